This design comes from an exercise in tuning for small area and a short achievable clock period on the open sky130 flow, not from production work. At most, simulation tests tie the RTL to the original design; equivalence was not proved. The runs stand in the order in which they began. Some may have run side by side, so a run need not build on the results above it, and the first need not be the original design. Some runs may be left out. An edit can pass the tests and still lose a function that they never use. No functional check of the RTL was part of runs 2 to 4, 11, 12, 17, 18 and 21. Power is estimated from default activity; no workload was simulated.

==> design/flow/design.v <==
module decom(
	input clk,
	input rst_n,
	input [15:0] data_in,
	output reg[15:0] data_out_o,
	output reg[15:0] data_out_e
);
reg cnt;
reg [15:0] data_o_temp;
reg [15:0] data_e_temp;
always @(posedge clk or negedge rst_n) begin
	if(~rst_n)
		cnt <= 0;
	else
		cnt <= cnt + 1;
end
always @(posedge clk or negedge rst_n) begin
	if(!rst_n)
		data_o_temp <= 0;
	else if(cnt == 1'b0)
		data_o_temp <= data_in;
end
always @(posedge clk or negedge rst_n) begin
	if(!rst_n)
		data_e_temp <= 0;
	else if(cnt == 1'b1)
		data_e_temp <= data_in;
end
always@(posedge clk or negedge rst_n) begin
	if(!rst_n)
		data_out_e <= 0;
	else
		data_out_e <= data_e_temp;
end
always@(posedge clk or negedge rst_n) begin
	if(!rst_n)
		data_out_o <= 0;
	else
		data_out_o <= data_o_temp;
end
endmodule
module filter(
	input clk,
	input rst_n,
	input signed  [15:0] data_in,
	output signed [19:0] data_out
);
reg signed [15:0 ]  shift_reg[4];
parameter COF0 = 0  ;
parameter COF1 = 0  ;
parameter COF2 = 0  ;
parameter COF3 = 0  ;
wire signed [31:0] mul_temp0 = shift_reg[0] * COF0;
wire signed [31:0] mul_temp1 = shift_reg[1] * COF1;
wire signed [31:0] mul_temp2 = shift_reg[2] * COF2;
wire signed [31:0] mul_temp3 = shift_reg[3] * COF3;
assign data_out = mul_temp0[31:8] + mul_temp1[31:8] + mul_temp2[31:8] + mul_temp3[31:8];
genvar  i;
generate
	for(i = 0; i < 3 ; i = i + 1)begin:shift_reg_inst
		always @(posedge clk or negedge rst_n) begin
			if(!rst_n)
				shift_reg[i] <= 0;
			else
				shift_reg[i] <= shift_reg[i+1];
		end
	end
endgenerate
always @(posedge clk or negedge rst_n) begin
	if(!rst_n) begin
		shift_reg[3] <= 0;
		end
	else
		shift_reg[3] <= data_in;
end
endmodule
module wavlet(
	input clk,
	input rst_n,
	input [15:0] data_in,
	output signed [20:0] data_out_hd,
	output signed [20:0] data_out_ld
);
localparam HD_COF0 = -59;
localparam HD_COF1 = 183;
localparam HD_COF2 = -162;
localparam HD_COF3 = -7;
localparam HD_COF4 = 48;
localparam HD_COF5 = 8;
localparam HD_COF6 = -8;
localparam HD_COF7 = -3;
localparam LD_COF0 = -3;
localparam LD_COF1 = 8;
localparam LD_COF2 = 8;
localparam LD_COF3 = -48;
localparam LD_COF4 = -7;
localparam LD_COF5 = 162;
localparam LD_COF6 = 183;
localparam LD_COF7 = 59;
wire signed [19:0] hd_out_e;
wire signed [19:0] hd_out_o;
wire signed [19:0] ld_out_e;
wire signed [19:0] ld_out_o;
wire signed [15:0] data_out_o;
wire signed [15:0] data_out_e;
decom decom_inst (
        .clk         (clk         ) , 
        .rst_n       (rst_n       ) , 
        .data_in     (data_in     ) , 
        .data_out_o  (data_out_o  ) , 
        .data_out_e  (data_out_e  )); 
filter #(
        .COF0      (HD_COF0      ),
        .COF1      (HD_COF2      ),
        .COF2      (HD_COF4      ),
        .COF3      (HD_COF6      ))
       filter_inst0 (
        .clk       (clk       ) , 
        .rst_n     (rst_n     ) , 
        .data_in   (data_out_o) , 
        .data_out  (hd_out_o  )); 
filter #(
        .COF0      (LD_COF0      ),
        .COF1      (LD_COF2      ),
        .COF2      (LD_COF4      ),
        .COF3      (LD_COF6      ))
       filter_inst1 (
        .clk       (clk       ) , 
        .rst_n     (rst_n     ) , 
        .data_in   (data_out_o) , 
        .data_out  (ld_out_o  )); 
filter #(
        .COF0      (HD_COF1      ),
        .COF1      (HD_COF3      ),
        .COF2      (HD_COF5      ),
        .COF3      (HD_COF7      ))
       filter_inst2 (
        .clk       (clk       ) , 
        .rst_n     (rst_n     ) , 
        .data_in   (data_out_e) , 
        .data_out  (hd_out_e  )); 
filter #(
        .COF0      (LD_COF1      ),
        .COF1      (LD_COF3      ),
        .COF2      (LD_COF5      ),
        .COF3      (LD_COF7      ))
       filter_inst3 (
        .clk       (clk       ) , 
        .rst_n     (rst_n     ) , 
        .data_in   (data_out_e) , 
        .data_out  (ld_out_e  )); 
assign data_out_hd = hd_out_e + hd_out_o;
assign data_out_ld = ld_out_e + ld_out_o;
endmodule
==> design/flow/run.sh <==
#!/bin/bash
# synth_recipe.tcl (not shown) runs the flow's synth.tcl, then flattens the netlist and writes it again
# the make line also repeats each setting of config.mk as NAME=value (left out here)
make -C /OpenROAD-flow-scripts/flow DESIGN_CONFIG=/design/flow/config.mk WORK_HOME=/design/flow/orfs CLKGATE_MAP_FILE= SYNTH_SCRIPT=/design/flow/synth_recipe.tcl finish
==> design/flow/config.mk <==
export PLATFORM = sky130hd
export DESIGN_NAME = wavlet
export DESIGN_NICKNAME = wavlet
export VERILOG_FILES = /design/flow/design.v
export SDC_FILE = /design/flow/constraint.sdc
export NUM_CORES = 4
export LEC_CHECK = 0
export CAP_MARGIN = 20
export CORE_MARGIN = 2
export CORE_UTILIZATION = 40
export SLEW_MARGIN = 20
==> design/flow/constraint.sdc <==
create_clock -name core_clock -period 12.0 [get_ports {clk}]
set_input_delay 2.4000 -clock core_clock [delete_from_list [all_inputs] [get_ports {clk}]]
set_output_delay 2.4000 -clock core_clock [all_outputs]
set_load 0.01 [all_outputs]
==> impl_metrics.yaml, run 1 <==
status:
  status: "complete, no violations"
yosys:
  ys_async_sr_fraction: 1.000
  yosys_register_bits: 193
  muxShareOfSynthArea: 0.01267
  yosys.area_share.simple: 0.07792
  postSynthAreaPerCell_sq_um: 9.535
  synth_sequential_area_ratio: 0.1477
  syn_area_sq_um: 32690
  post_synth_xor_area_fraction: 0.07983
  synth_enable_flop_cells: 0
  ys_types: 69
  synth-adder-area-share: 0.4896
  synth-main-ff-cell: "sky130_fd_sc_hd__dfrtp_1"
  synth_top_family_by_area: "adder cells"
  number_of_warnings_issued_by_yosys: 9
  synth_nets: 4518
  fraction_of_the_mapped_netlist_area_in_compound_gates: 0.09855
  postSynthCellCount: 3429
timing:
  layout_setup_ws_ps: 552.8
  min_period_ps: 11450
  finalClockSkew_ps: 12.55
  max_freq_ghz: 0.08736
  worst_pin_slew_ps: 903.4
  final.period_utilization: 0.9539
  finalSetupViolations: 0
  max_slew_margin: 0.3978
  slew_violations: 0
  finalHoldViolCount: 0
  fin_setup_tns_ps: 0
clocking:
  clock_tree_from_tritoncts: "yes"
  cts_buffer_depth: 2
  clk_transition_reported_paths_ps: 90
  worst_skew_pair.late_latency_ps: 480
  htree_num_levels: 4
  cts_inserted_buffers: 17
  clock_tree.root_cell: "sky130_fd_sc_hd__clkbuf_16"
  cts_num_sinks: 193
cells_and_area:
  layout-area-overhead-vs-synth_pct: 8.921
  finalNetCount: 4610
  layout-drive-gt1-share: 0.04329
  utilization: 0.4414
  most_common_library_cell_in_the_layout_ignoring_fill_and_taps: "sky130_fd_sc_hd__inv_1"
  post-route-cell-area_sq_um: 35610
  layout.cells.most_common_list: "800 x sky130_fd_sc_hd__inv_1, 724 x sky130_fd_sc_hd__ha_1, 347 x sky130_fd_sc_hd__fa_1"
  diodes: 0
  num-fill-cells: 7851
detailed_routing:
  wl_mm: 71.54
  dr_total_vias: 22170
  postRouteAntennaNets: 0
  drt-pass1-iter-count: 5
  detailedRoute.firstIterationViolations: 1036
  post-route-drc-count: 0
  routed_via_density: 4.827
  wl_per_cell_um: 15.57
global_routing:
  grt_start_max_net_pins: 75
  grtUsageTotal: 0.1777
  antenna_found_initial: 0
  grt_first_pass_wirelength_mm: 119.5
  grt_pass1_vias: 23080
  gr-total-overflow: 0
floorplan:
  boundaryPins: 60
  floorplan.die_area_sq_um: 84040
  initial_core_util: 0.4052
  std_cell_rows: 104
  core_region_area_sq_um: 80680
  die_height_um: 289.9
  dieWidth_um: 289.9
place:
  dp.final_hpwl_mm: 62.23
  weighted_congestion_at_the_end_of_routability_driven_global_placement: 0.8449
  placedInstanceArea_sq_um: 34720
  io_buffers: 59
  dp_worst_setup_slack_ps: 316.8
critical_path:
  crit_top_cell: "sky130_fd_sc_hd__fa_1"
  critical_path.startpoint_type: "flop"
  cp_max_fo: 4
  nature_of_the_critical_path_endpoint: "output pin"
  timing.setup.critical_path_class: "reg2out"
  timing.critical_path.slowest_stage_cell: "sky130_fd_sc_hd__clkdlybuf4s50_1"
  slowest_delay_ps: 550
  cp.required_ps: 9600
  worst_ep_arrival_time_ps: 9050
hold_path:
  min_path_type: "reg2reg"
run:
  cap_viol_max_count: 0
[synthesized netlist by cell type, types with 4 or more instances]
cell type | count | area share
sky130_fd_sc_hd__inv_1 | 800 | 0.092
sky130_fd_sc_hd__ha_1 | 724 | 0.28
sky130_fd_sc_hd__fa_1 | 347 | 0.21
sky130_fd_sc_hd__xnor2_1 | 211 | 0.057
sky130_fd_sc_hd__dfrtp_1 | 193 | 0.15
sky130_fd_sc_hd__nor2_1 | 167 | 0.019
sky130_fd_sc_hd__a21oi_1 | 165 | 0.025
sky130_fd_sc_hd__nand2_1 | 84 | 0.0096
sky130_fd_sc_hd__xor2_1 | 76 | 0.020
sky130_fd_sc_hd__nor3_1 | 57 | 0.0087
sky130_fd_sc_hd__a21o_1 | 56 | 0.013
sky130_fd_sc_hd__nor2b_1 | 56 | 0.011
sky130_fd_sc_hd__o21ai_1 | 55 | 0.0084
sky130_fd_sc_hd__nand3_1 | 48 | 0.0073
sky130_fd_sc_hd__mux2_2 | 35 | 0.012
sky130_fd_sc_hd__o21a_1 | 34 | 0.0078
sky130_fd_sc_hd__o21ai_0 | 29 | 0.0044
sky130_fd_sc_hd__nand2b_1 | 28 | 0.0054
sky130_fd_sc_hd__o21bai_1 | 27 | 0.0062
sky130_fd_sc_hd__and3_1 | 25 | 0.0048
sky130_fd_sc_hd__a31oi_1 | 14 | 0.0027
sky130_fd_sc_hd__or3_1 | 14 | 0.0027
sky130_fd_sc_hd__a211oi_1 | 11 | 0.0025
sky130_fd_sc_hd__a21boi_1 | 11 | 0.0025
sky130_fd_sc_hd__nand4_1 | 10 | 0.0019
sky130_fd_sc_hd__clkbuf_1 | 9 | 0.0010
sky130_fd_sc_hd__o31ai_1 | 9 | 0.0021
sky130_fd_sc_hd__o41ai_1 | 9 | 0.0024
sky130_fd_sc_hd__or2_1 | 9 | 0.0017
sky130_fd_sc_hd__or2_2 | 9 | 0.0017
sky130_fd_sc_hd__a41o_1 | 8 | 0.0024
sky130_fd_sc_hd__o31a_1 | 8 | 0.0021
sky130_fd_sc_hd__a2111oi_0 | 7 | 0.0019
sky130_fd_sc_hd__a211o_1 | 7 | 0.0019
sky130_fd_sc_hd__and2_1 | 7 | 0.0013
sky130_fd_sc_hd__a41oi_1 | 5 | 0.0013
sky130_fd_sc_hd__nor4_1 | 5 | 0.00096
sky130_fd_sc_hd__o211ai_1 | 5 | 0.0011
sky130_fd_sc_hd__a311oi_1 | 4 | 0.0011
sky130_fd_sc_hd__a31o_1 | 4 | 0.0011
[metrics by stage]
step           instances  hold slack, ps
5_1_grt             4594           352.0
2_1_floorplan       3429           331.2
3_3_place_gp        4558           331.3
4_1_cts             4590           346.0
3_5_place_dp        4558           334.7
6_report            4594           343.9
[final cells by class]
type / instances / area, sq um / area share
sequential: 193 / 4837 / 0.1358
clock inverter: 15 / 207.7 / 0.005833
tap: 1060 / 1326 / 0.03724
clock buffer: 17 / 425.4 / 0.01195
timing repair buffer: 82 / 775.7 / 0.02178
inverter: 807 / 3032 / 0.08513
multi-input combinational: 2420 / 25010 / 0.7022
[final timing paths]
path / start / to / slack, ps / cells past startpoint
setup reg to reg: decom_inst.cnt / decom_inst.data_e_temp[12] / 10570 / 2
hold reg to reg: decom_inst.data_out_o[1] / filter_inst1.shift_reg[3][1] / 340 / 0
max in group asynchronous: rst_n / filter_inst1.shift_reg[3][3] / 8640 / 2
hold / removal: decom_inst.data_out_o[1] / filter_inst1.shift_reg[3][1] / 340 / 0
setup / recovery: filter_inst1.shift_reg[1][5] / data_out_hd[18] / 550 / 34
min in group asynchronous: rst_n / filter_inst2.shift_reg[3][15] / 1910 / 1
[timing repair]
item	4_1_cts	5_1_grt
gates resized for setup	11	43
hold buffers	0	0
pin swaps	1	10
setup buffers	0	4
endpoints found under the setup margin	5	14
[cells by family (layout without fill, tap and decap cells)]
| logic type | Yosys count | in the layout |
|---|---|---|
| buf+inv | 816 | 921 |
| compound gates | 495 | 495 |
| simple gates | 526 | 526 |
| xor+xnor | 291 | 291 |
| fa+ha+maj | 1071 | 1071 |
| mux | 37 | 37 |
| flops | 193 | 193 |
[per-layer routing]
metal  GRT usage  vias up  wire, um
li1            -    11310         -
met1      0.2678    10610     37900
met2      0.2795      218     31020
met3     0.01425       36      1775
met4     0.03379        0       847
met5           0        -         0
[critical path: cells and delay by family (launching register included)]
family                   cells  cell delay, ps
XOR/XNOR                     2             240
AND/OR/NAND/NOR              3             700
flip-flops                   1             410
AO/OA/AOI/OAI               14            2370
buffers and inverters        6             790
adder cells (fa/ha/maj)      9            4070
Power of run 1 is left out: the tool's default activity adds up to more than one toggle a clock period on the data nets, which glitch-free logic cannot reach.
==> run 2: changes to the inputs <==
==> design/flow/design.v (replaced) <==
module wavlet(
	input clk,
	input rst_n,
	input [15:0] data_in,
	output reg signed [20:0] data_out_hd,
	output reg signed [20:0] data_out_ld
);
reg [15:0] x1, x2, x3, x4, x5, x6;
reg ph;
always @(posedge clk or negedge rst_n) begin
	if (!rst_n) begin
		ph <= 1'b1;
		x1 <= 16'd0; x2 <= 16'd0; x3 <= 16'd0; x4 <= 16'd0; x5 <= 16'd0; x6 <= 16'd0;
	end else begin
		ph <= ~ph;
		x1 <= data_in; x2 <= x1; x3 <= x2; x4 <= x3; x5 <= x4; x6 <= x5;
	end
end
wire [15:0] o2 = ph ? x2 : x3;
wire [15:0] o3 = ph ? x4 : x3;
wire [15:0] o4 = ph ? x4 : x5;
wire [15:0] o5 = ph ? x6 : x5;
wire [15:0] e2 = ph ? x3 : x2;
wire [15:0] e3 = ph ? x3 : x4;
wire [15:0] e4 = ph ? x5 : x4;
wire [15:0] e5 = ph ? x5 : x6;
wire hd_o2_m8_c = ~|{o2[4], o2[3], o2[2], o2[1], o2[0]};
wire [10:0] hd_o3_p48_u = {3'b0, ~{o3[3], o3[2], o3[1], o3[0], 1'b0, 1'b0, 1'b0, 1'b0}} + {3'b0, {o3[1], o3[0], 1'b0, 1'b0, 1'b0, 1'b0, 1'b0, 1'b0}} + 11'd1;
wire [10:0] hd_o4_m162_u = {3'b0, ~{o4[6], o4[5], o4[4], o4[3], o4[2], o4[1], o4[0], 1'b0}} + {3'b0, ~{o4[2], o4[1], o4[0], 1'b0, 1'b0, 1'b0, 1'b0, 1'b0}} + {3'b0, ~{o4[0], 1'b0, 1'b0, 1'b0, 1'b0, 1'b0, 1'b0, 1'b0}} + 11'd3;
wire [10:0] hd_o5_m59_u = {3'b0, {o5[7], o5[6], o5[5], o5[4], o5[3], o5[2], o5[1], o5[0]}} + {3'b0, {o5[5], o5[4], o5[3], o5[2], o5[1], o5[0], 1'b0, 1'b0}} + {3'b0, ~{o5[1], o5[0], 1'b0, 1'b0, 1'b0, 1'b0, 1'b0, 1'b0}} + 11'd1;
wire [10:0] hd_e2_m3_u = {3'b0, {e2[7], e2[6], e2[5], e2[4], e2[3], e2[2], e2[1], e2[0]}} + {3'b0, ~{e2[5], e2[4], e2[3], e2[2], e2[1], e2[0], 1'b0, 1'b0}} + 11'd1;
wire [10:0] hd_e4_m7_u = {3'b0, {e4[7], e4[6], e4[5], e4[4], e4[3], e4[2], e4[1], e4[0]}} + {3'b0, ~{e4[4], e4[3], e4[2], e4[1], e4[0], 1'b0, 1'b0, 1'b0}} + 11'd1;
wire [10:0] hd_e5_p183_u = {3'b0, ~{e5[7], e5[6], e5[5], e5[4], e5[3], e5[2], e5[1], e5[0]}} + {3'b0, ~{e5[4], e5[3], e5[2], e5[1], e5[0], 1'b0, 1'b0, 1'b0}} + {3'b0, ~{e5[1], e5[0], 1'b0, 1'b0, 1'b0, 1'b0, 1'b0, 1'b0}} + 11'd3;
wire [20:0] hd_sum = {o2[15], ~o2[14], ~o2[13], ~o2[12], ~o2[11], ~o2[10], ~o2[9], ~o2[8], ~o2[7], ~o2[6], ~o2[5]}
    + {hd_o2_m8_c}
    + {o3[15], ~o3[14], ~o3[13], ~o3[12], ~o3[11], ~o3[10], ~o3[9], ~o3[8], ~o3[7], ~o3[6], ~o3[5], ~o3[4]}
    + {~o3[15], o3[14], o3[13], o3[12], o3[11], o3[10], o3[9], o3[8], o3[7], o3[6], o3[5], o3[4], o3[3], o3[2]}
    + {hd_o3_p48_u[10], hd_o3_p48_u[9], hd_o3_p48_u[8]}
    + {o4[15], ~o4[14], ~o4[13], ~o4[12], ~o4[11], ~o4[10], ~o4[9], ~o4[8], ~o4[7]}
    + {o4[15], ~o4[14], ~o4[13], ~o4[12], ~o4[11], ~o4[10], ~o4[9], ~o4[8], ~o4[7], ~o4[6], ~o4[5], ~o4[4], ~o4[3]}
    + {o4[15], ~o4[14], ~o4[13], ~o4[12], ~o4[11], ~o4[10], ~o4[9], ~o4[8], ~o4[7], ~o4[6], ~o4[5], ~o4[4], ~o4[3], ~o4[2], ~o4[1]}
    + {hd_o4_m162_u[10], hd_o4_m162_u[9], hd_o4_m162_u[8]}
    + {~o5[15], o5[14], o5[13], o5[12], o5[11], o5[10], o5[9], o5[8]}
    + {~o5[15], o5[14], o5[13], o5[12], o5[11], o5[10], o5[9], o5[8], o5[7], o5[6]}
    + {o5[15], ~o5[14], ~o5[13], ~o5[12], ~o5[11], ~o5[10], ~o5[9], ~o5[8], ~o5[7], ~o5[6], ~o5[5], ~o5[4], ~o5[3], ~o5[2]}
    + {hd_o5_m59_u[10], hd_o5_m59_u[9], hd_o5_m59_u[8]}
    + {~e2[15], e2[14], e2[13], e2[12], e2[11], e2[10], e2[9], e2[8]}
    + {e2[15], ~e2[14], ~e2[13], ~e2[12], ~e2[11], ~e2[10], ~e2[9], ~e2[8], ~e2[7], ~e2[6]}
    + {hd_e2_m3_u[10], hd_e2_m3_u[9], hd_e2_m3_u[8]}
    + {~e3[15], e3[14], e3[13], e3[12], e3[11], e3[10], e3[9], e3[8], e3[7], e3[6], e3[5]}
    + {~e4[15], e4[14], e4[13], e4[12], e4[11], e4[10], e4[9], e4[8]}
    + {e4[15], ~e4[14], ~e4[13], ~e4[12], ~e4[11], ~e4[10], ~e4[9], ~e4[8], ~e4[7], ~e4[6], ~e4[5]}
    + {hd_e4_m7_u[10], hd_e4_m7_u[9], hd_e4_m7_u[8]}
    + {e5[15], ~e5[14], ~e5[13], ~e5[12], ~e5[11], ~e5[10], ~e5[9], ~e5[8]}
    + {e5[15], ~e5[14], ~e5[13], ~e5[12], ~e5[11], ~e5[10], ~e5[9], ~e5[8], ~e5[7], ~e5[6], ~e5[5]}
    + {e5[15], ~e5[14], ~e5[13], ~e5[12], ~e5[11], ~e5[10], ~e5[9], ~e5[8], ~e5[7], ~e5[6], ~e5[5], ~e5[4], ~e5[3], ~e5[2]}
    + {~e5[15], e5[14], e5[13], e5[12], e5[11], e5[10], e5[9], e5[8], e5[7], e5[6], e5[5], e5[4], e5[3], e5[2], e5[1], e5[0]}
    + {hd_e5_p183_u[10], hd_e5_p183_u[9], hd_e5_p183_u[8]}
    + 21'd2011392;
wire [10:0] ld_o2_p183_u = {3'b0, ~{o2[7], o2[6], o2[5], o2[4], o2[3], o2[2], o2[1], o2[0]}} + {3'b0, ~{o2[4], o2[3], o2[2], o2[1], o2[0], 1'b0, 1'b0, 1'b0}} + {3'b0, ~{o2[1], o2[0], 1'b0, 1'b0, 1'b0, 1'b0, 1'b0, 1'b0}} + 11'd3;
wire [10:0] ld_o3_m7_u = {3'b0, {o3[7], o3[6], o3[5], o3[4], o3[3], o3[2], o3[1], o3[0]}} + {3'b0, ~{o3[4], o3[3], o3[2], o3[1], o3[0], 1'b0, 1'b0, 1'b0}} + 11'd1;
wire [10:0] ld_o5_m3_u = {3'b0, {o5[7], o5[6], o5[5], o5[4], o5[3], o5[2], o5[1], o5[0]}} + {3'b0, ~{o5[5], o5[4], o5[3], o5[2], o5[1], o5[0], 1'b0, 1'b0}} + 11'd1;
wire [10:0] ld_e2_p59_u = {3'b0, ~{e2[7], e2[6], e2[5], e2[4], e2[3], e2[2], e2[1], e2[0]}} + {3'b0, ~{e2[5], e2[4], e2[3], e2[2], e2[1], e2[0], 1'b0, 1'b0}} + {3'b0, {e2[1], e2[0], 1'b0, 1'b0, 1'b0, 1'b0, 1'b0, 1'b0}} + 11'd2;
wire [10:0] ld_e3_p162_u = {3'b0, {e3[6], e3[5], e3[4], e3[3], e3[2], e3[1], e3[0], 1'b0}} + {3'b0, {e3[2], e3[1], e3[0], 1'b0, 1'b0, 1'b0, 1'b0, 1'b0}} + {3'b0, {e3[0], 1'b0, 1'b0, 1'b0, 1'b0, 1'b0, 1'b0, 1'b0}};
wire [10:0] ld_e4_m48_u = {3'b0, {e4[3], e4[2], e4[1], e4[0], 1'b0, 1'b0, 1'b0, 1'b0}} + {3'b0, ~{e4[1], e4[0], 1'b0, 1'b0, 1'b0, 1'b0, 1'b0, 1'b0}} + 11'd1;
wire [20:0] ld_sum = {o2[15], ~o2[14], ~o2[13], ~o2[12], ~o2[11], ~o2[10], ~o2[9], ~o2[8]}
    + {o2[15], ~o2[14], ~o2[13], ~o2[12], ~o2[11], ~o2[10], ~o2[9], ~o2[8], ~o2[7], ~o2[6], ~o2[5]}
    + {o2[15], ~o2[14], ~o2[13], ~o2[12], ~o2[11], ~o2[10], ~o2[9], ~o2[8], ~o2[7], ~o2[6], ~o2[5], ~o2[4], ~o2[3], ~o2[2]}
    + {~o2[15], o2[14], o2[13], o2[12], o2[11], o2[10], o2[9], o2[8], o2[7], o2[6], o2[5], o2[4], o2[3], o2[2], o2[1], o2[0]}
    + {ld_o2_p183_u[10], ld_o2_p183_u[9], ld_o2_p183_u[8]}
    + {~o3[15], o3[14], o3[13], o3[12], o3[11], o3[10], o3[9], o3[8]}
    + {o3[15], ~o3[14], ~o3[13], ~o3[12], ~o3[11], ~o3[10], ~o3[9], ~o3[8], ~o3[7], ~o3[6], ~o3[5]}
    + {ld_o3_m7_u[10], ld_o3_m7_u[9], ld_o3_m7_u[8]}
    + {~o4[15], o4[14], o4[13], o4[12], o4[11], o4[10], o4[9], o4[8], o4[7], o4[6], o4[5]}
    + {~o5[15], o5[14], o5[13], o5[12], o5[11], o5[10], o5[9], o5[8]}
    + {o5[15], ~o5[14], ~o5[13], ~o5[12], ~o5[11], ~o5[10], ~o5[9], ~o5[8], ~o5[7], ~o5[6]}
    + {ld_o5_m3_u[10], ld_o5_m3_u[9], ld_o5_m3_u[8]}
    + {e2[15], ~e2[14], ~e2[13], ~e2[12], ~e2[11], ~e2[10], ~e2[9], ~e2[8]}
    + {e2[15], ~e2[14], ~e2[13], ~e2[12], ~e2[11], ~e2[10], ~e2[9], ~e2[8], ~e2[7], ~e2[6]}
    + {~e2[15], e2[14], e2[13], e2[12], e2[11], e2[10], e2[9], e2[8], e2[7], e2[6], e2[5], e2[4], e2[3], e2[2]}
    + {ld_e2_p59_u[10], ld_e2_p59_u[9], ld_e2_p59_u[8]}
    + {~e3[15], e3[14], e3[13], e3[12], e3[11], e3[10], e3[9], e3[8], e3[7]}
    + {~e3[15], e3[14], e3[13], e3[12], e3[11], e3[10], e3[9], e3[8], e3[7], e3[6], e3[5], e3[4], e3[3]}
    + {~e3[15], e3[14], e3[13], e3[12], e3[11], e3[10], e3[9], e3[8], e3[7], e3[6], e3[5], e3[4], e3[3], e3[2], e3[1]}
    + {ld_e3_p162_u[10], ld_e3_p162_u[9], ld_e3_p162_u[8]}
    + {~e4[15], e4[14], e4[13], e4[12], e4[11], e4[10], e4[9], e4[8], e4[7], e4[6], e4[5], e4[4]}
    + {e4[15], ~e4[14], ~e4[13], ~e4[12], ~e4[11], ~e4[10], ~e4[9], ~e4[8], ~e4[7], ~e4[6], ~e4[5], ~e4[4], ~e4[3], ~e4[2]}
    + {ld_e4_m48_u[10], ld_e4_m48_u[9], ld_e4_m48_u[8]}
    + {~e5[15], e5[14], e5[13], e5[12], e5[11], e5[10], e5[9], e5[8], e5[7], e5[6], e5[5]}
    + 21'd2011392;
always @(posedge clk or negedge rst_n) begin
	if (!rst_n) begin
		data_out_hd <= 21'd0;
		data_out_ld <= 21'd0;
	end else begin
		data_out_hd <= hd_sum;
		data_out_ld <= ld_sum;
	end
end
endmodule
==> impl_metrics.yaml, run 2 <==
detailed_routing:
  drt-pass1-iter-count: 5
  wl_mm: 44.55
  routed_via_density: 4.939
  postRouteAntennaNets: 0
  detailedRoute.firstIterationViolations: 778
  dr_total_vias: 11750
  post-route-drc-count: 0
  wl_per_cell_um: 18.73
floorplan:
  core_region_area_sq_um: 44410
  initial_core_util: 0.4071
  floorplan.die_area_sq_um: 46920
  boundaryPins: 60
  dieWidth_um: 216.6
  die_height_um: 216.6
  std_cell_rows: 77
place:
  weighted_congestion_at_the_end_of_routability_driven_global_placement: 0.9341
  place_inst: 2344
  dp.final_hpwl_mm: 38.10
  io_buffers: 59
timing:
  min_period_ps: 9575
  unrepaired_setup_endpoints_after_global_routing: "no"
  max_freq_ghz: 0.1044
  finalHoldViolCount: 0
  max_slew_margin: 0.2675
  slew_violations: 0
  fin_setup_tns_ps: 0
  finalSetupViolations: 0
  worst_pin_slew_ps: 1091
  finalClockSkew_ps: 14.28
  final.period_utilization: 0.7979
hold_path:
  min_delay_path_depth: 0
  hold-path-endpoint: "x2[3]"
  min_path_type: "reg2reg"
  min_from: "x1[3]"
critical_path:
  cp.required_ps: 12350
  worst_ep_arrival_time_ps: 9930
  r2r.worst_path.cells: 29
  end_of_the_worst_register_to_register_path: "data_out_hd[14]"
  crit_top_cell: "sky130_fd_sc_hd__fa_1"
  timing.setup.critical_path_class: "reg2reg"
  path_delay_family: "adder cells"
  r2r_slack_ps: 2420
  nature_of_the_critical_path_endpoint: "flop"
  crit-reg2reg-launch: "ph"
  cp_num_buf_inv: 7
  critical_path.startpoint_type: "flop"
  timing.critical_path.slowest_stage_cell: "sky130_fd_sc_hd__dfstp_4"
  cp_max_fo: 84
  slowest_delay_ps: 1100
yosys:
  most_area_hungry_cell_type_in_the_yosys_netlist: "sky130_fd_sc_hd__fa_1"
  synth.cells.most_frequent: "492 x sky130_fd_sc_hd__inv_1, 370 x sky130_fd_sc_hd__fa_1, 183 x sky130_fd_sc_hd__ha_1"
  number_of_warnings_issued_by_yosys: 1
  yosys_register_bits: 139
  postSynthCellCount: 1699
  synth_nets: 2270
  synth-main-ff-cell: "sky130_fd_sc_hd__dfrtp_1"
  ys_async_sr_fraction: 1.000
  synth.top_cell.area_share: 0.4097
  syn_area_sq_um: 18080
  synth_sequential_area_ratio: 0.1925
  synth_enable_flop_cells: 0
  yosys.cell_count.top_type: "sky130_fd_sc_hd__inv_1"
  synth_area_leaders: "sky130_fd_sc_hd__fa_1 41%, sky130_fd_sc_hd__dfrtp_1 19%, sky130_fd_sc_hd__ha_1 13%, sky130_fd_sc_hd__inv_1 10%, sky130_fd_sc_hd__nand2_1 2.4%"
  ys_types: 67
  postSynthAreaPerCell_sq_um: 10.64
cells_and_area:
  most_common_library_cell_in_the_layout_ignoring_fill_and_taps: "sky130_fd_sc_hd__inv_1"
  diodes: 0
  num-fill-cells: 4135
  area_occupied_by_multi_input_gates_sq_um: 12630
  layout.cells.most_common_list: "492 x sky130_fd_sc_hd__inv_1, 370 x sky130_fd_sc_hd__fa_1, 183 x sky130_fd_sc_hd__ha_1"
  finalNetCount: 2344
  layout-area-overhead-vs-synth_pct: 10.76
  post_layout_nonfiller_instances: 2378
  layout-drive-gt1-share: 0.04367
  sequential_cell_area_sq_um: 3483
clocking:
  cts_buffer_depth: 2
  cts_inserted_buffers: 17
  clock_tree_from_tritoncts: "yes"
  cts_num_sinks: 139
  post_cts_gate_resize_count: 0
  worst_skew_pair.late_latency_ps: 470
  htree_num_levels: 4
  cts_hold_buffers: 0
  post_cts.repair.setup_buffers: 0
  clock_tree.root_cell: "sky130_fd_sc_hd__clkbuf_16"
  clk_transition_reported_paths_ps: 70
global_routing:
  antenna_found_initial: 0
  gr-total-overflow: 0
  grt_start_max_net_pins: 92
  grtUsageTotal: 0.2093
  grt_pass1_vias: 13060
  grt_first_pass_wirelength_mm: 72.66
run:
  cap_viol_max_count: 0
status:
  status: "complete, no violations"
## run 2: changes by cell type after synthesis, moves of 48 or more
cell / change
sky130_fd_sc_hd__ha_1: -541
sky130_fd_sc_hd__inv_1: -308
sky130_fd_sc_hd__xnor2_1: -183
sky130_fd_sc_hd__nor2_1: -137
sky130_fd_sc_hd__a21oi_1: -83
sky130_fd_sc_hd__xor2_1: -64
sky130_fd_sc_hd__dfrtp_1: -55
sky130_fd_sc_hd__o21ai_1: -54
sky130_fd_sc_hd__nor3_1: -48
## run 2: per-stage QoR
stage / area [sq um] / worst slack, ps / utilization / hold WS [ps]
6_report: 20030 / 2425 / 0.4509 / 347.7
5_1_grt: 20030 / 1887 / 0.4509 / 358.2
4_1_cts: 20010 / 2441 / 0.4506 / 347.8
3_5_place_dp: 19440 / 2439 / 0.4378 / 334.7
3_3_place_gp: 19430 / 2699 / 0.4376 / 335.2
2_1_floorplan: 18080 / 3309 / - / 331.2
## run 2: cells by family (layout without fill, tap and decap cells)
logic type / after synthesis / count (layout) / synth area share
flip-flops: 139 / 139 / 0.1925
AND/OR/NAND/NOR: 219 / 219 / 0.05495
buffers and inverters: 519 / 606 / 0.1093
AO/OA/AOI/OAI: 217 / 217 / 0.08069
XOR/XNOR: 40 / 40 / 0.01938
multiplexers: 11 / 11 / 0.006367
adder cells (fa/ha/maj): 554 / 554 / 0.5369
## run 2: how the worst max path moves through the flow
stage          start               to  cells past startpoint
2_1_floorplan     ph  data_out_hd[14]                     33
3_3_place_gp      ph  data_out_hd[14]                     29
3_5_place_dp      ph  data_out_hd[14]                     29
4_1_cts           ph  data_out_hd[14]                     29
5_1_grt           ph  data_out_hd[20]                     29
6_report          ph  data_out_hd[14]                     29
## run 2: layer usage
metal  up-vias  track usage  wire, um
li1       5283            -         -
met1      6058       0.2657     18120
met2       315       0.3489     22290
met3        90      0.03860      2317
met4         0      0.09521      1826
met5         -            0         0
## run 2: area by class of cell
| type | count | area share |
|---|---|---|
| Multi-Input combinational cell | 1041 | 0.6306 |
| Sequential cell | 139 | 0.1739 |
| Inverter | 493 | 0.09241 |
| Timing Repair Buffer | 81 | 0.03774 |
| Tap cell | 592 | 0.03699 |
| Clock buffer | 18 | 0.02143 |
| Clock inverter | 14 | 0.006873 |
Power of run 2 is left out for the same reason.
==> run 3: changes to the inputs <==
==> design/flow/design.v (replaced) <==
module wavlet(
	input clk,
	input rst_n,
	input [15:0] data_in,
	output reg signed [20:0] data_out_hd,
	output reg signed [20:0] data_out_ld
);
reg [15:0] x1, x2, x3, x4;
reg ph;
reg hd_s2_0_0, hd_s2_0_1, hd_s2_1_0, hd_s2_1_1, hd_s2_2_0, hd_s2_2_1, hd_s2_3_0, hd_s2_3_1, hd_s2_4_0, hd_s2_4_1, hd_s2_5_0, hd_s2_5_1, hd_s2_6_0, hd_s2_6_1, hd_s2_7_0, hd_s2_7_1, hd_s2_8_0, hd_s2_9_0, hd_s2_10_0, hd_s2_11_0, hd_s2_11_1, hd_s2_12_0, hd_s2_12_1, hd_s2_13_0, hd_s2_13_1, hd_s2_14_0, hd_s2_15_0, hd_s2_16_0, hd_s1_0_0, hd_s1_0_1, hd_s1_1_0, hd_s1_2_0, hd_s1_2_1, hd_s1_3_0, hd_s1_3_1, hd_s1_4_0, hd_s1_4_1, hd_s1_5_0, hd_s1_5_1, hd_s1_6_0, hd_s1_6_1, hd_s1_7_0, hd_s1_7_1, hd_s1_8_0, hd_s1_8_1, hd_s1_9_0, hd_s1_10_0, hd_s1_10_1, hd_s1_11_0, hd_s1_11_1, hd_s1_12_0, hd_s1_12_1, hd_s1_13_0, hd_s1_14_0, hd_s1_15_0, hd_s1_15_1, hd_s1_16_0, ld_s2_0_0, ld_s2_0_1, ld_s2_1_0, ld_s2_1_1, ld_s2_2_0, ld_s2_2_1, ld_s2_3_0, ld_s2_3_1, ld_s2_4_0, ld_s2_4_1, ld_s2_5_0, ld_s2_5_1, ld_s2_6_0, ld_s2_6_1, ld_s2_7_0, ld_s2_7_1, ld_s2_8_0, ld_s2_9_0, ld_s2_10_0, ld_s2_10_1, ld_s2_11_0, ld_s2_12_0, ld_s2_13_0, ld_s2_13_1, ld_s1_0_0, ld_s1_1_0, ld_s1_2_0, ld_s1_2_1, ld_s1_3_0, ld_s1_3_1, ld_s1_4_0, ld_s1_4_1, ld_s1_5_0, ld_s1_5_1, ld_s1_6_0, ld_s1_6_1, ld_s1_7_0, ld_s1_7_1, ld_s1_8_0, ld_s1_8_1, ld_s1_9_0, ld_s1_10_0, ld_s1_10_1, ld_s1_11_0, ld_s1_11_1, ld_s1_12_0, ld_s1_12_1, ld_s1_13_0, ld_s1_14_0, ld_s1_15_0, ld_s1_15_1, ld_s1_16_0;
wire [15:0] o4_d2 = ph ? x2 : x3;
wire n1 = ~o4_d2[4] ^ ~o4_d2[0];
wire n2 = ~(~o4_d2[4] | ~o4_d2[0]);
wire n3 = o4_d2[5] ^ o4_d2[1] ^ n2;
wire n4 = (o4_d2[5] & o4_d2[1]) | (o4_d2[5] & n2) | (o4_d2[1] & n2);
wire n5 = ~o4_d2[6] ^ ~o4_d2[2];
wire n6 = ~(~o4_d2[6] | ~o4_d2[2]);
wire n7 = o4_d2[0] ^ n5 ^ n4;
wire n8 = (o4_d2[0] & n5) | (o4_d2[0] & n4) | (n5 & n4);
wire c9 = (~n7 & (~n3 & (~n1 & (~o4_d2[3] & (~o4_d2[2] & (~o4_d2[1] & ((~o4_d2[0] & 1'b1) | ((~o4_d2[0] | 1'b1) & 1'b0))))))));
wire [15:0] o5_d2 = ~ph ? x3 : x4;
wire n10 = o5_d2[6] ^ o5_d2[4];
wire n11 = ~(o5_d2[6] | o5_d2[4]);
wire n12 = o5_d2[7] ^ o5_d2[5] ^ ~o5_d2[1];
wire n13 = (o5_d2[7] & o5_d2[5]) | (o5_d2[7] & ~o5_d2[1]) | (o5_d2[5] & ~o5_d2[1]);
wire c14 = ((~n11 & n12) | ((~n11 | n12) & ((~o5_d2[0] & ~n10) | ((~o5_d2[0] | ~n10) & ((o5_d2[5] & o5_d2[3]) | ((o5_d2[5] | o5_d2[3]) & ((o5_d2[4] & o5_d2[2]) | ((o5_d2[4] | o5_d2[2]) & ((o5_d2[3] & o5_d2[1]) | ((o5_d2[3] | o5_d2[1]) & ((o5_d2[2] & o5_d2[0]) | ((o5_d2[2] | o5_d2[0]) & (o5_d2[1] & (o5_d2[0] & 1'b0))))))))))))));
wire [15:0] e4_d2 = ph ? x3 : x2;
wire n15 = e4_d2[3] ^ ~e4_d2[0];
wire n16 = ~(e4_d2[3] | ~e4_d2[0]);
wire n17 = ~e4_d2[4] ^ e4_d2[1] ^ n16;
wire n18 = (~e4_d2[4] & e4_d2[1]) | (~e4_d2[4] & n16) | (e4_d2[1] & n16);
wire n19 = ~e4_d2[5] ^ e4_d2[2] ^ n18;
wire n20 = (~e4_d2[5] & e4_d2[2]) | (~e4_d2[5] & n18) | (e4_d2[2] & n18);
wire n21 = ~e4_d2[6] ^ e4_d2[3] ^ n20;
wire n22 = (~e4_d2[6] & e4_d2[3]) | (~e4_d2[6] & n20) | (e4_d2[3] & n20);
wire n23 = ~e4_d2[7] ^ e4_d2[4] ^ n22;
wire n24 = (~e4_d2[7] & e4_d2[4]) | (~e4_d2[7] & n22) | (e4_d2[4] & n22);
wire c25 = (~n23 & (~n21 & (~n19 & (~n17 & (~n15 & (e4_d2[2] & (e4_d2[1] & (e4_d2[0] & 1'b0))))))));
wire [15:0] e5_d2 = ~ph ? x4 : x3;
wire n26 = ~e5_d2[3] ^ ~e5_d2[0];
wire n27 = ~(~e5_d2[3] | ~e5_d2[0]);
wire n28 = e5_d2[4] ^ e5_d2[1] ^ n27;
wire n29 = (e5_d2[4] & e5_d2[1]) | (e5_d2[4] & n27) | (e5_d2[1] & n27);
wire n30 = e5_d2[5] ^ e5_d2[2] ^ n29;
wire n31 = (e5_d2[5] & e5_d2[2]) | (e5_d2[5] & n29) | (e5_d2[2] & n29);
wire n32 = ~e5_d2[6] ^ ~e5_d2[3];
wire n33 = ~(~e5_d2[6] | ~e5_d2[3]);
wire n34 = e5_d2[0] ^ n32 ^ n31;
wire n35 = (e5_d2[0] & n32) | (e5_d2[0] & n31) | (n32 & n31);
wire n36 = e5_d2[7] ^ e5_d2[4] ^ e5_d2[1];
wire n37 = (e5_d2[7] & e5_d2[4]) | (e5_d2[7] & e5_d2[1]) | (e5_d2[4] & e5_d2[1]);
wire n38 = n33 ^ n36 ^ n35;
wire n39 = (n33 & n36) | (n33 & n35) | (n36 & n35);
wire c40 = (~n38 & (~n34 & (~n30 & (~n28 & (~n26 & (~e5_d2[2] & (~e5_d2[1] & ((~e5_d2[0] & 1'b1) | ((~e5_d2[0] | 1'b1) & 1'b0)))))))));
wire n41 = o4_d2[7] ^ o4_d2[3] ^ o4_d2[1];
wire n42 = (o4_d2[7] & o4_d2[3]) | (o4_d2[7] & o4_d2[1]) | (o4_d2[3] & o4_d2[1]);
wire n43 = o5_d2[8] ^ o5_d2[6] ^ e4_d2[8];
wire n44 = (o5_d2[8] & o5_d2[6]) | (o5_d2[8] & e4_d2[8]) | (o5_d2[6] & e4_d2[8]);
wire n45 = o5_d2[2] ^ e4_d2[5] ^ e5_d2[8];
wire n46 = (o5_d2[2] & e4_d2[5]) | (o5_d2[2] & e5_d2[8]) | (e4_d2[5] & e5_d2[8]);
wire n47 = e5_d2[5] ^ e5_d2[2] ^ n6;
wire n48 = (e5_d2[5] & e5_d2[2]) | (e5_d2[5] & n6) | (e5_d2[2] & n6);
wire n49 = e5_d2[0] ^ n13 ^ n43;
wire n50 = (e5_d2[0] & n13) | (e5_d2[0] & n43) | (n13 & n43);
wire n51 = n37 ^ n41 ^ n45;
wire n52 = (n37 & n41) | (n37 & n45) | (n41 & n45);
wire n53 = n47 ^ n51 ^ n8;
wire n54 = (n47 & n51) | (n47 & n8) | (n51 & n8);
wire n55 = n49 ^ c14 ^ ~n53;
wire n56 = (n49 & c14) | (n49 & ~n53) | (c14 & ~n53);
wire n57 = n24 ^ n39 ^ ~c9;
wire n58 = (n24 & n39) | (n24 & ~c9) | (n39 & ~c9);
wire n59 = n55 ^ c25 ^ c40;
wire n60 = (n55 & c25) | (n55 & c40) | (c25 & c40);
wire n61 = o4_d2[8] ^ o4_d2[4] ^ o4_d2[2];
wire n62 = (o4_d2[8] & o4_d2[4]) | (o4_d2[8] & o4_d2[2]) | (o4_d2[4] & o4_d2[2]);
wire n63 = o5_d2[9] ^ o5_d2[7] ^ e4_d2[9];
wire n64 = (o5_d2[9] & o5_d2[7]) | (o5_d2[9] & e4_d2[9]) | (o5_d2[7] & e4_d2[9]);
wire n65 = o5_d2[3] ^ e4_d2[6] ^ e5_d2[9];
wire n66 = (o5_d2[3] & e4_d2[6]) | (o5_d2[3] & e5_d2[9]) | (e4_d2[6] & e5_d2[9]);
wire n67 = e5_d2[6] ^ e5_d2[3] ^ ~e5_d2[1];
wire n68 = (e5_d2[6] & e5_d2[3]) | (e5_d2[6] & ~e5_d2[1]) | (e5_d2[3] & ~e5_d2[1]);
wire n69 = n42 ^ n46 ^ n61;
wire n70 = (n42 & n46) | (n42 & n61) | (n46 & n61);
wire n71 = n65 ^ n67 ^ n48;
wire n72 = (n65 & n67) | (n65 & n48) | (n67 & n48);
wire n73 = n44 ^ n63 ^ n50;
wire n74 = (n44 & n63) | (n44 & n50) | (n63 & n50);
wire n75 = n52 ^ n69 ^ n71;
wire n76 = (n52 & n69) | (n52 & n71) | (n69 & n71);
wire n77 = ~n73 ^ n54 ^ n75;
wire n78 = (~n73 & n54) | (~n73 & n75) | (n54 & n75);
wire n79 = ~n56 ^ n77 ^ n58;
wire n80 = (~n56 & n77) | (~n56 & n58) | (n77 & n58);
wire n81 = o4_d2[9] ^ o4_d2[5] ^ o4_d2[3];
wire n82 = (o4_d2[9] & o4_d2[5]) | (o4_d2[9] & o4_d2[3]) | (o4_d2[5] & o4_d2[3]);
wire n83 = o5_d2[10] ^ o5_d2[8] ^ e4_d2[10];
wire n84 = (o5_d2[10] & o5_d2[8]) | (o5_d2[10] & e4_d2[10]) | (o5_d2[8] & e4_d2[10]);
wire n85 = o5_d2[4] ^ e4_d2[7] ^ e5_d2[10];
wire n86 = (o5_d2[4] & e4_d2[7]) | (o5_d2[4] & e5_d2[10]) | (e4_d2[7] & e5_d2[10]);
wire n87 = e5_d2[7] ^ e5_d2[4] ^ ~e5_d2[2];
wire n88 = (e5_d2[7] & e5_d2[4]) | (e5_d2[7] & ~e5_d2[2]) | (e5_d2[4] & ~e5_d2[2]);
wire n89 = n62 ^ n66 ^ n68;
wire n90 = (n62 & n66) | (n62 & n68) | (n66 & n68);
wire n91 = n81 ^ n85 ^ n87;
wire n92 = (n81 & n85) | (n81 & n87) | (n85 & n87);
wire n93 = n70 ^ n89 ^ n91;
wire n94 = (n70 & n89) | (n70 & n91) | (n89 & n91);
wire n95 = n64 ^ n83 ^ n74;
wire n96 = (n64 & n83) | (n64 & n74) | (n83 & n74);
wire n97 = n72 ^ n93 ^ n76;
wire n98 = (n72 & n93) | (n72 & n76) | (n93 & n76);
wire n99 = ~n95 ^ n78 ^ n97;
wire n100 = (~n95 & n78) | (~n95 & n97) | (n78 & n97);
wire n101 = o4_d2[10] ^ o4_d2[6] ^ o4_d2[4];
wire n102 = (o4_d2[10] & o4_d2[6]) | (o4_d2[10] & o4_d2[4]) | (o4_d2[6] & o4_d2[4]);
wire n103 = o5_d2[11] ^ o5_d2[9] ^ e4_d2[11];
wire n104 = (o5_d2[11] & o5_d2[9]) | (o5_d2[11] & e4_d2[11]) | (o5_d2[9] & e4_d2[11]);
wire n105 = o5_d2[5] ^ e4_d2[8] ^ e5_d2[11];
wire n106 = (o5_d2[5] & e4_d2[8]) | (o5_d2[5] & e5_d2[11]) | (e4_d2[8] & e5_d2[11]);
wire n107 = e5_d2[8] ^ e5_d2[5] ^ ~e5_d2[3];
wire n108 = (e5_d2[8] & e5_d2[5]) | (e5_d2[8] & ~e5_d2[3]) | (e5_d2[5] & ~e5_d2[3]);
wire n109 = n82 ^ n86 ^ n88;
wire n110 = (n82 & n86) | (n82 & n88) | (n86 & n88);
wire n111 = n101 ^ n105 ^ n107;
wire n112 = (n101 & n105) | (n101 & n107) | (n105 & n107);
wire n113 = n90 ^ n92 ^ n109;
wire n114 = (n90 & n92) | (n90 & n109) | (n92 & n109);
wire n115 = n84 ^ n103 ^ ~n111;
wire n116 = (n84 & n103) | (n84 & ~n111) | (n103 & ~n111);
wire n117 = n94 ^ n113 ^ ~n115;
wire n118 = (n94 & n113) | (n94 & ~n115) | (n113 & ~n115);
wire n119 = ~n96 ^ n98 ^ n117;
wire n120 = (~n96 & n98) | (~n96 & n117) | (n98 & n117);
wire n121 = o4_d2[11] ^ o4_d2[7] ^ o4_d2[5];
wire n122 = (o4_d2[11] & o4_d2[7]) | (o4_d2[11] & o4_d2[5]) | (o4_d2[7] & o4_d2[5]);
wire n123 = o5_d2[12] ^ o5_d2[10] ^ e4_d2[12];
wire n124 = (o5_d2[12] & o5_d2[10]) | (o5_d2[12] & e4_d2[12]) | (o5_d2[10] & e4_d2[12]);
wire n125 = o5_d2[6] ^ e4_d2[9] ^ e5_d2[12];
wire n126 = (o5_d2[6] & e4_d2[9]) | (o5_d2[6] & e5_d2[12]) | (e4_d2[9] & e5_d2[12]);
wire n127 = e5_d2[9] ^ e5_d2[6] ^ ~e5_d2[4];
wire n128 = (e5_d2[9] & e5_d2[6]) | (e5_d2[9] & ~e5_d2[4]) | (e5_d2[6] & ~e5_d2[4]);
wire n129 = n102 ^ n106 ^ n108;
wire n130 = (n102 & n106) | (n102 & n108) | (n106 & n108);
wire n131 = n121 ^ n125 ^ n127;
wire n132 = (n121 & n125) | (n121 & n127) | (n125 & n127);
wire n133 = n110 ^ n112 ^ n129;
wire n134 = (n110 & n112) | (n110 & n129) | (n112 & n129);
wire n135 = n104 ^ n123 ^ ~n131;
wire n136 = (n104 & n123) | (n104 & ~n131) | (n123 & ~n131);
wire n137 = n114 ^ n133 ^ ~n116;
wire n138 = (n114 & n133) | (n114 & ~n116) | (n133 & ~n116);
wire n139 = ~n135 ^ n118 ^ n137;
wire n140 = (~n135 & n118) | (~n135 & n137) | (n118 & n137);
wire n141 = o4_d2[12] ^ o4_d2[8] ^ o4_d2[6];
wire n142 = (o4_d2[12] & o4_d2[8]) | (o4_d2[12] & o4_d2[6]) | (o4_d2[8] & o4_d2[6]);
wire n143 = o5_d2[13] ^ o5_d2[11] ^ e4_d2[13];
wire n144 = (o5_d2[13] & o5_d2[11]) | (o5_d2[13] & e4_d2[13]) | (o5_d2[11] & e4_d2[13]);
wire n145 = o5_d2[7] ^ e4_d2[10] ^ e5_d2[13];
wire n146 = (o5_d2[7] & e4_d2[10]) | (o5_d2[7] & e5_d2[13]) | (e4_d2[10] & e5_d2[13]);
wire n147 = e5_d2[10] ^ e5_d2[7] ^ ~e5_d2[5];
wire n148 = (e5_d2[10] & e5_d2[7]) | (e5_d2[10] & ~e5_d2[5]) | (e5_d2[7] & ~e5_d2[5]);
wire n149 = n122 ^ n126 ^ n128;
wire n150 = (n122 & n126) | (n122 & n128) | (n126 & n128);
wire n151 = n141 ^ n145 ^ n147;
wire n152 = (n141 & n145) | (n141 & n147) | (n145 & n147);
wire n153 = n130 ^ n132 ^ n149;
wire n154 = (n130 & n132) | (n130 & n149) | (n132 & n149);
wire n155 = n124 ^ n143 ^ ~n151;
wire n156 = (n124 & n143) | (n124 & ~n151) | (n143 & ~n151);
wire n157 = n134 ^ n153 ^ ~n136;
wire n158 = (n134 & n153) | (n134 & ~n136) | (n153 & ~n136);
wire n159 = ~n155 ^ n138 ^ n157;
wire n160 = (~n155 & n138) | (~n155 & n157) | (n138 & n157);
wire n161 = o4_d2[13] ^ o4_d2[9] ^ o4_d2[7];
wire n162 = (o4_d2[13] & o4_d2[9]) | (o4_d2[13] & o4_d2[7]) | (o4_d2[9] & o4_d2[7]);
wire n163 = o5_d2[14] ^ o5_d2[12] ^ e4_d2[14];
wire n164 = (o5_d2[14] & o5_d2[12]) | (o5_d2[14] & e4_d2[14]) | (o5_d2[12] & e4_d2[14]);
wire n165 = o5_d2[8] ^ e4_d2[11] ^ e5_d2[14];
wire n166 = (o5_d2[8] & e4_d2[11]) | (o5_d2[8] & e5_d2[14]) | (e4_d2[11] & e5_d2[14]);
wire n167 = e5_d2[11] ^ e5_d2[8] ^ ~e5_d2[6];
wire n168 = (e5_d2[11] & e5_d2[8]) | (e5_d2[11] & ~e5_d2[6]) | (e5_d2[8] & ~e5_d2[6]);
wire n169 = n142 ^ n146 ^ n148;
wire n170 = (n142 & n146) | (n142 & n148) | (n146 & n148);
wire n171 = n161 ^ n165 ^ n167;
wire n172 = (n161 & n165) | (n161 & n167) | (n165 & n167);
wire n173 = n150 ^ n152 ^ n169;
wire n174 = (n150 & n152) | (n150 & n169) | (n152 & n169);
wire n175 = n144 ^ n163 ^ ~n171;
wire n176 = (n144 & n163) | (n144 & ~n171) | (n163 & ~n171);
wire n177 = n154 ^ n173 ^ ~n156;
wire n178 = (n154 & n173) | (n154 & ~n156) | (n173 & ~n156);
wire n179 = ~n175 ^ n158 ^ n177;
wire n180 = (~n175 & n158) | (~n175 & n177) | (n158 & n177);
wire n181 = o4_d2[14] ^ o4_d2[10] ^ o4_d2[8];
wire n182 = (o4_d2[14] & o4_d2[10]) | (o4_d2[14] & o4_d2[8]) | (o4_d2[10] & o4_d2[8]);
wire n183 = o5_d2[15] ^ o5_d2[9] ^ e4_d2[15];
wire n184 = (o5_d2[15] & o5_d2[9]) | (o5_d2[15] & e4_d2[15]) | (o5_d2[9] & e4_d2[15]);
wire n185 = o5_d2[13] ^ e5_d2[15] ^ e5_d2[7];
wire n186 = (o5_d2[13] & e5_d2[15]) | (o5_d2[13] & e5_d2[7]) | (e5_d2[15] & e5_d2[7]);
wire n187 = e4_d2[12] ^ e5_d2[12] ^ e5_d2[9];
wire n188 = (e4_d2[12] & e5_d2[12]) | (e4_d2[12] & e5_d2[9]) | (e5_d2[12] & e5_d2[9]);
wire n189 = n162 ^ n166 ^ n168;
wire n190 = (n162 & n166) | (n162 & n168) | (n166 & n168);
wire n191 = n181 ^ n183 ^ n187;
wire n192 = (n181 & n183) | (n181 & n187) | (n183 & n187);
wire n193 = n170 ^ n172 ^ n189;
wire n194 = (n170 & n172) | (n170 & n189) | (n172 & n189);
wire n195 = n164 ^ n185 ^ ~n191;
wire n196 = (n164 & n185) | (n164 & ~n191) | (n185 & ~n191);
wire n197 = n174 ^ n193 ^ ~n176;
wire n198 = (n174 & n193) | (n174 & ~n176) | (n193 & ~n176);
wire n199 = ~n195 ^ n178 ^ n197;
wire n200 = (~n195 & n178) | (~n195 & n197) | (n178 & n197);
wire n201 = o4_d2[11] ^ o4_d2[9] ^ o5_d2[10];
wire n202 = (o4_d2[11] & o4_d2[9]) | (o4_d2[11] & o5_d2[10]) | (o4_d2[9] & o5_d2[10]);
wire n203 = o4_d2[15] ^ o5_d2[14] ^ e5_d2[8];
wire n204 = (o4_d2[15] & o5_d2[14]) | (o4_d2[15] & e5_d2[8]) | (o5_d2[14] & e5_d2[8]);
wire n205 = e4_d2[13] ^ e5_d2[13] ^ e5_d2[10];
wire n206 = (e4_d2[13] & e5_d2[13]) | (e4_d2[13] & e5_d2[10]) | (e5_d2[13] & e5_d2[10]);
wire n207 = n182 ^ n184 ^ n188;
wire n208 = (n182 & n184) | (n182 & n188) | (n184 & n188);
wire n209 = n186 ^ ~n201 ^ n203;
wire n210 = (n186 & ~n201) | (n186 & n203) | (~n201 & n203);
wire n211 = n205 ^ n190 ^ n192;
wire n212 = (n205 & n190) | (n205 & n192) | (n190 & n192);
wire n213 = n207 ^ n194 ^ n211;
wire n214 = (n207 & n194) | (n207 & n211) | (n194 & n211);
wire n215 = n209 ^ n196 ^ ~n213;
wire n216 = (n209 & n196) | (n209 & ~n213) | (n196 & ~n213);
wire n217 = n198 ^ ~n215 ^ n200;
wire n218 = (n198 & ~n215) | (n198 & n200) | (~n215 & n200);
wire n219 = o4_d2[12] ^ o4_d2[10] ^ o5_d2[15];
wire n220 = (o4_d2[12] & o4_d2[10]) | (o4_d2[12] & o5_d2[15]) | (o4_d2[10] & o5_d2[15]);
wire n221 = o5_d2[11] ^ e4_d2[14] ^ e5_d2[14];
wire n222 = (o5_d2[11] & e4_d2[14]) | (o5_d2[11] & e5_d2[14]) | (e4_d2[14] & e5_d2[14]);
wire n223 = e5_d2[11] ^ n202 ^ n206;
wire n224 = (e5_d2[11] & n202) | (e5_d2[11] & n206) | (n202 & n206);
wire n225 = e5_d2[9] ^ n204 ^ ~n219;
wire n226 = (e5_d2[9] & n204) | (e5_d2[9] & ~n219) | (n204 & ~n219);
wire n227 = n221 ^ n208 ^ n223;
wire n228 = (n221 & n208) | (n221 & n223) | (n208 & n223);
wire n229 = n210 ^ n225 ^ ~n212;
wire n230 = (n210 & n225) | (n210 & ~n212) | (n225 & ~n212);
wire n231 = n227 ^ n214 ^ ~n229;
wire n232 = (n227 & n214) | (n227 & ~n229) | (n214 & ~n229);
wire n233 = ~n216 ^ n231 ^ n218;
wire n234 = (~n216 & n231) | (~n216 & n218) | (n231 & n218);
wire n235 = o4_d2[13] ^ o4_d2[11] ^ o5_d2[12];
wire n236 = (o4_d2[13] & o4_d2[11]) | (o4_d2[13] & o5_d2[12]) | (o4_d2[11] & o5_d2[12]);
wire n237 = e4_d2[15] ^ e5_d2[15] ^ e5_d2[10];
wire n238 = (e4_d2[15] & e5_d2[15]) | (e4_d2[15] & e5_d2[10]) | (e5_d2[15] & e5_d2[10]);
wire n239 = e5_d2[12] ^ n220 ^ n222;
wire n240 = (e5_d2[12] & n220) | (e5_d2[12] & n222) | (n220 & n222);
wire n241 = n235 ^ n224 ^ n239;
wire n242 = (n235 & n224) | (n235 & n239) | (n224 & n239);
wire n243 = n237 ^ n226 ^ ~n228;
wire n244 = (n237 & n226) | (n237 & ~n228) | (n226 & ~n228);
wire n245 = ~n241 ^ n230 ^ n243;
wire n246 = (~n241 & n230) | (~n241 & n243) | (n230 & n243);
wire n247 = n232 ^ ~n245 ^ n234;
wire n248 = (n232 & ~n245) | (n232 & n234) | (~n245 & n234);
wire n249 = o4_d2[14] ^ o4_d2[12] ^ o5_d2[13];
wire n250 = (o4_d2[14] & o4_d2[12]) | (o4_d2[14] & o5_d2[13]) | (o4_d2[12] & o5_d2[13]);
wire n251 = e5_d2[13] ^ n236 ^ n249;
wire n252 = (e5_d2[13] & n236) | (e5_d2[13] & n249) | (n236 & n249);
wire n253 = e5_d2[11] ^ n238 ^ ~n240;
wire n254 = (e5_d2[11] & n238) | (e5_d2[11] & ~n240) | (n238 & ~n240);
wire n255 = n251 ^ n242 ^ ~n253;
wire n256 = (n251 & n242) | (n251 & ~n253) | (n242 & ~n253);
wire n257 = n244 ^ ~n255 ^ n246;
wire n258 = (n244 & ~n255) | (n244 & n246) | (~n255 & n246);
wire n259 = o4_d2[13] ^ o5_d2[14] ^ e5_d2[14];
wire n260 = (o4_d2[13] & o5_d2[14]) | (o4_d2[13] & e5_d2[14]) | (o5_d2[14] & e5_d2[14]);
wire n261 = o4_d2[15] ^ e5_d2[12] ^ ~n250;
wire n262 = (o4_d2[15] & e5_d2[12]) | (o4_d2[15] & ~n250) | (e5_d2[12] & ~n250);
wire n263 = n259 ^ n252 ^ ~n261;
wire n264 = (n259 & n252) | (n259 & ~n261) | (n252 & ~n261);
wire n265 = ~n254 ^ n263 ^ n256;
wire n266 = (~n254 & n263) | (~n254 & n256) | (n263 & n256);
wire n267 = o5_d2[15] ^ e5_d2[15] ^ e5_d2[13];
wire n268 = (o5_d2[15] & e5_d2[15]) | (o5_d2[15] & e5_d2[13]) | (e5_d2[15] & e5_d2[13]);
wire n269 = o4_d2[14] ^ n260 ^ ~n267;
wire n270 = (o4_d2[14] & n260) | (o4_d2[14] & ~n267) | (n260 & ~n267);
wire n271 = ~n262 ^ n269 ^ n264;
wire n272 = (~n262 & n269) | (~n262 & n264) | (n269 & n264);
wire n273 = o4_d2[15] ^ e5_d2[14] ^ n268;
wire n274 = (o4_d2[15] & e5_d2[14]) | (o4_d2[15] & n268) | (e5_d2[14] & n268);
wire n275 = ~n273 ^ n270 ^ n272;
wire n276 = (~n273 & n270) | (~n273 & n272) | (n270 & n272);
wire n277 = e5_d2[15] ^ ~n274 ^ n276;
wire n278 = (e5_d2[15] & ~n274) | (e5_d2[15] & n276) | (~n274 & n276);
wire [15:0] o2_d1 = ~ph ? x1 : x2;
wire c279 = (~o2_d1[4] & (~o2_d1[3] & (~o2_d1[2] & (~o2_d1[1] & ((~o2_d1[0] & 1'b1) | ((~o2_d1[0] | 1'b1) & 1'b0))))));
wire [15:0] o3_d1 = ph ? x2 : x3;
wire c280 = ((~o3_d1[3] & o3_d1[1]) | ((~o3_d1[3] | o3_d1[1]) & ((~o3_d1[2] & o3_d1[0]) | ((~o3_d1[2] | o3_d1[0]) & (~o3_d1[1] & ((~o3_d1[0] & 1'b1) | ((~o3_d1[0] | 1'b1) & 1'b0)))))));
wire [15:0] e2_d1 = ~ph ? x2 : x1;
wire n281 = e2_d1[2] ^ ~e2_d1[0];
wire n282 = ~(e2_d1[2] | ~e2_d1[0]);
wire n283 = ~e2_d1[3] ^ e2_d1[1] ^ n282;
wire n284 = (~e2_d1[3] & e2_d1[1]) | (~e2_d1[3] & n282) | (e2_d1[1] & n282);
wire n285 = ~e2_d1[4] ^ e2_d1[2] ^ n284;
wire n286 = (~e2_d1[4] & e2_d1[2]) | (~e2_d1[4] & n284) | (e2_d1[2] & n284);
wire n287 = ~e2_d1[5] ^ e2_d1[3] ^ n286;
wire n288 = (~e2_d1[5] & e2_d1[3]) | (~e2_d1[5] & n286) | (e2_d1[3] & n286);
wire n289 = ~e2_d1[6] ^ e2_d1[4] ^ n288;
wire n290 = (~e2_d1[6] & e2_d1[4]) | (~e2_d1[6] & n288) | (e2_d1[4] & n288);
wire n291 = ~e2_d1[7] ^ e2_d1[5] ^ n290;
wire n292 = (~e2_d1[7] & e2_d1[5]) | (~e2_d1[7] & n290) | (e2_d1[5] & n290);
wire c293 = (~n291 & (~n289 & (~n287 & (~n285 & (~n283 & (~n281 & (e2_d1[1] & (e2_d1[0] & 1'b0))))))));
wire [15:0] e3_d1 = ph ? x3 : x2;
wire n294 = hd_s2_0_0 ^ o2_d1[5] ^ o3_d1[4];
wire n295 = (hd_s2_0_0 & o2_d1[5]) | (hd_s2_0_0 & o3_d1[4]) | (o2_d1[5] & o3_d1[4]);
wire n296 = hd_s2_0_1 ^ o3_d1[2] ^ e2_d1[8];
wire n297 = (hd_s2_0_1 & o3_d1[2]) | (hd_s2_0_1 & e2_d1[8]) | (o3_d1[2] & e2_d1[8]);
wire n298 = e2_d1[6] ^ ~e3_d1[5] ^ n294;
wire n299 = (e2_d1[6] & ~e3_d1[5]) | (e2_d1[6] & n294) | (~e3_d1[5] & n294);
wire n300 = n296 ^ c279 ^ c280;
wire n301 = (n296 & c279) | (n296 & c280) | (c279 & c280);
wire n302 = n298 ^ ~n300 ^ n292;
wire n303 = (n298 & ~n300) | (n298 & n292) | (~n300 & n292);
wire n304 = hd_s2_1_0 ^ o3_d1[3] ^ e2_d1[9];
wire n305 = (hd_s2_1_0 & o3_d1[3]) | (hd_s2_1_0 & e2_d1[9]) | (o3_d1[3] & e2_d1[9]);
wire n306 = hd_s2_1_1 ^ o2_d1[6] ^ o3_d1[5];
wire n307 = (hd_s2_1_1 & o2_d1[6]) | (hd_s2_1_1 & o3_d1[5]) | (o2_d1[6] & o3_d1[5]);
wire n308 = e2_d1[7] ^ n295 ^ n306;
wire n309 = (e2_d1[7] & n295) | (e2_d1[7] & n306) | (n295 & n306);
wire n310 = e3_d1[6] ^ n297 ^ n304;
wire n311 = (e3_d1[6] & n297) | (e3_d1[6] & n304) | (n297 & n304);
wire n312 = n299 ^ n308 ^ ~n310;
wire n313 = (n299 & n308) | (n299 & ~n310) | (n308 & ~n310);
wire n314 = ~n301 ^ n312 ^ n303;
wire n315 = (~n301 & n312) | (~n301 & n303) | (n312 & n303);
wire n316 = hd_s2_2_0 ^ hd_s2_2_1 ^ o2_d1[7];
wire n317 = (hd_s2_2_0 & hd_s2_2_1) | (hd_s2_2_0 & o2_d1[7]) | (hd_s2_2_1 & o2_d1[7]);
wire n318 = o3_d1[4] ^ e2_d1[10] ^ e3_d1[7];
wire n319 = (o3_d1[4] & e2_d1[10]) | (o3_d1[4] & e3_d1[7]) | (e2_d1[10] & e3_d1[7]);
wire n320 = o3_d1[6] ^ e2_d1[8] ^ n307;
wire n321 = (o3_d1[6] & e2_d1[8]) | (o3_d1[6] & n307) | (e2_d1[8] & n307);
wire n322 = n305 ^ ~n316 ^ n318;
wire n323 = (n305 & ~n316) | (n305 & n318) | (~n316 & n318);
wire n324 = n309 ^ ~n311 ^ n320;
wire n325 = (n309 & ~n311) | (n309 & n320) | (~n311 & n320);
wire n326 = ~n322 ^ n313 ^ n324;
wire n327 = (~n322 & n313) | (~n322 & n324) | (n313 & n324);
wire n328 = hd_s2_3_0 ^ hd_s2_3_1 ^ o2_d1[8];
wire n329 = (hd_s2_3_0 & hd_s2_3_1) | (hd_s2_3_0 & o2_d1[8]) | (hd_s2_3_1 & o2_d1[8]);
wire n330 = o3_d1[5] ^ e2_d1[11] ^ e3_d1[8];
wire n331 = (o3_d1[5] & e2_d1[11]) | (o3_d1[5] & e3_d1[8]) | (e2_d1[11] & e3_d1[8]);
wire n332 = o3_d1[7] ^ e2_d1[9] ^ n317;
wire n333 = (o3_d1[7] & e2_d1[9]) | (o3_d1[7] & n317) | (e2_d1[9] & n317);
wire n334 = n319 ^ ~n328 ^ n330;
wire n335 = (n319 & ~n328) | (n319 & n330) | (~n328 & n330);
wire n336 = n321 ^ n332 ^ ~n323;
wire n337 = (n321 & n332) | (n321 & ~n323) | (n332 & ~n323);
wire n338 = ~n334 ^ n325 ^ n336;
wire n339 = (~n334 & n325) | (~n334 & n336) | (n325 & n336);
wire n340 = hd_s2_4_0 ^ hd_s2_4_1 ^ o2_d1[9];
wire n341 = (hd_s2_4_0 & hd_s2_4_1) | (hd_s2_4_0 & o2_d1[9]) | (hd_s2_4_1 & o2_d1[9]);
wire n342 = o3_d1[6] ^ e2_d1[12] ^ e3_d1[9];
wire n343 = (o3_d1[6] & e2_d1[12]) | (o3_d1[6] & e3_d1[9]) | (e2_d1[12] & e3_d1[9]);
wire n344 = o3_d1[8] ^ e2_d1[10] ^ n329;
wire n345 = (o3_d1[8] & e2_d1[10]) | (o3_d1[8] & n329) | (e2_d1[10] & n329);
wire n346 = n331 ^ ~n340 ^ n342;
wire n347 = (n331 & ~n340) | (n331 & n342) | (~n340 & n342);
wire n348 = n333 ^ n344 ^ ~n335;
wire n349 = (n333 & n344) | (n333 & ~n335) | (n344 & ~n335);
wire n350 = ~n346 ^ n337 ^ n348;
wire n351 = (~n346 & n337) | (~n346 & n348) | (n337 & n348);
wire n352 = hd_s2_5_0 ^ hd_s2_5_1 ^ o2_d1[10];
wire n353 = (hd_s2_5_0 & hd_s2_5_1) | (hd_s2_5_0 & o2_d1[10]) | (hd_s2_5_1 & o2_d1[10]);
wire n354 = o3_d1[7] ^ e2_d1[13] ^ e3_d1[10];
wire n355 = (o3_d1[7] & e2_d1[13]) | (o3_d1[7] & e3_d1[10]) | (e2_d1[13] & e3_d1[10]);
wire n356 = o3_d1[9] ^ e2_d1[11] ^ n341;
wire n357 = (o3_d1[9] & e2_d1[11]) | (o3_d1[9] & n341) | (e2_d1[11] & n341);
wire n358 = n343 ^ ~n352 ^ n354;
wire n359 = (n343 & ~n352) | (n343 & n354) | (~n352 & n354);
wire n360 = n345 ^ n356 ^ ~n347;
wire n361 = (n345 & n356) | (n345 & ~n347) | (n356 & ~n347);
wire n362 = ~n358 ^ n349 ^ n360;
wire n363 = (~n358 & n349) | (~n358 & n360) | (n349 & n360);
wire n364 = hd_s2_6_0 ^ hd_s2_6_1 ^ o2_d1[11];
wire n365 = (hd_s2_6_0 & hd_s2_6_1) | (hd_s2_6_0 & o2_d1[11]) | (hd_s2_6_1 & o2_d1[11]);
wire n366 = o3_d1[8] ^ e2_d1[14] ^ e3_d1[11];
wire n367 = (o3_d1[8] & e2_d1[14]) | (o3_d1[8] & e3_d1[11]) | (e2_d1[14] & e3_d1[11]);
wire n368 = o3_d1[10] ^ e2_d1[12] ^ n353;
wire n369 = (o3_d1[10] & e2_d1[12]) | (o3_d1[10] & n353) | (e2_d1[12] & n353);
wire n370 = n355 ^ ~n364 ^ n366;
wire n371 = (n355 & ~n364) | (n355 & n366) | (~n364 & n366);
wire n372 = n357 ^ n368 ^ ~n359;
wire n373 = (n357 & n368) | (n357 & ~n359) | (n368 & ~n359);
wire n374 = ~n370 ^ n361 ^ n372;
wire n375 = (~n370 & n361) | (~n370 & n372) | (n361 & n372);
wire n376 = hd_s2_7_0 ^ hd_s2_7_1 ^ o2_d1[12];
wire n377 = (hd_s2_7_0 & hd_s2_7_1) | (hd_s2_7_0 & o2_d1[12]) | (hd_s2_7_1 & o2_d1[12]);
wire n378 = o3_d1[11] ^ e2_d1[15] ^ e2_d1[13];
wire n379 = (o3_d1[11] & e2_d1[15]) | (o3_d1[11] & e2_d1[13]) | (e2_d1[15] & e2_d1[13]);
wire n380 = o3_d1[9] ^ e3_d1[12] ^ n367;
wire n381 = (o3_d1[9] & e3_d1[12]) | (o3_d1[9] & n367) | (e3_d1[12] & n367);
wire n382 = n365 ^ n376 ^ n378;
wire n383 = (n365 & n376) | (n365 & n378) | (n376 & n378);
wire n384 = ~n369 ^ n380 ^ n371;
wire n385 = (~n369 & n380) | (~n369 & n371) | (n380 & n371);
wire n386 = n382 ^ n373 ^ ~n384;
wire n387 = (n382 & n373) | (n382 & ~n384) | (n373 & ~n384);
wire n388 = hd_s2_8_0 ^ o2_d1[13] ^ o3_d1[12];
wire n389 = (hd_s2_8_0 & o2_d1[13]) | (hd_s2_8_0 & o3_d1[12]) | (o2_d1[13] & o3_d1[12]);
wire n390 = o3_d1[10] ^ ~e2_d1[14] ^ e3_d1[13];
wire n391 = (o3_d1[10] & ~e2_d1[14]) | (o3_d1[10] & e3_d1[13]) | (~e2_d1[14] & e3_d1[13]);
wire n392 = n377 ^ n379 ^ n388;
wire n393 = (n377 & n379) | (n377 & n388) | (n379 & n388);
wire n394 = n390 ^ n381 ^ ~n383;
wire n395 = (n390 & n381) | (n390 & ~n383) | (n381 & ~n383);
wire n396 = ~n392 ^ n385 ^ n394;
wire n397 = (~n392 & n385) | (~n392 & n394) | (n385 & n394);
wire n398 = hd_s2_9_0 ^ o2_d1[14] ^ o3_d1[13];
wire n399 = (hd_s2_9_0 & o2_d1[14]) | (hd_s2_9_0 & o3_d1[13]) | (o2_d1[14] & o3_d1[13]);
wire n400 = o3_d1[11] ^ e2_d1[15] ^ e3_d1[14];
wire n401 = (o3_d1[11] & e2_d1[15]) | (o3_d1[11] & e3_d1[14]) | (e2_d1[15] & e3_d1[14]);
wire n402 = n389 ^ ~n391 ^ n398;
wire n403 = (n389 & ~n391) | (n389 & n398) | (~n391 & n398);
wire n404 = ~n400 ^ n393 ^ n402;
wire n405 = (~n400 & n393) | (~n400 & n402) | (n393 & n402);
wire n406 = n395 ^ ~n404 ^ n397;
wire n407 = (n395 & ~n404) | (n395 & n397) | (~n404 & n397);
wire n408 = hd_s2_10_0 ^ o3_d1[14] ^ e3_d1[15];
wire n409 = (hd_s2_10_0 & o3_d1[14]) | (hd_s2_10_0 & e3_d1[15]) | (o3_d1[14] & e3_d1[15]);
wire n410 = o2_d1[15] ^ o3_d1[12] ^ n401;
wire n411 = (o2_d1[15] & o3_d1[12]) | (o2_d1[15] & n401) | (o3_d1[12] & n401);
wire n412 = n399 ^ n408 ^ n403;
wire n413 = (n399 & n408) | (n399 & n403) | (n408 & n403);
wire n414 = ~n410 ^ n405 ^ n412;
wire n415 = (~n410 & n405) | (~n410 & n412) | (n405 & n412);
wire n416 = hd_s2_11_1 ^ o3_d1[15] ^ o3_d1[13];
wire n417 = (hd_s2_11_1 & o3_d1[15]) | (hd_s2_11_1 & o3_d1[13]) | (o3_d1[15] & o3_d1[13]);
wire n418 = hd_s2_11_0 ^ n409 ^ ~n416;
wire n419 = (hd_s2_11_0 & n409) | (hd_s2_11_0 & ~n416) | (n409 & ~n416);
wire n420 = ~n411 ^ n418 ^ n413;
wire n421 = (~n411 & n418) | (~n411 & n413) | (n418 & n413);
wire n422 = hd_s2_12_0 ^ ~hd_s2_12_1 ^ o3_d1[14];
wire n423 = (hd_s2_12_0 & ~hd_s2_12_1) | (hd_s2_12_0 & o3_d1[14]) | (~hd_s2_12_1 & o3_d1[14]);
wire n424 = n417 ^ n422 ^ ~n419;
wire n425 = (n417 & n422) | (n417 & ~n419) | (n422 & ~n419);
wire n426 = hd_s2_13_0 ^ hd_s2_13_1 ^ o3_d1[15];
wire n427 = (hd_s2_13_0 & hd_s2_13_1) | (hd_s2_13_0 & o3_d1[15]) | (hd_s2_13_1 & o3_d1[15]);
wire n428 = n423 ^ ~n426 ^ n425;
wire n429 = (n423 & ~n426) | (n423 & n425) | (~n426 & n425);
wire n430 = hd_s2_14_0 ^ n427 ^ ~n429;
wire n431 = (hd_s2_14_0 & n427) | (hd_s2_14_0 & ~n429) | (n427 & ~n429);
wire [20:0] hd_sum = {1'b0, 1'b0, 1'b0, 1'b0, ~hd_s1_16_0, ~hd_s1_15_0, ~hd_s1_14_0, hd_s1_13_0, ~hd_s1_12_0, ~hd_s1_11_0, hd_s1_10_0, hd_s1_9_0, ~hd_s1_8_0, ~hd_s1_7_0, ~hd_s1_6_0, ~hd_s1_5_0, ~hd_s1_4_0, ~hd_s1_3_0, ~hd_s1_2_0, ~hd_s1_1_0, hd_s1_0_0} + {1'b0, 1'b0, 1'b0, 1'b0, 1'b0, ~hd_s1_15_1, 1'b0, 1'b0, hd_s1_12_1, ~hd_s1_11_1, ~hd_s1_10_1, 1'b0, hd_s1_8_1, ~hd_s1_7_1, ~hd_s1_6_1, ~hd_s1_5_1, ~hd_s1_4_1, ~hd_s1_3_1, ~hd_s1_2_1, 1'b0, ~hd_s1_0_1} + 21'd2011392;
wire n432 = o5_d2[2] ^ ~o5_d2[0];
wire n433 = ~(o5_d2[2] | ~o5_d2[0]);
wire n434 = ~o5_d2[3] ^ o5_d2[1] ^ n433;
wire n435 = (~o5_d2[3] & o5_d2[1]) | (~o5_d2[3] & n433) | (o5_d2[1] & n433);
wire n436 = ~o5_d2[4] ^ o5_d2[2] ^ n435;
wire n437 = (~o5_d2[4] & o5_d2[2]) | (~o5_d2[4] & n435) | (o5_d2[2] & n435);
wire n438 = ~o5_d2[5] ^ o5_d2[3] ^ n437;
wire n439 = (~o5_d2[5] & o5_d2[3]) | (~o5_d2[5] & n437) | (o5_d2[3] & n437);
wire n440 = ~o5_d2[6] ^ o5_d2[4] ^ n439;
wire n441 = (~o5_d2[6] & o5_d2[4]) | (~o5_d2[6] & n439) | (o5_d2[4] & n439);
wire n442 = ~o5_d2[7] ^ o5_d2[5] ^ n441;
wire n443 = (~o5_d2[7] & o5_d2[5]) | (~o5_d2[7] & n441) | (o5_d2[5] & n441);
wire c444 = (~n442 & (~n440 & (~n438 & (~n436 & (~n434 & (~n432 & (o5_d2[1] & (o5_d2[0] & 1'b0))))))));
wire n445 = e4_d2[2] ^ ~e4_d2[0];
wire n446 = ~(e4_d2[2] | ~e4_d2[0]);
wire n447 = ~e4_d2[3] ^ e4_d2[1] ^ n446;
wire n448 = (~e4_d2[3] & e4_d2[1]) | (~e4_d2[3] & n446) | (e4_d2[1] & n446);
wire c449 = (~n447 & (~n445 & (e4_d2[1] & (e4_d2[0] & 1'b0))));
wire n450 = o4_d2[5] ^ o5_d2[8] ^ e4_d2[4];
wire n451 = (o4_d2[5] & o5_d2[8]) | (o4_d2[5] & e4_d2[4]) | (o5_d2[8] & e4_d2[4]);
wire n452 = o5_d2[6] ^ e4_d2[2] ^ ~e5_d2[5];
wire n453 = (o5_d2[6] & e4_d2[2]) | (o5_d2[6] & ~e5_d2[5]) | (e4_d2[2] & ~e5_d2[5]);
wire n454 = ~n450 ^ n452 ^ n448;
wire n455 = (~n450 & n452) | (~n450 & n448) | (n452 & n448);
wire n456 = n454 ^ ~c449 ^ n443;
wire n457 = (n454 & ~c449) | (n454 & n443) | (~c449 & n443);
wire n458 = o4_d2[6] ^ o5_d2[9] ^ e4_d2[5];
wire n459 = (o4_d2[6] & o5_d2[9]) | (o4_d2[6] & e4_d2[5]) | (o5_d2[9] & e4_d2[5]);
wire n460 = o5_d2[7] ^ e4_d2[3] ^ ~e5_d2[6];
wire n461 = (o5_d2[7] & e4_d2[3]) | (o5_d2[7] & ~e5_d2[6]) | (e4_d2[3] & ~e5_d2[6]);
wire n462 = n451 ^ ~n453 ^ n458;
wire n463 = (n451 & ~n453) | (n451 & n458) | (~n453 & n458);
wire n464 = n460 ^ ~n462 ^ n455;
wire n465 = (n460 & ~n462) | (n460 & n455) | (~n462 & n455);
wire n466 = o4_d2[7] ^ o5_d2[10] ^ e4_d2[6];
wire n467 = (o4_d2[7] & o5_d2[10]) | (o4_d2[7] & e4_d2[6]) | (o5_d2[10] & e4_d2[6]);
wire n468 = o5_d2[8] ^ e4_d2[4] ^ ~e5_d2[7];
wire n469 = (o5_d2[8] & e4_d2[4]) | (o5_d2[8] & ~e5_d2[7]) | (e4_d2[4] & ~e5_d2[7]);
wire n470 = n459 ^ ~n461 ^ n466;
wire n471 = (n459 & ~n461) | (n459 & n466) | (~n461 & n466);
wire n472 = ~n468 ^ n463 ^ n470;
wire n473 = (~n468 & n463) | (~n468 & n470) | (n463 & n470);
wire n474 = o4_d2[8] ^ o5_d2[11] ^ e4_d2[7];
wire n475 = (o4_d2[8] & o5_d2[11]) | (o4_d2[8] & e4_d2[7]) | (o5_d2[11] & e4_d2[7]);
wire n476 = o5_d2[9] ^ e4_d2[5] ^ ~e5_d2[8];
wire n477 = (o5_d2[9] & e4_d2[5]) | (o5_d2[9] & ~e5_d2[8]) | (e4_d2[5] & ~e5_d2[8]);
wire n478 = n467 ^ ~n469 ^ n474;
wire n479 = (n467 & ~n469) | (n467 & n474) | (~n469 & n474);
wire n480 = ~n476 ^ n471 ^ n478;
wire n481 = (~n476 & n471) | (~n476 & n478) | (n471 & n478);
wire n482 = o4_d2[9] ^ o5_d2[12] ^ e4_d2[8];
wire n483 = (o4_d2[9] & o5_d2[12]) | (o4_d2[9] & e4_d2[8]) | (o5_d2[12] & e4_d2[8]);
wire n484 = o5_d2[10] ^ e4_d2[6] ^ ~e5_d2[9];
wire n485 = (o5_d2[10] & e4_d2[6]) | (o5_d2[10] & ~e5_d2[9]) | (e4_d2[6] & ~e5_d2[9]);
wire n486 = n475 ^ ~n477 ^ n482;
wire n487 = (n475 & ~n477) | (n475 & n482) | (~n477 & n482);
wire n488 = ~n484 ^ n479 ^ n486;
wire n489 = (~n484 & n479) | (~n484 & n486) | (n479 & n486);
wire n490 = o4_d2[10] ^ o5_d2[13] ^ e4_d2[9];
wire n491 = (o4_d2[10] & o5_d2[13]) | (o4_d2[10] & e4_d2[9]) | (o5_d2[13] & e4_d2[9]);
wire n492 = o5_d2[11] ^ e4_d2[7] ^ ~e5_d2[10];
wire n493 = (o5_d2[11] & e4_d2[7]) | (o5_d2[11] & ~e5_d2[10]) | (e4_d2[7] & ~e5_d2[10]);
wire n494 = n483 ^ ~n485 ^ n490;
wire n495 = (n483 & ~n485) | (n483 & n490) | (~n485 & n490);
wire n496 = ~n492 ^ n487 ^ n494;
wire n497 = (~n492 & n487) | (~n492 & n494) | (n487 & n494);
wire n498 = o4_d2[11] ^ o5_d2[14] ^ e4_d2[10];
wire n499 = (o4_d2[11] & o5_d2[14]) | (o4_d2[11] & e4_d2[10]) | (o5_d2[14] & e4_d2[10]);
wire n500 = o5_d2[12] ^ e4_d2[8] ^ ~e5_d2[11];
wire n501 = (o5_d2[12] & e4_d2[8]) | (o5_d2[12] & ~e5_d2[11]) | (e4_d2[8] & ~e5_d2[11]);
wire n502 = n491 ^ ~n493 ^ n498;
wire n503 = (n491 & ~n493) | (n491 & n498) | (~n493 & n498);
wire n504 = ~n500 ^ n495 ^ n502;
wire n505 = (~n500 & n495) | (~n500 & n502) | (n495 & n502);
wire n506 = o4_d2[12] ^ e4_d2[11] ^ e5_d2[12];
wire n507 = (o4_d2[12] & e4_d2[11]) | (o4_d2[12] & e5_d2[12]) | (e4_d2[11] & e5_d2[12]);
wire n508 = o5_d2[15] ^ o5_d2[13] ^ e4_d2[9];
wire n509 = (o5_d2[15] & o5_d2[13]) | (o5_d2[15] & e4_d2[9]) | (o5_d2[13] & e4_d2[9]);
wire n510 = n499 ^ ~n501 ^ n506;
wire n511 = (n499 & ~n501) | (n499 & n506) | (~n501 & n506);
wire n512 = ~n508 ^ n503 ^ n510;
wire n513 = (~n508 & n503) | (~n508 & n510) | (n503 & n510);
wire n514 = o4_d2[13] ^ e4_d2[12] ^ e5_d2[13];
wire n515 = (o4_d2[13] & e4_d2[12]) | (o4_d2[13] & e5_d2[13]) | (e4_d2[12] & e5_d2[13]);
wire n516 = o5_d2[14] ^ e4_d2[10] ^ n509;
wire n517 = (o5_d2[14] & e4_d2[10]) | (o5_d2[14] & n509) | (e4_d2[10] & n509);
wire n518 = n507 ^ n514 ^ n511;
wire n519 = (n507 & n514) | (n507 & n511) | (n514 & n511);
wire n520 = ~n516 ^ n513 ^ n518;
wire n521 = (~n516 & n513) | (~n516 & n518) | (n513 & n518);
wire n522 = o4_d2[14] ^ o5_d2[15] ^ e4_d2[13];
wire n523 = (o4_d2[14] & o5_d2[15]) | (o4_d2[14] & e4_d2[13]) | (o5_d2[15] & e4_d2[13]);
wire n524 = e5_d2[14] ^ n515 ^ n522;
wire n525 = (e5_d2[14] & n515) | (e5_d2[14] & n522) | (n515 & n522);
wire n526 = e4_d2[11] ^ n517 ^ ~n524;
wire n527 = (e4_d2[11] & n517) | (e4_d2[11] & ~n524) | (n517 & ~n524);
wire n528 = n519 ^ ~n526 ^ n521;
wire n529 = (n519 & ~n526) | (n519 & n521) | (~n526 & n521);
wire n530 = o4_d2[15] ^ e4_d2[12] ^ e5_d2[15];
wire n531 = (o4_d2[15] & e4_d2[12]) | (o4_d2[15] & e5_d2[15]) | (e4_d2[12] & e5_d2[15]);
wire n532 = e4_d2[14] ^ n523 ^ ~n530;
wire n533 = (e4_d2[14] & n523) | (e4_d2[14] & ~n530) | (n523 & ~n530);
wire n534 = n525 ^ n532 ^ ~n527;
wire n535 = (n525 & n532) | (n525 & ~n527) | (n532 & ~n527);
wire n536 = e4_d2[15] ^ e4_d2[13] ^ n531;
wire n537 = (e4_d2[15] & e4_d2[13]) | (e4_d2[15] & n531) | (e4_d2[13] & n531);
wire n538 = ~n536 ^ n533 ^ n535;
wire n539 = (~n536 & n533) | (~n536 & n535) | (n533 & n535);
wire n540 = e4_d2[14] ^ n537 ^ ~n539;
wire n541 = (e4_d2[14] & n537) | (e4_d2[14] & ~n539) | (n537 & ~n539);
wire n542 = ~o2_d1[3] ^ ~o2_d1[0];
wire n543 = ~(~o2_d1[3] | ~o2_d1[0]);
wire n544 = o2_d1[4] ^ o2_d1[1] ^ n543;
wire n545 = (o2_d1[4] & o2_d1[1]) | (o2_d1[4] & n543) | (o2_d1[1] & n543);
wire n546 = o2_d1[5] ^ o2_d1[2] ^ n545;
wire n547 = (o2_d1[5] & o2_d1[2]) | (o2_d1[5] & n545) | (o2_d1[2] & n545);
wire n548 = ~o2_d1[6] ^ ~o2_d1[3];
wire n549 = ~(~o2_d1[6] | ~o2_d1[3]);
wire n550 = o2_d1[0] ^ n548 ^ n547;
wire n551 = (o2_d1[0] & n548) | (o2_d1[0] & n547) | (n548 & n547);
wire n552 = o2_d1[7] ^ o2_d1[4] ^ o2_d1[1];
wire n553 = (o2_d1[7] & o2_d1[4]) | (o2_d1[7] & o2_d1[1]) | (o2_d1[4] & o2_d1[1]);
wire n554 = n549 ^ n552 ^ n551;
wire n555 = (n549 & n552) | (n549 & n551) | (n552 & n551);
wire c556 = (~n554 & (~n550 & (~n546 & (~n544 & (~n542 & (~o2_d1[2] & (~o2_d1[1] & ((~o2_d1[0] & 1'b1) | ((~o2_d1[0] | 1'b1) & 1'b0)))))))));
wire n557 = o3_d1[3] ^ ~o3_d1[0];
wire n558 = ~(o3_d1[3] | ~o3_d1[0]);
wire n559 = ~o3_d1[4] ^ o3_d1[1] ^ n558;
wire n560 = (~o3_d1[4] & o3_d1[1]) | (~o3_d1[4] & n558) | (o3_d1[1] & n558);
wire n561 = ~o3_d1[5] ^ o3_d1[2] ^ n560;
wire n562 = (~o3_d1[5] & o3_d1[2]) | (~o3_d1[5] & n560) | (o3_d1[2] & n560);
wire n563 = ~o3_d1[6] ^ o3_d1[3] ^ n562;
wire n564 = (~o3_d1[6] & o3_d1[3]) | (~o3_d1[6] & n562) | (o3_d1[3] & n562);
wire n565 = ~o3_d1[7] ^ o3_d1[4] ^ n564;
wire n566 = (~o3_d1[7] & o3_d1[4]) | (~o3_d1[7] & n564) | (o3_d1[4] & n564);
wire c567 = (~n565 & (~n563 & (~n561 & (~n559 & (~n557 & (o3_d1[2] & (o3_d1[1] & (o3_d1[0] & 1'b0))))))));
wire n568 = ~e2_d1[2] ^ ~e2_d1[0];
wire n569 = ~(~e2_d1[2] | ~e2_d1[0]);
wire n570 = e2_d1[3] ^ e2_d1[1] ^ n569;
wire n571 = (e2_d1[3] & e2_d1[1]) | (e2_d1[3] & n569) | (e2_d1[1] & n569);
wire n572 = e2_d1[4] ^ e2_d1[2] ^ n571;
wire n573 = (e2_d1[4] & e2_d1[2]) | (e2_d1[4] & n571) | (e2_d1[2] & n571);
wire n574 = e2_d1[5] ^ e2_d1[3] ^ n573;
wire n575 = (e2_d1[5] & e2_d1[3]) | (e2_d1[5] & n573) | (e2_d1[3] & n573);
wire n576 = e2_d1[6] ^ e2_d1[4] ^ ~e2_d1[0];
wire n577 = (e2_d1[6] & e2_d1[4]) | (e2_d1[6] & ~e2_d1[0]) | (e2_d1[4] & ~e2_d1[0]);
wire n578 = e2_d1[7] ^ e2_d1[5] ^ ~e2_d1[1];
wire n579 = (e2_d1[7] & e2_d1[5]) | (e2_d1[7] & ~e2_d1[1]) | (e2_d1[5] & ~e2_d1[1]);
wire c580 = ((~n577 & ~n578) | ((~n577 | ~n578) & ((~n575 & ~n576) | ((~n575 | ~n576) & (~n574 & (~n572 & (~n570 & (~n568 & (~e2_d1[1] & ((~e2_d1[0] & 1'b1) | ((~e2_d1[0] | 1'b1) & 1'b0)))))))))));
wire n581 = e3_d1[6] ^ e3_d1[2] ^ e3_d1[0];
wire n582 = (e3_d1[6] & e3_d1[2]) | (e3_d1[6] & e3_d1[0]) | (e3_d1[2] & e3_d1[0]);
wire c583 = (n581 & ((e3_d1[5] & e3_d1[1]) | ((e3_d1[5] | e3_d1[1]) & ((e3_d1[4] & e3_d1[0]) | ((e3_d1[4] | e3_d1[0]) & (e3_d1[3] & (e3_d1[2] & (e3_d1[1] & (e3_d1[0] & 1'b0)))))))));
wire n584 = ld_s2_0_0 ^ o2_d1[0] ^ o3_d1[8];
wire n585 = (ld_s2_0_0 & o2_d1[0]) | (ld_s2_0_0 & o3_d1[8]) | (o2_d1[0] & o3_d1[8]);
wire n586 = ld_s2_0_1 ^ o2_d1[8] ^ o2_d1[5];
wire n587 = (ld_s2_0_1 & o2_d1[8]) | (ld_s2_0_1 & o2_d1[5]) | (o2_d1[8] & o2_d1[5]);
wire n588 = o2_d1[2] ^ o3_d1[5] ^ e2_d1[8];
wire n589 = (o2_d1[2] & o3_d1[5]) | (o2_d1[2] & e2_d1[8]) | (o3_d1[5] & e2_d1[8]);
wire n590 = e2_d1[2] ^ e3_d1[7] ^ e3_d1[3];
wire n591 = (e2_d1[2] & e3_d1[7]) | (e2_d1[2] & e3_d1[3]) | (e3_d1[7] & e3_d1[3]);
wire n592 = e2_d1[6] ^ n553 ^ n579;
wire n593 = (e2_d1[6] & n553) | (e2_d1[6] & n579) | (n553 & n579);
wire n594 = e3_d1[1] ^ n582 ^ n584;
wire n595 = (e3_d1[1] & n582) | (e3_d1[1] & n584) | (n582 & n584);
wire n596 = n586 ^ n588 ^ ~n590;
wire n597 = (n586 & n588) | (n586 & ~n590) | (n588 & ~n590);
wire n598 = n592 ^ ~n594 ^ n596;
wire n599 = (n592 & ~n594) | (n592 & n596) | (~n594 & n596);
wire n600 = n598 ^ n555 ^ n566;
wire n601 = (n598 & n555) | (n598 & n566) | (n555 & n566);
wire n602 = c583 ^ c580 ^ ~n600;
wire n603 = (c583 & c580) | (c583 & ~n600) | (c580 & ~n600);
wire n604 = c556 ^ c567 ^ n602;
wire n605 = (c556 & c567) | (c556 & n602) | (c567 & n602);
wire n606 = ld_s2_1_0 ^ ld_s2_1_1 ^ o2_d1[9];
wire n607 = (ld_s2_1_0 & ld_s2_1_1) | (ld_s2_1_0 & o2_d1[9]) | (ld_s2_1_1 & o2_d1[9]);
wire n608 = o2_d1[6] ^ o2_d1[3] ^ o3_d1[6];
wire n609 = (o2_d1[6] & o2_d1[3]) | (o2_d1[6] & o3_d1[6]) | (o2_d1[3] & o3_d1[6]);
wire n610 = o2_d1[1] ^ o3_d1[9] ^ e2_d1[3];
wire n611 = (o2_d1[1] & o3_d1[9]) | (o2_d1[1] & e2_d1[3]) | (o3_d1[9] & e2_d1[3]);
wire n612 = e3_d1[8] ^ e3_d1[4] ^ e3_d1[2];
wire n613 = (e3_d1[8] & e3_d1[4]) | (e3_d1[8] & e3_d1[2]) | (e3_d1[4] & e3_d1[2]);
wire n614 = e2_d1[9] ^ e2_d1[7] ^ n587;
wire n615 = (e2_d1[9] & e2_d1[7]) | (e2_d1[9] & n587) | (e2_d1[7] & n587);
wire n616 = n585 ^ n591 ^ n610;
wire n617 = (n585 & n591) | (n585 & n610) | (n591 & n610);
wire n618 = n589 ^ n606 ^ n608;
wire n619 = (n589 & n606) | (n589 & n608) | (n606 & n608);
wire n620 = n612 ^ n595 ^ n616;
wire n621 = (n612 & n595) | (n612 & n616) | (n595 & n616);
wire n622 = n593 ^ n614 ^ n597;
wire n623 = (n593 & n614) | (n593 & n597) | (n614 & n597);
wire n624 = n618 ^ n599 ^ n622;
wire n625 = (n618 & n599) | (n618 & n622) | (n599 & n622);
wire n626 = ~n620 ^ n624 ^ n601;
wire n627 = (~n620 & n624) | (~n620 & n601) | (n624 & n601);
wire n628 = ~n626 ^ n603 ^ n605;
wire n629 = (~n626 & n603) | (~n626 & n605) | (n603 & n605);
wire n630 = ld_s2_2_0 ^ o2_d1[10] ^ o2_d1[7];
wire n631 = (ld_s2_2_0 & o2_d1[10]) | (ld_s2_2_0 & o2_d1[7]) | (o2_d1[10] & o2_d1[7]);
wire n632 = ld_s2_2_1 ^ o2_d1[2] ^ o3_d1[10];
wire n633 = (ld_s2_2_1 & o2_d1[2]) | (ld_s2_2_1 & o3_d1[10]) | (o2_d1[2] & o3_d1[10]);
wire n634 = o2_d1[4] ^ o3_d1[7] ^ e2_d1[10];
wire n635 = (o2_d1[4] & o3_d1[7]) | (o2_d1[4] & e2_d1[10]) | (o3_d1[7] & e2_d1[10]);
wire n636 = e2_d1[4] ^ e3_d1[9] ^ e3_d1[5];
wire n637 = (e2_d1[4] & e3_d1[9]) | (e2_d1[4] & e3_d1[5]) | (e3_d1[9] & e3_d1[5]);
wire n638 = e2_d1[8] ^ n607 ^ n609;
wire n639 = (e2_d1[8] & n607) | (e2_d1[8] & n609) | (n607 & n609);
wire n640 = e3_d1[3] ^ n611 ^ n613;
wire n641 = (e3_d1[3] & n611) | (e3_d1[3] & n613) | (n611 & n613);
wire n642 = n630 ^ ~n632 ^ n634;
wire n643 = (n630 & ~n632) | (n630 & n634) | (~n632 & n634);
wire n644 = n636 ^ n617 ^ n640;
wire n645 = (n636 & n617) | (n636 & n640) | (n617 & n640);
wire n646 = n615 ^ n619 ^ n638;
wire n647 = (n615 & n619) | (n615 & n638) | (n619 & n638);
wire n648 = n642 ^ n623 ^ n646;
wire n649 = (n642 & n623) | (n642 & n646) | (n623 & n646);
wire n650 = n621 ^ n644 ^ ~n648;
wire n651 = (n621 & n644) | (n621 & ~n648) | (n644 & ~n648);
wire n652 = n625 ^ ~n650 ^ n627;
wire n653 = (n625 & ~n650) | (n625 & n627) | (~n650 & n627);
wire n654 = ld_s2_3_0 ^ ld_s2_3_1 ^ o2_d1[3];
wire n655 = (ld_s2_3_0 & ld_s2_3_1) | (ld_s2_3_0 & o2_d1[3]) | (ld_s2_3_1 & o2_d1[3]);
wire n656 = o2_d1[11] ^ o2_d1[8] ^ o2_d1[5];
wire n657 = (o2_d1[11] & o2_d1[8]) | (o2_d1[11] & o2_d1[5]) | (o2_d1[8] & o2_d1[5]);
wire n658 = o3_d1[11] ^ e2_d1[5] ^ e3_d1[10];
wire n659 = (o3_d1[11] & e2_d1[5]) | (o3_d1[11] & e3_d1[10]) | (e2_d1[5] & e3_d1[10]);
wire n660 = o3_d1[8] ^ e2_d1[11] ^ e2_d1[9];
wire n661 = (o3_d1[8] & e2_d1[11]) | (o3_d1[8] & e2_d1[9]) | (e2_d1[11] & e2_d1[9]);
wire n662 = e3_d1[6] ^ e3_d1[4] ^ n633;
wire n663 = (e3_d1[6] & e3_d1[4]) | (e3_d1[6] & n633) | (e3_d1[4] & n633);
wire n664 = n631 ^ n635 ^ n656;
wire n665 = (n631 & n635) | (n631 & n656) | (n635 & n656);
wire n666 = n637 ^ n654 ^ n658;
wire n667 = (n637 & n654) | (n637 & n658) | (n654 & n658);
wire n668 = n660 ^ n639 ^ n643;
wire n669 = (n660 & n639) | (n660 & n643) | (n639 & n643);
wire n670 = n641 ^ n662 ^ n666;
wire n671 = (n641 & n662) | (n641 & n666) | (n662 & n666);
wire n672 = n664 ^ n647 ^ n668;
wire n673 = (n664 & n647) | (n664 & n668) | (n647 & n668);
wire n674 = n645 ^ n670 ^ ~n649;
wire n675 = (n645 & n670) | (n645 & ~n649) | (n670 & ~n649);
wire n676 = ~n672 ^ n651 ^ n674;
wire n677 = (~n672 & n651) | (~n672 & n674) | (n651 & n674);
wire n678 = ld_s2_4_0 ^ ld_s2_4_1 ^ o2_d1[4];
wire n679 = (ld_s2_4_0 & ld_s2_4_1) | (ld_s2_4_0 & o2_d1[4]) | (ld_s2_4_1 & o2_d1[4]);
wire n680 = o2_d1[12] ^ o2_d1[9] ^ o2_d1[6];
wire n681 = (o2_d1[12] & o2_d1[9]) | (o2_d1[12] & o2_d1[6]) | (o2_d1[9] & o2_d1[6]);
wire n682 = o3_d1[12] ^ e2_d1[6] ^ e3_d1[11];
wire n683 = (o3_d1[12] & e2_d1[6]) | (o3_d1[12] & e3_d1[11]) | (e2_d1[6] & e3_d1[11]);
wire n684 = o3_d1[9] ^ e2_d1[12] ^ e2_d1[10];
wire n685 = (o3_d1[9] & e2_d1[12]) | (o3_d1[9] & e2_d1[10]) | (e2_d1[12] & e2_d1[10]);
wire n686 = e3_d1[7] ^ e3_d1[5] ^ n655;
wire n687 = (e3_d1[7] & e3_d1[5]) | (e3_d1[7] & n655) | (e3_d1[5] & n655);
wire n688 = n657 ^ n661 ^ n680;
wire n689 = (n657 & n661) | (n657 & n680) | (n661 & n680);
wire n690 = n659 ^ n678 ^ n682;
wire n691 = (n659 & n678) | (n659 & n682) | (n678 & n682);
wire n692 = n663 ^ n667 ^ n686;
wire n693 = (n663 & n667) | (n663 & n686) | (n667 & n686);
wire n694 = n684 ^ n665 ^ n688;
wire n695 = (n684 & n665) | (n684 & n688) | (n665 & n688);
wire n696 = n690 ^ n671 ^ n692;
wire n697 = (n690 & n671) | (n690 & n692) | (n671 & n692);
wire n698 = n669 ^ n694 ^ n673;
wire n699 = (n669 & n694) | (n669 & n673) | (n694 & n673);
wire n700 = n696 ^ n675 ^ ~n698;
wire n701 = (n696 & n675) | (n696 & ~n698) | (n675 & ~n698);
wire n702 = ld_s2_5_0 ^ ld_s2_5_1 ^ o2_d1[5];
wire n703 = (ld_s2_5_0 & ld_s2_5_1) | (ld_s2_5_0 & o2_d1[5]) | (ld_s2_5_1 & o2_d1[5]);
wire n704 = o2_d1[13] ^ o2_d1[10] ^ o2_d1[7];
wire n705 = (o2_d1[13] & o2_d1[10]) | (o2_d1[13] & o2_d1[7]) | (o2_d1[10] & o2_d1[7]);
wire n706 = o3_d1[13] ^ e2_d1[7] ^ e3_d1[12];
wire n707 = (o3_d1[13] & e2_d1[7]) | (o3_d1[13] & e3_d1[12]) | (e2_d1[7] & e3_d1[12]);
wire n708 = o3_d1[10] ^ e2_d1[13] ^ e2_d1[11];
wire n709 = (o3_d1[10] & e2_d1[13]) | (o3_d1[10] & e2_d1[11]) | (e2_d1[13] & e2_d1[11]);
wire n710 = e3_d1[8] ^ e3_d1[6] ^ n679;
wire n711 = (e3_d1[8] & e3_d1[6]) | (e3_d1[8] & n679) | (e3_d1[6] & n679);
wire n712 = n681 ^ n685 ^ n704;
wire n713 = (n681 & n685) | (n681 & n704) | (n685 & n704);
wire n714 = n683 ^ n702 ^ n706;
wire n715 = (n683 & n702) | (n683 & n706) | (n702 & n706);
wire n716 = n687 ^ n691 ^ n710;
wire n717 = (n687 & n691) | (n687 & n710) | (n691 & n710);
wire n718 = n708 ^ n689 ^ n712;
wire n719 = (n708 & n689) | (n708 & n712) | (n689 & n712);
wire n720 = n714 ^ n693 ^ n716;
wire n721 = (n714 & n693) | (n714 & n716) | (n693 & n716);
wire n722 = n695 ^ n718 ^ ~n697;
wire n723 = (n695 & n718) | (n695 & ~n697) | (n718 & ~n697);
wire n724 = ~n720 ^ n699 ^ n722;
wire n725 = (~n720 & n699) | (~n720 & n722) | (n699 & n722);
wire n726 = ld_s2_6_0 ^ ld_s2_6_1 ^ o2_d1[6];
wire n727 = (ld_s2_6_0 & ld_s2_6_1) | (ld_s2_6_0 & o2_d1[6]) | (ld_s2_6_1 & o2_d1[6]);
wire n728 = o2_d1[14] ^ o2_d1[11] ^ o2_d1[8];
wire n729 = (o2_d1[14] & o2_d1[11]) | (o2_d1[14] & o2_d1[8]) | (o2_d1[11] & o2_d1[8]);
wire n730 = o3_d1[14] ^ e2_d1[8] ^ e3_d1[13];
wire n731 = (o3_d1[14] & e2_d1[8]) | (o3_d1[14] & e3_d1[13]) | (e2_d1[8] & e3_d1[13]);
wire n732 = o3_d1[11] ^ e2_d1[14] ^ e2_d1[12];
wire n733 = (o3_d1[11] & e2_d1[14]) | (o3_d1[11] & e2_d1[12]) | (e2_d1[14] & e2_d1[12]);
wire n734 = e3_d1[9] ^ e3_d1[7] ^ n703;
wire n735 = (e3_d1[9] & e3_d1[7]) | (e3_d1[9] & n703) | (e3_d1[7] & n703);
wire n736 = n705 ^ n709 ^ n728;
wire n737 = (n705 & n709) | (n705 & n728) | (n709 & n728);
wire n738 = n707 ^ n726 ^ n730;
wire n739 = (n707 & n726) | (n707 & n730) | (n726 & n730);
wire n740 = n711 ^ n715 ^ n734;
wire n741 = (n711 & n715) | (n711 & n734) | (n715 & n734);
wire n742 = n732 ^ n713 ^ n736;
wire n743 = (n732 & n713) | (n732 & n736) | (n713 & n736);
wire n744 = n738 ^ n717 ^ n740;
wire n745 = (n738 & n717) | (n738 & n740) | (n717 & n740);
wire n746 = n719 ^ n742 ^ ~n721;
wire n747 = (n719 & n742) | (n719 & ~n721) | (n742 & ~n721);
wire n748 = ~n744 ^ n723 ^ n746;
wire n749 = (~n744 & n723) | (~n744 & n746) | (n723 & n746);
wire n750 = ld_s2_7_0 ^ ld_s2_7_1 ^ o2_d1[15];
wire n751 = (ld_s2_7_0 & ld_s2_7_1) | (ld_s2_7_0 & o2_d1[15]) | (ld_s2_7_1 & o2_d1[15]);
wire n752 = o2_d1[12] ^ o2_d1[9] ^ o3_d1[15];
wire n753 = (o2_d1[12] & o2_d1[9]) | (o2_d1[12] & o3_d1[15]) | (o2_d1[9] & o3_d1[15]);
wire n754 = o2_d1[7] ^ e2_d1[15] ^ e2_d1[9];
wire n755 = (o2_d1[7] & e2_d1[15]) | (o2_d1[7] & e2_d1[9]) | (e2_d1[15] & e2_d1[9]);
wire n756 = e3_d1[14] ^ e3_d1[10] ^ e3_d1[8];
wire n757 = (e3_d1[14] & e3_d1[10]) | (e3_d1[14] & e3_d1[8]) | (e3_d1[10] & e3_d1[8]);
wire n758 = o3_d1[12] ^ e2_d1[13] ^ n729;
wire n759 = (o3_d1[12] & e2_d1[13]) | (o3_d1[12] & n729) | (e2_d1[13] & n729);
wire n760 = n727 ^ n731 ^ n750;
wire n761 = (n727 & n731) | (n727 & n750) | (n731 & n750);
wire n762 = n733 ^ n752 ^ ~n754;
wire n763 = (n733 & n752) | (n733 & ~n754) | (n752 & ~n754);
wire n764 = n756 ^ n735 ^ n739;
wire n765 = (n756 & n735) | (n756 & n739) | (n735 & n739);
wire n766 = n737 ^ n758 ^ n762;
wire n767 = (n737 & n758) | (n737 & n762) | (n758 & n762);
wire n768 = n760 ^ n741 ^ n764;
wire n769 = (n760 & n741) | (n760 & n764) | (n741 & n764);
wire n770 = n743 ^ n766 ^ ~n745;
wire n771 = (n743 & n766) | (n743 & ~n745) | (n766 & ~n745);
wire n772 = ~n768 ^ n747 ^ n770;
wire n773 = (~n768 & n747) | (~n768 & n770) | (n747 & n770);
wire n774 = ld_s2_8_0 ^ o2_d1[8] ^ e2_d1[10];
wire n775 = (ld_s2_8_0 & o2_d1[8]) | (ld_s2_8_0 & e2_d1[10]) | (o2_d1[8] & e2_d1[10]);
wire n776 = o2_d1[13] ^ o2_d1[10] ^ o3_d1[13];
wire n777 = (o2_d1[13] & o2_d1[10]) | (o2_d1[13] & o3_d1[13]) | (o2_d1[10] & o3_d1[13]);
wire n778 = e2_d1[14] ^ e3_d1[15] ^ ~e3_d1[11];
wire n779 = (e2_d1[14] & e3_d1[15]) | (e2_d1[14] & ~e3_d1[11]) | (e3_d1[15] & ~e3_d1[11]);
wire n780 = e3_d1[9] ^ n751 ^ n755;
wire n781 = (e3_d1[9] & n751) | (e3_d1[9] & n755) | (n751 & n755);
wire n782 = n753 ^ n776 ^ n778;
wire n783 = (n753 & n776) | (n753 & n778) | (n776 & n778);
wire n784 = n757 ^ n774 ^ n761;
wire n785 = (n757 & n774) | (n757 & n761) | (n774 & n761);
wire n786 = n759 ^ n763 ^ n782;
wire n787 = (n759 & n763) | (n759 & n782) | (n763 & n782);
wire n788 = n780 ^ n765 ^ n784;
wire n789 = (n780 & n765) | (n780 & n784) | (n765 & n784);
wire n790 = n767 ^ n786 ^ ~n769;
wire n791 = (n767 & n786) | (n767 & ~n769) | (n786 & ~n769);
wire n792 = ~n788 ^ n771 ^ n790;
wire n793 = (~n788 & n771) | (~n788 & n790) | (n771 & n790);
wire n794 = ld_s2_9_0 ^ o2_d1[9] ^ e2_d1[15];
wire n795 = (ld_s2_9_0 & o2_d1[9]) | (ld_s2_9_0 & e2_d1[15]) | (o2_d1[9] & e2_d1[15]);
wire n796 = o2_d1[14] ^ o2_d1[11] ^ o3_d1[14];
wire n797 = (o2_d1[14] & o2_d1[11]) | (o2_d1[14] & o3_d1[14]) | (o2_d1[11] & o3_d1[14]);
wire n798 = e2_d1[11] ^ e3_d1[12] ^ e3_d1[10];
wire n799 = (e2_d1[11] & e3_d1[12]) | (e2_d1[11] & e3_d1[10]) | (e3_d1[12] & e3_d1[10]);
wire n800 = n775 ^ n794 ^ n798;
wire n801 = (n775 & n794) | (n775 & n798) | (n794 & n798);
wire n802 = n777 ^ n779 ^ n796;
wire n803 = (n777 & n779) | (n777 & n796) | (n779 & n796);
wire n804 = n781 ^ ~n783 ^ n800;
wire n805 = (n781 & ~n783) | (n781 & n800) | (~n783 & n800);
wire n806 = n802 ^ ~n785 ^ n787;
wire n807 = (n802 & ~n785) | (n802 & n787) | (~n785 & n787);
wire n808 = n804 ^ n789 ^ ~n806;
wire n809 = (n804 & n789) | (n804 & ~n806) | (n789 & ~n806);
wire n810 = n791 ^ ~n808 ^ n793;
wire n811 = (n791 & ~n808) | (n791 & n793) | (~n808 & n793);
wire n812 = ld_s2_10_0 ^ ld_s2_10_1 ^ o2_d1[15];
wire n813 = (ld_s2_10_0 & ld_s2_10_1) | (ld_s2_10_0 & o2_d1[15]) | (ld_s2_10_1 & o2_d1[15]);
wire n814 = o2_d1[10] ^ o3_d1[15] ^ e2_d1[12];
wire n815 = (o2_d1[10] & o3_d1[15]) | (o2_d1[10] & e2_d1[12]) | (o3_d1[15] & e2_d1[12]);
wire n816 = ~o2_d1[12] ^ e3_d1[13] ^ e3_d1[11];
wire n817 = (~o2_d1[12] & e3_d1[13]) | (~o2_d1[12] & e3_d1[11]) | (e3_d1[13] & e3_d1[11]);
wire n818 = n795 ^ n799 ^ n812;
wire n819 = (n795 & n799) | (n795 & n812) | (n799 & n812);
wire n820 = ~n797 ^ n814 ^ n816;
wire n821 = (~n797 & n814) | (~n797 & n816) | (n814 & n816);
wire n822 = n801 ^ n818 ^ n820;
wire n823 = (n801 & n818) | (n801 & n820) | (n818 & n820);
wire n824 = ~n803 ^ n805 ^ n822;
wire n825 = (~n803 & n805) | (~n803 & n822) | (n805 & n822);
wire n826 = ~n807 ^ n824 ^ n809;
wire n827 = (~n807 & n824) | (~n807 & n809) | (n824 & n809);
wire n828 = ld_s2_11_0 ^ o2_d1[11] ^ e2_d1[13];
wire n829 = (ld_s2_11_0 & o2_d1[11]) | (ld_s2_11_0 & e2_d1[13]) | (o2_d1[11] & e2_d1[13]);
wire n830 = ~o2_d1[13] ^ e3_d1[14] ^ e3_d1[12];
wire n831 = (~o2_d1[13] & e3_d1[14]) | (~o2_d1[13] & e3_d1[12]) | (e3_d1[14] & e3_d1[12]);
wire n832 = n813 ^ n815 ^ n817;
wire n833 = (n813 & n815) | (n813 & n817) | (n815 & n817);
wire n834 = n828 ^ n830 ^ n819;
wire n835 = (n828 & n830) | (n828 & n819) | (n830 & n819);
wire n836 = n821 ^ n832 ^ n834;
wire n837 = (n821 & n832) | (n821 & n834) | (n832 & n834);
wire n838 = n823 ^ n836 ^ n825;
wire n839 = (n823 & n836) | (n823 & n825) | (n836 & n825);
wire n840 = ld_s2_12_0 ^ o2_d1[14] ^ e3_d1[15];
wire n841 = (ld_s2_12_0 & o2_d1[14]) | (ld_s2_12_0 & e3_d1[15]) | (o2_d1[14] & e3_d1[15]);
wire n842 = o2_d1[12] ^ e2_d1[14] ^ e3_d1[13];
wire n843 = (o2_d1[12] & e2_d1[14]) | (o2_d1[12] & e3_d1[13]) | (e2_d1[14] & e3_d1[13]);
wire n844 = n829 ^ n831 ^ n842;
wire n845 = (n829 & n831) | (n829 & n842) | (n831 & n842);
wire n846 = ~n840 ^ n833 ^ n844;
wire n847 = (~n840 & n833) | (~n840 & n844) | (n833 & n844);
wire n848 = n835 ^ n846 ^ n837;
wire n849 = (n835 & n846) | (n835 & n837) | (n846 & n837);
wire n850 = ld_s2_13_0 ^ o2_d1[15] ^ o2_d1[13];
wire n851 = (ld_s2_13_0 & o2_d1[15]) | (ld_s2_13_0 & o2_d1[13]) | (o2_d1[15] & o2_d1[13]);
wire n852 = ld_s2_13_1 ^ e2_d1[15] ^ ~e3_d1[14];
wire n853 = (ld_s2_13_1 & e2_d1[15]) | (ld_s2_13_1 & ~e3_d1[14]) | (e2_d1[15] & ~e3_d1[14]);
wire n854 = ~n841 ^ n843 ^ n850;
wire n855 = (~n841 & n843) | (~n841 & n850) | (n843 & n850);
wire n856 = ~n852 ^ n845 ^ n854;
wire n857 = (~n852 & n845) | (~n852 & n854) | (n845 & n854);
wire n858 = n847 ^ n856 ^ n849;
wire n859 = (n847 & n856) | (n847 & n849) | (n856 & n849);
wire n860 = o2_d1[14] ^ ~e3_d1[15] ^ n851;
wire n861 = (o2_d1[14] & ~e3_d1[15]) | (o2_d1[14] & n851) | (~e3_d1[15] & n851);
wire n862 = ~n853 ^ n855 ^ n860;
wire n863 = (~n853 & n855) | (~n853 & n860) | (n855 & n860);
wire n864 = n857 ^ n862 ^ n859;
wire n865 = (n857 & n862) | (n857 & n859) | (n862 & n859);
wire n866 = ~o2_d1[15] ^ n861 ^ n863;
wire n867 = (~o2_d1[15] & n861) | (~o2_d1[15] & n863) | (n861 & n863);
wire [20:0] ld_sum = {1'b0, 1'b0, 1'b0, 1'b0, ld_s1_16_0, ld_s1_15_0, ld_s1_14_0, ld_s1_13_0, ld_s1_12_0, ld_s1_11_0, ~ld_s1_10_0, ~ld_s1_9_0, ~ld_s1_8_0, ~ld_s1_7_0, ~ld_s1_6_0, ld_s1_5_0, ld_s1_4_0, ~ld_s1_3_0, ld_s1_2_0, ld_s1_1_0, ld_s1_0_0} + {1'b0, 1'b0, 1'b0, 1'b0, 1'b0, ld_s1_15_1, 1'b0, 1'b0, ld_s1_12_1, ld_s1_11_1, ld_s1_10_1, 1'b0, ~ld_s1_8_1, ~ld_s1_7_1, ~ld_s1_6_1, ~ld_s1_5_1, ld_s1_4_1, ld_s1_3_1, ~ld_s1_2_1, 1'b0, 1'b0} + 21'd2011392;
always @(posedge clk or negedge rst_n) begin
	if (!rst_n) begin
		ph <= 1'b1;
		x1 <= 16'd0;
		x2 <= 16'd0;
		x3 <= 16'd0;
		x4 <= 16'd0;
		hd_s2_0_0 <= 1'b0;
		hd_s2_0_1 <= 1'b1;
		hd_s2_1_0 <= 1'b0;
		hd_s2_1_1 <= 1'b0;
		hd_s2_2_0 <= 1'b0;
		hd_s2_2_1 <= 1'b1;
		hd_s2_3_0 <= 1'b1;
		hd_s2_3_1 <= 1'b0;
		hd_s2_4_0 <= 1'b1;
		hd_s2_4_1 <= 1'b0;
		hd_s2_5_0 <= 1'b1;
		hd_s2_5_1 <= 1'b0;
		hd_s2_6_0 <= 1'b1;
		hd_s2_6_1 <= 1'b0;
		hd_s2_7_0 <= 1'b1;
		hd_s2_7_1 <= 1'b1;
		hd_s2_8_0 <= 1'b1;
		hd_s2_9_0 <= 1'b1;
		hd_s2_10_0 <= 1'b0;
		hd_s2_11_0 <= 1'b0;
		hd_s2_11_1 <= 1'b0;
		hd_s2_12_0 <= 1'b1;
		hd_s2_12_1 <= 1'b1;
		hd_s2_13_0 <= 1'b0;
		hd_s2_13_1 <= 1'b0;
		hd_s2_14_0 <= 1'b0;
		hd_s2_15_0 <= 1'b0;
		hd_s2_16_0 <= 1'b1;
		hd_s1_0_0 <= 1'b0;
		hd_s1_0_1 <= 1'b1;
		hd_s1_1_0 <= 1'b1;
		hd_s1_2_0 <= 1'b0;
		hd_s1_2_1 <= 1'b0;
		hd_s1_3_0 <= 1'b1;
		hd_s1_3_1 <= 1'b0;
		hd_s1_4_0 <= 1'b1;
		hd_s1_4_1 <= 1'b0;
		hd_s1_5_0 <= 1'b1;
		hd_s1_5_1 <= 1'b0;
		hd_s1_6_0 <= 1'b1;
		hd_s1_6_1 <= 1'b0;
		hd_s1_7_0 <= 1'b1;
		hd_s1_7_1 <= 1'b0;
		hd_s1_8_0 <= 1'b0;
		hd_s1_8_1 <= 1'b1;
		hd_s1_9_0 <= 1'b0;
		hd_s1_10_0 <= 1'b1;
		hd_s1_10_1 <= 1'b1;
		hd_s1_11_0 <= 1'b1;
		hd_s1_11_1 <= 1'b0;
		hd_s1_12_0 <= 1'b1;
		hd_s1_12_1 <= 1'b0;
		hd_s1_13_0 <= 1'b0;
		hd_s1_14_0 <= 1'b0;
		hd_s1_15_0 <= 1'b0;
		hd_s1_15_1 <= 1'b0;
		hd_s1_16_0 <= 1'b1;
		ld_s2_0_0 <= 1'b0;
		ld_s2_0_1 <= 1'b1;
		ld_s2_1_0 <= 1'b0;
		ld_s2_1_1 <= 1'b0;
		ld_s2_2_0 <= 1'b1;
		ld_s2_2_1 <= 1'b1;
		ld_s2_3_0 <= 1'b0;
		ld_s2_3_1 <= 1'b1;
		ld_s2_4_0 <= 1'b0;
		ld_s2_4_1 <= 1'b1;
		ld_s2_5_0 <= 1'b0;
		ld_s2_5_1 <= 1'b1;
		ld_s2_6_0 <= 1'b0;
		ld_s2_6_1 <= 1'b1;
		ld_s2_7_0 <= 1'b0;
		ld_s2_7_1 <= 1'b0;
		ld_s2_8_0 <= 1'b0;
		ld_s2_9_0 <= 1'b1;
		ld_s2_10_0 <= 1'b0;
		ld_s2_10_1 <= 1'b0;
		ld_s2_11_0 <= 1'b0;
		ld_s2_12_0 <= 1'b0;
		ld_s2_13_0 <= 1'b0;
		ld_s2_13_1 <= 1'b0;
		ld_s1_0_0 <= 1'b0;
		ld_s1_1_0 <= 1'b0;
		ld_s1_2_0 <= 1'b1;
		ld_s1_2_1 <= 1'b0;
		ld_s1_3_0 <= 1'b1;
		ld_s1_3_1 <= 1'b1;
		ld_s1_4_0 <= 1'b0;
		ld_s1_4_1 <= 1'b1;
		ld_s1_5_0 <= 1'b1;
		ld_s1_5_1 <= 1'b1;
		ld_s1_6_0 <= 1'b0;
		ld_s1_6_1 <= 1'b1;
		ld_s1_7_0 <= 1'b0;
		ld_s1_7_1 <= 1'b1;
		ld_s1_8_0 <= 1'b0;
		ld_s1_8_1 <= 1'b0;
		ld_s1_9_0 <= 1'b1;
		ld_s1_10_0 <= 1'b1;
		ld_s1_10_1 <= 1'b1;
		ld_s1_11_0 <= 1'b0;
		ld_s1_11_1 <= 1'b1;
		ld_s1_12_0 <= 1'b0;
		ld_s1_12_1 <= 1'b0;
		ld_s1_13_0 <= 1'b0;
		ld_s1_14_0 <= 1'b1;
		ld_s1_15_0 <= 1'b0;
		ld_s1_15_1 <= 1'b0;
		ld_s1_16_0 <= 1'b1;
		data_out_hd <= 21'd0;
		data_out_ld <= 21'd0;
	end else begin
		ph <= ~ph;
		x1 <= data_in;
		x2 <= x1;
		x3 <= x2;
		x4 <= x3;
		hd_s2_0_0 <= n57;
		hd_s2_0_1 <= n59;
		hd_s2_1_0 <= n60;
		hd_s2_1_1 <= n79;
		hd_s2_2_0 <= n80;
		hd_s2_2_1 <= n99;
		hd_s2_3_0 <= n100;
		hd_s2_3_1 <= n119;
		hd_s2_4_0 <= n120;
		hd_s2_4_1 <= n139;
		hd_s2_5_0 <= n140;
		hd_s2_5_1 <= n159;
		hd_s2_6_0 <= n160;
		hd_s2_6_1 <= n179;
		hd_s2_7_0 <= n180;
		hd_s2_7_1 <= n199;
		hd_s2_8_0 <= n217;
		hd_s2_9_0 <= n233;
		hd_s2_10_0 <= n247;
		hd_s2_11_0 <= n248;
		hd_s2_11_1 <= n257;
		hd_s2_12_0 <= n258;
		hd_s2_12_1 <= n265;
		hd_s2_13_0 <= n266;
		hd_s2_13_1 <= n271;
		hd_s2_14_0 <= n275;
		hd_s2_15_0 <= n277;
		hd_s2_16_0 <= n278;
		hd_s1_0_0 <= c293;
		hd_s1_0_1 <= n302;
		hd_s1_1_0 <= n314;
		hd_s1_2_0 <= n315;
		hd_s1_2_1 <= n326;
		hd_s1_3_0 <= n327;
		hd_s1_3_1 <= n338;
		hd_s1_4_0 <= n339;
		hd_s1_4_1 <= n350;
		hd_s1_5_0 <= n351;
		hd_s1_5_1 <= n362;
		hd_s1_6_0 <= n363;
		hd_s1_6_1 <= n374;
		hd_s1_7_0 <= n375;
		hd_s1_7_1 <= n386;
		hd_s1_8_0 <= n387;
		hd_s1_8_1 <= n396;
		hd_s1_9_0 <= n406;
		hd_s1_10_0 <= n407;
		hd_s1_10_1 <= n414;
		hd_s1_11_0 <= n415;
		hd_s1_11_1 <= n420;
		hd_s1_12_0 <= n421;
		hd_s1_12_1 <= n424;
		hd_s1_13_0 <= n428;
		hd_s1_14_0 <= n430;
		hd_s1_15_0 <= hd_s2_15_0;
		hd_s1_15_1 <= n431;
		hd_s1_16_0 <= hd_s2_16_0;
		ld_s2_0_0 <= c444;
		ld_s2_0_1 <= n456;
		ld_s2_1_0 <= n457;
		ld_s2_1_1 <= n464;
		ld_s2_2_0 <= n465;
		ld_s2_2_1 <= n472;
		ld_s2_3_0 <= n473;
		ld_s2_3_1 <= n480;
		ld_s2_4_0 <= n481;
		ld_s2_4_1 <= n488;
		ld_s2_5_0 <= n489;
		ld_s2_5_1 <= n496;
		ld_s2_6_0 <= n497;
		ld_s2_6_1 <= n504;
		ld_s2_7_0 <= n505;
		ld_s2_7_1 <= n512;
		ld_s2_8_0 <= n520;
		ld_s2_9_0 <= n528;
		ld_s2_10_0 <= n529;
		ld_s2_10_1 <= n534;
		ld_s2_11_0 <= n538;
		ld_s2_12_0 <= n540;
		ld_s2_13_0 <= e4_d2[15];
		ld_s2_13_1 <= n541;
		ld_s1_0_0 <= n604;
		ld_s1_1_0 <= n628;
		ld_s1_2_0 <= n629;
		ld_s1_2_1 <= n652;
		ld_s1_3_0 <= n653;
		ld_s1_3_1 <= n676;
		ld_s1_4_0 <= n677;
		ld_s1_4_1 <= n700;
		ld_s1_5_0 <= n701;
		ld_s1_5_1 <= n724;
		ld_s1_6_0 <= n725;
		ld_s1_6_1 <= n748;
		ld_s1_7_0 <= n749;
		ld_s1_7_1 <= n772;
		ld_s1_8_0 <= n773;
		ld_s1_8_1 <= n792;
		ld_s1_9_0 <= n810;
		ld_s1_10_0 <= n811;
		ld_s1_10_1 <= n826;
		ld_s1_11_0 <= n827;
		ld_s1_11_1 <= n838;
		ld_s1_12_0 <= n839;
		ld_s1_12_1 <= n848;
		ld_s1_13_0 <= n858;
		ld_s1_14_0 <= n864;
		ld_s1_15_0 <= n865;
		ld_s1_15_1 <= n866;
		ld_s1_16_0 <= n867;
		data_out_hd <= hd_sum;
		data_out_ld <= ld_sum;
	end
end
endmodule
==> impl_metrics.yaml, run 3 <==
timing:
  final.period_utilization: 0.5561
  max_slew_margin: 0.3203
  min_period_ps: 6673
  fin_setup_tns_ps: 0
  slew_violations: 0
  max_freq_ghz: 0.1499
  finalClockSkew_ps: 16.33
  finalHoldViolCount: 0
  worst_pin_slew_ps: 1020
  unrepaired_setup_endpoints_after_global_routing: "no"
  finalSetupViolations: 0
critical_path:
  timing.critical_path.slowest_stage_cell: "sky130_fd_sc_hd__dfstp_4"
  cp.required_ps: 12430
  slowest_delay_ps: 910
  timing.critical_path.cells: "buf_4 -> nor2b_1 -> a21oi_1 -> inv_1 -> fa_1 -> fa_1 -> fa_1 -> inv_1 -> fa_1 -> fa_1 -> fa_1 -> fa_1 -> inv_1 -> fa_1"
  cp_num_buf_inv: 4
  crit_top_cell: "sky130_fd_sc_hd__fa_1"
  cp_max_fo: 70
  worst_ep_arrival_time_ps: 7100
  timing.setup.critical_path_class: "reg2reg"
  nature_of_the_critical_path_endpoint: "flop"
  critical_path.startpoint_type: "flop"
  path_delay_family: "adder cells"
floorplan:
  die_height_um: 218.4
  dieWidth_um: 218.4
  initial_core_util: 0.4053
  floorplan.die_area_sq_um: 47720
  std_cell_rows: 78
  boundaryPins: 60
  core_region_area_sq_um: 45380
yosys:
  ys_types: 73
  synth.cells.most_frequent: "501 x sky130_fd_sc_hd__inv_1, 393 x sky130_fd_sc_hd__fa_1, 163 x sky130_fd_sc_hd__dfrtp_1"
  post_synth_xor_area_fraction: 0.01571
  syn_area_sq_um: 18400
  number_of_warnings_issued_by_yosys: 1
  fraction_of_the_mapped_netlist_area_in_compound_gates: 0.06557
  synth_area_leaders: "sky130_fd_sc_hd__fa_1 43%, sky130_fd_sc_hd__dfrtp_1 22%, sky130_fd_sc_hd__inv_1 10%, sky130_fd_sc_hd__dfstp_2 7.0%, sky130_fd_sc_hd__ha_1 3.0%"
  postSynthAreaPerCell_sq_um: 11.60
  ys_async_sr_fraction: 1.000
  synth_top_family_by_area: "adder cells"
  muxShareOfSynthArea: 0.006122
  yosys.area_share.simple: 0.04890
  yosys_register_bits: 212
  yosys.cell_count.top_type: "sky130_fd_sc_hd__inv_1"
  most_area_hungry_cell_type_in_the_yosys_netlist: "sky130_fd_sc_hd__fa_1"
  synth_sequential_area_ratio: 0.2917
  synth_nets: 2041
  postSynthCellCount: 1586
  synth_enable_flop_cells: 0
  synth-main-ff-cell: "sky130_fd_sc_hd__dfrtp_1"
  synth.top_cell.area_share: 0.4277
  synth-adder-area-share: 0.4635
cells_and_area:
  diodes: 0
  num-fill-cells: 4173
  sequential_cell_area_sq_um: 5370
  layout-drive-gt1-share: 0.08491
  finalNetCount: 2129
  most_common_library_cell_in_the_layout_ignoring_fill_and_taps: "sky130_fd_sc_hd__inv_1"
  utilization: 0.4584
  layout.cells.most_common_list: "501 x sky130_fd_sc_hd__inv_1, 393 x sky130_fd_sc_hd__fa_1, 163 x sky130_fd_sc_hd__dfrtp_1"
  area_occupied_by_multi_input_gates_sq_um: 11030
  layout-area-overhead-vs-synth_pct: 13.09
detailed_routing:
  wl_per_cell_um: 19.14
  wl_mm: 43.95
  post-route-drc-count: 0
  postRouteAntennaNets: 0
  dr_total_vias: 10870
  detailedRoute.firstIterationViolations: 695
  drt-pass1-iter-count: 5
  routed_via_density: 4.736
clocking:
  clk_transition_reported_paths_ps: 60
  htree_num_levels: 1
  worst_skew_pair.late_latency_ps: 570
  cts_num_sinks: 212
  cts_hold_buffers: 0
  post_cts_gate_resize_count: 0
  cts_inserted_buffers: 29
  post_cts.repair.setup_buffers: 0
  clock_tree_from_tritoncts: "yes"
  clock_tree.root_cell: "sky130_fd_sc_hd__clkbuf_16"
  cts_buffer_depth: 3
place:
  io_buffers: 59
  dp.final_hpwl_mm: 36.12
  weighted_congestion_at_the_end_of_routability_driven_global_placement: 0.9129
global_routing:
  grt_start_max_net_pins: 82
  gr-total-overflow: 0
  grt_first_pass_wirelength_mm: 70.18
  grtUsageTotal: 0.1981
  antenna_found_initial: 0
  grt_pass1_vias: 12110
power_and_ir_drop:
  vdd_drop_max_mv: 0.1252
  leakagePower_nw: 10.17
  totalPowerFinal_w: 0.005477
  p_per_area_nw_per_um2: 263.3
hold_path:
  min_path_type: "reg2reg"
status:
  status: "complete, no violations"
run:
  cap_viol_max_count: 0
[run 3: changes by cell type in the layout (fill, tap and decap cells not counted), moves of 23 or more]
| cell | previous run | this run |
|---|---|---|
| sky130_fd_sc_hd__dfstp_2 | 0 | 48 |
| sky130_fd_sc_hd__ha_1 | 183 | 44 |
| sky130_fd_sc_hd__o21ai_0 | 34 | 10 |
| sky130_fd_sc_hd__fa_1 | 370 | 393 |
| sky130_fd_sc_hd__nand2_1 | 118 | 67 |
| sky130_fd_sc_hd__dfrtp_1 | 138 | 163 |
[run 3: where the power goes]
group / switching, W / total (W) / leakage (nW) / internal (W)
clock: 0.000342 / 0.000907 / 0.490 / 0.000565
combinational: 0.00186 / 0.00333 / 7.26 / 0.00147
sequential: 0.000108 / 0.00124 / 2.41 / 0.00113
total: 0.00231 / 0.00548 / 10.2 / 0.00316
[run 3: cell families after synthesis]
kind of cell / after synthesis
buffers and inverters: 525
adder cells (fa/ha/maj): 447
multiplexers: 11
flip-flops: 212
XOR/XNOR: 33
AO/OA/AOI/OAI: 181
AND/OR/NAND/NOR: 177
[run 3: per-stage QoR]
step	instances	area (sq um)	setup slack, ps	hold slack [ps]
after floorplan	1586	18400	5957	331.2
after global placement	2243	19790	5534	335.9
after detailed placement	2243	19790	5419	339.4
after CTS	2296	20800	5403	348.6
after global routing	2296	20800	5048	354.7
final	2296	20800	5327	347.3
[run 3: cell type report]
type                       instances  share of cell area
clock buffer                      39             0.03958
timing repair buffer              79             0.03603
inverter                         503             0.09088
multi-input combinational        849              0.5304
clock inverter                    14            0.008902
tap                              600             0.03609
sequential                       212              0.2581
[run 3: final timing paths]
check | startpoint | end | depth (start not counted) | slack, ps
worst max-delay path | ph | hd_s2_10_0 | 14 | 5330
worst min-delay path | ld_s1_0_0 | data_out_ld[0] | 0 | 350
worst max register to register | ph | hd_s2_10_0 | 14 | 5330
worst min register to register | ld_s1_0_0 | data_out_ld[0] | 0 | 350
max in group asynchronous | rst_n | ld_s1_8_0 | 3 | 8280
min in group asynchronous | rst_n | data_out_hd[1] | 1 | 1800
[run 3: per-layer routing]
metal | track usage | part of all wire | vias to the layer above
met5 | 0 | 0 | -
li1 | - | - | 4818
met2 | 0.3327 | 0.50 | 235
met1 | 0.2645 | 0.42 | 5744
met4 | 0.06122 | 0.035 | 0
met3 | 0.03145 | 0.046 | 76
[run 3: worst reg2reg max path, cell delays in order, from the launching register on]
cell and delay, ps:
sky130_fd_sc_hd__dfstp_4 910, sky130_fd_sc_hd__buf_4 630, sky130_fd_sc_hd__nor2b_1 220, sky130_fd_sc_hd__a21oi_1 570, sky130_fd_sc_hd__inv_1 370, sky130_fd_sc_hd__fa_1 510
sky130_fd_sc_hd__fa_1 430, sky130_fd_sc_hd__fa_1 520, sky130_fd_sc_hd__inv_1 60, sky130_fd_sc_hd__fa_1 510, sky130_fd_sc_hd__fa_1 520, sky130_fd_sc_hd__fa_1 430
sky130_fd_sc_hd__fa_1 420, sky130_fd_sc_hd__inv_1 80, sky130_fd_sc_hd__fa_1 380
## Run 4: large edit since run 3, in outline
design/flow/design.v: 1125 -> 1023 lines; modules unchanged: 0
  wavlet: edited, 1125 -> 1023 lines, shown in part
==> module wavlet as of run 4, first 26 of 1023 lines <==
module wavlet(
	input clk,
	input rst_n,
	input [15:0] data_in,
	output reg signed [20:0] data_out_hd,
	output reg signed [20:0] data_out_ld
);
reg [15:0] x1, x2, x3, x4, x5;
reg ph;
reg hd_s1_0_0, hd_s1_0_1, hd_s1_1_0, hd_s1_2_0, hd_s1_2_1, hd_s1_3_0, hd_s1_3_1, hd_s1_4_0, hd_s1_4_1, hd_s1_5_0, hd_s1_5_1, hd_s1_6_0, hd_s1_6_1, hd_s1_7_0, hd_s1_7_1, hd_s1_8_0, hd_s1_8_1, hd_s1_9_0, hd_s1_10_0, hd_s1_10_1, hd_s1_11_0, hd_s1_11_1, hd_s1_12_0, hd_s1_12_1, hd_s1_13_0, hd_s1_14_0, hd_s1_15_0, hd_s1_15_1, hd_s1_16_0, ld_s1_0_0, ld_s1_1_0, ld_s1_2_0, ld_s1_2_1, ld_s1_3_0, ld_s1_3_1, ld_s1_4_0, ld_s1_4_1, ld_s1_5_0, ld_s1_5_1, ld_s1_6_0, ld_s1_6_1, ld_s1_7_0, ld_s1_7_1, ld_s1_8_0, ld_s1_8_1, ld_s1_9_0, ld_s1_10_0, ld_s1_10_1, ld_s1_11_0, ld_s1_11_1, ld_s1_12_0, ld_s1_12_1, ld_s1_13_0, ld_s1_14_0, ld_s1_15_0, ld_s1_15_1, ld_s1_16_0;
wire [15:0] o2_d1 = ~ph ? x1 : x2;
wire c1 = (~o2_d1[4] & (~o2_d1[3] & (~o2_d1[2] & (~o2_d1[1] & ((~o2_d1[0] & 1'b1) | ((~o2_d1[0] | 1'b1) & 1'b0))))));
wire [15:0] o3_d1 = ph ? x2 : x3;
wire c2 = ((~o3_d1[3] & o3_d1[1]) | ((~o3_d1[3] | o3_d1[1]) & ((~o3_d1[2] & o3_d1[0]) | ((~o3_d1[2] | o3_d1[0]) & (~o3_d1[1] & ((~o3_d1[0] & 1'b1) | ((~o3_d1[0] | 1'b1) & 1'b0)))))));
wire [15:0] o4_d1 = ~ph ? x3 : x4;
wire n3 = ~o4_d1[4] ^ ~o4_d1[0];
wire n4 = ~(~o4_d1[4] | ~o4_d1[0]);
wire n5 = o4_d1[5] ^ o4_d1[1] ^ n4;
wire n6 = (o4_d1[5] & o4_d1[1]) | (o4_d1[5] & n4) | (o4_d1[1] & n4);
wire n7 = ~o4_d1[6] ^ ~o4_d1[2];
wire n8 = ~(~o4_d1[6] | ~o4_d1[2]);
wire n9 = o4_d1[0] ^ n7 ^ n6;
wire n10 = (o4_d1[0] & n7) | (o4_d1[0] & n6) | (n7 & n6);
wire c11 = (~n9 & (~n5 & (~n3 & (~o4_d1[3] & (~o4_d1[2] & (~o4_d1[1] & ((~o4_d1[0] & 1'b1) | ((~o4_d1[0] | 1'b1) & 1'b0))))))));
wire [15:0] o5_d1 = ph ? x4 : x5;
wire n12 = o5_d1[6] ^ o5_d1[4];
==> impl_metrics.yaml, run 4 <==
timing:
  finalSetupViolations: 0
  finalHoldViolCount: 0
  max_freq_ghz: 0.1501
  fin_setup_tns_ps: 0
  slew_violations: 0
  final.period_utilization: 0.5553
  min_period_ps: 6663
  finalClockSkew_ps: 10.09
  unrepaired_setup_endpoints_after_global_routing: "no"
  holdWs_ps: 350.2
  worst_pin_slew_ps: 1103
  max_slew_margin: 0.2597
yosys:
  synth.cells.most_frequent: "485 x sky130_fd_sc_hd__inv_1, 390 x sky130_fd_sc_hd__fa_1, 150 x sky130_fd_sc_hd__dfrtp_1"
  yosys_register_bits: 178
  synth_top_family_by_area: "adder cells"
  ys_async_sr_fraction: 1.000
  yosys.area_share.simple: 0.06179
  muxShareOfSynthArea: 0.007697
  synth.top_cell.area_share: 0.4406
  synth-adder-area-share: 0.4778
  number_of_warnings_issued_by_yosys: 1
  synth_area_leaders: "sky130_fd_sc_hd__fa_1 44%, sky130_fd_sc_hd__dfrtp_1 21%, sky130_fd_sc_hd__inv_1 10%, sky130_fd_sc_hd__dfstp_2 4.2%, sky130_fd_sc_hd__ha_1 3.3%"
  post_synth_xor_area_fraction: 0.02027
  synth_sequential_area_ratio: 0.2534
  syn_area_sq_um: 17720
  yosys.cell_count.top_type: "sky130_fd_sc_hd__inv_1"
  postSynthCellCount: 1590
  synth-main-ff-cell: "sky130_fd_sc_hd__dfrtp_1"
  postSynthAreaPerCell_sq_um: 11.14
  synth_nets: 2045
  fraction_of_the_mapped_netlist_area_in_compound_gates: 0.06977
  most_area_hungry_cell_type_in_the_yosys_netlist: "sky130_fd_sc_hd__fa_1"
  synth_enable_flop_cells: 0
  ys_types: 79
floorplan:
  core_region_area_sq_um: 43930
  die_height_um: 214.5
  dieWidth_um: 214.5
  floorplan.die_area_sq_um: 46000
  initial_core_util: 0.4033
  std_cell_rows: 77
  boundaryPins: 60
power_and_ir_drop:
  vdd_drop_max_mv: 0.1299
  power.share.switching: 0.4457
  p_sw_w: 0.002105
  internal_dissipation_w: 0.002618
  share_seq_of_total_power: 0.207
  leakagePower_nw: 9.570
  p_clk_frac: 0.127
  proportion_of_power_drawn_by_combinational_gates: 0.666
  p_per_area_nw_per_um2: 240.5
place:
  dp.final_hpwl_mm: 35.97
  placedInstanceArea_sq_um: 19010
  place_inst: 2226
  io_buffers: 59
  weighted_congestion_at_the_end_of_routability_driven_global_placement: 0.8799
cells_and_area:
  layout.cells.most_common_list: "485 x sky130_fd_sc_hd__inv_1, 390 x sky130_fd_sc_hd__fa_1, 150 x sky130_fd_sc_hd__dfrtp_1"
  most_common_library_cell_in_the_layout_ignoring_fill_and_taps: "sky130_fd_sc_hd__inv_1"
  finalNetCount: 2109
  utilization: 0.4470
  post-route-cell-area_sq_um: 19640
  layout-area-overhead-vs-synth_pct: 10.83
  layout-drive-gt1-share: 0.06359
  post_layout_nonfiller_instances: 2259
  diodes: 0
critical_path:
  timing.setup.critical_path_class: "reg2reg"
  critical_path.startpoint_type: "flop"
  cp.required_ps: 12380
  cp_num_buf_inv: 3
  nature_of_the_critical_path_endpoint: "flop"
  cp_max_fo: 92
  worst_ep_arrival_time_ps: 7040
  path_delay_family: "adder cells"
  slowest_delay_ps: 860
  timing.critical_path.cells: "buf_4 -> mux2i_1 -> inv_1 -> ha_1 -> fa_1 -> fa_1 -> fa_1 -> or4b_2 -> o41ai_1 -> a22o_1 -> o21ai_0 -> fa_1 -> inv_1 -> ha_1 -> ha_1 -> fa_1"
  timing.critical_path.slowest_stage_cell: "sky130_fd_sc_hd__dfstp_4"
  crit_top_cell: "sky130_fd_sc_hd__fa_1"
clocking:
  htree_num_levels: 4
  clk_transition_reported_paths_ps: 70
  cts_buffer_depth: 2
  cts_hold_buffers: 0
  post_cts.repair.setup_buffers: 0
  clock_tree.root_cell: "sky130_fd_sc_hd__clkbuf_16"
  clock_tree_from_tritoncts: "yes"
  cts_inserted_buffers: 17
  post_cts_gate_resize_count: 0
  worst_skew_pair.late_latency_ps: 520
  cts_num_sinks: 178
status:
  status: "complete, no violations"
detailed_routing:
  post-route-drc-count: 0
  detailedRoute.firstIterationViolations: 746
  routed_via_density: 4.763
  wl_per_cell_um: 18.76
  wl_mm: 42.37
  dr_total_vias: 10760
  drt-pass1-iter-count: 5
  postRouteAntennaNets: 0
global_routing:
  grt_pass1_vias: 12020
  grt_first_pass_wirelength_mm: 67.93
  antenna_found_initial: 0
  grt_start_max_net_pins: 122
  gr-total-overflow: 0
  grtUsageTotal: 0.2020
run:
  cap_viol_max_count: 0
hold_path:
  min_path_type: "reg2reg"
[run 4: cell types whose count changed after synthesis, sizes merged, moves of 12 or more]
cell   before  now
a21oi      76   64
and2        3   19
dfrtp     163  150
dfstp      49   28
inv       503  486
nand2      67  113
o21ai      22   38
[run 4: final cells by class]
| type | count | area [sq um] |
|---|---|---|
| well taps | 592 | 740.7 |
| inverters | 486 | 1824 |
| fillers | 4221 | 24290 |
| clock inverters | 14 | 155.1 |
| repair buffers | 69 | 689.4 |
| clock buffers | 18 | 439.2 |
| flip-flops and latches | 178 | 4493 |
| multi-input cells | 902 | 11300 |
[run 4: path summary, 6_finish.rpt]
| check | startpoint | endpoint | slack (ps) | cells past startpoint |
|---|---|---|---|---|
| setup / recovery | ph | ld_s1_1_0 | 5340 | 16 |
| hold / removal | ld_s1_1_0 | data_out_ld[1] | 350 | 0 |
| setup reg to reg | ph | ld_s1_1_0 | 5340 | 16 |
| hold reg to reg | ld_s1_1_0 | data_out_ld[1] | 350 | 0 |
| max in group asynchronous | rst_n | data_out_ld[14] | 8660 | 3 |
| min in group asynchronous | rst_n | data_out_hd[0] | 1810 | 1 |
[run 4: cells by family after synthesis]
| logic type | Yosys count |
|---|---|
| buffers and inverters | 510 |
| AO/OA/AOI/OAI | 183 |
| XOR/XNOR | 38 |
| AND/OR/NAND/NOR | 224 |
| flip-flops | 178 |
| multiplexers | 13 |
| adder cells (fa/ha/maj) | 444 |
[run 4: per-stage QoR]
step	setup slack, ps	power [W]
after detailed placement	5402	0.004240
after global placement	5583	0.004150
final	5337	0.004723
after CTS	5383	0.004861
after floorplan	5956	0.003408
after global routing	5059	0.005361
[run 4: power groups by stage]
| stage | Sequential (W) | Clock, W | Combinational [W] |
|---|---|---|---|
| after floorplan | 0.00101 | 0 | 0.00239 |
| after global placement | 0.000990 | 0 | 0.00316 |
| after detailed placement | 0.000993 | 0 | 0.00325 |
| after CTS | 0.000982 | 0.000617 | 0.00326 |
| after global routing | 0.00100 | 0.000642 | 0.00372 |
| final | 0.000979 | 0.000598 | 0.00315 |
[run 4: routing by layer]
metal  GRT usage  part of all wire  wire length (um)  vias up
li1            -                 -                 -     4809
met1      0.2515              0.40             17060     5603
met2      0.3346              0.50             21290      250
met3     0.05035             0.052              2210       97
met4     0.08958             0.043              1807        0
met5           0                 0                 0        -
## Run 5: large edit since run 4, in outline
design/flow/design.v: 1023 -> 1177 lines; modules unchanged: 0
  wavlet: edited, 1023 -> 1177 lines, shown in part
==> module wavlet as of run 5, first 14 of 1177 lines <==
module wavlet(
	input clk,
	input rst_n,
	input [15:0] data_in,
	output reg signed [20:0] data_out_hd,
	output reg signed [20:0] data_out_ld
);
reg [15:0] or1, or2, or3, er1, er2, er3;
reg ph;
reg hd_s2_0_0, hd_s2_0_1, hd_s2_1_0, hd_s2_1_1, hd_s2_2_0, hd_s2_2_1, hd_s2_3_0, hd_s2_3_1, hd_s2_4_0, hd_s2_4_1, hd_s2_5_0, hd_s2_5_1, hd_s2_6_0, hd_s2_6_1, hd_s2_7_0, hd_s2_7_1, hd_s2_8_0, hd_s2_8_1, hd_s2_9_0, hd_s2_9_1, hd_s2_10_0, hd_s2_10_1, hd_s2_11_0, hd_s2_11_1, hd_s2_12_0, hd_s2_12_1, hd_s2_13_0, hd_s2_13_1, hd_s2_14_0, hd_s2_14_1, hd_s2_15_0, hd_s2_15_1, hd_s2_16_0, hd_s1_0_0, hd_s1_0_1, hd_s1_1_0, hd_s1_1_1, hd_s1_2_0, hd_s1_2_1, hd_s1_3_0, hd_s1_3_1, hd_s1_4_0, hd_s1_4_1, hd_s1_5_0, hd_s1_5_1, hd_s1_6_0, hd_s1_6_1, hd_s1_7_0, hd_s1_7_1, hd_s1_8_0, hd_s1_8_1, hd_s1_9_0, hd_s1_9_1, hd_s1_10_0, hd_s1_10_1, hd_s1_11_0, hd_s1_11_1, hd_s1_12_0, hd_s1_12_1, hd_s1_13_0, hd_s1_13_1, hd_s1_14_0, hd_s1_14_1, hd_s1_15_0, hd_s1_15_1, hd_s1_16_0, hd_s1_16_1, ld_s2_0_0, ld_s2_0_1, ld_s2_1_0, ld_s2_1_1, ld_s2_2_0, ld_s2_2_1, ld_s2_3_0, ld_s2_3_1, ld_s2_4_0, ld_s2_4_1, ld_s2_5_0, ld_s2_5_1, ld_s2_6_0, ld_s2_6_1, ld_s2_7_0, ld_s2_7_1, ld_s2_8_0, ld_s2_9_0, ld_s2_9_1, ld_s2_10_0, ld_s2_10_1, ld_s2_11_0, ld_s2_11_1, ld_s2_12_0, ld_s2_12_1, ld_s2_13_0, ld_s2_13_1, ld_s2_14_0, ld_s2_14_1, ld_s2_15_0, ld_s1_0_0, ld_s1_0_1, ld_s1_1_0, ld_s1_2_0, ld_s1_2_1, ld_s1_3_0, ld_s1_3_1, ld_s1_4_0, ld_s1_4_1, ld_s1_5_0, ld_s1_5_1, ld_s1_6_0, ld_s1_6_1, ld_s1_7_0, ld_s1_7_1, ld_s1_8_0, ld_s1_8_1, ld_s1_9_0, ld_s1_9_1, ld_s1_10_0, ld_s1_10_1, ld_s1_11_0, ld_s1_11_1, ld_s1_12_0, ld_s1_12_1, ld_s1_13_0, ld_s1_13_1, ld_s1_14_0, ld_s1_14_1, ld_s1_15_0, ld_s1_15_1, ld_s1_16_0, ld_s1_16_1;
wire n1 = ~or2[4] ^ ~or2[0];
wire n2 = ~(~or2[4] | ~or2[0]);
wire n3 = or2[5] ^ or2[1];
wire n4 = ~(or2[5] | or2[1]);
==> impl_metrics.yaml, run 5 <==
status:
  status: "complete, no violations"
detailed_routing:
  drt-pass1-iter-count: 4
  dr_total_vias: 11040
  routed_via_density: 4.622
  wl_per_cell_um: 17.93
  postRouteAntennaNets: 0
  post-route-drc-count: 0
  wl_mm: 42.83
  detailedRoute.firstIterationViolations: 530
yosys:
  synth_nets: 2109
  synth.cells.most_frequent: "522 x sky130_fd_sc_hd__inv_1, 376 x sky130_fd_sc_hd__fa_1, 207 x sky130_fd_sc_hd__dfrtp_1"
  postSynthCellCount: 1617
  synth-main-ff-cell: "sky130_fd_sc_hd__dfrtp_1"
  ys_async_sr_fraction: 1.000
  yosys_register_bits: 267
  syn_area_sq_um: 19820
  most_area_hungry_cell_type_in_the_yosys_netlist: "sky130_fd_sc_hd__fa_1"
  synth_area_leaders: "sky130_fd_sc_hd__fa_1 38%, sky130_fd_sc_hd__dfrtp_1 26%, sky130_fd_sc_hd__inv_1 9.9%, sky130_fd_sc_hd__dfstp_2 8.0%, sky130_fd_sc_hd__ha_1 6.2%"
  yosys.cell_count.top_type: "sky130_fd_sc_hd__inv_1"
  synth.top_cell.area_share: 0.3798
  postSynthAreaPerCell_sq_um: 12.26
  synth_enable_flop_cells: 0
  number_of_warnings_issued_by_yosys: 1
  synth_sequential_area_ratio: 0.3409
  ys_types: 59
cells_and_area:
  utilization: 0.4581
  layout-area-overhead-vs-synth_pct: 13.15
  finalNetCount: 2192
  layout-drive-gt1-share: 0.08580
  most_common_library_cell_in_the_layout_ignoring_fill_and_taps: "sky130_fd_sc_hd__inv_1"
  layout.cells.most_common_list: "522 x sky130_fd_sc_hd__inv_1, 376 x sky130_fd_sc_hd__fa_1, 207 x sky130_fd_sc_hd__dfrtp_1"
  diodes: 0
critical_path:
  worst_ep_arrival_time_ps: 1450
  cp_max_fo: 2
  cp.required_ps: 9600
  crit-reg2reg-launch: "er1[3]"
  path_delay_family: "buffers and inverters"
  critical_path.startpoint_type: "flop"
  r2r.worst_path.cells: 10
  worst_setup_startpoint: "data_out_ld[19]"
  worst-path-stages: 1
  timing.critical_path.slowest_stage_cell: "sky130_fd_sc_hd__clkdlybuf4s50_1"
  timing.critical_path.cells: "clkdlybuf4s50_1"
  nature_of_the_critical_path_endpoint: "output pin"
  timing.setup.critical_path_class: "reg2out"
  cp_num_buf_inv: 1
  slowest_delay_ps: 540
timing:
  worst_pin_slew_ps: 914.3
  max_slew_margin: 0.3905
  finalHoldViolCount: 0
  max_freq_ghz: 0.2599
  final.period_utilization: 0.3207
  finalSetupViolations: 0
  slew_violations: 0
  finalClockSkew_ps: 16.55
  min_period_ps: 3848
  fin_setup_tns_ps: 0
  unrepaired_setup_endpoints_after_global_routing: "no"
place:
  weighted_congestion_at_the_end_of_routability_driven_global_placement: 0.8599
  dp.final_hpwl_mm: 33.40
  io_buffers: 59
clocking:
  clock_tree_from_tritoncts: "yes"
  worst_skew_pair.late_latency_ps: 550
  post_cts.repair.setup_buffers: 0
  cts_buffer_depth: 3
  cts_num_sinks: 267
  cts_inserted_buffers: 35
  htree_num_levels: 2
  clock_tree.root_cell: "sky130_fd_sc_hd__clkbuf_16"
  cts_hold_buffers: 0
  post_cts_gate_resize_count: 0
  clk_transition_reported_paths_ps: 60
power_and_ir_drop:
  power.share.switching: 0.4143
  leakagePower_nw: 11.05
  proportion_of_power_drawn_by_combinational_gates: 0.579
  vdd_drop_max_mv: 0.2256
  p_sw_w: 0.002605
  internal_dissipation_w: 0.003683
  share_seq_of_total_power: 0.243
  p_clk_frac: 0.178
  p_per_area_nw_per_um2: 280.4
global_routing:
  grt_start_max_net_pins: 158
  grt_pass1_vias: 13010
  grtUsageTotal: 0.1868
  antenna_found_initial: 0
  gr-total-overflow: 0
  grt_first_pass_wirelength_mm: 72.44
floorplan:
  floorplan.die_area_sq_um: 51340
  std_cell_rows: 81
  initial_core_util: 0.4049
  die_height_um: 226.6
  boundaryPins: 60
  core_region_area_sq_um: 48950
  dieWidth_um: 226.6
hold_path:
  min_from: "hd_s2_16_0"
  min_path_type: "reg2reg"
  min_delay_path_depth: 0
run:
  cap_viol_max_count: 0
-- run 5: cell count changes in the layout (fill, tap and decap cells not counted), sizes merged, moves of 19 or more --
cell    previous run  this run
nor2b             22         3
inv              490       523
a21oi             64        40
nand2            113        42
dfrtp            150       207
ha                47        98
clkbuf            19        48
a21boi            22         2
dfstp             28        60
-- run 5: metal layers --
layer  vias up  global-route usage  wire [um]
met5         -                   0          0
met4         0             0.04435        864
met3        58             0.02980       1878
met2       198              0.3071      20750
met1      5863              0.2616      19330
li1       4922                   -          -
-- run 5: worst paths after layout --
path	endpoint	slack, ps
worst max register to register	hd_s1_1_0	8420
worst min register to register	hd_s1_16_0	360
worst max-delay path	data_out_ld[20]	8150
worst min-delay path	hd_s1_16_0	360
min in group asynchronous	data_out_hd[0]	1900
max in group asynchronous	ld_s1_9_1	8600
-- run 5: power groups by stage --
stage | logic (W) | clock network (W) | registers (W)
2_1_floorplan | 0.00264 | 0 | 0.00153
6_report | 0.00364 | 0.00112 | 0.00153
3_5_place_dp | 0.00363 | 0 | 0.00154
4_1_cts | 0.00372 | 0.00115 | 0.00153
3_3_place_gp | 0.00359 | 0 | 0.00154
5_1_grt | 0.00425 | 0.00118 | 0.00157
-- run 5: final cells by class --
cell class | count | area [sq um]
tap | 664 | 830.8
sequential | 267 | 6756
fill | 4431 | 26530
clock buffer | 48 | 1017
inverter | 522 | 1959
clock inverter | 14 | 210.2
timing repair buffer | 60 | 615.6
multi-input combinational | 814 | 11030
-- run 5: logic make-up after synthesis --
kind of cell | share of synthesized area
adder cells (fa/ha/maj) | 0.4488
buffers and inverters | 0.1023
AO/OA/AOI/OAI | 0.04779
AND/OR/NAND/NOR | 0.03031
multiplexers | 0.01136
XOR/XNOR | 0.01856
flip-flops | 0.3409
-- run 5: metrics by stage --
step	setup slack [ps]	cell area, sq um	cells	power [W]	hold WS, ps
after detailed placement	8088	21200	2327	0.005174	346.5
after global placement	8129	21200	2327	0.005137	344.8
after floorplan	8771	19820	1617	0.004172	331.2
final	8152	22420	2389	0.006288	358.4
after global routing	8081	22420	2389	0.006999	375.3
after CTS	8090	22420	2389	0.006404	359.6
==> run 6: changes to the inputs <==
--- a/design/flow/config.mk
+++ b/design/flow/config.mk
@@ -10,2 +10,4 @@
 export CORE_UTILIZATION = 40
+export CTS_CLUSTER_DIAMETER = 80
+export CTS_CLUSTER_SIZE = 30
 export SLEW_MARGIN = 20
==> impl_metrics.yaml, run 6 <==
critical_path:
  crit-reg2reg-launch: "er1[3]"
  worst_ep_arrival_time_ps: 1470
  path_delay_family: "buffers and inverters"
  slowest_delay_ps: 540
  worst-path-stages: 1
  timing.critical_path.cells: "clkdlybuf4s50_1"
  r2r_slack_ps: 8400
  cp.required_ps: 9600
  nature_of_the_critical_path_endpoint: "output pin"
  worst_setup_startpoint: "data_out_ld[19]"
  r2r.worst_path.cells: 10
  crit_path_end: "data_out_ld[20]"
  timing.setup.critical_path_class: "reg2out"
  timing.critical_path.slowest_stage_cell: "sky130_fd_sc_hd__clkdlybuf4s50_1"
  cp_max_fo: 2
  cp_num_buf_inv: 1
  end_of_the_worst_register_to_register_path: "hd_s1_1_0"
  critical_path.startpoint_type: "flop"
timing:
  layout_setup_ws_ps: 8133
  min_period_ps: 3867
  unrepaired_setup_endpoints_after_global_routing: "no"
  fin_setup_tns_ps: 0
  finalClockSkew_ps: 25.11
  finalHoldViolCount: 0
  max_freq_ghz: 0.2586
  max_slew_margin: 0.4111
  final.period_utilization: 0.3222
  worst_pin_slew_ps: 883.4
  slew_violations: 0
  finalSetupViolations: 0
clocking:
  worst_skew_pair.late_latency_ps: 560
  post_cts.repair.setup_buffers: 0
  cts_num_sinks: 267
  cts_inserted_buffers: 22
  cts_buffer_depth: 3
  post_cts_gate_resize_count: 0
  clock_tree.root_cell: "sky130_fd_sc_hd__clkbuf_16"
  clk_transition_reported_paths_ps: 90
  clock_tree_from_tritoncts: "yes"
  htree_num_levels: 1
  cts_hold_buffers: 0
yosys:
  postSynthCellCount: 1617
  synth_nets: 2109
  muxShareOfSynthArea: 0.01136
  postSynthAreaPerCell_sq_um: 12.26
  synth-main-ff-cell: "sky130_fd_sc_hd__dfrtp_1"
  synth-adder-area-share: 0.4488
  synth_sequential_area_ratio: 0.3409
  ys_async_sr_fraction: 1.000
  ys_types: 59
  post_synth_xor_area_fraction: 0.01856
  yosys_register_bits: 267
  number_of_warnings_issued_by_yosys: 1
  synth.top_cell.area_share: 0.3798
  fraction_of_the_mapped_netlist_area_in_compound_gates: 0.04779
  yosys.area_share.simple: 0.03030
  synth_enable_flop_cells: 0
  most_area_hungry_cell_type_in_the_yosys_netlist: "sky130_fd_sc_hd__fa_1"
  synth_area_leaders: "sky130_fd_sc_hd__fa_1 38%, sky130_fd_sc_hd__dfrtp_1 26%, sky130_fd_sc_hd__inv_1 9.9%, sky130_fd_sc_hd__dfstp_2 8.0%, sky130_fd_sc_hd__ha_1 6.2%"
  synth.cells.most_frequent: "522 x sky130_fd_sc_hd__inv_1, 376 x sky130_fd_sc_hd__fa_1, 207 x sky130_fd_sc_hd__dfrtp_1"
  yosys.cell_count.top_type: "sky130_fd_sc_hd__inv_1"
  synth_top_family_by_area: "adder cells"
  syn_area_sq_um: 19820
power_and_ir_drop:
  vdd_drop_max_mv: 0.2092
  p_per_area_nw_per_um2: 272.1
  leakagePower_nw: 10.86
  totalPowerFinal_w: 0.005996
global_routing:
  gr-total-overflow: 0
  grt_pass1_vias: 12860
  antenna_found_initial: 0
  grt_start_max_net_pins: 158
  grt_first_pass_wirelength_mm: 71.21
  grtUsageTotal: 0.1821
cells_and_area:
  sequential_cell_area_sq_um: 6756
  finalNetCount: 2179
  area_occupied_by_multi_input_gates_sq_um: 11030
  num-fill-cells: 4466
  layout-drive-gt1-share: 0.07751
  layout.cells.most_common_list: "522 x sky130_fd_sc_hd__inv_1, 376 x sky130_fd_sc_hd__fa_1, 207 x sky130_fd_sc_hd__dfrtp_1"
  diodes: 0
  most_common_library_cell_in_the_layout_ignoring_fill_and_taps: "sky130_fd_sc_hd__inv_1"
  layout-area-overhead-vs-synth_pct: 11.21
detailed_routing:
  drt-pass1-iter-count: 4
  wl_per_cell_um: 17.81
  post-route-drc-count: 0
  detailedRoute.firstIterationViolations: 488
  postRouteAntennaNets: 0
  routed_via_density: 4.639
  wl_mm: 42.16
  dr_total_vias: 10980
place:
  dp.final_hpwl_mm: 33.40
  weighted_congestion_at_the_end_of_routability_driven_global_placement: 0.8599
  dp_worst_setup_slack_ps: 8088
  io_buffers: 59
run:
  cap_viol_max_count: 0
floorplan:
  die_height_um: 226.6
  std_cell_rows: 81
  dieWidth_um: 226.6
  floorplan.die_area_sq_um: 51340
  core_region_area_sq_um: 48950
  initial_core_util: 0.4049
  boundaryPins: 60
status:
  status: "complete, no violations"
hold_path:
  min_path_type: "reg2reg"
## run 6: worst reg2reg max path: stages, from the launching register on
cell and delay [ps]:
sky130_fd_sc_hd__dfrtp_1 630, sky130_fd_sc_hd__inv_1 160, sky130_fd_sc_hd__ha_1 350, sky130_fd_sc_hd__o21ai_0 100, sky130_fd_sc_hd__nand2_1 70, sky130_fd_sc_hd__o31ai_1 60, sky130_fd_sc_hd__maj3_1 360, sky130_fd_sc_hd__maj3_1 360
sky130_fd_sc_hd__maj3_1 410, sky130_fd_sc_hd__fa_1 530, sky130_fd_sc_hd__fa_1 450
## run 6: metal layers
layer	track usage	wire (um)	vias up
li1	-	-	4898
met1	0.2578	19410	5858
met2	0.3046	20510	174
met3	0.02216	1433	50
met4	0.03693	804	0
met5	0	0	-
## run 6: how the worst min path moves through the flow
stage / cells past startpoint / slack, ps / end / start
6_report: 0 / 360 / hd_s1_16_0 / hd_s2_16_0
5_1_grt: 0 / 380 / hd_s1_16_0 / hd_s2_16_0
4_1_cts: 0 / 370 / hd_s1_16_0 / hd_s2_16_0
3_5_place_dp: 0 / 350 / hd_s1_16_0 / hd_s2_16_0
3_3_place_gp: 0 / 340 / hd_s1_16_0 / hd_s2_16_0
2_1_floorplan: 0 / 330 / hd_s1_16_0 / hd_s2_16_0
## run 6: report_power, final
part	switching (W)	internal, W	total [W]
logic	0.00203	0.00161	0.00364
clock network	0.000425	0.000411	0.000836
registers	0.000158	0.00137	0.00152
total	0.00261	0.00338	0.00600
## run 6: cell families after synthesis
group	Yosys count
flip-flops	267
AO/OA/AOI/OAI	141
multiplexers	20
AND/OR/NAND/NOR	123
adder cells (fa/ha/maj)	488
buffers and inverters	536
XOR/XNOR	42
## run 6: area by class of cell
class,count,area share
Multi-Input combinational cell,814,0.5007
Tap cell,664,0.03770
Inverter,522,0.08891
Clock inverter,17,0.01209
Sequential cell,267,0.3066
Timing Repair Buffer,60,0.02793
Clock buffer,23,0.02612
## run 6: stage by stage
step	hold slack (ps)	utilization	cells	area [sq um]
floorplan	331.2	-	1617	19820
global placement	344.8	0.4330	2327	21200
detailed placement	346.5	0.4330	2327	21200
CTS	366.9	0.4502	2367	22040
global route	381.4	0.4502	2367	22040
finish	358.8	0.4502	2367	22040
==> run 7: changes to the inputs <==
==> design/flow/flow/run.sh (new file) <==
#!/bin/bash
# Own layout flow: the standard synthesis (unchanged), then flipfa.py, a
# netlist pass that removes inverters around full adders (a full adder is
# self-dual, so it can work on complemented signals), then the standard
# layout with plain buffers (buf_4 instead of clkdlybuf4s50_1) on the ports,
# and with ORFS's timing repair aiming at a setup slack of $MARGIN ns (the
# constraints are unchanged: the clock is still the design's period).
# If a layout attempt fails (e.g. a routing fault the extractor rejects), the
# layout steps are run again with a slightly different placement density.
set -uo pipefail
W=$PWD
R=$W/orfs/results/$FLOW_PLATFORM/wavlet/base
bash standard.sh "$R/1_2_yosys.v" > "$W/synth.log" 2>&1 || exit 1
cp "$R/1_2_yosys.v" "$W/yosys_standard.v"
python3 flow/flipfa.py "$W/yosys_standard.v" "$W/yosys_flipped.v" > "$W/flipfa.log" 2>&1 || exit 1
cp "$W/yosys_flipped.v" "$R/1_2_yosys.v"
export BUFFER_PORTS_ARGS="-buffer_cell sky130_fd_sc_hd__buf_4"
MARGIN=8.45
n=0
for dens in "" 0.58 0.62 0.55; do
  n=$((n + 1))
  if [[ -n "$dens" ]]; then
    rm -f "$R"/[2-6]_* "$W"/orfs/logs/"$FLOW_PLATFORM"/wavlet/base/[2-6]_*
    bash standard.sh SETUP_SLACK_MARGIN=$MARGIN PLACE_DENSITY=$dens finish > "$W/layout$n.log" 2>&1 && exit 0
  else
    bash standard.sh SETUP_SLACK_MARGIN=$MARGIN finish > "$W/layout$n.log" 2>&1 && exit 0
  fi
done
exit 1
==> design/flow/flow/flipfa.py (new file) <==
#!/usr/bin/env python3
"""Remove inverters around full adders in a gate netlist.

A full adder is self-dual: FA(~a,~b,~c) = (~sum, ~carry).  Yosys's adder
extraction often leaves full adders whose inputs and outputs all pass through
inverters.  This script chooses, for every sky130 fa cell, whether to use it
on complemented signals, so that as few inverters as possible remain, and
rewrites the netlist.  Logic function is unchanged.

usage: flipfa.py in.v out.v
"""
import re, sys
from collections import defaultdict

OUTPINS = {'X', 'Y', 'Q', 'Q_N', 'SUM', 'COUT', 'HI', 'LO'}
src = open(sys.argv[1]).read()
m = re.search(r'^\s*sky130_fd_sc_hd__', src, re.M)
head = src[:m.start()]
body = src[m.start():]
cell_re = re.compile(r'\s*(sky130_fd_sc_hd__\w+)\s+(\S+)\s*\((.*?)\);', re.S)
pin_re = re.compile(r'\.(\w+)\(\s*(.*?)\s*\)\s*(?:,|$)', re.S)
cells = []
pos = 0
while True:
    mm = cell_re.match(body, pos)
    if not mm:
        break
    typ, name, pins = mm.group(1), mm.group(2), mm.group(3)
    cells.append([typ, name, [(p, n.strip()) for p, n in pin_re.findall(pins)]])
    pos = mm.end()
tail = body[pos:]
assert tail.strip() == 'endmodule', tail[:200]

ports = set()
for mm in re.finditer(r'^\s*output\s+(\[(\d+):(\d+)\]\s+)?(\S+)\s*;', head, re.M):
    nm = mm.group(4)
    if mm.group(1):
        for i in range(int(mm.group(3)), int(mm.group(2)) + 1):
            ports.add(f"{nm}[{i}]")
    else:
        ports.add(nm)

def is_inv(t):
    return re.match(r'sky130_fd_sc_hd__(clk)?inv_\d+$', t) is not None

driver = {}
for ci, (t, n, pins) in enumerate(cells):
    for p, net in pins:
        if p in OUTPINS:
            driver[net] = ci
invs = set()
for ci, (t, n, pins) in enumerate(cells):
    if is_inv(t):
        d = dict(pins)
        if d['Y'] in ports or d['Y'] == '' :
            continue
        invs.add(ci)

def root(net):
    p = 0
    while net in driver and driver[net] in invs:
        net = dict(cells[driver[net]][2])['A']; p ^= 1
    return net, p

fas = [ci for ci, c in enumerate(cells) if re.match(r'sky130_fd_sc_hd__fa_\d+$', c[0])]
isfa = set(fas)
# consumers: (ci, pin, root, parity)
cons = []
for ci, (t, n, pins) in enumerate(cells):
    if ci in invs:
        continue
    for p, net in pins:
        if p in OUTPINS or net == '' or net.startswith("1'"):
            continue
        r, par = root(net)
        cons.append((ci, p, r, par))
# fixed FAs: outputs that are port nets
fixed = set()
for ci in fas:
    for p, net in cells[ci][2]:
        if p in OUTPINS and net in ports:
            fixed.add(ci)
flip = defaultdict(int)
byroot = defaultdict(list)
for k, (ci, p, r, par) in enumerate(cons):
    byroot[r].append(k)
def rdrv(r):
    ci = driver.get(r)
    return ci if ci in isfa else None
def root_cost(r):
    fd = flip[rdrv(r)] if rdrv(r) is not None else 0
    need = 0
    for k in byroot[r]:
        ci, p, _, par = cons[k]
        e = par ^ (flip[ci] if ci in isfa else 0) ^ fd
        if e:
            need = 1
            break
    return need
# roots touched by each FA
touch = defaultdict(set)
for k, (ci, p, r, par) in enumerate(cons):
    if ci in isfa:
        touch[ci].add(r)
for ci in fas:
    for p, net in cells[ci][2]:
        if p in OUTPINS:
            touch[ci].add(net)
before = sum(root_cost(r) for r in byroot)
changed = True
it = 0
while changed and it < 50:
    changed = False; it += 1
    for ci in fas:
        if ci in fixed:
            continue
        rs = touch[ci]
        c0 = sum(root_cost(r) for r in rs)
        flip[ci] ^= 1
        c1 = sum(root_cost(r) for r in rs)
        if c1 < c0:
            changed = True
        else:
            flip[ci] ^= 1
after = sum(root_cost(r) for r in byroot)
# rewrite
invnet = {}
newcells = []
newwires = []
cnt = [0]
def inv_of(r):
    if r not in invnet:
        cnt[0] += 1
        nn = f"_flipinv{cnt[0]}_"
        invnet[r] = nn
        newwires.append(nn)
        newcells.append(['sky130_fd_sc_hd__inv_1', f"_flipinvc{cnt[0]}_", [('A', r), ('Y', nn)]])
    return invnet[r]
conmap = {}
for k, (ci, p, r, par) in enumerate(cons):
    fd = flip[rdrv(r)] if rdrv(r) is not None else 0
    e = par ^ (flip[ci] if ci in isfa else 0) ^ fd
    conmap[(ci, p)] = inv_of(r) if e else r
out = []
for ci, (t, n, pins) in enumerate(cells):
    if ci in invs:
        continue
    np = []
    for p, net in pins:
        if (ci, p) in conmap:
            net = conmap[(ci, p)]
        np.append((p, net))
    out.append((t, n, np))
out.extend(newcells)
L = [head.rstrip('\n')]
for w in newwires:
    L.append(f"  wire {w};")
for t, n, pins in out:
    L.append(f"  {t} {n} (")
    L.append(",\n".join(f"    .{p}({net}{' ' if net.startswith(chr(92)) else ''})" for p, net in pins))
    L.append("  );")
L.append("endmodule")
open(sys.argv[2], 'w').write("\n".join(L) + "\n")
print(f"flipfa: {len(fas)} fa, {len(invs)} inverters removed, {len(newcells)} added "
      f"(cost {before} -> {after}), {sum(flip.values())} flipped", file=sys.stderr)
==> design/flow/standard.sh (new file) <==
#!/bin/bash
# synth_recipe.tcl (not shown) runs the flow's synth.tcl, then flattens the netlist and writes it again
# the make line also repeats each setting of config.mk as NAME=value (left out here)
make -C /OpenROAD-flow-scripts/flow DESIGN_CONFIG=/design/flow/config.mk WORK_HOME=/design/flow/orfs CLKGATE_MAP_FILE= SYNTH_SCRIPT=/design/flow/synth_recipe.tcl "${@:-finish}"
--- a/design/flow/config.mk
+++ b/design/flow/config.mk
@@ -10,4 +10,2 @@
 export CORE_UTILIZATION = 40
-export CTS_CLUSTER_DIAMETER = 80
-export CTS_CLUSTER_SIZE = 30
 export SLEW_MARGIN = 20
removed: design/flow/run.sh
==> impl_metrics.yaml, run 7 <==
detailed_routing:
  dr_total_vias: 10210
  wl_met3_mm: 2.427
  postRouteAntennaNets: 0
  sum_of_met2_wire_segment_lengths_after_detailed_routing_mm: 21.26
  wl_per_cell_um: 20.13
  routed_via_density: 4.897
  drt-pass1-iter-count: 4
  top_layer: "met4"
  met1Wirelength_mm: 16.95
  wl_mm: 41.97
  detailedRoute.firstIterationViolations: 543
  post-route-drc-count: 0
timing:
  finalSetupViolations: 0
  finalHoldViolCount: 0
  max_slew_margin: 0.3796
  max_freq_ghz: 0.2825
  finalClockSkew_ps: 17.60
  layout_setup_ws_ps: 8460
  final.period_utilization: 0.2950
  unrepaired_setup_endpoints_after_global_routing: "yes"
  slew_violations: 0
  worst_pin_slew_ps: 930.5
  fin_setup_tns_ps: 0
  min_period_ps: 3540
cells_and_area:
  sequential_cell_area_sq_um: 6784
  diodes: 0
  area_occupied_by_multi_input_gates_sq_um: 11030
  num-fill-cells: 4077
  most_common_library_cell_in_the_layout_ignoring_fill_and_taps: "sky130_fd_sc_hd__fa_1"
  finalNetCount: 1945
  layout.cells.most_common_list: "376 x sky130_fd_sc_hd__fa_1, 263 x sky130_fd_sc_hd__inv_1, 185 x sky130_fd_sc_hd__dfrtp_1"
  layout-drive-gt1-share: 0.1658
  layout-area-overhead-vs-synth_pct: 13.10
clocking:
  clock_tree_from_tritoncts: "yes"
  htree_num_levels: 1
  worst_skew_pair.late_latency_ps: 600
  cts_buffer_depth: 3
  cts_num_sinks: 267
  cts_hold_buffers: 0
  clock_tree.root_cell: "sky130_fd_sc_hd__clkbuf_16"
  clk_transition_reported_paths_ps: 60
  cts_inserted_buffers: 31
power_and_ir_drop:
  power.share.switching: 0.4099
  leakagePower_nw: 9.751
  p_per_area_nw_per_um2: 284.8
  share_seq_of_total_power: 0.254
  p_clk_frac: 0.167
  totalPowerFinal_w: 0.006074
  proportion_of_power_drawn_by_combinational_gates: 0.579
  p_sw_w: 0.002490
  internal_dissipation_w: 0.003584
  vdd_drop_max_mv: 0.2034
place:
  io_buffers: 59
  weighted_congestion_at_the_end_of_routability_driven_global_placement: 0.8576
  dp_worst_setup_slack_ps: 7848
  dp.final_hpwl_mm: 33.29
global_routing:
  grt_first_pass_wirelength_mm: 68.70
  grt_pass1_vias: 11940
  grtUsageTotal: 0.1848
  gr-total-overflow: 0
  antenna_found_initial: 1
  grt_start_max_net_pins: 125
floorplan:
  core_region_area_sq_um: 46560
  dieWidth_um: 221.1
  std_cell_rows: 79
  boundaryPins: 60
  initial_core_util: 0.4050
  floorplan.die_area_sq_um: 48890
  die_height_um: 221.1
critical_path:
  nature_of_the_critical_path_endpoint: "output pin"
  path_delay_family: "flip-flops"
  critical_path.startpoint_type: "flop"
  timing.critical_path.cells: "buf_6"
  slowest_delay_ps: 410
  timing.critical_path.slowest_stage_cell: "sky130_fd_sc_hd__dfrtp_1"
  cp_num_buf_inv: 1
  timing.setup.critical_path_class: "reg2out"
  cp.required_ps: 9600
  cp_max_fo: 2
  worst_ep_arrival_time_ps: 1140
yosys:
  number_of_warnings_issued_by_yosys: 1
  syn_area_sq_um: 18860
  synth_nets: 1853
  postSynthAreaPerCell_sq_um: 13.86
  postSynthCellCount: 1361
hold_path:
  min_path_type: "reg2reg"
status:
  status: "complete, no violations"
run:
  cap_viol_max_count: 0
[run 7: per-stage QoR]
stage | instances | util | hold slack, ps | instance area, sq um
2_1_floorplan | 1361 | - | 331.2 | 18860
3_3_place_gp | 2016 | 0.4301 | 339.6 | 20020
3_5_place_dp | 2016 | 0.4301 | 342.7 | 20020
4_1_cts | 2074 | 0.4546 | 356.8 | 21170
5_1_grt | 2085 | 0.4581 | 363.4 | 21330
6_report | 2085 | 0.4581 | 353.7 | 21330
[run 7: cell type report]
cell class | instances | area share
clock inverter | 22 | 0.01279
inverter | 266 | 0.04735
timing repair buffer | 73 | 0.02963
clock buffer | 36 | 0.03913
multi-input combinational | 814 | 0.5174
sequential | 267 | 0.3181
tap | 607 | 0.03561
[run 7: per-layer routing]
layer  up-vias  GRT usage
li1       4425          -
met3        64    0.03784
met2       217     0.3190
met4         0    0.05044
met1      5504     0.2373
met5         -          0
[run 7: worst paths after layout]
| path | start | to | slack, ps | depth (start not counted) |
|---|---|---|---|---|
| worst max-delay path | data_out_hd[19] | data_out_hd[20] | 8460 | 1 |
| worst min-delay path | hd_s2_16_0 | hd_s1_16_0 | 350 | 0 |
| worst max register to register | er1[6] | ld_s2_8_0 | 8560 | 7 |
| worst min register to register | hd_s2_16_0 | hd_s1_16_0 | 350 | 0 |
| max in group asynchronous | rst_n | er1[8] | 8840 | 3 |
| min in group asynchronous | rst_n | or1[6] | 1670 | 1 |
[run 7: power by group through the flow]
stage	Sequential, W	Clock [W]	Combinational [W]
floorplan	0.00153	0	0.00260
global placement	0.00156	0	0.00347
detailed placement	0.00156	0	0.00355
CTS	0.00155	0.00104	0.00359
global route	0.00158	0.00108	0.00411
finish	0.00154	0.00102	0.00351
[run 7: what timing repair did]
| action | in CTS | in global routing |
|---|---|---|
| buffers inserted | 0 | 10 |
| endpoints found under the setup margin | 18 | 92 |
| gates cloned | 0 | 0 |
| gates resized for setup | 14 | 26 |
| pin swaps | 0 | 0 |
==> run 8: changes to the inputs <==
--- a/design/flow/flow/run.sh
+++ b/design/flow/flow/run.sh
@@ -4,5 +4,3 @@
 # self-dual, so it can work on complemented signals), then the standard
-# layout with plain buffers (buf_4 instead of clkdlybuf4s50_1) on the ports,
-# and with ORFS's timing repair aiming at a setup slack of $MARGIN ns (the
-# constraints are unchanged: the clock is still the design's period).
+# layout with plain buffers (buf_4 instead of clkdlybuf4s50_1) on the ports.
 # If a layout attempt fails (e.g. a routing fault the extractor rejects), the
@@ -17,3 +15,2 @@
 export BUFFER_PORTS_ARGS="-buffer_cell sky130_fd_sc_hd__buf_4"
-MARGIN=8.45
 n=0
@@ -23,5 +20,5 @@
     rm -f "$R"/[2-6]_* "$W"/orfs/logs/"$FLOW_PLATFORM"/wavlet/base/[2-6]_*
-    bash standard.sh SETUP_SLACK_MARGIN=$MARGIN PLACE_DENSITY=$dens finish > "$W/layout$n.log" 2>&1 && exit 0
+    bash standard.sh PLACE_DENSITY=$dens finish > "$W/layout$n.log" 2>&1 && exit 0
   else
-    bash standard.sh SETUP_SLACK_MARGIN=$MARGIN finish > "$W/layout$n.log" 2>&1 && exit 0
+    bash standard.sh > "$W/layout$n.log" 2>&1 && exit 0
   fi
==> impl_metrics.yaml, run 8 <==
status:
  status: "complete, no violations"
clocking:
  clock_tree.root_cell: "sky130_fd_sc_hd__clkbuf_16"
  post_cts_gate_resize_count: 0
  cts_hold_buffers: 0
  clock_tree_from_tritoncts: "yes"
  post_cts.repair.setup_buffers: 0
  cts_buffer_depth: 3
  clk_transition_reported_paths_ps: 60
  worst_skew_pair.late_latency_ps: 600
  htree_num_levels: 1
  cts_inserted_buffers: 31
  cts_num_sinks: 267
critical_path:
  nature_of_the_critical_path_endpoint: "flop"
  critical_path.startpoint_type: "flop"
  timing.critical_path.cells: "inv_1 -> fa_1 -> fa_1 -> fa_1 -> fa_1 -> inv_1 -> fa_1"
  worst_ep_arrival_time_ps: 4210
  slowest_delay_ps: 730
  cp_max_fo: 6
  cp.required_ps: 12540
  timing.critical_path.slowest_stage_cell: "sky130_fd_sc_hd__dfrtp_1"
  timing.setup.critical_path_class: "reg2reg"
  crit_top_cell: "sky130_fd_sc_hd__fa_1"
detailed_routing:
  drt-pass1-iter-count: 5
  post-route-drc-count: 0
  routed_via_density: 4.908
  wl_met3_mm: 2.115
  postRouteAntennaNets: 0
  detailedRoute.firstIterationViolations: 582
  met1Wirelength_mm: 17.28
  sum_of_met2_wire_segment_lengths_after_detailed_routing_mm: 21.45
  wl_mm: 42.02
  dr_total_vias: 10190
  wl_per_cell_um: 20.24
  top_layer: "met4"
cells_and_area:
  post-route-cell-area_sq_um: 21160
  layout-area-overhead-vs-synth_pct: 12.21
  layout.cells.most_common_list: "376 x sky130_fd_sc_hd__fa_1, 266 x sky130_fd_sc_hd__inv_1, 207 x sky130_fd_sc_hd__dfrtp_1"
  num-fill-cells: 4084
  most_common_library_cell_in_the_layout_ignoring_fill_and_taps: "sky130_fd_sc_hd__fa_1"
  post_layout_nonfiller_instances: 2076
  layout-drive-gt1-share: 0.1431
  finalNetCount: 1935
timing:
  max_slew_margin: 0.3765
  slew_violations: 0
  finalSetupViolations: 0
  max_freq_ghz: 0.2724
  min_period_ps: 3672
  fin_setup_tns_ps: 0
  worst_pin_slew_ps: 935.3
  finalHoldViolCount: 0
  unrepaired_setup_endpoints_after_global_routing: "no"
  finalClockSkew_ps: 18.26
  final.period_utilization: 0.3060
floorplan:
  floorplan.die_area_sq_um: 48890
  dieWidth_um: 221.1
  boundaryPins: 60
  initial_core_util: 0.4050
  std_cell_rows: 79
  die_height_um: 221.1
  core_region_area_sq_um: 46560
place:
  io_buffers: 59
  place_inst: 2016
  placedInstanceArea_sq_um: 20020
  dp.final_hpwl_mm: 33.29
  weighted_congestion_at_the_end_of_routability_driven_global_placement: 0.8576
power_and_ir_drop:
  totalPowerFinal_w: 0.006061
  leakagePower_nw: 9.721
  vdd_drop_max_mv: 0.2025
  p_per_area_nw_per_um2: 286.4
global_routing:
  grtUsageTotal: 0.1846
  antenna_found_initial: 1
  gr-total-overflow: 0
  grt_first_pass_wirelength_mm: 68.65
  grt_pass1_vias: 11930
  grt_start_max_net_pins: 125
yosys:
  postSynthCellCount: 1361
  number_of_warnings_issued_by_yosys: 1
  synth_nets: 1853
  syn_area_sq_um: 18860
  postSynthAreaPerCell_sq_um: 13.86
run:
  cap_viol_max_count: 0
hold_path:
  min_path_type: "reg2reg"
## run 8: through the flow
step	utilization	hold WS, ps	setup WS [ps]
final	0.4545	352.2	8328
after global routing	0.4544	363.4	8200
after CTS	0.4538	356.8	8342
after detailed placement	0.4301	342.7	7848
after global placement	0.4301	339.6	7902
after floorplan	-	331.2	8736
## run 8: report_power, final
part | switching (W) | internal (W)
clock | 0.000410 | 0.000608
sequential | 0.000168 | 0.00137
combinational | 0.00191 | 0.00159
## run 8: path summary, 6_finish.rpt
check,from,endpoint,slack [ps],cells after the start
worst max-delay path,or2[12],ld_s2_8_0,8330,7
worst min-delay path,hd_s2_16_0,hd_s1_16_0,350,0
worst max register to register,or2[12],ld_s2_8_0,8330,7
worst min register to register,hd_s2_16_0,hd_s1_16_0,350,0
max in group asynchronous,rst_n,ld_s2_4_0,8620,3
min in group asynchronous,rst_n,or1[6],1670,1
## run 8: routing by layer
metal  GRT usage  up-vias
met2      0.3190      201
met1      0.2370     5527
met5           0        -
li1            -     4404
met3     0.03784       57
met4     0.05044        0
## run 8: final cells by class
class	instances	area, sq um	area share
Multi-Input combinational cell	814	11030	0.5215
Sequential cell	267	6756	0.3193
Timing Repair Buffer	63	500.5	0.02365
Clock inverter	22	272.8	0.01289
Clock buffer	36	834.6	0.03944
Antenna cell	1	2.502	0.0001183
Tap cell	607	759.5	0.03589
Inverter	266	998.5	0.04719
## run 8: critical path, delay by kind of cell (launching register included)
family | cells | cell delay (ps)
flops | 1 | 730
fa+ha+maj | 5 | 2440
buf+inv | 2 | 440
## Run 9: large edit since run 8, in outline
design/flow/design.v: 1177 -> 1163 lines; modules unchanged: 0
  wavlet: edited, 1177 -> 1163 lines, shown in part
==> module wavlet as of run 9, first 15 of 1163 lines <==
module wavlet(
	input clk,
	input rst_n,
	input [15:0] data_in,
	output reg signed [20:0] data_out_hd,
	output reg signed [20:0] data_out_ld
);
reg [15:0] or1, or2, or3, er1, er2, er3;
reg ph;
reg hd_s2_0_0, hd_s2_0_1, hd_s2_1_0, hd_s2_1_1, hd_s2_2_0, hd_s2_2_1, hd_s2_3_0, hd_s2_3_1, hd_s2_4_0, hd_s2_4_1, hd_s2_5_0, hd_s2_5_1, hd_s2_6_0, hd_s2_6_1, hd_s2_7_0, hd_s2_7_1, hd_s2_8_0, hd_s2_8_1, hd_s2_9_0, hd_s2_9_1, hd_s2_10_0, hd_s2_10_1, hd_s2_11_0, hd_s2_11_1, hd_s2_12_0, hd_s2_12_1, hd_s2_13_0, hd_s2_13_1, hd_s2_14_0, hd_s2_14_1, hd_s2_15_0, hd_s2_15_1, hd_s1_0_0, hd_s1_0_1, hd_s1_1_0, hd_s1_1_1, hd_s1_2_0, hd_s1_2_1, hd_s1_3_0, hd_s1_3_1, hd_s1_4_0, hd_s1_4_1, hd_s1_5_0, hd_s1_5_1, hd_s1_6_0, hd_s1_6_1, hd_s1_7_0, hd_s1_7_1, hd_s1_8_0, hd_s1_8_1, hd_s1_9_0, hd_s1_9_1, hd_s1_10_0, hd_s1_10_1, hd_s1_11_0, hd_s1_11_1, hd_s1_12_0, hd_s1_12_1, hd_s1_13_0, hd_s1_13_1, hd_s1_14_0, hd_s1_14_1, hd_s1_15_0, hd_s1_15_1, hd_s1_16_0, ld_s2_0_0, ld_s2_0_1, ld_s2_1_0, ld_s2_1_1, ld_s2_2_0, ld_s2_2_1, ld_s2_3_0, ld_s2_3_1, ld_s2_4_0, ld_s2_4_1, ld_s2_5_0, ld_s2_5_1, ld_s2_6_0, ld_s2_6_1, ld_s2_7_0, ld_s2_7_1, ld_s2_8_0, ld_s2_9_0, ld_s2_9_1, ld_s2_10_0, ld_s2_10_1, ld_s2_11_0, ld_s2_11_1, ld_s2_12_0, ld_s2_12_1, ld_s2_13_0, ld_s2_13_1, ld_s2_14_0, ld_s2_14_1, ld_s1_0_0, ld_s1_0_1, ld_s1_1_0, ld_s1_1_1, ld_s1_2_0, ld_s1_2_1, ld_s1_3_0, ld_s1_3_1, ld_s1_4_0, ld_s1_4_1, ld_s1_5_0, ld_s1_5_1, ld_s1_6_0, ld_s1_6_1, ld_s1_7_0, ld_s1_7_1, ld_s1_8_0, ld_s1_8_1, ld_s1_9_0, ld_s1_9_1, ld_s1_10_0, ld_s1_10_1, ld_s1_11_0, ld_s1_11_1, ld_s1_12_0, ld_s1_12_1, ld_s1_13_0, ld_s1_13_1, ld_s1_14_0, ld_s1_14_1, ld_s1_15_0, ld_s1_15_1, ld_s1_16_0;
wire n1 = ~or2[4] ^ ~or2[0];
wire n2 = ~(~or2[4] | ~or2[0]);
wire n3 = or2[5] ^ or2[1];
wire n4 = ~(or2[5] | or2[1]);
wire n5 = ~or2[6] ^ ~or2[2];
new, not shown: design/flow/flow/flipfa2.py
removed: design/flow/flow/flipfa.py
==> design/flow/flow/run.sh (replaced) <==
#!/bin/bash
# Own layout flow: the standard synthesis (unchanged), then flipfa2.py, a
# netlist pass that removes inverters (a full adder is
# self-dual, and many gates have a complement cell), then the standard
# layout with plain buffers (buf_4 instead of clkdlybuf4s50_1) on the ports,
# and with ORFS's timing repair aiming at a setup slack of $MARGIN ns (the
# constraints are unchanged: the clock is still the design's period).
# If a layout attempt fails (e.g. a routing fault the extractor rejects), the
# layout steps are run again with a slightly different placement density.
set -uo pipefail
W=$PWD
R=$W/orfs/results/$FLOW_PLATFORM/wavlet/base
bash standard.sh "$R/1_2_yosys.v" > "$W/synth.log" 2>&1 || exit 1
cp "$R/1_2_yosys.v" "$W/yosys_standard.v"
python3 flow/flipfa2.py "$FLOW_HOME/platforms/$FLOW_PLATFORM/lib/sky130_fd_sc_hd__tt_025C_1v80.lib" "$W/yosys_standard.v" "$W/yosys_flipped.v" 1500 > "$W/flipfa.log" 2>&1 || exit 1
cp "$W/yosys_flipped.v" "$R/1_2_yosys.v"
export BUFFER_PORTS_ARGS="-buffer_cell sky130_fd_sc_hd__buf_4"
MARGIN=8.45
n=0
for dens in "" 0.58 0.62 0.55; do
  n=$((n + 1))
  if [[ -n "$dens" ]]; then
    rm -f "$R"/[2-6]_* "$W"/orfs/logs/"$FLOW_PLATFORM"/wavlet/base/[2-6]_*
    bash standard.sh SETUP_SLACK_MARGIN=$MARGIN PLACE_DENSITY=$dens finish > "$W/layout$n.log" 2>&1 && exit 0
  else
    bash standard.sh SETUP_SLACK_MARGIN=$MARGIN finish > "$W/layout$n.log" 2>&1 && exit 0
  fi
done
exit 1
==> impl_metrics.yaml, run 9 <==
detailed_routing:
  detailedRoute.firstIterationViolations: 549
  postRouteAntennaNets: 0
  wl_per_cell_um: 19.23
  post-route-drc-count: 0
  wl_mm: 38.03
  drt-pass1-iter-count: 4
  routed_via_density: 4.924
  dr_total_vias: 9739
timing:
  unrepaired_setup_endpoints_after_global_routing: "yes"
  max_freq_ghz: 0.2835
  worst_pin_slew_ps: 909.0
  min_period_ps: 3528
  slew_violations: 0
  finalHoldViolCount: 0
  fin_setup_tns_ps: 0
  finalClockSkew_ps: 13.92
  layout_setup_ws_ps: 8472
  max_slew_margin: 0.3940
  finalSetupViolations: 0
  final.period_utilization: 0.2940
clocking:
  clk_transition_reported_paths_ps: 60
  clock_tree.root_cell: "sky130_fd_sc_hd__clkbuf_16"
  cts_buffer_depth: 3
  cts_hold_buffers: 0
  worst_skew_pair.late_latency_ps: 590
  cts_inserted_buffers: 31
  clock_tree_from_tritoncts: "yes"
  htree_num_levels: 1
  cts_num_sinks: 263
place:
  dp.final_hpwl_mm: 30.02
  place_inst: 1909
  dp_worst_setup_slack_ps: 8123
  io_buffers: 59
  weighted_congestion_at_the_end_of_routability_driven_global_placement: 0.9292
cells_and_area:
  finalNetCount: 1834
  most_common_library_cell_in_the_layout_ignoring_fill_and_taps: "sky130_fd_sc_hd__fa_1"
  diodes: 0
  layout.cells.most_common_list: "374 x sky130_fd_sc_hd__fa_1, 179 x sky130_fd_sc_hd__dfrtp_1, 174 x sky130_fd_sc_hd__inv_1"
  post_layout_nonfiller_instances: 1978
  num-fill-cells: 3989
  layout-drive-gt1-share: 0.1894
  layout-area-overhead-vs-synth_pct: 13.20
critical_path:
  cp_max_fo: 2
  slowest_delay_ps: 410
  r2r_slack_ps: 8550
  r2r.worst_path.cells: 9
  worst_ep_arrival_time_ps: 1130
  path_delay_family: "flip-flops"
  timing.setup.critical_path_class: "reg2out"
  nature_of_the_critical_path_endpoint: "output pin"
  timing.critical_path.slowest_stage_cell: "sky130_fd_sc_hd__dfrtp_1"
  critical_path.startpoint_type: "flop"
  crit-reg2reg-launch: "er1[3]"
  timing.critical_path.cells: "buf_6"
  cp_num_buf_inv: 1
  end_of_the_worst_register_to_register_path: "hd_s1_1_0"
  cp.required_ps: 9600
power_and_ir_drop:
  p_per_area_nw_per_um2: 277.4
  totalPowerFinal_w: 0.005744
  vdd_drop_max_mv: 0.09441
  leakagePower_nw: 9.106
floorplan:
  std_cell_rows: 78
  dieWidth_um: 217.8
  floorplan.die_area_sq_um: 47450
  core_region_area_sq_um: 45280
  boundaryPins: 60
  die_height_um: 217.8
  initial_core_util: 0.4039
yosys:
  postSynthCellCount: 1260
  postSynthAreaPerCell_sq_um: 14.52
  number_of_warnings_issued_by_yosys: 1
  synth_nets: 1741
  syn_area_sq_um: 18290
global_routing:
  grtUsageTotal: 0.1766
  antenna_found_initial: 0
  gr-total-overflow: 0
  grt_first_pass_wirelength_mm: 63.58
  grt_pass1_vias: 11280
  grt_start_max_net_pins: 153
hold_path:
  hold-path-endpoint: "er3[1]"
  min_path_type: "reg2reg"
  min_from: "er2[1]"
  min_delay_path_depth: 0
run:
  cap_viol_max_count: 0
status:
  status: "complete, no violations"
[run 9: cell types whose count changed in the layout (fill, tap and decap cells not counted), sizes merged, moves of 7 or more]
cell,delta
buf,+8
inv,-92
nand2,+7
nand3,-9
ha,-9
[run 9: area by class of cell]
| cell class | count | area [sq um] | area share |
|---|---|---|---|
| well taps | 600 | 750.7 | 0.03626 |
| inverters | 177 | 674.4 | 0.03257 |
| clock buffers | 39 | 875.8 | 0.04230 |
| clock inverters | 19 | 201.4 | 0.009730 |
| flip-flops and latches | 263 | 6686 | 0.3230 |
| multi-input cells | 809 | 10940 | 0.5286 |
| repair buffers | 71 | 571.8 | 0.02762 |
[run 9: repair_timing]
item                       4_1_cts  5_1_grt
gates resized for setup         11       27
setup endpoints to repair       18       25
hold endpoints to repair         0        0
buffers inserted                 1       10
pin swaps                        0        1
[run 9: worst max-delay path by stage]
stage / startpoint / to / slack, ps / cells after the start
CTS: or2[12] / hd_s2_6_1 / 8370 / 6
detailed placement: rst_n / data_out_hd[0] / 8120 / 2
global placement: rst_n / data_out_hd[0] / 8150 / 2
global route: data_out_ld[19] / data_out_ld[19] / 8430 / 1
finish: data_out_hd[19] / data_out_hd[19] / 8470 / 1
floorplan: er1[2] / hd_s1_1_0 / 8640 / 9
[run 9: stage by stage]
stage	cell area [sq um]	utilization	hold slack [ps]
2_1_floorplan	18290	-	353.7
3_3_place_gp	19460	0.4297	364.8
3_5_place_dp	19460	0.4297	362.3
4_1_cts	20560	0.4541	381.5
5_1_grt	20700	0.4572	392.3
6_report	20700	0.4572	377.3
[run 9: power breakdown]
part	internal, W	switching [W]
sequential	0.00135	0.000162
combinational	0.00149	0.00177
clock	0.000582	0.000403
[run 9: per-layer routing]
metal	global-route usage	part of all wire	vias to the layer above
li1	-	-	4208
met1	0.2446	0.42	5270
met2	0.2931	0.51	205
met3	0.02636	0.043	56
met4	0.04762	0.025	0
met5	0	0	-
==> run 10: changes to the inputs <==
--- a/design/flow/config.mk
+++ b/design/flow/config.mk
@@ -10,2 +10,4 @@
 export CORE_UTILIZATION = 40
+export CTS_CLUSTER_DIAMETER = 80
+export CTS_CLUSTER_SIZE = 30
 export SLEW_MARGIN = 20
==> impl_metrics.yaml, run 10 <==
power_and_ir_drop:
  leakagePower_nw: 8.962
  p_per_area_nw_per_um2: 269.9
  vdd_drop_max_mv: 0.1086
place:
  io_buffers: 59
  dp.final_hpwl_mm: 30.02
  weighted_congestion_at_the_end_of_routability_driven_global_placement: 0.9292
  place_inst: 1909
timing:
  finalHoldViolCount: 0
  max_slew_margin: 0.3933
  final.period_utilization: 0.2906
  unrepaired_setup_endpoints_after_global_routing: "yes"
  worst_pin_slew_ps: 910.0
  holdWs_ps: 373.5
  finalClockSkew_ps: 30.84
  slew_violations: 0
  min_period_ps: 3487
  fin_setup_tns_ps: 0
  finalSetupViolations: 0
  max_freq_ghz: 0.2868
global_routing:
  grtUsageTotal: 0.1746
  antenna_found_initial: 0
  gr-total-overflow: 0
  grt_start_max_net_pins: 153
  grt_first_pass_wirelength_mm: 63.32
  grt_pass1_vias: 11120
clocking:
  cts_num_sinks: 263
  cts_inserted_buffers: 20
  htree_num_levels: 1
  clock_tree.root_cell: "sky130_fd_sc_hd__clkbuf_16"
  worst_skew_pair.late_latency_ps: 540
  cts_buffer_depth: 3
  clk_transition_reported_paths_ps: 100
  clock_tree_from_tritoncts: "yes"
run:
  cap_viol_max_count: 0
detailed_routing:
  routed_via_density: 4.961
  wl_mm: 37.86
  detailedRoute.firstIterationViolations: 603
  post-route-drc-count: 0
  wl_per_cell_um: 19.30
  dr_total_vias: 9728
  postRouteAntennaNets: 0
  drt-pass1-iter-count: 5
critical_path:
  worst_ep_arrival_time_ps: 1090
  slowest_delay_ps: 400
  timing.critical_path.slowest_stage_cell: "sky130_fd_sc_hd__dfrtp_1"
  timing.setup.critical_path_class: "reg2out"
  cp.required_ps: 9600
  path_delay_family: "flip-flops"
  cp_num_buf_inv: 1
  critical_path.startpoint_type: "flop"
  nature_of_the_critical_path_endpoint: "output pin"
  cp_max_fo: 2
  timing.critical_path.cells: "buf_4"
cells_and_area:
  layout-area-overhead-vs-synth_pct: 11.68
  post_layout_nonfiller_instances: 1961
  diodes: 0
  layout-drive-gt1-share: 0.1815
  layout.cells.most_common_list: "374 x sky130_fd_sc_hd__fa_1, 178 x sky130_fd_sc_hd__dfrtp_1, 173 x sky130_fd_sc_hd__inv_1"
  finalNetCount: 1828
  most_common_library_cell_in_the_layout_ignoring_fill_and_taps: "sky130_fd_sc_hd__fa_1"
  utilization: 0.4511
hold_path:
  min_path_type: "reg2reg"
yosys:
  postSynthCellCount: 1260
  postSynthAreaPerCell_sq_um: 14.52
  synth_nets: 1741
  number_of_warnings_issued_by_yosys: 1
  syn_area_sq_um: 18290
floorplan:
  boundaryPins: 60
  dieWidth_um: 217.8
  core_region_area_sq_um: 45280
  floorplan.die_area_sq_um: 47450
  initial_core_util: 0.4039
  std_cell_rows: 78
  die_height_um: 217.8
status:
  status: "complete, no violations"
[run 10: layer usage]
metal | track usage | routed length, um | part of all wire | vias to the layer above
li1 | - | - | - | 4187
met1 | 0.2494 | 16480 | 0.44 | 5348
met2 | 0.2928 | 19430 | 0.51 | 150
met3 | 0.01897 | 1254 | 0.033 | 43
met4 | 0.03379 | 687 | 0.018 | 0
met5 | 0 | 0 | 0 | -
[run 10: where the power goes]
group	total, W	leakage, nW	switching (W)	internal [W]
registers	0.00150	2.98	0.000160	0.00134
logic	0.00323	5.61	0.00175	0.00148
clock network	0.000780	0.370	0.000418	0.000362
total	0.00551	8.96	0.00233	0.00318
[run 10: final timing paths]
check	depth (start not counted)	slack, ps	from	end
max	1	8510	data_out_hd[19]	data_out_hd[19]
min	0	370	er2[3]	er3[3]
max reg2reg	6	8550	er3[12]	hd_s2_6_1
min reg2reg	0	370	er2[3]	er3[3]
max in group asynchronous	2	8840	rst_n	or2[10]
min in group asynchronous	1	1850	rst_n	ld_s1_16_0
[run 10: cell type report]
cell class | instances | area [sq um]
multi-input cells | 809 | 10930
flip-flops and latches | 263 | 6688
clock inverters | 15 | 257.7
clock buffers | 21 | 525.5
fillers | 4018 | 24860
inverters | 177 | 678.2
well taps | 600 | 750.7
repair buffers | 76 | 598.1
[run 10: timing repair]
item                                    4_1_cts  5_1_grt
buffers inserted                              1       15
endpoints found under the setup margin       19       16
resized for setup                            16       18
endpoints found under the hold margin         0        0
hold buffers                                  0        0
[run 10: through the flow]
stage	area, sq um	total power [W]	setup slack, ps
after CTS	20270	0.005645	8469
after floorplan	18290	0.003922	8638
after global routing	20430	0.006191	8427
final	20430	0.005513	8513
after global placement	19460	0.004779	8155
after detailed placement	19460	0.004830	8123
==> run 11: changes to the inputs <==
--- a/design/flow/design.v
+++ b/design/flow/design.v
@@ -9,3 +9,3 @@
 reg ph;
-reg hd_s2_0_0, hd_s2_0_1, hd_s2_1_0, hd_s2_1_1, hd_s2_2_0, hd_s2_2_1, hd_s2_3_0, hd_s2_3_1, hd_s2_4_0, hd_s2_4_1, hd_s2_5_0, hd_s2_5_1, hd_s2_6_0, hd_s2_6_1, hd_s2_7_0, hd_s2_7_1, hd_s2_8_0, hd_s2_8_1, hd_s2_9_0, hd_s2_9_1, hd_s2_10_0, hd_s2_10_1, hd_s2_11_0, hd_s2_11_1, hd_s2_12_0, hd_s2_12_1, hd_s2_13_0, hd_s2_13_1, hd_s2_14_0, hd_s2_14_1, hd_s2_15_0, hd_s2_15_1, hd_s1_0_0, hd_s1_0_1, hd_s1_1_0, hd_s1_1_1, hd_s1_2_0, hd_s1_2_1, hd_s1_3_0, hd_s1_3_1, hd_s1_4_0, hd_s1_4_1, hd_s1_5_0, hd_s1_5_1, hd_s1_6_0, hd_s1_6_1, hd_s1_7_0, hd_s1_7_1, hd_s1_8_0, hd_s1_8_1, hd_s1_9_0, hd_s1_9_1, hd_s1_10_0, hd_s1_10_1, hd_s1_11_0, hd_s1_11_1, hd_s1_12_0, hd_s1_12_1, hd_s1_13_0, hd_s1_13_1, hd_s1_14_0, hd_s1_14_1, hd_s1_15_0, hd_s1_15_1, hd_s1_16_0, ld_s2_0_0, ld_s2_0_1, ld_s2_1_0, ld_s2_1_1, ld_s2_2_0, ld_s2_2_1, ld_s2_3_0, ld_s2_3_1, ld_s2_4_0, ld_s2_4_1, ld_s2_5_0, ld_s2_5_1, ld_s2_6_0, ld_s2_6_1, ld_s2_7_0, ld_s2_7_1, ld_s2_8_0, ld_s2_9_0, ld_s2_9_1, ld_s2_10_0, ld_s2_10_1, ld_s2_11_0, ld_s2_11_1, ld_s2_12_0, ld_s2_12_1, ld_s2_13_0, ld_s2_13_1, ld_s2_14_0, ld_s2_14_1, ld_s1_0_0, ld_s1_0_1, ld_s1_1_0, ld_s1_1_1, ld_s1_2_0, ld_s1_2_1, ld_s1_3_0, ld_s1_3_1, ld_s1_4_0, ld_s1_4_1, ld_s1_5_0, ld_s1_5_1, ld_s1_6_0, ld_s1_6_1, ld_s1_7_0, ld_s1_7_1, ld_s1_8_0, ld_s1_8_1, ld_s1_9_0, ld_s1_9_1, ld_s1_10_0, ld_s1_10_1, ld_s1_11_0, ld_s1_11_1, ld_s1_12_0, ld_s1_12_1, ld_s1_13_0, ld_s1_13_1, ld_s1_14_0, ld_s1_14_1, ld_s1_15_0, ld_s1_15_1, ld_s1_16_0;
+reg hd_s2_0_0, hd_s2_0_1, hd_s2_1_0, hd_s2_1_1, hd_s2_2_0, hd_s2_2_1, hd_s2_3_0, hd_s2_3_1, hd_s2_4_0, hd_s2_4_1, hd_s2_5_0, hd_s2_5_1, hd_s2_6_0, hd_s2_6_1, hd_s2_7_0, hd_s2_7_1, hd_s2_8_0, hd_s2_8_1, hd_s2_9_0, hd_s2_9_1, hd_s2_10_0, hd_s2_10_1, hd_s2_11_0, hd_s2_11_1, hd_s2_12_0, hd_s2_12_1, hd_s2_13_0, hd_s2_13_1, hd_s2_14_0, hd_s2_14_1, hd_s2_15_0, hd_s2_15_1, hd_s1_0_0, hd_s1_0_1, hd_s1_1_0, hd_s1_2_0, hd_s1_2_1, hd_s1_3_0, hd_s1_3_1, hd_s1_4_0, hd_s1_4_1, hd_s1_5_0, hd_s1_5_1, hd_s1_6_0, hd_s1_6_1, hd_s1_7_0, hd_s1_7_1, hd_s1_8_0, hd_s1_8_1, hd_s1_9_0, hd_s1_9_1, hd_s1_10_0, hd_s1_10_1, hd_s1_11_0, hd_s1_11_1, hd_s1_12_0, hd_s1_12_1, hd_s1_13_0, hd_s1_13_1, hd_s1_14_0, hd_s1_14_1, hd_s1_15_0, hd_s1_15_1, hd_s1_16_0, ld_s2_0_0, ld_s2_0_1, ld_s2_1_0, ld_s2_1_1, ld_s2_2_0, ld_s2_2_1, ld_s2_3_0, ld_s2_3_1, ld_s2_4_0, ld_s2_4_1, ld_s2_5_0, ld_s2_5_1, ld_s2_6_0, ld_s2_6_1, ld_s2_7_0, ld_s2_7_1, ld_s2_8_0, ld_s2_9_0, ld_s2_9_1, ld_s2_10_0, ld_s2_10_1, ld_s2_11_0, ld_s2_11_1, ld_s2_12_0, ld_s2_12_1, ld_s2_13_0, ld_s2_13_1, ld_s2_14_0, ld_s2_14_1, ld_s1_0_0, ld_s1_0_1, ld_s1_1_0, ld_s1_1_1, ld_s1_2_0, ld_s1_2_1, ld_s1_3_0, ld_s1_3_1, ld_s1_4_0, ld_s1_4_1, ld_s1_5_0, ld_s1_5_1, ld_s1_6_0, ld_s1_6_1, ld_s1_7_0, ld_s1_7_1, ld_s1_8_0, ld_s1_8_1, ld_s1_9_0, ld_s1_9_1, ld_s1_10_0, ld_s1_10_1, ld_s1_11_0, ld_s1_11_1, ld_s1_12_0, ld_s1_12_1, ld_s1_13_0, ld_s1_13_1, ld_s1_14_0, ld_s1_14_1, ld_s1_15_0, ld_s1_15_1, ld_s1_16_0;
 wire n1 = ~or2[4] ^ ~or2[0];
@@ -255,58 +255,58 @@
 wire c245 = ((n242 & n243) | ((n242 | n243) & ((n240 & n241) | ((n240 | n241) & ((n238 & n239) | ((n238 | n239) & ((~n236 & n237) | ((~n236 | n237) & (~n235 & (er3[2] & (er3[1] & (er3[0] & 1'b0))))))))))));
-wire n246 = hd_s2_0_0 ^ or1[5] ^ er1[7];
-wire n247 = (hd_s2_0_0 & or1[5]) | (hd_s2_0_0 & er1[7]) | (or1[5] & er1[7]);
-wire n248 = hd_s2_0_1 ^ or2[3] ^ or2[4];
-wire n249 = (hd_s2_0_1 & or2[3]) | (hd_s2_0_1 & or2[4]) | (or2[3] & or2[4]);
-wire n250 = er2[5] ^ er3[8] ^ n233;
-wire n251 = (er2[5] & er3[8]) | (er2[5] & n233) | (er3[8] & n233);
-wire n252 = er1[8] ^ er3[5] ^ n246;
-wire n253 = (er1[8] & er3[5]) | (er1[8] & n246) | (er3[5] & n246);
-wire n254 = n244 ^ n248 ^ n250;
-wire n255 = (n244 & n248) | (n244 & n250) | (n248 & n250);
-wire n256 = c218 ^ c219 ^ c234;
-wire n257 = (c218 & c219) | (c218 & c234) | (c219 & c234);
-wire n258 = ~n252 ^ c245 ^ n254;
-wire n259 = (~n252 & c245) | (~n252 & n254) | (c245 & n254);
-wire n260 = hd_s2_1_0 ^ hd_s2_1_1 ^ or2[4];
-wire n261 = (hd_s2_1_0 & hd_s2_1_1) | (hd_s2_1_0 & or2[4]) | (hd_s2_1_1 & or2[4]);
-wire n262 = or1[6] ^ er1[8] ^ er1[9];
-wire n263 = (or1[6] & er1[8]) | (or1[6] & er1[9]) | (er1[8] & er1[9]);
-wire n264 = or2[5] ^ er2[6] ^ er3[9];
-wire n265 = (or2[5] & er2[6]) | (or2[5] & er3[9]) | (er2[6] & er3[9]);
-wire n266 = er3[6] ^ n247 ^ n262;
-wire n267 = (er3[6] & n247) | (er3[6] & n262) | (n247 & n262);
-wire n268 = n249 ^ n260 ^ n264;
-wire n269 = (n249 & n260) | (n249 & n264) | (n260 & n264);
-wire n270 = n251 ^ n268 ^ n255;
-wire n271 = (n251 & n268) | (n251 & n255) | (n268 & n255);
-wire n272 = n257 ^ n259 ^ n270;
-wire n273 = (n257 & n259) | (n257 & n270) | (n259 & n270);
-wire n274 = n253 ^ n266;
-wire n275 = ~(n253 | n266);
-wire n276 = hd_s2_2_0 ^ hd_s2_2_1 ^ or2[5];
-wire n277 = (hd_s2_2_0 & hd_s2_2_1) | (hd_s2_2_0 & or2[5]) | (hd_s2_2_1 & or2[5]);
-wire n278 = or1[7] ^ er1[9] ^ er1[10];
-wire n279 = (or1[7] & er1[9]) | (or1[7] & er1[10]) | (er1[9] & er1[10]);
-wire n280 = or2[6] ^ er2[7] ^ er3[10];
-wire n281 = (or2[6] & er2[7]) | (or2[6] & er3[10]) | (er2[7] & er3[10]);
-wire n282 = er3[7] ^ n263 ^ n278;
-wire n283 = (er3[7] & n263) | (er3[7] & n278) | (n263 & n278);
-wire n284 = n261 ^ n265 ^ n276;
-wire n285 = (n261 & n265) | (n261 & n276) | (n265 & n276);
+wire n246 = hd_s2_0_0 ^ hd_s2_0_1 ^ or1[5];
+wire n247 = (hd_s2_0_0 & hd_s2_0_1) | (hd_s2_0_0 & or1[5]) | (hd_s2_0_1 & or1[5]);
+wire n248 = or2[3] ^ or2[4] ^ er2[5];
+wire n249 = (or2[3] & or2[4]) | (or2[3] & er2[5]) | (or2[4] & er2[5]);
+wire n250 = er1[7] ^ er1[8] ^ er3[5];
+wire n251 = (er1[7] & er1[8]) | (er1[7] & er3[5]) | (er1[8] & er3[5]);
+wire n252 = er3[8] ^ n233 ^ n244;
+wire n253 = (er3[8] & n233) | (er3[8] & n244) | (n233 & n244);
+wire n254 = n246 ^ ~n248 ^ n250;
+wire n255 = (n246 & ~n248) | (n246 & n250) | (~n248 & n250);
+wire n256 = n252 ^ c218 ^ c219;
+wire n257 = (n252 & c218) | (n252 & c219) | (c218 & c219);
+wire n258 = c234 ^ c245 ^ n256;
+wire n259 = (c234 & c245) | (c234 & n256) | (c245 & n256);
+wire n260 = hd_s2_1_0 ^ or1[6] ^ er1[8];
+wire n261 = (hd_s2_1_0 & or1[6]) | (hd_s2_1_0 & er1[8]) | (or1[6] & er1[8]);
+wire n262 = hd_s2_1_1 ^ or2[4] ^ or2[5];
+wire n263 = (hd_s2_1_1 & or2[4]) | (hd_s2_1_1 & or2[5]) | (or2[4] & or2[5]);
+wire n264 = ~er1[9] ^ er2[6] ^ er3[9];
+wire n265 = (~er1[9] & er2[6]) | (~er1[9] & er3[9]) | (er2[6] & er3[9]);
+wire n266 = er3[6] ^ n247 ^ n251;
+wire n267 = (er3[6] & n247) | (er3[6] & n251) | (n247 & n251);
+wire n268 = n249 ^ n262 ^ n264;
+wire n269 = (n249 & n262) | (n249 & n264) | (n262 & n264);
+wire n270 = n260 ^ n266 ^ n255;
+wire n271 = (n260 & n266) | (n260 & n255) | (n266 & n255);
+wire n272 = n253 ^ n268 ^ n257;
+wire n273 = (n253 & n268) | (n253 & n257) | (n268 & n257);
+wire n274 = ~n270 ^ n259 ^ n272;
+wire n275 = (~n270 & n259) | (~n270 & n272) | (n259 & n272);
+wire n276 = hd_s2_2_0 ^ or1[7] ^ er1[9];
+wire n277 = (hd_s2_2_0 & or1[7]) | (hd_s2_2_0 & er1[9]) | (or1[7] & er1[9]);
+wire n278 = hd_s2_2_1 ^ or2[5] ^ or2[6];
+wire n279 = (hd_s2_2_1 & or2[5]) | (hd_s2_2_1 & or2[6]) | (or2[5] & or2[6]);
+wire n280 = ~er1[10] ^ er2[7] ^ er3[10];
+wire n281 = (~er1[10] & er2[7]) | (~er1[10] & er3[10]) | (er2[7] & er3[10]);
+wire n282 = er3[7] ^ n261 ^ n276;
+wire n283 = (er3[7] & n261) | (er3[7] & n276) | (n261 & n276);
+wire n284 = n263 ^ n265 ^ n278;
+wire n285 = (n263 & n265) | (n263 & n278) | (n265 & n278);
 wire n286 = n280 ^ n269 ^ n284;
 wire n287 = (n280 & n269) | (n280 & n284) | (n269 & n284);
-wire n288 = n267 ^ n282 ^ ~n275;
-wire n289 = (n267 & n282) | (n267 & ~n275) | (n282 & ~n275);
-wire n290 = n286 ^ n271 ^ ~n288;
-wire n291 = (n286 & n271) | (n286 & ~n288) | (n271 & ~n288);
-wire n292 = hd_s2_3_0 ^ hd_s2_3_1 ^ or2[6];
-wire n293 = (hd_s2_3_0 & hd_s2_3_1) | (hd_s2_3_0 & or2[6]) | (hd_s2_3_1 & or2[6]);
-wire n294 = or1[8] ^ er1[10] ^ er1[11];
-wire n295 = (or1[8] & er1[10]) | (or1[8] & er1[11]) | (er1[10] & er1[11]);
-wire n296 = or2[7] ^ er2[8] ^ er3[11];
-wire n297 = (or2[7] & er2[8]) | (or2[7] & er3[11]) | (er2[8] & er3[11]);
-wire n298 = er3[8] ^ n279 ^ n294;
-wire n299 = (er3[8] & n279) | (er3[8] & n294) | (n279 & n294);
-wire n300 = n277 ^ n281 ^ n292;
-wire n301 = (n277 & n281) | (n277 & n292) | (n281 & n292);
+wire n288 = n267 ^ n282 ^ n271;
+wire n289 = (n267 & n282) | (n267 & n271) | (n282 & n271);
+wire n290 = n286 ^ n273 ^ ~n288;
+wire n291 = (n286 & n273) | (n286 & ~n288) | (n273 & ~n288);
+wire n292 = hd_s2_3_0 ^ or1[8] ^ er1[10];
+wire n293 = (hd_s2_3_0 & or1[8]) | (hd_s2_3_0 & er1[10]) | (or1[8] & er1[10]);
+wire n294 = hd_s2_3_1 ^ or2[6] ^ or2[7];
+wire n295 = (hd_s2_3_1 & or2[6]) | (hd_s2_3_1 & or2[7]) | (or2[6] & or2[7]);
+wire n296 = ~er1[11] ^ er2[8] ^ er3[11];
+wire n297 = (~er1[11] & er2[8]) | (~er1[11] & er3[11]) | (er2[8] & er3[11]);
+wire n298 = er3[8] ^ n277 ^ n292;
+wire n299 = (er3[8] & n277) | (er3[8] & n292) | (n277 & n292);
+wire n300 = n279 ^ n281 ^ n294;
+wire n301 = (n279 & n281) | (n279 & n294) | (n281 & n294);
 wire n302 = n296 ^ n285 ^ n300;
@@ -317,12 +317,12 @@
 wire n307 = (~n302 & n289) | (~n302 & n304) | (n289 & n304);
-wire n308 = hd_s2_4_0 ^ hd_s2_4_1 ^ or2[7];
-wire n309 = (hd_s2_4_0 & hd_s2_4_1) | (hd_s2_4_0 & or2[7]) | (hd_s2_4_1 & or2[7]);
-wire n310 = or1[9] ^ er1[11] ^ er1[12];
-wire n311 = (or1[9] & er1[11]) | (or1[9] & er1[12]) | (er1[11] & er1[12]);
-wire n312 = or2[8] ^ er2[9] ^ er3[12];
-wire n313 = (or2[8] & er2[9]) | (or2[8] & er3[12]) | (er2[9] & er3[12]);
-wire n314 = er3[9] ^ n295 ^ n310;
-wire n315 = (er3[9] & n295) | (er3[9] & n310) | (n295 & n310);
-wire n316 = n293 ^ n297 ^ n308;
-wire n317 = (n293 & n297) | (n293 & n308) | (n297 & n308);
+wire n308 = hd_s2_4_0 ^ or1[9] ^ er1[11];
+wire n309 = (hd_s2_4_0 & or1[9]) | (hd_s2_4_0 & er1[11]) | (or1[9] & er1[11]);
+wire n310 = hd_s2_4_1 ^ or2[7] ^ or2[8];
+wire n311 = (hd_s2_4_1 & or2[7]) | (hd_s2_4_1 & or2[8]) | (or2[7] & or2[8]);
+wire n312 = ~er1[12] ^ er2[9] ^ er3[12];
+wire n313 = (~er1[12] & er2[9]) | (~er1[12] & er3[12]) | (er2[9] & er3[12]);
+wire n314 = er3[9] ^ n293 ^ n308;
+wire n315 = (er3[9] & n293) | (er3[9] & n308) | (n293 & n308);
+wire n316 = n295 ^ n297 ^ n310;
+wire n317 = (n295 & n297) | (n295 & n310) | (n297 & n310);
 wire n318 = n312 ^ n301 ^ n316;
@@ -333,12 +333,12 @@
 wire n323 = (~n318 & n305) | (~n318 & n320) | (n305 & n320);
-wire n324 = hd_s2_5_0 ^ hd_s2_5_1 ^ or2[8];
-wire n325 = (hd_s2_5_0 & hd_s2_5_1) | (hd_s2_5_0 & or2[8]) | (hd_s2_5_1 & or2[8]);
-wire n326 = or1[10] ^ er1[12] ^ er1[13];
-wire n327 = (or1[10] & er1[12]) | (or1[10] & er1[13]) | (er1[12] & er1[13]);
-wire n328 = or2[9] ^ er2[10] ^ er3[13];
-wire n329 = (or2[9] & er2[10]) | (or2[9] & er3[13]) | (er2[10] & er3[13]);
-wire n330 = er3[10] ^ n311 ^ n326;
-wire n331 = (er3[10] & n311) | (er3[10] & n326) | (n311 & n326);
-wire n332 = n309 ^ n313 ^ n324;
-wire n333 = (n309 & n313) | (n309 & n324) | (n313 & n324);
+wire n324 = hd_s2_5_0 ^ or1[10] ^ er1[12];
+wire n325 = (hd_s2_5_0 & or1[10]) | (hd_s2_5_0 & er1[12]) | (or1[10] & er1[12]);
+wire n326 = hd_s2_5_1 ^ or2[8] ^ or2[9];
+wire n327 = (hd_s2_5_1 & or2[8]) | (hd_s2_5_1 & or2[9]) | (or2[8] & or2[9]);
+wire n328 = ~er1[13] ^ er2[10] ^ er3[13];
+wire n329 = (~er1[13] & er2[10]) | (~er1[13] & er3[13]) | (er2[10] & er3[13]);
+wire n330 = er3[10] ^ n309 ^ n324;
+wire n331 = (er3[10] & n309) | (er3[10] & n324) | (n309 & n324);
+wire n332 = n311 ^ n313 ^ n326;
+wire n333 = (n311 & n313) | (n311 & n326) | (n313 & n326);
 wire n334 = n328 ^ n317 ^ n332;
@@ -349,12 +349,12 @@
 wire n339 = (~n334 & n321) | (~n334 & n336) | (n321 & n336);
-wire n340 = hd_s2_6_0 ^ hd_s2_6_1 ^ or2[9];
-wire n341 = (hd_s2_6_0 & hd_s2_6_1) | (hd_s2_6_0 & or2[9]) | (hd_s2_6_1 & or2[9]);
-wire n342 = or1[11] ^ er1[13] ^ er1[14];
-wire n343 = (or1[11] & er1[13]) | (or1[11] & er1[14]) | (er1[13] & er1[14]);
-wire n344 = or2[10] ^ er2[11] ^ er3[14];
-wire n345 = (or2[10] & er2[11]) | (or2[10] & er3[14]) | (er2[11] & er3[14]);
-wire n346 = er3[11] ^ n327 ^ n342;
-wire n347 = (er3[11] & n327) | (er3[11] & n342) | (n327 & n342);
-wire n348 = n325 ^ n329 ^ n340;
-wire n349 = (n325 & n329) | (n325 & n340) | (n329 & n340);
+wire n340 = hd_s2_6_0 ^ or1[11] ^ er1[13];
+wire n341 = (hd_s2_6_0 & or1[11]) | (hd_s2_6_0 & er1[13]) | (or1[11] & er1[13]);
+wire n342 = hd_s2_6_1 ^ or2[9] ^ or2[10];
+wire n343 = (hd_s2_6_1 & or2[9]) | (hd_s2_6_1 & or2[10]) | (or2[9] & or2[10]);
+wire n344 = ~er1[14] ^ er2[11] ^ er3[14];
+wire n345 = (~er1[14] & er2[11]) | (~er1[14] & er3[14]) | (er2[11] & er3[14]);
+wire n346 = er3[11] ^ n325 ^ n340;
+wire n347 = (er3[11] & n325) | (er3[11] & n340) | (n325 & n340);
+wire n348 = n327 ^ n329 ^ n342;
+wire n349 = (n327 & n329) | (n327 & n342) | (n329 & n342);
 wire n350 = n344 ^ n333 ^ n348;
@@ -365,12 +365,12 @@
 wire n355 = (~n350 & n337) | (~n350 & n352) | (n337 & n352);
-wire n356 = hd_s2_7_0 ^ hd_s2_7_1 ^ or2[10];
-wire n357 = (hd_s2_7_0 & hd_s2_7_1) | (hd_s2_7_0 & or2[10]) | (hd_s2_7_1 & or2[10]);
-wire n358 = or1[12] ^ er1[14] ^ er3[15];
-wire n359 = (or1[12] & er1[14]) | (or1[12] & er3[15]) | (er1[14] & er3[15]);
-wire n360 = or2[11] ^ er1[15] ^ er2[12];
-wire n361 = (or2[11] & er1[15]) | (or2[11] & er2[12]) | (er1[15] & er2[12]);
-wire n362 = er3[12] ^ n343 ^ n358;
-wire n363 = (er3[12] & n343) | (er3[12] & n358) | (n343 & n358);
-wire n364 = n341 ^ n345 ^ n356;
-wire n365 = (n341 & n345) | (n341 & n356) | (n345 & n356);
+wire n356 = hd_s2_7_0 ^ or1[12] ^ er1[14];
+wire n357 = (hd_s2_7_0 & or1[12]) | (hd_s2_7_0 & er1[14]) | (or1[12] & er1[14]);
+wire n358 = hd_s2_7_1 ^ or2[10] ^ or2[11];
+wire n359 = (hd_s2_7_1 & or2[10]) | (hd_s2_7_1 & or2[11]) | (or2[10] & or2[11]);
+wire n360 = er1[15] ^ er2[12] ^ ~er3[15];
+wire n361 = (er1[15] & er2[12]) | (er1[15] & ~er3[15]) | (er2[12] & ~er3[15]);
+wire n362 = er3[12] ^ n341 ^ n356;
+wire n363 = (er3[12] & n341) | (er3[12] & n356) | (n341 & n356);
+wire n364 = n343 ^ n345 ^ n358;
+wire n365 = (n343 & n345) | (n343 & n358) | (n345 & n358);
 wire n366 = n360 ^ n349 ^ n364;
@@ -381,40 +381,40 @@
 wire n371 = (~n366 & n353) | (~n366 & n368) | (n353 & n368);
-wire n372 = hd_s2_8_0 ^ hd_s2_8_1 ^ or2[11];
-wire n373 = (hd_s2_8_0 & hd_s2_8_1) | (hd_s2_8_0 & or2[11]) | (hd_s2_8_1 & or2[11]);
-wire n374 = or2[12] ^ er1[15] ^ er2[13];
-wire n375 = (or2[12] & er1[15]) | (or2[12] & er2[13]) | (er1[15] & er2[13]);
-wire n376 = or1[13] ^ er3[13] ^ n359;
-wire n377 = (or1[13] & er3[13]) | (or1[13] & n359) | (er3[13] & n359);
-wire n378 = n357 ^ n361 ^ n372;
-wire n379 = (n357 & n361) | (n357 & n372) | (n361 & n372);
-wire n380 = n374 ^ n365 ^ n378;
-wire n381 = (n374 & n365) | (n374 & n378) | (n365 & n378);
-wire n382 = n363 ^ n376 ^ ~n367;
-wire n383 = (n363 & n376) | (n363 & ~n367) | (n376 & ~n367);
+wire n372 = hd_s2_8_0 ^ or1[13] ^ er3[13];
+wire n373 = (hd_s2_8_0 & or1[13]) | (hd_s2_8_0 & er3[13]) | (or1[13] & er3[13]);
+wire n374 = hd_s2_8_1 ^ or2[11] ^ or2[12];
+wire n375 = (hd_s2_8_1 & or2[11]) | (hd_s2_8_1 & or2[12]) | (or2[11] & or2[12]);
+wire n376 = er1[15] ^ er2[13] ^ n359;
+wire n377 = (er1[15] & er2[13]) | (er1[15] & n359) | (er2[13] & n359);
+wire n378 = n357 ^ ~n361 ^ n372;
+wire n379 = (n357 & ~n361) | (n357 & n372) | (~n361 & n372);
+wire n380 = n374 ^ n365 ^ n376;
+wire n381 = (n374 & n365) | (n374 & n376) | (n365 & n376);
+wire n382 = n363 ^ n378 ^ ~n367;
+wire n383 = (n363 & n378) | (n363 & ~n367) | (n378 & ~n367);
 wire n384 = ~n380 ^ n369 ^ n382;
 wire n385 = (~n380 & n369) | (~n380 & n382) | (n369 & n382);
-wire n386 = hd_s2_9_0 ^ hd_s2_9_1 ^ or2[12];
-wire n387 = (hd_s2_9_0 & hd_s2_9_1) | (hd_s2_9_0 & or2[12]) | (hd_s2_9_1 & or2[12]);
-wire n388 = ~or1[14] ^ or2[13] ^ er2[14];
-wire n389 = (~or1[14] & or2[13]) | (~or1[14] & er2[14]) | (or2[13] & er2[14]);
-wire n390 = n373 ^ n375 ^ n386;
-wire n391 = (n373 & n375) | (n373 & n386) | (n375 & n386);
-wire n392 = n388 ^ n379 ^ n390;
-wire n393 = (n388 & n379) | (n388 & n390) | (n379 & n390);
-wire n394 = er3[14] ^ n377 ^ ~n381;
-wire n395 = (er3[14] & n377) | (er3[14] & ~n381) | (n377 & ~n381);
-wire n396 = ~n392 ^ n383 ^ n394;
-wire n397 = (~n392 & n383) | (~n392 & n394) | (n383 & n394);
-wire n398 = hd_s2_10_0 ^ or1[15] ^ or2[13];
-wire n399 = (hd_s2_10_0 & or1[15]) | (hd_s2_10_0 & or2[13]) | (or1[15] & or2[13]);
-wire n400 = hd_s2_10_1 ^ ~or2[14] ^ er2[15];
-wire n401 = (hd_s2_10_1 & ~or2[14]) | (hd_s2_10_1 & er2[15]) | (~or2[14] & er2[15]);
-wire n402 = er3[15] ^ n387 ^ n389;
-wire n403 = (er3[15] & n387) | (er3[15] & n389) | (n387 & n389);
-wire n404 = n398 ^ n391 ^ n402;
-wire n405 = (n398 & n391) | (n398 & n402) | (n391 & n402);
-wire n406 = ~n400 ^ n393 ^ n404;
-wire n407 = (~n400 & n393) | (~n400 & n404) | (n393 & n404);
-wire n408 = ~n395 ^ n406;
-wire n409 = ~n395 & n406;
+wire n386 = hd_s2_9_0 ^ or1[14] ^ er3[14];
+wire n387 = (hd_s2_9_0 & or1[14]) | (hd_s2_9_0 & er3[14]) | (or1[14] & er3[14]);
+wire n388 = hd_s2_9_1 ^ or2[12] ^ or2[13];
+wire n389 = (hd_s2_9_1 & or2[12]) | (hd_s2_9_1 & or2[13]) | (or2[12] & or2[13]);
+wire n390 = er2[14] ^ n375 ^ n388;
+wire n391 = (er2[14] & n375) | (er2[14] & n388) | (n375 & n388);
+wire n392 = n373 ^ n386 ^ n379;
+wire n393 = (n373 & n386) | (n373 & n379) | (n386 & n379);
+wire n394 = n377 ^ n390 ^ n381;
+wire n395 = (n377 & n390) | (n377 & n381) | (n390 & n381);
+wire n396 = n392 ^ ~n394 ^ n383;
+wire n397 = (n392 & ~n394) | (n392 & n383) | (~n394 & n383);
+wire n398 = hd_s2_10_1 ^ or1[15] ^ or2[13];
+wire n399 = (hd_s2_10_1 & or1[15]) | (hd_s2_10_1 & or2[13]) | (or1[15] & or2[13]);
+wire n400 = hd_s2_10_0 ^ ~or2[14] ^ er2[15];
+wire n401 = (hd_s2_10_0 & ~or2[14]) | (hd_s2_10_0 & er2[15]) | (~or2[14] & er2[15]);
+wire n402 = er3[15] ^ n389 ^ n398;
+wire n403 = (er3[15] & n389) | (er3[15] & n398) | (n389 & n398);
+wire n404 = n387 ^ n400 ^ ~n391;
+wire n405 = (n387 & n400) | (n387 & ~n391) | (n400 & ~n391);
+wire n406 = ~n402 ^ n393 ^ n404;
+wire n407 = (~n402 & n393) | (~n402 & n404) | (n393 & n404);
+wire n408 = n395 ^ ~n406;
+wire n409 = n395 & ~n406;
 wire n410 = hd_s2_11_0 ^ hd_s2_11_1 ^ or2[15];
@@ -425,19 +425,19 @@
 wire n415 = (~n410 & n403) | (~n410 & n412) | (n403 & n412);
-wire n416 = n405 ^ n414 ^ n407;
-wire n417 = (n405 & n414) | (n405 & n407) | (n414 & n407);
-wire n418 = hd_s2_12_0 ^ ~hd_s2_12_1 ^ or2[15];
-wire n419 = (hd_s2_12_0 & ~hd_s2_12_1) | (hd_s2_12_0 & or2[15]) | (~hd_s2_12_1 & or2[15]);
-wire n420 = n411 ^ n418 ^ ~n413;
-wire n421 = (n411 & n418) | (n411 & ~n413) | (n418 & ~n413);
-wire n422 = n415 ^ ~n420;
-wire n423 = n415 & ~n420;
+wire n416 = n405 ^ ~n414 ^ n407;
+wire n417 = (n405 & ~n414) | (n405 & n407) | (~n414 & n407);
+wire n418 = hd_s2_12_0 ^ hd_s2_12_1 ^ ~or2[15];
+wire n419 = (hd_s2_12_0 & hd_s2_12_1) | (hd_s2_12_0 & ~or2[15]) | (hd_s2_12_1 & ~or2[15]);
+wire n420 = ~n411 ^ n418 ^ n413;
+wire n421 = (~n411 & n418) | (~n411 & n413) | (n418 & n413);
+wire n422 = n415 ^ n420;
+wire n423 = n415 & n420;
 wire n424 = hd_s2_13_0 ^ hd_s2_13_1 ^ ~n419;
 wire n425 = (hd_s2_13_0 & hd_s2_13_1) | (hd_s2_13_0 & ~n419) | (hd_s2_13_1 & ~n419);
-wire n426 = n424 ^ ~n421;
-wire n427 = n424 & ~n421;
-wire n428 = hd_s2_14_0 ^ hd_s2_14_1 ^ n425;
-wire n429 = (hd_s2_14_0 & hd_s2_14_1) | (hd_s2_14_0 & n425) | (hd_s2_14_1 & n425);
-wire n430 = hd_s2_15_0 ^ hd_s2_15_1;
-wire n431 = hd_s2_15_0 & hd_s2_15_1;
-wire [20:0] hd_sum = {1'b0, 1'b0, 1'b0, 1'b0, hd_s1_16_0, hd_s1_15_0, hd_s1_14_0, hd_s1_13_0, hd_s1_12_0, hd_s1_11_0, ~hd_s1_10_0, ~hd_s1_9_0, ~hd_s1_8_0, ~hd_s1_7_0, ~hd_s1_6_0, ~hd_s1_5_0, ~hd_s1_4_0, hd_s1_3_0, hd_s1_2_0, hd_s1_1_0, hd_s1_0_0} + {1'b0, 1'b0, 1'b0, 1'b0, 1'b0, hd_s1_15_1, hd_s1_14_1, hd_s1_13_1, hd_s1_12_1, hd_s1_11_1, hd_s1_10_1, ~hd_s1_9_1, ~hd_s1_8_1, ~hd_s1_7_1, ~hd_s1_6_1, ~hd_s1_5_1, ~hd_s1_4_1, ~hd_s1_3_1, hd_s1_2_1, hd_s1_1_1, hd_s1_0_1} + 21'd2032128;
+wire n426 = ~n424 ^ n421;
+wire n427 = ~n424 & n421;
+wire n428 = hd_s2_14_0 ^ hd_s2_14_1 ^ ~n425;
+wire n429 = (hd_s2_14_0 & hd_s2_14_1) | (hd_s2_14_0 & ~n425) | (hd_s2_14_1 & ~n425);
+wire n430 = hd_s2_15_0 ^ ~hd_s2_15_1;
+wire n431 = hd_s2_15_0 & ~hd_s2_15_1;
+wire [20:0] hd_sum = {1'b0, 1'b0, 1'b0, 1'b0, hd_s1_16_0, hd_s1_15_0, hd_s1_14_0, hd_s1_13_0, hd_s1_12_0, hd_s1_11_0, hd_s1_10_0, ~hd_s1_9_0, ~hd_s1_8_0, ~hd_s1_7_0, ~hd_s1_6_0, ~hd_s1_5_0, ~hd_s1_4_0, ~hd_s1_3_0, ~hd_s1_2_0, hd_s1_1_0, hd_s1_0_0} + {1'b0, 1'b0, 1'b0, 1'b0, 1'b0, ~hd_s1_15_1, ~hd_s1_14_1, ~hd_s1_13_1, ~hd_s1_12_1, ~hd_s1_11_1, hd_s1_10_1, ~hd_s1_9_1, hd_s1_8_1, hd_s1_7_1, hd_s1_6_1, hd_s1_5_1, hd_s1_4_1, hd_s1_3_1, ~hd_s1_2_1, 1'b0, hd_s1_0_1} + 21'd2032128;
 wire n432 = ~or3[0] ^ ~or3[1];
@@ -668,12 +668,12 @@
 wire c657 = ((~n654 & ~n655) | ((~n654 | ~n655) & ((n652 & ~n653) | ((n652 | ~n653) & ((n650 & n651) | ((n650 | n651) & ((n648 & n649) | ((n648 | n649) & ((~n646 & n647) | ((~n646 | n647) & (~n645 & (~er1[1] & ((~er1[0] & 1'b1) | ((~er1[0] | 1'b1) & 1'b0))))))))))))));
-wire n658 = ld_s2_0_0 ^ ld_s2_0_1 ^ or1[1];
-wire n659 = (ld_s2_0_0 & ld_s2_0_1) | (ld_s2_0_0 & or1[1]) | (ld_s2_0_1 & or1[1]);
-wire n660 = or1[2] ^ or2[8] ^ er1[2];
-wire n661 = (or1[2] & or2[8]) | (or1[2] & er1[2]) | (or2[8] & er1[2]);
-wire n662 = or1[5] ^ or1[8] ^ or2[5];
-wire n663 = (or1[5] & or1[8]) | (or1[5] & or2[5]) | (or1[8] & or2[5]);
-wire n664 = er1[8] ^ er1[6] ^ n656;
-wire n665 = (er1[8] & er1[6]) | (er1[8] & n656) | (er1[6] & n656);
-wire n666 = n643 ^ n630 ^ n658;
-wire n667 = (n643 & n630) | (n643 & n658) | (n630 & n658);
+wire n658 = ld_s2_0_0 ^ ld_s2_0_1 ^ or1[5];
+wire n659 = (ld_s2_0_0 & ld_s2_0_1) | (ld_s2_0_0 & or1[5]) | (ld_s2_0_1 & or1[5]);
+wire n660 = or1[1] ^ or1[2] ^ or2[8];
+wire n661 = (or1[1] & or1[2]) | (or1[1] & or2[8]) | (or1[2] & or2[8]);
+wire n662 = or1[8] ^ or2[5] ^ er1[8];
+wire n663 = (or1[8] & or2[5]) | (or1[8] & er1[8]) | (or2[5] & er1[8]);
+wire n664 = er1[6] ^ n656 ^ n658;
+wire n665 = (er1[6] & n656) | (er1[6] & n658) | (n656 & n658);
+wire n666 = er1[2] ^ n643 ^ n630;
+wire n667 = (er1[2] & n643) | (er1[2] & n630) | (n643 & n630);
 wire n668 = n662 ^ n664 ^ n632;
@@ -690,10 +690,10 @@
 wire n679 = (or2[6] & er1[9]) | (or2[6] & er1[7]) | (er1[9] & er1[7]);
-wire n680 = or2[9] ^ er1[3] ^ n659;
-wire n681 = (or2[9] & er1[3]) | (or2[9] & n659) | (er1[3] & n659);
-wire n682 = n663 ^ n674 ^ n678;
-wire n683 = (n663 & n674) | (n663 & n678) | (n674 & n678);
-wire n684 = n661 ^ n676 ^ n667;
-wire n685 = (n661 & n676) | (n661 & n667) | (n676 & n667);
-wire n686 = n665 ^ ~n680 ^ n682;
-wire n687 = (n665 & ~n680) | (n665 & n682) | (~n680 & n682);
+wire n680 = or2[9] ^ er1[3] ^ n661;
+wire n681 = (or2[9] & er1[3]) | (or2[9] & n661) | (er1[3] & n661);
+wire n682 = n659 ^ n663 ^ n674;
+wire n683 = (n659 & n663) | (n659 & n674) | (n663 & n674);
+wire n684 = n676 ^ n667 ^ n680;
+wire n685 = (n676 & n667) | (n676 & n680) | (n667 & n680);
+wire n686 = n678 ^ n665 ^ n682;
+wire n687 = (n678 & n665) | (n678 & n682) | (n665 & n682);
 wire n688 = ~n684 ^ n669 ^ n686;
@@ -702,34 +702,34 @@
 wire n691 = n671 & ~n688;
-wire n692 = ld_s2_2_0 ^ ld_s2_2_1 ^ or1[3];
-wire n693 = (ld_s2_2_0 & ld_s2_2_1) | (ld_s2_2_0 & or1[3]) | (ld_s2_2_1 & or1[3]);
-wire n694 = or1[4] ^ or2[10] ^ er1[4];
-wire n695 = (or1[4] & or2[10]) | (or1[4] & er1[4]) | (or2[10] & er1[4]);
-wire n696 = or1[7] ^ or1[10] ^ or2[7];
-wire n697 = (or1[7] & or1[10]) | (or1[7] & or2[7]) | (or1[10] & or2[7]);
-wire n698 = er1[10] ^ er1[8] ^ n675;
-wire n699 = (er1[10] & er1[8]) | (er1[10] & n675) | (er1[8] & n675);
-wire n700 = n677 ^ n692 ^ n694;
-wire n701 = (n677 & n692) | (n677 & n694) | (n692 & n694);
-wire n702 = n679 ^ n696 ^ n683;
-wire n703 = (n679 & n696) | (n679 & n683) | (n696 & n683);
-wire n704 = n681 ^ ~n698 ^ n700;
-wire n705 = (n681 & ~n698) | (n681 & n700) | (~n698 & n700);
-wire n706 = ~n685 ^ n687 ^ n702;
-wire n707 = (~n685 & n687) | (~n685 & n702) | (n687 & n702);
-wire n708 = ~n704 ^ n689 ^ n706;
-wire n709 = (~n704 & n689) | (~n704 & n706) | (n689 & n706);
-wire n710 = ld_s2_3_0 ^ ld_s2_3_1 ^ or1[4];
-wire n711 = (ld_s2_3_0 & ld_s2_3_1) | (ld_s2_3_0 & or1[4]) | (ld_s2_3_1 & or1[4]);
-wire n712 = or1[5] ^ or2[11] ^ er1[5];
-wire n713 = (or1[5] & or2[11]) | (or1[5] & er1[5]) | (or2[11] & er1[5]);
-wire n714 = or1[8] ^ or1[11] ^ or2[8];
-wire n715 = (or1[8] & or1[11]) | (or1[8] & or2[8]) | (or1[11] & or2[8]);
-wire n716 = er1[11] ^ er1[9] ^ n697;
-wire n717 = (er1[11] & er1[9]) | (er1[11] & n697) | (er1[9] & n697);
-wire n718 = n693 ^ n695 ^ n710;
-wire n719 = (n693 & n695) | (n693 & n710) | (n695 & n710);
-wire n720 = n714 ^ n699 ^ n716;
-wire n721 = (n714 & n699) | (n714 & n716) | (n699 & n716);
-wire n722 = n712 ^ n701 ^ n718;
-wire n723 = (n712 & n701) | (n712 & n718) | (n701 & n718);
+wire n692 = ld_s2_2_0 ^ or1[7] ^ or1[10];
+wire n693 = (ld_s2_2_0 & or1[7]) | (ld_s2_2_0 & or1[10]) | (or1[7] & or1[10]);
+wire n694 = ld_s2_2_1 ^ or1[3] ^ or1[4];
+wire n695 = (ld_s2_2_1 & or1[3]) | (ld_s2_2_1 & or1[4]) | (or1[3] & or1[4]);
+wire n696 = or2[7] ^ er1[10] ^ er1[8];
+wire n697 = (or2[7] & er1[10]) | (or2[7] & er1[8]) | (er1[10] & er1[8]);
+wire n698 = or2[10] ^ er1[4] ^ n677;
+wire n699 = (or2[10] & er1[4]) | (or2[10] & n677) | (er1[4] & n677);
+wire n700 = n675 ^ n679 ^ n692;
+wire n701 = (n675 & n679) | (n675 & n692) | (n679 & n692);
+wire n702 = n694 ^ n681 ^ n698;
+wire n703 = (n694 & n681) | (n694 & n698) | (n681 & n698);
+wire n704 = n696 ^ n683 ^ n700;
+wire n705 = (n696 & n683) | (n696 & n700) | (n683 & n700);
+wire n706 = n685 ^ ~n687 ^ n702;
+wire n707 = (n685 & ~n687) | (n685 & n702) | (~n687 & n702);
+wire n708 = n704 ^ n689 ^ ~n706;
+wire n709 = (n704 & n689) | (n704 & ~n706) | (n689 & ~n706);
+wire n710 = ld_s2_3_0 ^ or1[8] ^ or1[11];
+wire n711 = (ld_s2_3_0 & or1[8]) | (ld_s2_3_0 & or1[11]) | (or1[8] & or1[11]);
+wire n712 = ld_s2_3_1 ^ or1[4] ^ or1[5];
+wire n713 = (ld_s2_3_1 & or1[4]) | (ld_s2_3_1 & or1[5]) | (or1[4] & or1[5]);
+wire n714 = or2[8] ^ er1[11] ^ er1[9];
+wire n715 = (or2[8] & er1[11]) | (or2[8] & er1[9]) | (er1[11] & er1[9]);
+wire n716 = or2[11] ^ er1[5] ^ n695;
+wire n717 = (or2[11] & er1[5]) | (or2[11] & n695) | (er1[5] & n695);
+wire n718 = n693 ^ n697 ^ n710;
+wire n719 = (n693 & n697) | (n693 & n710) | (n697 & n710);
+wire n720 = n712 ^ n699 ^ n716;
+wire n721 = (n712 & n699) | (n712 & n716) | (n699 & n716);
+wire n722 = n714 ^ n701 ^ n718;
+wire n723 = (n714 & n701) | (n714 & n718) | (n701 & n718);
 wire n724 = n703 ^ ~n705 ^ n720;
@@ -738,16 +738,16 @@
 wire n727 = (~n722 & n707) | (~n722 & n724) | (n707 & n724);
-wire n728 = ld_s2_4_0 ^ ld_s2_4_1 ^ or1[5];
-wire n729 = (ld_s2_4_0 & ld_s2_4_1) | (ld_s2_4_0 & or1[5]) | (ld_s2_4_1 & or1[5]);
-wire n730 = or1[6] ^ or2[12] ^ er1[6];
-wire n731 = (or1[6] & or2[12]) | (or1[6] & er1[6]) | (or2[12] & er1[6]);
-wire n732 = or1[9] ^ or1[12] ^ or2[9];
-wire n733 = (or1[9] & or1[12]) | (or1[9] & or2[9]) | (or1[12] & or2[9]);
-wire n734 = er1[12] ^ er1[10] ^ n715;
-wire n735 = (er1[12] & er1[10]) | (er1[12] & n715) | (er1[10] & n715);
-wire n736 = n711 ^ n713 ^ n728;
-wire n737 = (n711 & n713) | (n711 & n728) | (n713 & n728);
-wire n738 = n732 ^ n717 ^ n734;
-wire n739 = (n732 & n717) | (n732 & n734) | (n717 & n734);
-wire n740 = n730 ^ n719 ^ n736;
-wire n741 = (n730 & n719) | (n730 & n736) | (n719 & n736);
+wire n728 = ld_s2_4_0 ^ or1[9] ^ or1[12];
+wire n729 = (ld_s2_4_0 & or1[9]) | (ld_s2_4_0 & or1[12]) | (or1[9] & or1[12]);
+wire n730 = ld_s2_4_1 ^ or1[5] ^ or1[6];
+wire n731 = (ld_s2_4_1 & or1[5]) | (ld_s2_4_1 & or1[6]) | (or1[5] & or1[6]);
+wire n732 = or2[9] ^ er1[12] ^ er1[10];
+wire n733 = (or2[9] & er1[12]) | (or2[9] & er1[10]) | (er1[12] & er1[10]);
+wire n734 = or2[12] ^ er1[6] ^ n713;
+wire n735 = (or2[12] & er1[6]) | (or2[12] & n713) | (er1[6] & n713);
+wire n736 = n711 ^ n715 ^ n728;
+wire n737 = (n711 & n715) | (n711 & n728) | (n715 & n728);
+wire n738 = n730 ^ n717 ^ n734;
+wire n739 = (n730 & n717) | (n730 & n734) | (n717 & n734);
+wire n740 = n732 ^ n719 ^ n736;
+wire n741 = (n732 & n719) | (n732 & n736) | (n719 & n736);
 wire n742 = n721 ^ ~n723 ^ n738;
@@ -756,16 +756,16 @@
 wire n745 = (~n740 & n725) | (~n740 & n742) | (n725 & n742);
-wire n746 = ld_s2_5_0 ^ ld_s2_5_1 ^ or1[6];
-wire n747 = (ld_s2_5_0 & ld_s2_5_1) | (ld_s2_5_0 & or1[6]) | (ld_s2_5_1 & or1[6]);
-wire n748 = or1[7] ^ or2[13] ^ er1[7];
-wire n749 = (or1[7] & or2[13]) | (or1[7] & er1[7]) | (or2[13] & er1[7]);
-wire n750 = or1[10] ^ or1[13] ^ or2[10];
-wire n751 = (or1[10] & or1[13]) | (or1[10] & or2[10]) | (or1[13] & or2[10]);
-wire n752 = er1[13] ^ er1[11] ^ n733;
-wire n753 = (er1[13] & er1[11]) | (er1[13] & n733) | (er1[11] & n733);
-wire n754 = n729 ^ n731 ^ n746;
-wire n755 = (n729 & n731) | (n729 & n746) | (n731 & n746);
-wire n756 = n750 ^ n735 ^ n752;
-wire n757 = (n750 & n735) | (n750 & n752) | (n735 & n752);
-wire n758 = n748 ^ n737 ^ n754;
-wire n759 = (n748 & n737) | (n748 & n754) | (n737 & n754);
+wire n746 = ld_s2_5_0 ^ or1[10] ^ or1[13];
+wire n747 = (ld_s2_5_0 & or1[10]) | (ld_s2_5_0 & or1[13]) | (or1[10] & or1[13]);
+wire n748 = ld_s2_5_1 ^ or1[6] ^ or1[7];
+wire n749 = (ld_s2_5_1 & or1[6]) | (ld_s2_5_1 & or1[7]) | (or1[6] & or1[7]);
+wire n750 = or2[10] ^ er1[13] ^ er1[11];
+wire n751 = (or2[10] & er1[13]) | (or2[10] & er1[11]) | (er1[13] & er1[11]);
+wire n752 = or2[13] ^ er1[7] ^ n731;
+wire n753 = (or2[13] & er1[7]) | (or2[13] & n731) | (er1[7] & n731);
+wire n754 = n729 ^ n733 ^ n746;
+wire n755 = (n729 & n733) | (n729 & n746) | (n733 & n746);
+wire n756 = n748 ^ n735 ^ n752;
+wire n757 = (n748 & n735) | (n748 & n752) | (n735 & n752);
+wire n758 = n750 ^ n737 ^ n754;
+wire n759 = (n750 & n737) | (n750 & n754) | (n737 & n754);
 wire n760 = n739 ^ ~n741 ^ n756;
@@ -774,16 +774,16 @@
 wire n763 = (~n758 & n743) | (~n758 & n760) | (n743 & n760);
-wire n764 = ld_s2_6_0 ^ ld_s2_6_1 ^ or1[7];
-wire n765 = (ld_s2_6_0 & ld_s2_6_1) | (ld_s2_6_0 & or1[7]) | (ld_s2_6_1 & or1[7]);
-wire n766 = or1[8] ^ or2[14] ^ er1[8];
-wire n767 = (or1[8] & or2[14]) | (or1[8] & er1[8]) | (or2[14] & er1[8]);
-wire n768 = or1[11] ^ or1[14] ^ or2[11];
-wire n769 = (or1[11] & or1[14]) | (or1[11] & or2[11]) | (or1[14] & or2[11]);
-wire n770 = er1[14] ^ er1[12] ^ n751;
-wire n771 = (er1[14] & er1[12]) | (er1[14] & n751) | (er1[12] & n751);
-wire n772 = n747 ^ n749 ^ n764;
-wire n773 = (n747 & n749) | (n747 & n764) | (n749 & n764);
-wire n774 = n768 ^ n753 ^ n770;
-wire n775 = (n768 & n753) | (n768 & n770) | (n753 & n770);
-wire n776 = n766 ^ n755 ^ n772;
-wire n777 = (n766 & n755) | (n766 & n772) | (n755 & n772);
+wire n764 = ld_s2_6_0 ^ or1[11] ^ or1[14];
+wire n765 = (ld_s2_6_0 & or1[11]) | (ld_s2_6_0 & or1[14]) | (or1[11] & or1[14]);
+wire n766 = ld_s2_6_1 ^ or1[7] ^ or1[8];
+wire n767 = (ld_s2_6_1 & or1[7]) | (ld_s2_6_1 & or1[8]) | (or1[7] & or1[8]);
+wire n768 = or2[11] ^ er1[14] ^ er1[12];
+wire n769 = (or2[11] & er1[14]) | (or2[11] & er1[12]) | (er1[14] & er1[12]);
+wire n770 = or2[14] ^ er1[8] ^ n749;
+wire n771 = (or2[14] & er1[8]) | (or2[14] & n749) | (er1[8] & n749);
+wire n772 = n747 ^ n751 ^ n764;
+wire n773 = (n747 & n751) | (n747 & n764) | (n751 & n764);
+wire n774 = n766 ^ n753 ^ n770;
+wire n775 = (n766 & n753) | (n766 & n770) | (n753 & n770);
+wire n776 = n768 ^ n755 ^ n772;
+wire n777 = (n768 & n755) | (n768 & n772) | (n755 & n772);
 wire n778 = n757 ^ ~n759 ^ n774;
@@ -792,34 +792,34 @@
 wire n781 = (~n776 & n761) | (~n776 & n778) | (n761 & n778);
-wire n782 = ld_s2_7_0 ^ ld_s2_7_1 ^ or1[8];
-wire n783 = (ld_s2_7_0 & ld_s2_7_1) | (ld_s2_7_0 & or1[8]) | (ld_s2_7_1 & or1[8]);
-wire n784 = or1[9] ^ or1[15] ^ er1[15];
-wire n785 = (or1[9] & or1[15]) | (or1[9] & er1[15]) | (or1[15] & er1[15]);
-wire n786 = or1[12] ^ or2[15] ^ or2[12];
-wire n787 = (or1[12] & or2[15]) | (or1[12] & or2[12]) | (or2[15] & or2[12]);
-wire n788 = er1[9] ^ n765 ^ n767;
-wire n789 = (er1[9] & n765) | (er1[9] & n767) | (n765 & n767);
-wire n790 = er1[13] ^ n769 ^ n786;
-wire n791 = (er1[13] & n769) | (er1[13] & n786) | (n769 & n786);
-wire n792 = n782 ^ n784 ^ n773;
-wire n793 = (n782 & n784) | (n782 & n773) | (n784 & n773);
-wire n794 = n771 ^ ~n788 ^ n790;
-wire n795 = (n771 & ~n788) | (n771 & n790) | (~n788 & n790);
-wire n796 = ~n775 ^ n777 ^ n792;
-wire n797 = (~n775 & n777) | (~n775 & n792) | (n777 & n792);
-wire n798 = n794 ^ n779 ^ ~n796;
-wire n799 = (n794 & n779) | (n794 & ~n796) | (n779 & ~n796);
-wire n800 = ld_s2_8_0 ^ or1[9] ^ or1[10];
-wire n801 = (ld_s2_8_0 & or1[9]) | (ld_s2_8_0 & or1[10]) | (or1[9] & or1[10]);
-wire n802 = or1[13] ^ or2[13] ^ er1[14];
-wire n803 = (or1[13] & or2[13]) | (or1[13] & er1[14]) | (or2[13] & er1[14]);
-wire n804 = er1[10] ^ n783 ^ n785;
-wire n805 = (er1[10] & n783) | (er1[10] & n785) | (n783 & n785);
-wire n806 = n787 ^ ~n800 ^ n802;
-wire n807 = (n787 & ~n800) | (n787 & n802) | (~n800 & n802);
-wire n808 = n789 ^ ~n791 ^ n804;
-wire n809 = (n789 & ~n791) | (n789 & n804) | (~n791 & n804);
-wire n810 = n806 ^ ~n793 ^ n795;
-wire n811 = (n806 & ~n793) | (n806 & n795) | (~n793 & n795);
-wire n812 = n808 ^ n797 ^ ~n810;
-wire n813 = (n808 & n797) | (n808 & ~n810) | (n797 & ~n810);
+wire n782 = ld_s2_7_0 ^ ld_s2_7_1 ^ or1[12];
+wire n783 = (ld_s2_7_0 & ld_s2_7_1) | (ld_s2_7_0 & or1[12]) | (ld_s2_7_1 & or1[12]);
+wire n784 = or1[8] ^ or1[9] ^ or1[15];
+wire n785 = (or1[8] & or1[9]) | (or1[8] & or1[15]) | (or1[9] & or1[15]);
+wire n786 = or2[15] ^ or2[12] ^ er1[13];
+wire n787 = (or2[15] & or2[12]) | (or2[15] & er1[13]) | (or2[12] & er1[13]);
+wire n788 = er1[15] ^ er1[9] ^ n767;
+wire n789 = (er1[15] & er1[9]) | (er1[15] & n767) | (er1[9] & n767);
+wire n790 = n765 ^ n769 ^ n782;
+wire n791 = (n765 & n769) | (n765 & n782) | (n769 & n782);
+wire n792 = n784 ^ n771 ^ n788;
+wire n793 = (n784 & n771) | (n784 & n788) | (n771 & n788);
+wire n794 = n786 ^ n773 ^ n790;
+wire n795 = (n786 & n773) | (n786 & n790) | (n773 & n790);
+wire n796 = n775 ^ ~n777 ^ n792;
+wire n797 = (n775 & ~n777) | (n775 & n792) | (~n777 & n792);
+wire n798 = ~n794 ^ n779 ^ n796;
+wire n799 = (~n794 & n779) | (~n794 & n796) | (n779 & n796);
+wire n800 = ld_s2_8_0 ^ or1[13] ^ or2[13];
+wire n801 = (ld_s2_8_0 & or1[13]) | (ld_s2_8_0 & or2[13]) | (or1[13] & or2[13]);
+wire n802 = or1[9] ^ or1[10] ^ er1[10];
+wire n803 = (or1[9] & or1[10]) | (or1[9] & er1[10]) | (or1[10] & er1[10]);
+wire n804 = er1[14] ^ n783 ^ n787;
+wire n805 = (er1[14] & n783) | (er1[14] & n787) | (n783 & n787);
+wire n806 = n785 ^ ~n800 ^ n802;
+wire n807 = (n785 & ~n800) | (n785 & n802) | (~n800 & n802);
+wire n808 = ~n789 ^ n791 ^ n804;
+wire n809 = (~n789 & n791) | (~n789 & n804) | (n791 & n804);
+wire n810 = n806 ^ n793 ^ ~n795;
+wire n811 = (n806 & n793) | (n806 & ~n795) | (n793 & ~n795);
+wire n812 = ~n808 ^ n797 ^ n810;
+wire n813 = (~n808 & n797) | (~n808 & n810) | (n797 & n810);
 wire n814 = ld_s2_9_0 ^ ld_s2_9_1 ^ or1[10];
@@ -828,32 +828,32 @@
 wire n817 = (or1[11] & er1[15]) | (or1[11] & er1[11]) | (er1[15] & er1[11]);
-wire n818 = or1[14] ^ or2[14] ^ n803;
-wire n819 = (or1[14] & or2[14]) | (or1[14] & n803) | (or2[14] & n803);
-wire n820 = n801 ^ n814 ^ n816;
-wire n821 = (n801 & n814) | (n801 & n816) | (n814 & n816);
-wire n822 = ~n805 ^ n818 ^ n807;
-wire n823 = (~n805 & n818) | (~n805 & n807) | (n818 & n807);
-wire n824 = n820 ^ n809 ^ ~n822;
-wire n825 = (n820 & n809) | (n820 & ~n822) | (n809 & ~n822);
-wire n826 = ~n811 ^ n824;
-wire n827 = ~n811 & n824;
-wire n828 = ld_s2_10_0 ^ ld_s2_10_1 ^ or1[11];
-wire n829 = (ld_s2_10_0 & ld_s2_10_1) | (ld_s2_10_0 & or1[11]) | (ld_s2_10_1 & or1[11]);
-wire n830 = or1[12] ^ or1[15] ^ or2[15];
-wire n831 = (or1[12] & or1[15]) | (or1[12] & or2[15]) | (or1[15] & or2[15]);
+wire n818 = or1[14] ^ or2[14] ^ n801;
+wire n819 = (or1[14] & or2[14]) | (or1[14] & n801) | (or2[14] & n801);
+wire n820 = n803 ^ n814 ^ n816;
+wire n821 = (n803 & n814) | (n803 & n816) | (n814 & n816);
+wire n822 = n805 ^ n818 ^ ~n807;
+wire n823 = (n805 & n818) | (n805 & ~n807) | (n818 & ~n807);
+wire n824 = ~n820 ^ n809 ^ n822;
+wire n825 = (~n820 & n809) | (~n820 & n822) | (n809 & n822);
+wire n826 = n811 ^ ~n824;
+wire n827 = n811 & ~n824;
+wire n828 = or1[11] ^ or1[12] ^ or1[15];
+wire n829 = (or1[11] & or1[12]) | (or1[11] & or1[15]) | (or1[12] & or1[15]);
+wire n830 = ld_s2_10_0 ^ ld_s2_10_1 ^ ~or2[15];
+wire n831 = (ld_s2_10_0 & ld_s2_10_1) | (ld_s2_10_0 & ~or2[15]) | (ld_s2_10_1 & ~or2[15]);
 wire n832 = er1[12] ^ n815 ^ n817;
 wire n833 = (er1[12] & n815) | (er1[12] & n817) | (n815 & n817);
-wire n834 = n828 ^ n830 ^ n821;
-wire n835 = (n828 & n830) | (n828 & n821) | (n830 & n821);
-wire n836 = n819 ^ ~n832 ^ n823;
-wire n837 = (n819 & ~n832) | (n819 & n823) | (~n832 & n823);
-wire n838 = n834 ^ ~n836 ^ n825;
-wire n839 = (n834 & ~n836) | (n834 & n825) | (~n836 & n825);
-wire n840 = ld_s2_11_0 ^ ld_s2_11_1 ^ or1[12];
-wire n841 = (ld_s2_11_0 & ld_s2_11_1) | (ld_s2_11_0 & or1[12]) | (ld_s2_11_1 & or1[12]);
-wire n842 = or1[13] ^ er1[13] ^ n829;
-wire n843 = (or1[13] & er1[13]) | (or1[13] & n829) | (er1[13] & n829);
-wire n844 = n831 ^ n840 ^ n833;
-wire n845 = (n831 & n840) | (n831 & n833) | (n840 & n833);
-wire n846 = n842 ^ n835 ^ n844;
-wire n847 = (n842 & n835) | (n842 & n844) | (n835 & n844);
+wire n834 = n828 ^ n821 ^ n832;
+wire n835 = (n828 & n821) | (n828 & n832) | (n821 & n832);
+wire n836 = n830 ^ n819 ^ n823;
+wire n837 = (n830 & n819) | (n830 & n823) | (n819 & n823);
+wire n838 = ~n834 ^ n825 ^ n836;
+wire n839 = (~n834 & n825) | (~n834 & n836) | (n825 & n836);
+wire n840 = ld_s2_11_0 ^ or1[12] ^ or1[13];
+wire n841 = (ld_s2_11_0 & or1[12]) | (ld_s2_11_0 & or1[13]) | (or1[12] & or1[13]);
+wire n842 = er1[13] ^ n829 ^ n840;
+wire n843 = (er1[13] & n829) | (er1[13] & n840) | (n829 & n840);
+wire n844 = ld_s2_11_1 ^ n831 ^ ~n833;
+wire n845 = (ld_s2_11_1 & n831) | (ld_s2_11_1 & ~n833) | (n831 & ~n833);
+wire n846 = n842 ^ n835 ^ ~n844;
+wire n847 = (n842 & n835) | (n842 & ~n844) | (n835 & ~n844);
 wire n848 = ~n837 ^ n846;
@@ -866,10 +866,10 @@
 wire n855 = (n850 & n843) | (n850 & n852) | (n843 & n852);
-wire n856 = n845 ^ n854 ^ n847;
-wire n857 = (n845 & n854) | (n845 & n847) | (n854 & n847);
-wire n858 = ld_s2_13_0 ^ ld_s2_13_1 ^ or1[14];
-wire n859 = (ld_s2_13_0 & ld_s2_13_1) | (ld_s2_13_0 & or1[14]) | (ld_s2_13_1 & or1[14]);
-wire n860 = or1[15] ^ er1[15] ^ ~n851;
-wire n861 = (or1[15] & er1[15]) | (or1[15] & ~n851) | (er1[15] & ~n851);
-wire n862 = n858 ^ n853 ^ ~n860;
-wire n863 = (n858 & n853) | (n858 & ~n860) | (n853 & ~n860);
+wire n856 = ~n845 ^ n854 ^ n847;
+wire n857 = (~n845 & n854) | (~n845 & n847) | (n854 & n847);
+wire n858 = ld_s2_13_1 ^ or1[15] ^ er1[15];
+wire n859 = (ld_s2_13_1 & or1[15]) | (ld_s2_13_1 & er1[15]) | (or1[15] & er1[15]);
+wire n860 = ld_s2_13_0 ^ or1[14] ^ n851;
+wire n861 = (ld_s2_13_0 & or1[14]) | (ld_s2_13_0 & n851) | (or1[14] & n851);
+wire n862 = ~n858 ^ n853 ^ n860;
+wire n863 = (~n858 & n853) | (~n858 & n860) | (n853 & n860);
 wire n864 = n855 ^ n862;
@@ -878,9 +878,9 @@
 wire n867 = (ld_s2_14_0 & ~ld_s2_14_1) | (ld_s2_14_0 & or1[15]) | (~ld_s2_14_1 & or1[15]);
-wire n868 = ~n859 ^ n866 ^ n861;
-wire n869 = (~n859 & n866) | (~n859 & n861) | (n866 & n861);
-wire n870 = ~n868 ^ n863;
-wire n871 = ~n868 & n863;
+wire n868 = n859 ^ n866 ^ ~n861;
+wire n869 = (n859 & n866) | (n859 & ~n861) | (n866 & ~n861);
+wire n870 = n863 ^ ~n868;
+wire n871 = n863 & ~n868;
 wire n872 = n867 ^ n869;
 wire n873 = ~(n867 | n869);
-wire [20:0] ld_sum = {1'b0, 1'b0, 1'b0, 1'b0, ld_s1_16_0, ld_s1_15_0, ld_s1_14_0, ld_s1_13_0, ld_s1_12_0, ld_s1_11_0, ld_s1_10_0, ld_s1_9_0, ~ld_s1_8_0, ~ld_s1_7_0, ~ld_s1_6_0, ~ld_s1_5_0, ~ld_s1_4_0, ~ld_s1_3_0, ld_s1_2_0, ld_s1_1_0, ~ld_s1_0_0} + {1'b0, 1'b0, 1'b0, 1'b0, 1'b0, ld_s1_15_1, ld_s1_14_1, ld_s1_13_1, ld_s1_12_1, ld_s1_11_1, ld_s1_10_1, ld_s1_9_1, ld_s1_8_1, ~ld_s1_7_1, ~ld_s1_6_1, ~ld_s1_5_1, ~ld_s1_4_1, ~ld_s1_3_1, ~ld_s1_2_1, ld_s1_1_1, ld_s1_0_1} + 21'd2032128;
+wire [20:0] ld_sum = {1'b0, 1'b0, 1'b0, 1'b0, ld_s1_16_0, ld_s1_15_0, ld_s1_14_0, ld_s1_13_0, ld_s1_12_0, ld_s1_11_0, ~ld_s1_10_0, ld_s1_9_0, ~ld_s1_8_0, ~ld_s1_7_0, ~ld_s1_6_0, ~ld_s1_5_0, ~ld_s1_4_0, ~ld_s1_3_0, ld_s1_2_0, ~ld_s1_1_0, ~ld_s1_0_0} + {1'b0, 1'b0, 1'b0, 1'b0, 1'b0, ~ld_s1_15_1, ~ld_s1_14_1, ~ld_s1_13_1, ~ld_s1_12_1, ~ld_s1_11_1, ld_s1_10_1, ld_s1_9_1, ld_s1_8_1, ld_s1_7_1, ld_s1_6_1, ld_s1_5_1, ld_s1_4_1, ld_s1_3_1, ~ld_s1_2_1, ld_s1_1_1, ~ld_s1_0_1} + 21'd2032128;
 always @(posedge clk or negedge rst_n) begin
@@ -895,29 +895,29 @@
 		hd_s2_0_0 <= 1'b0;
-		hd_s2_0_1 <= 1'b1;
-		hd_s2_1_0 <= 1'b1;
+		hd_s2_0_1 <= 1'b0;
+		hd_s2_1_0 <= 1'b0;
 		hd_s2_1_1 <= 1'b0;
-		hd_s2_2_0 <= 1'b1;
+		hd_s2_2_0 <= 1'b0;
 		hd_s2_2_1 <= 1'b0;
-		hd_s2_3_0 <= 1'b1;
+		hd_s2_3_0 <= 1'b0;
 		hd_s2_3_1 <= 1'b0;
-		hd_s2_4_0 <= 1'b1;
+		hd_s2_4_0 <= 1'b0;
 		hd_s2_4_1 <= 1'b0;
-		hd_s2_5_0 <= 1'b1;
+		hd_s2_5_0 <= 1'b0;
 		hd_s2_5_1 <= 1'b0;
-		hd_s2_6_0 <= 1'b1;
+		hd_s2_6_0 <= 1'b0;
 		hd_s2_6_1 <= 1'b0;
-		hd_s2_7_0 <= 1'b1;
+		hd_s2_7_0 <= 1'b0;
 		hd_s2_7_1 <= 1'b0;
-		hd_s2_8_0 <= 1'b1;
+		hd_s2_8_0 <= 1'b0;
 		hd_s2_8_1 <= 1'b0;
-		hd_s2_9_0 <= 1'b1;
+		hd_s2_9_0 <= 1'b0;
 		hd_s2_9_1 <= 1'b0;
-		hd_s2_10_0 <= 1'b1;
-		hd_s2_10_1 <= 1'b1;
+		hd_s2_10_0 <= 1'b0;
+		hd_s2_10_1 <= 1'b0;
 		hd_s2_11_0 <= 1'b0;
 		hd_s2_11_1 <= 1'b0;
-		hd_s2_12_0 <= 1'b1;
+		hd_s2_12_0 <= 1'b0;
 		hd_s2_12_1 <= 1'b0;
-		hd_s2_13_0 <= 1'b1;
-		hd_s2_13_1 <= 1'b1;
+		hd_s2_13_0 <= 1'b0;
+		hd_s2_13_1 <= 1'b0;
 		hd_s2_14_0 <= 1'b0;
@@ -925,3 +925,3 @@
 		hd_s2_15_0 <= 1'b0;
-		hd_s2_15_1 <= 1'b1;
+		hd_s2_15_1 <= 1'b0;
 		hd_s1_0_0 <= 1'b0;
@@ -929,55 +929,54 @@
 		hd_s1_1_0 <= 1'b0;
-		hd_s1_1_1 <= 1'b0;
-		hd_s1_2_0 <= 1'b1;
-		hd_s1_2_1 <= 1'b1;
-		hd_s1_3_0 <= 1'b1;
-		hd_s1_3_1 <= 1'b1;
+		hd_s1_2_0 <= 1'b0;
+		hd_s1_2_1 <= 1'b0;
+		hd_s1_3_0 <= 1'b0;
+		hd_s1_3_1 <= 1'b0;
 		hd_s1_4_0 <= 1'b0;
-		hd_s1_4_1 <= 1'b1;
+		hd_s1_4_1 <= 1'b0;
 		hd_s1_5_0 <= 1'b0;
-		hd_s1_5_1 <= 1'b1;
+		hd_s1_5_1 <= 1'b0;
 		hd_s1_6_0 <= 1'b0;
-		hd_s1_6_1 <= 1'b1;
+		hd_s1_6_1 <= 1'b0;
 		hd_s1_7_0 <= 1'b0;
-		hd_s1_7_1 <= 1'b1;
+		hd_s1_7_1 <= 1'b0;
 		hd_s1_8_0 <= 1'b0;
-		hd_s1_8_1 <= 1'b1;
+		hd_s1_8_1 <= 1'b0;
 		hd_s1_9_0 <= 1'b0;
 		hd_s1_9_1 <= 1'b0;
-		hd_s1_10_0 <= 1'b1;
+		hd_s1_10_0 <= 1'b0;
 		hd_s1_10_1 <= 1'b0;
-		hd_s1_11_0 <= 1'b1;
+		hd_s1_11_0 <= 1'b0;
 		hd_s1_11_1 <= 1'b0;
-		hd_s1_12_0 <= 1'b1;
+		hd_s1_12_0 <= 1'b0;
 		hd_s1_12_1 <= 1'b0;
 		hd_s1_13_0 <= 1'b0;
-		hd_s1_13_1 <= 1'b1;
+		hd_s1_13_1 <= 1'b0;
 		hd_s1_14_0 <= 1'b0;
-		hd_s1_14_1 <= 1'b1;
+		hd_s1_14_1 <= 1'b0;
 		hd_s1_15_0 <= 1'b0;
-		hd_s1_15_1 <= 1'b1;
+		hd_s1_15_1 <= 1'b0;
 		hd_s1_16_0 <= 1'b0;
-		ld_s2_0_0 <= 1'b1;
-		ld_s2_0_1 <= 1'b1;
+		ld_s2_0_0 <= 1'b0;
+		ld_s2_0_1 <= 1'b0;
 		ld_s2_1_0 <= 1'b0;
 		ld_s2_1_1 <= 1'b0;
-		ld_s2_2_0 <= 1'b1;
+		ld_s2_2_0 <= 1'b0;
 		ld_s2_2_1 <= 1'b0;
-		ld_s2_3_0 <= 1'b1;
+		ld_s2_3_0 <= 1'b0;
 		ld_s2_3_1 <= 1'b0;
-		ld_s2_4_0 <= 1'b1;
+		ld_s2_4_0 <= 1'b0;
 		ld_s2_4_1 <= 1'b0;
-		ld_s2_5_0 <= 1'b1;
+		ld_s2_5_0 <= 1'b0;
 		ld_s2_5_1 <= 1'b0;
-		ld_s2_6_0 <= 1'b1;
+		ld_s2_6_0 <= 1'b0;
 		ld_s2_6_1 <= 1'b0;
-		ld_s2_7_0 <= 1'b1;
-		ld_s2_7_1 <= 1'b1;
-		ld_s2_8_0 <= 1'b1;
+		ld_s2_7_0 <= 1'b0;
+		ld_s2_7_1 <= 1'b0;
+		ld_s2_8_0 <= 1'b0;
 		ld_s2_9_0 <= 1'b0;
 		ld_s2_9_1 <= 1'b0;
-		ld_s2_10_0 <= 1'b1;
-		ld_s2_10_1 <= 1'b1;
+		ld_s2_10_0 <= 1'b0;
+		ld_s2_10_1 <= 1'b0;
 		ld_s2_11_0 <= 1'b0;
-		ld_s2_11_1 <= 1'b1;
+		ld_s2_11_1 <= 1'b0;
 		ld_s2_12_0 <= 1'b0;
@@ -985,3 +984,3 @@
 		ld_s2_13_0 <= 1'b0;
-		ld_s2_13_1 <= 1'b1;
+		ld_s2_13_1 <= 1'b0;
 		ld_s2_14_0 <= 1'b0;
@@ -989,4 +988,4 @@
 		ld_s1_0_0 <= 1'b0;
-		ld_s1_0_1 <= 1'b1;
-		ld_s1_1_0 <= 1'b1;
+		ld_s1_0_1 <= 1'b0;
+		ld_s1_1_0 <= 1'b0;
 		ld_s1_1_1 <= 1'b0;
@@ -994,12 +993,12 @@
 		ld_s1_2_1 <= 1'b0;
-		ld_s1_3_0 <= 1'b1;
+		ld_s1_3_0 <= 1'b0;
 		ld_s1_3_1 <= 1'b0;
 		ld_s1_4_0 <= 1'b0;
-		ld_s1_4_1 <= 1'b1;
+		ld_s1_4_1 <= 1'b0;
 		ld_s1_5_0 <= 1'b0;
-		ld_s1_5_1 <= 1'b1;
+		ld_s1_5_1 <= 1'b0;
 		ld_s1_6_0 <= 1'b0;
-		ld_s1_6_1 <= 1'b1;
+		ld_s1_6_1 <= 1'b0;
 		ld_s1_7_0 <= 1'b0;
-		ld_s1_7_1 <= 1'b1;
+		ld_s1_7_1 <= 1'b0;
 		ld_s1_8_0 <= 1'b0;
@@ -1008,14 +1007,14 @@
 		ld_s1_9_1 <= 1'b0;
-		ld_s1_10_0 <= 1'b1;
+		ld_s1_10_0 <= 1'b0;
 		ld_s1_10_1 <= 1'b0;
 		ld_s1_11_0 <= 1'b0;
-		ld_s1_11_1 <= 1'b1;
+		ld_s1_11_1 <= 1'b0;
 		ld_s1_12_0 <= 1'b0;
-		ld_s1_12_1 <= 1'b1;
+		ld_s1_12_1 <= 1'b0;
 		ld_s1_13_0 <= 1'b0;
-		ld_s1_13_1 <= 1'b1;
+		ld_s1_13_1 <= 1'b0;
 		ld_s1_14_0 <= 1'b0;
-		ld_s1_14_1 <= 1'b1;
+		ld_s1_14_1 <= 1'b0;
 		ld_s1_15_0 <= 1'b0;
-		ld_s1_15_1 <= 1'b1;
+		ld_s1_15_1 <= 1'b0;
 		ld_s1_16_0 <= 1'b0;
@@ -1032,29 +1031,29 @@
 		hd_s2_0_0 <= n38;
-		hd_s2_0_1 <= n42;
-		hd_s2_1_0 <= n43;
+		hd_s2_0_1 <= ~n42;
+		hd_s2_1_0 <= ~n43;
 		hd_s2_1_1 <= n58;
-		hd_s2_2_0 <= n59;
+		hd_s2_2_0 <= ~n59;
 		hd_s2_2_1 <= n74;
-		hd_s2_3_0 <= n75;
+		hd_s2_3_0 <= ~n75;
 		hd_s2_3_1 <= n90;
-		hd_s2_4_0 <= n91;
+		hd_s2_4_0 <= ~n91;
 		hd_s2_4_1 <= n106;
-		hd_s2_5_0 <= n107;
+		hd_s2_5_0 <= ~n107;
 		hd_s2_5_1 <= n122;
-		hd_s2_6_0 <= n123;
+		hd_s2_6_0 <= ~n123;
 		hd_s2_6_1 <= n138;
-		hd_s2_7_0 <= n139;
+		hd_s2_7_0 <= ~n139;
 		hd_s2_7_1 <= n154;
-		hd_s2_8_0 <= n155;
+		hd_s2_8_0 <= ~n155;
 		hd_s2_8_1 <= n168;
-		hd_s2_9_0 <= n169;
+		hd_s2_9_0 <= ~n169;
 		hd_s2_9_1 <= n180;
-		hd_s2_10_0 <= n181;
-		hd_s2_10_1 <= n190;
+		hd_s2_10_0 <= ~n181;
+		hd_s2_10_1 <= ~n190;
 		hd_s2_11_0 <= n191;
 		hd_s2_11_1 <= n198;
-		hd_s2_12_0 <= n199;
+		hd_s2_12_0 <= ~n199;
 		hd_s2_12_1 <= n206;
-		hd_s2_13_0 <= n207;
-		hd_s2_13_1 <= n212;
+		hd_s2_13_0 <= ~n207;
+		hd_s2_13_1 <= ~n212;
 		hd_s2_14_0 <= n213;
@@ -1062,24 +1061,23 @@
 		hd_s2_15_0 <= n215;
-		hd_s2_15_1 <= n217;
-		hd_s1_0_0 <= n256;
+		hd_s2_15_1 <= ~n217;
+		hd_s1_0_0 <= ~n254;
 		hd_s1_0_1 <= n258;
-		hd_s1_1_0 <= n272;
-		hd_s1_1_1 <= n274;
-		hd_s1_2_0 <= n273;
-		hd_s1_2_1 <= n290;
-		hd_s1_3_0 <= n291;
-		hd_s1_3_1 <= n306;
+		hd_s1_1_0 <= n274;
+		hd_s1_2_0 <= ~n275;
+		hd_s1_2_1 <= ~n290;
+		hd_s1_3_0 <= ~n291;
+		hd_s1_3_1 <= ~n306;
 		hd_s1_4_0 <= n307;
-		hd_s1_4_1 <= n322;
+		hd_s1_4_1 <= ~n322;
 		hd_s1_5_0 <= n323;
-		hd_s1_5_1 <= n338;
+		hd_s1_5_1 <= ~n338;
 		hd_s1_6_0 <= n339;
-		hd_s1_6_1 <= n354;
+		hd_s1_6_1 <= ~n354;
 		hd_s1_7_0 <= n355;
-		hd_s1_7_1 <= n370;
+		hd_s1_7_1 <= ~n370;
 		hd_s1_8_0 <= n371;
-		hd_s1_8_1 <= n384;
+		hd_s1_8_1 <= ~n384;
 		hd_s1_9_0 <= n385;
 		hd_s1_9_1 <= n396;
-		hd_s1_10_0 <= n397;
+		hd_s1_10_0 <= ~n397;
 		hd_s1_10_1 <= n408;
@@ -1087,34 +1085,34 @@
 		hd_s1_11_1 <= n416;
-		hd_s1_12_0 <= n417;
-		hd_s1_12_1 <= n422;
+		hd_s1_12_0 <= ~n417;
+		hd_s1_12_1 <= ~n422;
 		hd_s1_13_0 <= n423;
-		hd_s1_13_1 <= n426;
+		hd_s1_13_1 <= ~n426;
 		hd_s1_14_0 <= n427;
-		hd_s1_14_1 <= n428;
+		hd_s1_14_1 <= ~n428;
 		hd_s1_15_0 <= n429;
-		hd_s1_15_1 <= n430;
+		hd_s1_15_1 <= ~n430;
 		hd_s1_16_0 <= n431;
-		ld_s2_0_0 <= n467;
-		ld_s2_0_1 <= n469;
+		ld_s2_0_0 <= ~n467;
+		ld_s2_0_1 <= ~n469;
 		ld_s2_1_0 <= n481;
 		ld_s2_1_1 <= n483;
-		ld_s2_2_0 <= n484;
+		ld_s2_2_0 <= ~n484;
 		ld_s2_2_1 <= n497;
-		ld_s2_3_0 <= n498;
+		ld_s2_3_0 <= ~n498;
 		ld_s2_3_1 <= n511;
-		ld_s2_4_0 <= n512;
+		ld_s2_4_0 <= ~n512;
 		ld_s2_4_1 <= n525;
-		ld_s2_5_0 <= n526;
+		ld_s2_5_0 <= ~n526;
 		ld_s2_5_1 <= n539;
-		ld_s2_6_0 <= n540;
+		ld_s2_6_0 <= ~n540;
 		ld_s2_6_1 <= n553;
-		ld_s2_7_0 <= n554;
-		ld_s2_7_1 <= n567;
-		ld_s2_8_0 <= n581;
+		ld_s2_7_0 <= ~n554;
+		ld_s2_7_1 <= ~n567;
+		ld_s2_8_0 <= ~n581;
 		ld_s2_9_0 <= n582;
 		ld_s2_9_1 <= n593;
-		ld_s2_10_0 <= n594;
-		ld_s2_10_1 <= n603;
+		ld_s2_10_0 <= ~n594;
+		ld_s2_10_1 <= ~n603;
 		ld_s2_11_0 <= n604;
-		ld_s2_11_1 <= n611;
+		ld_s2_11_1 <= ~n611;
 		ld_s2_12_0 <= n612;
@@ -1122,3 +1120,3 @@
 		ld_s2_13_0 <= n618;
-		ld_s2_13_1 <= n619;
+		ld_s2_13_1 <= ~n619;
 		ld_s2_14_0 <= er1[15];
@@ -1126,4 +1124,4 @@
 		ld_s1_0_0 <= n668;
-		ld_s1_0_1 <= n672;
-		ld_s1_1_0 <= n673;
+		ld_s1_0_1 <= ~n672;
+		ld_s1_1_0 <= ~n673;
 		ld_s1_1_1 <= n690;
@@ -1133,11 +1131,11 @@
 		ld_s1_3_1 <= n726;
-		ld_s1_4_0 <= n727;
+		ld_s1_4_0 <= ~n727;
 		ld_s1_4_1 <= n744;
-		ld_s1_5_0 <= n745;
+		ld_s1_5_0 <= ~n745;
 		ld_s1_5_1 <= n762;
-		ld_s1_6_0 <= n763;
+		ld_s1_6_0 <= ~n763;
 		ld_s1_6_1 <= n780;
-		ld_s1_7_0 <= n781;
+		ld_s1_7_0 <= ~n781;
 		ld_s1_7_1 <= n798;
-		ld_s1_8_0 <= n799;
+		ld_s1_8_0 <= ~n799;
 		ld_s1_8_1 <= n812;
@@ -1145,14 +1143,14 @@
 		ld_s1_9_1 <= n826;
-		ld_s1_10_0 <= n827;
-		ld_s1_10_1 <= n838;
-		ld_s1_11_0 <= n839;
-		ld_s1_11_1 <= n848;
+		ld_s1_10_0 <= ~n827;
+		ld_s1_10_1 <= ~n838;
+		ld_s1_11_0 <= ~n839;
+		ld_s1_11_1 <= ~n848;
 		ld_s1_12_0 <= n849;
-		ld_s1_12_1 <= n856;
+		ld_s1_12_1 <= ~n856;
 		ld_s1_13_0 <= n857;
-		ld_s1_13_1 <= n864;
+		ld_s1_13_1 <= ~n864;
 		ld_s1_14_0 <= n865;
-		ld_s1_14_1 <= n870;
+		ld_s1_14_1 <= ~n870;
 		ld_s1_15_0 <= n871;
-		ld_s1_15_1 <= n872;
+		ld_s1_15_1 <= ~n872;
 		ld_s1_16_0 <= n873;
==> impl_metrics.yaml, run 11 <==
cells_and_area:
  post_layout_nonfiller_instances: 2016
  finalNetCount: 1883
  layout-area-overhead-vs-synth_pct: 11.34
  most_common_library_cell_in_the_layout_ignoring_fill_and_taps: "sky130_fd_sc_hd__fa_1"
  layout.cells.most_common_list: "374 x sky130_fd_sc_hd__fa_1, 239 x sky130_fd_sc_hd__dfrtp_1, 230 x sky130_fd_sc_hd__inv_1"
  layout-drive-gt1-share: 0.1230
timing:
  unrepaired_setup_endpoints_after_global_routing: "no"
  final.period_utilization: 0.2888
  worst_pin_slew_ps: 936.7
  fin_setup_tns_ps: 0
  finalSetupViolations: 0
  layout_setup_ws_ps: 8535
  finalHoldViolCount: 0
  min_period_ps: 3465
  max_slew_margin: 0.3755
  max_freq_ghz: 0.2886
  slew_violations: 0
  finalClockSkew_ps: 25.68
yosys:
  postSynthAreaPerCell_sq_um: 13.99
  number_of_warnings_issued_by_yosys: 1
  synth_nets: 1792
  syn_area_sq_um: 18360
  postSynthCellCount: 1312
place:
  dp_worst_setup_slack_ps: 7754
  io_buffers: 59
  place_inst: 1966
  dp.final_hpwl_mm: 31.84
  weighted_congestion_at_the_end_of_routability_driven_global_placement: 0.8644
floorplan:
  die_height_um: 218.2
  initial_core_util: 0.4045
  boundaryPins: 60
  std_cell_rows: 78
  core_region_area_sq_um: 45380
  dieWidth_um: 218.2
  floorplan.die_area_sq_um: 47620
power_and_ir_drop:
  share_seq_of_total_power: 0.252
  leakagePower_nw: 9.167
  vdd_drop_max_mv: 0.1476
  p_per_area_nw_per_um2: 272.2
  proportion_of_power_drawn_by_combinational_gates: 0.622
  totalPowerFinal_w: 0.005563
  p_sw_w: 0.002439
  p_clk_frac: 0.127
  internal_dissipation_w: 0.003124
  power.share.switching: 0.4384
clocking:
  cts_buffer_depth: 3
  clock_tree.root_cell: "sky130_fd_sc_hd__clkbuf_16"
  worst_skew_pair.late_latency_ps: 540
  clock_tree_from_tritoncts: "yes"
  htree_num_levels: 1
  cts_num_sinks: 262
  clk_transition_reported_paths_ps: 100
  cts_inserted_buffers: 18
hold_path:
  min_path_type: "reg2reg"
critical_path:
  critical_path.startpoint_type: "flop"
  nature_of_the_critical_path_endpoint: "output pin"
  cp_num_buf_inv: 1
  cp_max_fo: 2
  timing.setup.critical_path_class: "reg2out"
  worst_ep_arrival_time_ps: 1070
  timing.critical_path.slowest_stage_cell: "sky130_fd_sc_hd__dfrtp_1"
  path_delay_family: "flip-flops"
  timing.critical_path.cells: "buf_4"
  slowest_delay_ps: 400
  cp.required_ps: 9600
detailed_routing:
  routed_via_density: 4.835
  drt-pass1-iter-count: 4
  dr_total_vias: 9747
  postRouteAntennaNets: 0
  wl_per_cell_um: 19.20
  post-route-drc-count: 0
  detailedRoute.firstIterationViolations: 507
  wl_mm: 38.70
global_routing:
  grtUsageTotal: 0.1760
  grt_start_max_net_pins: 118
  grt_pass1_vias: 10930
  gr-total-overflow: 0
  grt_first_pass_wirelength_mm: 62.45
  antenna_found_initial: 0
status:
  status: "complete, no violations"
run:
  cap_viol_max_count: 0
[run 11: changes by cell type in the layout (fill, tap and decap cells not counted), sizes merged, moves of 7 or more]
cell	previous run	this run
nand2	49	34
dfstp	59	1
dfrtp	204	261
xor2	18	10
o21ai	40	47
inv	180	236
[run 11: path summary, 6_finish.rpt]
| check | from | endpoint | slack, ps | cells past startpoint |
|---|---|---|---|---|
| hold reg to reg | er2[11] | er3[11] | 380 | 0 |
| setup reg to reg | or1[5] | ld_s1_4_1 | 8560 | 7 |
| setup / recovery | data_out_hd[19] | data_out_hd[19] | 8530 | 1 |
| hold / removal | er2[11] | er3[11] | 380 | 0 |
| min in group asynchronous | rst_n | data_out_hd[10] | 1900 | 1 |
| max in group asynchronous | rst_n | or2[13] | 8770 | 2 |
[run 11: worst reg2reg max path: cells and delay by family, from the launching register on]
family / cells / cell delay (ps)
adders and majority gates: 5 / 2370
DFF: 1 / 650
buffers and inverters: 2 / 290
[run 11: repair_timing]
item / in CTS / in global routing
pin swaps: 0 / 0
endpoints found under the hold margin: 0 / 0
setup endpoints to repair: 101 / 93
hold buffers: 0 / 0
gates resized for setup: 15 / 19
buffers inserted: 4 / 13
cloned: 0 / 0
[run 11: through the flow]
stage | hold WS, ps | instance area, sq um | util
finish | 382.5 | 20440 | 0.4503
floorplan | 353.7 | 18360 | -
detailed placement | 360.7 | 19550 | 0.4307
global placement | 355.1 | 19550 | 0.4307
global route | 394.7 | 20430 | 0.4503
CTS | 382.4 | 20290 | 0.4472
[run 11: cell type report]
cell class	instances	area, sq um
Tap cell	600	750.7
Antenna cell	1	2.502
Inverter	238	923.4
Fill cell	4041	24950
Sequential cell	262	6585
Timing Repair Buffer	81	625.6
Multi-Input combinational cell	802	10860
Clock buffer	19	475.5
Clock inverter	13	211.5
[run 11: per-layer routing]
metal / up-vias / routed length [um] / global-route usage
li1: 4309 / - / -
met1: 5218 / 16870 / 0.2455
met2: 172 / 18880 / 0.2828
met3: 48 / 1920 / 0.03688
met4: 0 / 1026 / 0.04467
met5: - / 0 / 0
[run 11: power groups by stage]
stage / clock (W) / sequential (W) / combinational, W
2_1_floorplan: 0 / 0.00142 / 0.00241
3_3_place_gp: 0 / 0.00142 / 0.00348
3_5_place_dp: 0 / 0.00142 / 0.00354
4_1_cts: 0.000736 / 0.00141 / 0.00356
5_1_grt: 0.000769 / 0.00143 / 0.00399
6_report: 0.000705 / 0.00140 / 0.00346
==> run 12: changes to the inputs <==
--- a/design/flow/config.mk
+++ b/design/flow/config.mk
@@ -10,4 +10,4 @@
 export CORE_UTILIZATION = 40
-export CTS_CLUSTER_DIAMETER = 80
-export CTS_CLUSTER_SIZE = 30
+export CTS_CLUSTER_DIAMETER = 100
+export CTS_CLUSTER_SIZE = 40
 export SLEW_MARGIN = 20
==> impl_metrics.yaml, run 12 <==
yosys:
  number_of_warnings_issued_by_yosys: 1
  synth_nets: 1792
  postSynthCellCount: 1312
  syn_area_sq_um: 18360
  postSynthAreaPerCell_sq_um: 13.99
detailed_routing:
  detailedRoute.firstIterationViolations: 520
  wl_per_cell_um: 19.31
  postRouteAntennaNets: 0
  wl_mm: 38.87
  drt-pass1-iter-count: 5
  routed_via_density: 4.837
  dr_total_vias: 9737
  post-route-drc-count: 0
place:
  weighted_congestion_at_the_end_of_routability_driven_global_placement: 0.8644
  placedInstanceArea_sq_um: 19550
  place_inst: 1966
  io_buffers: 59
  dp.final_hpwl_mm: 31.84
  dp_worst_setup_slack_ps: 7754
critical_path:
  timing.critical_path.cells: "buf_4"
  timing.setup.critical_path_class: "reg2out"
  cp_max_fo: 2
  worst_setup_startpoint: "data_out_hd[19]"
  nature_of_the_critical_path_endpoint: "output pin"
  path_delay_family: "flip-flops"
  cp.required_ps: 9600
  crit-reg2reg-launch: "er1[10]"
  critical_path.startpoint_type: "flop"
  worst_ep_arrival_time_ps: 1070
  slowest_delay_ps: 400
  timing.critical_path.slowest_stage_cell: "sky130_fd_sc_hd__dfrtp_1"
  cp_num_buf_inv: 1
cells_and_area:
  num-fill-cells: 4072
  post-route-cell-area_sq_um: 20300
  post_layout_nonfiller_instances: 2013
  most_common_library_cell_in_the_layout_ignoring_fill_and_taps: "sky130_fd_sc_hd__fa_1"
  finalNetCount: 1885
  layout-area-overhead-vs-synth_pct: 10.58
  layout-drive-gt1-share: 0.1196
  layout.cells.most_common_list: "374 x sky130_fd_sc_hd__fa_1, 242 x sky130_fd_sc_hd__dfrtp_1, 229 x sky130_fd_sc_hd__inv_1"
  diodes: 0
global_routing:
  gr-total-overflow: 0
  grt_pass1_vias: 10920
  grt_start_max_net_pins: 118
  grt_first_pass_wirelength_mm: 62.36
  antenna_found_initial: 0
  grtUsageTotal: 0.1749
timing:
  final.period_utilization: 0.2891
  worst_pin_slew_ps: 946.1
  finalClockSkew_ps: 36.66
  unrepaired_setup_endpoints_after_global_routing: "no"
  min_period_ps: 3469
  fin_setup_tns_ps: 0
  slew_violations: 0
  layout_setup_ws_ps: 8531
  finalSetupViolations: 0
  finalHoldViolCount: 0
  max_freq_ghz: 0.2882
  max_slew_margin: 0.3693
floorplan:
  die_height_um: 218.2
  std_cell_rows: 78
  core_region_area_sq_um: 45380
  floorplan.die_area_sq_um: 47620
  dieWidth_um: 218.2
  boundaryPins: 60
  initial_core_util: 0.4045
status:
  status: "complete, no violations"
clocking:
  clock_tree.root_cell: "sky130_fd_sc_hd__clkbuf_16"
  clock_tree_from_tritoncts: "yes"
  worst_skew_pair.late_latency_ps: 520
  cts_hold_buffers: 0
  cts_inserted_buffers: 15
  cts_buffer_depth: 3
  clk_transition_reported_paths_ps: 110
  cts_num_sinks: 262
  htree_num_levels: 1
power_and_ir_drop:
  p_per_area_nw_per_um2: 268.9
  vdd_drop_max_mv: 0.1250
  leakagePower_nw: 9.112
hold_path:
  min_from: "er2[6]"
  min_path_type: "reg2reg"
run:
  cap_viol_max_count: 0
run 12: metrics by stage:
stage / total power (W) / utilization / hold slack, ps
detailed placement: 0.004960 / 0.4307 / 360.7
floorplan: 0.003830 / - / 353.7
global route: 0.006066 / 0.4473 / 397.1
CTS: 0.005588 / 0.4434 / 384.8
finish: 0.005458 / 0.4473 / 384.8
global placement: 0.004896 / 0.4307 / 355.1
run 12: report_power, final:
group / switching (W) / total (W) / internal (W) / leakage [nW]
logic: 0.00192 / 0.00347 / 0.00154 / 5.84
registers: 0.000140 / 0.00140 / 0.00126 / 3.03
clock network: 0.000334 / 0.000593 / 0.000260 / 0.245
total: 0.00240 / 0.00546 / 0.00306 / 9.11
run 12: worst paths after layout:
path | slack (ps) | to | cells past startpoint
worst max-delay path | 8530 | data_out_hd[19] | 1
worst min-delay path | 380 | er3[6] | 0
worst max register to register | 8540 | ld_s2_10_1 | 6
worst min register to register | 380 | er3[6] | 0
max in group asynchronous | 8720 | hd_s2_4_1 | 2
min in group asynchronous | 1900 | data_out_hd[19] | 1
run 12: area by class of cell:
cell class / instances / area, sq um / area share
Clock buffer: 18 / 406.6 / 0.02003
Clock inverter: 7 / 96.34 / 0.004747
Inverter: 238 / 927.1 / 0.04568
Multi-Input combinational cell: 802 / 10860 / 0.5351
Sequential cell: 262 / 6581 / 0.3243
Tap cell: 600 / 750.7 / 0.03699
Timing Repair Buffer: 86 / 673.1 / 0.03316
run 12: worst reg2reg max path, cell delays in order, from the launching register on:
cell	delay [ps]
sky130_fd_sc_hd__dfrtp_1	880
sky130_fd_sc_hd__fa_1	580
sky130_fd_sc_hd__fa_1	580
sky130_fd_sc_hd__fa_1	430
sky130_fd_sc_hd__fa_1	390
sky130_fd_sc_hd__fa_1	490
sky130_fd_sc_hd__inv_1	40
run 12: timing repair:
| item | 4_1_cts | 5_1_grt |
|---|---|---|
| gates resized for setup | 10 | 21 |
| setup buffers | 5 | 17 |
| endpoints found under the setup margin | 99 | 91 |
run 12: routing by layer:
layer  wire length [um]  vias up  track usage  part of all wire
met3               2053       46      0.03285             0.053
met5                  0        -            0                 0
met1              16910     5214       0.2451              0.43
li1                   -     4308            -                 -
met2              19010      169       0.2824              0.49
met4                899        0      0.04467             0.023
==> run 13: changes to the inputs <==
==> design/flow/design.v (replaced) <==
module wavlet(
	input clk,
	input rst_n,
	input [15:0] data_in,
	output reg signed [20:0] data_out_hd,
	output reg signed [20:0] data_out_ld
);
reg [15:0] or1, or2, or3, er1, er2, er3;
reg ph;
reg hd_s2_0_0, hd_s2_0_1, hd_s2_1_0, hd_s2_1_1, hd_s2_2_0, hd_s2_2_1, hd_s2_3_0, hd_s2_3_1, hd_s2_4_0, hd_s2_4_1, hd_s2_5_0, hd_s2_5_1, hd_s2_6_0, hd_s2_6_1, hd_s2_7_0, hd_s2_7_1, hd_s2_8_0, hd_s2_8_1, hd_s2_9_0, hd_s2_9_1, hd_s2_10_0, hd_s2_10_1, hd_s2_11_0, hd_s2_11_1, hd_s2_12_0, hd_s2_12_1, hd_s2_13_0, hd_s2_13_1, hd_s2_14_0, hd_s2_14_1, hd_s2_15_0, hd_s2_15_1, hd_s1_0_0, hd_s1_0_1, hd_s1_1_0, hd_s1_2_0, hd_s1_2_1, hd_s1_3_0, hd_s1_3_1, hd_s1_4_0, hd_s1_4_1, hd_s1_5_0, hd_s1_5_1, hd_s1_6_0, hd_s1_6_1, hd_s1_7_0, hd_s1_7_1, hd_s1_8_0, hd_s1_8_1, hd_s1_9_0, hd_s1_9_1, hd_s1_10_0, hd_s1_10_1, hd_s1_11_0, hd_s1_11_1, hd_s1_12_0, hd_s1_12_1, hd_s1_13_0, hd_s1_13_1, hd_s1_14_0, hd_s1_14_1, hd_s1_15_0, hd_s1_15_1, hd_s1_16_0, ld_s2_0_0, ld_s2_0_1, ld_s2_1_0, ld_s2_1_1, ld_s2_2_0, ld_s2_2_1, ld_s2_3_0, ld_s2_3_1, ld_s2_4_0, ld_s2_4_1, ld_s2_5_0, ld_s2_5_1, ld_s2_6_0, ld_s2_6_1, ld_s2_7_0, ld_s2_7_1, ld_s2_8_0, ld_s2_8_1, ld_s2_9_0, ld_s2_9_1, ld_s2_10_0, ld_s2_10_1, ld_s2_11_0, ld_s2_11_1, ld_s2_12_0, ld_s2_12_1, ld_s2_13_0, ld_s1_0_0, ld_s1_1_0, ld_s1_1_1, ld_s1_2_0, ld_s1_2_1, ld_s1_3_0, ld_s1_3_1, ld_s1_4_0, ld_s1_4_1, ld_s1_5_0, ld_s1_5_1, ld_s1_6_0, ld_s1_6_1, ld_s1_7_0, ld_s1_7_1, ld_s1_8_0, ld_s1_8_1, ld_s1_9_0, ld_s1_9_1, ld_s1_10_0, ld_s1_10_1, ld_s1_11_0, ld_s1_11_1, ld_s1_12_0, ld_s1_12_1, ld_s1_13_0, ld_s1_13_1, ld_s1_14_0, ld_s1_14_1, ld_s1_15_0, ld_s1_15_1, ld_s1_16_0;
wire n1 = ~or2[4] ^ ~or2[0];
wire n2 = ~(~or2[4] | ~or2[0]);
wire n3 = or2[5] ^ or2[1];
wire n4 = ~(or2[5] | or2[1]);
wire n5 = ~or2[6] ^ ~or2[2];
wire n6 = ~(~or2[6] | ~or2[2]);
wire n7 = or2[0] ^ n5 ^ ~n4;
wire n8 = (or2[0] & n5) | (or2[0] & ~n4) | (n5 & ~n4);
wire c9 = (~n7 & ((~n2 & n3) | ((~n2 | n3) & (~n1 & (~or2[3] & (~or2[2] & (~or2[1] & ((~or2[0] & 1'b1) | ((~or2[0] | 1'b1) & 1'b0)))))))));
wire n10 = or3[6] ^ or3[4];
wire n11 = ~(or3[6] | or3[4]);
wire n12 = or3[7] ^ or3[5] ^ ~or3[1];
wire n13 = (or3[7] & or3[5]) | (or3[7] & ~or3[1]) | (or3[5] & ~or3[1]);
wire c14 = ((~n11 & n12) | ((~n11 | n12) & ((~or3[0] & ~n10) | ((~or3[0] | ~n10) & ((or3[5] & or3[3]) | ((or3[5] | or3[3]) & ((or3[4] & or3[2]) | ((or3[4] | or3[2]) & ((or3[3] & or3[1]) | ((or3[3] | or3[1]) & ((or3[2] & or3[0]) | ((or3[2] | or3[0]) & (or3[1] & (or3[0] & 1'b0))))))))))))));
wire n15 = ~er3[0] ^ ~er3[3];
wire n16 = ~(~er3[0] | ~er3[3]);
wire n17 = er3[1] ^ er3[4];
wire n18 = ~(er3[1] | er3[4]);
wire n19 = er3[2] ^ er3[5];
wire n20 = ~(er3[2] | er3[5]);
wire n21 = ~er3[0] ^ er3[3] ^ er3[6];
wire n22 = (~er3[0] & er3[3]) | (~er3[0] & er3[6]) | (er3[3] & er3[6]);
wire n23 = er3[0] ^ er3[1] ^ ~er3[4];
wire n24 = (er3[0] & er3[1]) | (er3[0] & ~er3[4]) | (er3[1] & ~er3[4]);
wire n25 = er3[7] ^ n22 ^ ~n23;
wire n26 = (er3[7] & n22) | (er3[7] & ~n23) | (n22 & ~n23);
wire c27 = (~n25 & ((n20 & ~n21) | ((n20 | ~n21) & ((n18 & n19) | ((n18 | n19) & ((~n16 & n17) | ((~n16 | n17) & (~n15 & (~er3[2] & (~er3[1] & ((~er3[0] & 1'b1) | ((~er3[0] | 1'b1) & 1'b0))))))))))));
wire n28 = or2[7] ^ or2[3] ^ or2[1];
wire n29 = (or2[7] & or2[3]) | (or2[7] & or2[1]) | (or2[3] & or2[1]);
wire n30 = or3[8] ^ or3[6] ^ er3[1];
wire n31 = (or3[8] & or3[6]) | (or3[8] & er3[1]) | (or3[6] & er3[1]);
wire n32 = or3[2] ^ er3[5] ^ er3[8];
wire n33 = (or3[2] & er3[5]) | (or3[2] & er3[8]) | (er3[5] & er3[8]);
wire n34 = er3[2] ^ n13 ^ n24;
wire n35 = (er3[2] & n13) | (er3[2] & n24) | (n13 & n24);
wire n36 = n6 ^ n28 ^ n32;
wire n37 = (n6 & n28) | (n6 & n32) | (n28 & n32);
wire n38 = n8 ^ n36 ^ n26;
wire n39 = (n8 & n36) | (n8 & n26) | (n36 & n26);
wire n40 = n30 ^ n34 ^ c14;
wire n41 = (n30 & n34) | (n30 & c14) | (n34 & c14);
wire n42 = c9 ^ n40 ^ c27;
wire n43 = (c9 & n40) | (c9 & c27) | (n40 & c27);
wire n44 = or2[8] ^ or2[4] ^ or2[2];
wire n45 = (or2[8] & or2[4]) | (or2[8] & or2[2]) | (or2[4] & or2[2]);
wire n46 = or3[9] ^ or3[7] ^ er3[2];
wire n47 = (or3[9] & or3[7]) | (or3[9] & er3[2]) | (or3[7] & er3[2]);
wire n48 = or3[3] ^ er3[6] ^ er3[9];
wire n49 = (or3[3] & er3[6]) | (or3[3] & er3[9]) | (er3[6] & er3[9]);
wire n50 = er3[3] ^ n31 ^ n46;
wire n51 = (er3[3] & n31) | (er3[3] & n46) | (n31 & n46);
wire n52 = n29 ^ n33 ^ n44;
wire n53 = (n29 & n33) | (n29 & n44) | (n33 & n44);
wire n54 = n48 ^ n37 ^ n52;
wire n55 = (n48 & n37) | (n48 & n52) | (n37 & n52);
wire n56 = n35 ^ n50 ^ ~n39;
wire n57 = (n35 & n50) | (n35 & ~n39) | (n50 & ~n39);
wire n58 = ~n54 ^ n41 ^ n56;
wire n59 = (~n54 & n41) | (~n54 & n56) | (n41 & n56);
wire n60 = or2[9] ^ or2[5] ^ or2[3];
wire n61 = (or2[9] & or2[5]) | (or2[9] & or2[3]) | (or2[5] & or2[3]);
wire n62 = or3[10] ^ or3[8] ^ er3[3];
wire n63 = (or3[10] & or3[8]) | (or3[10] & er3[3]) | (or3[8] & er3[3]);
wire n64 = or3[4] ^ er3[7] ^ er3[10];
wire n65 = (or3[4] & er3[7]) | (or3[4] & er3[10]) | (er3[7] & er3[10]);
wire n66 = er3[4] ^ n47 ^ n62;
wire n67 = (er3[4] & n47) | (er3[4] & n62) | (n47 & n62);
wire n68 = n45 ^ n49 ^ n60;
wire n69 = (n45 & n49) | (n45 & n60) | (n49 & n60);
wire n70 = n64 ^ n53 ^ n68;
wire n71 = (n64 & n53) | (n64 & n68) | (n53 & n68);
wire n72 = n51 ^ n66 ^ ~n55;
wire n73 = (n51 & n66) | (n51 & ~n55) | (n66 & ~n55);
wire n74 = ~n70 ^ n57 ^ n72;
wire n75 = (~n70 & n57) | (~n70 & n72) | (n57 & n72);
wire n76 = or2[10] ^ or2[6] ^ or2[4];
wire n77 = (or2[10] & or2[6]) | (or2[10] & or2[4]) | (or2[6] & or2[4]);
wire n78 = or3[11] ^ or3[9] ^ er3[4];
wire n79 = (or3[11] & or3[9]) | (or3[11] & er3[4]) | (or3[9] & er3[4]);
wire n80 = or3[5] ^ er3[8] ^ er3[11];
wire n81 = (or3[5] & er3[8]) | (or3[5] & er3[11]) | (er3[8] & er3[11]);
wire n82 = er3[5] ^ n63 ^ n78;
wire n83 = (er3[5] & n63) | (er3[5] & n78) | (n63 & n78);
wire n84 = n61 ^ n65 ^ n76;
wire n85 = (n61 & n65) | (n61 & n76) | (n65 & n76);
wire n86 = n80 ^ n69 ^ n84;
wire n87 = (n80 & n69) | (n80 & n84) | (n69 & n84);
wire n88 = n67 ^ n82 ^ ~n71;
wire n89 = (n67 & n82) | (n67 & ~n71) | (n82 & ~n71);
wire n90 = ~n86 ^ n73 ^ n88;
wire n91 = (~n86 & n73) | (~n86 & n88) | (n73 & n88);
wire n92 = or2[11] ^ or2[7] ^ or2[5];
wire n93 = (or2[11] & or2[7]) | (or2[11] & or2[5]) | (or2[7] & or2[5]);
wire n94 = or3[12] ^ or3[10] ^ er3[5];
wire n95 = (or3[12] & or3[10]) | (or3[12] & er3[5]) | (or3[10] & er3[5]);
wire n96 = or3[6] ^ er3[9] ^ er3[12];
wire n97 = (or3[6] & er3[9]) | (or3[6] & er3[12]) | (er3[9] & er3[12]);
wire n98 = er3[6] ^ n79 ^ n94;
wire n99 = (er3[6] & n79) | (er3[6] & n94) | (n79 & n94);
wire n100 = n77 ^ n81 ^ n92;
wire n101 = (n77 & n81) | (n77 & n92) | (n81 & n92);
wire n102 = n96 ^ n85 ^ n100;
wire n103 = (n96 & n85) | (n96 & n100) | (n85 & n100);
wire n104 = n83 ^ n98 ^ ~n87;
wire n105 = (n83 & n98) | (n83 & ~n87) | (n98 & ~n87);
wire n106 = ~n102 ^ n89 ^ n104;
wire n107 = (~n102 & n89) | (~n102 & n104) | (n89 & n104);
wire n108 = or2[12] ^ or2[8] ^ or2[6];
wire n109 = (or2[12] & or2[8]) | (or2[12] & or2[6]) | (or2[8] & or2[6]);
wire n110 = or3[13] ^ or3[11] ^ er3[6];
wire n111 = (or3[13] & or3[11]) | (or3[13] & er3[6]) | (or3[11] & er3[6]);
wire n112 = or3[7] ^ er3[10] ^ er3[13];
wire n113 = (or3[7] & er3[10]) | (or3[7] & er3[13]) | (er3[10] & er3[13]);
wire n114 = er3[7] ^ n95 ^ n110;
wire n115 = (er3[7] & n95) | (er3[7] & n110) | (n95 & n110);
wire n116 = n93 ^ n97 ^ n108;
wire n117 = (n93 & n97) | (n93 & n108) | (n97 & n108);
wire n118 = n112 ^ n101 ^ n116;
wire n119 = (n112 & n101) | (n112 & n116) | (n101 & n116);
wire n120 = n99 ^ n114 ^ ~n103;
wire n121 = (n99 & n114) | (n99 & ~n103) | (n114 & ~n103);
wire n122 = ~n118 ^ n105 ^ n120;
wire n123 = (~n118 & n105) | (~n118 & n120) | (n105 & n120);
wire n124 = or2[13] ^ or2[9] ^ or2[7];
wire n125 = (or2[13] & or2[9]) | (or2[13] & or2[7]) | (or2[9] & or2[7]);
wire n126 = or3[14] ^ or3[12] ^ er3[7];
wire n127 = (or3[14] & or3[12]) | (or3[14] & er3[7]) | (or3[12] & er3[7]);
wire n128 = or3[8] ^ er3[11] ^ er3[14];
wire n129 = (or3[8] & er3[11]) | (or3[8] & er3[14]) | (er3[11] & er3[14]);
wire n130 = er3[8] ^ n111 ^ n126;
wire n131 = (er3[8] & n111) | (er3[8] & n126) | (n111 & n126);
wire n132 = n109 ^ n113 ^ n124;
wire n133 = (n109 & n113) | (n109 & n124) | (n113 & n124);
wire n134 = n128 ^ n117 ^ n132;
wire n135 = (n128 & n117) | (n128 & n132) | (n117 & n132);
wire n136 = n115 ^ n130 ^ ~n119;
wire n137 = (n115 & n130) | (n115 & ~n119) | (n130 & ~n119);
wire n138 = ~n134 ^ n121 ^ n136;
wire n139 = (~n134 & n121) | (~n134 & n136) | (n121 & n136);
wire n140 = or2[14] ^ or2[10] ^ or2[8];
wire n141 = (or2[14] & or2[10]) | (or2[14] & or2[8]) | (or2[10] & or2[8]);
wire n142 = or3[15] ^ or3[9] ^ er3[12];
wire n143 = (or3[15] & or3[9]) | (or3[15] & er3[12]) | (or3[9] & er3[12]);
wire n144 = or3[13] ^ er3[8] ^ er3[9];
wire n145 = (or3[13] & er3[8]) | (or3[13] & er3[9]) | (er3[8] & er3[9]);
wire n146 = er3[15] ^ n127 ^ n144;
wire n147 = (er3[15] & n127) | (er3[15] & n144) | (n127 & n144);
wire n148 = n125 ^ n129 ^ n140;
wire n149 = (n125 & n129) | (n125 & n140) | (n129 & n140);
wire n150 = n142 ^ n133 ^ n148;
wire n151 = (n142 & n133) | (n142 & n148) | (n133 & n148);
wire n152 = n131 ^ n146 ^ ~n135;
wire n153 = (n131 & n146) | (n131 & ~n135) | (n146 & ~n135);
wire n154 = ~n150 ^ n137 ^ n152;
wire n155 = (~n150 & n137) | (~n150 & n152) | (n137 & n152);
wire n156 = or2[15] ^ or3[14] ^ er3[9];
wire n157 = (or2[15] & or3[14]) | (or2[15] & er3[9]) | (or3[14] & er3[9]);
wire n158 = or2[11] ^ or2[9] ^ or3[10];
wire n159 = (or2[11] & or2[9]) | (or2[11] & or3[10]) | (or2[9] & or3[10]);
wire n160 = er3[13] ^ n141 ^ n143;
wire n161 = (er3[13] & n141) | (er3[13] & n143) | (n141 & n143);
wire n162 = er3[10] ^ n145 ^ n156;
wire n163 = (er3[10] & n145) | (er3[10] & n156) | (n145 & n156);
wire n164 = n158 ^ n149 ^ n160;
wire n165 = (n158 & n149) | (n158 & n160) | (n149 & n160);
wire n166 = n147 ^ n162 ^ ~n151;
wire n167 = (n147 & n162) | (n147 & ~n151) | (n162 & ~n151);
wire n168 = ~n164 ^ n153 ^ n166;
wire n169 = (~n164 & n153) | (~n164 & n166) | (n153 & n166);
wire n170 = or2[12] ^ or2[10] ^ or3[15];
wire n171 = (or2[12] & or2[10]) | (or2[12] & or3[15]) | (or2[10] & or3[15]);
wire n172 = ~or3[11] ^ er3[10] ^ er3[11];
wire n173 = (~or3[11] & er3[10]) | (~or3[11] & er3[11]) | (er3[10] & er3[11]);
wire n174 = er3[14] ^ n159 ^ n170;
wire n175 = (er3[14] & n159) | (er3[14] & n170) | (n159 & n170);
wire n176 = n157 ^ n172 ^ n163;
wire n177 = (n157 & n172) | (n157 & n163) | (n172 & n163);
wire n178 = n161 ^ n174 ^ n165;
wire n179 = (n161 & n174) | (n161 & n165) | (n174 & n165);
wire n180 = n176 ^ ~n178 ^ n167;
wire n181 = (n176 & ~n178) | (n176 & n167) | (~n178 & n167);
wire n182 = or2[13] ^ or2[11] ^ or3[12];
wire n183 = (or2[13] & or2[11]) | (or2[13] & or3[12]) | (or2[11] & or3[12]);
wire n184 = er3[11] ^ er3[12] ^ er3[15];
wire n185 = (er3[11] & er3[12]) | (er3[11] & er3[15]) | (er3[12] & er3[15]);
wire n186 = n171 ^ ~n173 ^ n182;
wire n187 = (n171 & ~n173) | (n171 & n182) | (~n173 & n182);
wire n188 = ~n184 ^ n175 ^ n186;
wire n189 = (~n184 & n175) | (~n184 & n186) | (n175 & n186);
wire n190 = ~n177 ^ n188 ^ n179;
wire n191 = (~n177 & n188) | (~n177 & n179) | (n188 & n179);
wire n192 = or2[14] ^ or2[12] ^ or3[13];
wire n193 = (or2[14] & or2[12]) | (or2[14] & or3[13]) | (or2[12] & or3[13]);
wire n194 = er3[12] ^ er3[13] ^ n185;
wire n195 = (er3[12] & er3[13]) | (er3[12] & n185) | (er3[13] & n185);
wire n196 = n183 ^ n192 ^ n187;
wire n197 = (n183 & n192) | (n183 & n187) | (n192 & n187);
wire n198 = ~n194 ^ n189 ^ n196;
wire n199 = (~n194 & n189) | (~n194 & n196) | (n189 & n196);
wire n200 = or2[15] ^ er3[13] ^ er3[14];
wire n201 = (or2[15] & er3[13]) | (or2[15] & er3[14]) | (er3[13] & er3[14]);
wire n202 = or2[13] ^ or3[14] ^ n193;
wire n203 = (or2[13] & or3[14]) | (or2[13] & n193) | (or3[14] & n193);
wire n204 = n200 ^ n195 ^ ~n202;
wire n205 = (n200 & n195) | (n200 & ~n202) | (n195 & ~n202);
wire n206 = ~n197 ^ n204;
wire n207 = ~n197 & n204;
wire n208 = ~or2[14] ^ or3[15] ^ er3[14];
wire n209 = (~or2[14] & or3[15]) | (~or2[14] & er3[14]) | (or3[15] & er3[14]);
wire n210 = ~er3[15] ^ n201 ^ n208;
wire n211 = (~er3[15] & n201) | (~er3[15] & n208) | (n201 & n208);
wire n212 = ~n203 ^ n210 ^ n205;
wire n213 = (~n203 & n210) | (~n203 & n205) | (n210 & n205);
wire n214 = or2[15] ^ ~er3[15] ^ n209;
wire n215 = (or2[15] & ~er3[15]) | (or2[15] & n209) | (~er3[15] & n209);
wire n216 = n211 ^ n214;
wire n217 = n211 & n214;
wire c218 = (~or1[4] & (~or1[3] & (~or1[2] & (~or1[1] & ((~or1[0] & 1'b1) | ((~or1[0] | 1'b1) & 1'b0))))));
wire c219 = ((or2[2] & or2[3]) | ((or2[2] | or2[3]) & ((or2[1] & or2[2]) | ((or2[1] | or2[2]) & ((or2[0] & or2[1]) | ((or2[0] | or2[1]) & (or2[0] & 1'b0)))))));
wire n220 = ~er1[0] ^ ~er1[1];
wire n221 = ~(~er1[0] | ~er1[1]);
wire n222 = er1[1] ^ er1[2];
wire n223 = ~(er1[1] | er1[2]);
wire n224 = er1[2] ^ er1[3];
wire n225 = ~(er1[2] | er1[3]);
wire n226 = er1[3] ^ er1[4];
wire n227 = ~(er1[3] | er1[4]);
wire n228 = er1[4] ^ er1[5];
wire n229 = ~(er1[4] | er1[5]);
wire n230 = er1[5] ^ er1[6];
wire n231 = ~(er1[5] | er1[6]);
wire n232 = er1[6] ^ er1[7];
wire n233 = ~(er1[6] | er1[7]);
wire c234 = ((n231 & n232) | ((n231 | n232) & ((n229 & n230) | ((n229 | n230) & ((n227 & n228) | ((n227 | n228) & ((n225 & n226) | ((n225 | n226) & ((n223 & n224) | ((n223 | n224) & ((~n221 & n222) | ((~n221 | n222) & (~n220 & ((~er1[0] & 1'b1) | ((~er1[0] | 1'b1) & 1'b0)))))))))))))));
wire n235 = er3[3] ^ ~er3[0];
wire n236 = ~(er3[3] | ~er3[0]);
wire n237 = er3[4] ^ ~er3[1];
wire n238 = er3[4] & ~er3[1];
wire n239 = er3[5] ^ ~er3[2];
wire n240 = er3[5] & ~er3[2];
wire n241 = er3[6] ^ ~er3[3];
wire n242 = er3[6] & ~er3[3];
wire n243 = er3[7] ^ ~er3[4];
wire n244 = er3[7] & ~er3[4];
wire c245 = ((n242 & n243) | ((n242 | n243) & ((n240 & n241) | ((n240 | n241) & ((n238 & n239) | ((n238 | n239) & ((~n236 & n237) | ((~n236 | n237) & (~n235 & (er3[2] & (er3[1] & (er3[0] & 1'b0))))))))))));
wire n246 = hd_s2_0_0 ^ hd_s2_0_1 ^ or1[5];
wire n247 = (hd_s2_0_0 & hd_s2_0_1) | (hd_s2_0_0 & or1[5]) | (hd_s2_0_1 & or1[5]);
wire n248 = or2[3] ^ or2[4] ^ er2[5];
wire n249 = (or2[3] & or2[4]) | (or2[3] & er2[5]) | (or2[4] & er2[5]);
wire n250 = er1[7] ^ er1[8] ^ er3[5];
wire n251 = (er1[7] & er1[8]) | (er1[7] & er3[5]) | (er1[8] & er3[5]);
wire n252 = er3[8] ^ n233 ^ n244;
wire n253 = (er3[8] & n233) | (er3[8] & n244) | (n233 & n244);
wire n254 = n246 ^ ~n248 ^ n250;
wire n255 = (n246 & ~n248) | (n246 & n250) | (~n248 & n250);
wire n256 = n252 ^ c218 ^ c219;
wire n257 = (n252 & c218) | (n252 & c219) | (c218 & c219);
wire n258 = c234 ^ c245 ^ n256;
wire n259 = (c234 & c245) | (c234 & n256) | (c245 & n256);
wire n260 = hd_s2_1_0 ^ or1[6] ^ er1[8];
wire n261 = (hd_s2_1_0 & or1[6]) | (hd_s2_1_0 & er1[8]) | (or1[6] & er1[8]);
wire n262 = hd_s2_1_1 ^ or2[4] ^ or2[5];
wire n263 = (hd_s2_1_1 & or2[4]) | (hd_s2_1_1 & or2[5]) | (or2[4] & or2[5]);
wire n264 = ~er1[9] ^ er2[6] ^ er3[9];
wire n265 = (~er1[9] & er2[6]) | (~er1[9] & er3[9]) | (er2[6] & er3[9]);
wire n266 = er3[6] ^ n247 ^ n251;
wire n267 = (er3[6] & n247) | (er3[6] & n251) | (n247 & n251);
wire n268 = n249 ^ n262 ^ n264;
wire n269 = (n249 & n262) | (n249 & n264) | (n262 & n264);
wire n270 = n260 ^ n266 ^ n255;
wire n271 = (n260 & n266) | (n260 & n255) | (n266 & n255);
wire n272 = n253 ^ n268 ^ n257;
wire n273 = (n253 & n268) | (n253 & n257) | (n268 & n257);
wire n274 = ~n270 ^ n259 ^ n272;
wire n275 = (~n270 & n259) | (~n270 & n272) | (n259 & n272);
wire n276 = hd_s2_2_0 ^ or1[7] ^ er1[9];
wire n277 = (hd_s2_2_0 & or1[7]) | (hd_s2_2_0 & er1[9]) | (or1[7] & er1[9]);
wire n278 = hd_s2_2_1 ^ or2[5] ^ or2[6];
wire n279 = (hd_s2_2_1 & or2[5]) | (hd_s2_2_1 & or2[6]) | (or2[5] & or2[6]);
wire n280 = ~er1[10] ^ er2[7] ^ er3[10];
wire n281 = (~er1[10] & er2[7]) | (~er1[10] & er3[10]) | (er2[7] & er3[10]);
wire n282 = er3[7] ^ n261 ^ n276;
wire n283 = (er3[7] & n261) | (er3[7] & n276) | (n261 & n276);
wire n284 = n263 ^ n265 ^ n278;
wire n285 = (n263 & n265) | (n263 & n278) | (n265 & n278);
wire n286 = n280 ^ n269 ^ n284;
wire n287 = (n280 & n269) | (n280 & n284) | (n269 & n284);
wire n288 = n267 ^ n282 ^ n271;
wire n289 = (n267 & n282) | (n267 & n271) | (n282 & n271);
wire n290 = n286 ^ n273 ^ ~n288;
wire n291 = (n286 & n273) | (n286 & ~n288) | (n273 & ~n288);
wire n292 = hd_s2_3_0 ^ or1[8] ^ er1[10];
wire n293 = (hd_s2_3_0 & or1[8]) | (hd_s2_3_0 & er1[10]) | (or1[8] & er1[10]);
wire n294 = hd_s2_3_1 ^ or2[6] ^ or2[7];
wire n295 = (hd_s2_3_1 & or2[6]) | (hd_s2_3_1 & or2[7]) | (or2[6] & or2[7]);
wire n296 = ~er1[11] ^ er2[8] ^ er3[11];
wire n297 = (~er1[11] & er2[8]) | (~er1[11] & er3[11]) | (er2[8] & er3[11]);
wire n298 = er3[8] ^ n277 ^ n292;
wire n299 = (er3[8] & n277) | (er3[8] & n292) | (n277 & n292);
wire n300 = n279 ^ n281 ^ n294;
wire n301 = (n279 & n281) | (n279 & n294) | (n281 & n294);
wire n302 = n296 ^ n285 ^ n300;
wire n303 = (n296 & n285) | (n296 & n300) | (n285 & n300);
wire n304 = n283 ^ n298 ^ ~n287;
wire n305 = (n283 & n298) | (n283 & ~n287) | (n298 & ~n287);
wire n306 = ~n302 ^ n289 ^ n304;
wire n307 = (~n302 & n289) | (~n302 & n304) | (n289 & n304);
wire n308 = hd_s2_4_0 ^ or1[9] ^ er1[11];
wire n309 = (hd_s2_4_0 & or1[9]) | (hd_s2_4_0 & er1[11]) | (or1[9] & er1[11]);
wire n310 = hd_s2_4_1 ^ or2[7] ^ or2[8];
wire n311 = (hd_s2_4_1 & or2[7]) | (hd_s2_4_1 & or2[8]) | (or2[7] & or2[8]);
wire n312 = ~er1[12] ^ er2[9] ^ er3[12];
wire n313 = (~er1[12] & er2[9]) | (~er1[12] & er3[12]) | (er2[9] & er3[12]);
wire n314 = er3[9] ^ n293 ^ n308;
wire n315 = (er3[9] & n293) | (er3[9] & n308) | (n293 & n308);
wire n316 = n295 ^ n297 ^ n310;
wire n317 = (n295 & n297) | (n295 & n310) | (n297 & n310);
wire n318 = n312 ^ n301 ^ n316;
wire n319 = (n312 & n301) | (n312 & n316) | (n301 & n316);
wire n320 = n299 ^ n314 ^ ~n303;
wire n321 = (n299 & n314) | (n299 & ~n303) | (n314 & ~n303);
wire n322 = ~n318 ^ n305 ^ n320;
wire n323 = (~n318 & n305) | (~n318 & n320) | (n305 & n320);
wire n324 = hd_s2_5_0 ^ or1[10] ^ er1[12];
wire n325 = (hd_s2_5_0 & or1[10]) | (hd_s2_5_0 & er1[12]) | (or1[10] & er1[12]);
wire n326 = hd_s2_5_1 ^ or2[8] ^ or2[9];
wire n327 = (hd_s2_5_1 & or2[8]) | (hd_s2_5_1 & or2[9]) | (or2[8] & or2[9]);
wire n328 = ~er1[13] ^ er2[10] ^ er3[13];
wire n329 = (~er1[13] & er2[10]) | (~er1[13] & er3[13]) | (er2[10] & er3[13]);
wire n330 = er3[10] ^ n309 ^ n324;
wire n331 = (er3[10] & n309) | (er3[10] & n324) | (n309 & n324);
wire n332 = n311 ^ n313 ^ n326;
wire n333 = (n311 & n313) | (n311 & n326) | (n313 & n326);
wire n334 = n328 ^ n317 ^ n332;
wire n335 = (n328 & n317) | (n328 & n332) | (n317 & n332);
wire n336 = n315 ^ n330 ^ ~n319;
wire n337 = (n315 & n330) | (n315 & ~n319) | (n330 & ~n319);
wire n338 = ~n334 ^ n321 ^ n336;
wire n339 = (~n334 & n321) | (~n334 & n336) | (n321 & n336);
wire n340 = hd_s2_6_0 ^ or1[11] ^ er1[13];
wire n341 = (hd_s2_6_0 & or1[11]) | (hd_s2_6_0 & er1[13]) | (or1[11] & er1[13]);
wire n342 = hd_s2_6_1 ^ or2[9] ^ or2[10];
wire n343 = (hd_s2_6_1 & or2[9]) | (hd_s2_6_1 & or2[10]) | (or2[9] & or2[10]);
wire n344 = ~er1[14] ^ er2[11] ^ er3[14];
wire n345 = (~er1[14] & er2[11]) | (~er1[14] & er3[14]) | (er2[11] & er3[14]);
wire n346 = er3[11] ^ n325 ^ n340;
wire n347 = (er3[11] & n325) | (er3[11] & n340) | (n325 & n340);
wire n348 = n327 ^ n329 ^ n342;
wire n349 = (n327 & n329) | (n327 & n342) | (n329 & n342);
wire n350 = n344 ^ n333 ^ n348;
wire n351 = (n344 & n333) | (n344 & n348) | (n333 & n348);
wire n352 = n331 ^ n346 ^ ~n335;
wire n353 = (n331 & n346) | (n331 & ~n335) | (n346 & ~n335);
wire n354 = ~n350 ^ n337 ^ n352;
wire n355 = (~n350 & n337) | (~n350 & n352) | (n337 & n352);
wire n356 = hd_s2_7_0 ^ or1[12] ^ er1[14];
wire n357 = (hd_s2_7_0 & or1[12]) | (hd_s2_7_0 & er1[14]) | (or1[12] & er1[14]);
wire n358 = hd_s2_7_1 ^ or2[10] ^ or2[11];
wire n359 = (hd_s2_7_1 & or2[10]) | (hd_s2_7_1 & or2[11]) | (or2[10] & or2[11]);
wire n360 = er1[15] ^ er2[12] ^ ~er3[15];
wire n361 = (er1[15] & er2[12]) | (er1[15] & ~er3[15]) | (er2[12] & ~er3[15]);
wire n362 = er3[12] ^ n341 ^ n356;
wire n363 = (er3[12] & n341) | (er3[12] & n356) | (n341 & n356);
wire n364 = n343 ^ n345 ^ n358;
wire n365 = (n343 & n345) | (n343 & n358) | (n345 & n358);
wire n366 = n360 ^ n349 ^ n364;
wire n367 = (n360 & n349) | (n360 & n364) | (n349 & n364);
wire n368 = n347 ^ n362 ^ ~n351;
wire n369 = (n347 & n362) | (n347 & ~n351) | (n362 & ~n351);
wire n370 = ~n366 ^ n353 ^ n368;
wire n371 = (~n366 & n353) | (~n366 & n368) | (n353 & n368);
wire n372 = hd_s2_8_0 ^ or1[13] ^ er3[13];
wire n373 = (hd_s2_8_0 & or1[13]) | (hd_s2_8_0 & er3[13]) | (or1[13] & er3[13]);
wire n374 = hd_s2_8_1 ^ or2[11] ^ or2[12];
wire n375 = (hd_s2_8_1 & or2[11]) | (hd_s2_8_1 & or2[12]) | (or2[11] & or2[12]);
wire n376 = er1[15] ^ er2[13] ^ n359;
wire n377 = (er1[15] & er2[13]) | (er1[15] & n359) | (er2[13] & n359);
wire n378 = n357 ^ ~n361 ^ n372;
wire n379 = (n357 & ~n361) | (n357 & n372) | (~n361 & n372);
wire n380 = n374 ^ n365 ^ n376;
wire n381 = (n374 & n365) | (n374 & n376) | (n365 & n376);
wire n382 = n363 ^ n378 ^ ~n367;
wire n383 = (n363 & n378) | (n363 & ~n367) | (n378 & ~n367);
wire n384 = ~n380 ^ n369 ^ n382;
wire n385 = (~n380 & n369) | (~n380 & n382) | (n369 & n382);
wire n386 = hd_s2_9_0 ^ or1[14] ^ er3[14];
wire n387 = (hd_s2_9_0 & or1[14]) | (hd_s2_9_0 & er3[14]) | (or1[14] & er3[14]);
wire n388 = hd_s2_9_1 ^ or2[12] ^ or2[13];
wire n389 = (hd_s2_9_1 & or2[12]) | (hd_s2_9_1 & or2[13]) | (or2[12] & or2[13]);
wire n390 = er2[14] ^ n375 ^ n388;
wire n391 = (er2[14] & n375) | (er2[14] & n388) | (n375 & n388);
wire n392 = n373 ^ n386 ^ n379;
wire n393 = (n373 & n386) | (n373 & n379) | (n386 & n379);
wire n394 = n377 ^ n390 ^ n381;
wire n395 = (n377 & n390) | (n377 & n381) | (n390 & n381);
wire n396 = n392 ^ ~n394 ^ n383;
wire n397 = (n392 & ~n394) | (n392 & n383) | (~n394 & n383);
wire n398 = hd_s2_10_1 ^ or1[15] ^ or2[13];
wire n399 = (hd_s2_10_1 & or1[15]) | (hd_s2_10_1 & or2[13]) | (or1[15] & or2[13]);
wire n400 = hd_s2_10_0 ^ ~or2[14] ^ er2[15];
wire n401 = (hd_s2_10_0 & ~or2[14]) | (hd_s2_10_0 & er2[15]) | (~or2[14] & er2[15]);
wire n402 = er3[15] ^ n389 ^ n398;
wire n403 = (er3[15] & n389) | (er3[15] & n398) | (n389 & n398);
wire n404 = n387 ^ n400 ^ ~n391;
wire n405 = (n387 & n400) | (n387 & ~n391) | (n400 & ~n391);
wire n406 = ~n402 ^ n393 ^ n404;
wire n407 = (~n402 & n393) | (~n402 & n404) | (n393 & n404);
wire n408 = n395 ^ ~n406;
wire n409 = n395 & ~n406;
wire n410 = hd_s2_11_0 ^ hd_s2_11_1 ^ or2[15];
wire n411 = (hd_s2_11_0 & hd_s2_11_1) | (hd_s2_11_0 & or2[15]) | (hd_s2_11_1 & or2[15]);
wire n412 = or2[14] ^ n399 ^ ~n401;
wire n413 = (or2[14] & n399) | (or2[14] & ~n401) | (n399 & ~n401);
wire n414 = ~n410 ^ n403 ^ n412;
wire n415 = (~n410 & n403) | (~n410 & n412) | (n403 & n412);
wire n416 = n405 ^ ~n414 ^ n407;
wire n417 = (n405 & ~n414) | (n405 & n407) | (~n414 & n407);
wire n418 = hd_s2_12_0 ^ hd_s2_12_1 ^ ~or2[15];
wire n419 = (hd_s2_12_0 & hd_s2_12_1) | (hd_s2_12_0 & ~or2[15]) | (hd_s2_12_1 & ~or2[15]);
wire n420 = ~n411 ^ n418 ^ n413;
wire n421 = (~n411 & n418) | (~n411 & n413) | (n418 & n413);
wire n422 = n415 ^ n420;
wire n423 = n415 & n420;
wire n424 = hd_s2_13_0 ^ hd_s2_13_1 ^ ~n419;
wire n425 = (hd_s2_13_0 & hd_s2_13_1) | (hd_s2_13_0 & ~n419) | (hd_s2_13_1 & ~n419);
wire n426 = ~n424 ^ n421;
wire n427 = ~n424 & n421;
wire n428 = hd_s2_14_0 ^ hd_s2_14_1 ^ ~n425;
wire n429 = (hd_s2_14_0 & hd_s2_14_1) | (hd_s2_14_0 & ~n425) | (hd_s2_14_1 & ~n425);
wire n430 = hd_s2_15_0 ^ ~hd_s2_15_1;
wire n431 = hd_s2_15_0 & ~hd_s2_15_1;
wire [20:0] hd_sum = {1'b0, 1'b0, 1'b0, 1'b0, hd_s1_16_0, hd_s1_15_0, hd_s1_14_0, hd_s1_13_0, hd_s1_12_0, hd_s1_11_0, hd_s1_10_0, ~hd_s1_9_0, ~hd_s1_8_0, ~hd_s1_7_0, ~hd_s1_6_0, ~hd_s1_5_0, ~hd_s1_4_0, ~hd_s1_3_0, ~hd_s1_2_0, hd_s1_1_0, hd_s1_0_0} + {1'b0, 1'b0, 1'b0, 1'b0, 1'b0, ~hd_s1_15_1, ~hd_s1_14_1, ~hd_s1_13_1, ~hd_s1_12_1, ~hd_s1_11_1, hd_s1_10_1, ~hd_s1_9_1, hd_s1_8_1, hd_s1_7_1, hd_s1_6_1, hd_s1_5_1, hd_s1_4_1, hd_s1_3_1, ~hd_s1_2_1, 1'b0, hd_s1_0_1} + 21'd2032128;
wire n432 = or1[3] ^ ~or1[0];
wire n433 = ~(or1[3] | ~or1[0]);
wire n434 = or1[4] ^ ~or1[1];
wire n435 = or1[4] & ~or1[1];
wire n436 = or1[5] ^ ~or1[2];
wire n437 = or1[5] & ~or1[2];
wire n438 = or1[6] ^ ~or1[3];
wire n439 = or1[6] & ~or1[3];
wire n440 = or1[7] ^ ~or1[4];
wire n441 = or1[7] & ~or1[4];
wire c442 = ((n439 & n440) | ((n439 | n440) & ((n437 & n438) | ((n437 | n438) & ((n435 & n436) | ((n435 | n436) & ((~n433 & n434) | ((~n433 | n434) & (~n432 & (or1[2] & (or1[1] & (or1[0] & 1'b0))))))))))));
wire n443 = ~or3[0] ^ ~or3[1];
wire n444 = ~(~or3[0] | ~or3[1]);
wire n445 = or3[1] ^ or3[2];
wire n446 = ~(or3[1] | or3[2]);
wire n447 = or3[2] ^ or3[3];
wire n448 = ~(or3[2] | or3[3]);
wire n449 = or3[3] ^ or3[4];
wire n450 = ~(or3[3] | or3[4]);
wire n451 = or3[4] ^ or3[5];
wire n452 = ~(or3[4] | or3[5]);
wire n453 = or3[5] ^ or3[6];
wire n454 = ~(or3[5] | or3[6]);
wire n455 = or3[6] ^ or3[7];
wire n456 = ~(or3[6] | or3[7]);
wire c457 = ((n454 & n455) | ((n454 | n455) & ((n452 & n453) | ((n452 | n453) & ((n450 & n451) | ((n450 | n451) & ((n448 & n449) | ((n448 | n449) & ((n446 & n447) | ((n446 | n447) & ((~n444 & n445) | ((~n444 | n445) & (~n443 & ((~or3[0] & 1'b1) | ((~or3[0] | 1'b1) & 1'b0)))))))))))))));
wire n458 = ~er2[0] ^ ~er2[1];
wire n459 = ~(~er2[0] | ~er2[1]);
wire n460 = er2[1] ^ er2[2];
wire n461 = ~(er2[1] | er2[2]);
wire n462 = er2[2] ^ er2[3];
wire n463 = ~(er2[2] | er2[3]);
wire c464 = ((n461 & n462) | ((n461 | n462) & ((~n459 & n460) | ((~n459 | n460) & (~n458 & ((~er2[0] & 1'b1) | ((~er2[0] | 1'b1) & 1'b0)))))));
wire n465 = or1[8] ^ or2[5] ^ er3[5];
wire n466 = (or1[8] & or2[5]) | (or1[8] & er3[5]) | (or2[5] & er3[5]);
wire n467 = or1[5] ^ or3[7] ^ or3[8];
wire n468 = (or1[5] & or3[7]) | (or1[5] & or3[8]) | (or3[7] & or3[8]);
wire n469 = n441 ^ n456 ^ n463;
wire n470 = (n441 & n456) | (n441 & n463) | (n456 & n463);
wire n471 = er2[3] ^ er2[4] ^ n467;
wire n472 = (er2[3] & er2[4]) | (er2[3] & n467) | (er2[4] & n467);
wire n473 = n465 ^ n469 ^ c442;
wire n474 = (n465 & n469) | (n465 & c442) | (n469 & c442);
wire n475 = ~n471 ^ c457 ^ c464;
wire n476 = (~n471 & c457) | (~n471 & c464) | (c457 & c464);
wire n477 = or1[9] ^ or2[6] ^ er3[6];
wire n478 = (or1[9] & or2[6]) | (or1[9] & er3[6]) | (or2[6] & er3[6]);
wire n479 = or1[6] ^ or3[8] ^ or3[9];
wire n480 = (or1[6] & or3[8]) | (or1[6] & or3[9]) | (or3[8] & or3[9]);
wire n481 = er2[4] ^ er2[5] ^ n468;
wire n482 = (er2[4] & er2[5]) | (er2[4] & n468) | (er2[5] & n468);
wire n483 = n466 ^ n477 ^ n470;
wire n484 = (n466 & n477) | (n466 & n470) | (n477 & n470);
wire n485 = n479 ^ n472 ^ n481;
wire n486 = (n479 & n472) | (n479 & n481) | (n472 & n481);
wire n487 = n483 ^ n474 ^ n476;
wire n488 = (n483 & n474) | (n483 & n476) | (n474 & n476);
wire n489 = or1[10] ^ or2[7] ^ er3[7];
wire n490 = (or1[10] & or2[7]) | (or1[10] & er3[7]) | (or2[7] & er3[7]);
wire n491 = or1[7] ^ or3[9] ^ or3[10];
wire n492 = (or1[7] & or3[9]) | (or1[7] & or3[10]) | (or3[9] & or3[10]);
wire n493 = er2[5] ^ er2[6] ^ n480;
wire n494 = (er2[5] & er2[6]) | (er2[5] & n480) | (er2[6] & n480);
wire n495 = n478 ^ n489 ^ ~n491;
wire n496 = (n478 & n489) | (n478 & ~n491) | (n489 & ~n491);
wire n497 = n482 ^ n493 ^ ~n495;
wire n498 = (n482 & n493) | (n482 & ~n495) | (n493 & ~n495);
wire n499 = ~n484 ^ n486 ^ n497;
wire n500 = (~n484 & n486) | (~n484 & n497) | (n486 & n497);
wire n501 = or1[11] ^ or2[8] ^ er3[8];
wire n502 = (or1[11] & or2[8]) | (or1[11] & er3[8]) | (or2[8] & er3[8]);
wire n503 = or1[8] ^ or3[10] ^ or3[11];
wire n504 = (or1[8] & or3[10]) | (or1[8] & or3[11]) | (or3[10] & or3[11]);
wire n505 = er2[6] ^ er2[7] ^ n492;
wire n506 = (er2[6] & er2[7]) | (er2[6] & n492) | (er2[7] & n492);
wire n507 = n490 ^ n501 ^ ~n503;
wire n508 = (n490 & n501) | (n490 & ~n503) | (n501 & ~n503);
wire n509 = n494 ^ n505 ^ ~n496;
wire n510 = (n494 & n505) | (n494 & ~n496) | (n505 & ~n496);
wire n511 = ~n507 ^ n498 ^ n509;
wire n512 = (~n507 & n498) | (~n507 & n509) | (n498 & n509);
wire n513 = or1[12] ^ or2[9] ^ er3[9];
wire n514 = (or1[12] & or2[9]) | (or1[12] & er3[9]) | (or2[9] & er3[9]);
wire n515 = or1[9] ^ or3[11] ^ or3[12];
wire n516 = (or1[9] & or3[11]) | (or1[9] & or3[12]) | (or3[11] & or3[12]);
wire n517 = er2[7] ^ er2[8] ^ n504;
wire n518 = (er2[7] & er2[8]) | (er2[7] & n504) | (er2[8] & n504);
wire n519 = n502 ^ n513 ^ ~n515;
wire n520 = (n502 & n513) | (n502 & ~n515) | (n513 & ~n515);
wire n521 = n506 ^ n517 ^ ~n508;
wire n522 = (n506 & n517) | (n506 & ~n508) | (n517 & ~n508);
wire n523 = ~n519 ^ n510 ^ n521;
wire n524 = (~n519 & n510) | (~n519 & n521) | (n510 & n521);
wire n525 = or1[13] ^ or2[10] ^ er3[10];
wire n526 = (or1[13] & or2[10]) | (or1[13] & er3[10]) | (or2[10] & er3[10]);
wire n527 = or1[10] ^ or3[12] ^ or3[13];
wire n528 = (or1[10] & or3[12]) | (or1[10] & or3[13]) | (or3[12] & or3[13]);
wire n529 = er2[8] ^ er2[9] ^ n516;
wire n530 = (er2[8] & er2[9]) | (er2[8] & n516) | (er2[9] & n516);
wire n531 = n514 ^ n525 ^ ~n527;
wire n532 = (n514 & n525) | (n514 & ~n527) | (n525 & ~n527);
wire n533 = n518 ^ n529 ^ ~n520;
wire n534 = (n518 & n529) | (n518 & ~n520) | (n529 & ~n520);
wire n535 = ~n531 ^ n522 ^ n533;
wire n536 = (~n531 & n522) | (~n531 & n533) | (n522 & n533);
wire n537 = or1[14] ^ or2[11] ^ er3[11];
wire n538 = (or1[14] & or2[11]) | (or1[14] & er3[11]) | (or2[11] & er3[11]);
wire n539 = or1[11] ^ or3[13] ^ or3[14];
wire n540 = (or1[11] & or3[13]) | (or1[11] & or3[14]) | (or3[13] & or3[14]);
wire n541 = er2[9] ^ er2[10] ^ n528;
wire n542 = (er2[9] & er2[10]) | (er2[9] & n528) | (er2[10] & n528);
wire n543 = n526 ^ n537 ^ ~n539;
wire n544 = (n526 & n537) | (n526 & ~n539) | (n537 & ~n539);
wire n545 = n530 ^ n541 ^ ~n532;
wire n546 = (n530 & n541) | (n530 & ~n532) | (n541 & ~n532);
wire n547 = ~n543 ^ n534 ^ n545;
wire n548 = (~n543 & n534) | (~n543 & n545) | (n534 & n545);
wire n549 = or1[15] ^ or1[12] ^ or3[14];
wire n550 = (or1[15] & or1[12]) | (or1[15] & or3[14]) | (or1[12] & or3[14]);
wire n551 = or2[12] ^ or3[15] ^ er3[12];
wire n552 = (or2[12] & or3[15]) | (or2[12] & er3[12]) | (or3[15] & er3[12]);
wire n553 = er2[10] ^ er2[11] ^ n540;
wire n554 = (er2[10] & er2[11]) | (er2[10] & n540) | (er2[11] & n540);
wire n555 = n538 ^ ~n549 ^ n551;
wire n556 = (n538 & ~n549) | (n538 & n551) | (~n549 & n551);
wire n557 = n542 ^ n553 ^ ~n544;
wire n558 = (n542 & n553) | (n542 & ~n544) | (n553 & ~n544);
wire n559 = ~n555 ^ n546 ^ n557;
wire n560 = (~n555 & n546) | (~n555 & n557) | (n546 & n557);
wire n561 = or1[13] ^ er2[11] ^ er2[12];
wire n562 = (or1[13] & er2[11]) | (or1[13] & er2[12]) | (er2[11] & er2[12]);
wire n563 = or2[13] ^ or3[15] ^ er3[13];
wire n564 = (or2[13] & or3[15]) | (or2[13] & er3[13]) | (or3[15] & er3[13]);
wire n565 = n550 ^ ~n552 ^ n561;
wire n566 = (n550 & ~n552) | (n550 & n561) | (~n552 & n561);
wire n567 = n563 ^ ~n554 ^ n556;
wire n568 = (n563 & ~n554) | (n563 & n556) | (~n554 & n556);
wire n569 = n565 ^ n558 ^ ~n567;
wire n570 = (n565 & n558) | (n565 & ~n567) | (n558 & ~n567);
wire n571 = or1[14] ^ er2[12] ^ er2[13];
wire n572 = (or1[14] & er2[12]) | (or1[14] & er2[13]) | (er2[12] & er2[13]);
wire n573 = or2[14] ^ er3[14] ^ n564;
wire n574 = (or2[14] & er3[14]) | (or2[14] & n564) | (er3[14] & n564);
wire n575 = n562 ^ n571 ^ n566;
wire n576 = (n562 & n571) | (n562 & n566) | (n571 & n566);
wire n577 = n573 ^ n568 ^ ~n575;
wire n578 = (n573 & n568) | (n573 & ~n575) | (n568 & ~n575);
wire n579 = or2[15] ^ er2[13] ^ er2[14];
wire n580 = (or2[15] & er2[13]) | (or2[15] & er2[14]) | (er2[13] & er2[14]);
wire n581 = er3[15] ^ n572 ^ n579;
wire n582 = (er3[15] & n572) | (er3[15] & n579) | (n572 & n579);
wire n583 = or1[15] ^ n574 ^ ~n581;
wire n584 = (or1[15] & n574) | (or1[15] & ~n581) | (n574 & ~n581);
wire n585 = ~n576 ^ n583;
wire n586 = ~n576 & n583;
wire n587 = er2[14] ^ ~er2[15] ^ n580;
wire n588 = (er2[14] & ~er2[15]) | (er2[14] & n580) | (~er2[15] & n580);
wire n589 = n582 ^ n587 ^ ~n584;
wire n590 = (n582 & n587) | (n582 & ~n584) | (n587 & ~n584);
wire n591 = er2[15] ^ ~n588;
wire n592 = er2[15] & ~n588;
wire n593 = ~or1[0] ^ ~or1[3];
wire n594 = ~(~or1[0] | ~or1[3]);
wire n595 = or1[1] ^ or1[4];
wire n596 = ~(or1[1] | or1[4]);
wire n597 = or1[2] ^ or1[5];
wire n598 = ~(or1[2] | or1[5]);
wire n599 = ~or1[0] ^ or1[3] ^ or1[6];
wire n600 = (~or1[0] & or1[3]) | (~or1[0] & or1[6]) | (or1[3] & or1[6]);
wire n601 = or1[0] ^ or1[1] ^ ~or1[4];
wire n602 = (or1[0] & or1[1]) | (or1[0] & ~or1[4]) | (or1[1] & ~or1[4]);
wire n603 = or1[7] ^ n600 ^ ~n601;
wire n604 = (or1[7] & n600) | (or1[7] & ~n601) | (n600 & ~n601);
wire c605 = (~n603 & ((n598 & ~n599) | ((n598 | ~n599) & ((n596 & n597) | ((n596 | n597) & ((~n594 & n595) | ((~n594 | n595) & (~n593 & (~or1[2] & (~or1[1] & ((~or1[0] & 1'b1) | ((~or1[0] | 1'b1) & 1'b0))))))))))));
wire n606 = ~er1[2] ^ ~er1[0];
wire n607 = ~(~er1[2] | ~er1[0]);
wire n608 = er1[3] ^ er1[1];
wire n609 = ~(er1[3] | er1[1]);
wire n610 = er1[4] ^ er1[2];
wire n611 = ~(er1[4] | er1[2]);
wire n612 = er1[5] ^ er1[3];
wire n613 = ~(er1[5] | er1[3]);
wire n614 = er1[6] ^ er1[4] ^ ~er1[0];
wire n615 = (er1[6] & er1[4]) | (er1[6] & ~er1[0]) | (er1[4] & ~er1[0]);
wire n616 = er1[7] ^ er1[5] ^ ~er1[1];
wire n617 = (er1[7] & er1[5]) | (er1[7] & ~er1[1]) | (er1[5] & ~er1[1]);
wire c618 = ((~n615 & ~n616) | ((~n615 | ~n616) & ((n613 & ~n614) | ((n613 | ~n614) & ((n611 & n612) | ((n611 | n612) & ((n609 & n610) | ((n609 | n610) & ((~n607 & n608) | ((~n607 | n608) & (~n606 & (~er1[1] & ((~er1[0] & 1'b1) | ((~er1[0] | 1'b1) & 1'b0))))))))))))));
wire n619 = er2[6] ^ er2[2] ^ er2[0];
wire n620 = (er2[6] & er2[2]) | (er2[6] & er2[0]) | (er2[2] & er2[0]);
wire c621 = (n619 & ((er2[5] & er2[1]) | ((er2[5] | er2[1]) & ((er2[4] & er2[0]) | ((er2[4] | er2[0]) & (er2[3] & (er2[2] & (er2[1] & (er2[0] & 1'b0)))))))));
wire n622 = ld_s2_0_0 ^ ld_s2_0_1 ^ or1[5];
wire n623 = (ld_s2_0_0 & ld_s2_0_1) | (ld_s2_0_0 & or1[5]) | (ld_s2_0_1 & or1[5]);
wire n624 = or1[1] ^ or1[2] ^ er1[2];
wire n625 = (or1[1] & or1[2]) | (or1[1] & er1[2]) | (or1[2] & er1[2]);
wire n626 = or1[8] ^ er1[8] ^ er1[6];
wire n627 = (or1[8] & er1[8]) | (or1[8] & er1[6]) | (er1[8] & er1[6]);
wire n628 = er2[7] ^ er2[3] ^ er2[1];
wire n629 = (er2[7] & er2[3]) | (er2[7] & er2[1]) | (er2[3] & er2[1]);
wire n630 = n620 ^ n602 ^ n624;
wire n631 = (n620 & n602) | (n620 & n624) | (n602 & n624);
wire n632 = n617 ^ n622 ^ n626;
wire n633 = (n617 & n622) | (n617 & n626) | (n622 & n626);
wire n634 = n628 ^ n630 ^ ~n632;
wire n635 = (n628 & n630) | (n628 & ~n632) | (n630 & ~n632);
wire n636 = c621 ^ c618 ^ n634;
wire n637 = (c621 & c618) | (c621 & n634) | (c618 & n634);
wire n638 = ~n604 ^ c605 ^ n636;
wire n639 = (~n604 & c605) | (~n604 & n636) | (c605 & n636);
wire n640 = ld_s2_1_0 ^ or1[6] ^ or1[9];
wire n641 = (ld_s2_1_0 & or1[6]) | (ld_s2_1_0 & or1[9]) | (or1[6] & or1[9]);
wire n642 = ld_s2_1_1 ^ or1[2] ^ or1[3];
wire n643 = (ld_s2_1_1 & or1[2]) | (ld_s2_1_1 & or1[3]) | (or1[2] & or1[3]);
wire n644 = er1[3] ^ er2[8] ^ er2[4];
wire n645 = (er1[3] & er2[8]) | (er1[3] & er2[4]) | (er2[8] & er2[4]);
wire n646 = er1[9] ^ er1[7] ^ ~er2[2];
wire n647 = (er1[9] & er1[7]) | (er1[9] & ~er2[2]) | (er1[7] & ~er2[2]);
wire n648 = n623 ^ n627 ^ n640;
wire n649 = (n623 & n627) | (n623 & n640) | (n627 & n640);
wire n650 = n625 ^ n629 ^ n642;
wire n651 = (n625 & n629) | (n625 & n642) | (n629 & n642);
wire n652 = n644 ^ n631 ^ n650;
wire n653 = (n644 & n631) | (n644 & n650) | (n631 & n650);
wire n654 = n646 ^ n633 ^ n648;
wire n655 = (n646 & n633) | (n646 & n648) | (n633 & n648);
wire n656 = n635 ^ n652 ^ ~n654;
wire n657 = (n635 & n652) | (n635 & ~n654) | (n652 & ~n654);
wire n658 = n637 ^ n656;
wire n659 = n637 & n656;
wire n660 = ld_s2_2_0 ^ or1[7] ^ or1[10];
wire n661 = (ld_s2_2_0 & or1[7]) | (ld_s2_2_0 & or1[10]) | (or1[7] & or1[10]);
wire n662 = ld_s2_2_1 ^ or1[3] ^ or1[4];
wire n663 = (ld_s2_2_1 & or1[3]) | (ld_s2_2_1 & or1[4]) | (or1[3] & or1[4]);
wire n664 = er1[4] ^ er2[9] ^ er2[5];
wire n665 = (er1[4] & er2[9]) | (er1[4] & er2[5]) | (er2[9] & er2[5]);
wire n666 = er1[10] ^ er1[8] ^ ~er2[3];
wire n667 = (er1[10] & er1[8]) | (er1[10] & ~er2[3]) | (er1[8] & ~er2[3]);
wire n668 = n641 ^ n647 ^ n660;
wire n669 = (n641 & n647) | (n641 & n660) | (n647 & n660);
wire n670 = n643 ^ n645 ^ n662;
wire n671 = (n643 & n645) | (n643 & n662) | (n645 & n662);
wire n672 = n664 ^ n651 ^ n670;
wire n673 = (n664 & n651) | (n664 & n670) | (n651 & n670);
wire n674 = n666 ^ n649 ^ n668;
wire n675 = (n666 & n649) | (n666 & n668) | (n649 & n668);
wire n676 = n653 ^ ~n655 ^ n672;
wire n677 = (n653 & ~n655) | (n653 & n672) | (~n655 & n672);
wire n678 = ~n674 ^ n657 ^ n676;
wire n679 = (~n674 & n657) | (~n674 & n676) | (n657 & n676);
wire n680 = ld_s2_3_0 ^ or1[8] ^ or1[11];
wire n681 = (ld_s2_3_0 & or1[8]) | (ld_s2_3_0 & or1[11]) | (or1[8] & or1[11]);
wire n682 = ld_s2_3_1 ^ or1[4] ^ or1[5];
wire n683 = (ld_s2_3_1 & or1[4]) | (ld_s2_3_1 & or1[5]) | (or1[4] & or1[5]);
wire n684 = er1[5] ^ er2[10] ^ er2[6];
wire n685 = (er1[5] & er2[10]) | (er1[5] & er2[6]) | (er2[10] & er2[6]);
wire n686 = er1[11] ^ er1[9] ^ ~er2[4];
wire n687 = (er1[11] & er1[9]) | (er1[11] & ~er2[4]) | (er1[9] & ~er2[4]);
wire n688 = n661 ^ n667 ^ n680;
wire n689 = (n661 & n667) | (n661 & n680) | (n667 & n680);
wire n690 = n663 ^ n665 ^ n682;
wire n691 = (n663 & n665) | (n663 & n682) | (n665 & n682);
wire n692 = n684 ^ n671 ^ n690;
wire n693 = (n684 & n671) | (n684 & n690) | (n671 & n690);
wire n694 = n686 ^ n669 ^ n688;
wire n695 = (n686 & n669) | (n686 & n688) | (n669 & n688);
wire n696 = n673 ^ ~n675 ^ n692;
wire n697 = (n673 & ~n675) | (n673 & n692) | (~n675 & n692);
wire n698 = ~n694 ^ n677 ^ n696;
wire n699 = (~n694 & n677) | (~n694 & n696) | (n677 & n696);
wire n700 = ld_s2_4_0 ^ or1[9] ^ or1[12];
wire n701 = (ld_s2_4_0 & or1[9]) | (ld_s2_4_0 & or1[12]) | (or1[9] & or1[12]);
wire n702 = ld_s2_4_1 ^ or1[5] ^ or1[6];
wire n703 = (ld_s2_4_1 & or1[5]) | (ld_s2_4_1 & or1[6]) | (or1[5] & or1[6]);
wire n704 = er1[6] ^ er2[11] ^ er2[7];
wire n705 = (er1[6] & er2[11]) | (er1[6] & er2[7]) | (er2[11] & er2[7]);
wire n706 = er1[12] ^ er1[10] ^ ~er2[5];
wire n707 = (er1[12] & er1[10]) | (er1[12] & ~er2[5]) | (er1[10] & ~er2[5]);
wire n708 = n681 ^ n687 ^ n700;
wire n709 = (n681 & n687) | (n681 & n700) | (n687 & n700);
wire n710 = n683 ^ n685 ^ n702;
wire n711 = (n683 & n685) | (n683 & n702) | (n685 & n702);
wire n712 = n704 ^ n691 ^ n710;
wire n713 = (n704 & n691) | (n704 & n710) | (n691 & n710);
wire n714 = n706 ^ n689 ^ n708;
wire n715 = (n706 & n689) | (n706 & n708) | (n689 & n708);
wire n716 = n693 ^ ~n695 ^ n712;
wire n717 = (n693 & ~n695) | (n693 & n712) | (~n695 & n712);
wire n718 = ~n714 ^ n697 ^ n716;
wire n719 = (~n714 & n697) | (~n714 & n716) | (n697 & n716);
wire n720 = ld_s2_5_0 ^ or1[10] ^ or1[13];
wire n721 = (ld_s2_5_0 & or1[10]) | (ld_s2_5_0 & or1[13]) | (or1[10] & or1[13]);
wire n722 = ld_s2_5_1 ^ or1[6] ^ or1[7];
wire n723 = (ld_s2_5_1 & or1[6]) | (ld_s2_5_1 & or1[7]) | (or1[6] & or1[7]);
wire n724 = er1[7] ^ er2[12] ^ er2[8];
wire n725 = (er1[7] & er2[12]) | (er1[7] & er2[8]) | (er2[12] & er2[8]);
wire n726 = er1[13] ^ er1[11] ^ ~er2[6];
wire n727 = (er1[13] & er1[11]) | (er1[13] & ~er2[6]) | (er1[11] & ~er2[6]);
wire n728 = n701 ^ n707 ^ n720;
wire n729 = (n701 & n707) | (n701 & n720) | (n707 & n720);
wire n730 = n703 ^ n705 ^ n722;
wire n731 = (n703 & n705) | (n703 & n722) | (n705 & n722);
wire n732 = n724 ^ n711 ^ n730;
wire n733 = (n724 & n711) | (n724 & n730) | (n711 & n730);
wire n734 = n726 ^ n709 ^ n728;
wire n735 = (n726 & n709) | (n726 & n728) | (n709 & n728);
wire n736 = n713 ^ ~n715 ^ n732;
wire n737 = (n713 & ~n715) | (n713 & n732) | (~n715 & n732);
wire n738 = ~n734 ^ n717 ^ n736;
wire n739 = (~n734 & n717) | (~n734 & n736) | (n717 & n736);
wire n740 = ld_s2_6_0 ^ or1[11] ^ or1[14];
wire n741 = (ld_s2_6_0 & or1[11]) | (ld_s2_6_0 & or1[14]) | (or1[11] & or1[14]);
wire n742 = ld_s2_6_1 ^ or1[7] ^ or1[8];
wire n743 = (ld_s2_6_1 & or1[7]) | (ld_s2_6_1 & or1[8]) | (or1[7] & or1[8]);
wire n744 = er1[8] ^ er2[13] ^ er2[9];
wire n745 = (er1[8] & er2[13]) | (er1[8] & er2[9]) | (er2[13] & er2[9]);
wire n746 = er1[14] ^ er1[12] ^ ~er2[7];
wire n747 = (er1[14] & er1[12]) | (er1[14] & ~er2[7]) | (er1[12] & ~er2[7]);
wire n748 = n721 ^ n727 ^ n740;
wire n749 = (n721 & n727) | (n721 & n740) | (n727 & n740);
wire n750 = n723 ^ n725 ^ n742;
wire n751 = (n723 & n725) | (n723 & n742) | (n725 & n742);
wire n752 = n744 ^ n731 ^ n750;
wire n753 = (n744 & n731) | (n744 & n750) | (n731 & n750);
wire n754 = n746 ^ n729 ^ n748;
wire n755 = (n746 & n729) | (n746 & n748) | (n729 & n748);
wire n756 = n733 ^ ~n735 ^ n752;
wire n757 = (n733 & ~n735) | (n733 & n752) | (~n735 & n752);
wire n758 = ~n754 ^ n737 ^ n756;
wire n759 = (~n754 & n737) | (~n754 & n756) | (n737 & n756);
wire n760 = ld_s2_7_0 ^ or1[12] ^ er1[13];
wire n761 = (ld_s2_7_0 & or1[12]) | (ld_s2_7_0 & er1[13]) | (or1[12] & er1[13]);
wire n762 = ld_s2_7_1 ^ or1[8] ^ or1[9];
wire n763 = (ld_s2_7_1 & or1[8]) | (ld_s2_7_1 & or1[9]) | (or1[8] & or1[9]);
wire n764 = or1[15] ^ er1[15] ^ er1[9];
wire n765 = (or1[15] & er1[15]) | (or1[15] & er1[9]) | (er1[15] & er1[9]);
wire n766 = er2[14] ^ er2[10] ^ er2[8];
wire n767 = (er2[14] & er2[10]) | (er2[14] & er2[8]) | (er2[10] & er2[8]);
wire n768 = n741 ^ n747 ^ n760;
wire n769 = (n741 & n747) | (n741 & n760) | (n747 & n760);
wire n770 = n743 ^ n745 ^ n762;
wire n771 = (n743 & n745) | (n743 & n762) | (n745 & n762);
wire n772 = n764 ^ n766 ^ n751;
wire n773 = (n764 & n766) | (n764 & n751) | (n766 & n751);
wire n774 = n749 ^ n768 ^ ~n770;
wire n775 = (n749 & n768) | (n749 & ~n770) | (n768 & ~n770);
wire n776 = n753 ^ ~n755 ^ n772;
wire n777 = (n753 & ~n755) | (n753 & n772) | (~n755 & n772);
wire n778 = ~n774 ^ n757 ^ n776;
wire n779 = (~n774 & n757) | (~n774 & n776) | (n757 & n776);
wire n780 = ld_s2_8_0 ^ or1[13] ^ er1[14];
wire n781 = (ld_s2_8_0 & or1[13]) | (ld_s2_8_0 & er1[14]) | (or1[13] & er1[14]);
wire n782 = ld_s2_8_1 ^ or1[9] ^ or1[10];
wire n783 = (ld_s2_8_1 & or1[9]) | (ld_s2_8_1 & or1[10]) | (or1[9] & or1[10]);
wire n784 = er1[10] ^ er2[11] ^ er2[9];
wire n785 = (er1[10] & er2[11]) | (er1[10] & er2[9]) | (er2[11] & er2[9]);
wire n786 = n763 ^ n765 ^ n767;
wire n787 = (n763 & n765) | (n763 & n767) | (n765 & n767);
wire n788 = er2[15] ^ n761 ^ n780;
wire n789 = (er2[15] & n761) | (er2[15] & n780) | (n761 & n780);
wire n790 = n782 ^ n784 ^ n771;
wire n791 = (n782 & n784) | (n782 & n771) | (n784 & n771);
wire n792 = n769 ^ ~n786 ^ n788;
wire n793 = (n769 & ~n786) | (n769 & n788) | (~n786 & n788);
wire n794 = n773 ^ n790 ^ ~n775;
wire n795 = (n773 & n790) | (n773 & ~n775) | (n790 & ~n775);
wire n796 = ~n792 ^ n777 ^ n794;
wire n797 = (~n792 & n777) | (~n792 & n794) | (n777 & n794);
wire n798 = ld_s2_9_0 ^ ld_s2_9_1 ^ or1[14];
wire n799 = (ld_s2_9_0 & ld_s2_9_1) | (ld_s2_9_0 & or1[14]) | (ld_s2_9_1 & or1[14]);
wire n800 = or1[10] ^ or1[11] ^ er1[15];
wire n801 = (or1[10] & or1[11]) | (or1[10] & er1[15]) | (or1[11] & er1[15]);
wire n802 = er1[11] ^ er2[12] ^ er2[10];
wire n803 = (er1[11] & er2[12]) | (er1[11] & er2[10]) | (er2[12] & er2[10]);
wire n804 = n783 ^ n785 ^ n800;
wire n805 = (n783 & n785) | (n783 & n800) | (n785 & n800);
wire n806 = n781 ^ n798 ^ ~n802;
wire n807 = (n781 & n798) | (n781 & ~n802) | (n798 & ~n802);
wire n808 = n787 ^ ~n789 ^ n804;
wire n809 = (n787 & ~n789) | (n787 & n804) | (~n789 & n804);
wire n810 = n806 ^ ~n791 ^ n793;
wire n811 = (n806 & ~n791) | (n806 & n793) | (~n791 & n793);
wire n812 = n808 ^ ~n810 ^ n795;
wire n813 = (n808 & ~n810) | (n808 & n795) | (~n810 & n795);
wire n814 = ld_s2_10_0 ^ ld_s2_10_1 ^ or1[11];
wire n815 = (ld_s2_10_0 & ld_s2_10_1) | (ld_s2_10_0 & or1[11]) | (ld_s2_10_1 & or1[11]);
wire n816 = or1[12] ^ or1[15] ^ er1[12];
wire n817 = (or1[12] & or1[15]) | (or1[12] & er1[12]) | (or1[15] & er1[12]);
wire n818 = er2[13] ^ er2[11] ^ n801;
wire n819 = (er2[13] & er2[11]) | (er2[13] & n801) | (er2[11] & n801);
wire n820 = n803 ^ n814 ^ n816;
wire n821 = (n803 & n814) | (n803 & n816) | (n814 & n816);
wire n822 = n805 ^ n818 ^ n820;
wire n823 = (n805 & n818) | (n805 & n820) | (n818 & n820);
wire n824 = n799 ^ n807 ^ ~n809;
wire n825 = (n799 & n807) | (n799 & ~n809) | (n807 & ~n809);
wire n826 = ~n822 ^ n811 ^ n824;
wire n827 = (~n822 & n811) | (~n822 & n824) | (n811 & n824);
wire n828 = or1[12] ^ or1[13] ^ er1[13];
wire n829 = (or1[12] & or1[13]) | (or1[12] & er1[13]) | (or1[13] & er1[13]);
wire n830 = ld_s2_11_0 ^ ld_s2_11_1 ^ ~er2[14];
wire n831 = (ld_s2_11_0 & ld_s2_11_1) | (ld_s2_11_0 & ~er2[14]) | (ld_s2_11_1 & ~er2[14]);
wire n832 = er2[12] ^ n815 ^ n817;
wire n833 = (er2[12] & n815) | (er2[12] & n817) | (n815 & n817);
wire n834 = n828 ^ n819 ^ n821;
wire n835 = (n828 & n819) | (n828 & n821) | (n819 & n821);
wire n836 = n832 ^ n823 ^ n834;
wire n837 = (n832 & n823) | (n832 & n834) | (n823 & n834);
wire n838 = n830 ^ n825 ^ ~n836;
wire n839 = (n830 & n825) | (n830 & ~n836) | (n825 & ~n836);
wire n840 = ld_s2_12_0 ^ or1[13] ^ or1[14];
wire n841 = (ld_s2_12_0 & or1[13]) | (ld_s2_12_0 & or1[14]) | (or1[13] & or1[14]);
wire n842 = ld_s2_12_1 ^ ~er1[14] ^ er2[15];
wire n843 = (ld_s2_12_1 & ~er1[14]) | (ld_s2_12_1 & er2[15]) | (~er1[14] & er2[15]);
wire n844 = er2[13] ^ n829 ^ n840;
wire n845 = (er2[13] & n829) | (er2[13] & n840) | (n829 & n840);
wire n846 = n831 ^ n842 ^ ~n833;
wire n847 = (n831 & n842) | (n831 & ~n833) | (n842 & ~n833);
wire n848 = n844 ^ n835 ^ ~n846;
wire n849 = (n844 & n835) | (n844 & ~n846) | (n835 & ~n846);
wire n850 = n837 ^ n848;
wire n851 = n837 & n848;
wire n852 = ld_s2_13_0 ^ or1[14] ^ er2[14];
wire n853 = (ld_s2_13_0 & or1[14]) | (ld_s2_13_0 & er2[14]) | (or1[14] & er2[14]);
wire n854 = or1[15] ^ er1[15] ^ n843;
wire n855 = (or1[15] & er1[15]) | (or1[15] & n843) | (er1[15] & n843);
wire n856 = n841 ^ n852 ^ n845;
wire n857 = (n841 & n852) | (n841 & n845) | (n852 & n845);
wire n858 = n854 ^ n847 ^ ~n856;
wire n859 = (n854 & n847) | (n854 & ~n856) | (n847 & ~n856);
wire n860 = n849 ^ ~n858;
wire n861 = n849 & ~n858;
wire n862 = or1[15] ^ er2[15] ^ ~n853;
wire n863 = (or1[15] & er2[15]) | (or1[15] & ~n853) | (er2[15] & ~n853);
wire n864 = n855 ^ n862 ^ ~n857;
wire n865 = (n855 & n862) | (n855 & ~n857) | (n862 & ~n857);
wire n866 = n859 ^ n864;
wire n867 = ~(n859 | n864);
wire n868 = n863 ^ n865;
wire n869 = ~(n863 | n865);
wire [20:0] ld_sum = {1'b0, 1'b0, 1'b0, 1'b0, ld_s1_16_0, ld_s1_15_0, ld_s1_14_0, ld_s1_13_0, ld_s1_12_0, ld_s1_11_0, ~ld_s1_10_0, ld_s1_9_0, ld_s1_8_0, ld_s1_7_0, ld_s1_6_0, ld_s1_5_0, ld_s1_4_0, ld_s1_3_0, ld_s1_2_0, ~ld_s1_1_0, ld_s1_0_0} + {1'b0, 1'b0, 1'b0, 1'b0, 1'b0, ~ld_s1_15_1, ~ld_s1_14_1, ~ld_s1_13_1, ~ld_s1_12_1, ~ld_s1_11_1, ld_s1_10_1, ld_s1_9_1, ~ld_s1_8_1, ~ld_s1_7_1, ~ld_s1_6_1, ~ld_s1_5_1, ~ld_s1_4_1, ~ld_s1_3_1, ~ld_s1_2_1, ~ld_s1_1_1, 1'b0} + 21'd2032128;
always @(posedge clk or negedge rst_n) begin
	if (!rst_n) begin
		ph <= 1'b1;
		or1 <= 16'd0;
		or2 <= 16'd0;
		or3 <= 16'd0;
		er1 <= 16'd0;
		er2 <= 16'd0;
		er3 <= 16'd0;
		hd_s2_0_0 <= 1'b0;
		hd_s2_0_1 <= 1'b0;
		hd_s2_1_0 <= 1'b0;
		hd_s2_1_1 <= 1'b0;
		hd_s2_2_0 <= 1'b0;
		hd_s2_2_1 <= 1'b0;
		hd_s2_3_0 <= 1'b0;
		hd_s2_3_1 <= 1'b0;
		hd_s2_4_0 <= 1'b0;
		hd_s2_4_1 <= 1'b0;
		hd_s2_5_0 <= 1'b0;
		hd_s2_5_1 <= 1'b0;
		hd_s2_6_0 <= 1'b0;
		hd_s2_6_1 <= 1'b0;
		hd_s2_7_0 <= 1'b0;
		hd_s2_7_1 <= 1'b0;
		hd_s2_8_0 <= 1'b0;
		hd_s2_8_1 <= 1'b0;
		hd_s2_9_0 <= 1'b0;
		hd_s2_9_1 <= 1'b0;
		hd_s2_10_0 <= 1'b0;
		hd_s2_10_1 <= 1'b0;
		hd_s2_11_0 <= 1'b0;
		hd_s2_11_1 <= 1'b0;
		hd_s2_12_0 <= 1'b0;
		hd_s2_12_1 <= 1'b0;
		hd_s2_13_0 <= 1'b0;
		hd_s2_13_1 <= 1'b0;
		hd_s2_14_0 <= 1'b0;
		hd_s2_14_1 <= 1'b0;
		hd_s2_15_0 <= 1'b0;
		hd_s2_15_1 <= 1'b0;
		hd_s1_0_0 <= 1'b0;
		hd_s1_0_1 <= 1'b0;
		hd_s1_1_0 <= 1'b0;
		hd_s1_2_0 <= 1'b0;
		hd_s1_2_1 <= 1'b0;
		hd_s1_3_0 <= 1'b0;
		hd_s1_3_1 <= 1'b0;
		hd_s1_4_0 <= 1'b0;
		hd_s1_4_1 <= 1'b0;
		hd_s1_5_0 <= 1'b0;
		hd_s1_5_1 <= 1'b0;
		hd_s1_6_0 <= 1'b0;
		hd_s1_6_1 <= 1'b0;
		hd_s1_7_0 <= 1'b0;
		hd_s1_7_1 <= 1'b0;
		hd_s1_8_0 <= 1'b0;
		hd_s1_8_1 <= 1'b0;
		hd_s1_9_0 <= 1'b0;
		hd_s1_9_1 <= 1'b0;
		hd_s1_10_0 <= 1'b0;
		hd_s1_10_1 <= 1'b0;
		hd_s1_11_0 <= 1'b0;
		hd_s1_11_1 <= 1'b0;
		hd_s1_12_0 <= 1'b0;
		hd_s1_12_1 <= 1'b0;
		hd_s1_13_0 <= 1'b0;
		hd_s1_13_1 <= 1'b0;
		hd_s1_14_0 <= 1'b0;
		hd_s1_14_1 <= 1'b0;
		hd_s1_15_0 <= 1'b0;
		hd_s1_15_1 <= 1'b0;
		hd_s1_16_0 <= 1'b0;
		ld_s2_0_0 <= 1'b0;
		ld_s2_0_1 <= 1'b0;
		ld_s2_1_0 <= 1'b0;
		ld_s2_1_1 <= 1'b0;
		ld_s2_2_0 <= 1'b0;
		ld_s2_2_1 <= 1'b0;
		ld_s2_3_0 <= 1'b0;
		ld_s2_3_1 <= 1'b0;
		ld_s2_4_0 <= 1'b0;
		ld_s2_4_1 <= 1'b0;
		ld_s2_5_0 <= 1'b0;
		ld_s2_5_1 <= 1'b0;
		ld_s2_6_0 <= 1'b0;
		ld_s2_6_1 <= 1'b0;
		ld_s2_7_0 <= 1'b0;
		ld_s2_7_1 <= 1'b0;
		ld_s2_8_0 <= 1'b0;
		ld_s2_8_1 <= 1'b0;
		ld_s2_9_0 <= 1'b0;
		ld_s2_9_1 <= 1'b0;
		ld_s2_10_0 <= 1'b0;
		ld_s2_10_1 <= 1'b0;
		ld_s2_11_0 <= 1'b0;
		ld_s2_11_1 <= 1'b0;
		ld_s2_12_0 <= 1'b0;
		ld_s2_12_1 <= 1'b0;
		ld_s2_13_0 <= 1'b0;
		ld_s1_0_0 <= 1'b0;
		ld_s1_1_0 <= 1'b0;
		ld_s1_1_1 <= 1'b0;
		ld_s1_2_0 <= 1'b0;
		ld_s1_2_1 <= 1'b0;
		ld_s1_3_0 <= 1'b0;
		ld_s1_3_1 <= 1'b0;
		ld_s1_4_0 <= 1'b0;
		ld_s1_4_1 <= 1'b0;
		ld_s1_5_0 <= 1'b0;
		ld_s1_5_1 <= 1'b0;
		ld_s1_6_0 <= 1'b0;
		ld_s1_6_1 <= 1'b0;
		ld_s1_7_0 <= 1'b0;
		ld_s1_7_1 <= 1'b0;
		ld_s1_8_0 <= 1'b0;
		ld_s1_8_1 <= 1'b0;
		ld_s1_9_0 <= 1'b0;
		ld_s1_9_1 <= 1'b0;
		ld_s1_10_0 <= 1'b0;
		ld_s1_10_1 <= 1'b0;
		ld_s1_11_0 <= 1'b0;
		ld_s1_11_1 <= 1'b0;
		ld_s1_12_0 <= 1'b0;
		ld_s1_12_1 <= 1'b0;
		ld_s1_13_0 <= 1'b0;
		ld_s1_13_1 <= 1'b0;
		ld_s1_14_0 <= 1'b0;
		ld_s1_14_1 <= 1'b0;
		ld_s1_15_0 <= 1'b0;
		ld_s1_15_1 <= 1'b0;
		ld_s1_16_0 <= 1'b0;
		data_out_hd <= 21'd0;
		data_out_ld <= 21'd0;
	end else begin
		ph <= ~ph;
		if (ph) or1 <= data_in;
		if (!ph) er1 <= data_in;
		or2 <= or1;
		or3 <= or2;
		er2 <= er1;
		er3 <= er2;
		hd_s2_0_0 <= n38;
		hd_s2_0_1 <= ~n42;
		hd_s2_1_0 <= ~n43;
		hd_s2_1_1 <= n58;
		hd_s2_2_0 <= ~n59;
		hd_s2_2_1 <= n74;
		hd_s2_3_0 <= ~n75;
		hd_s2_3_1 <= n90;
		hd_s2_4_0 <= ~n91;
		hd_s2_4_1 <= n106;
		hd_s2_5_0 <= ~n107;
		hd_s2_5_1 <= n122;
		hd_s2_6_0 <= ~n123;
		hd_s2_6_1 <= n138;
		hd_s2_7_0 <= ~n139;
		hd_s2_7_1 <= n154;
		hd_s2_8_0 <= ~n155;
		hd_s2_8_1 <= n168;
		hd_s2_9_0 <= ~n169;
		hd_s2_9_1 <= n180;
		hd_s2_10_0 <= ~n181;
		hd_s2_10_1 <= ~n190;
		hd_s2_11_0 <= n191;
		hd_s2_11_1 <= n198;
		hd_s2_12_0 <= ~n199;
		hd_s2_12_1 <= n206;
		hd_s2_13_0 <= ~n207;
		hd_s2_13_1 <= ~n212;
		hd_s2_14_0 <= n213;
		hd_s2_14_1 <= n216;
		hd_s2_15_0 <= n215;
		hd_s2_15_1 <= ~n217;
		hd_s1_0_0 <= ~n254;
		hd_s1_0_1 <= n258;
		hd_s1_1_0 <= n274;
		hd_s1_2_0 <= ~n275;
		hd_s1_2_1 <= ~n290;
		hd_s1_3_0 <= ~n291;
		hd_s1_3_1 <= ~n306;
		hd_s1_4_0 <= n307;
		hd_s1_4_1 <= ~n322;
		hd_s1_5_0 <= n323;
		hd_s1_5_1 <= ~n338;
		hd_s1_6_0 <= n339;
		hd_s1_6_1 <= ~n354;
		hd_s1_7_0 <= n355;
		hd_s1_7_1 <= ~n370;
		hd_s1_8_0 <= n371;
		hd_s1_8_1 <= ~n384;
		hd_s1_9_0 <= n385;
		hd_s1_9_1 <= n396;
		hd_s1_10_0 <= ~n397;
		hd_s1_10_1 <= n408;
		hd_s1_11_0 <= n409;
		hd_s1_11_1 <= n416;
		hd_s1_12_0 <= ~n417;
		hd_s1_12_1 <= ~n422;
		hd_s1_13_0 <= n423;
		hd_s1_13_1 <= ~n426;
		hd_s1_14_0 <= n427;
		hd_s1_14_1 <= ~n428;
		hd_s1_15_0 <= n429;
		hd_s1_15_1 <= ~n430;
		hd_s1_16_0 <= n431;
		ld_s2_0_0 <= ~n473;
		ld_s2_0_1 <= ~n475;
		ld_s2_1_0 <= n485;
		ld_s2_1_1 <= n487;
		ld_s2_2_0 <= ~n488;
		ld_s2_2_1 <= ~n499;
		ld_s2_3_0 <= n500;
		ld_s2_3_1 <= ~n511;
		ld_s2_4_0 <= n512;
		ld_s2_4_1 <= ~n523;
		ld_s2_5_0 <= n524;
		ld_s2_5_1 <= ~n535;
		ld_s2_6_0 <= n536;
		ld_s2_6_1 <= ~n547;
		ld_s2_7_0 <= n548;
		ld_s2_7_1 <= ~n559;
		ld_s2_8_0 <= n560;
		ld_s2_8_1 <= ~n569;
		ld_s2_9_0 <= n570;
		ld_s2_9_1 <= ~n577;
		ld_s2_10_0 <= n578;
		ld_s2_10_1 <= n585;
		ld_s2_11_0 <= ~n586;
		ld_s2_11_1 <= n589;
		ld_s2_12_0 <= ~n590;
		ld_s2_12_1 <= ~n591;
		ld_s2_13_0 <= n592;
		ld_s1_0_0 <= n638;
		ld_s1_1_0 <= ~n639;
		ld_s1_1_1 <= ~n658;
		ld_s1_2_0 <= n659;
		ld_s1_2_1 <= ~n678;
		ld_s1_3_0 <= n679;
		ld_s1_3_1 <= ~n698;
		ld_s1_4_0 <= n699;
		ld_s1_4_1 <= ~n718;
		ld_s1_5_0 <= n719;
		ld_s1_5_1 <= ~n738;
		ld_s1_6_0 <= n739;
		ld_s1_6_1 <= ~n758;
		ld_s1_7_0 <= n759;
		ld_s1_7_1 <= ~n778;
		ld_s1_8_0 <= n779;
		ld_s1_8_1 <= ~n796;
		ld_s1_9_0 <= n797;
		ld_s1_9_1 <= n812;
		ld_s1_10_0 <= ~n813;
		ld_s1_10_1 <= ~n826;
		ld_s1_11_0 <= ~n827;
		ld_s1_11_1 <= n838;
		ld_s1_12_0 <= ~n839;
		ld_s1_12_1 <= ~n850;
		ld_s1_13_0 <= n851;
		ld_s1_13_1 <= ~n860;
		ld_s1_14_0 <= n861;
		ld_s1_14_1 <= ~n866;
		ld_s1_15_0 <= n867;
		ld_s1_15_1 <= ~n868;
		ld_s1_16_0 <= n869;
		data_out_hd <= hd_sum;
		data_out_ld <= ld_sum;
	end
end
endmodule
--- a/design/flow/config.mk
+++ b/design/flow/config.mk
@@ -10,4 +10,4 @@
 export CORE_UTILIZATION = 40
-export CTS_CLUSTER_DIAMETER = 100
-export CTS_CLUSTER_SIZE = 40
+export CTS_CLUSTER_DIAMETER = 80
+export CTS_CLUSTER_SIZE = 30
 export SLEW_MARGIN = 20
==> impl_metrics.yaml, run 13 <==
critical_path:
  r2r_slack_ps: 8530
  worst_ep_arrival_time_ps: 1100
  cp_max_fo: 1
  nature_of_the_critical_path_endpoint: "output pin"
  timing.setup.critical_path_class: "reg2out"
  end_of_the_worst_register_to_register_path: "ld_s1_2_1"
  r2r.worst_path.cells: 7
  slowest_delay_ps: 420
  critical_path.startpoint_type: "flop"
  timing.critical_path.slowest_stage_cell: "sky130_fd_sc_hd__dfrtp_1"
  timing.critical_path.cells: "buf_4"
  cp.required_ps: 9600
  crit-reg2reg-launch: "or1[9]"
  cp_num_buf_inv: 1
  path_delay_family: "flip-flops"
  worst_setup_startpoint: "data_out_hd[1]"
global_routing:
  gr-total-overflow: 0
  grt_start_max_net_pins: 157
  antenna_found_initial: 0
  grt_first_pass_wirelength_mm: 61.26
  grtUsageTotal: 0.1729
  grt_pass1_vias: 10680
clocking:
  cts_num_sinks: 260
  clock_tree_from_tritoncts: "yes"
  htree_num_levels: 1
  clk_transition_reported_paths_ps: 90
  cts_inserted_buffers: 18
  cts_hold_buffers: 0
  clock_tree.root_cell: "sky130_fd_sc_hd__clkbuf_16"
  cts_buffer_depth: 3
  worst_skew_pair.late_latency_ps: 530
cells_and_area:
  num-fill-cells: 3943
  layout-area-overhead-vs-synth_pct: 10.58
  layout.cells.most_common_list: "375 x sky130_fd_sc_hd__fa_1, 237 x sky130_fd_sc_hd__dfrtp_1, 222 x sky130_fd_sc_hd__inv_1"
  most_common_library_cell_in_the_layout_ignoring_fill_and_taps: "sky130_fd_sc_hd__fa_1"
  diodes: 0
  finalNetCount: 1815
  layout-drive-gt1-share: 0.1164
  utilization: 0.4504
power_and_ir_drop:
  leakagePower_nw: 9.071
  totalPowerFinal_w: 0.005496
  p_per_area_nw_per_um2: 274.7
  vdd_drop_max_mv: 0.1620
yosys:
  number_of_warnings_issued_by_yosys: 1
  syn_area_sq_um: 18090
  postSynthAreaPerCell_sq_um: 14.31
  postSynthCellCount: 1264
  synth_nets: 1742
detailed_routing:
  dr_total_vias: 9393
  wl_per_cell_um: 19.44
  post-route-drc-count: 0
  postRouteAntennaNets: 0
  routed_via_density: 4.839
  drt-pass1-iter-count: 4
  detailedRoute.firstIterationViolations: 531
  wl_mm: 37.74
floorplan:
  boundaryPins: 60
  die_height_um: 216.7
  floorplan.die_area_sq_um: 46950
  core_region_area_sq_um: 44410
  initial_core_util: 0.4073
  std_cell_rows: 77
  dieWidth_um: 216.7
timing:
  slew_violations: 0
  fin_setup_tns_ps: 0
  finalHoldViolCount: 0
  unrepaired_setup_endpoints_after_global_routing: "yes"
  max_slew_margin: 0.3223
  worst_pin_slew_ps: 1017
  finalSetupViolations: 0
  layout_setup_ws_ps: 8503
  final.period_utilization: 0.2914
  max_freq_ghz: 0.2860
  min_period_ps: 3497
  finalClockSkew_ps: 26.92
place:
  weighted_congestion_at_the_end_of_routability_driven_global_placement: 0.8042
  io_buffers: 59
  dp.final_hpwl_mm: 30.33
  dp_worst_setup_slack_ps: 8135
hold_path:
  min_path_type: "reg2reg"
  hold-path-endpoint: "data_out_ld[0]"
  min_from: "ld_s1_0_0"
  min_delay_path_depth: 0
run:
  cap_viol_max_count: 0
status:
  status: "complete, no violations"
-- run 13: layout make-up --
cell class                      count  area (sq um)  area share
Multi-Input combinational cell    774         10710      0.5355
Sequential cell                   260          6535      0.3267
Inverter                          222         833.3     0.04165
Tap cell                          592         740.7     0.03703
Clock buffer                       20         489.2     0.02445
Timing Repair Buffer               61         478.0     0.02389
Clock inverter                     12         216.5     0.01082
-- run 13: timing repair --
action,in CTS,in global routing
endpoints found under the setup margin,2,17
gates resized for setup,2,20
setup buffers,0,1
-- run 13: power breakdown --
group          internal [W]  total [W]  switching, W
combinational       0.00155    0.00338       0.00183
clock              0.000349   0.000718      0.000369
sequential          0.00125    0.00139      0.000143
total               0.00315    0.00550       0.00235
-- run 13: how the worst max path moves through the flow --
| stage | end | slack (ps) | cells past startpoint |
|---|---|---|---|
| after global routing | ld_s1_2_1 | 8440 | 7 |
| after global placement | or3[8] | 8170 | 2 |
| after CTS | ld_s1_2_1 | 8440 | 7 |
| after detailed placement | or3[4] | 8140 | 2 |
| after floorplan | ld_s1_0_0 | 8710 | 6 |
| final | data_out_hd[1] | 8500 | 1 |
-- run 13: per-layer routing --
metal	part of all wire	vias up	GRT usage
li1	-	4080	-
met1	0.44	5153	0.2424
met2	0.51	134	0.2935
met3	0.036	26	0.02596
met4	0.013	0	0.02557
met5	0	-	0
-- run 13: stage by stage --
stage | instance area, sq um | cells | hold slack, ps
2_1_floorplan | 18090 | 1264 | 331.2
5_1_grt | 20010 | 1941 | 381.9
3_3_place_gp | 19260 | 1908 | 347.8
3_5_place_dp | 19260 | 1908 | 347.2
6_report | 20010 | 1941 | 362.8
4_1_cts | 19970 | 1940 | 369.6
==> run 14: changes to the inputs <==
--- a/design/flow/config.mk
+++ b/design/flow/config.mk
@@ -9,3 +9,3 @@
 export CORE_MARGIN = 2
-export CORE_UTILIZATION = 40
+export CORE_UTILIZATION = 68
 export CTS_CLUSTER_DIAMETER = 80
==> impl_metrics.yaml, run 14 <==
place:
  io_buffers: 59
  dp.final_hpwl_mm: 29.71
  weighted_congestion_at_the_end_of_routability_driven_global_placement: 0.8938
critical_path:
  cp.required_ps: 12400
  cp_max_fo: 6
  timing.setup.critical_path_class: "reg2reg"
  nature_of_the_critical_path_endpoint: "flop"
  worst_ep_arrival_time_ps: 3860
  critical_path.startpoint_type: "flop"
cells_and_area:
  layout.cells.most_common_list: "374 x sky130_fd_sc_hd__fa_1, 240 x sky130_fd_sc_hd__dfrtp_1, 220 x sky130_fd_sc_hd__inv_1"
  utilization: 0.7479
  layout-drive-gt1-share: 0.1144
  most_common_library_cell_in_the_layout_ignoring_fill_and_taps: "sky130_fd_sc_hd__fa_1"
  finalNetCount: 1816
  layout-area-overhead-vs-synth_pct: 7.732
timing:
  min_period_ps: 3457
  finalHoldViolCount: 0
  worst_pin_slew_ps: 981.1
  max_slew_margin: 0.3460
  slew_violations: 0
  max_freq_ghz: 0.2892
  finalSetupViolations: 0
  unrepaired_setup_endpoints_after_global_routing: "no"
  finalClockSkew_ps: 25.50
  final.period_utilization: 0.2881
  fin_setup_tns_ps: 0
detailed_routing:
  dr_total_vias: 9663
  drt-pass1-iter-count: 4
  detailedRoute.firstIterationViolations: 670
  wl_per_cell_um: 21.82
  postRouteAntennaNets: 0
  post-route-drc-count: 0
  routed_via_density: 5.745
  wl_mm: 36.70
global_routing:
  grtUsageTotal: 0.2899
  grt_start_max_net_pins: 131
  gr-total-overflow: 0
  grt_first_pass_wirelength_mm: 60.13
  antenna_found_initial: 0
  grt_pass1_vias: 10930
run:
  cap_viol_max_count: 0
floorplan:
  dieWidth_um: 167.1
  core_region_area_sq_um: 26060
  boundaryPins: 60
  std_cell_rows: 59
  initial_core_util: 0.6942
  die_height_um: 167.1
  floorplan.die_area_sq_um: 27930
clocking:
  cts_num_sinks: 260
  cts_buffer_depth: 3
  cts_inserted_buffers: 15
  htree_num_levels: 1
  clk_transition_reported_paths_ps: 100
  clock_tree_from_tritoncts: "yes"
  clock_tree.root_cell: "sky130_fd_sc_hd__clkbuf_16"
  cts_hold_buffers: 0
  worst_skew_pair.late_latency_ps: 510
yosys:
  postSynthCellCount: 1264
  number_of_warnings_issued_by_yosys: 1
  synth_nets: 1742
  syn_area_sq_um: 18090
  postSynthAreaPerCell_sq_um: 14.31
hold_path:
  min_path_type: "reg2reg"
status:
  status: "complete, no violations"
[run 14: layout make-up]
cell class              count  area, sq um
flip-flops and latches    260         6531
clock inverters             9        92.59
clock buffers              16        389.1
diodes                      1        2.502
inverters                 222        837.1
repair buffers             65        503.0
well taps                 335        419.2
fillers                  1725         6569
multi-input cells         774        10720
[run 14: metal layers]
metal / vias to the layer above / global-route usage / part of all wire / wire [um]
li1: 4068 / - / - / -
met1: 5243 / 0.4065 / 0.40 / 14790
met2: 272 / 0.4654 / 0.49 / 18070
met3: 80 / 0.06358 / 0.065 / 2377
met4: 0 / 0.09558 / 0.040 / 1462
met5: - / 0 / 0 / 0
[run 14: repair_timing]
| action | 4_1_cts | 5_1_grt |
|---|---|---|
| gates resized for setup | 4 | 20 |
| endpoints found under the setup margin | 64 | 76 |
| buffers inserted | 0 | 4 |
[run 14: through the flow]
step | instance area, sq um | hold WS (ps) | std cells | setup WS, ps
5_1_grt | 19490 | 380.9 | 1681 | 8453
3_5_place_dp | 18940 | 341.7 | 1652 | 7884
3_3_place_gp | 18940 | 348.2 | 1652 | 7919
4_1_cts | 19430 | 372.2 | 1677 | 8470
6_report | 19490 | 367.2 | 1682 | 8543
2_1_floorplan | 18090 | 331.2 | 1264 | 8707
[run 14: worst paths after layout]
check	slack, ps	cells after the start	startpoint	to
max	8540	6	er3[8]	hd_s2_1_1
min	370	0	ld_s1_0_0	data_out_ld[0]
max reg2reg	8540	6	er3[8]	hd_s2_1_1
min reg2reg	370	0	ld_s1_0_0	data_out_ld[0]
max in group asynchronous	8760	2	rst_n	hd_s1_2_1
min in group asynchronous	2030	1	rst_n	data_out_ld[15]
[run 14: critical path, cell delays in order (launching register included)]
cell and delay (ps):
sky130_fd_sc_hd__dfrtp_1 720, sky130_fd_sc_hd__fa_1 550, sky130_fd_sc_hd__fa_1 520, sky130_fd_sc_hd__fa_1 460, sky130_fd_sc_hd__fa_1 530, sky130_fd_sc_hd__fa_1 550
sky130_fd_sc_hd__inv_1 40
Power of run 14 is not shown: the default activity estimate is doubtful for this run.
==> run 15: changes to the inputs <==
--- a/design/flow/config.mk
+++ b/design/flow/config.mk
@@ -9,3 +9,3 @@
 export CORE_MARGIN = 2
-export CORE_UTILIZATION = 68
+export CORE_UTILIZATION = 55
 export CTS_CLUSTER_DIAMETER = 80
==> impl_metrics.yaml, run 15 <==
critical_path:
  slowest_delay_ps: 400
  critical_path.startpoint_type: "flop"
  timing.critical_path.cells: "buf_4"
  nature_of_the_critical_path_endpoint: "output pin"
  crit-reg2reg-launch: "er1[10]"
  r2r.worst_path.cells: 8
  timing.critical_path.slowest_stage_cell: "sky130_fd_sc_hd__dfrtp_1"
  end_of_the_worst_register_to_register_path: "hd_s1_4_1"
  timing.setup.critical_path_class: "reg2out"
  worst_ep_arrival_time_ps: 1060
  cp_num_buf_inv: 1
  cp_max_fo: 2
  cp.required_ps: 9600
  path_delay_family: "flip-flops"
  r2r_slack_ps: 8590
cells_and_area:
  num-fill-cells: 2582
  diodes: 0
  layout-area-overhead-vs-synth_pct: 9.185
  most_common_library_cell_in_the_layout_ignoring_fill_and_taps: "sky130_fd_sc_hd__fa_1"
  finalNetCount: 1819
  layout-drive-gt1-share: 0.1207
  layout.cells.most_common_list: "374 x sky130_fd_sc_hd__fa_1, 236 x sky130_fd_sc_hd__dfrtp_1, 220 x sky130_fd_sc_hd__inv_1"
place:
  dp.final_hpwl_mm: 30.06
  io_buffers: 59
  weighted_congestion_at_the_end_of_routability_driven_global_placement: 0.8320
detailed_routing:
  wl_mm: 37.46
  detailedRoute.firstIterationViolations: 420
  dr_total_vias: 9416
  postRouteAntennaNets: 0
  post-route-drc-count: 0
  routed_via_density: 5.252
  wl_per_cell_um: 20.89
  drt-pass1-iter-count: 5
hold_path:
  min_delay_path_depth: 0
  hold-path-endpoint: "data_out_ld[0]"
  min_from: "ld_s1_0_0"
  min_path_type: "reg2reg"
global_routing:
  grt_start_max_net_pins: 110
  gr-total-overflow: 0
  grt_pass1_vias: 10580
  grt_first_pass_wirelength_mm: 59.93
  grtUsageTotal: 0.2394
  antenna_found_initial: 0
yosys:
  postSynthCellCount: 1264
  number_of_warnings_issued_by_yosys: 1
  postSynthAreaPerCell_sq_um: 14.31
  syn_area_sq_um: 18090
  synth_nets: 1742
floorplan:
  floorplan.die_area_sq_um: 34360
  die_height_um: 185.4
  initial_core_util: 0.5574
  core_region_area_sq_um: 32450
  dieWidth_um: 185.4
  boundaryPins: 60
  std_cell_rows: 66
power_and_ir_drop:
  p_per_area_nw_per_um2: 275.4
  leakagePower_nw: 9.033
  totalPowerFinal_w: 0.005441
  vdd_drop_max_mv: 0.1309
clocking:
  cts_buffer_depth: 3
  htree_num_levels: 1
  clk_transition_reported_paths_ps: 110
  clock_tree.root_cell: "sky130_fd_sc_hd__clkbuf_16"
  clock_tree_from_tritoncts: "yes"
  cts_num_sinks: 260
  cts_hold_buffers: 0
  cts_inserted_buffers: 17
  worst_skew_pair.late_latency_ps: 520
timing:
  finalHoldViolCount: 0
  max_freq_ghz: 0.2887
  final.period_utilization: 0.2887
  min_period_ps: 3464
  slew_violations: 0
  fin_setup_tns_ps: 0
  unrepaired_setup_endpoints_after_global_routing: "no"
  worst_pin_slew_ps: 1018
  finalClockSkew_ps: 22.74
  finalSetupViolations: 0
  max_slew_margin: 0.3213
status:
  status: "complete, no violations"
run:
  cap_viol_max_count: 0
run 15: how the worst max path moves through the flow:
stage	startpoint	endpoint	slack (ps)	cells after the start
2_1_floorplan	or1[8]	ld_s1_0_0	8710	6
3_3_place_gp	rst_n	hd_s1_3_0	6980	3
3_5_place_dp	rst_n	hd_s1_4_0	6910	3
4_1_cts	or1[5]	ld_s1_0_0	8450	6
5_1_grt	or3[2]	ld_s2_1_1	8460	9
6_report	data_out_hd[19]	data_out_hd[20]	8540	1
run 15: cell type report:
| type | count | area (sq um) | area share |
|---|---|---|---|
| multi-input combinational | 774 | 10720 | 0.5425 |
| sequential | 260 | 6536 | 0.3309 |
| inverter | 222 | 837.1 | 0.04238 |
| tap | 442 | 553.0 | 0.02800 |
| timing repair buffer | 66 | 528.0 | 0.02673 |
| clock buffer | 18 | 439.2 | 0.02223 |
| clock inverter | 11 | 143.9 | 0.007284 |
run 15: what timing repair did:
action,in CTS,in global routing
buffers inserted,0,5
setup endpoints to repair,160,98
pin swaps,0,1
resized for setup,10,23
gates cloned,0,0
run 15: metrics by stage:
stage                       util  cell area [sq um]  cells  setup WS [ps]  hold WS (ps)
final                     0.6086              19750   1793           8536         366.2
after global routing      0.6086              19750   1793           8458         374.8
after CTS                 0.6064              19680   1788           8454         370.0
after detailed placement  0.5877              19070   1759           6905         341.1
after global placement    0.5877              19070   1759           6980         347.4
after floorplan                -              18090   1264           8707         331.2
run 15: metal layers:
metal	track usage	share of wire	routed length [um]	vias up
li1	-	-	-	4080
met1	0.3426	0.43	16230	5135
met2	0.3848	0.49	18460	155
met3	0.03873	0.041	1523	46
met4	0.06984	0.033	1238	0
met5	0	0	0	-
run 15: where the power goes:
group / switching, W / total [W] / internal (W)
registers: 0.000141 / 0.00139 / 0.00125
logic: 0.00185 / 0.00341 / 0.00156
clock network: 0.000349 / 0.000638 / 0.000290
==> run 16: changes to the inputs <==
--- a/design/flow/flow/run.sh
+++ b/design/flow/flow/run.sh
@@ -4,3 +4,3 @@
 # self-dual, and many gates have a complement cell), then the standard
-# layout with plain buffers (buf_4 instead of clkdlybuf4s50_1) on the ports,
+# layout with plain buffers (buf_1 instead of clkdlybuf4s50_1) on the ports,
 # and with ORFS's timing repair aiming at a setup slack of $MARGIN ns (the
@@ -16,3 +16,3 @@
 cp "$W/yosys_flipped.v" "$R/1_2_yosys.v"
-export BUFFER_PORTS_ARGS="-buffer_cell sky130_fd_sc_hd__buf_4"
+export BUFFER_PORTS_ARGS="-buffer_cell sky130_fd_sc_hd__buf_1"
 MARGIN=8.45
==> impl_metrics.yaml, run 16 <==
global_routing:
  grt_first_pass_wirelength_mm: 59.89
  gr-total-overflow: 0
  grt_start_max_net_pins: 78
  grt_pass1_vias: 10630
  antenna_found_initial: 0
  grtUsageTotal: 0.2385
floorplan:
  core_region_area_sq_um: 32450
  dieWidth_um: 185.4
  die_height_um: 185.4
  initial_core_util: 0.5574
  std_cell_rows: 66
  boundaryPins: 60
  floorplan.die_area_sq_um: 34360
yosys:
  synth_nets: 1742
  syn_area_sq_um: 18090
  postSynthCellCount: 1264
  number_of_warnings_issued_by_yosys: 1
  postSynthAreaPerCell_sq_um: 14.31
timing:
  fin_setup_tns_ps: 0
  slew_violations: 0
  max_slew_margin: 0.3492
  worst_pin_slew_ps: 976.2
  finalHoldViolCount: 0
  unrepaired_setup_endpoints_after_global_routing: "yes"
  final.period_utilization: 0.2882
  finalClockSkew_ps: 18.28
  min_period_ps: 3459
  finalSetupViolations: 0
  max_freq_ghz: 0.2891
  layout_setup_ws_ps: 8541
clocking:
  cts_hold_buffers: 0
  worst_skew_pair.late_latency_ps: 510
  cts_num_sinks: 260
  post_cts.repair.setup_buffers: 0
  clock_tree_from_tritoncts: "yes"
  clk_transition_reported_paths_ps: 100
  clock_tree.root_cell: "sky130_fd_sc_hd__clkbuf_16"
  cts_inserted_buffers: 16
  htree_num_levels: 1
  cts_buffer_depth: 3
critical_path:
  cp_num_buf_inv: 2
  crit_top_cell: "sky130_fd_sc_hd__fa_1"
  slowest_delay_ps: 540
  path_delay_family: "adder cells"
  worst_ep_arrival_time_ps: 3880
  r2r_slack_ps: 8540
  cp.required_ps: 12420
  critical_path.startpoint_type: "flop"
  timing.critical_path.slowest_stage_cell: "sky130_fd_sc_hd__fa_1"
  crit-reg2reg-launch: "or1[9]"
  timing.critical_path.cells: "inv_1 -> fa_1 -> fa_1 -> fa_1 -> fa_1 -> fa_1 -> inv_1"
  timing.setup.critical_path_class: "reg2reg"
  end_of_the_worst_register_to_register_path: "ld_s1_2_1"
  r2r.worst_path.cells: 7
  cp_max_fo: 6
  nature_of_the_critical_path_endpoint: "flop"
hold_path:
  min_from: "ld_s1_0_0"
  min_delay_path_depth: 0
  hold-path-endpoint: "data_out_ld[0]"
  min_path_type: "reg2reg"
detailed_routing:
  drt-pass1-iter-count: 4
  wl_per_cell_um: 20.85
  post-route-drc-count: 0
  wl_mm: 37.28
  detailedRoute.firstIterationViolations: 557
  dr_total_vias: 9385
  routed_via_density: 5.249
  postRouteAntennaNets: 0
cells_and_area:
  layout-drive-gt1-share: 0.07429
  post_layout_nonfiller_instances: 1788
  finalNetCount: 1814
  most_common_library_cell_in_the_layout_ignoring_fill_and_taps: "sky130_fd_sc_hd__fa_1"
  diodes: 0
  layout-area-overhead-vs-synth_pct: 7.767
  layout.cells.most_common_list: "375 x sky130_fd_sc_hd__fa_1, 234 x sky130_fd_sc_hd__dfrtp_1, 221 x sky130_fd_sc_hd__inv_1"
  num-fill-cells: 2595
  utilization: 0.6007
run:
  cap_viol_max_count: 0
place:
  dp_worst_setup_slack_ps: 7225
  weighted_congestion_at_the_end_of_routability_driven_global_placement: 0.8425
  dp.final_hpwl_mm: 29.92
  place_inst: 1760
  io_buffers: 59
power_and_ir_drop:
  vdd_drop_max_mv: 0.1316
  p_per_area_nw_per_um2: 274.5
  leakagePower_nw: 8.813
status:
  status: "complete, no violations"
==> run 16: report_power, final <==
group	internal, W	switching (W)
registers	0.00125	0.000141
clock network	0.000336	0.000325
logic	0.00149	0.00181
total	0.00307	0.00228
==> run 16: what timing repair did <==
item | CTS | global route
gates cloned | 0 | 0
gates resized for setup | 10 | 20
setup endpoints to repair | 96 | 18
==> run 16: area by class of cell <==
| type | instances | area (sq um) | share of cell area |
|---|---|---|---|
| flip-flops and latches | 260 | 6539 | 0.3354 |
| well taps | 442 | 553.0 | 0.02837 |
| inverters | 222 | 833.3 | 0.04274 |
| multi-input cells | 774 | 10710 | 0.5495 |
| clock buffers | 17 | 425.4 | 0.02182 |
| repair buffers | 62 | 265.3 | 0.01361 |
| clock inverters | 11 | 167.7 | 0.008600 |
==> run 16: how the worst max path moves through the flow <==
stage,slack (ps),from,end,depth (start not counted)
CTS,8480,or1[5],ld_s1_0_0,6
global route,8400,er1[2],hd_s1_1_0,10
floorplan,8710,or1[8],ld_s1_0_0,6
global placement,7270,rst_n,hd_s1_6_0,3
detailed placement,7230,rst_n,er2[12],3
finish,8540,or1[9],ld_s1_2_1,7
==> run 16: worst reg2reg max path, stage by stage, from the launching register on <==
cell,delay [ps]
sky130_fd_sc_hd__dfrtp_2,510
sky130_fd_sc_hd__inv_1,280
sky130_fd_sc_hd__fa_1,500
sky130_fd_sc_hd__fa_1,520
sky130_fd_sc_hd__fa_1,540
sky130_fd_sc_hd__fa_1,480
sky130_fd_sc_hd__fa_1,510
sky130_fd_sc_hd__inv_1,40
==> run 16: routing by layer <==
layer / global-route usage / share of wire / vias to the layer above / routed length (um)
li1: - / - / 4058 / -
met1: 0.3478 / 0.44 / 5139 / 16520
met2: 0.3896 / 0.49 / 152 / 18320
met3: 0.03008 / 0.045 / 36 / 1664
met4: 0.05524 / 0.021 / 0 / 776
met5: 0 / 0 / - / 0
==> run 16: stage by stage <==
| stage | area, sq um | power, W | hold slack [ps] |
|---|---|---|---|
| 3_5_place_dp | 18850 | 0.004806 | 344.2 |
| 2_1_floorplan | 18090 | 0.003850 | 331.2 |
| 4_1_cts | 19470 | 0.005484 | 367.3 |
| 3_3_place_gp | 18850 | 0.004729 | 339.4 |
| 5_1_grt | 19500 | 0.005980 | 380.2 |
| 6_report | 19500 | 0.005353 | 365.0 |
==> run 17: changes to the inputs <==
--- a/design/flow/design.v
+++ b/design/flow/design.v
@@ -441,3 +441,3 @@
 wire n431 = hd_s2_15_0 & ~hd_s2_15_1;
-wire [20:0] hd_sum = {1'b0, 1'b0, 1'b0, 1'b0, hd_s1_16_0, hd_s1_15_0, hd_s1_14_0, hd_s1_13_0, hd_s1_12_0, hd_s1_11_0, hd_s1_10_0, ~hd_s1_9_0, ~hd_s1_8_0, ~hd_s1_7_0, ~hd_s1_6_0, ~hd_s1_5_0, ~hd_s1_4_0, ~hd_s1_3_0, ~hd_s1_2_0, hd_s1_1_0, hd_s1_0_0} + {1'b0, 1'b0, 1'b0, 1'b0, 1'b0, ~hd_s1_15_1, ~hd_s1_14_1, ~hd_s1_13_1, ~hd_s1_12_1, ~hd_s1_11_1, hd_s1_10_1, ~hd_s1_9_1, hd_s1_8_1, hd_s1_7_1, hd_s1_6_1, hd_s1_5_1, hd_s1_4_1, hd_s1_3_1, ~hd_s1_2_1, 1'b0, hd_s1_0_1} + 21'd2032128;
+wire [20:0] hd_sum = {1'b0, 1'b0, 1'b0, 1'b0, hd_s1_16_0, hd_s1_15_0, hd_s1_14_0, hd_s1_13_0, hd_s1_12_0, hd_s1_11_0, hd_s1_10_0, hd_s1_9_0, hd_s1_8_0, hd_s1_7_0, hd_s1_6_0, hd_s1_5_0, hd_s1_4_0, hd_s1_3_0, hd_s1_2_0, hd_s1_1_0, hd_s1_0_0} + {1'b0, 1'b0, 1'b0, 1'b0, 1'b0, hd_s1_15_1, hd_s1_14_1, hd_s1_13_1, hd_s1_12_1, hd_s1_11_1, hd_s1_10_1, hd_s1_9_1, hd_s1_8_1, hd_s1_7_1, hd_s1_6_1, hd_s1_5_1, hd_s1_4_1, hd_s1_3_1, hd_s1_2_1, 1'b0, hd_s1_0_1} + 21'd2032128;
 wire n432 = or1[3] ^ ~or1[0];
@@ -880,3 +880,3 @@
 wire n869 = ~(n863 | n865);
-wire [20:0] ld_sum = {1'b0, 1'b0, 1'b0, 1'b0, ld_s1_16_0, ld_s1_15_0, ld_s1_14_0, ld_s1_13_0, ld_s1_12_0, ld_s1_11_0, ~ld_s1_10_0, ld_s1_9_0, ld_s1_8_0, ld_s1_7_0, ld_s1_6_0, ld_s1_5_0, ld_s1_4_0, ld_s1_3_0, ld_s1_2_0, ~ld_s1_1_0, ld_s1_0_0} + {1'b0, 1'b0, 1'b0, 1'b0, 1'b0, ~ld_s1_15_1, ~ld_s1_14_1, ~ld_s1_13_1, ~ld_s1_12_1, ~ld_s1_11_1, ld_s1_10_1, ld_s1_9_1, ~ld_s1_8_1, ~ld_s1_7_1, ~ld_s1_6_1, ~ld_s1_5_1, ~ld_s1_4_1, ~ld_s1_3_1, ~ld_s1_2_1, ~ld_s1_1_1, 1'b0} + 21'd2032128;
+wire [20:0] ld_sum = {1'b0, 1'b0, 1'b0, 1'b0, ld_s1_16_0, ld_s1_15_0, ld_s1_14_0, ld_s1_13_0, ld_s1_12_0, ld_s1_11_0, ld_s1_10_0, ld_s1_9_0, ld_s1_8_0, ld_s1_7_0, ld_s1_6_0, ld_s1_5_0, ld_s1_4_0, ld_s1_3_0, ld_s1_2_0, ld_s1_1_0, ld_s1_0_0} + {1'b0, 1'b0, 1'b0, 1'b0, 1'b0, ld_s1_15_1, ld_s1_14_1, ld_s1_13_1, ld_s1_12_1, ld_s1_11_1, ld_s1_10_1, ld_s1_9_1, ld_s1_8_1, ld_s1_7_1, ld_s1_6_1, ld_s1_5_1, ld_s1_4_1, ld_s1_3_1, ld_s1_2_1, ld_s1_1_1, 1'b0} + 21'd2032128;
 always @(posedge clk or negedge rst_n) begin
@@ -925,18 +925,18 @@
 		hd_s1_1_0 <= 1'b0;
-		hd_s1_2_0 <= 1'b0;
-		hd_s1_2_1 <= 1'b0;
-		hd_s1_3_0 <= 1'b0;
+		hd_s1_2_0 <= 1'b1;
+		hd_s1_2_1 <= 1'b1;
+		hd_s1_3_0 <= 1'b1;
 		hd_s1_3_1 <= 1'b0;
-		hd_s1_4_0 <= 1'b0;
+		hd_s1_4_0 <= 1'b1;
 		hd_s1_4_1 <= 1'b0;
-		hd_s1_5_0 <= 1'b0;
+		hd_s1_5_0 <= 1'b1;
 		hd_s1_5_1 <= 1'b0;
-		hd_s1_6_0 <= 1'b0;
+		hd_s1_6_0 <= 1'b1;
 		hd_s1_6_1 <= 1'b0;
-		hd_s1_7_0 <= 1'b0;
+		hd_s1_7_0 <= 1'b1;
 		hd_s1_7_1 <= 1'b0;
-		hd_s1_8_0 <= 1'b0;
+		hd_s1_8_0 <= 1'b1;
 		hd_s1_8_1 <= 1'b0;
-		hd_s1_9_0 <= 1'b0;
-		hd_s1_9_1 <= 1'b0;
+		hd_s1_9_0 <= 1'b1;
+		hd_s1_9_1 <= 1'b1;
 		hd_s1_10_0 <= 1'b0;
@@ -944,11 +944,11 @@
 		hd_s1_11_0 <= 1'b0;
-		hd_s1_11_1 <= 1'b0;
+		hd_s1_11_1 <= 1'b1;
 		hd_s1_12_0 <= 1'b0;
-		hd_s1_12_1 <= 1'b0;
+		hd_s1_12_1 <= 1'b1;
 		hd_s1_13_0 <= 1'b0;
-		hd_s1_13_1 <= 1'b0;
+		hd_s1_13_1 <= 1'b1;
 		hd_s1_14_0 <= 1'b0;
-		hd_s1_14_1 <= 1'b0;
+		hd_s1_14_1 <= 1'b1;
 		hd_s1_15_0 <= 1'b0;
-		hd_s1_15_1 <= 1'b0;
+		hd_s1_15_1 <= 1'b1;
 		hd_s1_16_0 <= 1'b0;
@@ -982,32 +982,32 @@
 		ld_s1_0_0 <= 1'b0;
-		ld_s1_1_0 <= 1'b0;
-		ld_s1_1_1 <= 1'b0;
+		ld_s1_1_0 <= 1'b1;
+		ld_s1_1_1 <= 1'b1;
 		ld_s1_2_0 <= 1'b0;
-		ld_s1_2_1 <= 1'b0;
+		ld_s1_2_1 <= 1'b1;
 		ld_s1_3_0 <= 1'b0;
-		ld_s1_3_1 <= 1'b0;
+		ld_s1_3_1 <= 1'b1;
 		ld_s1_4_0 <= 1'b0;
-		ld_s1_4_1 <= 1'b0;
+		ld_s1_4_1 <= 1'b1;
 		ld_s1_5_0 <= 1'b0;
-		ld_s1_5_1 <= 1'b0;
+		ld_s1_5_1 <= 1'b1;
 		ld_s1_6_0 <= 1'b0;
-		ld_s1_6_1 <= 1'b0;
+		ld_s1_6_1 <= 1'b1;
 		ld_s1_7_0 <= 1'b0;
-		ld_s1_7_1 <= 1'b0;
+		ld_s1_7_1 <= 1'b1;
 		ld_s1_8_0 <= 1'b0;
-		ld_s1_8_1 <= 1'b0;
+		ld_s1_8_1 <= 1'b1;
 		ld_s1_9_0 <= 1'b0;
 		ld_s1_9_1 <= 1'b0;
-		ld_s1_10_0 <= 1'b0;
+		ld_s1_10_0 <= 1'b1;
 		ld_s1_10_1 <= 1'b0;
 		ld_s1_11_0 <= 1'b0;
-		ld_s1_11_1 <= 1'b0;
+		ld_s1_11_1 <= 1'b1;
 		ld_s1_12_0 <= 1'b0;
-		ld_s1_12_1 <= 1'b0;
+		ld_s1_12_1 <= 1'b1;
 		ld_s1_13_0 <= 1'b0;
-		ld_s1_13_1 <= 1'b0;
+		ld_s1_13_1 <= 1'b1;
 		ld_s1_14_0 <= 1'b0;
-		ld_s1_14_1 <= 1'b0;
+		ld_s1_14_1 <= 1'b1;
 		ld_s1_15_0 <= 1'b0;
-		ld_s1_15_1 <= 1'b0;
+		ld_s1_15_1 <= 1'b1;
 		ld_s1_16_0 <= 1'b0;
@@ -1058,18 +1058,18 @@
 		hd_s1_1_0 <= n274;
-		hd_s1_2_0 <= ~n275;
-		hd_s1_2_1 <= ~n290;
-		hd_s1_3_0 <= ~n291;
+		hd_s1_2_0 <= n275;
+		hd_s1_2_1 <= n290;
+		hd_s1_3_0 <= n291;
 		hd_s1_3_1 <= ~n306;
-		hd_s1_4_0 <= n307;
+		hd_s1_4_0 <= ~n307;
 		hd_s1_4_1 <= ~n322;
-		hd_s1_5_0 <= n323;
+		hd_s1_5_0 <= ~n323;
 		hd_s1_5_1 <= ~n338;
-		hd_s1_6_0 <= n339;
+		hd_s1_6_0 <= ~n339;
 		hd_s1_6_1 <= ~n354;
-		hd_s1_7_0 <= n355;
+		hd_s1_7_0 <= ~n355;
 		hd_s1_7_1 <= ~n370;
-		hd_s1_8_0 <= n371;
+		hd_s1_8_0 <= ~n371;
 		hd_s1_8_1 <= ~n384;
-		hd_s1_9_0 <= n385;
-		hd_s1_9_1 <= n396;
+		hd_s1_9_0 <= ~n385;
+		hd_s1_9_1 <= ~n396;
 		hd_s1_10_0 <= ~n397;
@@ -1077,11 +1077,11 @@
 		hd_s1_11_0 <= n409;
-		hd_s1_11_1 <= n416;
+		hd_s1_11_1 <= ~n416;
 		hd_s1_12_0 <= ~n417;
-		hd_s1_12_1 <= ~n422;
+		hd_s1_12_1 <= n422;
 		hd_s1_13_0 <= n423;
-		hd_s1_13_1 <= ~n426;
+		hd_s1_13_1 <= n426;
 		hd_s1_14_0 <= n427;
-		hd_s1_14_1 <= ~n428;
+		hd_s1_14_1 <= n428;
 		hd_s1_15_0 <= n429;
-		hd_s1_15_1 <= ~n430;
+		hd_s1_15_1 <= n430;
 		hd_s1_16_0 <= n431;
@@ -1115,32 +1115,32 @@
 		ld_s1_0_0 <= n638;
-		ld_s1_1_0 <= ~n639;
-		ld_s1_1_1 <= ~n658;
+		ld_s1_1_0 <= n639;
+		ld_s1_1_1 <= n658;
 		ld_s1_2_0 <= n659;
-		ld_s1_2_1 <= ~n678;
+		ld_s1_2_1 <= n678;
 		ld_s1_3_0 <= n679;
-		ld_s1_3_1 <= ~n698;
+		ld_s1_3_1 <= n698;
 		ld_s1_4_0 <= n699;
-		ld_s1_4_1 <= ~n718;
+		ld_s1_4_1 <= n718;
 		ld_s1_5_0 <= n719;
-		ld_s1_5_1 <= ~n738;
+		ld_s1_5_1 <= n738;
 		ld_s1_6_0 <= n739;
-		ld_s1_6_1 <= ~n758;
+		ld_s1_6_1 <= n758;
 		ld_s1_7_0 <= n759;
-		ld_s1_7_1 <= ~n778;
+		ld_s1_7_1 <= n778;
 		ld_s1_8_0 <= n779;
-		ld_s1_8_1 <= ~n796;
+		ld_s1_8_1 <= n796;
 		ld_s1_9_0 <= n797;
 		ld_s1_9_1 <= n812;
-		ld_s1_10_0 <= ~n813;
+		ld_s1_10_0 <= n813;
 		ld_s1_10_1 <= ~n826;
 		ld_s1_11_0 <= ~n827;
-		ld_s1_11_1 <= n838;
+		ld_s1_11_1 <= ~n838;
 		ld_s1_12_0 <= ~n839;
-		ld_s1_12_1 <= ~n850;
+		ld_s1_12_1 <= n850;
 		ld_s1_13_0 <= n851;
-		ld_s1_13_1 <= ~n860;
+		ld_s1_13_1 <= n860;
 		ld_s1_14_0 <= n861;
-		ld_s1_14_1 <= ~n866;
+		ld_s1_14_1 <= n866;
 		ld_s1_15_0 <= n867;
-		ld_s1_15_1 <= ~n868;
+		ld_s1_15_1 <= n868;
 		ld_s1_16_0 <= n869;
--- a/design/flow/flow/run.sh
+++ b/design/flow/flow/run.sh
@@ -17,3 +17,3 @@
 export BUFFER_PORTS_ARGS="-buffer_cell sky130_fd_sc_hd__buf_1"
-MARGIN=8.45
+MARGIN=8.62
 n=0
==> impl_metrics.yaml, run 17 <==
place:
  weighted_congestion_at_the_end_of_routability_driven_global_placement: 0.8783
  io_buffers: 59
  dp.final_hpwl_mm: 29.87
  dp_worst_setup_slack_ps: 8081
  place_inst: 1681
floorplan:
  std_cell_rows: 65
  boundaryPins: 60
  initial_core_util: 0.5618
  floorplan.die_area_sq_um: 33940
  die_height_um: 184.2
  dieWidth_um: 184.2
  core_region_area_sq_um: 31800
clocking:
  cts_num_sinks: 260
  clock_tree_from_tritoncts: "yes"
  worst_skew_pair.late_latency_ps: 530
  cts_hold_buffers: 0
  cts_inserted_buffers: 17
  htree_num_levels: 1
  clock_tree.root_cell: "sky130_fd_sc_hd__clkbuf_16"
  clk_transition_reported_paths_ps: 90
  cts_buffer_depth: 3
run:
  cap_viol_max_count: 0
timing:
  max_freq_ghz: 0.2906
  finalHoldViolCount: 0
  worst_pin_slew_ps: 917.7
  finalClockSkew_ps: 26.27
  final.period_utilization: 0.2868
  fin_setup_tns_ps: 0
  finalSetupViolations: 0
  slew_violations: 0
  unrepaired_setup_endpoints_after_global_routing: "yes"
  max_slew_margin: 0.3882
  min_period_ps: 3442
  layout_setup_ws_ps: 8558
detailed_routing:
  postRouteAntennaNets: 0
  post-route-drc-count: 0
  drt-pass1-iter-count: 4
  wl_mm: 37.31
  detailedRoute.firstIterationViolations: 445
  dr_total_vias: 9271
  routed_via_density: 5.277
  wl_per_cell_um: 21.24
critical_path:
  worst_setup_startpoint: "data_out_ld[19]"
  critical_path.startpoint_type: "flop"
  cp_max_fo: 2
  crit-reg2reg-launch: "or2[6]"
  slowest_delay_ps: 390
  path_delay_family: "flip-flops"
  timing.critical_path.cells: "clkbuf_2"
  timing.critical_path.slowest_stage_cell: "sky130_fd_sc_hd__dfrtp_1"
  worst_ep_arrival_time_ps: 1040
  cp.required_ps: 9600
  cp_num_buf_inv: 1
  timing.setup.critical_path_class: "reg2out"
  nature_of_the_critical_path_endpoint: "output pin"
yosys:
  postSynthAreaPerCell_sq_um: 14.94
  synth_nets: 1674
  syn_area_sq_um: 17860
  number_of_warnings_issued_by_yosys: 1
  postSynthCellCount: 1196
cells_and_area:
  num-fill-cells: 2462
  layout.cells.most_common_list: "374 x sky130_fd_sc_hd__fa_1, 191 x sky130_fd_sc_hd__dfrtp_1, 146 x sky130_fd_sc_hd__inv_1"
  layout-drive-gt1-share: 0.1891
  utilization: 0.6216
  post_layout_nonfiller_instances: 1757
  layout-area-overhead-vs-synth_pct: 10.65
  diodes: 0
  most_common_library_cell_in_the_layout_ignoring_fill_and_taps: "sky130_fd_sc_hd__fa_1"
  finalNetCount: 1789
global_routing:
  grt_pass1_vias: 10630
  antenna_found_initial: 0
  grt_first_pass_wirelength_mm: 61.21
  grtUsageTotal: 0.2459
  grt_start_max_net_pins: 156
  gr-total-overflow: 0
status:
  status: "complete, no violations"
power_and_ir_drop:
  vdd_drop_max_mv: 0.1260
  leakagePower_nw: 8.742
  p_per_area_nw_per_um2: 265.0
hold_path:
  min_from: "ld_s1_0_0"
  min_path_type: "reg2reg"
## run 17: layout make-up
| class | count | area, sq um | area share |
|---|---|---|---|
| Clock buffer | 18 | 439.2 | 0.02222 |
| Clock inverter | 12 | 197.7 | 0.01000 |
| Inverter | 166 | 670.6 | 0.03393 |
| Multi-Input combinational cell | 759 | 10660 | 0.5392 |
| Sequential cell | 260 | 6595 | 0.3336 |
| Tap cell | 435 | 544.3 | 0.02754 |
| Timing Repair Buffer | 107 | 660.6 | 0.03342 |
## run 17: routing by layer
| layer | vias to the layer above | share of wire | track usage |
|---|---|---|---|
| met4 | 0 | 0.015 | 0.04096 |
| met1 | 5091 | 0.46 | 0.3733 |
| met3 | 34 | 0.030 | 0.02885 |
| li1 | 4003 | - | - |
| met2 | 143 | 0.50 | 0.3965 |
| met5 | - | 0 | 0 |
## run 17: repair_timing
item,4_1_cts,5_1_grt
setup buffers,10,36
pin swaps,5,4
setup endpoints to repair,69,260
resized for setup,29,79
endpoints found under the hold margin,0,0
## run 17: worst register-to-register path, cell delays in order (launching register included)
cell and delay, ps:
sky130_fd_sc_hd__dfrtp_2 480, sky130_fd_sc_hd__buf_4 170, sky130_fd_sc_hd__buf_4 140, sky130_fd_sc_hd__fa_1 480, sky130_fd_sc_hd__fa_1 510, sky130_fd_sc_hd__fa_1 430, sky130_fd_sc_hd__inv_1 90, sky130_fd_sc_hd__fa_1 410
sky130_fd_sc_hd__fa_1 540
## run 17: path summary, 6_finish.rpt
check,end,slack (ps),cells after the start
worst max-delay path,data_out_ld[19],8560,1
worst min-delay path,data_out_ld[0],370,0
worst max register to register,hd_s2_4_1,8680,8
worst min register to register,data_out_ld[0],370,0
max in group asynchronous,or3[2],8950,2
min in group asynchronous,data_out_ld[18],1830,1
## run 17: stage by stage
| stage | hold WS (ps) | total power, W | instance area, sq um |
|---|---|---|---|
| finish | 368.8 | 0.005239 | 19770 |
| CTS | 371.3 | 0.005312 | 19370 |
| floorplan | 331.2 | 0.003781 | 17870 |
| detailed placement | 341.8 | 0.004610 | 18610 |
| global route | 376.4 | 0.005848 | 19770 |
| global placement | 346.9 | 0.004489 | 18610 |
## run 17: power by group
| part | internal (W) | total [W] | switching, W |
|---|---|---|---|
| logic | 0.00144 | 0.00312 | 0.00168 |
| clock network | 0.000332 | 0.000681 | 0.000350 |
| registers | 0.00130 | 0.00144 | 0.000139 |
| total | 0.00307 | 0.00524 | 0.00217 |
==> run 18: changes to the inputs <==
--- a/design/flow/flow/run.sh
+++ b/design/flow/flow/run.sh
@@ -17,3 +17,3 @@
 export BUFFER_PORTS_ARGS="-buffer_cell sky130_fd_sc_hd__buf_1"
-MARGIN=8.62
+MARGIN=8.55
 n=0
==> impl_metrics.yaml, run 18 <==
floorplan:
  std_cell_rows: 65
  core_region_area_sq_um: 31800
  floorplan.die_area_sq_um: 33940
  die_height_um: 184.2
  boundaryPins: 60
  dieWidth_um: 184.2
  initial_core_util: 0.5618
place:
  place_inst: 1681
  weighted_congestion_at_the_end_of_routability_driven_global_placement: 0.8739
  dp.final_hpwl_mm: 30.13
  placedInstanceArea_sq_um: 18610
  io_buffers: 59
timing:
  max_slew_margin: 0.3457
  final.period_utilization: 0.2879
  finalSetupViolations: 0
  unrepaired_setup_endpoints_after_global_routing: "yes"
  fin_setup_tns_ps: 0
  finalHoldViolCount: 0
  slew_violations: 0
  holdWs_ps: 375.0
  max_freq_ghz: 0.2895
  min_period_ps: 3454
  worst_pin_slew_ps: 981.4
  finalClockSkew_ps: 31.84
power_and_ir_drop:
  vdd_drop_max_mv: 0.1805
  p_clk_frac: 0.125
  internal_dissipation_w: 0.003051
  p_sw_w: 0.002175
  power.share.switching: 0.4162
  share_seq_of_total_power: 0.275
  p_per_area_nw_per_um2: 268.0
  leakagePower_nw: 8.604
  proportion_of_power_drawn_by_combinational_gates: 0.599
yosys:
  postSynthCellCount: 1196
  syn_area_sq_um: 17860
  postSynthAreaPerCell_sq_um: 14.94
  synth_nets: 1674
  number_of_warnings_issued_by_yosys: 1
cells_and_area:
  layout-drive-gt1-share: 0.1388
  most_common_library_cell_in_the_layout_ignoring_fill_and_taps: "sky130_fd_sc_hd__fa_1"
  post-route-cell-area_sq_um: 19500
  post_layout_nonfiller_instances: 1732
  finalNetCount: 1764
  layout-area-overhead-vs-synth_pct: 9.140
  num-fill-cells: 2463
  layout.cells.most_common_list: "374 x sky130_fd_sc_hd__fa_1, 206 x sky130_fd_sc_hd__dfrtp_1, 155 x sky130_fd_sc_hd__inv_1"
  diodes: 0
global_routing:
  grt_start_max_net_pins: 158
  antenna_found_initial: 0
  gr-total-overflow: 0
  grt_pass1_vias: 10430
  grtUsageTotal: 0.2439
  grt_first_pass_wirelength_mm: 60.57
detailed_routing:
  detailedRoute.firstIterationViolations: 551
  wl_per_cell_um: 21.61
  post-route-drc-count: 0
  drt-pass1-iter-count: 4
  routed_via_density: 5.326
  wl_mm: 37.43
  postRouteAntennaNets: 0
  dr_total_vias: 9224
critical_path:
  timing.critical_path.slowest_stage_cell: "sky130_fd_sc_hd__fa_1"
  worst_ep_arrival_time_ps: 3860
  cp_max_fo: 2
  crit_top_cell: "sky130_fd_sc_hd__maj3_2"
  cp.required_ps: 12410
  timing.setup.critical_path_class: "reg2reg"
  timing.critical_path.cells: "ha_1 -> nor3_1 -> maj3_1 -> maj3_2 -> maj3_2 -> maj3_2 -> maj3_1 -> fa_1 -> fa_1"
  nature_of_the_critical_path_endpoint: "flop"
  critical_path.startpoint_type: "flop"
  slowest_delay_ps: 530
clocking:
  cts_num_sinks: 260
  worst_skew_pair.late_latency_ps: 530
  clk_transition_reported_paths_ps: 90
  clock_tree.root_cell: "sky130_fd_sc_hd__clkbuf_16"
  htree_num_levels: 1
  cts_inserted_buffers: 17
  cts_buffer_depth: 3
  clock_tree_from_tritoncts: "yes"
status:
  status: "complete, no violations"
hold_path:
  min_path_type: "reg2reg"
run:
  cap_viol_max_count: 0
-- run 18: cell types whose count changed in the layout (fill, tap and decap cells not counted), moves of 9 or more --
| cell | change |
|---|---|
| sky130_fd_sc_hd__buf_1 | +17 |
| sky130_fd_sc_hd__buf_4 | -27 |
| sky130_fd_sc_hd__clkbuf_2 | -21 |
| sky130_fd_sc_hd__dfrtp_1 | +15 |
| sky130_fd_sc_hd__dfrtp_2 | -14 |
| sky130_fd_sc_hd__inv_1 | +9 |
-- run 18: layout make-up --
| class | instances | area, sq um | area share |
|---|---|---|---|
| inverter | 166 | 649.4 | 0.03331 |
| tap | 435 | 544.3 | 0.02792 |
| sequential | 260 | 6574 | 0.3372 |
| timing repair buffer | 82 | 481.7 | 0.02471 |
| multi-input combinational | 759 | 10660 | 0.5465 |
| clock inverter | 11 | 150.1 | 0.007701 |
| clock buffer | 19 | 442.9 | 0.02272 |
-- run 18: repair_timing --
action                                  4_1_cts  5_1_grt
endpoints found under the setup margin       13       59
gates resized for setup                       9       60
buffers inserted                              6       15
hold buffers                                  0        0
pin swaps                                     0        0
-- run 18: worst max-delay path, delay by kind of cell, from the launching register on --
family | cells | cell delay [ps]
fa+ha+maj | 8 | 2870
flops | 1 | 420
simple gates | 1 | 50
-- run 18: power by group through the flow --
stage	Sequential [W]	Clock [W]	Combinational [W]
floorplan	0.00145	0	0.00233
global placement	0.00145	0	0.00306
detailed placement	0.00146	0	0.00317
CTS	0.00144	0.000676	0.00319
global route	0.00147	0.000712	0.00364
finish	0.00144	0.000656	0.00313
-- run 18: per-stage QoR --
step,setup slack (ps),utilization,power [W]
6_report,8546,0.6131,0.005225
5_1_grt,8463,0.6131,0.005823
4_1_cts,8504,0.6059,0.005303
3_5_place_dp,8233,0.5853,0.004627
3_3_place_gp,8264,0.5853,0.004510
2_1_floorplan,8559,-,0.003781
-- run 18: path summary, 6_finish.rpt --
kind	from	endpoint	slack (ps)	cells past startpoint
setup / recovery	er1[0]	ld_s1_0_0	8550	9
hold / removal	ld_s1_0_0	data_out_ld[0]	370	0
setup reg to reg	er1[0]	ld_s1_0_0	8550	9
hold reg to reg	ld_s1_0_0	data_out_ld[0]	370	0
max in group asynchronous	rst_n	or3[3]	8840	2
min in group asynchronous	rst_n	data_out_ld[19]	1850	1
-- run 18: metal layers --
| layer | share of wire | vias up | global-route usage |
|---|---|---|---|
| met5 | 0 | - | 0 |
| met4 | 0.025 | 0 | 0.05504 |
| met3 | 0.048 | 49 | 0.03932 |
| met2 | 0.48 | 157 | 0.3842 |
| met1 | 0.45 | 5069 | 0.3647 |
| li1 | - | 3949 | - |
==> run 19: changes to the inputs <==
==> design/flow/design.v: back to that of run 13 <==
==> impl_metrics.yaml, run 19 <==
status:
  status: "complete, no violations"
detailed_routing:
  dr_total_vias: 9452
  wl_per_cell_um: 20.75
  wl_mm: 37.41
  routed_via_density: 5.242
  wl_met3_mm: 1.780
  drt-pass1-iter-count: 6
  top_layer: "met4"
  post-route-drc-count: 0
  sum_of_met2_wire_segment_lengths_after_detailed_routing_mm: 18.60
  met1Wirelength_mm: 16.28
  detailedRoute.firstIterationViolations: 473
  postRouteAntennaNets: 0
critical_path:
  timing.critical_path.slowest_stage_cell: "sky130_fd_sc_hd__dfrtp_1"
  nature_of_the_critical_path_endpoint: "output pin"
  worst_ep_arrival_time_ps: 1020
  critical_path.startpoint_type: "flop"
  cp.required_ps: 9600
  timing.setup.critical_path_class: "reg2out"
  timing.critical_path.cells: "clkbuf_2"
  path_delay_family: "flip-flops"
  cp_num_buf_inv: 1
  cp_max_fo: 1
  slowest_delay_ps: 390
hold_path:
  min_path_type: "reg2reg"
place:
  dp.final_hpwl_mm: 29.92
  weighted_congestion_at_the_end_of_routability_driven_global_placement: 0.8425
  dp_worst_setup_slack_ps: 7225
  io_buffers: 59
timing:
  max_slew_margin: 0.3596
  max_freq_ghz: 0.2925
  finalHoldViolCount: 0
  finalSetupViolations: 0
  final.period_utilization: 0.2849
  min_period_ps: 3419
  finalClockSkew_ps: 17.51
  layout_setup_ws_ps: 8581
  slew_violations: 0
  worst_pin_slew_ps: 960.6
  unrepaired_setup_endpoints_after_global_routing: "yes"
  holdWs_ps: 364.8
  fin_setup_tns_ps: 0
floorplan:
  core_region_area_sq_um: 32450
  die_height_um: 185.4
  dieWidth_um: 185.4
  std_cell_rows: 66
  floorplan.die_area_sq_um: 34360
  initial_core_util: 0.5574
  boundaryPins: 60
cells_and_area:
  most_common_library_cell_in_the_layout_ignoring_fill_and_taps: "sky130_fd_sc_hd__fa_1"
  utilization: 0.6058
  sequential_cell_area_sq_um: 6548
  finalNetCount: 1829
  diodes: 0
  area_occupied_by_multi_input_gates_sq_um: 10720
  layout-drive-gt1-share: 0.1036
  num-fill-cells: 2584
  layout-area-overhead-vs-synth_pct: 8.680
  layout.cells.most_common_list: "373 x sky130_fd_sc_hd__fa_1, 227 x sky130_fd_sc_hd__dfrtp_1, 220 x sky130_fd_sc_hd__inv_1"
yosys:
  number_of_warnings_issued_by_yosys: 1
  postSynthAreaPerCell_sq_um: 14.31
  synth_nets: 1742
  postSynthCellCount: 1264
  syn_area_sq_um: 18090
global_routing:
  grt_first_pass_wirelength_mm: 59.95
  antenna_found_initial: 0
  grt_pass1_vias: 10650
  gr-total-overflow: 0
  grt_start_max_net_pins: 78
  grtUsageTotal: 0.2387
clocking:
  cts_buffer_depth: 3
  worst_skew_pair.late_latency_ps: 510
  clk_transition_reported_paths_ps: 100
  clock_tree.root_cell: "sky130_fd_sc_hd__clkbuf_16"
  cts_inserted_buffers: 16
  clock_tree_from_tritoncts: "yes"
  htree_num_levels: 1
  cts_num_sinks: 260
power_and_ir_drop:
  totalPowerFinal_w: 0.005372
  vdd_drop_max_mv: 0.1335
  leakagePower_nw: 8.922
  p_per_area_nw_per_um2: 273.2
run:
  cap_viol_max_count: 0
-- run 19: cell types whose count changed in the layout (fill, tap and decap cells not counted), moves of 7 or more --
| cell | before | now |
|---|---|---|
| sky130_fd_sc_hd__inv_1 | 155 | 220 |
| sky130_fd_sc_hd__buf_1 | 34 | 42 |
| sky130_fd_sc_hd__xnor2_1 | 29 | 22 |
| sky130_fd_sc_hd__nor2_1 | 18 | 30 |
| sky130_fd_sc_hd__dfrtp_2 | 23 | 32 |
| sky130_fd_sc_hd__dfstp_2 | 31 | 1 |
| sky130_fd_sc_hd__dfrtp_1 | 206 | 227 |
| sky130_fd_sc_hd__a21oi_1 | 28 | 20 |
-- run 19: what timing repair did --
action / CTS / global route
endpoints found under the setup margin: 227 / 89
buffers inserted: 2 / 13
hold buffers: 0 / 0
endpoints found under the hold margin: 0 / 0
pin swaps: 1 / 2
resized for setup: 29 / 31
-- run 19: layout make-up --
class | instances | area share
multi-input combinational | 774 | 0.5451
sequential | 260 | 0.3330
inverter | 222 | 0.04257
tap | 442 | 0.02813
clock buffer | 17 | 0.02164
timing repair buffer | 77 | 0.02100
clock inverter | 11 | 0.008527
-- run 19: worst reg2reg max path: cells and delay by family, from the launching register on --
| kind | cells | cell delay, ps |
|---|---|---|
| adders and majority gates | 8 | 2710 |
| DFF | 1 | 410 |
| buffers and inverters | 1 | 120 |
-- run 19: path summary, 6_finish.rpt --
| check | slack [ps] | end | from | cells past startpoint |
|---|---|---|---|---|
| max | 8580 | data_out_ld[16] | data_out_ld[16] | 1 |
| min | 360 | data_out_ld[0] | ld_s1_0_0 | 0 |
| max reg2reg | 8640 | ld_s2_1_1 | or3[3] | 9 |
| min reg2reg | 360 | data_out_ld[0] | ld_s1_0_0 | 0 |
| max in group asynchronous | 8890 | or2[13] | rst_n | 3 |
| min in group asynchronous | 1850 | data_out_ld[14] | rst_n | 1 |
-- run 19: routing by layer --
metal  track usage  vias to the layer above
met5             0                        -
met4       0.05524                        0
met3       0.03008                       34
met2        0.3904                      160
met1        0.3475                     5170
li1              -                     4088
-- run 19: report_power, final --
part / leakage, nW / switching [W] / internal (W) / total (W)
Clock: 0.290 / 0.000324 / 0.000336 / 0.000660
Combinational: 5.64 / 0.00182 / 0.00150 / 0.00332
Sequential: 2.99 / 0.000138 / 0.00125 / 0.00139
-- run 19: stage by stage --
stage | cells | area (sq um)
floorplan | 1264 | 18090
global placement | 1760 | 18850
detailed placement | 1760 | 18850
CTS | 1790 | 19520
global route | 1803 | 19660
finish | 1803 | 19660
==> run 20: changes to the inputs <==
--- a/design/flow/config.mk
+++ b/design/flow/config.mk
@@ -9,3 +9,3 @@
 export CORE_MARGIN = 2
-export CORE_UTILIZATION = 55
+export CORE_UTILIZATION = 65
 export CTS_CLUSTER_DIAMETER = 80
==> impl_metrics.yaml, run 20 <==
critical_path:
  timing.setup.critical_path_class: "reg2out"
  cp.required_ps: 9600
  cp_num_buf_inv: 1
  nature_of_the_critical_path_endpoint: "output pin"
  path_delay_family: "flip-flops"
  timing.critical_path.cells: "clkbuf_2"
  timing.critical_path.slowest_stage_cell: "sky130_fd_sc_hd__dfrtp_1"
  slowest_delay_ps: 410
  cp_max_fo: 2
  critical_path.startpoint_type: "flop"
  worst_ep_arrival_time_ps: 1040
timing:
  max_slew_margin: 0.3588
  finalHoldViolCount: 0
  finalSetupViolations: 0
  holdWs_ps: 363.6
  final.period_utilization: 0.2866
  layout_setup_ws_ps: 8561
  worst_pin_slew_ps: 961.8
  min_period_ps: 3439
  fin_setup_tns_ps: 0
  slew_violations: 0
  max_freq_ghz: 0.2908
  unrepaired_setup_endpoints_after_global_routing: "yes"
  finalClockSkew_ps: 22.23
floorplan:
  boundaryPins: 60
  floorplan.die_area_sq_um: 29180
  dieWidth_um: 170.8
  core_region_area_sq_um: 27630
  initial_core_util: 0.6548
  die_height_um: 170.8
  std_cell_rows: 61
cells_and_area:
  sequential_cell_area_sq_um: 6548
  post-route-cell-area_sq_um: 19450
  finalNetCount: 1828
  layout-drive-gt1-share: 0.09285
  num-fill-cells: 1954
  most_common_library_cell_in_the_layout_ignoring_fill_and_taps: "sky130_fd_sc_hd__fa_1"
  area_occupied_by_multi_input_gates_sq_um: 10720
  layout.cells.most_common_list: "374 x sky130_fd_sc_hd__fa_1, 227 x sky130_fd_sc_hd__dfrtp_1, 218 x sky130_fd_sc_hd__inv_1"
  layout-area-overhead-vs-synth_pct: 7.525
  diodes: 0
run:
  cap_viol_max_count: 0
place:
  io_buffers: 59
  dp.final_hpwl_mm: 29.78
  placedInstanceArea_sq_um: 18780
  dp_worst_setup_slack_ps: 8201
  weighted_congestion_at_the_end_of_routability_driven_global_placement: 0.8832
global_routing:
  global_route.usage.met2: 0.4584
  grt_first_pass_wirelength_mm: 59.76
  grt_start_max_net_pins: 156
  grt_pass1_vias: 10620
  antenna_found_initial: 0
  gr-total-overflow: 0
  globalRoute.busiestLayer: "met2"
  grtUsageTotal: 0.2832
  groute.layer.met1.usage: 0.4051
  global_route.usage.met3: 0.04719
power_and_ir_drop:
  share_seq_of_total_power: 0.262
  internal_dissipation_w: 0.003016
  p_per_area_nw_per_um2: 272.8
  proportion_of_power_drawn_by_combinational_gates: 0.629
  p_sw_w: 0.002289
  power.share.switching: 0.4315
  leakagePower_nw: 8.837
  p_clk_frac: 0.108
  vdd_drop_max_mv: 0.1596
clocking:
  cts_num_sinks: 260
  clock_tree.root_cell: "sky130_fd_sc_hd__clkbuf_16"
  cts_hold_buffers: 0
  htree_num_levels: 1
  clk_transition_reported_paths_ps: 100
  cts_inserted_buffers: 15
  cts_buffer_depth: 3
  worst_skew_pair.late_latency_ps: 510
  clock_tree_from_tritoncts: "yes"
yosys:
  number_of_warnings_issued_by_yosys: 1
  synth_nets: 1742
  postSynthCellCount: 1264
  postSynthAreaPerCell_sq_um: 14.31
  syn_area_sq_um: 18090
detailed_routing:
  detailedRoute.firstIterationViolations: 571
  wl_mm: 37.29
  post-route-drc-count: 0
  postRouteAntennaNets: 0
  wl_per_cell_um: 21.49
  dr_total_vias: 9547
  routed_via_density: 5.503
  drt-pass1-iter-count: 5
status:
  status: "complete, no violations"
hold_path:
  min_path_type: "reg2reg"
run 20: stage by stage:
stage	utilization	total power, W	std cells
after floorplan	-	0.003850	1264
after global placement	0.6797	0.004659	1695
after detailed placement	0.6797	0.004817	1695
after CTS	0.6984	0.005409	1720
after global routing	0.7041	0.005904	1735
final	0.7041	0.005306	1735
run 20: layout make-up:
cell class              count  share of cell area
well taps                 378             0.02431
clock buffers              17             0.01968
repair buffers             77             0.02045
inverters                 222             0.04303
multi-input cells         774              0.5508
clock inverters             7            0.005081
flip-flops and latches    260              0.3366
run 20: power groups by stage:
stage / Clock (W) / Sequential (W) / Combinational [W]
floorplan: 0 / 0.00141 / 0.00244
global placement: 0 / 0.00141 / 0.00325
detailed placement: 0 / 0.00141 / 0.00340
CTS: 0.000595 / 0.00140 / 0.00342
global route: 0.000627 / 0.00143 / 0.00385
finish: 0.000574 / 0.00139 / 0.00334
run 20: what timing repair did:
item / CTS / global route
resized for setup: 19 / 28
setup buffers: 1 / 15
setup endpoints to repair: 23 / 55
pin swaps: 0 / 1
run 20: path summary, 6_finish.rpt:
kind                                 startpoint              end  slack (ps)  depth (start not counted)
max in group asynchronous                 rst_n           or3[2]        8800                          2
worst min register to register        ld_s1_0_0   data_out_ld[0]         360                          0
worst max-delay path            data_out_ld[19]  data_out_ld[20]        8560                          1
worst min-delay path                  ld_s1_0_0   data_out_ld[0]         360                          0
worst max register to register          or1[10]        ld_s1_3_1        8620                          7
min in group asynchronous                 rst_n  data_out_ld[15]        1930                          1
run 20: per-layer routing:
| metal | share of wire | vias up |
|---|---|---|
| met2 | 0.49 | 244 |
| met1 | 0.42 | 5152 |
| met5 | 0 | - |
| met4 | 0.033 | 0 |
| met3 | 0.055 | 60 |
| li1 | - | 4091 |
==> run 21: changes to the inputs <==
==> design/flow/design.v: back to that of run 17 <==
--- a/design/flow/flow/run.sh
+++ b/design/flow/flow/run.sh
@@ -1,3 +1,3 @@
 #!/bin/bash
-# Own layout flow: the standard synthesis (unchanged), then flipfa2.py, a
+# Own layout flow: the standard synthesis (unchanged), then flipfa3.py, a
 # netlist pass that removes inverters (a full adder is
@@ -14,3 +14,3 @@
 cp "$R/1_2_yosys.v" "$W/yosys_standard.v"
-python3 flow/flipfa2.py "$FLOW_HOME/platforms/$FLOW_PLATFORM/lib/sky130_fd_sc_hd__tt_025C_1v80.lib" "$W/yosys_standard.v" "$W/yosys_flipped.v" 1500 > "$W/flipfa.log" 2>&1 || exit 1
+python3 flow/flipfa3.py "$FLOW_HOME/platforms/$FLOW_PLATFORM/lib/sky130_fd_sc_hd__tt_025C_1v80.lib" "$W/yosys_standard.v" "$W/yosys_flipped.v" 1500 > "$W/flipfa.log" 2>&1 || exit 1
 cp "$W/yosys_flipped.v" "$R/1_2_yosys.v"
==> design/flow/flow/flipfa3.py (new file) <==
#!/usr/bin/env python3
"""Remove inverters from a sky130hd gate netlist without changing its function.

Three kinds of node may change polarity:
  * full adders (fa): a full adder is self-dual, FA(~a,~b,~c) = (~sum, ~carry),
    so it can work on complemented inputs and give complemented outputs;
  * single-output gates with a complement cell (nand2 <-> and2, a21oi <-> a21o,
    xor2 <-> xnor2, ...): swapping the cell complements the output;
  * half adders (ha), split into an xor gate and an and-type gate, each of
    which takes any input polarity and gives either output polarity by its
    choice of cell (xor2/xnor2; and2, nand2, nor2, or2, and2b, nand2b); a
    half adder whose halves end up as xor2 + and2 on true inputs stays a
    half adder cell.
Inverters are then removed, and one inverter is added for each signal that
some input still needs complemented.  A local search picks the polarities
that minimise inverter area plus the area change of swapped cells.
Registers, ports and other cells are left as they are.

usage: flipfa3.py liberty in.v out.v
"""
import re, sys
from collections import defaultdict

OUTPINS = {'X', 'Y', 'Q', 'Q_N', 'SUM', 'COUT', 'HI', 'LO'}
PAIRS = [('nand2', 'and2'), ('nor2', 'or2'), ('nand3', 'and3'), ('nor3', 'or3'),
         ('nand4', 'and4'), ('nor4', 'or4'), ('a21oi', 'a21o'), ('o21ai', 'o21a'),
         ('a22oi', 'a22o'), ('o22ai', 'o22a'), ('a211oi', 'a211o'), ('o211ai', 'o211a'),
         ('a31oi', 'a31o'), ('o31ai', 'o31a'), ('a32oi', 'a32o'), ('o32ai', 'o32a'),
         ('a21boi', 'a21bo'), ('o21bai', 'o21ba'), ('xor2', 'xnor2'), ('xor3', 'xnor3'),
         ('nand2b', 'and2b'), ('nor2b', 'or2b'), ('mux2i', 'mux2'), ('a41oi', 'a41o'),
         ('o41ai', 'o41a'), ('a311oi', 'a311o'), ('o311ai', 'o311a'), ('a2111oi', 'a2111o'),
         ('o2111ai', 'o2111a'), ('a221oi', 'a221o'), ('o221ai', 'o221a'), ('a222oi', None),
         ('nand3b', 'and3b'), ('nor3b', 'or3b'), ('nand4b', 'and4b'), ('nor4b', 'or4b'),
         ('a2bb2oi', 'a2bb2o'), ('o2bb2ai', 'o2bb2a')]
COMP = {}
for a, b in PAIRS:
    if a and b:
        COMP[a] = b; COMP[b] = a

lib = open(sys.argv[1]).read()
area = {}; outpin = {}
cur = None
curpin = None
for line in lib.split('\n'):
    m = re.match(r'\s*cell \("(\w+)"\)', line)
    if m:
        cur = m.group(1); curpin = None; continue
    m = re.match(r'\s*area : ([\d.]+);', line)
    if m and cur and cur not in area:
        area[cur] = float(m.group(1))
    m = re.match(r'\s*pin \("(\w+)"\)', line)
    if m:
        curpin = m.group(1)
    if re.match(r'\s*direction : "?output"?;', line) and cur and curpin:
        outpin.setdefault(cur, curpin)
INV_AREA = area['sky130_fd_sc_hd__inv_1']

def comp_cell(t):
    m = re.match(r'sky130_fd_sc_hd__(\w+?)_(\d+)$', t)
    if not m:
        return None
    base, drv = m.group(1), m.group(2)
    if base not in COMP:
        return None
    for d in (drv, '1', '2', '0', '4'):
        c = f"sky130_fd_sc_hd__{COMP[base]}_{d}"
        if c in area:
            return c
    return None

src = open(sys.argv[2]).read()
m = re.search(r'^\s*sky130_fd_sc_hd__', src, re.M)
head = src[:m.start()]
body = src[m.start():]
cell_re = re.compile(r'\s*(sky130_fd_sc_hd__\w+)\s+(\S+)\s*\((.*?)\);', re.S)
pin_re = re.compile(r'\.(\w+)\(\s*(.*?)\s*\)\s*(?:,|$)', re.S)
cells = []
pos = 0
while True:
    mm = cell_re.match(body, pos)
    if not mm:
        break
    cells.append([mm.group(1), mm.group(2), [(p, n.strip()) for p, n in pin_re.findall(mm.group(3))]])
    pos = mm.end()
assert body[pos:].strip() == 'endmodule', body[pos:pos + 200]

# half adders become an xor gate and an and-type gate whose cells are chosen
# later, so that both can take either polarity on every pin
hapair = {}
newlist = []
for t, n, pins in cells:
    m_ = re.match(r'sky130_fd_sc_hd__ha_\d+$', t)
    if m_:
        d = dict(pins)
        newlist.append(['HX', n + '_hx', [('A', d['A']), ('B', d['B']), ('X', d['SUM'])]])
        newlist.append(['HN', n + '_hn', [('A', d['A']), ('B', d['B']), ('X', d['COUT'])]])
        hapair[len(newlist) - 1] = (len(newlist) - 2, n)
    else:
        newlist.append([t, n, pins])
cells = newlist

ports = set()
for mm in re.finditer(r'^\s*output\s+(\[(\d+):(\d+)\]\s+)?(\S+)\s*;', head, re.M):
    nm = mm.group(4)
    if mm.group(1):
        for i in range(int(mm.group(3)), int(mm.group(2)) + 1):
            ports.add(f"{nm}[{i}]")
    else:
        ports.add(nm)

def is_inv(t):
    return re.match(r'sky130_fd_sc_hd__(clk)?inv_\d+$', t) is not None

driver = {}
for ci, (t, n, pins) in enumerate(cells):
    for p, net in pins:
        if p in OUTPINS:
            driver[net] = ci
invs = set()
for ci, (t, n, pins) in enumerate(cells):
    if is_inv(t):
        d = dict(pins)
        if d['Y'] in ports:
            continue
        invs.add(ci)

def root(net):
    p = 0
    while net in driver and driver[net] in invs:
        net = dict(cells[driver[net]][2])['A']; p ^= 1
    return net, p

# node kinds: 'fa' (inputs+outputs flip), 'g' (output flips, cell swaps)
kind = {}
for ci, (t, n, pins) in enumerate(cells):
    if ci in invs:
        continue
    if t == 'HX':
        kind[ci] = 'hx'
    elif t == 'HN':
        kind[ci] = 'hn'
    elif re.match(r'sky130_fd_sc_hd__fa_\d+$', t):
        kind[ci] = 'fa'
    elif comp_cell(t):
        outs = [net for p, net in pins if p in OUTPINS]
        if len(outs) == 1:
            kind[ci] = 'g'
# nodes driving ports directly stay fixed
for ci in list(kind):
    for p, net in cells[ci][2]:
        if p in OUTPINS and net in ports:
            del kind[ci]; break

cons = []
flexin = defaultdict(list)
flexby = defaultdict(set)   # root -> flex nodes reading it
for ci, (t, n, pins) in enumerate(cells):
    if ci in invs:
        continue
    for p, net in pins:
        if p in OUTPINS or net == '' or net.startswith("1'"):
            continue
        r, par = root(net)
        if kind.get(ci) in ('hx', 'hn'):
            flexin[ci].append((p, r, par))
            flexby[r].add(ci)
        else:
            cons.append((ci, p, r, par))
flip = defaultdict(int)
byroot = defaultdict(list)
for k, (ci, p, r, par) in enumerate(cons):
    byroot[r].append(k)

def in_flip(ci):
    return flip[ci] if kind.get(ci) == 'fa' else 0

def out_flip(ci):
    return flip[ci] if ci in kind else 0

def root_cost(r):
    d = driver.get(r)
    fd = out_flip(d) if d is not None else 0
    for k in byroot[r]:
        ci, p, _, par = cons[k]
        if par ^ in_flip(ci) ^ fd:
            return INV_AREA
    return 0.0

HNCOST = {(0, 0, 0): 3.7536, (0, 0, 1): 3.7536, (1, 1, 0): 3.7536, (1, 1, 1): 6.256,
          (1, 0, 0): 7.5072, (1, 0, 1): 6.256, (0, 1, 0): 7.5072, (0, 1, 1): 6.256}
def flex_inpol(ci):
    res = []
    for p, r, par in flexin[ci]:
        d = driver.get(r)
        fd = out_flip(d) if d is not None else 0
        res.append(par ^ fd)
    return res
def node_cost(ci):
    k = kind.get(ci)
    if k == 'g' and flip[ci]:
        t = cells[ci][0]
        return area[comp_cell(t)] - area[t]
    if k == 'hn':
        ia, ib = flex_inpol(ci)
        return HNCOST[(ia, ib, flip[ci])]
    return 0.0

touch = defaultdict(set)
for k, (ci, p, r, par) in enumerate(cons):
    if kind.get(ci) == 'fa':
        touch[ci].add(r)
for ci in kind:
    for p, net in cells[ci][2]:
        if p in OUTPINS:
            touch[ci].add(net)
ntouch = defaultdict(set)
for ci in kind:
    ntouch[ci].add(ci)
    for p, net in cells[ci][2]:
        if p in OUTPINS:
            ntouch[ci] |= flexby.get(net, set())

def total():
    return sum(root_cost(r) for r in byroot) + sum(node_cost(ci) for ci in kind)

import random
before = total()
order = sorted(kind)

def descend():
    for it in range(60):
        changed = False
        for ci in order:
            rs = touch[ci]
            ns = ntouch[ci]
            c0 = sum(root_cost(r) for r in rs) + sum(node_cost(x) for x in ns)
            flip[ci] ^= 1
            c1 = sum(root_cost(r) for r in rs) + sum(node_cost(x) for x in ns)
            if c1 < c0 - 1e-9:
                changed = True
            elif c1 <= c0 + 1e-9 and random.random() < 0.3:
                changed = changed
            else:
                flip[ci] ^= 1
        if not changed:
            break

random.seed(12345)
descend()
best = total(); bestflip = dict(flip)
for rnd in range(int(sys.argv[4]) if len(sys.argv) > 4 else 40):
    # perturb: flip a random neighbourhood, then descend
    for ci in random.sample(order, max(1, len(order) // 20)):
        flip[ci] ^= 1
    descend()
    c = total()
    if c < best - 1e-9:
        best = c; bestflip = dict(flip)
    else:
        flip.clear(); flip.update(bestflip)
flip.clear(); flip.update(bestflip)
after = total()

invnet = {}
newcells = []
newwires = []
cnt = [0]
def inv_of(r):
    if r not in invnet:
        cnt[0] += 1
        nn = f"_flipinv{cnt[0]}_"
        invnet[r] = nn
        newwires.append(nn)
        newcells.append(['sky130_fd_sc_hd__inv_1', f"_flipinvc{cnt[0]}_", [('A', r), ('Y', nn)]])
    return invnet[r]
conmap = {}
for k, (ci, p, r, par) in enumerate(cons):
    d = driver.get(r)
    fd = out_flip(d) if d is not None else 0
    e = par ^ in_flip(ci) ^ fd
    conmap[(ci, p)] = inv_of(r) if e else r
out = []
nswap = 0
nmerge = 0
nsplit = 0
skip = set()
for hn, (hx, hname) in hapair.items():
    ia, ib = flex_inpol(hn)
    if (ia, ib, flip[hn]) == (0, 0, 0) and (ia ^ ib ^ flip[hx]) == 0:
        d = dict(cells[hn][2]); dx = dict(cells[hx][2])
        ra = [r for p, r, par in flexin[hn] if p == 'A'][0]
        rb = [r for p, r, par in flexin[hn] if p == 'B'][0]
        out.append(('sky130_fd_sc_hd__ha_1', hname, [('A', ra), ('B', rb), ('COUT', d['X']), ('SUM', dx['X'])]))
        skip.add(hn); skip.add(hx); nmerge += 1
for ci, (t, n, pins) in enumerate(cells):
    if ci in invs or ci in skip:
        continue
    if kind.get(ci) in ('hx', 'hn'):
        nsplit += 1
        ins = {p: r for p, r, par in flexin[ci]}
        ia, ib = flex_inpol(ci)
        o = flip[ci]
        onet = dict(pins)['X']
        if kind[ci] == 'hx':
            if ia ^ ib ^ o:
                out.append(('sky130_fd_sc_hd__xnor2_1', n, [('A', ins['A']), ('B', ins['B']), ('Y', onet)]))
            else:
                out.append(('sky130_fd_sc_hd__xor2_1', n, [('A', ins['A']), ('B', ins['B']), ('X', onet)]))
        else:
            A, B = ins['A'], ins['B']
            m = {(0, 0, 0): ('and2', [('A', A), ('B', B)], 'X'), (0, 0, 1): ('nand2', [('A', A), ('B', B)], 'Y'),
                 (1, 1, 0): ('nor2', [('A', A), ('B', B)], 'Y'), (1, 1, 1): ('or2', [('A', A), ('B', B)], 'X'),
                 (1, 0, 0): ('and2b', [('A_N', A), ('B', B)], 'X'), (1, 0, 1): ('nand2b', [('A_N', A), ('B', B)], 'Y'),
                 (0, 1, 0): ('and2b', [('A_N', B), ('B', A)], 'X'), (0, 1, 1): ('nand2b', [('A_N', B), ('B', A)], 'Y')}
            cell, ip, op = m[(ia, ib, o)]
            out.append((f'sky130_fd_sc_hd__{cell}_1', n, ip + [(op, onet)]))
        continue
    np = []
    if kind.get(ci) == 'g' and flip[ci]:
        nt = comp_cell(t)
        nswap += 1
        # output pin name of the new cell: X for non-inverting, Y for inverting
        newout = outpin[nt]
        t = nt
    for p, net in pins:
        if (ci, p) in conmap:
            net = conmap[(ci, p)]
        if kind.get(ci) == 'g' and flip[ci] and p in OUTPINS:
            p = newout
        np.append((p, net))
    out.append((t, n, np))
out.extend(newcells)
L = [head.rstrip('\n')]
for w in newwires:
    L.append(f"  wire {w};")
for t, n, pins in out:
    L.append(f"  {t} {n} (")
    L.append(",\n".join(f"    .{p}({net}{' ' if net.startswith(chr(92)) else ''})" for p, net in pins))
    L.append("  );")
L.append("endmodule")
open(sys.argv[3], 'w').write("\n".join(L) + "\n")
nfa = sum(1 for ci in kind if kind[ci] == 'fa' and flip[ci])
print(f"flipfa3: {len(invs)} inverters removed, {len(newcells)} added; "
      f"{nfa} full adders flipped, {nswap} gates swapped, {nsplit} half-adder halves as gates, {nmerge} half adders kept; cost {before:.1f} -> {after:.1f} um2",
      file=sys.stderr)
--- a/design/flow/config.mk
+++ b/design/flow/config.mk
@@ -9,3 +9,3 @@
 export CORE_MARGIN = 2
-export CORE_UTILIZATION = 65
+export CORE_UTILIZATION = 55
 export CTS_CLUSTER_DIAMETER = 80
removed: design/flow/flow/flipfa2.py
==> impl_metrics.yaml, run 21 <==
clocking:
  cts_hold_buffers: 0
  clock_tree_from_tritoncts: "yes"
  worst_skew_pair.late_latency_ps: 520
  cts_inserted_buffers: 17
  htree_num_levels: 1
  cts_num_sinks: 260
  clock_tree.root_cell: "sky130_fd_sc_hd__clkbuf_16"
  clk_transition_reported_paths_ps: 100
  cts_buffer_depth: 3
detailed_routing:
  wl_per_cell_um: 21.69
  wl_mm: 37.47
  post-route-drc-count: 0
  drt-pass1-iter-count: 4
  dr_total_vias: 9284
  postRouteAntennaNets: 0
  detailedRoute.firstIterationViolations: 527
  routed_via_density: 5.376
timing:
  unrepaired_setup_endpoints_after_global_routing: "yes"
  fin_setup_tns_ps: 0
  finalClockSkew_ps: 33.07
  holdWs_ps: 362.6
  worst_pin_slew_ps: 1018
  max_freq_ghz: 0.2906
  slew_violations: 0
  finalHoldViolCount: 0
  min_period_ps: 3442
  max_slew_margin: 0.3213
  final.period_utilization: 0.2868
  finalSetupViolations: 0
critical_path:
  worst-path-stages: 1
  path_delay_family: "flip-flops"
  r2r.worst_path.cells: 6
  cp_max_fo: 2
  slowest_delay_ps: 400
  cp_num_buf_inv: 1
  timing.critical_path.slowest_stage_cell: "sky130_fd_sc_hd__dfrtp_1"
  nature_of_the_critical_path_endpoint: "output pin"
  cp.required_ps: 9600
  critical_path.startpoint_type: "flop"
  worst_ep_arrival_time_ps: 1040
  timing.critical_path.cells: "clkbuf_2"
  timing.setup.critical_path_class: "reg2out"
power_and_ir_drop:
  vdd_drop_max_mv: 0.1321
  leakagePower_nw: 8.459
  p_per_area_nw_per_um2: 267.1
yosys:
  postSynthCellCount: 1207
  synth_nets: 1640
  syn_area_sq_um: 17760
  number_of_warnings_issued_by_yosys: 1
  postSynthAreaPerCell_sq_um: 14.71
hold_path:
  min_path_type: "reg2reg"
  min_delay_path_depth: 0
global_routing:
  grtUsageTotal: 0.2430
  antenna_found_initial: 0
  grt_start_max_net_pins: 77
  grt_first_pass_wirelength_mm: 60.29
  gr-total-overflow: 0
  grt_pass1_vias: 10540
floorplan:
  dieWidth_um: 183.7
  std_cell_rows: 65
  die_height_um: 183.7
  floorplan.die_area_sq_um: 33740
  boundaryPins: 60
  initial_core_util: 0.5613
  core_region_area_sq_um: 31640
cells_and_area:
  layout.cells.most_common_list: "375 x sky130_fd_sc_hd__fa_1, 195 x sky130_fd_sc_hd__dfrtp_1, 134 x sky130_fd_sc_hd__inv_1"
  num-fill-cells: 2442
  finalNetCount: 1748
  area_occupied_by_multi_input_gates_sq_um: 10630
  diodes: 0
  layout-drive-gt1-share: 0.1487
  most_common_library_cell_in_the_layout_ignoring_fill_and_taps: "sky130_fd_sc_hd__fa_1"
  sequential_cell_area_sq_um: 6588
  layout-area-overhead-vs-synth_pct: 9.646
place:
  weighted_congestion_at_the_end_of_routability_driven_global_placement: 0.8327
  io_buffers: 59
  dp.final_hpwl_mm: 29.60
status:
  status: "complete, no violations"
run:
  cap_viol_max_count: 0
run 21: stage by stage:
stage | power [W] | utilization | std cells | area (sq um) | worst slack [ps]
floorplan | 0.003789 | - | 1207 | 17760 | 8589
global placement | 0.004510 | 0.5834 | 1660 | 18460 | 6940
detailed placement | 0.004599 | 0.5834 | 1660 | 18460 | 6905
CTS | 0.005284 | 0.6061 | 1697 | 19180 | 8530
global route | 0.005784 | 0.6154 | 1727 | 19470 | 8510
finish | 0.005201 | 0.6154 | 1727 | 19470 | 8558
run 21: power breakdown:
part	leakage, nW	switching (W)	internal (W)
registers	2.96	0.000144	0.00130
clock network	0.291	0.000354	0.000308
logic	5.21	0.00167	0.00143
total	8.46	0.00217	0.00303
run 21: cell type report:
type                       count  share of cell area
clock buffer                  17             0.02185
inverter                     143             0.02911
multi-input combinational    793              0.5458
sequential                   260              0.3383
clock inverter                12            0.009125
timing repair buffer         100             0.02995
tap                          402             0.02583
run 21: per-layer routing:
layer,wire length (um),vias to the layer above,track usage,part of all wire
met3,1418,37,0.02793,0.038
met4,612,0,0.04288,0.016
li1,-,4008,-,-
met2,18650,153,0.3991,0.50
met5,0,-,0,0
met1,16790,5086,0.3615,0.45
run 21: final timing paths:
kind / startpoint / end / slack [ps]
max in group asynchronous: rst_n / or1[9] / 8880
min in group asynchronous: rst_n / data_out_ld[16] / 1870
max: data_out_hd[19] / data_out_hd[19] / 8560
min: ld_s1_0_0 / data_out_ld[0] / 360
min reg2reg: ld_s1_0_0 / data_out_ld[0] / 360
max reg2reg: or1[8] / ld_s1_0_0 / 8670
run 21: repair_timing:
| item | 4_1_cts | 5_1_grt |
|---|---|---|
| gates resized for setup | 28 | 38 |
| setup endpoints to repair | 164 | 121 |
| setup buffers | 8 | 30 |
==> run 22: changes to the inputs <==
==> design/flow/design.v: back to that of run 13 <==
==> impl_metrics.yaml, run 22 <==
critical_path:
  timing.critical_path.slowest_stage_cell: "sky130_fd_sc_hd__dfrtp_1"
  cp_max_fo: 1
  cp_num_buf_inv: 1
  end_of_the_worst_register_to_register_path: "ld_s1_0_0"
  nature_of_the_critical_path_endpoint: "output pin"
  slowest_delay_ps: 390
  crit-reg2reg-launch: "or1[8]"
  timing.setup.critical_path_class: "reg2out"
  timing.critical_path.cells: "clkbuf_2"
  cp.required_ps: 9600
  r2r_slack_ps: 8610
  critical_path.startpoint_type: "flop"
  r2r.worst_path.cells: 6
  path_delay_family: "flip-flops"
  worst_ep_arrival_time_ps: 1060
clocking:
  cts_num_sinks: 260
  cts_buffer_depth: 3
  htree_num_levels: 1
  worst_skew_pair.late_latency_ps: 540
  clock_tree_from_tritoncts: "yes"
  clock_tree.root_cell: "sky130_fd_sc_hd__clkbuf_16"
  cts_inserted_buffers: 18
  cts_hold_buffers: 0
  clk_transition_reported_paths_ps: 110
timing:
  holdWs_ps: 367.7
  finalSetupViolations: 0
  fin_setup_tns_ps: 0
  max_slew_margin: 0.3449
  finalClockSkew_ps: 24.66
  worst_pin_slew_ps: 982.7
  min_period_ps: 3458
  finalHoldViolCount: 0
  unrepaired_setup_endpoints_after_global_routing: "yes"
  slew_violations: 0
  max_freq_ghz: 0.2892
  final.period_utilization: 0.2882
detailed_routing:
  drt-pass1-iter-count: 4
  postRouteAntennaNets: 0
  post-route-drc-count: 0
  routed_via_density: 5.249
  wl_mm: 38.24
  wl_per_cell_um: 20.84
  detailedRoute.firstIterationViolations: 509
  dr_total_vias: 9631
cells_and_area:
  num-fill-cells: 2563
  finalNetCount: 1783
  layout-drive-gt1-share: 0.1106
  area_occupied_by_multi_input_gates_sq_um: 10770
  sequential_cell_area_sq_um: 6541
  layout-area-overhead-vs-synth_pct: 9.159
  diodes: 0
  layout.cells.most_common_list: "375 x sky130_fd_sc_hd__fa_1, 232 x sky130_fd_sc_hd__dfrtp_1, 179 x sky130_fd_sc_hd__inv_1"
  most_common_library_cell_in_the_layout_ignoring_fill_and_taps: "sky130_fd_sc_hd__fa_1"
place:
  dp.final_hpwl_mm: 29.75
  weighted_congestion_at_the_end_of_routability_driven_global_placement: 0.8593
  io_buffers: 59
power_and_ir_drop:
  p_per_area_nw_per_um2: 273.8
  totalPowerFinal_w: 0.005382
  vdd_drop_max_mv: 0.1360
  leakagePower_nw: 8.651
global_routing:
  grt_pass1_vias: 10710
  gr-total-overflow: 0
  grtUsageTotal: 0.2445
  grt_start_max_net_pins: 176
  grt_first_pass_wirelength_mm: 61.25
  antenna_found_initial: 1
floorplan:
  initial_core_util: 0.5562
  die_height_um: 184.9
  std_cell_rows: 66
  core_region_area_sq_um: 32370
  floorplan.die_area_sq_um: 34200
  dieWidth_um: 184.9
  boundaryPins: 60
status:
  status: "complete, no violations"
yosys:
  number_of_warnings_issued_by_yosys: 1
  postSynthAreaPerCell_sq_um: 13.94
  syn_area_sq_um: 18000
  postSynthCellCount: 1292
  synth_nets: 1693
hold_path:
  min_path_type: "reg2reg"
  min_delay_path_depth: 0
  min_from: "ld_s1_0_0"
  hold-path-endpoint: "data_out_ld[0]"
run:
  cap_viol_max_count: 0
## run 22: cell count changes in the layout (fill, tap and decap cells not counted), sizes merged, moves of 23 or more
cell | previous run | this run
dfstp | 31 | 1
and2b | 11 | 36
inv | 142 | 186
dfrtp | 229 | 259
xnor2 | 36 | 59
buf | 84 | 50
ha | 40 | 8
## run 22: worst max path at each step
| stage | startpoint | endpoint | slack (ps) | cells after the start |
|---|---|---|---|---|
| 2_1_floorplan | or1[8] | ld_s1_0_0 | 8690 | 6 |
| 3_3_place_gp | rst_n | or3[2] | 8440 | 2 |
| 3_5_place_dp | rst_n | or3[4] | 8410 | 2 |
| 4_1_cts | data_out_hd[2] | data_out_hd[2] | 8530 | 1 |
| 5_1_grt | er1[2] | ld_s1_0_0 | 8460 | 10 |
| 6_report | data_out_hd[2] | data_out_hd[2] | 8540 | 1 |
## run 22: cell type report
type / count / area share
Clock buffer: 21 / 0.02559
Clock inverter: 10 / 0.007767
Multi-Input combinational cell: 839 / 0.5477
Sequential cell: 260 / 0.3328
Inverter: 185 / 0.03648
Timing Repair Buffer: 78 / 0.02145
Tap cell: 442 / 0.02814
## run 22: through the flow
step                      setup WS (ps)    util  cell area [sq um]  instances
after floorplan                    8691       -              18000       1292
after global placement             8438  0.5799              18770       1787
after detailed placement           8413  0.5799              18770       1787
after CTS                          8525  0.6009              19450       1819
after global routing               8462  0.6071              19650       1835
final                              8542  0.6071              19650       1835
## run 22: report_power, final
group / internal (W) / switching (W)
registers: 0.00125 / 0.000185
clock network: 0.000327 / 0.000368
logic: 0.00150 / 0.00175
## run 22: repair_timing
action	in CTS	in global routing
gates resized for setup	10	53
setup buffers	1	16
setup endpoints to repair	14	56
pin swaps	0	0
## run 22: metal layers
metal,part of all wire,global-route usage,vias up,wire [um]
li1,-,-,4164,-
met1,0.43,0.3525,5233,16430
met2,0.50,0.3960,181,19020
met3,0.050,0.04168,53,1931
met4,0.023,0.05778,0,867
met5,0,0,-,0

## separate check: timing with driven ports
In the flow no input, the clock included, has a driving cell. The finished layouts below were timed again as built, in two steps.
Step 1 assumes that a clkbuf_16 drives the clock port and a buf_2 every other input.
Step 2 times the ports against the registers' clock, not the clock port: input delays grow and output delays shrink by t, the midpoint of the rising clock arrivals with the driver on.
Slacks: ideal / step 1 / step 2; pairs: ideal / step 1.
| run | t, ns | setup slack, ns | worst register clock-pin slew, ns |
|---|---|---|---|
| run 1 | 0.536 | 0.553 / 0.495 / 1.031 | 0.09 / 0.09 |
| run 2 | 0.518 | 2.425 / 2.425 / 2.425 | 0.07 / 0.07 |
| run 3 | 0.609 | 5.327 / 5.327 / 5.327 | 0.07 / 0.07 |
| run 4 | 0.566 | 5.337 / 5.337 / 5.337 | 0.08 / 0.08 |
| run 5 | 0.591 | 8.152 / 8.098 / 8.009 | 0.06 / 0.06 |
| run 6 | 0.601 | 8.133 / 8.076 / 8.031 | 0.10 / 0.10 |
| run 7 | 0.646 | 8.460 / 8.401 / 8.205 | 0.06 / 0.06 |
| run 8 | 0.649 | 8.328 / 8.328 / 7.976 | 0.06 / 0.06 |
| run 9 | 0.636 | 8.472 / 8.420 / 8.174 | 0.07 / 0.07 |
| run 10 | 0.581 | 8.513 / 8.461 / 8.266 | 0.11 / 0.11 |
| run 11 | 0.583 | 8.535 / 8.478 / 8.197 | 0.11 / 0.11 |
| run 12 | 0.562 | 8.531 / 8.475 / 8.164 | 0.12 / 0.12 |
| run 13 | 0.571 | 8.503 / 8.449 / 8.200 | 0.11 / 0.11 |
| run 14 | 0.544 | 8.543 / 8.514 / 8.223 | 0.11 / 0.11 |
| run 15 | 0.557 | 8.536 / 8.487 / 8.192 | 0.11 / 0.11 |
| run 16 | 0.553 | 8.541 / 8.533 / 8.212 | 0.10 / 0.10 |
| run 17 | 0.567 | 8.558 / 8.505 / 8.396 | 0.10 / 0.10 |
| run 18 | 0.564 | 8.546 / 8.517 / 8.298 | 0.10 / 0.10 |
| run 19 | 0.555 | 8.581 / 8.531 / 8.353 | 0.10 / 0.10 |
| run 20 | 0.548 | 8.561 / 8.511 / 8.278 | 0.12 / 0.12 |
| run 21 | 0.560 | 8.558 / 8.506 / 8.337 | 0.11 / 0.11 |
| run 22 | 0.574 | 8.542 / 8.490 / 8.406 | 0.11 / 0.11 |
After both steps setup and hold are still met in every run listed. For run 12, which loses most, drivers alone change the setup slack by -0.056 ns; drivers and shift together by -0.367 ns. Setup slack includes reset recovery checks.
